What follows belongs to an exercise in optimizing a design on an open flow for small area and a short achievable clock period; a production flow would make more cautious choices.
RTL that was checked went through simulation tests only; none was proved equivalent to the original.
Order is by start time. A run may have started before the one above it ended, and the first run may already hold edits.
The series may have gaps, and a smaller design here may also do less where the tests do not look.
No functional check of the RTL was part of runs 3 to 7, 12 to 15, 17, 20, 28 and 29.
Power is estimated from default activity; no workload was simulated.

===== design.v =====
`timescale 1ns / 1ps
    module counterFromZeroToLimit #
    (
        parameter integer C_WIDTH = 8
    )
    (
        output reg [C_WIDTH - 1 : 0] oCount,
        input wire [C_WIDTH - 1 : 0] iLimit,
        input wire iClk,
        input wire iRst,
        input wire iEn
    );
    always @(posedge iClk or negedge iRst) begin
        if (!iRst) begin
            oCount <= 0;
        end else begin
            if(iEn) begin
                if (oCount < iLimit - 1) begin
                    oCount <= oCount + 1;
                end else begin
                    oCount <= 0;
                end
            end
        end
    end
    endmodule
`timescale 1ns / 1ps
    module lcdTimCtrlCore #
    (
        parameter integer C_HOR_WIDTH = 12,
        parameter integer C_VER_WIDTH = 12
    )
    (
        output reg oHSynch,
        output reg oVSynch,
        output reg oEnVideo,
        output reg [C_HOR_WIDTH - 1 : 0] oHAddr,
        output reg [C_VER_WIDTH - 1 : 0] oVAddr,
        input wire [C_HOR_WIDTH - 1 : 0] iHWidth,
        input wire [C_HOR_WIDTH - 1 : 0] iHBackPorch,
        input wire [C_HOR_WIDTH - 1 : 0] iHFrontPorch,
        input wire [C_HOR_WIDTH - 1 : 0] iHResolution,
        input wire iHPolarity,
        input wire [C_VER_WIDTH - 1 : 0] iVWidth,
        input wire [C_VER_WIDTH - 1 : 0] iVBackPorch,
        input wire [C_VER_WIDTH - 1 : 0] iVFrontPorch,
        input wire [C_VER_WIDTH - 1 : 0] iVResolution,
        input wire iVPolarity,
        input wire iEnVideoPolarity,
        input wire iClkPixel,
        input wire iRst,
        input wire iEn
    );
    wire [C_VER_WIDTH + 1 : 0] vCounter;
    wire [C_VER_WIDTH + 1 : 0] vPeriod;
    wire [C_HOR_WIDTH + 1 : 0] hCounter;
    wire [C_HOR_WIDTH + 1 : 0] hPeriod;
    reg hEnabler;
    reg vEnabler;
    counterFromZeroToLimit #
        (
            .C_WIDTH(C_HOR_WIDTH + 2)
        )HorizontalCounter(
            .oCount(hCounter),
            .iLimit(hPeriod),
            .iClk(iClkPixel),
            .iRst(iRst),
            .iEn(iEn)
        );
    counterFromZeroToLimit #
        (
            .C_WIDTH(C_VER_WIDTH + 2)
        )VerticalCounter(
            .oCount(vCounter),
            .iLimit(vPeriod),
            .iClk(iClkPixel),
            .iRst(iRst),
            .iEn(vEnabler)
        );
    assign vPeriod = iVWidth + iVBackPorch + iVFrontPorch + iVResolution;
    assign hPeriod = iHWidth + iHBackPorch + iHFrontPorch + iHResolution;
    always @(*) begin 
        if((0 <= hCounter) && (hCounter < iHWidth)) begin
            oHSynch = iHPolarity;
        end else begin 
            oHSynch = ~iHPolarity;
        end    
    end
    always @(*) begin 
        if(((iHWidth + iHBackPorch) <= hCounter) && (hCounter < (iHWidth + iHBackPorch + iHResolution)) &&
        (hEnabler == 1'b1)) begin
            oHAddr = hCounter[C_HOR_WIDTH - 1 : 0] - (iHWidth + iHBackPorch);
        end else begin 
            oHAddr = 0;
        end    
    end     
    always @(*) begin 
        if(((iVWidth + iVBackPorch) <= vCounter) && (vCounter < (iVWidth + iVBackPorch + iVResolution))) begin
            hEnabler = 1'b1;
        end else begin 
            hEnabler = 1'b0;
        end    
    end
    always @(*) begin 
        if(((iHWidth + iHBackPorch) <= hCounter) && (hCounter < (iHWidth + iHBackPorch + iHResolution)) && 
        (hEnabler == 1'b1)) begin
            oEnVideo = iEnVideoPolarity;
        end else begin 
            oEnVideo = ~iEnVideoPolarity;
        end    
    end    
    always @(*) begin 
        if((hCounter == 0) && (iEn == 1'b1)) begin
            vEnabler = 1'b1;
        end else begin 
            vEnabler = 1'b0;
        end    
    end 
    always @(*) begin 
        if((0 <= vCounter) && (vCounter < iVWidth)) begin
            oVSynch = iVPolarity;
        end else begin 
            oVSynch = ~iVPolarity;
        end    
    end    
    always @(*) begin 
        if(((iVWidth + iVBackPorch) <= vCounter) && (vCounter < (iVWidth + iVBackPorch + iVResolution))) begin
            oVAddr = vCounter[C_VER_WIDTH - 1 : 0] - (iVWidth + iVBackPorch);
        end else begin 
            oVAddr = 0;
        end    
    end   
    endmodule

===== run.sh =====
#!/bin/bash
# synth_recipe.tcl (not shown) runs the flow's synth.tcl, then flattens the netlist and writes it again
# the make line also repeats each setting of config.mk as NAME=value (left out here)
make -C /OpenROAD-flow-scripts/flow DESIGN_CONFIG=/design/flow/config.mk WORK_HOME=/design/flow/orfs CLKGATE_MAP_FILE= SYNTH_SCRIPT=/design/flow/synth_recipe.tcl finish

===== config.mk =====
export PLATFORM = sky130hd
export DESIGN_NAME = lcdTimCtrlCore
export DESIGN_NICKNAME = lcdTimCtrlCore
export VERILOG_FILES = /design/flow/design.v
export SDC_FILE = /design/flow/constraint.sdc
export NUM_CORES = 4
export LEC_CHECK = 0
export CAP_MARGIN = 20
export CORE_MARGIN = 2
export CORE_UTILIZATION = 40
export SLEW_MARGIN = 20

===== constraint.sdc =====
create_clock -name core_clock -period 11.0 [get_ports {iClkPixel}]
set_input_delay 2.2000 -clock core_clock [delete_from_list [all_inputs] [get_ports {iClkPixel}]]
set_output_delay 2.2000 -clock core_clock [all_outputs]
set_load 0.01 [all_outputs]

==> results.txt, run 1 <==
- Among all flip-flop cells after synthesis, the most frequent one is dfrtp_1.
- The reg-to-reg endpoint is VerticalCounter.oCount[7].
- The TritonCTS clock tree is built.
- The slowest cell on the critical path is or4b_4.
- Counting flops with a built-in enable in the synthesized netlist gives 0.
- The die boundary width is approximately 160 µm.
- Setup repair after global routing left no endpoint under its margin.
- The remaining antenna violation count is 0.
- The count of cells along the worst hold path is 2.
- At the end of routability-driven placement, the weighted congestion stood at between 0.8 and 0.9.
- The cell area power density is 194 mW/mm².
- The signal on the critical path passes through clkdlybuf4s50_1, ha_1, fa_1, a21o_1, a21oi_1, nor2b_1, o21a_1, o311a_1, o21a_1, nor2_1, ha_1, and3_1, a211oi_1, o21bai_1, a21oi_1, xor2_1, ha_1, a21o_1, a21o_1, a21oi_1, o211ai_1, or4b_4, nor3_1, clkdlybuf4s50_1.
- The filler cells instantiated in the layout total 2288.
- The kind of launch point of the worst setup path is a primary input.
- The placed instance count is between 1500 and 2000.
- Clock latency on the worst-skew pair, taken at its later pin, is 270 ps.
- The headroom to the max-slew limit is 0.358.
- The max-capacitance violation count is 0.
- The launch point of the worst reg-to-reg path is VerticalCounter.oCount[1].
- The min-delay analysis places its worst path in the category register to register.
- The buffer depth of the longest clock path is 2.
- The mapped netlist covers 0.00958 mm².
- The library cell used most frequently in the layout, excluding fill and tap cells, is ha_1.
- The setup slack of the worst register-to-register path is 8120 ps.
- The maximum clock skew at final layout is 7.62 ps.
- The critical path class is primary input to output pin.
- In the global route stage, overall resource usage came out at 0.188.
- The combined flip-flop and latch cell area is 701 µm².
- Once placement finished, the instance area stood at roughly 0.011 mm².
- The initial antenna violation count is 0.
- The multi-input combinational cells in the finished layout cover a total of about 0.0083 mm².
- The highest clock frequency the design can meet is 95.0 MHz.
- The layout cell share with drive strength beyond 1 is 0.0461.
- The post-detailed-route wirelength per cell is 15.1 µm.
- The final standard cell area without fillers is 0.0114 mm².
- The startpoint of the tightest hold check path is HorizontalCounter.oCount[0].
- Synthesis produced a netlist with a net count of 1506.
- The number of hold buffers added after CTS was 0.
- The net count of the finished layout is around 1600.
- The final-report setup violation count is 0.
- The reported leakage power is 0.00542 µW.
- The run finished with no timing, DRC or antenna violations.
- The clock sink count is 28.
- The cell at the root of the clock tree is clkbuf_16.
- 0 antenna diodes ended up in the layout.
- Summing over every cut layer, the via total after detailed routing is 8054.
- The number of global-route vias before repair came to a little under 8000.
- After clock tree synthesis, the clock-pin slew on the worst setup and hold paths is 70 ps.
- The total negative setup slack is 0 ps.
- Detailed placement finished with a half-perimeter wire length of 20.7 mm.
- The number of unique standard cell types used by synthesis is 76.
- On the critical path the largest part of the delay comes from compound AO/OA/AOI/OAI gates.
- In this run the vertical extent of the chip is approximately 160 µm.
- Together, buffers and inverters on the worst path number 2.
- The async set-or-reset flop fraction in the synthesized netlist is 1.00.
- The total congestion overflow after global routing is 0.
- The pin count of the biggest net entering global routing is 29.
- The total wirelength of the detailed-routed design is around 24 mm.
- The sequential fraction of the synthesis area is 0.0731.
- The cell count after synthesis is 1128.
- At the worst endpoint, the required time is 8800 ps.
- The count of final max-slew check failures is 0.
- After layout, the minimum clock period comes to 10530 ps.
- The finished layout holds between 1500 and 2000 standard cells, fillers aside.
- The number of DRC violations after detailed routing is 0.
- The flip-flop and latch count after synthesis is 28.
- Post-CTS repair changed the size of 0 cells.
- In the layout the commonest cells are ha_1 (224), inv_1 (133), clkdlybuf4s50_1 (128).
- The via-per-instance ratio is 5.11.
- The Yosys step of the flow raised 2 warnings.
- The initial utilization of the core area, before any placement, comes to 0.408.
- STA classifies the critical path endpoint as an output pin.
- The number of failing hold endpoints at the final stage is 0.
- The total iterations of the first detailed-routing run is 5.
- The final core utilization is 0.485.
- The number of setup buffers added after CTS is 0.
- The number of placement rows is 56.
- Port buffering added between 100 and 150 buffers.
- In this run the worst path has a maximum fanout of 13.
- In this run the count of I/O pins placed on the die edge is between 100 and 150.
- The critical path arrival is 8330 ps.
- The clock buffer count from CTS is 3.
- The die covers 0.0252 mm².
- The highest ir drop seen on vdd is ~99 µV.
- The actual transition at the worst max-transition pin is 954 ps.
- In this run the number of cells on the critical path is 24.
- The final clock period utilization by the worst path is 0.957.
- CTS built an H-tree with a depth of 1.
- The worst hold path terminates at HorizontalCounter.oCount[0].
- The wire length of the first global-routing pass is 39.5 mm.
- The growth of design area from synthesis to finish is 18.8%.
- The core area is around 0.023 mm².
- For the worst flop-to-flop path, the logic depth is 10.
- In this design, the stage delay of the slowest critical-path cell is 630 ps.
- After the first detailed-routing iteration, the DRC count stood at 367.
- Each instance of the synthesized netlist takes up on average 8.49 µm².
[worst max-delay path by stage]
stage	start	endpoint	slack, ps
global route	iHWidth[0]	oHAddr[3]	70
finish	iVWidth[0]	oHAddr[3]	470
detailed placement	iVWidth[0]	oHAddr[3]	210
global placement	iVWidth[0]	oHAddr[5]	380
CTS	iVWidth[0]	oHAddr[3]	180
floorplan	iVWidth[0]	oHAddr[10]	1660
[metrics by stage]
step	total power (µW)	setup slack (ps)	hold slack (ps)
2_1_floorplan	1580	1660	544
5_1_grt	2470	65.8	690
6_report	2210	473	629
4_1_cts	2210	182	631
3_5_place_dp	2080	207	611
3_3_place_gp	2070	383	586
[routing by layer]
layer	GRT usage	routed length, µm	vias to the layer above	part of all wire
met5	0	0	-	0
met4	0.0217	172	0	0.0072
met3	0.0178	812	10	0.034
met2	0.285	9630	136	0.41
met1	0.293	13100	3668	0.55
li1	-	-	4240	-
[kinds of logic after synthesis]
logic type / count (synthesis) / synth area share
and+or+nand+nor: 269 / 0.143
AOI/OAI and AO/OA: 283 / 0.205
adders and majority gates: 276 / 0.401
muxes: 2 / 0.00222
buffers and inverters: 144 / 0.0581
DFF: 28 / 0.0731
xor gates and xnor gates: 126 / 0.117
[registers in the layout, summed over array words and instances (netlist names)]
register and flops:
VerticalCounter.oCount 14, HorizontalCounter.oCount 14
[report_power, final]
| part | total, µW | leakage [µW] | internal (µW) | switching, µW |
|---|---|---|---|---|
| logic | 1880 | 0.00500 | 863 | 1010 |
| clock network | 112 | 0.0000511 | 72.7 | 39.4 |
| registers | 220 | 0.000365 | 132 | 88.0 |
| total | 2210 | 0.00542 | 1070 | 1140 |
[synthesized netlist by cell type, drive strengths merged (12+ instances only)]
library cell / n / area [µm²]
ha: 224 / 2800
inv: 133 / 499
xnor2: 87 / 769
a21oi: 84 / 462
nor2: 77 / 297
fa: 52 / 1040
o21ai: 51 / 263
nand2: 49 / 184
a21o: 47 / 353
xor2: 39 / 349
nor3: 32 / 175
dfrtp: 28 / 701
nand3: 21 / 105
o21a: 21 / 158
nand4: 18 / 113
nor2b: 15 / 93.8
a211oi: 12 / 100
nor4: 12 / 96.3
[cell type report]
class / instances / share of cell area
clock inverter: 1 / 0.00264
inverter: 133 / 0.0439
clock buffer: 3 / 0.00660
multi-input combinational: 956 / 0.732
sequential: 28 / 0.0616
tap: 319 / 0.0351
timing repair buffer: 137 / 0.119
[worst reg2reg max path: cells and delay by family (launching register included)]
kind / cells / cell delay [ps]
AOI/OAI and AO/OA: 8 / 1210
DFF: 1 / 650
and+or+nand+nor: 1 / 650
adders and majority gates: 1 / 230
==> inputs of run 2 (changes only) <==
==> design.v (replaced) <==
`timescale 1ns / 1ps
    module counterFromZeroToLimit #
    (
        parameter integer C_WIDTH = 12
    )
    (
        output reg [1 : 0] oPhase,              
        output reg [C_WIDTH - 1 : 0] oCount,    
        input wire [C_WIDTH - 1 : 0] iLen0,
        input wire [C_WIDTH - 1 : 0] iLen1,
        input wire [C_WIDTH - 1 : 0] iLen2,
        input wire [C_WIDTH - 1 : 0] iLen3,
        input wire iClk,
        input wire iRst,
        input wire iEn
    );
    reg [C_WIDTH - 1 : 0] len;
    always @(*) begin
        case (oPhase)
            2'd0: len = iLen0;
            2'd1: len = iLen1;
            2'd2: len = iLen2;
            default: len = iLen3;
        endcase
    end
    wire [C_WIDTH - 1 : 0] countInc = oCount + 1'b1;
    wire last = (countInc == len);
    always @(posedge iClk or negedge iRst) begin
        if (!iRst) begin
            oPhase <= 2'd0;
            oCount <= 0;
        end else if (iEn) begin
            if (last) begin
                oPhase <= oPhase + 1'b1;
                oCount <= 0;
            end else begin
                oCount <= countInc;
            end
        end
    end
    endmodule
`timescale 1ns / 1ps
    module lcdTimCtrlCore #
    (
        parameter integer C_HOR_WIDTH = 12,
        parameter integer C_VER_WIDTH = 12
    )
    (
        output wire oHSynch,
        output wire oVSynch,
        output wire oEnVideo,
        output wire [C_HOR_WIDTH - 1 : 0] oHAddr,
        output wire [C_VER_WIDTH - 1 : 0] oVAddr,
        input wire [C_HOR_WIDTH - 1 : 0] iHWidth,
        input wire [C_HOR_WIDTH - 1 : 0] iHBackPorch,
        input wire [C_HOR_WIDTH - 1 : 0] iHFrontPorch,
        input wire [C_HOR_WIDTH - 1 : 0] iHResolution,
        input wire iHPolarity,
        input wire [C_VER_WIDTH - 1 : 0] iVWidth,
        input wire [C_VER_WIDTH - 1 : 0] iVBackPorch,
        input wire [C_VER_WIDTH - 1 : 0] iVFrontPorch,
        input wire [C_VER_WIDTH - 1 : 0] iVResolution,
        input wire iVPolarity,
        input wire iEnVideoPolarity,
        input wire iClkPixel,
        input wire iRst,
        input wire iEn
    );
    wire [1 : 0] hPhase;
    wire [C_HOR_WIDTH - 1 : 0] hCount;
    wire [1 : 0] vPhase;
    wire [C_VER_WIDTH - 1 : 0] vCount;
    reg hPol, vPol, dePol;
    always @(posedge iClkPixel) begin
        hPol <= iHPolarity;
        vPol <= iVPolarity;
        dePol <= iEnVideoPolarity;
    end
    wire hZero = (hPhase == 2'd0) && (hCount == 0);
    wire vEnabler = iEn && hZero;
    counterFromZeroToLimit #
        (
            .C_WIDTH(C_HOR_WIDTH)
        )HorizontalCounter(
            .oPhase(hPhase),
            .oCount(hCount),
            .iLen0(iHWidth),
            .iLen1(iHBackPorch),
            .iLen2(iHResolution),
            .iLen3(iHFrontPorch),
            .iClk(iClkPixel),
            .iRst(iRst),
            .iEn(iEn)
        );
    counterFromZeroToLimit #
        (
            .C_WIDTH(C_VER_WIDTH)
        )VerticalCounter(
            .oPhase(vPhase),
            .oCount(vCount),
            .iLen0(iVWidth),
            .iLen1(iVBackPorch),
            .iLen2(iVResolution),
            .iLen3(iVFrontPorch),
            .iClk(iClkPixel),
            .iRst(iRst),
            .iEn(vEnabler)
        );
    wire hAct = (hPhase == 2'd2);
    wire vAct = (vPhase == 2'd2);
    wire act = hAct && vAct;
    assign oHSynch = (hPhase == 2'd0) ? hPol : ~hPol;
    assign oVSynch = (vPhase == 2'd0) ? vPol : ~vPol;
    assign oEnVideo = act ? dePol : ~dePol;
    assign oHAddr = act ? hCount : {C_HOR_WIDTH{1'b0}};
    assign oVAddr = vAct ? vCount : {C_VER_WIDTH{1'b0}};
    endmodule
==> results.txt, run 2 <==
- The slowest cell on the critical path is nand4b_1.
- The number of DRC violations after detailed routing was 0 (unchanged).
- The post-CTS setup buffer count is 0 (unchanged).
- The area share of the largest cell type after synthesis was 0.233 (-0.0596).
- The layout cell share with drive strength beyond 1 is 0.0582 (+0.0121).
- The synthesized netlist net count is 463 (-69%).
- The async set-or-reset flop fraction in the synthesized netlist was 0.903 (-0.0968).
- The number of placement rows is 31 (-45%).
- The routability-driven placement congestion ratio is 0.785 (-11%).
- The area growth from synthesis to layout is 46.7%.
- The total buffers and inverters traversed by the critical path was 2 (unchanged).
- Traced cell by cell, the critical path runs through clkdlybuf4s50_1, inv_1, nor4_1, nor4bb_1, nand4b_1, or3_1, a21oi_1, a21o_1.
- Setup repair after global routing left no endpoint under its margin.
- The cell count after synthesis is 350 (-69%).
- The highest clock frequency the design can meet is 195 MHz (+100%).
- The initial core utilization is 0.415 (+0.00649).
- The combined global-route utilization of all metal layers is 0.208 (+0.0199).
- The synthesized design spends more area on one cell type than any other, namely dfrtp_1.
- The number of global-route vias before repair is 2915 (-63%).
- The number of flops mapped to enable cells by yosys is 0 (unchanged).
- The number of H-tree branching levels is 2 (+1).
- The dominant register cell in the synthesized netlist is dfrtp_1.
- The placed wire-length estimate came to 6.69 mm (-68%).
- The pin count of the biggest net entering global routing was 36 (+24%).
- By area the synthesized netlist is led by dfrtp_1 (23%), xnor2_1 (9.6%), a222oi_1 (8.0%), ha_1 (4.6%), mux2i_1 (4.0%).
- The actual transition at the worst max-transition pin is 932 ps (-22.4 ps).
- The commonest non-fill, non-tap cell in the layout is clkdlybuf4s50_1.
- The total negative setup slack is 0 ps (unchanged).
- The initial DRC count came to 184 (-50%).
- The highest ir drop seen on vdd was 55.6 µV (-44%).
- The count of cells resized by post-cts repair was 0 (unchanged).
- The clock buffer count from CTS is 5 (+2).
- The total iterations of the first detailed-routing run was 8 (+3).
- The total of hold buffers inserted after clock tree synthesis is 0 (unchanged).
- The final worst-path setup slack was 5860 ps (+5390 ps).
- The clock latency of the later-clocked register in the worst-skew pair came to 280 ps (about the same).
- The post-detailed-route wirelength per cell was 15.3 µm (+1.4%).
- The cell area power density is 83.5 mW/mm² (-57%).
- The worst setup path is captured at a register.
- The top-level port count was 129 (unchanged).
- The flip-flop and latch count after synthesis is 31 (+11%).
- The via-per-instance ratio is 5.37 (+5.2%).
- The headroom to the max-slew limit is 0.375 (+0.0175).
- The final critical-path required period is 5140 ps (-5390 ps).
- By count the netlist is led by xnor2_1 (33), dfrtp_1 (28), a222oi_1 (24), inv_1 (24), a21oi_1 (19).
- The total congestion overflow after global routing came to 0 (unchanged).
- The critical path data required time is 11220 ps (+2420 ps).
- The number of failing hold endpoints at the final stage is 0 (unchanged).
- The post-layout net count is 576 (-65%).
- The total die area is 0.00823 mm² (-67%).
- The initial antenna violation count is 0 (unchanged).
- The synthesized cell area is 0.00301 mm² (-69%).
- The most frequent cell after synthesis is xnor2_1.
- The count of yosys warnings during synthesis is 2 (unchanged).
- The buffer depth of the longest clock path is 2 (unchanged).
- The sequential fraction of the synthesis area is 0.253 (+0.180).
- In the final layout, the registers with the most flip-flops are HorizontalCounter.oCount x12, VerticalCounter.oCount x12.
- The total wirelength of the detailed-routed design came to 8.60 mm (-64%).
- The kind of cell with the highest combined delay on the critical path is simple AND/OR/NAND/NOR gates.
- The critical path arrival is 5360 ps (-2970 ps).
- The mean instance size in the synthesized netlist is 8.59 µm² (+1.2%).
- The placement-stage worst setup slack is 5620 ps (+5410 ps).
- The clock-pin transition on the worst setup and hold timing paths is 70 ps (about the same).
- The final-report setup violation count is 0 (unchanged).
- The cell at the root of the clock tree is clkbuf_8.
- In the layout the commonest cells are clkdlybuf4s50_1 (128), xnor2_1 (33), dfrtp_1 (28).
- TritonCTS built the clock tree.
- The number of diodes added for antenna fixing came to 0 (unchanged).
- The wire length of the first global-routing pass is 14.1 mm (-64%).
- The number of unique standard cell types used by synthesis is 52 (-32%).
- The die boundary width is 90.7 µm (-43%).
- The maximum clock skew at final layout is 11.6 ps (+3.98 ps).
- The run finished with no timing, DRC or antenna violations.
- The die span in y is 90.7 µm (-43%).
- The critical path class is primary input to register.
- The setup slack of the worst register-to-register path came to 7600 ps (-520 ps).
- The delay of the slowest cell on the worst path was 780 ps (+150 ps).
- The total via count after detailed routing is 3025 (-62%).
- The largest fanout of any net on the critical path is 25 (+12).
- The final clock period utilization by the worst path was 0.467 (-0.490).
- The core area is 0.00725 mm² (-69%).
- The remaining antenna violation count is 0 (unchanged).
- The clock sink count was 31 (+11%).
- The tightest min-delay check is of the register to register type.
- The kind of launch point of the worst setup path is a primary input.
- The max-capacitance violation count is 0 (unchanged).
- The reported leakage power is 0.00185 µW (-66%).
- The count of final max-slew check failures came to 0 (unchanged).
- The port buffer count is 128 (unchanged).
==> run 2: cell types whose count changed after synthesis, sizes merged, moves of 40 or more <==
cell and change:
o21ai -40, fa -52, nor2 -64, a21oi -65
xnor2 -53, inv -109, ha -213
==> run 2: per-stage QoR <==
stage	area [µm²]	power, µW	util	cells	hold slack, ps
2_1_floorplan	3010	203	-	350	484
3_3_place_gp	4300	252	0.592	555	523
3_5_place_dp	4300	251	0.592	555	529
4_1_cts	4410	369	0.608	563	538
5_1_grt	4410	384	0.608	563	558
6_report	4410	368	0.608	563	532
==> run 2: layer usage <==
layer  track usage  wire (µm)
met5             0          0
met4        0.0500         90
met3        0.0309        352
met2         0.344       4050
met1         0.285       4110
==> run 2: cell families after synthesis <==
| logic type | share of synthesized area |
|---|---|
| flip-flops | 0.253 |
| AND/OR/NAND/NOR | 0.234 |
| AO/OA/AOI/OAI | 0.204 |
| multiplexers | 0.0562 |
| buffers and inverters | 0.0740 |
| XOR/XNOR | 0.133 |
| adder cells (fa/ha/maj) | 0.0458 |
==> run 2: worst paths after layout <==
kind	endpoint	startpoint	cells after the start
setup reg to reg	VerticalCounter.oPhase[1]	VerticalCounter.oPhase[0]	11
min in group asynchronous	HorizontalCounter.oCount[3]	iRst	2
hold / removal	VerticalCounter.oPhase[0]	VerticalCounter.oPhase[0]	1
hold reg to reg	VerticalCounter.oPhase[0]	VerticalCounter.oPhase[0]	1
setup / recovery	VerticalCounter.oCount[3]	iEn	8
max in group asynchronous	HorizontalCounter.oPhase[1]	iRst	2
==> run 2: area by class of cell <==
cell class	instances	area [µm²]
Fill cell	667	2840
Multi-Input combinational cell	271	2020
Timing Repair Buffer	130	1300
Sequential cell	31	761
Tap cell	99	124
Inverter	24	90.1
Clock buffer	6	82.6
Clock inverter	2	35.0
==> run 2: where the power goes <==
| group | internal (µW) | switching [µW] | leakage, µW |
|---|---|---|---|
| clock network | 73.3 | 44.6 | 0.0000612 |
| logic | 66.5 | 39.4 | 0.00142 |
| registers | 124 | 20.8 | 0.000364 |
| total | 263 | 105 | 0.00185 |
==> run 2: worst reg2reg max path, stage by stage (launching register included) <==
cell      delay, ps
dfrtp_1         410
inv_1            80
ha_1            200
buf_4           230
a222oi_1        400
mux2i_1         140
xnor2_1         160
nor3_1          230
nand4_1         210
nor4_4          720
nand2b_1        210
mux2_2          310
==> inputs of run 3 (changes only) <==
--- a/design.v
+++ b/design.v
@@ -3,3 +3,4 @@
     (
-        parameter integer C_WIDTH = 12
+        parameter integer C_WIDTH = 12,
+        parameter integer C_SLOW = 0
     )
@@ -26,3 +27,15 @@
     wire [C_WIDTH - 1 : 0] countInc = oCount + 1'b1;
-    wire last = (countInc == len);
+    wire lastNow = (countInc == len);
+    wire last;
+    generate
+        if (C_SLOW) begin : gSlow
+            reg lastReg;
+            always @(posedge iClk) begin
+                lastReg <= lastNow;
+            end
+            assign last = lastReg;
+        end else begin : gFast
+            assign last = lastNow;
+        end
+    endgenerate
     always @(posedge iClk or negedge iRst) begin
@@ -96,3 +109,4 @@
         (
-            .C_WIDTH(C_VER_WIDTH)
+            .C_WIDTH(C_VER_WIDTH),
+            .C_SLOW(1)
         )VerticalCounter(
==> flow/run.sh (new file) <==
#!/bin/bash
# Own flow: the standard layout (standard.sh) with two changes:
#  - the port buffers are small buffers instead of the default delay cells;
#  - the timing repair aims for more setup slack than the clock needs.
# Each ORFS step writes its full log under orfs/logs/.
export BUFFER_PORTS_ARGS="-buffer_cell sky130_fd_sc_hd__buf_1"
export SETUP_SLACK_MARGIN=7.4
bash standard.sh > standard.log 2>&1
==> standard.sh (new file) <==
#!/bin/bash
# synth_recipe.tcl (not shown) runs the flow's synth.tcl, then flattens the netlist and writes it again
# the make line also repeats each setting of config.mk as NAME=value (left out here)
make -C /OpenROAD-flow-scripts/flow DESIGN_CONFIG=/design/flow/config.mk WORK_HOME=/design/flow/orfs CLKGATE_MAP_FILE= SYNTH_SCRIPT=/design/flow/synth_recipe.tcl "${@:-finish}"
removed: run.sh
==> results.txt, run 3 <==
- The maximum clock skew at final layout is 9.40 ps (-2.19 ps).
- The pin count of the biggest net entering global routing came to 29 (-19%).
- Ranked by instance count, the synthesized netlist is headed by dfrtp_1 (28), nand2_1 (26), xnor2_1 (25).
- The die boundary width is 90.1 µm (-0.66%).
- The cell at the root of the clock tree is clkbuf_8.
- The cell area power density came to 73.5 mW/mm² (-12%).
- The core area came to 0.00721 mm² (-0.53%).
- Leaving out fill and tap cells, the most frequent cells in the layout are buf_1 (101), dfrtp_1 (27), xnor2_1 (24), buf_6 (24), a222oi_1 (23).
- The sequential fraction of the synthesis area is 0.263 (+0.0103).
- The final-report setup violation count is 0 (unchanged).
- The remaining antenna violation count is 0 (unchanged).
- The initial DRC count came to 241 (+31%).
- The largest registers in the layout are HorizontalCounter.oCount x12, VerticalCounter.oCount x12.
- The initial antenna violation count is 0 (unchanged).
- Traced cell by cell, the critical path runs through buf_1, a222oi_1, mux2i_1, xnor3_1, nand2_1, nor4_1, nor3b_4, mux2_4.
- The kind of cell with the highest combined delay on the critical path is simple AND/OR/NAND/NOR gates.
- By area the synthesized netlist is led by dfrtp_1 (24%), a222oi_1 (7.8%), xnor2_1 (7.4%), mux2i_1 (4.7%), ha_1 (4.6%).
- The number of flops mapped to enable cells by yosys is 0 (unchanged).
- The via-per-instance ratio came to 5.50 (+2.4%).
- The area share of the largest cell type after synthesis is 0.236 (+0.00324).
- The wire length of the first global-routing pass is 14.8 mm (+5.0%).
- The die span in y is 90.1 µm (-0.66%).
- The total of hold buffers inserted after clock tree synthesis is 0 (unchanged).
- The number of placement rows is 31 (unchanged).
- The layout cell share with drive strength beyond 1 is 0.261 (+0.203).
- The setup slack of the worst register-to-register path came to 8030 ps (+430 ps).
- The max-capacitance violation count came to 0 (unchanged).
- The total buffers and inverters traversed by the critical path is 1 (-1).
- The mean instance size in the synthesized netlist is 8.08 µm² (-5.9%).
- The number of unique standard cell types used by synthesis is 42 (-19%).
- The final worst-path setup slack is 7120 ps (+1260 ps).
- The number of global-route vias before repair came to 3155 (+8.2%).
- The total die area is 0.00812 mm² (-1.3%).
- Setup repair after global routing could not meet its margin everywhere.
- The placed instance count is 569 (+2.5%).
- The cell type with the largest total area after synthesis is dfrtp_1.
- The largest fanout of any net on the critical path came to 3 (-88%).
- The total wirelength of the detailed-routed design is 9.49 mm (+10%).
- The actual transition at the worst max-transition pin is 756 ps (-176 ps).
- The final clock period utilization by the worst path is 0.353 (-0.114).
- The headroom to the max-slew limit is 0.496 (+0.121).
- The kind of launch point of the worst setup path is a primary input.
- The reported leakage power is 0.00180 µW (-2.8%).
- The buffer depth of the longest clock path is 2 (unchanged).
- The clock-pin transition on the worst setup and hold timing paths is 60 ps (about the same).
- The number of H-tree branching levels is 2 (unchanged).
- The final core utilization is 0.606 (-0.00211).
- The count of yosys warnings during synthesis is 3 (+1).
- The highest clock frequency the design can meet is 258 MHz (+32%).
- The post-detailed-route wirelength per cell is 15.6 µm (+2.0%).
- The clock buffer count from CTS was 5 (unchanged).
- The synthesized cell area is 0.00297 mm² (-1.4%).
- The async set-or-reset flop fraction in the synthesized netlist is 0.875 (-0.0282).
- The port buffer count came to 128 (unchanged).
- The synthesized netlist net count is 480 (+3.7%).
- The total congestion overflow after global routing is 0 (unchanged).
- The clock sink count came to 32 (+3.2%).
- The count of final max-slew check failures came to 0 (unchanged).
- The growth of design area from synthesis to finish is 47.4%.
- The flow ran to the end and the layout has no timing, DRC or antenna violations.
- The TritonCTS clock tree is built.
- The total negative setup slack came to 0 ps (unchanged).
- The final critical-path required period is 3880 ps (-1260 ps).
- The combined global-route utilization of all metal layers is 0.219 (+0.0112).
- The worst hold-check path type is register to register.
- The slowest cell on the critical path is mux2_4.
- The critical path class is primary input to register.
- The initial core utilization is 0.411 (-0.00349).
- The placed wire-length estimate is 6.21 mm (-7.1%).
- The worst setup path is captured at a register.
- The top-level port count was 129 (unchanged).
- The critical path arrival is 4040 ps (-1320 ps).
- The clock latency of the later-clocked register in the worst-skew pair came to 290 ps (about the same).
- The total iterations of the first detailed-routing run was 7 (-1).
- The flip-flop and latch count after synthesis came to 32 (+3.2%).
- The routability-driven placement congestion ratio was 0.791 (+0.65%).
- The number of diodes added for antenna fixing came to 0 (unchanged).
- The post-layout net count is 622 (+8.0%).
- The total via count after detailed routing is 3350 (+11%).
- The most frequent cell after synthesis is dfrtp_1.
- The number of failing hold endpoints at the final stage is 0 (unchanged).
- For this run, the leading register cell type out of synthesis is dfrtp_1.
- The highest ir drop seen on vdd came to 77.6 µV (+40%).
- The placement-stage worst setup slack is 5490 ps (-127 ps).
- The number of DRC violations after detailed routing is 0 (unchanged).
- The final non-filler cell total is 609 (+8.2%).
- The critical path data required time came to 11160 ps (-60 ps).
- The delay of the slowest cell on the worst path is 330 ps (-450 ps).
- The cell count after synthesis was 367 (+4.9%).
- The library cell used most frequently in the layout, excluding fill and tap cells, is buf_1.
-- run 3: changes by cell type in the layout (fill, tap and decap cells not counted), sizes merged, moves of 9 or more --
cell and delta:
a21o -10, buf +155, clkdlybuf4s50 -128, nor2 +11
nor3 +12, o21ai +11, xnor2 -9
-- run 3: tightest hold or removal path, cell delays in order (launching register included) --
cell,delay [ps]
dfrtp_1,400
nand2_2,60
o31ai_2,50
-- run 3: worst paths after layout --
kind                                                   from                          end  depth (start not counted)
worst max-delay path                        iHResolution[5]  HorizontalCounter.oPhase[1]                          8
worst min-delay path              VerticalCounter.oCount[4]    VerticalCounter.oCount[4]                          2
worst max register to register  HorizontalCounter.oPhase[1]  HorizontalCounter.oPhase[1]                          9
worst min register to register    VerticalCounter.oCount[4]    VerticalCounter.oCount[4]                          2
max in group asynchronous                              iRst    VerticalCounter.oPhase[1]                          2
min in group asynchronous                              iRst    VerticalCounter.oCount[1]                          2
-- run 3: routing by layer --
metal  vias to the layer above  track usage  routed length, µm
met2                       127        0.387               4640
met1                      1583        0.277               4040
met3                        18       0.0419                611
met4                         0       0.0487                198
li1                       1622            -                  -
met5                         -            0                  0
-- run 3: final cells by class --
type                    instances  area [µm²]
clock buffers                   8        90.1
well taps                      99         124
inverters                      23        90.1
repair buffers                162        1010
multi-input cells             285        2280
fillers                       664        2840
flip-flops and latches         32         782
-- run 3: metrics by stage --
step / total power, µW / area (µm²) / hold slack, ps
after global routing: 338 / 4370 / 591
after floorplan: 191 / 3060 / 493
after detailed placement: 216 / 3550 / 526
after global placement: 215 / 3550 / 520
after CTS: 318 / 3990 / 550
final: 322 / 4370 / 547
-- run 3: what timing repair did --
action | CTS | global route
gates resized for setup | 61 | 75
pin swaps | 5 | 7
endpoints found under the setup margin | 55 | 55
endpoints found under the hold margin | 0 | 0
buffers inserted | 15 | 10
cloned | 4 | 3
-- run 3: report_power, final --
part,switching [µW],internal [µW]
Sequential,10.7,123
Clock,43.6,51.0
Combinational,45.9,47.0
Total,100,221
-- run 3: cells by family after synthesis --
group,count (synthesis),share of synthesized area
xor+xnor,37,0.132
buf+inv,51,0.0692
simple gates,143,0.251
flops,32,0.263
compound gates,77,0.183
mux,16,0.0548
fa+ha+maj,11,0.0464
==> inputs of run 4 (changes only) <==
--- a/design.v
+++ b/design.v
@@ -7,8 +7,10 @@
     (
-        output reg [1 : 0] oPhase,              
+        output reg oSync,                       
+        output reg oAct,                        
         output reg [C_WIDTH - 1 : 0] oCount,    
-        input wire [C_WIDTH - 1 : 0] iLen0,
-        input wire [C_WIDTH - 1 : 0] iLen1,
-        input wire [C_WIDTH - 1 : 0] iLen2,
-        input wire [C_WIDTH - 1 : 0] iLen3,
+        output wire oZero,                      
+        input wire [C_WIDTH - 1 : 0] iLenSync,
+        input wire [C_WIDTH - 1 : 0] iLenBack,
+        input wire [C_WIDTH - 1 : 0] iLenAct,
+        input wire [C_WIDTH - 1 : 0] iLenFront,
         input wire iClk,
@@ -17,11 +19,6 @@
     );
-    reg [C_WIDTH - 1 : 0] len;
-    always @(*) begin
-        case (oPhase)
-            2'd0: len = iLen0;
-            2'd1: len = iLen1;
-            2'd2: len = iLen2;
-            default: len = iLen3;
-        endcase
-    end
+    reg front;
+    wire back = ~(oSync | oAct | front);
+    wire [C_WIDTH - 1 : 0] len = ({C_WIDTH{oSync}} & iLenSync) | ({C_WIDTH{back}} & iLenBack) |
+                                 ({C_WIDTH{oAct}} & iLenAct) | ({C_WIDTH{front}} & iLenFront);
     wire [C_WIDTH - 1 : 0] countInc = oCount + 1'b1;
@@ -40,5 +37,8 @@
     endgenerate
+    assign oZero = oSync && (oCount == 0);
     always @(posedge iClk or negedge iRst) begin
         if (!iRst) begin
-            oPhase <= 2'd0;
+            oSync <= 1'b1;
+            oAct <= 1'b0;
+            front <= 1'b0;
             oCount <= 0;
@@ -46,3 +46,5 @@
             if (last) begin
-                oPhase <= oPhase + 1'b1;
+                oSync <= front;
+                oAct <= back;
+                front <= oAct;
                 oCount <= 0;
@@ -81,5 +83,5 @@
     );
-    wire [1 : 0] hPhase;
+    wire hSync, hAct, hZero;
     wire [C_HOR_WIDTH - 1 : 0] hCount;
-    wire [1 : 0] vPhase;
+    wire vSync, vAct, vZero;
     wire [C_VER_WIDTH - 1 : 0] vCount;
@@ -91,3 +93,2 @@
     end
-    wire hZero = (hPhase == 2'd0) && (hCount == 0);
     wire vEnabler = iEn && hZero;
@@ -97,8 +98,10 @@
         )HorizontalCounter(
-            .oPhase(hPhase),
+            .oSync(hSync),
+            .oAct(hAct),
             .oCount(hCount),
-            .iLen0(iHWidth),
-            .iLen1(iHBackPorch),
-            .iLen2(iHResolution),
-            .iLen3(iHFrontPorch),
+            .oZero(hZero),
+            .iLenSync(iHWidth),
+            .iLenBack(iHBackPorch),
+            .iLenAct(iHResolution),
+            .iLenFront(iHFrontPorch),
             .iClk(iClkPixel),
@@ -112,8 +115,10 @@
         )VerticalCounter(
-            .oPhase(vPhase),
+            .oSync(vSync),
+            .oAct(vAct),
             .oCount(vCount),
-            .iLen0(iVWidth),
-            .iLen1(iVBackPorch),
-            .iLen2(iVResolution),
-            .iLen3(iVFrontPorch),
+            .oZero(vZero),
+            .iLenSync(iVWidth),
+            .iLenBack(iVBackPorch),
+            .iLenAct(iVResolution),
+            .iLenFront(iVFrontPorch),
             .iClk(iClkPixel),
@@ -122,10 +127,7 @@
         );
-    wire hAct = (hPhase == 2'd2);
-    wire vAct = (vPhase == 2'd2);
-    wire act = hAct && vAct;
-    assign oHSynch = (hPhase == 2'd0) ? hPol : ~hPol;
-    assign oVSynch = (vPhase == 2'd0) ? vPol : ~vPol;
-    assign oEnVideo = act ? dePol : ~dePol;
-    assign oHAddr = act ? hCount : {C_HOR_WIDTH{1'b0}};
-    assign oVAddr = vAct ? vCount : {C_VER_WIDTH{1'b0}};
+    assign oHSynch = hSync ? hPol : ~hPol;
+    assign oVSynch = vSync ? vPol : ~vPol;
+    assign oEnVideo = (hAct && vAct) ? dePol : ~dePol;
+    assign oHAddr = hCount & {C_HOR_WIDTH{hAct && vAct}};
+    assign oVAddr = vCount & {C_VER_WIDTH{vAct}};
     endmodule
==> results.txt, run 4 <==
- The final worst-path setup slack is 6930 ps (-190 ps).
- The clock buffer count from CTS is 5 (unchanged).
- The initial core utilization is 0.411 (unchanged).
- The post-synthesis share of cell area spent on and, or, nand and nor gates is 0.278 (+0.0270).
- The top-level port count is 129 (unchanged).
- The total wirelength of the detailed-routed design is 9.13 mm (-3.8%).
- The largest fanout of any net on the critical path is 4 (+1).
- The clock sink count is 34 (+6.3%).
- The total negative setup slack came to 0 ps (unchanged).
- The count of yosys warnings during synthesis is 3 (unchanged).
- The mean instance size in the synthesized netlist is 8.17 µm² (+1.1%).
- The headroom to the max-slew limit is 0.544 (+0.0485).
- The delay of the slowest cell on the worst path is 360 ps (+30 ps).
- The sum of met3 wire segment lengths after detailed routing is 483 µm (-21%).
- The slowest cell on the critical path is a2111oi_4.
- The final core utilization is 0.541 (-0.0654).
- The area share of the largest cell type after synthesis is 0.236 (unchanged).
- The share of the synthesized netlist area taken by xor and xnor gates was 0.133 (+0.000844).
- The routed length on met1 is 4.37 mm (+8.3%).
- The critical path in this run is classified as primary input to register.
- The cell type with the largest total area after synthesis is dfrtp_1.
- The initial antenna violation count was 0 (unchanged).
- The count of final max-slew check failures is 0 (unchanged).
- The die span in y is 90.1 µm (unchanged).
- The synthesized cell area was 0.00297 mm² (unchanged).
- The area share of fa/ha/maj cells after synthesis is 0.0127 (-0.0337).
- The share of the synthesized area in compound gates (AO/OA/AOI/OAI) is 0.212 (+0.0287).
- The number of placement rows is 31 (unchanged).
- The number of flops mapped to enable cells by yosys is 0 (unchanged).
- The mux share of post-synthesis cell area came to 0.0295 (-0.0253).
- The placement-stage worst setup slack is 6120 ps (+627 ps).
- The wire length of the first global-routing pass was 14.6 mm (-1.6%).
- The placed instance count came to 563 (-1.1%).
- The core area is 0.00721 mm² (unchanged).
- The initial DRC count is 289 (+20%).
- The highest clock frequency the design can meet is 246 MHz (-4.7%).
- STA classifies the critical path startpoint as a primary input.
- The total via count after detailed routing was 3228 (-3.6%).
- The combined global-route utilization of all metal layers is 0.219 (-0.000256).
- The synthesized netlist net count is 468 (-2.5%).
- Relative to the synthesized area, the layout overhead comes to 31.5%.
- The cell area power density is 94.3 mW/mm² (+28%).
- The sequential fraction of the synthesis area was 0.281 (+0.0177).
- Routed signal wires occupy layers up through met4.
- The post-detailed-route wirelength per cell is 15.6 µm (+0.34%).
- The final non-filler cell total was 584 (-4.1%).
- The post-layout net count is 589 (-5.3%).
- The clock latency of the later-clocked register in the worst-skew pair came to 280 ps (about the same).
- The placed wire-length estimate is 6.44 mm (+3.7%).
- The port buffer count is 128 (unchanged).
- The critical path arrival is 4240 ps (+200 ps).
- The number of H-tree branching levels is 2 (unchanged).
- The number of unique standard cell types used by synthesis is 56 (+33%).
- The buffer depth of the longest clock path is 2 (unchanged).
- The layout cell share with drive strength beyond 1 is 0.138 (-0.123).
- The critical path goes through buf_1, a222oi_1, a21boi_2, xnor3_2, a2111oi_4, nand4_4, nor4_4, buf_6, mux2_4.
- The total die area is 0.00812 mm² (unchanged).
- The worst hold-check path type is register to register.
- The final-report setup violation count is 0 (unchanged).
- The total iterations of the first detailed-routing run is 7 (unchanged).
- Leaving out fill and tap cells, the most frequent cells in the layout are buf_1 (127), nand2_1 (52), xnor2_1 (27).
- The dominant register cell in the synthesized netlist is dfrtp_1.
- The clock-pin transition on the worst setup and hold timing paths was 70 ps (about the same).
- The cell at the root of the clock tree is clkbuf_8.
- The cell count after synthesis was 363 (-1.1%).
- The total buffers and inverters traversed by the critical path came to 2 (+1).
- The flow ran to the end and the layout has no timing, DRC or antenna violations.
- The actual transition at the worst max-transition pin came to 674 ps (-82.2 ps).
- The number of failing hold endpoints at the final stage is 0 (unchanged).
- The combinational family with the most area after synthesis is simple AND/OR/NAND/NOR gates.
- The number of global-route vias before repair is 2884 (-8.6%).
- The final critical-path required period came to 4070 ps (+190 ps).
- The nature of the critical path endpoint is a register.
- The kind of cell with the highest combined delay on the critical path is compound AO/OA/AOI/OAI gates.
- The most frequent cell after synthesis is nand2_1.
- The remaining antenna violation count is 0 (unchanged).
- After synthesis, the most frequently instantiated cells are nand2_1 (53), dfrtp_1 (28), xnor2_1 (27).
- The async set-or-reset flop fraction in the synthesized netlist is 0.882 (+0.00735).
- Setup repair after global routing could not meet its margin everywhere.
- The flip-flop and latch count after synthesis is 34 (+6.3%).
- The number of diodes added for antenna fixing is 0 (unchanged).
- The final clock period utilization by the worst path is 0.370 (+0.0172).
- The reported leakage power is 0.00148 µW (-18%).
- The commonest non-fill, non-tap cell in the layout is buf_1.
- The max-capacitance violation count is 0 (unchanged).
- The pin count of the biggest net entering global routing is 38 (+31%).
- The number of DRC violations after detailed routing is 0 (unchanged).
- The length of routed met2 wiring is 4.21 mm (-9.4%).
- The highest ir drop seen on vdd is 64.6 µV (-17%).
- The total congestion overflow after global routing was 0 (unchanged).
- The total of hold buffers inserted after clock tree synthesis is 0 (unchanged).
- TritonCTS built the clock tree.
- The routability-driven placement congestion ratio was 0.845 (+6.9%).
- The largest registers in the layout are HorizontalCounter.oCount x12, VerticalCounter.oCount x12.
- The via-per-instance ratio is 5.53 (+0.48%).
- The maximum clock skew at final layout is 3.79 ps (-5.61 ps).
- In the post-synthesis netlist, the biggest area contributors are dfrtp_1 (24%), xnor2_1 (8.0%), a222oi_1 (7.8%), nand2_1 (6.7%), xor2_1 (3.8%).
- The die boundary width was 90.1 µm (unchanged).
- The critical path data required time is 11170 ps (about the same).
## run 4: cell families after synthesis
| kind of cell | after synthesis |
|---|---|
| and+or+nand+nor | 159 |
| AOI/OAI and AO/OA | 80 |
| xor gates and xnor gates | 42 |
| buffers and inverters | 37 |
| DFF | 34 |
| muxes | 8 |
| adders and majority gates | 3 |
## run 4: worst paths after layout
check | startpoint | endpoint | slack (ps) | cells past startpoint
hold / removal | VerticalCounter.oCount[11] | VerticalCounter.oCount[11] | 580 | 2
setup / recovery | iHWidth[5] | HorizontalCounter.front | 6930 | 9
min in group asynchronous | iRst | VerticalCounter.oCount[11] | 1920 | 2
hold reg to reg | VerticalCounter.oCount[11] | VerticalCounter.oCount[11] | 580 | 2
max in group asynchronous | iRst | VerticalCounter.oSync | 8750 | 2
setup reg to reg | HorizontalCounter.oAct | HorizontalCounter.front | 8080 | 8
## run 4: layout make-up
type | count | area (µm²)
clock buffer | 8 | 110
multi-input combinational | 293 | 2160
fill | 730 | 3310
inverter | 7 | 28.8
timing repair buffer | 143 | 638
sequential | 34 | 838
tap | 99 | 124
## run 4: where the power goes
| group | switching (µW) | internal (µW) | leakage, µW |
|---|---|---|---|
| clock network | 46.3 | 63.3 | 0.0000575 |
| logic | 49.8 | 50.8 | 0.00101 |
| registers | 23.0 | 135 | 0.000405 |
## run 4: worst register-to-register path, cell delays in order (launching register included)
cell,delay (ps)
dfrtp_4,570
buf_4,220
or4b_4,550
o2bb2ai_1,170
a2111oi_4,410
a31oi_4,130
nor4_4,300
buf_6,170
mux2_4,290
## run 4: through the flow
| stage | hold WS [ps] | total power, µW | instance area, µm² |
|---|---|---|---|
| after floorplan | 489 | 216 | 3030 |
| after global placement | 562 | 244 | 3520 |
| after detailed placement | 562 | 245 | 3520 |
| after CTS | 580 | 357 | 3740 |
| after global routing | 616 | 392 | 3900 |
| final | 581 | 368 | 3900 |
## run 4: layer usage
metal	GRT usage	vias to the layer above
li1	-	1579
met1	0.330	1514
met2	0.332	127
met3	0.0335	8
met4	0.0423	0
met5	0	-
## run 4: repair_timing
item	in CTS	in global routing
resized for setup	15	33
buffers inserted	8	4
setup endpoints to repair	43	36
pin swaps	3	18
gates cloned	1	0
==> inputs of run 5 (changes only) <==
--- a/flow/run.sh
+++ b/flow/run.sh
@@ -6,3 +6,3 @@
 export BUFFER_PORTS_ARGS="-buffer_cell sky130_fd_sc_hd__buf_1"
-export SETUP_SLACK_MARGIN=7.4
+export SETUP_SLACK_MARGIN=7.8
 bash standard.sh > standard.log 2>&1
==> results.txt, run 5 <==
- The flow ran to the end and the layout has no timing, DRC or antenna violations.
- The layout cell share with drive strength beyond 1 is 0.303 (+0.165).
- The total congestion overflow after global routing is 0 (unchanged).
- Setup repair after global routing could not meet its margin everywhere.
- For this run, the leading register cell type out of synthesis is dfrtp_1.
- The max-capacitance violation count came to 0 (unchanged).
- The count of final max-slew check failures is 0 (unchanged).
- The commonest cells after synthesis are nand2_1 (53), dfrtp_1 (28), xnor2_1 (27).
- The clock buffer count from CTS is 5 (unchanged).
- The sequential fraction of the synthesis area is 0.281 (unchanged).
- The count of yosys warnings during synthesis is 3 (unchanged).
- The final critical-path required period is 4080 ps (+8.52 ps).
- The pin count of the biggest net entering global routing is 31 (-18%).
- The count of cells along the worst hold path is 2 (unchanged).
- The flip-flop and latch count after synthesis is 34 (unchanged).
- The synthesized cell area was 0.00297 mm² (unchanged).
- The final clock period utilization by the worst path came to 0.371 (+0.000775).
- Among all stages on the critical path, the largest delay is contributed by a2111oi_4.
- The area occupied by multi-input gates is 0.00227 mm² (+5.1%).
- The largest registers in the layout are HorizontalCounter.oCount x12, VerticalCounter.oCount x12.
- The wire length of the first global-routing pass was 15.9 mm (+9.2%).
- The reported leakage power is 0.00183 µW (+24%).
- Yosys attributes the largest share of cell area to dfrtp_1 (24%), xnor2_1 (8.0%), a222oi_1 (7.8%), nand2_1 (6.7%), xor2_1 (3.8%).
- The total buffers and inverters traversed by the critical path was 4 (+2).
- The port buffer count is 128 (unchanged).
- The post-layout net count is 628 (+6.6%).
- The combined global-route utilization of all metal layers came to 0.243 (+0.0240).
- The highest ir drop seen on vdd is 46.6 µV (-28%).
- The mean instance size in the synthesized netlist came to 8.17 µm² (unchanged).
- The most numerous cell type found on the critical path is buf_6.
- By startpoint and endpoint, the worst setup path is classified as primary input to register.
- The most frequent cell after synthesis is nand2_1.
- The final non-filler cell total came to 623 (+6.7%).
- The met2 layer usage reported by global route came to 0.424 (+0.0915).
- The initial antenna violation count is 0 (unchanged).
- The number of fill cells in the layout was 604 (-17%).
- The total of hold buffers inserted after clock tree synthesis was 0 (unchanged).
- The largest fanout of any net on the critical path came to 2 (-2).
- The reg-to-reg endpoint is HorizontalCounter.oCount[9].
- The number of DRC violations after detailed routing is 0 (unchanged).
- The combined flip-flop and latch cell area came to 846 µm² (+0.90%).
- In this run the critical register-to-register path is launched from HorizontalCounter.oAct.
- The end point of the worst hold path is VerticalCounter.oCount[1].
- The top-level port count was 129 (unchanged).
- Grouping stages by cell kind, the critical path spends the most delay in compound AO/OA/AOI/OAI gates.
- The worst setup path is captured at a register.
- The final-report setup violation count is 0 (unchanged).
- The die boundary width is 90.1 µm (unchanged).
- The placed instance count is 563 (unchanged).
- The initial DRC count came to 241 (-17%).
- The cell type with the largest total area after synthesis is dfrtp_1.
- The clock-pin transition on the worst setup and hold timing paths is 70 ps (about the same).
- The placed wire-length estimate was 6.73 mm (+4.4%).
- The total wirelength of the detailed-routed design is 10.2 mm (+12%).
- The cell count after synthesis was 363 (unchanged).
- The cell area power density is 77.9 mW/mm² (-17%).
- The worst hold path begins at VerticalCounter.oCount[1].
- The delay of the slowest cell on the worst path was 350 ps (about the same).
- The area share of the largest cell type after synthesis is 0.236 (unchanged).
- The actual transition at the worst max-transition pin is 1130 ps (+453 ps).
- The highest clock frequency the design can meet is 245 MHz (-0.21%).
- The core area was 0.00721 mm² (unchanged).
- The number of placement rows is 31 (unchanged).
- The total negative setup slack is 0 ps (unchanged).
- The kind of launch point of the worst setup path is a primary input.
- The global-route met1 utilization is 0.280 (-0.0498).
- The number of unique standard cell types used by synthesis is 56 (unchanged).
- The met3 usage in global routing is 0.0453 (+0.0117).
- In the layout the commonest cells are buf_1 (100), nand2_1 (51), buf_4 (34).
- The clock latency of the later-clocked register in the worst-skew pair came to 290 ps (about the same).
- The remaining antenna violation count is 0 (unchanged).
- The die span in y was 90.1 µm (unchanged).
- The routability-driven placement congestion ratio is 0.881 (+4.3%).
- The synthesized netlist net count was 468 (unchanged).
- The maximum clock skew at final layout is 2.77 ps (-1.03 ps).
- The headroom to the max-slew limit was 0.243 (-0.301).
- The growth of design area from synthesis to finish is 55.2%.
- The total iterations of the first detailed-routing run is 6 (-1).
- The number of failing hold endpoints at the final stage is 0 (unchanged).
- The final core utilization is 0.638 (+0.0973).
- The number of flops mapped to enable cells by yosys came to 0 (unchanged).
- The worst-case reg-to-reg path depth is 11 (+3).
- The buffer depth of the longest clock path is 2 (unchanged).
- The library cell used most frequently in the layout, excluding fill and tap cells, is buf_1.
- The clock sink count came to 34 (unchanged).
- The global routing stage identified its most utilized layer as met2.
- The tightest min-delay check is of the register to register type.
- The TritonCTS clock tree is built.
- The post-detailed-route wirelength per cell was 16.4 µm (+4.9%).
- The critical path arrival was 4250 ps (about the same).
- Traced cell by cell, the critical path runs through buf_1, a222oi_1, a21boi_2, xnor3_1, a2111oi_4, nand4_4, buf_6, buf_6, buf_6, a211oi_2, nor2_1.
- The number of global-route vias before repair is 3263 (+13%).
- The initial core utilization is 0.411 (unchanged).
- The number of H-tree branching levels is 2 (unchanged).
- The total die area came to 0.00812 mm² (unchanged).
- The async set-or-reset flop fraction in the synthesized netlist is 0.882 (unchanged).
- The via-per-instance ratio was 5.55 (+0.36%).
- The total via count after detailed routing is 3456 (+7.1%).
- The cell at the root of the clock tree is clkbuf_8.
- The critical path data required time is 11170 ps (about the same).
- The number of diodes added for antenna fixing is 0 (unchanged).
- The setup slack of the worst register-to-register path is 7610 ps (-470 ps).
[run 5: cell counts after synthesis]
Identical to the previous run, type by type.
[run 5: metal layers]
metal	up-vias	routed length, µm	part of all wire
met5	-	0	0
met4	0	363	0.036
met3	22	653	0.064
met2	170	5080	0.50
met1	1607	4120	0.40
li1	1657	-	-
[run 5: cells by family (layout without fill, tap and decap cells)]
kind of cell	Yosys count	count (layout)	synth area share
AOI/OAI and AO/OA	80	80	0.212
xor gates and xnor gates	42	42	0.133
adders and majority gates	3	3	0.0127
buffers and inverters	37	197	0.0540
DFF	34	34	0.281
muxes	8	8	0.0295
and+or+nand+nor	159	160	0.278
[run 5: through the flow]
stage	hold WS (ps)	worst slack (ps)	area [µm²]	power, µW
2_1_floorplan	489	6740	3090	217
3_5_place_dp	546	6130	3550	246
3_3_place_gp	532	6220	3550	246
4_1_cts	560	6940	4230	351
5_1_grt	620	6840	4600	376
6_report	567	6920	4600	359
[run 5: layout make-up]
type | instances | area share
well taps | 99 | 0.0269
clock buffers | 7 | 0.0187
clock inverters | 1 | 0.00109
multi-input cells | 293 | 0.494
repair buffers | 182 | 0.267
flip-flops and latches | 34 | 0.184
inverters | 7 | 0.00842
[run 5: worst max path at each step]
stage | from | to | slack [ps] | cells after the start
final | iHWidth[5] | HorizontalCounter.oCount[9] | 6920 | 11
after global routing | iHWidth[10] | HorizontalCounter.oAct | 6840 | 9
after CTS | iHWidth[5] | HorizontalCounter.front | 6940 | 9
after detailed placement | iEn | VerticalCounter.oCount[5] | 6130 | 7
after global placement | iEn | VerticalCounter.oCount[5] | 6220 | 7
after floorplan | iHBackPorch[10] | HorizontalCounter.front | 6740 | 6
[run 5: timing repair]
item                       4_1_cts  5_1_grt
gates resized for setup         82       62
pin swaps                       18       33
cloned                           4        0
setup endpoints to repair       58       58
hold endpoints to repair         0        0
buffers inserted                28       20
[run 5: where the power goes]
group | switching (µW) | internal [µW] | leakage [µW] | total (µW)
Clock | 47.5 | 50.5 | 0.0000482 | 98.0
Combinational | 49.9 | 51.5 | 0.00138 | 101
Sequential | 24.6 | 135 | 0.000401 | 159
Total | 122 | 237 | 0.00183 | 359
[run 5: worst register-to-register path: stages, from the launching register on]
cell and delay (ps):
dfrtp_4 520, buf_4 150, nor3_1 900, a221o_1 360
nor4_1 100, a2111oi_4 400, nand4_4 180, buf_6 160
buf_6 120, buf_6 110, a211oi_2 180, nor2_1 90
==> inputs of run 6 (changes only) <==
--- a/design.v
+++ b/design.v
@@ -21,12 +21,12 @@
     wire back = ~(oSync | oAct | front);
-    wire [C_WIDTH - 1 : 0] len = ({C_WIDTH{oSync}} & iLenSync) | ({C_WIDTH{back}} & iLenBack) |
-                                 ({C_WIDTH{oAct}} & iLenAct) | ({C_WIDTH{front}} & iLenFront);
     wire [C_WIDTH - 1 : 0] countInc = oCount + 1'b1;
-    wire lastNow = (countInc == len);
     wire last;
+    wire step = iEn && last;
     generate
         if (C_SLOW) begin : gSlow
+            wire [C_WIDTH - 1 : 0] len = ({C_WIDTH{oSync}} & iLenSync) | ({C_WIDTH{back}} & iLenBack) |
+                                         ({C_WIDTH{oAct}} & iLenAct) | ({C_WIDTH{front}} & iLenFront);
             reg lastReg;
             always @(posedge iClk) begin
-                lastReg <= lastNow;
+                lastReg <= (countInc == len);
             end
@@ -34,3 +34,12 @@
         end else begin : gFast
-            assign last = lastNow;
+            wire [C_WIDTH - 1 : 0] lenNext = ({C_WIDTH{front}} & iLenSync) | ({C_WIDTH{oSync}} & iLenBack) |
+                                             ({C_WIDTH{back}} & iLenAct) | ({C_WIDTH{oAct}} & iLenFront);
+            reg [C_WIDTH - 1 : 0] len;
+            always @(posedge iClk) begin
+                if (!iRst)
+                    len <= iLenSync;
+                else if (step)
+                    len <= lenNext;
+            end
+            assign last = (countInc == len);
         end
==> results.txt, run 6 <==
- The flow ran to the end and the layout has no timing, DRC or antenna violations.
- The number of DRC violations after detailed routing was 0 (unchanged).
- The reported leakage power is 0.00175 µW (-4.8%).
- The final standard cell area without fillers is 0.00429 mm² (-6.8%).
- The via-per-instance ratio is 5.54 (about the same).
- The cell-internal power is 363 µW (+53%).
- The number of unique standard cell types used by synthesis is 45 (-20%).
- The cell area power density came to 127 mW/mm² (+63%).
- The delay of the slowest cell on the worst path is 410 ps (+60 ps).
- The total buffers and inverters traversed by the critical path came to 3 (-1).
- The initial DRC count is 340 (+41%).
- The routability-driven placement congestion ratio was 0.875 (-0.66%).
- The actual transition at the worst max-transition pin came to 484 ps (-643 ps).
- The total congestion overflow after global routing is 0 (unchanged).
- The max-capacitance violation count is 0 (unchanged).
- The final-report setup violation count is 0 (unchanged).
- The mean instance size in the synthesized netlist is 8.37 µm² (+2.5%).
- The total die area came to 0.00886 mm² (+9.1%).
- The remaining antenna violation count is 0 (unchanged).
- The cell count after synthesis came to 388 (+6.9%).
- The synthesized cell area is 0.00325 mm² (+9.5%).
- The count of final max-slew check failures came to 0 (unchanged).
- The count of yosys warnings during synthesis came to 3 (unchanged).
- The cell area reported after detailed placement came to 0.00385 mm² (+8.5%).
- The total wirelength of the detailed-routed design was 9.39 mm (-8.0%).
- The area share of the largest cell type after synthesis is 0.216 (-0.0206).
- In this design, the largest share of critical-path delay is due to flip-flops.
- The number of fill cells in the layout is 753 (+25%).
- The buffer depth of the longest clock path is 2 (unchanged).
- The core area came to 0.00781 mm² (+8.2%).
- Setup repair after global routing could not meet its margin everywhere.
- The placed wire-length estimate came to 6.79 mm (+0.98%).
- The count of cells along the worst hold path is 1 (-1).
- The kind of launch point of the worst setup path is a register.
- The layout cell share with drive strength beyond 1 came to 0.176 (-0.127).
- The maximum clock skew at final layout is 9.42 ps (+6.65 ps).
- The clock latency of the later-clocked register in the worst-skew pair is 300 ps (about the same).
- TritonCTS built the clock tree.
- The flip-flop and latch count after synthesis is 46 (+35%).
- The initial antenna violation count is 0 (unchanged).
- The critical path data required time is 8800 ps (-2370 ps).
- The initial core utilization is 0.416 (+0.00498).
- The cell at the root of the clock tree is clkbuf_8.
- The met2 layer usage reported by global route is 0.320 (-0.103).
- The number of flops mapped to enable cells by yosys is 12 (+12).
- The total negative setup slack came to 0 ps (unchanged).
- Summed over all instances, the cell type with the most area after synthesis is dfrtp_1.
- The combined global-route utilization of all metal layers came to 0.213 (-0.0299).
- The clock sink count came to 46 (+35%).
- The worst setup path is captured at an output pin.
- Relative to the synthesized area, the layout overhead comes to 32.0%.
- The sequential fraction of the synthesis area was 0.367 (+0.0865).
- The final clock period utilization by the worst path is 0.314 (-0.0565).
- The die span in y is 94.1 µm (+4.4%).
- The setup slack of the worst register-to-register path was 7910 ps (+300 ps).
- The number of diodes added for antenna fixing was 0 (unchanged).
- The highest-utilization routing layer at the global route stage is met2.
- The met3 usage in global routing was 0.0337 (-0.0116).
- The critical path class is register to output pin.
- The number of H-tree branching levels is 2 (unchanged).
- The clock buffer count from CTS is 5 (unchanged).
- The clock-pin transition on the worst setup and hold timing paths is 90 ps (+20 ps).
- The highest clock frequency the design can meet is 289 MHz (+18%).
- The final critical-path required period is 3460 ps (-621 ps).
- The cell count along the critical path came to 4 (-7).
- The total via count after detailed routing was 3431 (-0.72%).
- The highest ir drop seen on vdd is 59.8 µV (+28%).
- The net switching power came to 183 µW (+50%).
- In the layout the commonest cells are buf_1 (109), nand2_1 (55), o21ai_0 (41).
- The global-route met1 utilization is 0.320 (+0.0395).
- The synthesized netlist net count was 493 (+5.3%).
- The number of failing hold endpoints at the final stage is 0 (unchanged).
- The async set-or-reset flop fraction in the synthesized netlist is 0.652 (-0.230).
- The post-detailed-route wirelength per cell was 15.2 µm (-7.4%).
- The number of global-route vias before repair was 2940 (-9.9%).
- The top-level port count is 129 (unchanged).
- The wire length of the first global-routing pass came to 14.9 mm (-6.7%).
- The share of power burned in the clock network is 0.284 (+0.011).
- The number of placement rows came to 32 (+3.2%).
- The largest registers in the layout are HorizontalCounter.gFast.len x12, HorizontalCounter.oCount x12, VerticalCounter.oCount x12.
- The largest fanout of any net on the critical path is 9 (+7).
- The die boundary width is 94.1 µm (+4.4%).
- The final worst-path setup slack is 7540 ps (+621 ps).
- The placement-stage worst setup slack is 6650 ps (+520 ps).
- Yosys instantiated no cell more often than nand2_1.
- The commonest cells after synthesis are nand2_1 (57), o21ai_0 (43), dfrtp_1 (28).
- The critical path arrival is 1260 ps (-2990 ps).
- The proportion of total power due to net switching is 0.336 (-0.00402).
- The worst-case reg-to-reg path depth is 8 (-3).
- The combinational share of power is 0.294 (+0.011).
- The relative contribution of sequential cells to total power is 0.423 (-0.021).
- The slowest stage of the critical path is the dfrtp_1 cell.
- The post-layout net count is 621 (-1.1%).
- The pin count of the biggest net entering global routing is 34 (+9.7%).
- The most prevalent standard cell on the critical path is buf_12.
- For this run, the leading register cell type out of synthesis is dfrtp_1.
- The headroom to the max-slew limit is 0.675 (+0.432).
- By area the synthesized netlist is led by dfrtp_1 (22%), edfxtp_1 (11%), a222oi_1 (6.8%), xnor2_1 (6.7%), o21ai_0 (6.6%).
- The library cell used most frequently in the layout, excluding fill and tap cells, is buf_1.
- Walking the worst path, the cells encountered are buf_12, buf_12, and2_1, buf_1.
- The total iterations of the first detailed-routing run is 8 (+2).
- The worst hold-check path type is register to register.
- The port buffer count is 128 (unchanged).
run 6: worst reg2reg max path, cell delays in order (launching register included):
cell,delay [ps]
dfrtp_1,490
ha_2,370
nand3_1,200
nor4_2,470
xnor2_1,170
nand4_1,110
a2111o_2,620
o21ai_4,220
buf_12,150
run 6: kinds of logic (layout without fill, tap and decap cells):
logic type / after synthesis / after routing / synth area share
adders and majority gates: 3 / 3 / 0.0116
buffers and inverters: 39 / 168 / 0.0466
muxes: 9 / 9 / 0.0300
AOI/OAI and AO/OA: 98 / 98 / 0.211
and+or+nand+nor: 156 / 156 / 0.234
xor gates and xnor gates: 37 / 37 / 0.0997
DFF: 46 / 46 / 0.367
run 6: cell type report:
type,count,area (µm²),share of cell area
clock buffer,6,82.6,0.0193
clock inverter,2,60.1,0.0140
inverter,14,56.3,0.0131
multi-input combinational,303,2030,0.474
sequential,46,1200,0.281
tap,102,128,0.0298
timing repair buffer,146,727,0.169
run 6: power by group through the flow:
stage | Sequential (µW) | Clock, µW | Combinational, µW
after floorplan | 212 | 0 | 120
after global placement | 231 | 0 | 145
after detailed placement | 231 | 0 | 147
after CTS | 230 | 157 | 156
after global routing | 235 | 165 | 179
final | 231 | 155 | 160
run 6: path summary, 6_finish.rpt:
path | start | to
setup / recovery | VerticalCounter.oAct | oVAddr[1]
hold / removal | VerticalCounter.oCount[0] | VerticalCounter.oCount[0]
setup reg to reg | HorizontalCounter.oCount[0] | HorizontalCounter.gFast.len[2]
hold reg to reg | VerticalCounter.oCount[0] | VerticalCounter.oCount[0]
max in group asynchronous | iRst | VerticalCounter.oSync
min in group asynchronous | iRst | HorizontalCounter.front
run 6: timing repair:
action | 4_1_cts | 5_1_grt
hold buffers | 0 | 0
setup buffers | 13 | 1
setup endpoints to repair | 77 | 56
gates resized for setup | 32 | 15
pin swaps | 6 | 2
cloned | 1 | 0
run 6: per-stage QoR:
step / util / hold WS, ps / total power (µW) / std cells
global placement: 0.493 / 539 / 377 / 596
global route: 0.549 / 588 / 579 / 619
CTS: 0.542 / 563 / 544 / 618
floorplan: - / 503 / 333 / 388
finish: 0.549 / 565 / 546 / 619
detailed placement: 0.493 / 539 / 379 / 596
run 6: routing by layer:
metal,wire [µm],vias to the layer above
li1,-,1685
met1,4470,1583
met2,4230,155
met3,606,8
met4,84,0
met5,0,-
==> inputs of run 7 (changes only) <==
--- a/design.v
+++ b/design.v
@@ -10,3 +10,3 @@
         output reg [C_WIDTH - 1 : 0] oCount,    
-        output wire oZero,                      
+        output reg oZero,                       
         input wire [C_WIDTH - 1 : 0] iLenSync,
@@ -22,11 +22,9 @@
     wire [C_WIDTH - 1 : 0] countInc = oCount + 1'b1;
+    wire lastNow = oAct ? (countInc == iLenAct) : (oCount == {{(C_WIDTH - 1){1'b1}}, 1'b0});
     wire last;
-    wire step = iEn && last;
     generate
         if (C_SLOW) begin : gSlow
-            wire [C_WIDTH - 1 : 0] len = ({C_WIDTH{oSync}} & iLenSync) | ({C_WIDTH{back}} & iLenBack) |
-                                         ({C_WIDTH{oAct}} & iLenAct) | ({C_WIDTH{front}} & iLenFront);
             reg lastReg;
             always @(posedge iClk) begin
-                lastReg <= (countInc == len);
+                lastReg <= lastNow;
             end
@@ -34,15 +32,13 @@
         end else begin : gFast
-            wire [C_WIDTH - 1 : 0] lenNext = ({C_WIDTH{front}} & iLenSync) | ({C_WIDTH{oSync}} & iLenBack) |
-                                             ({C_WIDTH{back}} & iLenAct) | ({C_WIDTH{oAct}} & iLenFront);
-            reg [C_WIDTH - 1 : 0] len;
-            always @(posedge iClk) begin
-                if (!iRst)
-                    len <= iLenSync;
-                else if (step)
-                    len <= lenNext;
-            end
-            assign last = (countInc == len);
+            assign last = lastNow;
         end
     endgenerate
-    assign oZero = oSync && (oCount == 0);
+    wire [C_WIDTH - 1 : 0] countLoad = oSync ? ~iLenBack : (back ? {C_WIDTH{1'b0}} : (oAct ? ~iLenFront : ~iLenSync));
+    always @(posedge iClk) begin
+        if (!iRst) begin
+            oCount <= ~iLenSync;
+        end else if (iEn) begin
+            oCount <= last ? countLoad : countInc;
+        end
+    end
     always @(posedge iClk or negedge iRst) begin
@@ -52,4 +48,5 @@
             front <= 1'b0;
-            oCount <= 0;
+            oZero <= 1'b1;
         end else if (iEn) begin
+            oZero <= last && front;
             if (last) begin
@@ -58,5 +55,2 @@
                 front <= oAct;
-                oCount <= 0;
-            end else begin
-                oCount <= countInc;
             end
--- a/flow/run.sh
+++ b/flow/run.sh
@@ -6,3 +6,3 @@
 export BUFFER_PORTS_ARGS="-buffer_cell sky130_fd_sc_hd__buf_1"
-export SETUP_SLACK_MARGIN=7.8
+export SETUP_SLACK_MARGIN=7.6
 bash standard.sh > standard.log 2>&1
==> results.txt, run 7 <==
- The clock latency of the later-clocked register in the worst-skew pair is 290 ps (about the same).
- The total via count after detailed routing is 3523 (+2.7%).
- The actual transition at the worst max-transition pin came to 821 ps (+337 ps).
- The via-per-instance ratio is 5.59 (+0.89%).
- The post-detailed-route wirelength per cell came to 16.8 µm (+11%).
- The largest individual stage delay along the critical path comes from the cell or3_4.
- Clock tree synthesis selected as its root buffer the cell clkbuf_8.
- The initial core utilization came to 0.415 (-0.00152).
- The kind of cell with the highest combined delay on the critical path is simple AND/OR/NAND/NOR gates.
- The cell count after synthesis came to 392 (+1.0%).
- The final-report setup violation count is 0 (unchanged).
- The delay of the slowest cell on the worst path is 380 ps (-30 ps).
- The cell count along the critical path was 8 (+4).
- The highest ir drop seen on vdd is 50.6 µV (-15%).
- The total iterations of the first detailed-routing run came to 5 (-3).
- The async set-or-reset flop fraction in the synthesized netlist is 0.200 (-0.452).
- The final clock period utilization by the worst path is 0.347 (+0.0330).
- The clock buffer count from CTS is 5 (unchanged).
- The number of diodes added for antenna fixing was 0 (unchanged).
- The reported leakage power is 0.00160 µW (-8.4%).
- The number of global-route vias before repair is 3172 (+7.9%).
- The critical path data required time came to 11050 ps (+2250 ps).
- The area share of the largest cell type after synthesis is 0.225 (+0.00928).
- The number of H-tree branching levels is 2 (unchanged).
- The number of placement rows is 32 (unchanged).
- The final worst-path setup slack is 7180 ps (-363 ps).
- The number of fill cells in the layout came to 722 (-4.1%).
- The share of power burned in the clock network was 0.264 (-0.020).
- The highest clock frequency the design can meet is 262 MHz (-9.5%).
- The total die area came to 0.00874 mm² (-1.3%).
- The clock sink count is 35 (-24%).
- The pin count of the biggest net entering global routing is 39 (+15%).
- The cell area power density is 81.8 mW/mm² (-36%).
- The synthesized design spends more area on one cell type than any other, namely edfxtp_1.
- The dominant register cell in the synthesized netlist is edfxtp_1.
- The commonest non-fill, non-tap cell in the layout is buf_1.
- The worst-case reg-to-reg path depth is 8 (unchanged).
- The number of failing hold endpoints at the final stage is 0 (unchanged).
- The core area came to 0.00773 mm² (-1.0%).
- The worst hold-check path type is register to register.
- The maximum clock skew at final layout was 11.9 ps (+2.52 ps).
- The routability-driven placement congestion ratio is 0.835 (-4.6%).
- The critical path goes through buf_8, xor2_4, or3_4, a21boi_2, o2111a_1, and4_4, nor2_4, o311a_1.
- The initial antenna violation count came to 0 (unchanged).
- The placement-stage worst setup slack is 6470 ps (-183 ps).
- The final critical-path required period came to 3820 ps (+363 ps).
- The proportion of total power due to net switching came to 0.323 (-0.0126).
- The synthesized netlist net count is 498 (+1.0%).
- The total wirelength of the detailed-routed design was 10.6 mm (+13%).
- The die boundary width came to 93.5 µm (-0.66%).
- The number of flops mapped to enable cells by yosys was 24 (+12).
- The kind of launch point of the worst setup path is a primary input.
- The total buffers and inverters traversed by the critical path is 1 (-2).
- The cell-internal power is 245 µW (-33%).
- The die span in y came to 93.5 µm (-0.66%).
- The max-capacitance violation count came to 0 (unchanged).
- Setup repair after global routing could not meet its margin everywhere.
- The most frequent cell after synthesis is nand2_1.
- The sequential fraction of the synthesis area is 0.306 (-0.0616).
- The top-level port count is 129 (unchanged).
- The port buffer count is 128 (unchanged).
- The largest registers in the layout are HorizontalCounter.oCount x12, VerticalCounter.oCount x12.
- Leaving out fill and tap cells, the most frequent cells in the layout are buf_1 (102), nand2_1 (48), o21ai_0 (33).
- The synthesized cell area came to 0.00320 mm² (-1.4%).
- The number of DRC violations after detailed routing came to 0 (unchanged).
- The clock-pin transition on the worst setup and hold timing paths came to 80 ps (about the same).
- The layout cell share with drive strength beyond 1 is 0.220 (+0.0437).
- The remaining antenna violation count was 0 (unchanged).
- Ranked by instance count, the synthesized netlist is headed by nand2_1 (49), o21ai_0 (39), nor2_1 (27).
- The largest fanout of any net on the critical path is 6 (-3).
- The critical path class is primary input to register.
- The wire length of the first global-routing pass was 16.2 mm (+9.2%).
- The count of yosys warnings during synthesis is 3 (unchanged).
- By area the synthesized netlist is led by edfxtp_1 (22%), o21ai_0 (6.1%), xnor2_1 (6.0%), nand2_1 (5.7%), xor2_1 (5.5%).
- The critical path arrival is 3870 ps (+2610 ps).
- The count of cells along the worst hold path was 1 (unchanged).
- The total negative setup slack was 0 ps (unchanged).
- The flip-flop and latch count after synthesis is 35 (-24%).
- The mean instance size in the synthesized netlist is 8.17 µm² (-2.4%).
- The run finished with no timing, DRC or antenna violations.
- The buffer depth of the longest clock path was 2 (unchanged).
- STA classifies the critical path endpoint as a register.
- The relative contribution of sequential cells to total power came to 0.468 (+0.045).
- The combined global-route utilization of all metal layers came to 0.238 (+0.0250).
- Relative to the synthesized area, the layout overhead comes to 37.9%.
- The total congestion overflow after global routing came to 0 (unchanged).
- The headroom to the max-slew limit was 0.452 (-0.223).
- The number of unique standard cell types used by synthesis is 51 (+13%).
- The initial DRC count is 298 (-12%).
- The total of hold buffers inserted after clock tree synthesis is 0 (unchanged).
- The placed wire-length estimate was 7.23 mm (+6.4%).
- The net switching power is 117 µW (-36%).
- The post-layout net count is 633 (+1.9%).
- The count of final max-slew check failures came to 0 (unchanged).
- The TritonCTS clock tree is built.
- The combinational share of power is 0.268 (-0.026).
## run 7: cell count changes after synthesis, sizes merged, moves of 12 or more
cell | before | now
edfxtp | 12 | 24
o22ai | 0 | 22
dfrtp | 28 | 4
a222oi | 22 | 0
o211ai | 0 | 13
## run 7: final cells by class
class                      count  area, µm²  area share
clock inverter                 2       13.8     0.00312
timing repair buffer         156        927       0.210
tap                          102        128      0.0289
clock buffer                   6       72.6      0.0164
sequential                    35        988       0.224
multi-input combinational    321       2250       0.509
inverter                       7       33.8     0.00765
timing repair inverter         1       7.51     0.00170
## run 7: logic make-up (layout without fill, tap and decap cells)
kind of cell	count (synthesis)	after routing	synth area share
fa+ha+maj	4	4	0.0156
mux	7	7	0.0262
xor+xnor	46	46	0.143
compound gates	111	111	0.217
flops	35	35	0.306
buf+inv	36	172	0.0469
simple gates	153	153	0.245
## run 7: metrics by stage
stage,area [µm²],std cells,total power (µW),hold WS (ps),utilization
floorplan,3260,392,229,468,-
global placement,3740,594,258,490,0.484
detailed placement,3740,594,259,488,0.484
CTS,4330,629,360,500,0.561
global route,4420,630,379,507,0.572
finish,4420,630,362,496,0.572
## run 7: path summary, 6_finish.rpt
| check | startpoint | to | slack, ps |
|---|---|---|---|
| worst max-delay path | iHResolution[7] | HorizontalCounter.oCount[8] | 7180 |
| worst min-delay path | HorizontalCounter.oZero | HorizontalCounter.oZero | 500 |
| worst max register to register | HorizontalCounter.oCount[0] | HorizontalCounter.oCount[8] | 8170 |
| worst min register to register | HorizontalCounter.oZero | HorizontalCounter.oZero | 500 |
| max in group asynchronous | iRst | HorizontalCounter.oSync | 8820 |
| min in group asynchronous | iRst | VerticalCounter.oAct | 1890 |
## run 7: layer usage
layer / vias up / share of wire / global-route usage
met5: - / 0 / 0
met3: 11 / 0.068 / 0.0355
met4: 0 / 0.0080 / 0.0502
li1: 1706 / - / -
met1: 1653 / 0.44 / 0.346
met2: 153 / 0.48 / 0.375
## run 7: power groups by stage
stage | combinational, µW | clock, µW | sequential [µW]
after global placement | 84.0 | 0 | 174
final | 96.8 | 95.4 | 169
after global routing | 106 | 103 | 171
after floorplan | 65.3 | 0 | 163
after detailed placement | 85.0 | 0 | 174
after CTS | 94.4 | 96.6 | 169
## run 7: timing repair
item                                    in CTS  in global routing
endpoints found under the setup margin      43                 44
setup buffers                               24                  1
pin swaps                                   12                  8
gates cloned                                 3                  0
gates resized for setup                     82                 23
==> inputs of run 8 (changes only) <==
--- a/design.v
+++ b/design.v
@@ -3,4 +3,3 @@
     (
-        parameter integer C_WIDTH = 12,
-        parameter integer C_SLOW = 0
+        parameter integer C_WIDTH = 12
     )
@@ -9,3 +8,5 @@
         output reg oAct,                        
-        output reg [C_WIDTH - 1 : 0] oCount,    
+        output wire oSyncNext,
+        output wire oActNext,
+        output reg [C_WIDTH - 1 : 0] oAddr,     
         output reg oZero,                       
@@ -15,2 +16,3 @@
         input wire [C_WIDTH - 1 : 0] iLenFront,
+        input wire iAddrEn,
         input wire iClk,
@@ -21,22 +23,14 @@
     wire back = ~(oSync | oAct | front);
-    wire [C_WIDTH - 1 : 0] countInc = oCount + 1'b1;
-    wire lastNow = oAct ? (countInc == iLenAct) : (oCount == {{(C_WIDTH - 1){1'b1}}, 1'b0});
-    wire last;
-    generate
-        if (C_SLOW) begin : gSlow
-            reg lastReg;
-            always @(posedge iClk) begin
-                lastReg <= lastNow;
-            end
-            assign last = lastReg;
-        end else begin : gFast
-            assign last = lastNow;
-        end
-    endgenerate
-    wire [C_WIDTH - 1 : 0] countLoad = oSync ? ~iLenBack : (back ? {C_WIDTH{1'b0}} : (oAct ? ~iLenFront : ~iLenSync));
+    reg [C_WIDTH - 1 : 0] count;
+    wire last = (count == {{(C_WIDTH - 1){1'b1}}, 1'b0});
+    wire step = iEn && last;
+    assign oSyncNext = step ? front : oSync;
+    assign oActNext = step ? back : oAct;
+    wire [C_WIDTH - 1 : 0] countLoad = ~(({C_WIDTH{oSync}} & iLenBack) | ({C_WIDTH{back}} & iLenAct) |
+                                         ({C_WIDTH{oAct}} & iLenFront) | ({C_WIDTH{front}} & iLenSync));
     always @(posedge iClk) begin
         if (!iRst) begin
-            oCount <= ~iLenSync;
+            count <= ~iLenSync;
         end else if (iEn) begin
-            oCount <= last ? countLoad : countInc;
+            count <= last ? countLoad : count + 1'b1;
         end
@@ -49,4 +43,6 @@
             oZero <= 1'b1;
+            oAddr <= 0;
         end else if (iEn) begin
             oZero <= last && front;
+            oAddr <= (oAct && !last && iAddrEn) ? oAddr + 1'b1 : {C_WIDTH{1'b0}};
             if (last) begin
@@ -66,5 +62,5 @@
     (
-        output wire oHSynch,
-        output wire oVSynch,
-        output wire oEnVideo,
+        output reg oHSynch,
+        output reg oVSynch,
+        output reg oEnVideo,
         output wire [C_HOR_WIDTH - 1 : 0] oHAddr,
@@ -86,12 +82,4 @@
     );
-    wire hSync, hAct, hZero;
-    wire [C_HOR_WIDTH - 1 : 0] hCount;
-    wire vSync, vAct, vZero;
-    wire [C_VER_WIDTH - 1 : 0] vCount;
-    reg hPol, vPol, dePol;
-    always @(posedge iClkPixel) begin
-        hPol <= iHPolarity;
-        vPol <= iVPolarity;
-        dePol <= iEnVideoPolarity;
-    end
+    wire hSync, hAct, hSyncNext, hActNext, hZero;
+    wire vSync, vAct, vSyncNext, vActNext, vZero;
     wire vEnabler = iEn && hZero;
@@ -103,3 +91,5 @@
             .oAct(hAct),
-            .oCount(hCount),
+            .oSyncNext(hSyncNext),
+            .oActNext(hActNext),
+            .oAddr(oHAddr),
             .oZero(hZero),
@@ -109,2 +99,3 @@
             .iLenFront(iHFrontPorch),
+            .iAddrEn(vAct),
             .iClk(iClkPixel),
@@ -115,4 +106,3 @@
         (
-            .C_WIDTH(C_VER_WIDTH),
-            .C_SLOW(1)
+            .C_WIDTH(C_VER_WIDTH)
         )VerticalCounter(
@@ -120,3 +110,5 @@
             .oAct(vAct),
-            .oCount(vCount),
+            .oSyncNext(vSyncNext),
+            .oActNext(vActNext),
+            .oAddr(oVAddr),
             .oZero(vZero),
@@ -126,2 +118,3 @@
             .iLenFront(iVFrontPorch),
+            .iAddrEn(1'b1),
             .iClk(iClkPixel),
@@ -130,7 +123,7 @@
         );
-    assign oHSynch = hSync ? hPol : ~hPol;
-    assign oVSynch = vSync ? vPol : ~vPol;
-    assign oEnVideo = (hAct && vAct) ? dePol : ~dePol;
-    assign oHAddr = hCount & {C_HOR_WIDTH{hAct && vAct}};
-    assign oVAddr = vCount & {C_VER_WIDTH{vAct}};
+    always @(posedge iClkPixel) begin
+        oHSynch <= (hSyncNext || !iRst) ? iHPolarity : ~iHPolarity;
+        oVSynch <= (vSyncNext || !iRst) ? iVPolarity : ~iVPolarity;
+        oEnVideo <= (hActNext && vActNext && iRst) ? iEnVideoPolarity : ~iEnVideoPolarity;
+    end
     endmodule
--- a/flow/run.sh
+++ b/flow/run.sh
@@ -6,3 +6,3 @@
 export BUFFER_PORTS_ARGS="-buffer_cell sky130_fd_sc_hd__buf_1"
-export SETUP_SLACK_MARGIN=7.6
+export SETUP_SLACK_MARGIN=7.9
 bash standard.sh > standard.log 2>&1
==> results.txt, run 8 <==
- The number of unique standard cell types used by synthesis is 55 (+7.8%).
- The wire length of the first global-routing pass is 16.1 mm (-0.72%).
- The synthesized cell area is 0.00359 mm² (+12%).
- The flip-flop and latch count after synthesis is 58 (+66%).
- The area share of the largest cell type after synthesis is 0.201 (-0.0243).
- The total wirelength of the detailed-routed design is 10.1 mm (-5.1%).
- The total of hold buffers inserted after clock tree synthesis came to 0 (unchanged).
- The number of diodes added for antenna fixing is 0 (unchanged).
- The slowest cell on the critical path is dfrtp_1.
- The sum of met3 wire segment lengths after detailed routing was 609 µm (-15%).
- The highest clock frequency the design can meet was 321 MHz (+23%).
- Routed signal wires occupy layers up through met4.
- The maximum clock skew at final layout was 9.23 ps (-2.71 ps).
- Setup repair after global routing could not meet its margin everywhere.
- The share of power burned in the clock network came to 0.360 (+0.096).
- The placed wire-length estimate is 6.51 mm (-9.9%).
- The pin count of the biggest net entering global routing is 27 (-31%).
- The routability-driven placement congestion ratio is 0.772 (-7.5%).
- The final standard cell area without fillers is 0.00467 mm² (+5.6%).
- The total via count after detailed routing is 3554 (+0.88%).
- CTS placed an instance of clkbuf_8 at the clock tree root.
- The clock buffer count from CTS is 9 (+4).
- The number of flops mapped to enable cells by yosys came to 24 (unchanged).
- The top-level port count is 129 (unchanged).
- The initial core utilization is 0.412 (-0.00276).
- The cell count after synthesis came to 371 (-5.4%).
- The number of DRC violations after detailed routing is 0 (unchanged).
- The cell area power density was 107 mW/mm² (+31%).
- The total congestion overflow after global routing is 0 (unchanged).
- The port buffer count is 128 (unchanged).
- The growth of design area from synthesis to finish is 29.9%.
- The die span in y is 98.8 µm (+5.6%).
- The layout cell share with drive strength beyond 1 is 0.176 (-0.0436).
- The synthesized netlist net count was 479 (-3.8%).
- The combined global-route utilization of all metal layers was 0.205 (-0.0327).
- The combinational share of power is 0.144 (-0.124).
- The largest fanout of any net on the critical path is 4 (-2).
- The total iterations of the first detailed-routing run is 7 (+2).
- The number of failing hold endpoints at the final stage is 0 (unchanged).
- The run finished with no timing, DRC or antenna violations.
- The final worst-path setup slack is 7890 ps (+708 ps).
- The sequential fraction of the synthesis area is 0.434 (+0.129).
- The post-detailed-route wirelength per cell came to 15.8 µm (-6.0%).
- The via-per-instance ratio was 5.59 (about the same).
- The critical path arrival was 910 ps (-2960 ps).
- The core area is 0.00872 mm² (+13%).
- The number of global-route vias before repair was 3305 (+4.2%).
- The worst setup path is captured at an output pin.
- The placement-stage worst setup slack is 6660 ps (+199 ps).
- The critical path data required time was 8800 ps (-2250 ps).
- The relative contribution of sequential cells to total power is 0.496 (+0.028).
- The final clock period utilization by the worst path is 0.283 (-0.0644).
- The total die area was 0.00975 mm² (+12%).
- The initial DRC count came to 235 (-21%).
- The die boundary width is 98.8 µm (+5.6%).
- TritonCTS built the clock tree.
- The length of routed met2 wiring is 4.72 mm (-7.0%).
- The most frequent cell after synthesis is nand2_1.
- The buffer depth of the longest clock path was 2 (unchanged).
- The net switching power is 135 µW (+15%).
- The cell-internal power is 366 µW (+50%).
- The proportion of total power due to net switching is 0.269 (-0.0547).
- The number of H-tree branching levels is 3 (+1).
- The synthesized design spends more area on one cell type than any other, namely edfxtp_1.
- The critical path class is register to output pin.
- In the post-synthesis netlist, the biggest area contributors are edfxtp_1 (20%), dfrtp_1 (20%), a222oi_1 (6.7%), xor2_1 (6.3%), nand2_1 (5.2%).
- By count the netlist is led by nand2_1 (50), nor2_1 (31), dfrtp_1 (28).
- The total buffers and inverters traversed by the critical path is 1 (unchanged).
- The dominant register cell in the synthesized netlist is dfrtp_1.
- In this design, the largest share of critical-path delay is due to flip-flops.
- The initial antenna violation count is 0 (unchanged).
- The reported leakage power was 0.00194 µW (+21%).
- The number of placement rows is 34 (+6.3%).
- The remaining antenna violation count is 0 (unchanged).
- The commonest non-fill, non-tap cell in the layout is buf_1.
- The delay of the slowest cell on the worst path is 420 ps (+40 ps).
- The kind of launch point of the worst setup path is a register.
- The signal on the critical path passes through buf_2.
- The clock-pin transition on the worst setup and hold timing paths is 70 ps (about the same).
- The final-report setup violation count is 0 (unchanged).
- The highest ir drop seen on vdd came to 51.1 µV (+0.98%).
- The async set-or-reset flop fraction in the synthesized netlist was 0.534 (+0.334).
- The post-layout net count is 631 (-0.32%).
- The headroom to the max-slew limit came to 0.267 (-0.185).
- The routed length on met1 came to 4.58 mm (-2.6%).
- The cell area reported after detailed placement is 0.00414 mm² (+10%).
- The worst hold-check path type is register to register.
- The count of final max-slew check failures is 0 (unchanged).
- The total negative setup slack is 0 ps (unchanged).
- The clock sink count is 58 (+66%).
- The max-capacitance violation count came to 0 (unchanged).
- The count of yosys warnings during synthesis is 2 (-1).
- The actual transition at the worst max-transition pin came to 1090 ps (+269 ps).
- The clock latency of the later-clocked register in the worst-skew pair is 340 ps (+50 ps).
- The top cell types in the final layout, fill and taps aside, are buf_1 (110), nand2_1 (49), nor2_1 (31).
- The final critical-path required period is 3110 ps (-708 ps).
- The mean instance size in the synthesized netlist was 9.68 µm² (+18%).
## run 8: repair_timing
item / CTS / global route
cloned: 3 / 0
endpoints found under the setup margin: 76 / 23
endpoints found under the hold margin: 0 / 0
resized for setup: 15 / 17
setup buffers: 19 / 9
## run 8: final timing paths
path,from,to,slack (ps),depth (start not counted)
worst max-delay path,HorizontalCounter.oAddr[5],oHAddr[5],7890,1
worst min-delay path,HorizontalCounter.oZero,HorizontalCounter.oZero,510,2
worst max register to register,VerticalCounter.count[0],VerticalCounter.count[4],8440,7
worst min register to register,HorizontalCounter.oZero,HorizontalCounter.oZero,510,2
max in group asynchronous,iRst,HorizontalCounter.oSync,8770,2
min in group asynchronous,iRst,HorizontalCounter.oAct,2030,2
## run 8: logic make-up (layout without fill, tap and decap cells)
kind of cell               count (synthesis)  after routing  share of synthesized area
and+or+nand+nor                          145            145                      0.198
AOI/OAI and AO/OA                         90             90                      0.194
DFF                                       58             58                      0.434
xor gates and xnor gates                  37             37                     0.0902
buffers and inverters                     29            186                     0.0442
adders and majority gates                  6              6                     0.0209
muxes                                      6              6                     0.0181
## run 8: power by group through the flow
stage | Sequential (µW) | Combinational (µW) | Clock, µW
3_5_place_dp | 253 | 64.8 | 0
3_3_place_gp | 253 | 63.8 | 0
6_report | 249 | 72.1 | 180
4_1_cts | 249 | 71.0 | 185
5_1_grt | 250 | 80.3 | 195
2_1_floorplan | 250 | 40.6 | 0
## run 8: layout make-up
cell class | count | area, µm²
multi-input combinational | 284 | 1910
fill | 841 | 4060
clock inverter | 5 | 26.3
timing repair buffer | 161 | 832
sequential | 58 | 1560
tap | 108 | 135
timing repair inverter | 1 | 7.51
clock buffer | 11 | 153
inverter | 8 | 33.8
## run 8: layer usage
metal  GRT usage  vias up
li1            -     1731
met1       0.280     1668
met2       0.326      140
met3      0.0475       15
met4      0.0611        0
met5           0        -
## run 8: metrics by stage
step	total power [µW]	utilization	hold WS, ps	cells
after global routing	526	0.535	551	636
after global placement	316	0.474	496	589
after detailed placement	318	0.474	500	589
after CTS	505	0.523	511	627
after floorplan	291	-	472	371
final	501	0.535	510	636
==> inputs of run 9 (changes only) <==
--- a/flow/run.sh
+++ b/flow/run.sh
@@ -6,3 +6,3 @@
 export BUFFER_PORTS_ARGS="-buffer_cell sky130_fd_sc_hd__buf_1"
-export SETUP_SLACK_MARGIN=7.9
+export SETUP_SLACK_MARGIN=7.7
 bash standard.sh > standard.log 2>&1
==> results.txt, run 9 <==
- The cell type with the largest total area after synthesis is edfxtp_1.
- The layout cell share with drive strength beyond 1 is 0.0840 (-0.0921).
- The synthesized netlist net count came to 479 (unchanged).
- The total via count after detailed routing is 3398 (-4.4%).
- Relative to the synthesized area, the layout overhead comes to 22.3%.
- The critical path arrival is 3380 ps (+2470 ps).
- The flip-flop and latch count after synthesis came to 58 (unchanged).
- The max-capacitance violation count was 0 (unchanged).
- The proportion of total power due to net switching is 0.248 (-0.0204).
- The area share of the largest cell type after synthesis was 0.201 (unchanged).
- The share of power burned in the clock network was 0.413 (+0.053).
- The launch point of the worst reg-to-reg path is VerticalCounter.count[0].
- The commonest non-fill, non-tap cell in the layout is buf_1.
- The worst setup path is launched from a primary input.
- The total congestion overflow after global routing is 0 (unchanged).
- The net switching power came to 134 µW (-0.50%).
- The total die area is 0.00975 mm² (unchanged).
- The final clock period utilization by the worst path is 0.291 (+0.00835).
- The largest fanout of any net on the critical path is 53 (+49).
- The remaining antenna violation count is 0 (unchanged).
- TritonCTS built the clock tree.
- The number of flops mapped to enable cells by yosys came to 24 (unchanged).
- The worst hold path begins at HorizontalCounter.oZero.
- The number of global-route vias before repair is 3213 (-2.8%).
- The number of failing hold endpoints at the final stage is 0 (unchanged).
- The worst hold-check path type is register to register.
- The launch point of the worst path is iRst.
- The total wirelength of the detailed-routed design is 9.38 mm (-6.7%).
- The synthesized cell area came to 0.00359 mm² (unchanged).
- The async set-or-reset flop fraction in the synthesized netlist came to 0.534 (unchanged).
- The cell count after synthesis came to 371 (unchanged).
- The initial antenna violation count is 0 (unchanged).
- The port buffer count is 128 (unchanged).
- The wire length of the first global-routing pass was 15.1 mm (-6.4%).
- The final critical-path required period came to 3200 ps (+91.8 ps).
- The number of H-tree branching levels was 3 (unchanged).
- The sequential fraction of the synthesis area is 0.434 (unchanged).
- The reported leakage power is 0.00172 µW (-11%).
- The post-detailed-route wirelength per cell is 15.4 µm (-2.4%).
- The clock buffer count from CTS is 9 (unchanged).
- The initial DRC count is 246 (+4.7%).
- The number of placement rows was 34 (unchanged).
- The placed wire-length estimate came to 6.57 mm (+0.93%).
- The clock sink count is 58 (unchanged).
- The count of final max-slew check failures is 0 (unchanged).
- The pin count of the biggest net entering global routing was 54 (+100%).
- In the layout the commonest cells are buf_1 (126), nand2_1 (49), nor2_1 (31).
- The relative contribution of sequential cells to total power is 0.461 (-0.035).
- The die span in y is 98.8 µm (unchanged).
- The actual transition at the worst max-transition pin is 966 ps (-124 ps).
- The die boundary width is 98.8 µm (unchanged).
- The cell area power density is 123 mW/mm² (+14%).
- The via-per-instance ratio is 5.59 (about the same).
- The number of DRC violations after detailed routing was 0 (unchanged).
- The clock-pin transition on the worst setup and hold timing paths is 70 ps (about the same).
- The number of fill cells in the layout came to 848 (+0.83%).
- The critical path class is primary input to register.
- The count of yosys warnings during synthesis came to 2 (unchanged).
- The flow ran to the end and the layout has no timing, DRC or antenna violations.
- The combinational share of power is 0.126 (-0.018).
- The dominant register cell in the synthesized netlist is dfrtp_1.
- The buffer depth of the longest clock path was 2 (unchanged).
- The mean instance size in the synthesized netlist is 9.68 µm² (unchanged).
- After synthesis, the cell types taking the most area are edfxtp_1 (20%), dfrtp_1 (20%), a222oi_1 (6.7%), xor2_1 (6.3%), nand2_1 (5.2%).
- The total iterations of the first detailed-routing run was 5 (-2).
- The highest ir drop seen on vdd came to 62.9 µV (+23%).
- The routability-driven placement congestion ratio is 0.815 (+5.6%).
- The final-report setup violation count is 0 (unchanged).
- The nature of the critical path endpoint is a register.
- The combined global-route utilization of all metal layers is 0.191 (-0.0144).
- The total negative setup slack is 0 ps (unchanged).
- The worst slack on hold paths came to 504 ps (-6.40 ps).
- Ranked by instance count, the synthesized netlist is headed by nand2_1 (50), nor2_1 (31), dfrtp_1 (28).
- The headroom to the max-slew limit was 0.351 (+0.0831).
- The initial core utilization is 0.412 (unchanged).
- The cell at the root of the clock tree is clkbuf_8.
- The cell-internal power came to 405 µW (+11%).
- The highest clock frequency the design can meet is 312 MHz (-2.9%).
- The number of diodes added for antenna fixing is 0 (unchanged).
- Setup repair after global routing could not meet its margin everywhere.
- The maximum clock skew at final layout was 9.49 ps (+0.257 ps).
- The top-level port count was 129 (unchanged).
- The clock latency of the later-clocked register in the worst-skew pair was 330 ps (about the same).
- The number of unique standard cell types used by synthesis is 55 (unchanged).
- The most frequent cell after synthesis is nand2_1.
- The post-layout net count is 603 (-4.4%).
- The critical path data required time is 11170 ps (+2370 ps).
- The core area was 0.00872 mm² (unchanged).
[run 9: cell types whose count changed in the layout (fill, tap and decap cells not counted), moves of 2 or more]
cell	previous run	this run
buf_1	110	126
and4_1	4	6
dfrtp_2	3	0
clkbuf_8	9	12
clkinv_2	4	1
dfrtp_1	25	28
buf_2	4	0
and4_4	2	0
bufbuf_16	2	0
clkbuf_2	11	1
buf_4	30	4
buf_6	3	0
[run 9: cell type report]
class | count | area [µm²] | share of cell area
Tap cell | 108 | 135 | 0.0308
Timing Repair Buffer | 133 | 536 | 0.122
Multi-Input combinational cell | 284 | 1890 | 0.430
Timing Repair inverter | 1 | 7.51 | 0.00171
Clock inverter | 3 | 41.3 | 0.00940
Inverter | 8 | 33.8 | 0.00769
Sequential cell | 58 | 1560 | 0.355
Clock buffer | 13 | 190 | 0.0433
[run 9: cells by family after synthesis]
logic type | synth area share
AOI/OAI and AO/OA | 0.194
xor gates and xnor gates | 0.0902
adders and majority gates | 0.0209
buffers and inverters | 0.0442
DFF | 0.434
muxes | 0.0181
and+or+nand+nor | 0.198
[run 9: routing by layer]
| metal | share of wire | GRT usage | wire length, µm |
|---|---|---|---|
| met3 | 0.072 | 0.0397 | 672 |
| met4 | 0.017 | 0.0695 | 158 |
| met5 | 0 | 0 | 0 |
| met1 | 0.47 | 0.268 | 4410 |
| met2 | 0.44 | 0.292 | 4140 |
[run 9: through the flow]
stage / area (µm²) / total power [µW] / util / instances / setup WS [ps]
floorplan: 3600 / 290 / - / 371 / 7720
global placement: 4110 / 316 / 0.471 / 589 / 6730
detailed placement: 4110 / 318 / 0.471 / 589 / 6710
CTS: 4380 / 542 / 0.502 / 608 / 7710
global route: 4390 / 560 / 0.504 / 608 / 7680
finish: 4390 / 539 / 0.504 / 608 / 7800
[run 9: repair_timing]
item	CTS	global route
buffers inserted	2	0
gates resized for setup	6	3
hold buffers	0	0
gates cloned	1	0
setup endpoints to repair	58	12
[run 9: worst paths after layout]
kind / cells after the start / slack, ps / endpoint
max in group asynchronous: 2 / 8830 / HorizontalCounter.oZero
worst min register to register: 2 / 500 / HorizontalCounter.oZero
worst max-delay path: 6 / 7800 / HorizontalCounter.count[8]
worst max register to register: 7 / 8490 / VerticalCounter.count[3]
min in group asynchronous: 2 / 1860 / VerticalCounter.oAddr[8]
worst min-delay path: 2 / 500 / HorizontalCounter.oZero
[run 9: critical path: stages]
cell	delay (ps)
clkbuf_2	110
buf_12	270
clkinvlp_4	180
a21o_1	230
a32o_1	220
a41oi_1	140
[run 9: power by group through the flow]
stage	combinational, µW	sequential, µW	clock, µW
after floorplan	39.7	250	0
after global placement	63.6	253	0
after detailed placement	64.6	253	0
after CTS	66.9	249	227
after global routing	76.2	250	234
final	67.8	249	223
==> inputs of run 10 (changes only) <==
--- a/flow/run.sh
+++ b/flow/run.sh
@@ -6,3 +6,3 @@
 export BUFFER_PORTS_ARGS="-buffer_cell sky130_fd_sc_hd__buf_1"
-export SETUP_SLACK_MARGIN=7.7
+export SETUP_SLACK_MARGIN=7.5
 bash standard.sh > standard.log 2>&1
==> results.txt, run 10 <==
- The run finished with no timing, DRC or antenna violations.
- The count of yosys warnings during synthesis came to 2 (unchanged).
- The count of final max-slew check failures is 0 (unchanged).
- The tightest min-delay check is of the register to register type.
- The placed wire-length estimate is 6.76 mm (+2.9%).
- The number of global-route vias before repair is 3397 (+5.7%).
- The number of placement rows is 34 (unchanged).
- For this design, the slowest cell found on the critical path is buf_12.
- The cell type with the largest total area after synthesis is edfxtp_1.
- The total congestion overflow after global routing is 0 (unchanged).
- The wire length of the first global-routing pass is 16.1 mm (+6.8%).
- The maximum clock skew at final layout is 12.3 ps (+2.83 ps).
- The setup slack of the worst register-to-register path is 8500 ps (about the same).
- The critical path data required time is 11180 ps (about the same).
- The initial core utilization came to 0.412 (unchanged).
- The via-per-instance ratio is 5.68 (+1.7%).
- CTS placed an instance of clkbuf_8 at the clock tree root.
- The total die area is 0.00975 mm² (unchanged).
- The number of H-tree branching levels is 3 (unchanged).
- The total via count after detailed routing was 3460 (+1.8%).
- The post-synthesis share of cell area spent on and, or, nand and nor gates was 0.198 (unchanged).
- The mean instance size in the synthesized netlist was 9.68 µm² (unchanged).
- The pin count of the biggest net entering global routing is 54 (unchanged).
- The signal on the critical path passes through clkbuf_2, buf_12, clkinvlp_4, a21o_1, a32o_1, a41oi_1.
- Among all flip-flop cells after synthesis, the most frequent one is dfrtp_1.
- The delay of the slowest cell on the worst path was 260 ps (about the same).
- The die boundary width is 98.8 µm (unchanged).
- The total iterations of the first detailed-routing run was 5 (unchanged).
- The max-capacitance violation count is 0 (unchanged).
- The cell-internal power is 356 µW (-12%).
- The worst-case reg-to-reg path depth was 7 (unchanged).
- The library cell used most frequently in the layout, excluding fill and tap cells, is buf_1.
- The async set-or-reset flop fraction in the synthesized netlist was 0.534 (unchanged).
- The total wirelength of the detailed-routed design is 9.75 mm (+3.9%).
- The total of hold buffers inserted after clock tree synthesis is 0 (unchanged).
- The core area was 0.00872 mm² (unchanged).
- The combined global-route utilization of all metal layers is 0.205 (+0.0146).
- Ranked by instance count, the synthesized netlist is headed by nand2_1 (50), nor2_1 (31), dfrtp_1 (28).
- The actual transition at the worst max-transition pin was 897 ps (-69.4 ps).
- The relative contribution of sequential cells to total power came to 0.505 (+0.044).
- The clock latency of the later-clocked register in the worst-skew pair is 340 ps (about the same).
- The reported leakage power came to 0.00169 µW (-2.0%).
- The routability-driven placement congestion ratio is 0.804 (-1.3%).
- Compared with the post-synthesis result, the final layout area differs by 20.5%.
- The cell area power density is 114 mW/mm² (-7.0%).
- Setup repair after global routing left no endpoint under its margin.
- The number of failing hold endpoints at the final stage is 0 (unchanged).
- In this run the worst setup path begins at iRst.
- The number of diodes added for antenna fixing is 0 (unchanged).
- The total buffers and inverters traversed by the critical path is 3 (unchanged).
- The final clock period utilization by the worst path came to 0.295 (+0.00373).
- The number of DRC violations after detailed routing was 0 (unchanged).
- STA classifies the critical path startpoint as a primary input.
- The clock sink count is 58 (unchanged).
- The mux share of post-synthesis cell area is 0.0181 (unchanged).
- The number of unique standard cell types used by synthesis is 55 (unchanged).
- The synthesized cell area is 0.00359 mm² (unchanged).
- The highest ir drop seen on vdd is 55.7 µV (-12%).
- The proportion of total power due to net switching was 0.280 (+0.0319).
- By area, the combinational part of the netlist is dominated by simple AND/OR/NAND/NOR gates.
- The count of cells along the worst hold path is 2 (unchanged).
- The cell count after synthesis is 371 (unchanged).
- The buffer depth of the longest clock path is 2 (unchanged).
- The total negative setup slack is 0 ps (unchanged).
- The post-detailed-route wirelength per cell came to 16.0 µm (+3.7%).
- TritonCTS built the clock tree.
- The final-report setup violation count is 0 (unchanged).
- The final critical-path required period is 3250 ps (+41.0 ps).
- In this run the critical register-to-register path is captured at HorizontalCounter.oAddr[8].
- The most frequent cell after synthesis is nand2_1.
- Yosys attributes the largest share of cell area to edfxtp_1 (20%), dfrtp_1 (20%), a222oi_1 (6.7%), xor2_1 (6.3%), nand2_1 (5.2%).
- The port buffer count is 128 (unchanged).
- The worst setup path is captured at a register.
- The headroom to the max-slew limit was 0.397 (+0.0466).
- The combinational share of power is 0.136 (+0.010).
- The launch point of the worst reg-to-reg path is HorizontalCounter.count[0].
- The end point of the worst hold path is HorizontalCounter.oZero.
- The largest fanout of any net on the critical path is 53 (unchanged).
- The startpoint identified for the worst hold timing path is HorizontalCounter.oZero.
- The share of the synthesized netlist area taken by xor and xnor gates is 0.0902 (unchanged).
- The number of flops mapped to enable cells by yosys is 24 (unchanged).
- The sequential fraction of the synthesis area is 0.434 (unchanged).
- The clock buffer count from CTS is 9 (unchanged).
- In the layout the commonest cells are buf_1 (126), nand2_1 (49), nor2_1 (31).
- The post-layout net count is 604 (+0.17%).
- The clock-pin transition on the worst setup and hold timing paths was 70 ps (about the same).
- Grouping stages by cell kind, the critical path spends the most delay in compound AO/OA/AOI/OAI gates.
- The initial DRC count is 201 (-18%).
- The area share of fa/ha/maj cells after synthesis is 0.0209 (unchanged).
- The share of power burned in the clock network is 0.359 (-0.054).
- The total power is 494 µW (-8.4%).
- The layout cell share with drive strength beyond 1 came to 0.0838 (-0.000168).
- By startpoint and endpoint, the worst setup path is classified as primary input to register.
- The initial antenna violation count was 0 (unchanged).
- The net switching power was 138 µW (+3.3%).
- The critical path arrival came to 3420 ps (+40 ps).
- The top-level port count is 129 (unchanged).
- The highest clock frequency the design can meet is 308 MHz (-1.3%).
- The area share of the largest cell type after synthesis was 0.201 (unchanged).
- The share of the synthesized area in compound gates (AO/OA/AOI/OAI) is 0.194 (unchanged).
- The remaining antenna violation count is 0 (unchanged).
- The synthesized netlist net count was 479 (unchanged).
- The die span in y came to 98.8 µm (unchanged).
- The flip-flop and latch count after synthesis came to 58 (unchanged).
[run 10: area by class of cell]
cell class,count,area [µm²]
timing repair inverter,1,7.51
sequential,58,1560
clock inverter,5,27.5
clock buffer,11,141
tap,108,135
inverter,8,33.8
fill,874,4390
timing repair buffer,134,541
multi-input combinational,284,1880
[run 10: cell families after synthesis]
| logic type | after synthesis |
|---|---|
| AOI/OAI and AO/OA | 90 |
| xor gates and xnor gates | 37 |
| adders and majority gates | 6 |
| buffers and inverters | 29 |
| DFF | 58 |
| muxes | 6 |
| and+or+nand+nor | 145 |
[run 10: worst max-delay path by stage]
stage | endpoint | cells after the start
finish | HorizontalCounter.count[8] | 6
global route | HorizontalCounter.count[8] | 6
CTS | HorizontalCounter.count[8] | 6
detailed placement | HorizontalCounter.count[8] | 6
global placement | HorizontalCounter.count[8] | 6
floorplan | oEnVideo | 6
[run 10: timing repair]
item,in CTS,in global routing
setup endpoints to repair,32,6
cloned,1,0
buffers inserted,3,0
endpoints found under the hold margin,0,0
gates resized for setup,5,4
[run 10: per-layer routing]
metal | vias to the layer above | GRT usage | wire, µm
li1 | 1675 | - | -
met1 | 1647 | 0.270 | 4230
met2 | 128 | 0.337 | 4700
met3 | 10 | 0.0496 | 717
met4 | 0 | 0.0611 | 91
met5 | - | 0 | 0
[run 10: power by group through the flow]
stage | Combinational [µW] | Clock (µW) | Sequential (µW)
2_1_floorplan | 39.6 | 0 | 250
6_report | 67.3 | 177 | 249
3_5_place_dp | 64.5 | 0 | 253
5_1_grt | 76.2 | 193 | 251
3_3_place_gp | 63.5 | 0 | 253
4_1_cts | 66.8 | 179 | 249
[run 10: worst min-delay path, cell delays in order (launching register included)]
cell and delay, ps:
dfstp_2 390, inv_1 50, o21ai_0 60
[run 10: through the flow]
step	util	hold WS [ps]	instance area [µm²]	worst slack, ps	cells
final	0.496	504	4330	7750	609
after global routing	0.496	535	4330	7590	609
after CTS	0.495	511	4310	7560	609
after detailed placement	0.470	498	4100	6650	589
after global placement	0.470	492	4100	6700	589
after floorplan	-	466	3590	7630	371
==> inputs of run 11 (changes only) <==
--- a/flow/run.sh
+++ b/flow/run.sh
@@ -6,3 +6,3 @@
 export BUFFER_PORTS_ARGS="-buffer_cell sky130_fd_sc_hd__buf_1"
-export SETUP_SLACK_MARGIN=7.5
+export SETUP_SLACK_MARGIN=7.6
 bash standard.sh > standard.log 2>&1
--- a/config.mk
+++ b/config.mk
@@ -9,3 +9,3 @@
 export CORE_MARGIN = 2
-export CORE_UTILIZATION = 40
+export CORE_UTILIZATION = 60
 export SLEW_MARGIN = 20
==> results.txt, run 11 <==
- The run finished with no timing, DRC or antenna violations.
- The critical path class is primary input to register.
- Leaving out fill and tap cells, the most frequent cells in the layout are buf_1 (126), nand2_1 (50), nor2_1 (31).
- The sequential fraction of the synthesis area is 0.434 (unchanged).
- The area share of the largest cell type after synthesis is 0.201 (unchanged).
- The worst setup path is captured at a register.
- The placement-stage worst setup slack came to 6700 ps (+56.6 ps).
- The post-detailed-route wirelength per cell came to 16.5 µm (+3.0%).
- The total buffers and inverters traversed by the critical path was 3 (unchanged).
- The number of H-tree branching levels is 3 (unchanged).
- The share of the synthesized area in compound gates (AO/OA/AOI/OAI) is 0.194 (unchanged).
- The final worst-path setup slack is 7660 ps (-96.1 ps).
- The number of DRC violations after detailed routing is 0 (unchanged).
- The share of the synthesized netlist area taken by xor and xnor gates is 0.0902 (unchanged).
- The headroom to the max-slew limit is 0.353 (-0.0442).
- The post-layout net count is 604 (unchanged).
- The area share of fa/ha/maj cells after synthesis was 0.0209 (unchanged).
- The core area is 0.00585 mm² (-33%).
- The growth of design area from synthesis to finish was 20.5% (unchanged).
- The mean instance size in the synthesized netlist is 9.68 µm² (unchanged).
- The clock buffer count from CTS is 9 (unchanged).
- The dominant register cell in the synthesized netlist is dfrtp_1.
- The highest ir drop seen on vdd was 70.4 µV (+27%).
- STA classifies the critical path startpoint as a primary input.
- The setup slack of the worst register-to-register path is 8490 ps (about the same).
- The total iterations of the first detailed-routing run is 7 (+2).
- Walking the worst path, the cells encountered are clkbuf_2, buf_8, clkinvlp_4, a21o_1, a32o_1, a41oi_1.
- The largest fanout of any net on the critical path is 53 (unchanged).
- By area, the combinational part of the netlist is dominated by simple AND/OR/NAND/NOR gates.
- The initial core utilization is 0.614 (+0.202).
- The number of placement rows was 28 (-18%).
- The final core utilization is 0.740 (+0.243).
- The combinational share of power is 0.127 (-0.009).
- The net switching power is 145 µW (+4.8%).
- The async set-or-reset flop fraction in the synthesized netlist is 0.534 (unchanged).
- The synthesized netlist net count was 479 (unchanged).
- The worst slack on hold paths was 503 ps (-1.16 ps).
- The number of global-route vias before repair is 3411 (+0.41%).
- The clock sink count was 58 (unchanged).
- The total wirelength of the detailed-routed design was 9.49 mm (-2.6%).
- The final standard cell area without fillers was 0.00433 mm² (unchanged).
- The kind of cell with the highest combined delay on the critical path is buffers and inverters.
- The pin count of the biggest net entering global routing is 54 (unchanged).
- The total die area came to 0.00662 mm² (-32%).
- TritonCTS built the clock tree.
- The cell type with the largest total area after synthesis is edfxtp_1.
- The cell area reported after detailed placement was 0.00406 mm² (-1.0%).
- The total negative setup slack is 0 ps (unchanged).
- The clock latency of the later-clocked register in the worst-skew pair came to 340 ps (about the same).
- The number of failing hold endpoints at the final stage is 0 (unchanged).
- The flip-flop and latch count after synthesis is 58 (unchanged).
- The delay of the slowest cell on the worst path was 320 ps (+60 ps).
- The count of cells along the worst hold path is 2 (unchanged).
- The synthesized cell area is 0.00359 mm² (unchanged).
- The critical path arrival is 3520 ps (+100 ps).
- The remaining antenna violation count is 0 (unchanged).
- The final critical-path required period is 3340 ps (+96.1 ps).
- The routability-driven placement congestion ratio is 0.846 (+5.2%).
- The initial DRC count is 310 (+54%).
- The number of flops mapped to enable cells by yosys came to 24 (unchanged).
- The reported leakage power is 0.00170 µW (+1.0%).
- The final-report setup violation count was 0 (unchanged).
- The tree is rooted in a clkbuf_8.
- The critical path data required time was 11180 ps (about the same).
- The total congestion overflow after global routing is 0 (unchanged).
- The total via count after detailed routing is 3527 (+1.9%).
- The worst hold path belongs to the class register to register.
- The buffer depth of the longest clock path was 2 (unchanged).
- The largest individual stage delay along the critical path comes from the cell buf_8.
- The die span in y is 81.4 µm (-18%).
- The worst-case reg-to-reg path depth was 7 (unchanged).
- By area the synthesized netlist is led by edfxtp_1 (20%), dfrtp_1 (20%), a222oi_1 (6.7%), xor2_1 (6.3%), nand2_1 (5.2%).
- The number of unique standard cell types used by synthesis came to 55 (unchanged).
- The die boundary width is 81.4 µm (-18%).
- The maximum clock skew at final layout is 8.08 ps (-4.23 ps).
- The top-level port count was 129 (unchanged).
- The commonest non-fill, non-tap cell in the layout is buf_1.
- The layout cell share with drive strength beyond 1 came to 0.0838 (unchanged).
- The actual transition at the worst max-transition pin is 962 ps (+65.7 ps).
- The count of final max-slew check failures is 0 (unchanged).
- Setup repair after global routing could not meet its margin everywhere.
- The number of diodes added for antenna fixing was 0 (unchanged).
- The cell count after synthesis is 371 (unchanged).
- The relative contribution of sequential cells to total power came to 0.468 (-0.037).
- The cell count along the critical path is 6 (unchanged).
- The count of yosys warnings during synthesis is 2 (unchanged).
- The highest clock frequency the design can meet came to 299 MHz (-2.9%).
- The clock-pin transition on the worst setup and hold timing paths is 80 ps (about the same).
- The post-synthesis share of cell area spent on and, or, nand and nor gates is 0.198 (unchanged).
- The most frequent cell after synthesis is nand2_1.
- The placed wire-length estimate is 6.48 mm (-4.1%).
- The initial antenna violation count came to 0 (unchanged).
- The combined global-route utilization of all metal layers is 0.300 (+0.0947).
- The max-capacitance violation count is 0 (unchanged).
- Counting instances in the post-synthesis netlist gives the leading cell types as nand2_1 (50), nor2_1 (31), dfrtp_1 (28).
- The cell-internal power is 388 µW (+9.2%).
- The via-per-instance ratio is 6.12 (+7.8%).
- The proportion of total power due to net switching is 0.272 (-0.00835).
- The mux share of post-synthesis cell area is 0.0181 (unchanged).
- The final clock period utilization by the worst path is 0.304 (+0.00874).
- The wire length of the first global-routing pass came to 15.4 mm (-4.5%).
- The share of power burned in the clock network was 0.406 (+0.047).
- The port buffer count is 128 (unchanged).
- The cell area power density is 123 mW/mm² (+8.0%).
==> run 11: tightest hold or removal path, delay by kind of cell (launching register included) <==
| kind | cells | cell delay (ps) |
|---|---|---|
| DFF | 1 | 390 |
| AOI/OAI and AO/OA | 1 | 60 |
| buffers and inverters | 1 | 50 |
==> run 11: routing by layer <==
layer | global-route usage | vias to the layer above | wire (µm)
met5 | 0 | - | 0
met4 | 0.0932 | 0 | 165
met3 | 0.0600 | 15 | 706
li1 | - | 1670 | -
met2 | 0.520 | 164 | 4660
met1 | 0.375 | 1678 | 3970
==> run 11: repair_timing <==
| item | 4_1_cts | 5_1_grt |
|---|---|---|
| resized for setup | 4 | 3 |
| cloned | 1 | 0 |
| hold buffers | 0 | 0 |
| endpoints found under the setup margin | 38 | 11 |
| setup buffers | 3 | 0 |
| hold endpoints to repair | 0 | 0 |
==> run 11: final timing paths <==
path                                         endpoint                        from
max                        HorizontalCounter.count[8]                        iRst
min in group asynchronous   VerticalCounter.oAddr[10]                        iRst
max in group asynchronous     HorizontalCounter.oSync                        iRst
min reg2reg                   HorizontalCounter.oZero     HorizontalCounter.oZero
min                           HorizontalCounter.oZero     HorizontalCounter.oZero
max reg2reg                HorizontalCounter.oAddr[3]  HorizontalCounter.count[0]
==> run 11: logic make-up after synthesis <==
kind of cell             after synthesis
XOR/XNOR                              37
buffers and inverters                 29
AND/OR/NAND/NOR                      145
adder cells (fa/ha/maj)                6
AO/OA/AOI/OAI                         90
multiplexers                           6
flip-flops                            58
==> run 11: per-stage QoR <==
stage,power [µW],cells
2_1_floorplan,290,371
3_3_place_gp,316,556
3_5_place_dp,318,556
4_1_cts,533,576
5_1_grt,554,576
6_report,533,576
==> run 11: layout make-up <==
type	count	area (µm²)
multi-input combinational	284	1880
timing repair inverter	1	7.51
inverter	8	33.8
tap	75	93.8
sequential	58	1560
timing repair buffer	134	536
clock buffer	10	149
clock inverter	6	68.8
fill	469	1520
==> run 11: power groups by stage <==
stage | combinational [µW] | clock, µW | sequential, µW
detailed placement | 64.2 | 0 | 253
global placement | 62.5 | 0 | 253
finish | 67.6 | 216 | 249
global route | 75.3 | 228 | 251
CTS | 66.5 | 218 | 249
floorplan | 39.6 | 0 | 250
==> inputs of run 12 (changes only) <==
--- a/design.v
+++ b/design.v
@@ -28,9 +28,19 @@
     assign oActNext = step ? back : oAct;
-    wire [C_WIDTH - 1 : 0] countLoad = ~(({C_WIDTH{oSync}} & iLenBack) | ({C_WIDTH{back}} & iLenAct) |
-                                         ({C_WIDTH{oAct}} & iLenFront) | ({C_WIDTH{front}} & iLenSync));
+    wire selSync = front || !iRst;
+    wire [C_WIDTH - 1 : 0] countLoad = ~(({C_WIDTH{oSync && iRst}} & iLenBack) | ({C_WIDTH{back}} & iLenAct) |
+                                         ({C_WIDTH{oAct}} & iLenFront) | ({C_WIDTH{selSync}} & iLenSync));
     always @(posedge iClk) begin
+        if (step || !iRst) begin
+            count <= countLoad;
+        end else begin
+            count <= count + iEn;
+        end
+    end
+    always @(posedge iClk or negedge iRst) begin
         if (!iRst) begin
-            count <= ~iLenSync;
-        end else if (iEn) begin
-            count <= last ? countLoad : count + 1'b1;
+            oAddr <= 0;
+        end else if (iEn && !(oAct && !last && iAddrEn)) begin
+            oAddr <= 0;
+        end else begin
+            oAddr <= oAddr + iEn;
         end
@@ -43,6 +53,4 @@
             oZero <= 1'b1;
-            oAddr <= 0;
         end else if (iEn) begin
             oZero <= last && front;
-            oAddr <= (oAct && !last && iAddrEn) ? oAddr + 1'b1 : {C_WIDTH{1'b0}};
             if (last) begin
--- a/config.mk
+++ b/config.mk
@@ -9,3 +9,3 @@
 export CORE_MARGIN = 2
-export CORE_UTILIZATION = 60
+export CORE_UTILIZATION = 40
 export SLEW_MARGIN = 20
==> results.txt, run 12 <==
- The final critical-path required period is 3400 ps (+61.4 ps).
- The net switching power came to 120 µW (-17%).
- The remaining antenna violation count is 0 (unchanged).
- The highest clock frequency the design can meet is 294 MHz (-1.8%).
- The placed wire-length estimate was 5.85 mm (-9.7%).
- The wire length of the first global-routing pass is 13.3 mm (-13%).
- The pin count of the biggest net entering global routing is 43 (-20%).
- The routability-driven placement congestion ratio came to 0.818 (-3.3%).
- The mux share of post-synthesis cell area is 0.0145 (-0.00361).
- The combinational share of power is 0.103 (-0.024).
- The synthesized cell area came to 0.00311 mm² (-14%).
- The actual transition at the worst max-transition pin is 638 ps (-324 ps).
- Setup repair after global routing could not meet its margin everywhere.
- The total of hold buffers inserted after clock tree synthesis is 0 (unchanged).
- The clock-pin transition on the worst setup and hold timing paths was 60 ps (-20 ps).
- The post-layout net count is 583 (-3.5%).
- The number of unique standard cell types used by synthesis is 39 (-29%).
- The cell area power density was 124 mW/mm² (+0.65%).
- The die boundary width was 92.1 µm (+13%).
- The total wirelength of the detailed-routed design is 7.97 mm (-16%).
- The flow ran to the end and the layout has no timing, DRC or antenna violations.
- The highest ir drop seen on vdd is 54.9 µV (-22%).
- The total die area was 0.00849 mm² (+28%).
- The reported leakage power is 0.00160 µW (-6.0%).
- The max-capacitance violation count came to 0 (unchanged).
- The growth of design area from synthesis to finish is 27.2%.
- Leaving out fill and tap cells, the most frequent cell in the layout is buf_1.
- The area share of fa/ha/maj cells after synthesis was 0.0322 (+0.0113).
- The sequential fraction of the synthesis area is 0.425 (-0.00945).
- The most frequent cell after synthesis is nand3_1.
- Counting instances in the post-synthesis netlist gives the leading cell types as nand3_1 (45), nand2_1 (42), xor2_1 (32).
- The post-CTS setup buffer count was 0 (-3).
- STA classifies the critical path endpoint as a register.
- The port buffer count is 128 (unchanged).
- The number of global-route vias before repair was 2811 (-18%).
- The combined global-route utilization of all metal layers is 0.199 (-0.101).
- The number of H-tree branching levels came to 3 (unchanged).
- The initial DRC count came to 158 (-49%).
- The flip-flop and latch count after synthesis is 58 (unchanged).
- The area share of the largest cell type after synthesis was 0.226 (+0.0249).
- The share of power burned in the clock network is 0.422 (+0.016).
- The via-per-instance ratio is 5.19 (-15%).
- The final-report setup violation count came to 0 (unchanged).
- The post-detailed-route wirelength per cell came to 13.7 µm (-17%).
- The clock buffer count from CTS is 9 (unchanged).
- The number of placement rows came to 32 (+14%).
- The mean instance size in the synthesized netlist is 8.95 µm² (-7.5%).
- The count of yosys warnings during synthesis is 2 (unchanged).
- The share of the synthesized netlist area taken by xor and xnor gates is 0.121 (+0.0310).
- The min-delay analysis places its worst path in the category register to register.
- The dominant register cell in the synthesized netlist is dfrtp_1.
- The biggest area contributor in the post-synthesis netlist is dfrtp_1.
- The kind of launch point of the worst setup path is a primary input.
- The critical path is of the primary input to register type.
- The combinational family with the most area after synthesis is simple AND/OR/NAND/NOR gates.
- The library cells used most frequently in the layout, excluding fill and tap cells, are buf_1 (126), nand3_1 (45), nand2_1 (40).
- The clock sink count came to 58 (unchanged).
- The number of failing hold endpoints at the final stage is 0 (unchanged).
- The buffer depth of the longest clock path is 2 (unchanged).
- The relative contribution of sequential cells to total power is 0.475 (+0.007).
- The top-level port count came to 129 (unchanged).
- The count of final max-slew check failures was 0 (unchanged).
- The initial antenna violation count is 0 (unchanged).
- The total negative setup slack is 0 ps (unchanged).
- The proportion of total power due to net switching is 0.245 (-0.0271).
- The cell-internal power is 370 µW (-4.7%).
- The total power came to 490 µW (-8.1%).
- The die span in y is 92.1 µm (+13%).
- The maximum clock skew at final layout is 6.80 ps (-1.28 ps).
- The async set-or-reset flop fraction in the synthesized netlist is 0.534 (unchanged).
- The critical path data required time is 11230 ps (+50 ps).
- The post-synthesis share of cell area spent on and, or, nand and nor gates came to 0.238 (+0.0398).
- The critical path arrival is 3640 ps (+120 ps).
- The number of DRC violations after detailed routing is 0 (unchanged).
- The headroom to the max-slew limit came to 0.574 (+0.221).
- The total congestion overflow after global routing came to 0 (unchanged).
- The clock latency of the later-clocked register in the worst-skew pair is 340 ps (about the same).
- The number of flops mapped to enable cells by yosys is 0 (-100%).
- The tree is rooted in a clkbuf_8.
- The combined flip-flop and latch cell area is 0.00132 mm² (-15%).
- The layout cell share with drive strength beyond 1 is 0.0858 (+0.00194).
- The number of fill cells in the layout is 773 (+65%).
- The synthesized netlist net count was 457 (-4.6%).
- The worst slack on hold paths is 545 ps (+41.5 ps).
- The TritonCTS clock tree is built.
- The total via count after detailed routing is 3013 (-15%).
- The core area is 0.00761 mm² (+30%).
- The total iterations of the first detailed-routing run is 9 (+2).
- The share of the synthesized area in compound gates (AO/OA/AOI/OAI) is 0.133 (-0.0611).
- The initial core utilization is 0.408 (-0.206).
- The cell count after synthesis came to 347 (-6.5%).
- Ranked by total cell area, the synthesized netlist is headed by dfrtp_1 (23%), dfxtp_1 (17%), xor2_1 (9.0%), a222oi_1 (7.7%), nand3_1 (7.2%).
- The area occupied by multi-input gates is 0.00173 mm² (-7.9%).
- The final clock period utilization by the worst path came to 0.309 (+0.00558).
- The largest fanout of any net on the critical path is 6 (-89%).
- The number of diodes added for antenna fixing was 0 (unchanged).
-- run 12: final timing paths --
check	slack, ps	depth (start not counted)	end	from
max in group asynchronous	8900	2	HorizontalCounter.oSync	iRst
setup / recovery	7600	6	oVSynch	iEn
hold / removal	540	2	HorizontalCounter.oAddr[11]	HorizontalCounter.oAddr[11]
min in group asynchronous	1830	2	HorizontalCounter.oAddr[6]	iRst
setup reg to reg	9070	4	HorizontalCounter.oAddr[6]	HorizontalCounter.count[2]
hold reg to reg	540	2	HorizontalCounter.oAddr[11]	HorizontalCounter.oAddr[11]
-- run 12: area by class of cell --
class,count,area share
clock inverters,2,0.00886
clock buffers,14,0.0437
inverters,10,0.00950
flip-flops and latches,58,0.334
multi-input cells,262,0.438
well taps,102,0.0323
repair buffers,132,0.134
-- run 12: timing repair --
action	CTS	global route
pin swaps	0	2
gates resized for setup	8	8
endpoints found under the setup margin	40	22
-- run 12: power by group through the flow --
stage	sequential [µW]	combinational, µW	clock, µW
after global placement	236	48.0	0
final	233	50.3	207
after global routing	235	57.6	222
after CTS	233	49.8	213
after detailed placement	237	48.8	0
after floorplan	236	25.3	0
-- run 12: stage by stage --
step	utilization	instance area, µm²	std cells	setup slack, ps
global placement	0.483	3670	563	6650
floorplan	-	3130	347	7470
detailed placement	0.485	3690	564	6950
CTS	0.515	3920	580	7590
global route	0.520	3950	580	7590
finish	0.520	3950	580	7600
-- run 12: cell families (layout without fill, tap and decap cells) --
family | Yosys count | in the layout
AO/OA/AOI/OAI | 55 | 55
buffers and inverters | 27 | 158
adder cells (fa/ha/maj) | 8 | 8
XOR/XNOR | 43 | 43
multiplexers | 4 | 4
flip-flops | 58 | 58
AND/OR/NAND/NOR | 152 | 152
-- run 12: critical path: stages --
cell	delay (ps)
buf_2	160
nand2_4	80
or4_4	530
or2_4	300
o211a_1	230
xor2_1	140
-- run 12: layer usage --
metal | vias up | part of all wire | global-route usage
li1 | 1509 | - | -
met1 | 1372 | 0.47 | 0.285
met2 | 123 | 0.43 | 0.288
met3 | 9 | 0.078 | 0.0493
met4 | 0 | 0.015 | 0.0771
met5 | - | 0 | 0
==> inputs of run 13 (changes only) <==
--- a/config.mk
+++ b/config.mk
@@ -10,2 +10,4 @@
 export CORE_UTILIZATION = 40
+export CTS_CLUSTER_DIAMETER = 300
+export CTS_CLUSTER_SIZE = 64
 export SLEW_MARGIN = 20
==> results.txt, run 13 <==
- The total die area is 0.00849 mm² (unchanged).
- The die span in y is 92.1 µm (unchanged).
- The total wirelength of the detailed-routed design is 7.97 mm (unchanged).
- The area share of the largest cell type after synthesis is 0.226 (unchanged).
- The number of global-route vias before repair is 2811 (unchanged).
- The critical path is of the primary input to register type.
- The async set-or-reset flop fraction in the synthesized netlist is 0.534 (unchanged).
- The flow ran to the end and the layout has no timing, DRC or antenna violations.
- The number of DRC violations after detailed routing is 0 (unchanged).
- The final critical-path required period is 3400 ps (unchanged).
- Leaving out fill and tap cells, the most frequent cell in the layout is buf_1.
- In the layout the commonest cells are buf_1 (126), nand3_1 (45), nand2_1 (40).
- The post-layout net count is 583 (unchanged).
- The number of unique standard cell types used by synthesis is 39 (unchanged).
- The most frequent cell after synthesis is nand3_1.
- The clock sink count is 58 (unchanged).
- The worst setup path is launched from a primary input.
- For this run, the leading register cell type out of synthesis is dfrtp_1.
- The port buffer count is 128 (unchanged).
- In the post-synthesis netlist, the biggest area contributors are dfrtp_1 (23%), dfxtp_1 (17%), xor2_1 (9.0%), a222oi_1 (7.7%), nand3_1 (7.2%).
- The sequential fraction of the synthesis area was 0.425 (unchanged).
- The placed wire-length estimate is 5.85 mm (unchanged).
- The cell family contributing the most delay on the critical path is simple AND/OR/NAND/NOR gates.
- The die boundary width is 92.1 µm (unchanged).
- CTS placed an instance of clkbuf_8 at the clock tree root.
- The placement-stage worst setup slack is 6950 ps (unchanged).
- The delay of the slowest cell on the worst path came to 530 ps (about the same).
- STA classifies the critical path endpoint as a register.
- The critical path arrival is 3640 ps (about the same).
- Traced cell by cell, the critical path runs through buf_2, nand2_4, or4_4, or2_4, o211a_1, xor2_1.
- The clock-pin transition on the worst setup and hold timing paths is 60 ps (about the same).
- The combined global-route utilization of all metal layers is 0.199 (unchanged).
- The final clock period utilization by the worst path is 0.309 (unchanged).
- The total congestion overflow after global routing is 0 (unchanged).
- The total buffers and inverters traversed by the critical path came to 1 (unchanged).
- The clock latency of the later-clocked register in the worst-skew pair is 340 ps (about the same).
- The actual transition at the worst max-transition pin is 638 ps (unchanged).
- The final worst-path setup slack is 7600 ps (unchanged).
- The total via count after detailed routing is 3013 (unchanged).
- The highest clock frequency the design can meet came to 294 MHz (unchanged).
- The routability-driven placement congestion ratio is 0.818 (unchanged).
- The wire length of the first global-routing pass is 13.3 mm (unchanged).
- The buffer depth of the longest clock path is 2 (unchanged).
- The final-report setup violation count is 0 (unchanged).
- The initial DRC count is 158 (unchanged).
- Among all stages on the critical path, the largest delay is contributed by or4_4.
- The count of final max-slew check failures is 0 (unchanged).
- The number of H-tree branching levels was 3 (unchanged).
- The cell area power density was 124 mW/mm² (unchanged).
- The synthesized netlist net count came to 457 (unchanged).
- The TritonCTS clock tree is built.
- The growth of design area from synthesis to finish came to 27.2% (unchanged).
- The pin count of the biggest net entering global routing is 43 (unchanged).
- The layout cell share with drive strength beyond 1 is 0.0858 (unchanged).
- The core area is 0.00761 mm² (unchanged).
- The remaining antenna violation count came to 0 (unchanged).
- The initial core utilization is 0.408 (unchanged).
- The number of placement rows is 32 (unchanged).
- The highest ir drop seen on vdd is 54.9 µV (unchanged).
- The total iterations of the first detailed-routing run was 9 (unchanged).
- The clock buffer count from CTS is 9 (unchanged).
- The largest fanout of any net on the critical path is 6 (unchanged).
- The max-capacitance violation count is 0 (unchanged).
- The number of failing hold endpoints at the final stage was 0 (unchanged).
- The synthesized cell area is 0.00311 mm² (unchanged).
- Setup repair after global routing could not meet its margin everywhere.
- Counting instances in the post-synthesis netlist gives the leading cell types as nand3_1 (45), nand2_1 (42), xor2_1 (32).
- The number of flops mapped to enable cells by yosys is 0 (unchanged).
- The mean instance size in the synthesized netlist is 8.95 µm² (unchanged).
- The path class of the tightest hold or removal check is register to register.
- The top-level port count came to 129 (unchanged).
- The cell count after synthesis is 347 (unchanged).
- The reported leakage power is 0.00160 µW (unchanged).
- The flip-flop and latch count after synthesis is 58 (unchanged).
- The count of yosys warnings during synthesis came to 2 (unchanged).
- The headroom to the max-slew limit came to 0.574 (unchanged).
- The post-detailed-route wirelength per cell is 13.7 µm (unchanged).
- The critical path data required time is 11230 ps (about the same).
- The total power is 490 µW (unchanged).
- The maximum clock skew at final layout was 6.80 ps (unchanged).
- The initial antenna violation count is 0 (unchanged).
- The number of diodes added for antenna fixing is 0 (unchanged).
- The total negative setup slack came to 0 ps (unchanged).
- The largest total area in the synthesized netlist belongs to dfrtp_1.
- The via-per-instance ratio is 5.19 (unchanged).
## run 13: cell counts after synthesis
No cell type changed its count.
## run 13: area by class of cell
type | count | area, µm²
clock inverter | 2 | 35.0
tap | 102 | 128
clock buffer | 14 | 173
sequential | 58 | 1320
inverter | 10 | 37.5
multi-input combinational | 262 | 1730
timing repair buffer | 132 | 529
fill | 773 | 3650
## run 13: what timing repair did
item / in CTS / in global routing
hold buffers: 0 / 0
buffers inserted: 0 / 0
resized for setup: 8 / 8
pin swaps: 0 / 2
setup endpoints to repair: 40 / 22
## run 13: power breakdown
group	total [µW]	switching [µW]	internal, µW
clock network	207	83.8	123
logic	50.3	26.2	24.0
registers	233	9.92	223
total	490	120	370
## run 13: kinds of logic after synthesis
| group | Yosys count | synth area share |
|---|---|---|
| AND/OR/NAND/NOR | 152 | 0.238 |
| XOR/XNOR | 43 | 0.121 |
| buffers and inverters | 27 | 0.0363 |
| multiplexers | 4 | 0.0145 |
| adder cells (fa/ha/maj) | 8 | 0.0322 |
| flip-flops | 58 | 0.425 |
| AO/OA/AOI/OAI | 55 | 0.133 |
## run 13: routing by layer
metal / GRT usage / part of all wire / vias up
met5: 0 / 0 / -
met2: 0.288 / 0.43 / 123
met1: 0.285 / 0.47 / 1372
li1: - / - / 1509
met4: 0.0771 / 0.015 / 0
met3: 0.0493 / 0.078 / 9
## run 13: worst register-to-register path: cells and delay by family (launching register included)
family,cells,cell delay [ps]
AO/OA/AOI/OAI,1,560
AND/OR/NAND/NOR,3,790
flip-flops,1,440
## run 13: worst paths after layout
path                                        startpoint                          end  slack (ps)  cells past startpoint
max in group asynchronous                         iRst      HorizontalCounter.oSync        8900                      2
min reg2reg                HorizontalCounter.oAddr[11]  HorizontalCounter.oAddr[11]         540                      2
min in group asynchronous                         iRst   HorizontalCounter.oAddr[6]        1830                      2
max                                                iEn                      oVSynch        7600                      6
max reg2reg                 HorizontalCounter.count[2]   HorizontalCounter.oAddr[6]        9070                      4
min                        HorizontalCounter.oAddr[11]  HorizontalCounter.oAddr[11]         540                      2
## run 13: stage by stage
stage | instances | cell area (µm²) | utilization | hold WS, ps
after global placement | 563 | 3670 | 0.483 | 523
after detailed placement | 564 | 3690 | 0.485 | 533
after floorplan | 347 | 3130 | - | 505
after global routing | 580 | 3950 | 0.520 | 571
after CTS | 580 | 3920 | 0.515 | 550
final | 580 | 3950 | 0.520 | 545
==> inputs of run 14 (changes only) <==
==> flow/run.sh (replaced) <==
#!/bin/bash
# Own flow: the standard layout (standard.sh) with these changes:
#  - the port buffers are small buffers (buf_1) instead of the default delay cells;
#  - the timing repair aims for more setup slack than the clock needs;
#  - clock tree synthesis inserts no dummy loads.
# Each ORFS step writes its full log under orfs/logs/.
export BUFFER_PORTS_ARGS="-buffer_cell sky130_fd_sc_hd__buf_1"
export SETUP_SLACK_MARGIN=7.7
export CTS_ARGS="-sink_clustering_enable -repair_clock_nets -dont_use_dummy_load"
bash standard.sh > standard.log 2>&1
--- a/config.mk
+++ b/config.mk
@@ -10,4 +10,2 @@
 export CORE_UTILIZATION = 40
-export CTS_CLUSTER_DIAMETER = 300
-export CTS_CLUSTER_SIZE = 64
 export SLEW_MARGIN = 20
==> results.txt, run 14 <==
- The combinational family with the most area after synthesis is simple AND/OR/NAND/NOR gates.
- The initial DRC count is 145 (-8.2%).
- The total die area is 0.00849 mm² (unchanged).
- The total congestion overflow after global routing is 0 (unchanged).
- The share of the synthesized netlist area taken by xor and xnor gates is 0.121 (unchanged).
- Yosys attributes the largest share of cell area to dfrtp_1 (23%), dfxtp_1 (17%), xor2_1 (9.0%), a222oi_1 (7.7%), nand3_1 (7.2%).
- The actual transition at the worst max-transition pin was 1100 ps (+467 ps).
- The number of diodes added for antenna fixing is 0 (unchanged).
- The final clock period utilization by the worst path is 0.305 (-0.00443).
- The layout cell share with drive strength beyond 1 is 0.0907 (+0.00494).
- For hold timing, the worst endpoint is HorizontalCounter.oAddr[11].
- The combined flip-flop and latch cell area is 0.00132 mm² (unchanged).
- The critical path class is primary input to register.
- The initial antenna violation count came to 0 (unchanged).
- The via-per-instance ratio is 5.24 (+0.89%).
- The clock buffer count from CTS came to 9 (unchanged).
- The kind of cell with the highest combined delay on the critical path is simple AND/OR/NAND/NOR gates.
- The number of failing hold endpoints at the final stage was 0 (unchanged).
- The top-level port count is 129 (unchanged).
- The count of final max-slew check failures came to 0 (unchanged).
- The headroom to the max-slew limit is 0.260 (-0.315).
- The count of cells along the worst hold path is 2 (unchanged).
- The total wirelength of the detailed-routed design is 8.06 mm (+1.1%).
- The synthesized cell area is 0.00311 mm² (unchanged).
- The port buffer count is 128 (unchanged).
- The growth of design area from synthesis to finish is 26.6%.
- The worst slack on hold paths is 539 ps (-5.28 ps).
- The total power was 430 µW (-12%).
- The number of placement rows is 32 (unchanged).
- The pin count of the biggest net entering global routing is 43 (unchanged).
- The startpoint of the tightest hold check path is HorizontalCounter.oAddr[11].
- The total via count after detailed routing is 3019 (+0.20%).
- The placed instance count is 563 (-0.18%).
- The area occupied by multi-input gates is 0.00176 mm² (+1.4%).
- The clock sink count is 58 (unchanged).
- The worst hold-check path type is register to register.
- The placed wire-length estimate is 5.79 mm (-1.1%).
- The async set-or-reset flop fraction in the synthesized netlist is 0.534 (unchanged).
- The final core utilization is 0.517 (-0.00263).
- The number of global-route vias before repair came to 2862 (+1.8%).
- The cell area power density was 109 mW/mm² (-12%).
- The maximum clock skew at final layout is 15.5 ps (+8.71 ps).
- The largest fanout of any net on the critical path is 6 (unchanged).
- The mean instance size in the synthesized netlist is 8.95 µm² (unchanged).
- The core area came to 0.00761 mm² (unchanged).
- The clock-pin transition on the worst setup and hold timing paths came to 60 ps (about the same).
- The delay of the slowest cell on the worst path is 550 ps (+20 ps).
- The total of hold buffers inserted after clock tree synthesis is 0 (unchanged).
- The count of yosys warnings during synthesis is 2 (unchanged).
- The number of flops mapped to enable cells by yosys is 0 (unchanged).
- The worst register-to-register path ends at HorizontalCounter.oAddr[10].
- Leaving out fill and tap cells, the most frequent cell in the layout is buf_1.
- The number of unique standard cell types used by synthesis is 39 (unchanged).
- The post-synthesis share of cell area spent on and, or, nand and nor gates is 0.238 (unchanged).
- The share of the synthesized area in compound gates (AO/OA/AOI/OAI) was 0.133 (unchanged).
- The highest clock frequency the design can meet is 298 MHz (+1.5%).
- The area share of the largest cell type after synthesis is 0.226 (unchanged).
- The number of DRC violations after detailed routing was 0 (unchanged).
- The post-layout net count is 586 (+0.51%).
- The highest ir drop seen on vdd is 66.9 µV (+22%).
- The cell count after synthesis was 347 (unchanged).
- The routability-driven placement congestion ratio is 0.819 (+0.11%).
- The area share of fa/ha/maj cells after synthesis was 0.0322 (unchanged).
- The number of fill cells in the layout is 760 (-1.7%).
- The buffer depth of the longest clock path is 2 (unchanged).
- The initial core utilization came to 0.408 (unchanged).
- The worst-case reg-to-reg path depth is 4 (unchanged).
- The critical path goes through buf_8, nand2_4, or4_4, or2_4, o211a_1, xor2_1.
- The die span in y is 92.1 µm (unchanged).
- The number of H-tree branching levels was 3 (unchanged).
- The total buffers and inverters traversed by the critical path was 1 (unchanged).
- Counting instances in the post-synthesis netlist gives the leading cell types as nand3_1 (45), nand2_1 (42), xor2_1 (32).
- The total negative setup slack is 0 ps (unchanged).
- The cell at the root of the clock tree is clkbuf_8.
- The remaining antenna violation count came to 0 (unchanged).
- The die boundary width is 92.1 µm (unchanged).
- The flip-flop and latch count after synthesis came to 58 (unchanged).
- Setup repair after global routing could not meet its margin everywhere.
- The post-detailed-route wirelength per cell is 14.0 µm (+1.8%).
- The clock latency of the later-clocked register in the worst-skew pair was 320 ps (-20 ps).
- The synthesized netlist net count is 457 (unchanged).
- The critical path data required time was 11210 ps (-20 ps).
- The critical path arrival is 3570 ps (-70 ps).
- nand3_1 is the most common cell in the netlist.
- The combined global-route utilization of all metal layers is 0.196 (-0.00358).
- The total iterations of the first detailed-routing run came to 8 (-1).
- The nature of the critical path endpoint is a register.
- The biggest area contributor in the post-synthesis netlist is dfrtp_1.
- STA classifies the critical path startpoint as a primary input.
- The flow ran to the end and the layout has no timing, DRC or antenna violations.
- The wire length of the first global-routing pass came to 13.4 mm (+0.78%).
- The slowest cell on the critical path is or4_4.
- The max-capacitance violation count is 0 (unchanged).
- The final non-filler cell total is 576 (-0.69%).
- For this run, the leading register cell type out of synthesis is dfrtp_1.
- The launch point of the worst reg-to-reg path is HorizontalCounter.count[2].
- The final critical-path required period came to 3350 ps (-48.7 ps).
- The final-report setup violation count is 0 (unchanged).
- The reported leakage power is 0.00158 µW (-1.4%).
- The mux share of post-synthesis cell area is 0.0145 (unchanged).
- The TritonCTS clock tree is built.
- The setup slack of the worst register-to-register path was 8790 ps (-280 ps).
- The sequential fraction of the synthesis area came to 0.425 (unchanged).
- Leaving out fill and tap cells, the most frequent cells in the layout are buf_1 (126), nand3_1 (44), nand2_1 (40).
-- run 14: final cells by class --
type | instances | share of cell area
timing repair buffer | 134 | 0.144
inverter | 10 | 0.00955
tap | 102 | 0.0325
clock buffer | 9 | 0.0315
sequential | 58 | 0.336
multi-input combinational | 263 | 0.446
-- run 14: per-layer routing --
metal | part of all wire | up-vias | global-route usage
met5 | 0 | - | 0
met4 | 0.013 | 0 | 0.0647
met3 | 0.076 | 10 | 0.0427
met2 | 0.43 | 125 | 0.283
met1 | 0.48 | 1375 | 0.288
li1 | - | 1509 | -
-- run 14: worst max path at each step --
stage | end | cells past startpoint | slack [ps] | startpoint
6_report | oVSynch | 6 | 7650 | iEn
5_1_grt | VerticalCounter.oAddr[4] | 6 | 7610 | iEn
4_1_cts | oVSynch | 6 | 7680 | iEn
3_5_place_dp | HorizontalCounter.count[4] | 5 | 6910 | iEn
3_3_place_gp | VerticalCounter.count[2] | 5 | 6650 | iEn
2_1_floorplan | oVSynch | 6 | 7470 | iEn
-- run 14: cells by family (layout without fill, tap and decap cells) --
family | Yosys count | in the layout
flops | 58 | 58
simple gates | 152 | 152
mux | 4 | 4
xor+xnor | 43 | 43
compound gates | 55 | 56
buf+inv | 27 | 153
fa+ha+maj | 8 | 8
-- run 14: what timing repair did --
action	CTS	global route
pin swaps	2	2
endpoints found under the setup margin	53	38
gates cloned	0	2
gates resized for setup	13	9
setup buffers	2	0
-- run 14: worst min-delay path: stages, from the launching register on --
cell     delay, ps
dfrtp_1        360
xor2_1          70
nor2_1          70
-- run 14: power breakdown --
group	leakage [µW]	switching, µW	internal (µW)
Sequential	0.000647	10.1	223
Clock	0.0000647	72.1	72.6
Combinational	0.000868	26.9	25.2
-- run 14: per-stage QoR --
stage          worst slack [ps]  area (µm²)
5_1_grt                    7610        3930
4_1_cts                    7680        3860
6_report                   7650        3930
3_5_place_dp               6910        3680
3_3_place_gp               6650        3680
2_1_floorplan              7470        3130
==> inputs of run 15 (changes only) <==
--- a/design.v
+++ b/design.v
@@ -3,3 +3,4 @@
     (
-        parameter integer C_WIDTH = 12
+        parameter integer C_WIDTH = 12,
+        parameter integer C_HOLD = 0      
     )
@@ -31,18 +32,38 @@
                                          ({C_WIDTH{oAct}} & iLenFront) | ({C_WIDTH{selSync}} & iLenSync));
-    always @(posedge iClk) begin
-        if (step || !iRst) begin
-            count <= countLoad;
-        end else begin
-            count <= count + iEn;
+    wire addrCount = oAct && !last && iAddrEn;
+    generate
+        if (C_HOLD) begin : gHold
+            always @(posedge iClk) begin
+                if (step || !iRst) begin
+                    count <= countLoad;
+                end else if (iEn) begin
+                    count <= count + 1'b1;
+                end
+            end
+            always @(posedge iClk or negedge iRst) begin
+                if (!iRst) begin
+                    oAddr <= 0;
+                end else if (iEn) begin
+                    oAddr <= addrCount ? oAddr + 1'b1 : {C_WIDTH{1'b0}};
+                end
+            end
+        end else begin : gCarry
+            always @(posedge iClk) begin
+                if (step || !iRst) begin
+                    count <= countLoad;
+                end else begin
+                    count <= count + iEn;
+                end
+            end
+            always @(posedge iClk or negedge iRst) begin
+                if (!iRst) begin
+                    oAddr <= 0;
+                end else if (iEn && !addrCount) begin
+                    oAddr <= 0;
+                end else begin
+                    oAddr <= oAddr + iEn;
+                end
+            end
         end
-    end
-    always @(posedge iClk or negedge iRst) begin
-        if (!iRst) begin
-            oAddr <= 0;
-        end else if (iEn && !(oAct && !last && iAddrEn)) begin
-            oAddr <= 0;
-        end else begin
-            oAddr <= oAddr + iEn;
-        end
-    end
+    endgenerate
     always @(posedge iClk or negedge iRst) begin
@@ -114,3 +135,4 @@
         (
-            .C_WIDTH(C_VER_WIDTH)
+            .C_WIDTH(C_VER_WIDTH),
+            .C_HOLD(1)
         )VerticalCounter(
--- a/flow/run.sh
+++ b/flow/run.sh
@@ -7,3 +7,3 @@
 export BUFFER_PORTS_ARGS="-buffer_cell sky130_fd_sc_hd__buf_1"
-export SETUP_SLACK_MARGIN=7.7
+export SETUP_SLACK_MARGIN=7.8
 export CTS_ARGS="-sink_clustering_enable -repair_clock_nets -dont_use_dummy_load"
==> results.txt, run 15 <==
- The final-report setup violation count came to 0 (unchanged).
- The net switching power is 113 µW (+3.2%).
- The initial core utilization is 0.415 (+0.00688).
- The maximum clock skew at final layout was 26.3 ps (+10.8 ps).
- The layout cell share with drive strength beyond 1 came to 0.111 (+0.0206).
- The area share of the largest cell type after synthesis was 0.217 (-0.00831).
- The initial DRC count is 225 (+55%).
- The final clock period utilization by the worst path came to 0.284 (-0.0205).
- The growth of design area from synthesis to finish is 28.2%.
- The headroom to the max-slew limit is 0.624 (+0.364).
- The count of yosys warnings during synthesis is 3 (+1).
- The cell sitting at the root of the clock tree is a clkbuf_8.
- The post-detailed-route wirelength per cell is 14.0 µm (about the same).
- The number of flops mapped to enable cells by yosys is 12 (+12).
- The placement-stage worst setup slack is 6900 ps (-9.61 ps).
- The placed wire-length estimate was 5.75 mm (-0.61%).
- In the synthesized netlist the dominant register cell turns out to be dfrtp_1.
- The final worst-path setup slack is 7870 ps (+225 ps).
- The total of hold buffers inserted after clock tree synthesis is 0 (unchanged).
- The proportion of total power due to net switching is 0.254 (about the same).
- The number of failing hold endpoints at the final stage was 0 (unchanged).
- The synthesized cell area is 0.00323 mm² (+3.8%).
- The min-delay analysis places its worst path in the category register to register.
- The flow ran to the end and the layout has no timing, DRC or antenna violations.
- The cell count after synthesis came to 347 (unchanged).
- The number of DRC violations after detailed routing is 0 (unchanged).
- The actual transition at the worst max-transition pin is 563 ps (-542 ps).
- The number of H-tree branching levels came to 3 (unchanged).
- The wire length of the first global-routing pass is 13.6 mm (+1.4%).
- The total power is 444 µW (+3.1%).
- The top-level port count came to 129 (unchanged).
- The cell area reported after detailed placement is 0.00385 mm² (+4.7%).
- The total wirelength of the detailed-routed design was 8.09 mm (+0.42%).
- The mean instance size in the synthesized netlist is 9.30 µm² (+3.8%).
- The core area was 0.00777 mm² (+2.1%).
- The relative contribution of sequential cells to total power is 0.545 (+0.003).
- The sequential fraction of the synthesis area is 0.446 (+0.0216).
- The final critical-path required period is 3130 ps (-225 ps).
- The library cell used most frequently in the layout, excluding fill and tap cells, is buf_1.
- STA classifies the critical path startpoint as a primary input.
- The number of fill cells in the layout was 750 (-1.3%).
- The commonest cells after synthesis are nand2_1 (49), nand3_1 (46), dfrtp_1 (28), xor2_1 (28), o21ai_0 (26).
- The total congestion overflow after global routing was 0 (unchanged).
- The highest ir drop seen on vdd came to 76.9 µV (+15%).
- The via-per-instance ratio came to 5.24 (about the same).
- The number of unique standard cell types used by synthesis is 35 (-10%).
- The remaining antenna violation count is 0 (unchanged).
- Setup repair after global routing could not meet its margin everywhere.
- The flip-flop and latch count after synthesis came to 58 (unchanged).
- The largest fanout of any net on the critical path is 7 (+1).
- The reported leakage power came to 0.00160 µW (+1.5%).
- The synthesized netlist net count is 456 (-0.22%).
- The async set-or-reset flop fraction in the synthesized netlist is 0.534 (unchanged).
- The critical path arrival is 3330 ps (-240 ps).
- The clock buffer count from CTS came to 9 (unchanged).
- The die boundary width is 93.8 µm (+1.8%).
- The count of final max-slew check failures is 0 (unchanged).
- The routability-driven placement congestion ratio is 0.797 (-2.7%).
- The buffer depth of the longest clock path came to 2 (unchanged).
- The total via count after detailed routing is 3027 (+0.26%).
- The number of global-route vias before repair is 2868 (+0.21%).
- The total die area came to 0.00880 mm² (+3.7%).
- The clock sink count was 58 (unchanged).
- Yosys instantiated no cell more often than nand2_1.
- Of all cell types, the one taking the most synthesized area is dfrtp_1.
- The critical path data required time is 11200 ps (about the same).
- The cell-internal power came to 331 µW (+3.1%).
- TritonCTS built the clock tree.
- The critical path class is primary input to register.
- The highest clock frequency the design can meet is 320 MHz (+7.2%).
- The combined flip-flop and latch cell area is 0.00144 mm² (+9.4%).
- The port buffer count is 128 (unchanged).
- The nature of the critical path endpoint is a register.
- The initial antenna violation count came to 0 (unchanged).
- The max-capacitance violation count was 0 (unchanged).
- The combinational share of power is 0.127 (+0.006).
- The final standard cell area without fillers is 0.00414 mm² (+5.2%).
- The die span in y came to 93.8 µm (+1.8%).
- The area occupied by multi-input gates is 0.00182 mm² (+3.6%).
- The share of power burned in the clock network is 0.328 (-0.008).
- The clock latency of the later-clocked register in the worst-skew pair was 340 ps (+20 ps).
- The total iterations of the first detailed-routing run is 7 (-1).
- In the layout the commonest cells are buf_1 (126), nand2_1 (46), nand3_1 (43).
- Sorting the synthesized cells by area gives the leading types as dfrtp_1 (22%), edfxtp_1 (11%), dfxtp_1 (9.3%), xor2_1 (7.6%), a222oi_1 (7.4%).
- The post-layout net count is 587 (+0.17%).
- The clock-pin transition on the worst setup and hold timing paths came to 60 ps (about the same).
- The cell area power density is 107 mW/mm² (-1.9%).
- The number of diodes added for antenna fixing is 0 (unchanged).
- The combined global-route utilization of all metal layers came to 0.196 (about the same).
- The total negative setup slack came to 0 ps (unchanged).
- The pin count of the biggest net entering global routing is 23 (-47%).
- The number of placement rows came to 32 (unchanged).
-- run 15: cell count changes in the layout (fill, tap and decap cells not counted), moves of 3 or more --
cell      delta
dfxtp_1     -12
o31ai_1      +3
nor2_1       -7
dfrtp_2      +3
edfxtp_1    +12
nand4_1      -4
xor2_1       -4
nand2_1      +6
dfrtp_1      -3
-- run 15: final timing paths --
check,start,endpoint,slack (ps),cells after the start
worst max-delay path,iEn,HorizontalCounter.count[10],7870,8
worst min-delay path,HorizontalCounter.oZero,HorizontalCounter.oZero,510,2
worst max register to register,VerticalCounter.count[0],VerticalCounter.oAddr[4],9060,6
worst min register to register,HorizontalCounter.oZero,HorizontalCounter.oZero,510,2
max in group asynchronous,iRst,VerticalCounter.oAddr[4],8870,2
min in group asynchronous,iRst,VerticalCounter.oAct,1860,2
-- run 15: layout make-up --
cell class                 count  share of cell area
multi-input combinational    266               0.440
sequential                    58               0.349
timing repair buffer         136               0.144
tap                          102              0.0309
clock buffer                   9              0.0300
inverter                       7             0.00635
-- run 15: cell families after synthesis --
group	Yosys count	synth area share
AOI/OAI and AO/OA	55	0.126
buffers and inverters	24	0.0341
muxes	6	0.0233
and+or+nand+nor	156	0.232
DFF	58	0.446
adders and majority gates	7	0.0272
xor gates and xnor gates	41	0.111
-- run 15: power groups by stage --
stage	combinational (µW)	sequential [µW]	clock, µW
2_1_floorplan	29.3	244	0
3_3_place_gp	51.3	246	0
3_5_place_dp	51.6	246	0
4_1_cts	56.5	242	150
5_1_grt	65.1	243	160
6_report	56.4	242	145
-- run 15: routing by layer --
metal  track usage  vias up  routed length [µm]
met2         0.293      110                3570
met5             0        -                   0
met4        0.0580        0                  98
met1         0.280     1376                3950
met3        0.0457        6                 468
li1              -     1535                   -
-- run 15: repair_timing --
item                                    CTS  global route
resized for setup                        19             7
gates cloned                              2             0
pin swaps                                 2             7
setup buffers                             4             0
endpoints found under the setup margin   59            21
-- run 15: metrics by stage --
| stage | utilization | cells | hold slack, ps |
|---|---|---|---|
| floorplan | - | 347 | 476 |
| global placement | 0.496 | 563 | 494 |
| detailed placement | 0.496 | 563 | 491 |
| CTS | 0.531 | 578 | 509 |
| global route | 0.532 | 578 | 525 |
| finish | 0.532 | 578 | 505 |
-- run 15: worst max-delay path, stage by stage --
cell and delay [ps]:
buf_12 100, ha_4 150, ha_4 140, and3_4 210
nand3_4 90, nor3_2 200, xnor2_1 160, o21ai_1 70
==> inputs of run 16 (changes only) <==
--- a/design.v
+++ b/design.v
@@ -3,4 +3,3 @@
     (
-        parameter integer C_WIDTH = 12,
-        parameter integer C_HOLD = 0      
+        parameter integer C_WIDTH = 12
     )
@@ -32,38 +31,16 @@
                                          ({C_WIDTH{oAct}} & iLenFront) | ({C_WIDTH{selSync}} & iLenSync));
-    wire addrCount = oAct && !last && iAddrEn;
-    generate
-        if (C_HOLD) begin : gHold
-            always @(posedge iClk) begin
-                if (step || !iRst) begin
-                    count <= countLoad;
-                end else if (iEn) begin
-                    count <= count + 1'b1;
-                end
-            end
-            always @(posedge iClk or negedge iRst) begin
-                if (!iRst) begin
-                    oAddr <= 0;
-                end else if (iEn) begin
-                    oAddr <= addrCount ? oAddr + 1'b1 : {C_WIDTH{1'b0}};
-                end
-            end
-        end else begin : gCarry
-            always @(posedge iClk) begin
-                if (step || !iRst) begin
-                    count <= countLoad;
-                end else begin
-                    count <= count + iEn;
-                end
-            end
-            always @(posedge iClk or negedge iRst) begin
-                if (!iRst) begin
-                    oAddr <= 0;
-                end else if (iEn && !addrCount) begin
-                    oAddr <= 0;
-                end else begin
-                    oAddr <= oAddr + iEn;
-                end
-            end
+    always @(posedge iClk) begin
+        if (step || !iRst) begin
+            count <= countLoad;
+        end else begin
+            count <= count + iEn;
         end
-    endgenerate
+    end
+    always @(posedge iClk) begin
+        if (!iRst || (iEn && !(oAct && !last && iAddrEn))) begin
+            oAddr <= 0;
+        end else begin
+            oAddr <= oAddr + iEn;
+        end
+    end
     always @(posedge iClk or negedge iRst) begin
@@ -135,4 +112,3 @@
         (
-            .C_WIDTH(C_VER_WIDTH),
-            .C_HOLD(1)
+            .C_WIDTH(C_VER_WIDTH)
         )VerticalCounter(
--- a/flow/run.sh
+++ b/flow/run.sh
@@ -7,3 +7,3 @@
 export BUFFER_PORTS_ARGS="-buffer_cell sky130_fd_sc_hd__buf_1"
-export SETUP_SLACK_MARGIN=7.8
+export SETUP_SLACK_MARGIN=7.7
 export CTS_ARGS="-sink_clustering_enable -repair_clock_nets -dont_use_dummy_load"
==> results.txt, run 16 <==
- The maximum clock skew at final layout came to 20.4 ps (-5.96 ps).
- The highest clock frequency the design can meet is 306 MHz (-4.4%).
- The clock buffer count from CTS is 9 (unchanged).
- The number of placement rows was 31 (-3.1%).
- The total iterations of the first detailed-routing run was 5 (-2).
- The cell type with the largest total area after synthesis is dfxtp_1.
- The cell area power density is 111 mW/mm² (+3.8%).
- The number of flops mapped to enable cells by yosys came to 0 (-12).
- The area share of the largest cell type after synthesis came to 0.337 (+0.120).
- The total via count after detailed routing came to 2910 (-3.9%).
- The post-layout net count is 588 (+0.17%).
- The flip-flop and latch count after synthesis is 58 (unchanged).
- The highest ir drop seen on vdd is 51.8 µV (-33%).
- The layout cell share with drive strength beyond 1 is 0.0924 (-0.0189).
- The number of H-tree branching levels came to 3 (unchanged).
- The final standard cell area without fillers is 0.00379 mm² (-8.3%).
- The largest fanout of any net on the critical path came to 12 (+5).
- The kind of cell with the highest combined delay on the critical path is simple AND/OR/NAND/NOR gates.
- The critical path data required time is 11200 ps (about the same).
- Setup repair after global routing could not meet its margin everywhere.
- The die boundary width was 91.0 µm (-3.0%).
- The combined global-route utilization of all metal layers was 0.183 (-0.0128).
- The library cells used most frequently in the layout, excluding fill and tap cells, are buf_1 (126), dfxtp_1 (51), nand3_1 (51).
- The met3 usage in global routing is 0.0407 (-0.00508).
- The number of global-route vias before repair is 2814 (-1.9%).
- The total of hold buffers inserted after clock tree synthesis is 0 (unchanged).
- met2 is the most crowded layer.
- The critical path class is primary input to register.
- The growth of design area from synthesis to finish is 25.3%.
- The mean instance size in the synthesized netlist was 8.60 µm² (-7.5%).
- The count of yosys warnings during synthesis is 2 (-1).
- In this run the worst hold path is classified as register to register.
- The clock sink count was 58 (unchanged).
- The clock latency of the later-clocked register in the worst-skew pair is 340 ps (about the same).
- The met2 layer usage reported by global route is 0.322 (+0.0288).
- The top-level port count came to 129 (unchanged).
- The total wirelength of the detailed-routed design was 7.63 mm (-5.7%).
- The reported leakage power is 0.00137 µW (-14%).
- The total congestion overflow after global routing is 0 (unchanged).
- The final critical-path required period is 3270 ps (+144 ps).
- Among all flip-flop cells after synthesis, the most frequent one is dfxtp_1.
- The kind of launch point of the worst setup path is a primary input.
- The actual transition at the worst max-transition pin came to 620 ps (+57.4 ps).
- The remaining antenna violation count is 0 (unchanged).
- The final-report setup violation count came to 0 (unchanged).
- The sequential fraction of the synthesis area is 0.396 (-0.0502).
- The synthesized cell area was 0.00303 mm² (-6.1%).
- The pin count of the biggest net entering global routing is 26 (+13%).
- The tree is rooted in a clkbuf_8.
- The port buffer count was 128 (unchanged).
- The die span in y is 91.0 µm (-3.0%).
- The cell area reported after detailed placement was 0.00358 mm² (-7.2%).
- The number of diodes added for antenna fixing is 0 (unchanged).
- The number of unique standard cell types used by synthesis is 35 (unchanged).
- The async set-or-reset flop fraction in the synthesized netlist came to 0.121 (-0.414).
- The final clock period utilization by the worst path is 0.298 (+0.0131).
- The buffer depth of the longest clock path is 2 (unchanged).
- The final core utilization is 0.520 (-0.0121).
- The headroom to the max-slew limit is 0.586 (-0.0374).
- By area the synthesized netlist is led by dfxtp_1 (34%), nand3_1 (8.4%), a222oi_1 (7.9%), xor2_1 (7.2%), nand2_1 (5.5%).
- Counting instances in the post-synthesis netlist gives the leading cell types as dfxtp_1 (51), nand3_1 (51), nand2_1 (44).
- The cell count after synthesis came to 352 (+1.4%).
- The number of DRC violations after detailed routing is 0 (unchanged).
- The global-route met1 utilization is 0.213 (-0.0671).
- TritonCTS built the clock tree.
- The core area is 0.00729 mm² (-6.1%).
- The initial core utilization is 0.415 (about the same).
- The count of final max-slew check failures came to 0 (unchanged).
- The via-per-instance ratio is 5.06 (-3.4%).
- The number of failing hold endpoints at the final stage is 0 (unchanged).
- The max-capacitance violation count is 0 (unchanged).
- The commonest non-fill, non-tap cell in the layout is buf_1.
- The total negative setup slack is 0 ps (unchanged).
- The critical path arrival is 3470 ps (+140 ps).
- The nature of the critical path endpoint is a register.
- The placed wire-length estimate came to 5.56 mm (-3.4%).
- Walking the worst path, the cells encountered are clkbuf_4, nand2_2, or3_1, o21ai_4, o21bai_2, nor2_1.
- The initial DRC count is 120 (-47%).
- The delay of the slowest cell on the worst path is 460 ps (+250 ps).
- The wire length of the first global-routing pass is 12.4 mm (-9.3%).
- The setup slack of the worst register-to-register path was 9060 ps (about the same).
- The post-detailed-route wirelength per cell is 13.3 µm (-5.2%).
- The synthesized netlist net count was 462 (+1.3%).
- The clock-pin transition on the worst setup and hold timing paths came to 50 ps (about the same).
- The routability-driven placement congestion ratio is 0.775 (-2.7%).
- The total die area is 0.00828 mm² (-5.9%).
- The total buffers and inverters traversed by the critical path is 1 (unchanged).
- The total power is 422 µW (-4.8%).
- The flow ran to the end and the layout has no timing, DRC or antenna violations.
- The initial antenna violation count is 0 (unchanged).
- The slowest cell on the critical path is or3_1.
run 16: power breakdown:
group	leakage [µW]	total, µW	switching (µW)	internal (µW)
sequential	0.000507	231	9.94	222
combinational	0.000803	48.3	24.4	23.9
clock	0.0000647	142	70.1	72.3
total	0.00137	422	104	318
run 16: timing repair:
| item | CTS | global route |
|---|---|---|
| gates cloned | 1 | 0 |
| setup endpoints to repair | 51 | 50 |
| resized for setup | 17 | 9 |
| pin swaps | 1 | 2 |
| buffers inserted | 1 | 0 |
run 16: per-layer routing:
layer  wire length [µm]  up-vias
li1                   -     1513
met1               3310     1280
met2               3670      105
met3                519       12
met4                123        0
met5                  0        -
run 16: final timing paths:
path / startpoint / to / depth (start not counted)
worst min-delay path: HorizontalCounter.oZero / HorizontalCounter.oZero / 2
worst min register to register: HorizontalCounter.oZero / HorizontalCounter.oZero / 2
worst max-delay path: iEn / VerticalCounter.oAddr[7] / 6
min in group asynchronous: iRst / HorizontalCounter.oAct / 1
max in group asynchronous: iRst / HorizontalCounter.oZero / 1
worst max register to register: VerticalCounter.oAct / VerticalCounter.count[11] / 5
run 16: layout make-up:
type / count / area [µm²]
repair buffers: 131 / 510
inverters: 12 / 45.0
fillers: 753 / 3500
clock buffers: 9 / 124
flip-flops and latches: 58 / 1200
multi-input cells: 266 / 1790
well taps: 99 / 124
run 16: worst min-delay path: stages (launching register included):
cell	delay (ps)
dfstp_2	370
inv_1	40
o21ai_0	60
run 16: cell families after synthesis:
group / count (synthesis) / share of synthesized area
flip-flops: 58 / 0.396
adder cells (fa/ha/maj): 8 / 0.0331
multiplexers: 5 / 0.0198
XOR/XNOR: 43 / 0.124
AO/OA/AOI/OAI: 53 / 0.136
AND/OR/NAND/NOR: 156 / 0.245
buffers and inverters: 29 / 0.0459
run 16: through the flow:
stage,hold slack (ps),std cells,worst slack (ps)
3_5_place_dp,467,564,6590
6_report,475,575,7730
2_1_floorplan,448,352,7690
5_1_grt,496,575,7610
3_3_place_gp,463,564,6670
4_1_cts,475,575,7640
==> inputs of run 17 (changes only) <==
--- a/design.v
+++ b/design.v
@@ -3,3 +3,4 @@
     (
-        parameter integer C_WIDTH = 12
+        parameter integer C_WIDTH = 12,
+        parameter integer C_HOLD = 0      
     )
@@ -31,16 +32,36 @@
                                          ({C_WIDTH{oAct}} & iLenFront) | ({C_WIDTH{selSync}} & iLenSync));
-    always @(posedge iClk) begin
-        if (step || !iRst) begin
-            count <= countLoad;
-        end else begin
-            count <= count + iEn;
+    wire addrCount = oAct && !last && iAddrEn;
+    generate
+        if (C_HOLD) begin : gHold
+            always @(posedge iClk) begin
+                if (step || !iRst) begin
+                    count <= countLoad;
+                end else if (iEn) begin
+                    count <= count + 1'b1;
+                end
+            end
+            always @(posedge iClk) begin
+                if (!iRst) begin
+                    oAddr <= 0;
+                end else if (iEn) begin
+                    oAddr <= addrCount ? oAddr + 1'b1 : {C_WIDTH{1'b0}};
+                end
+            end
+        end else begin : gCarry
+            always @(posedge iClk) begin
+                if (step || !iRst) begin
+                    count <= countLoad;
+                end else begin
+                    count <= count + iEn;
+                end
+            end
+            always @(posedge iClk) begin
+                if (!iRst || (iEn && !addrCount)) begin
+                    oAddr <= 0;
+                end else begin
+                    oAddr <= oAddr + iEn;
+                end
+            end
         end
-    end
-    always @(posedge iClk) begin
-        if (!iRst || (iEn && !(oAct && !last && iAddrEn))) begin
-            oAddr <= 0;
-        end else begin
-            oAddr <= oAddr + iEn;
-        end
-    end
+    endgenerate
     always @(posedge iClk or negedge iRst) begin
@@ -112,3 +133,4 @@
         (
-            .C_WIDTH(C_VER_WIDTH)
+            .C_WIDTH(C_VER_WIDTH),
+            .C_HOLD(1)
         )VerticalCounter(
--- a/flow/run.sh
+++ b/flow/run.sh
@@ -7,3 +7,3 @@
 export BUFFER_PORTS_ARGS="-buffer_cell sky130_fd_sc_hd__buf_1"
-export SETUP_SLACK_MARGIN=7.7
+export SETUP_SLACK_MARGIN=7.8
 export CTS_ARGS="-sink_clustering_enable -repair_clock_nets -dont_use_dummy_load"
==> results.txt, run 17 <==
- The die span in y is 92.6 µm (+1.7%).
- The final worst-path setup slack is 7830 ps (+99.6 ps).
- The max-capacitance violation count came to 0 (unchanged).
- The mean instance size in the synthesized netlist was 8.91 µm² (+3.6%).
- The number of diodes added for antenna fixing was 0 (unchanged).
- The number of global-route vias before repair is 2828 (+0.50%).
- The signal on the critical path passes through buf_12, nand4b_1, nor4_4, mux2_4, or2_4, xnor2_1.
- The highest clock frequency the design can meet came to 315 MHz (+3.1%).
- The layout cell share with drive strength beyond 1 is 0.0981 (+0.00568).
- The initial DRC count is 157 (+31%).
- The total via count after detailed routing is 3024 (+3.9%).
- The die boundary width is 92.6 µm (+1.7%).
- The highest ir drop seen on vdd is 51.1 µV (-1.4%).
- Among all stages on the critical path, the largest delay is contributed by mux2_4.
- The delay of the slowest cell on the worst path is 340 ps (-120 ps).
- The placed wire-length estimate is 5.65 mm (+1.7%).
- The largest fanout of any net on the critical path came to 7 (-5).
- The cell count after synthesis is 352 (unchanged).
- The post-synthesis share of cell area spent on and, or, nand and nor gates is 0.245 (about the same).
- Ranked by total cell area, the synthesized netlist is headed by dfxtp_1 (25%), edfxtp_1 (11%), a222oi_1 (7.7%), xor2_1 (7.3%), nand2_1 (6.0%).
- The synthesized cell area is 0.00314 mm² (+3.6%).
- The top-level port count is 129 (unchanged).
- The share of the synthesized area in compound gates (AO/OA/AOI/OAI) is 0.130 (-0.00555).
- The mux share of post-synthesis cell area is 0.0239 (+0.00409).
- The count of final max-slew check failures was 0 (unchanged).
- The core area is 0.00765 mm² (+4.9%).
- The commonest non-fill, non-tap cell in the layout is buf_1.
- In the layout the commonest cells are buf_1 (126), nand2_1 (48), dfxtp_1 (38).
- The maximum clock skew at final layout is 15.4 ps (-4.91 ps).
- The combined global-route utilization of all metal layers is 0.188 (+0.00465).
- The remaining antenna violation count is 0 (unchanged).
- The placement-stage worst setup slack came to 6570 ps (-19.3 ps).
- The nature of the critical path endpoint is a register.
- The pin count of the biggest net entering global routing came to 26 (unchanged).
- The area share of the largest cell type after synthesis is 0.249 (-0.0884).
- The reported leakage power came to 0.00143 µW (+3.7%).
- The worst setup path is launched from a primary input.
- The most frequent cell after synthesis is nand2_1.
- The final clock period utilization by the worst path came to 0.288 (-0.00906).
- The synthesized netlist net count was 461 (-0.22%).
- The headroom to the max-slew limit is 0.619 (+0.0327).
- Among all flip-flop cells after synthesis, the most frequent one is dfxtp_1.
- The number of unique standard cell types used by synthesis is 39 (+11%).
- The initial core utilization came to 0.410 (-0.00490).
- The share of power burned in the clock network is 0.331 (-0.006).
- Compared with the post-synthesis result, the final layout area differs by 26.4%.
- The worst hold path belongs to the class register to register.
- The combinational share of power is 0.120 (+0.006).
- The root buffer cell chosen for the clock tree is clkbuf_8.
- The async set-or-reset flop fraction in the synthesized netlist is 0.121 (unchanged).
- The critical path arrival is 3390 ps (-80 ps).
- The final-report setup violation count is 0 (unchanged).
- The area share of fa/ha/maj cells after synthesis came to 0.0279 (-0.00515).
- The wire length of the first global-routing pass came to 12.9 mm (+4.6%).
- The net switching power is 107 µW (+2.2%).
- The commonest cells after synthesis are nand2_1 (50), dfxtp_1 (39), nand3_1 (34).
- The clock sink count is 58 (unchanged).
- The number of DRC violations after detailed routing is 0 (unchanged).
- The critical path data required time is 11220 ps (+20 ps).
- The total negative setup slack is 0 ps (unchanged).
- The clock-pin transition on the worst setup and hold timing paths is 60 ps (about the same).
- The final critical-path required period is 3170 ps (-99.6 ps).
- The number of H-tree branching levels is 3 (unchanged).
- The actual transition at the worst max-transition pin is 571 ps (-49.1 ps).
- TritonCTS built the clock tree.
- The buffer depth of the longest clock path is 2 (unchanged).
- The total of hold buffers inserted after clock tree synthesis came to 0 (unchanged).
- The cell area power density was 109 mW/mm² (-1.7%).
- The post-layout net count is 590 (+0.34%).
- The proportion of total power due to net switching is 0.246 (-0.00129).
- The total die area is 0.00857 mm² (+3.5%).
- The relative contribution of sequential cells to total power is 0.550 (+0.002).
- The clock latency of the later-clocked register in the worst-skew pair is 330 ps (about the same).
- The number of flops mapped to enable cells by yosys is 12 (+12).
- The sequential fraction of the synthesis area is 0.421 (+0.0244).
- The total congestion overflow after global routing was 0 (unchanged).
- The flip-flop and latch count after synthesis is 58 (unchanged).
- The number of fill cells in the layout came to 786 (+4.4%).
- The cell-internal power is 327 µW (+2.9%).
- The initial antenna violation count came to 0 (unchanged).
- The total iterations of the first detailed-routing run was 4 (-1).
- The via-per-instance ratio is 5.20 (+2.8%).
- The clock buffer count from CTS is 9 (unchanged).
- The run finished with no timing, DRC or antenna violations.
- The total wirelength of the detailed-routed design came to 7.75 mm (+1.6%).
- The count of yosys warnings during synthesis is 3 (+1).
- The number of placement rows is 32 (+3.2%).
- The combinational family with the most area after synthesis is simple AND/OR/NAND/NOR gates.
- The routability-driven placement congestion ratio is 0.780 (+0.61%).
- The number of failing hold endpoints at the final stage came to 0 (unchanged).
- The port buffer count is 128 (unchanged).
- Setup repair after global routing could not meet its margin everywhere.
- The post-detailed-route wirelength per cell is 13.3 µm (+0.54%).
- The share of the synthesized netlist area taken by xor and xnor gates is 0.117 (-0.00716).
- The critical path class is primary input to register.
- The largest total area in the synthesized netlist belongs to dfxtp_1.
==> run 17: changes by cell type after synthesis, moves of 3 or more <==
cell	previous run	this run
nand4_1	6	10
buf_6	3	0
inv_1	12	9
o21ai_0	22	25
nand3_1	51	34
buf_2	3	6
dfxtp_1	51	39
edfxtp_1	0	12
a21oi_1	0	3
and3_1	2	5
nand2_1	44	50
==> run 17: repair_timing <==
action                     CTS  global route
setup endpoints to repair   64            26
setup buffers                3             0
resized for setup           22             8
cloned                       0             1
pin swaps                    3             1
==> run 17: final cells by class <==
| cell class | instances | area (µm²) | area share |
|---|---|---|---|
| Timing Repair Buffer | 133 | 542 | 0.137 |
| Tap cell | 102 | 128 | 0.0322 |
| Inverter | 9 | 33.8 | 0.00852 |
| Clock buffer | 9 | 124 | 0.0312 |
| Sequential cell | 58 | 1320 | 0.333 |
| Multi-Input combinational cell | 270 | 1820 | 0.458 |
==> run 17: layer usage <==
layer  wire length (µm)  GRT usage
met1               3710      0.241
met2               3590      0.318
met3                355     0.0342
met4                 98     0.0634
met5                  0          0
==> run 17: critical path: cells and delay by family <==
kind,cells,cell delay [ps]
AND/OR/NAND/NOR,3,630
multiplexers,1,340
XOR/XNOR,1,110
buffers and inverters,1,100
==> run 17: path summary, 6_finish.rpt <==
check                      slack, ps                     endpoint  depth (start not counted)                         from
hold reg to reg                  520  HorizontalCounter.oAddr[11]                          2  HorizontalCounter.oAddr[11]
min in group asynchronous       1720      HorizontalCounter.front                          1                         iRst
hold / removal                   520  HorizontalCounter.oAddr[11]                          2  HorizontalCounter.oAddr[11]
max in group asynchronous       9030      HorizontalCounter.oSync                          1                         iRst
setup / recovery                7830                      oHSynch                          6                          iEn
setup reg to reg                9040                      oVSynch                          7     VerticalCounter.count[0]
==> run 17: logic make-up after synthesis <==
logic type,Yosys count
XOR/XNOR,42
adder cells (fa/ha/maj),7
multiplexers,6
AO/OA/AOI/OAI,56
buffers and inverters,25
flip-flops,58
AND/OR/NAND/NOR,158
==> run 17: power groups by stage <==
stage	Sequential, µW	Combinational (µW)	Clock, µW
after CTS	238	51.5	148
after floorplan	241	30.5	0
after detailed placement	243	49.3	0
after global placement	242	48.6	0
after global routing	240	59.8	156
final	238	52.0	143
==> run 17: per-stage QoR <==
step,total power (µW),utilization,area [µm²],instances,hold slack (ps)
floorplan,272,-,3210,352,500
global placement,291,0.487,3730,568,500
detailed placement,292,0.487,3730,568,507
CTS,438,0.514,3930,580,524
global route,456,0.518,3970,581,548
finish,434,0.518,3970,581,519
==> inputs of run 18 (changes only) <==
--- a/design.v
+++ b/design.v
@@ -3,4 +3,3 @@
     (
-        parameter integer C_WIDTH = 12,
-        parameter integer C_HOLD = 0      
+        parameter integer C_WIDTH = 12
     )
@@ -32,36 +31,16 @@
                                          ({C_WIDTH{oAct}} & iLenFront) | ({C_WIDTH{selSync}} & iLenSync));
-    wire addrCount = oAct && !last && iAddrEn;
-    generate
-        if (C_HOLD) begin : gHold
-            always @(posedge iClk) begin
-                if (step || !iRst) begin
-                    count <= countLoad;
-                end else if (iEn) begin
-                    count <= count + 1'b1;
-                end
-            end
-            always @(posedge iClk) begin
-                if (!iRst) begin
-                    oAddr <= 0;
-                end else if (iEn) begin
-                    oAddr <= addrCount ? oAddr + 1'b1 : {C_WIDTH{1'b0}};
-                end
-            end
-        end else begin : gCarry
-            always @(posedge iClk) begin
-                if (step || !iRst) begin
-                    count <= countLoad;
-                end else begin
-                    count <= count + iEn;
-                end
-            end
-            always @(posedge iClk) begin
-                if (!iRst || (iEn && !addrCount)) begin
-                    oAddr <= 0;
-                end else begin
-                    oAddr <= oAddr + iEn;
-                end
-            end
+    always @(posedge iClk) begin
+        if (step || !iRst) begin
+            count <= countLoad;
+        end else begin
+            count <= count + iEn;
         end
-    endgenerate
+    end
+    always @(posedge iClk) begin
+        if (!iRst || (iEn && !(oAct && !last && iAddrEn))) begin
+            oAddr <= 0;
+        end else begin
+            oAddr <= oAddr + iEn;
+        end
+    end
     always @(posedge iClk or negedge iRst) begin
@@ -133,4 +112,3 @@
         (
-            .C_WIDTH(C_VER_WIDTH),
-            .C_HOLD(1)
+            .C_WIDTH(C_VER_WIDTH)
         )VerticalCounter(
--- a/flow/run.sh
+++ b/flow/run.sh
@@ -7,3 +7,3 @@
 export BUFFER_PORTS_ARGS="-buffer_cell sky130_fd_sc_hd__buf_1"
-export SETUP_SLACK_MARGIN=7.8
+export SETUP_SLACK_MARGIN=7.9
 export CTS_ARGS="-sink_clustering_enable -repair_clock_nets -dont_use_dummy_load"
==> results.txt, run 18 <==
- The final clock period utilization by the worst path is 0.288 (-0.000309).
- The largest fanout of any net on the critical path is 6 (-1).
- The most prevalent standard cell on the critical path is buf_12.
- The cell area reported after detailed placement is 0.00373 mm² (about the same).
- The highest clock frequency the design can meet was 315 MHz (+0.11%).
- The routability-driven placement congestion ratio is 0.763 (-2.2%).
- The total die area is 0.00828 mm² (-3.4%).
- The core area is 0.00729 mm² (-4.6%).
- On the critical path the largest part of the delay comes from simple AND/OR/NAND/NOR gates.
- The die boundary width is 91.0 µm (-1.7%).
- The slowest cell on the critical path is or3_4.
- The actual transition at the worst max-transition pin is 775 ps (+203 ps).
- The total wirelength of the detailed-routed design is 8.33 mm (+7.4%).
- The clock latency of the later-clocked register in the worst-skew pair came to 330 ps (about the same).
- The delay of the slowest cell on the worst path is 390 ps (+50 ps).
- The flip-flop and latch count after synthesis is 58 (unchanged).
- The critical path arrival is 3380 ps (about the same).
- The initial core utilization is 0.415 (+0.00490).
- The mean instance size in the synthesized netlist is 8.60 µm² (-3.5%).
- The via-per-instance ratio is 5.17 (-0.61%).
- The initial DRC count came to 174 (+11%).
- The cell area power density was 101 mW/mm² (-8.1%).
- Yosys attributes the largest share of cell area to dfxtp_1 (34%), nand3_1 (8.4%), a222oi_1 (7.9%), xor2_1 (7.2%), nand2_1 (5.5%).
- The final critical-path required period is 3170 ps (-3.40 ps).
- The synthesized netlist net count came to 462 (+0.22%).
- Setup repair after global routing could not meet its margin everywhere.
- The top-level port count was 129 (unchanged).
- The pin count of the biggest net entering global routing is 22 (-15%).
- The reported leakage power is 0.00162 µW (+14%).
- The number of placement rows is 31 (-3.1%).
- The placement-stage worst setup slack is 6560 ps (-12.7 ps).
- The highest ir drop seen on vdd came to 53.8 µV (+5.2%).
- The run finished with no timing, DRC or antenna violations.
- TritonCTS built the clock tree.
- The number of DRC violations after detailed routing was 0 (unchanged).
- The combined global-route utilization of all metal layers is 0.195 (+0.00785).
- The total power is 443 µW (+2.1%).
- The critical path data required time was 11210 ps (about the same).
- Traced cell by cell, the critical path runs through buf_12, buf_12, nand2_8, or3_4, o21ai_4, buf_12, o21bai_4, nor2_1.
- The layout cell share with drive strength beyond 1 is 0.272 (+0.174).
- The port buffer count was 128 (unchanged).
- The post-layout net count is 608 (+3.1%).
- The growth of design area from synthesis to finish is 45.5%.
- The final-report setup violation count is 0 (unchanged).
- The total negative setup slack is 0 ps (unchanged).
- The area share of the largest cell type after synthesis is 0.337 (+0.0884).
- The count of final max-slew check failures is 0 (unchanged).
- The total iterations of the first detailed-routing run was 9 (+5).
- The cell type with the largest total area after synthesis is dfxtp_1.
- The buffer depth of the longest clock path came to 2 (unchanged).
- The cell at the root of the clock tree is clkbuf_8.
- The number of H-tree branching levels is 3 (unchanged).
- The clock sink count was 58 (unchanged).
- The maximum clock skew at final layout is 10.8 ps (-4.67 ps).
- The synthesized cell area is 0.00303 mm² (-3.5%).
- The die span in y is 91.0 µm (-1.7%).
- The placed wire-length estimate came to 5.61 mm (-0.68%).
- The kind of launch point of the worst setup path is a primary input.
- The number of diodes added for antenna fixing came to 0 (unchanged).
- The nature of the critical path endpoint is a register.
- In the synthesized netlist, the cells that appear most often are dfxtp_1 (51), nand3_1 (51), nand2_1 (44).
- The number of global-route vias before repair came to 2890 (+2.2%).
- The total of hold buffers inserted after clock tree synthesis is 0 (unchanged).
- The initial antenna violation count was 0 (unchanged).
- The clock buffer count from CTS came to 9 (unchanged).
- The count of yosys warnings during synthesis was 2 (-1).
- The async set-or-reset flop fraction in the synthesized netlist is 0.121 (unchanged).
- The total buffers and inverters traversed by the critical path is 3 (+2).
- The remaining antenna violation count is 0 (unchanged).
- The number of unique standard cell types used by synthesis is 35 (-10%).
- The number of failing hold endpoints at the final stage was 0 (unchanged).
- The total via count after detailed routing is 3078 (+1.8%).
- The worst hold-check path type is register to register.
- The total congestion overflow after global routing is 0 (unchanged).
- The number of fill cells in the layout came to 699 (-11%).
- The worst slack on hold paths is 510 ps (-9.38 ps).
- The post-detailed-route wirelength per cell was 14.0 µm (+4.9%).
- The most used flip-flop cell after synthesis is dfxtp_1.
- The cell count after synthesis was 352 (unchanged).
- The clock-pin transition on the worst setup and hold timing paths came to 50 ps (about the same).
- The final standard cell area without fillers is 0.00440 mm² (+11%).
- The headroom to the max-slew limit is 0.483 (-0.136).
- The final worst-path setup slack was 7830 ps (+3.40 ps).
- The max-capacitance violation count came to 0 (unchanged).
- The number of flops mapped to enable cells by yosys is 0 (-12).
- The critical path class is primary input to register.
- The library cells used most frequently in the layout, excluding fill and tap cells, are buf_1 (111), nand2_1 (39), dfxtp_1 (35).
- The wire length of the first global-routing pass was 13.2 mm (+1.9%).
- Leaving out fill and tap cells, the most frequent cell in the layout is buf_1.
- The sequential fraction of the synthesis area is 0.396 (-0.0244).
[run 18: per-layer routing]
| metal | GRT usage | routed length [µm] | share of wire |
|---|---|---|---|
| met3 | 0.0398 | 432 | 0.052 |
| met5 | 0 | 0 | 0 |
| met4 | 0.0758 | 119 | 0.014 |
| met1 | 0.251 | 3610 | 0.43 |
| met2 | 0.322 | 4160 | 0.50 |
[run 18: repair_timing]
action / CTS / global route
pin swaps: 20 / 14
setup buffers: 9 / 7
endpoints found under the hold margin: 0 / 0
setup endpoints to repair: 67 / 65
gates cloned: 4 / 1
resized for setup: 49 / 54
[run 18: power breakdown]
part | switching [µW] | leakage [µW] | internal (µW) | total, µW
sequential | 10.9 | 0.000515 | 221 | 232
combinational | 31.1 | 0.00104 | 34.7 | 65.8
clock | 72.3 | 0.0000647 | 72.6 | 145
total | 114 | 0.00162 | 329 | 443
[run 18: cell type report]
type	count	area (µm²)	area share
clock buffers	9	124	0.0281
well taps	99	124	0.0281
flip-flops and latches	58	1220	0.277
repair buffers	149	778	0.177
inverters	12	52.6	0.0119
multi-input cells	268	2110	0.478
[run 18: path summary, 6_finish.rpt]
| check | from | to | slack (ps) | cells past startpoint |
|---|---|---|---|---|
| max | iEn | VerticalCounter.oAddr[3] | 7830 | 8 |
| min reg2reg | HorizontalCounter.oZero | HorizontalCounter.oZero | 510 | 2 |
| max reg2reg | VerticalCounter.oAct | VerticalCounter.count[7] | 9020 | 5 |
| max in group asynchronous | iRst | HorizontalCounter.oZero | 8930 | 2 |
| min | HorizontalCounter.oZero | HorizontalCounter.oZero | 510 | 2 |
| min in group asynchronous | iRst | VerticalCounter.oAct | 1860 | 2 |
[run 18: tightest hold or removal path, stage by stage (launching register included)]
cell and delay, ps:
dfstp_2 390, inv_1 50, o21ai_0 60
[run 18: kinds of logic after synthesis]
logic type,after synthesis,share of synthesized area
AND/OR/NAND/NOR,156,0.245
buffers and inverters,29,0.0459
AO/OA/AOI/OAI,53,0.136
flip-flops,58,0.396
multiplexers,5,0.0198
adder cells (fa/ha/maj),8,0.0331
XOR/XNOR,43,0.124
[run 18: per-stage QoR]
step / std cells / util
3_5_place_dp: 565 / 0.511
2_1_floorplan: 352 / -
5_1_grt: 595 / 0.604
6_report: 595 / 0.604
3_3_place_gp: 565 / 0.511
4_1_cts: 587 / 0.571
==> inputs of run 19 (changes only) <==
--- a/flow/run.sh
+++ b/flow/run.sh
@@ -7,3 +7,3 @@
 export BUFFER_PORTS_ARGS="-buffer_cell sky130_fd_sc_hd__buf_1"
-export SETUP_SLACK_MARGIN=7.9
+export SETUP_SLACK_MARGIN=7.5
 export CTS_ARGS="-sink_clustering_enable -repair_clock_nets -dont_use_dummy_load"
==> results.txt, run 19 <==
- The worst hold path terminates at HorizontalCounter.oZero.
- The number of placement rows is 31 (unchanged).
- The worst-case reg-to-reg path depth came to 9 (+4).
- The number of flops mapped to enable cells by yosys came to 0 (unchanged).
- The share of the synthesized area in compound gates (AO/OA/AOI/OAI) was 0.136 (unchanged).
- The setup slack of the worst register-to-register path is 9190 ps (+170 ps).
- Walking the worst path, the cells encountered are buf_2, nand2_2, inv_1, ha_1, ha_2, nand3_2, inv_2, nand4_1, xor2_1, o21ai_0.
- The synthesized netlist net count is 462 (unchanged).
- The post-synthesis share of cell area spent on and, or, nand and nor gates is 0.245 (unchanged).
- The total negative setup slack is 0 ps (unchanged).
- The clock sink count is 58 (unchanged).
- The placement-stage worst setup slack is 6550 ps (-5.64 ps).
- The number of fill cells in the layout is 740 (+5.9%).
- The critical path data required time is 11240 ps (+30 ps).
- By area the synthesized netlist is led by dfxtp_1 (34%), nand3_1 (8.4%), a222oi_1 (7.9%), xor2_1 (7.2%), nand2_1 (5.5%).
- The core area is 0.00729 mm² (unchanged).
- CTS placed an instance of clkbuf_8 at the clock tree root.
- The top-level port count is 129 (unchanged).
- The initial DRC count came to 113 (-35%).
- The max-capacitance violation count came to 0 (unchanged).
- The post-layout net count is 588 (-3.3%).
- The final worst-path setup slack came to 7660 ps (-166 ps).
- The number of failing hold endpoints at the final stage is 0 (unchanged).
- The worst hold-check path type is register to register.
- The number of H-tree branching levels was 3 (unchanged).
- In this run the most critical hold path is launched from HorizontalCounter.oZero.
- The combined global-route utilization of all metal layers came to 0.171 (-0.0241).
- The reg-to-reg endpoint is VerticalCounter.count[10].
- The number of DRC violations after detailed routing is 0 (unchanged).
- In the layout the commonest cells are buf_1 (126), dfxtp_1 (51), nand3_1 (50).
- The async set-or-reset flop fraction in the synthesized netlist is 0.121 (unchanged).
- The via-per-instance ratio is 5.08 (-1.9%).
- The total congestion overflow after global routing came to 0 (unchanged).
- The total iterations of the first detailed-routing run was 5 (-4).
- The final critical-path required period is 3340 ps (+166 ps).
- The dominant register cell in the synthesized netlist is dfxtp_1.
- The cell area reported after detailed placement is 0.00355 mm² (-4.7%).
- The number of global-route vias before repair came to 2609 (-9.7%).
- The mux share of post-synthesis cell area came to 0.0198 (unchanged).
- The combined flip-flop and latch cell area is 0.00120 mm² (-1.6%).
- The buffer depth of the longest clock path is 2 (unchanged).
- The reported leakage power is 0.00137 µW (-16%).
- The delay of the slowest cell on the worst path came to 210 ps (-180 ps).
- The placed wire-length estimate is 5.48 mm (-2.4%).
- The largest fanout of any net on the critical path is 6 (unchanged).
- The count of yosys warnings during synthesis is 2 (unchanged).
- The kind of launch point of the worst setup path is a primary input.
- The total die area is 0.00828 mm² (unchanged).
- The synthesized cell area is 0.00303 mm² (unchanged).
- The highest clock frequency the design can meet is 300 MHz (-5.0%).
- TritonCTS built the clock tree.
- The total via count after detailed routing is 2919 (-5.2%).
- The final standard cell area without fillers is 0.00375 mm² (-15%).
- The final non-filler cell total is 575 (-3.4%).
- The count of cells along the worst hold path was 2 (unchanged).
- The number of unique standard cell types used by synthesis was 35 (unchanged).
- The highest ir drop seen on vdd was 56.1 µV (+4.3%).
- The clock-pin transition on the worst setup and hold timing paths is 60 ps (about the same).
- The wire length of the first global-routing pass is 11.6 mm (-12%).
- The area occupied by multi-input gates is 0.00175 mm² (-17%).
- The number of diodes added for antenna fixing is 0 (unchanged).
- The area share of the largest cell type after synthesis is 0.337 (unchanged).
- The flow ran to the end and the layout has no timing, DRC or antenna violations.
- By startpoint and endpoint, the worst setup path is classified as primary input to register.
- The area share of fa/ha/maj cells after synthesis is 0.0331 (unchanged).
- The clock buffer count from CTS is 9 (unchanged).
- STA classifies the critical path endpoint as a register.
- The layout cell share with drive strength beyond 1 is 0.0819 (-0.190).
- The cell count after synthesis is 352 (unchanged).
- The die span in y is 91.0 µm (unchanged).
- The final clock period utilization by the worst path is 0.303 (+0.0151).
- The placed instance count was 564 (-0.18%).
- The port buffer count is 128 (unchanged).
- The total wirelength of the detailed-routed design is 7.38 mm (-11%).
- The remaining antenna violation count is 0 (unchanged).
- The slowest cell on the critical path is ha_2.
- The library cell used most frequently in the layout, excluding fill and tap cells, is buf_1.
- The initial core utilization is 0.415 (unchanged).
- The die boundary width is 91.0 µm (unchanged).
- The flip-flop and latch count after synthesis came to 58 (unchanged).
- The mean instance size in the synthesized netlist is 8.60 µm² (unchanged).
- The final-report setup violation count is 0 (unchanged).
- The clock latency of the later-clocked register in the worst-skew pair is 320 ps (about the same).
- The maximum clock skew at final layout is 18.5 ps (+7.70 ps).
- In this run the critical register-to-register path is launched from HorizontalCounter.oZero.
- By area, the combinational part of the netlist is dominated by simple AND/OR/NAND/NOR gates.
- From synthesis to final layout, the design area changed by 23.7%.
- The share of the synthesized netlist area taken by xor and xnor gates came to 0.124 (unchanged).
- The count of final max-slew check failures is 0 (unchanged).
- The critical path arrival was 3580 ps (+200 ps).
- Setup repair after global routing left no endpoint under its margin.
- The cell area power density came to 112 mW/mm² (+12%).
- The total of hold buffers inserted after clock tree synthesis was 0 (unchanged).
- The initial antenna violation count is 0 (unchanged).
- The biggest area contributor in the post-synthesis netlist is dfxtp_1.
- The routability-driven placement congestion ratio is 0.776 (+1.8%).
- After synthesis, the most frequently instantiated cells are dfxtp_1 (51), nand3_1 (51), nand2_1 (44).
- The sequential fraction of the synthesis area is 0.396 (unchanged).
- The headroom to the max-slew limit was 0.595 (+0.111).
- The post-detailed-route wirelength per cell came to 12.8 µm (-8.3%).
- The actual transition at the worst max-transition pin is 608 ps (-167 ps).
- The pin count of the biggest net entering global routing is 26 (+18%).
[run 19: layout make-up]
cell class	instances	share of cell area
clock buffer	9	0.0331
inverter	12	0.0120
multi-input combinational	266	0.467
sequential	58	0.320
tap	99	0.0331
timing repair buffer	131	0.135
[run 19: power by group]
part | leakage, µW | switching, µW | internal [µW]
clock network | 0.0000647 | 69.4 | 72.4
registers | 0.000507 | 9.71 | 221
logic | 0.000794 | 24.2 | 23.6
[run 19: logic make-up (layout without fill, tap and decap cells)]
kind of cell,Yosys count,count (layout)
AND/OR/NAND/NOR,156,156
flip-flops,58,58
AO/OA/AOI/OAI,53,54
XOR/XNOR,43,43
buffers and inverters,29,152
adder cells (fa/ha/maj),8,8
multiplexers,5,5
[run 19: worst max path at each step]
stage | startpoint | endpoint | slack (ps) | cells after the start
2_1_floorplan | iEn | VerticalCounter.count[10] | 7660 | 9
3_3_place_gp | iEn | VerticalCounter.oAddr[9] | 6610 | 6
3_5_place_dp | iEn | VerticalCounter.oAddr[6] | 6550 | 6
4_1_cts | iRst | HorizontalCounter.count[1] | 7530 | 5
5_1_grt | iEn | VerticalCounter.count[10] | 7540 | 10
6_report | iEn | VerticalCounter.count[10] | 7660 | 10
[run 19: critical path: cells and delay by family]
family / cells / cell delay [ps]
simple gates: 3 / 320
buf+inv: 3 / 340
xor+xnor: 1 / 150
compound gates: 1 / 160
fa+ha+maj: 2 / 400
[run 19: per-layer routing]
metal  vias up  global-route usage  share of wire
met1      1278               0.215           0.45
li1       1511                   -              -
met2       120               0.293           0.46
met3        10              0.0332          0.073
met5         -                   0              0
met4         0              0.0606          0.012
[run 19: what timing repair did]
item,CTS,global route
pin swaps,1,0
buffers inserted,1,0
gates cloned,1,0
resized for setup,7,12
endpoints found under the setup margin,48,28
endpoints found under the hold margin,0,0
[run 19: per-stage QoR]
step	hold slack, ps	utilization	total power [µW]
floorplan	448	-	262
global placement	456	0.487	281
detailed placement	464	0.487	282
CTS	472	0.510	426
global route	499	0.514	442
finish	475	0.514	421
==> inputs of run 20 (changes only) <==
--- a/design.v
+++ b/design.v
@@ -3,3 +3,4 @@
     (
-        parameter integer C_WIDTH = 12
+        parameter integer C_WIDTH = 12,
+        parameter integer C_HOLD = 0      
     )
@@ -31,16 +32,36 @@
                                          ({C_WIDTH{oAct}} & iLenFront) | ({C_WIDTH{selSync}} & iLenSync));
-    always @(posedge iClk) begin
-        if (step || !iRst) begin
-            count <= countLoad;
-        end else begin
-            count <= count + iEn;
+    wire addrCount = oAct && !last && iAddrEn;
+    generate
+        if (C_HOLD) begin : gHold
+            always @(posedge iClk) begin
+                if (step || !iRst) begin
+                    count <= countLoad;
+                end else if (iEn) begin
+                    count <= count + 1'b1;
+                end
+            end
+            always @(posedge iClk) begin
+                if (!iRst) begin
+                    oAddr <= 0;
+                end else if (iEn) begin
+                    oAddr <= addrCount ? oAddr + 1'b1 : {C_WIDTH{1'b0}};
+                end
+            end
+        end else begin : gCarry
+            always @(posedge iClk) begin
+                if (step || !iRst) begin
+                    count <= countLoad;
+                end else begin
+                    count <= count + iEn;
+                end
+            end
+            always @(posedge iClk) begin
+                if (!iRst || (iEn && !addrCount)) begin
+                    oAddr <= 0;
+                end else begin
+                    oAddr <= oAddr + iEn;
+                end
+            end
         end
-    end
-    always @(posedge iClk) begin
-        if (!iRst || (iEn && !(oAct && !last && iAddrEn))) begin
-            oAddr <= 0;
-        end else begin
-            oAddr <= oAddr + iEn;
-        end
-    end
+    endgenerate
     always @(posedge iClk or negedge iRst) begin
@@ -112,3 +133,4 @@
         (
-            .C_WIDTH(C_VER_WIDTH)
+            .C_WIDTH(C_VER_WIDTH),
+            .C_HOLD(1)
         )VerticalCounter(
--- a/flow/run.sh
+++ b/flow/run.sh
@@ -7,3 +7,3 @@
 export BUFFER_PORTS_ARGS="-buffer_cell sky130_fd_sc_hd__buf_1"
-export SETUP_SLACK_MARGIN=7.5
+export SETUP_SLACK_MARGIN=7.9
 export CTS_ARGS="-sink_clustering_enable -repair_clock_nets -dont_use_dummy_load"
--- a/config.mk
+++ b/config.mk
@@ -11 +11,2 @@
 export SLEW_MARGIN = 20
+export TNS_END_PERCENT = 0
==> results.txt, run 20 <==
- The synthesized cell area was 0.00314 mm² (+3.6%).
- The number of placement rows is 32 (+3.2%).
- The final-report setup violation count is 0 (unchanged).
- The cell-internal power is 326 µW (+2.8%).
- The layout cell share with drive strength beyond 1 came to 0.0915 (+0.00954).
- The library cells used most frequently in the layout, excluding fill and tap cells, are buf_1 (126), nand2_1 (48), dfxtp_1 (39).
- The share of the synthesized netlist area taken by xor and xnor gates is 0.117 (-0.00716).
- By area the synthesized netlist is led by dfxtp_1 (25%), edfxtp_1 (11%), a222oi_1 (7.7%), xor2_1 (7.3%), nand2_1 (6.0%).
- STA classifies the critical path endpoint as a register.
- The proportion of total power due to net switching is 0.246 (+0.000555).
- The maximum clock skew at final layout was 15.4 ps (-3.03 ps).
- The flow ran to the end and the layout has no timing, DRC or antenna violations.
- The placed instance count came to 568 (+0.71%).
- The routability-driven placement congestion ratio is 0.757 (-2.5%).
- The area share of fa/ha/maj cells after synthesis was 0.0279 (-0.00515).
- The worst hold-check path type is register to register.
- The highest ir drop seen on vdd is 45.8 µV (-18%).
- The post-synthesis share of cell area spent on and, or, nand and nor gates came to 0.245 (about the same).
- The headroom to the max-slew limit is 0.555 (-0.0401).
- The highest clock frequency the design can meet is 312 MHz (+4.0%).
- Setup repair after global routing could not meet its margin everywhere.
- Ranked by instance count, the synthesized netlist is headed by nand2_1 (50), dfxtp_1 (39), nand3_1 (34).
- The synthesized netlist net count came to 461 (-0.22%).
- The sequential fraction of the synthesis area is 0.421 (+0.0244).
- The count of yosys warnings during synthesis was 3 (+1).
- Among all cell types in the netlist, the one instantiated most often is nand2_1.
- The pin count of the biggest net entering global routing is 25 (-3.8%).
- The total die area is 0.00857 mm² (+3.5%).
- The top-level port count is 129 (unchanged).
- The net switching power is 106 µW (+3.1%).
- The post-layout net count was 592 (+0.68%).
- The initial core utilization was 0.410 (-0.00490).
- The die span in y is 92.6 µm (+1.7%).
- The die boundary width is 92.6 µm (+1.7%).
- The growth of design area from synthesis to finish is 25.4%.
- The remaining antenna violation count came to 0 (unchanged).
- The buffer depth of the longest clock path came to 2 (unchanged).
- The reported leakage power is 0.00144 µW (+5.4%).
- The cell count after synthesis was 352 (unchanged).
- The combined global-route utilization of all metal layers was 0.189 (+0.0178).
- The async set-or-reset flop fraction in the synthesized netlist is 0.121 (unchanged).
- The mean instance size in the synthesized netlist is 8.91 µm² (+3.6%).
- The clock latency of the later-clocked register in the worst-skew pair is 330 ps (about the same).
- The total congestion overflow after global routing is 0 (unchanged).
- The share of power burned in the clock network came to 0.333 (-0.004).
- The combinational share of power is 0.117 (+0.003).
- The number of H-tree branching levels was 3 (unchanged).
- The number of diodes added for antenna fixing is 0 (unchanged).
- The actual transition at the worst max-transition pin was 663 ps (+55.1 ps).
- The port buffer count is 128 (unchanged).
- The core area is 0.00765 mm² (+4.9%).
- The number of DRC violations after detailed routing is 0 (unchanged).
- The total wirelength of the detailed-routed design came to 7.73 mm (+4.7%).
- The max-capacitance violation count is 0 (unchanged).
- The number of flops mapped to enable cells by yosys is 12 (+12).
- The largest fanout of any net on the critical path is 5 (-1).
- The critical path is of the primary input to register type.
- The worst slack on hold paths is 507 ps (+32.0 ps).
- By area, the combinational part of the netlist is dominated by simple AND/OR/NAND/NOR gates.
- The share of the synthesized area in compound gates (AO/OA/AOI/OAI) is 0.130 (-0.00555).
- In the synthesized netlist the dominant register cell turns out to be dfxtp_1.
- The initial antenna violation count was 0 (unchanged).
- The area share of the largest cell type after synthesis is 0.249 (-0.0884).
- The final clock period utilization by the worst path is 0.292 (-0.0116).
- The via-per-instance ratio came to 5.21 (+2.6%).
- The flip-flop and latch count after synthesis was 58 (unchanged).
- The relative contribution of sequential cells to total power came to 0.550 (about the same).
- The clock-pin transition on the worst setup and hold timing paths is 60 ps (about the same).
- The total power was 433 µW (+2.9%).
- The worst setup path is launched from a primary input.
- The number of unique standard cell types used by synthesis came to 39 (+11%).
- The total iterations of the first detailed-routing run is 8 (+3).
- The commonest non-fill, non-tap cell in the layout is buf_1.
- The final critical-path required period is 3210 ps (-127 ps).
- The number of global-route vias before repair is 2870 (+10%).
- The cell at the root of the clock tree is clkbuf_8.
- The total negative setup slack is 0 ps (unchanged).
- The total via count after detailed routing is 3038 (+4.1%).
- The critical path arrival is 3470 ps (-110 ps).
- The clock buffer count from CTS came to 9 (unchanged).
- The clock sink count was 58 (unchanged).
- The TritonCTS clock tree is built.
- The post-detailed-route wirelength per cell is 13.3 µm (+3.3%).
- The critical path data required time is 11260 ps (+20 ps).
- The initial DRC count was 173 (+53%).
- The final non-filler cell total is 583 (+1.4%).
- The wire length of the first global-routing pass is 13.0 mm (+12%).
- The placed wire-length estimate was 5.63 mm (+2.8%).
- The biggest area contributor in the post-synthesis netlist is dfxtp_1.
- The cell area power density came to 110 mW/mm² (-2.1%).
- The mux share of post-synthesis cell area is 0.0239 (+0.00409).
- The number of failing hold endpoints at the final stage came to 0 (unchanged).
- The count of final max-slew check failures is 0 (unchanged).
[run 20: changes by cell type in the layout (fill, tap and decap cells not counted), moves of 3 or more]
cell	previous run	this run
a21oi_1	0	3
edfxtp_1	0	12
o21ai_0	22	25
nand3_1	50	33
dfxtp_1	51	39
nand4_1	6	10
mux2_4	1	4
buf_4	3	7
nand2_1	43	48
[run 20: worst paths after layout]
| kind | from | end | slack (ps) | cells past startpoint |
|---|---|---|---|---|
| setup reg to reg | VerticalCounter.oAct | VerticalCounter.count[7] | 8930 | 5 |
| hold / removal | HorizontalCounter.oZero | HorizontalCounter.oZero | 510 | 2 |
| max in group asynchronous | iRst | HorizontalCounter.oSync | 8940 | 1 |
| setup / recovery | iEn | oEnVideo | 7790 | 7 |
| min in group asynchronous | iRst | VerticalCounter.front | 1780 | 1 |
| hold reg to reg | HorizontalCounter.oZero | HorizontalCounter.oZero | 510 | 2 |
[run 20: cell type report]
type                    count  area [µm²]
repair buffers            135         553
inverters                   9        33.8
fillers                   769        3710
flip-flops and latches     58        1320
multi-input cells         270        1780
clock buffers               9         124
well taps                 102         128
[run 20: repair_timing]
action                     in CTS  in global routing
hold endpoints to repair        0                  0
hold buffers                    0                  0
cloned                          1                  0
setup endpoints to repair      73                 75
buffers inserted                4                  1
pin swaps                       4                  4
resized for setup              20                  3
[run 20: power groups by stage]
| stage | logic (µW) | registers (µW) | clock network [µW] |
|---|---|---|---|
| finish | 50.8 | 238 | 144 |
| global route | 58.6 | 240 | 157 |
| CTS | 50.9 | 238 | 148 |
| detailed placement | 48.0 | 242 | 0 |
| global placement | 47.5 | 242 | 0 |
| floorplan | 28.4 | 241 | 0 |
[run 20: worst max-delay path, stage by stage]
cell and delay [ps]:
buf_12 80, nand4b_1 140, nor4_4 300, buf_4 190, mux2_4 320, nand3_4 90
xor2_1 150
[run 20: metrics by stage]
stage / util / setup slack (ps) / instance area [µm²]
floorplan: - / 7540 / 3150
global placement: 0.483 / 6780 / 3690
detailed placement: 0.483 / 6690 / 3690
CTS: 0.513 / 7690 / 3920
global route: 0.515 / 7680 / 3940
finish: 0.515 / 7790 / 3940
[run 20: logic make-up (layout without fill, tap and decap cells)]
kind of cell	count (synthesis)	count (layout)
adders and majority gates	7	7
AOI/OAI and AO/OA	56	56
and+or+nand+nor	158	159
xor gates and xnor gates	42	42
DFF	58	58
muxes	6	6
buffers and inverters	25	153
[run 20: per-layer routing]
metal,vias to the layer above,global-route usage,share of wire,wire length [µm]
met1,1393,0.256,0.47,3630
met3,8,0.0358,0.063,486
met5,-,0,0,0
li1,1534,-,-,-
met2,103,0.304,0.46,3530
met4,0,0.0634,0.012,92
==> inputs of run 21 (changes only) <==
--- a/design.v
+++ b/design.v
@@ -3,4 +3,3 @@
     (
-        parameter integer C_WIDTH = 12,
-        parameter integer C_HOLD = 0      
+        parameter integer C_WIDTH = 12
     )
@@ -32,36 +31,16 @@
                                          ({C_WIDTH{oAct}} & iLenFront) | ({C_WIDTH{selSync}} & iLenSync));
-    wire addrCount = oAct && !last && iAddrEn;
-    generate
-        if (C_HOLD) begin : gHold
-            always @(posedge iClk) begin
-                if (step || !iRst) begin
-                    count <= countLoad;
-                end else if (iEn) begin
-                    count <= count + 1'b1;
-                end
-            end
-            always @(posedge iClk) begin
-                if (!iRst) begin
-                    oAddr <= 0;
-                end else if (iEn) begin
-                    oAddr <= addrCount ? oAddr + 1'b1 : {C_WIDTH{1'b0}};
-                end
-            end
-        end else begin : gCarry
-            always @(posedge iClk) begin
-                if (step || !iRst) begin
-                    count <= countLoad;
-                end else begin
-                    count <= count + iEn;
-                end
-            end
-            always @(posedge iClk) begin
-                if (!iRst || (iEn && !addrCount)) begin
-                    oAddr <= 0;
-                end else begin
-                    oAddr <= oAddr + iEn;
-                end
-            end
+    always @(posedge iClk) begin
+        if (step || !iRst) begin
+            count <= countLoad;
+        end else begin
+            count <= count + iEn;
         end
-    endgenerate
+    end
+    always @(posedge iClk) begin
+        if (!iRst || (iEn && !(oAct && !last && iAddrEn))) begin
+            oAddr <= 0;
+        end else begin
+            oAddr <= oAddr + iEn;
+        end
+    end
     always @(posedge iClk or negedge iRst) begin
@@ -133,4 +112,3 @@
         (
-            .C_WIDTH(C_VER_WIDTH),
-            .C_HOLD(1)
+            .C_WIDTH(C_VER_WIDTH)
         )VerticalCounter(
--- a/flow/run.sh
+++ b/flow/run.sh
@@ -7,3 +7,3 @@
 export BUFFER_PORTS_ARGS="-buffer_cell sky130_fd_sc_hd__buf_1"
-export SETUP_SLACK_MARGIN=7.9
+export SETUP_SLACK_MARGIN=8.2
 export CTS_ARGS="-sink_clustering_enable -repair_clock_nets -dont_use_dummy_load"
==> results.txt, run 21 <==
- The area share of the largest cell type after synthesis is 0.337 (+0.0884).
- The post-synthesis share of cell area spent on and, or, nand and nor gates came to 0.245 (about the same).
- The met3 usage in global routing was 0.0456 (+0.00984).
- The final worst-path setup slack was 7870 ps (+74.7 ps).
- The maximum clock skew at final layout is 16.4 ps (+0.997 ps).
- The cell area power density is 109 mW/mm² (-1.0%).
- The async set-or-reset flop fraction in the synthesized netlist is 0.121 (unchanged).
- The worst hold-check path type is register to register.
- The final critical-path required period is 3130 ps (-74.7 ps).
- The number of DRC violations after detailed routing is 0 (unchanged).
- STA classifies the critical path startpoint as a register.
- The number of H-tree branching levels is 3 (unchanged).
- Setup repair after global routing could not meet its margin everywhere.
- The setup path with the least slack is of type register to output pin.
- The pin count of the biggest net entering global routing came to 22 (-12%).
- The layer flagged by global routing as most heavily used is met2.
- The sequential fraction of the synthesis area came to 0.396 (-0.0244).
- The share of the synthesized area in compound gates (AO/OA/AOI/OAI) was 0.136 (+0.00555).
- The routability-driven placement congestion ratio is 0.785 (+3.8%).
- The total die area is 0.00828 mm² (-3.4%).
- The final clock period utilization by the worst path is 0.285 (-0.00679).
- The reported leakage power is 0.00141 µW (-1.7%).
- The remaining antenna violation count is 0 (unchanged).
- The port buffer count is 128 (unchanged).
- The initial core utilization came to 0.415 (+0.00490).
- The die span in y is 91.0 µm (-1.7%).
- The number of placement rows is 31 (-3.1%).
- The cell area reported after detailed placement is 0.00360 mm² (-2.5%).
- The post-layout net count is 592 (unchanged).
- Walking the worst path, the cells encountered are buf_1.
- The share of the synthesized netlist area taken by xor and xnor gates is 0.124 (+0.00716).
- The core area is 0.00729 mm² (-4.6%).
- The buffer depth of the longest clock path is 2 (unchanged).
- The synthesized cell area came to 0.00303 mm² (-3.5%).
- The via-per-instance ratio is 5.15 (-1.1%).
- The total via count after detailed routing is 2984 (-1.8%).
- The nature of the critical path endpoint is an output pin.
- Ranked by total cell area, the synthesized netlist is headed by dfxtp_1 (34%), nand3_1 (8.4%), a222oi_1 (7.9%), xor2_1 (7.2%), nand2_1 (5.5%).
- The placed instance count is 564 (-0.70%).
- The slowest cell on the critical path is dfxtp_1.
- The total congestion overflow after global routing is 0 (unchanged).
- The worst slack on hold paths was 492 ps (-14.7 ps).
- The dominant register cell in the synthesized netlist is dfxtp_1.
- The number of failing hold endpoints at the final stage is 0 (unchanged).
- The initial DRC count is 173 (unchanged).
- The final non-filler cell total is 579 (-0.69%).
- The placed wire-length estimate came to 5.57 mm (-1.1%).
- The TritonCTS clock tree is built.
- The mux share of post-synthesis cell area is 0.0198 (-0.00409).
- Counting instances in the post-synthesis netlist gives the leading cell types as dfxtp_1 (51), nand3_1 (51), nand2_1 (44).
- The die boundary width is 91.0 µm (-1.7%).
- The max-capacitance violation count came to 0 (unchanged).
- The total buffers and inverters traversed by the critical path was 1 (-1).
- The total negative setup slack is 0 ps (unchanged).
- The top-level port count is 129 (unchanged).
- The clock sink count is 58 (unchanged).
- The number of diodes added for antenna fixing is 0 (unchanged).
- The actual transition at the worst max-transition pin is 642 ps (-21.2 ps).
- The cell count after synthesis came to 352 (unchanged).
- The total of hold buffers inserted after clock tree synthesis came to 0 (unchanged).
- The layout cell share with drive strength beyond 1 is 0.115 (+0.0231).
- The critical path arrival is 930 ps (-2540 ps).
- The critical path data required time came to 8800 ps (-2460 ps).
- The wire length of the first global-routing pass is 12.7 mm (-2.2%).
- The flow ran to the end and the layout has no timing, DRC or antenna violations.
- The number of global-route vias before repair is 2892 (+0.77%).
- The placement-stage worst setup slack came to 6550 ps (-138 ps).
- The count of final max-slew check failures is 0 (unchanged).
- The area share of fa/ha/maj cells after synthesis is 0.0331 (+0.00515).
- The cell type with the largest total area after synthesis is dfxtp_1.
- The growth of design area from synthesis to finish is 29.4%.
- The clock latency of the later-clocked register in the worst-skew pair was 330 ps (about the same).
- The cell at the root of the clock tree is clkbuf_8.
- The initial antenna violation count is 0 (unchanged).
- The mean instance size in the synthesized netlist came to 8.60 µm² (-3.5%).
- The combinational family with the most area after synthesis is simple AND/OR/NAND/NOR gates.
- The number of unique standard cell types used by synthesis is 35 (-10%).
- The post-detailed-route wirelength per cell is 13.4 µm (+1.4%).
- The largest fanout of any net on the critical path was 5 (unchanged).
- The number of fill cells in the layout is 727 (-5.5%).
- The number of flops mapped to enable cells by yosys is 0 (-12).
- The kind of cell with the highest combined delay on the critical path is flip-flops.
- The flip-flop and latch count after synthesis is 58 (unchanged).
- The commonest non-fill, non-tap cell in the layout is buf_1.
- The headroom to the max-slew limit came to 0.572 (+0.0175).
- The combined global-route utilization of all metal layers was 0.187 (-0.00176).
- The final-report setup violation count is 0 (unchanged).
- The total iterations of the first detailed-routing run is 5 (-3).
- The met2 layer usage reported by global route is 0.341 (+0.0378).
- The count of yosys warnings during synthesis was 2 (-1).
- The clock-pin transition on the worst setup and hold timing paths is 70 ps (about the same).
- The synthesized netlist net count is 462 (+0.22%).
- The delay of the slowest cell on the worst path is 420 ps (+100 ps).
- The clock buffer count from CTS is 9 (unchanged).
- The highest clock frequency the design can meet is 319 MHz (+2.4%).
- The total wirelength of the detailed-routed design came to 7.79 mm (+0.74%).
- The final standard cell area without fillers is 0.00392 mm² (-0.45%).
- The global-route met1 utilization is 0.210 (-0.0461).
- Leaving out fill and tap cells, the most frequent cells in the layout are buf_1 (126), nand3_1 (50), dfxtp_1 (49).
- The highest ir drop seen on vdd is 50.6 µV (+10%).
==> run 21: cell types whose count changed after synthesis, sizes merged, moves of 4 or more <==
cell	before	now
nand4	11	7
edfxtp	12	0
dfxtp	39	51
nand3	34	51
nand2	50	44
==> run 21: kinds of logic (layout without fill, tap and decap cells) <==
family / count (synthesis) / after routing
buf+inv: 29 / 155
compound gates: 53 / 54
xor+xnor: 43 / 43
mux: 5 / 5
simple gates: 156 / 157
fa+ha+maj: 8 / 8
flops: 58 / 58
==> run 21: worst paths after layout <==
kind	slack, ps	startpoint	to	cells after the start
max reg2reg	9050	VerticalCounter.oAct	VerticalCounter.count[11]	5
max in group asynchronous	9010	iRst	HorizontalCounter.oZero	1
min in group asynchronous	1720	iRst	VerticalCounter.oAct	1
min reg2reg	490	HorizontalCounter.oZero	HorizontalCounter.oZero	2
min	490	HorizontalCounter.oZero	HorizontalCounter.oZero	2
max	7870	VerticalCounter.oAddr[7]	oVAddr[7]	1
==> run 21: timing repair <==
item | in CTS | in global routing
gates cloned | 2 | 0
endpoints found under the hold margin | 0 | 0
pin swaps | 5 | 2
setup endpoints to repair | 85 | 85
resized for setup | 28 | 15
setup buffers | 4 | 0
==> run 21: layout make-up <==
| cell class | instances | area (µm²) | share of cell area |
|---|---|---|---|
| clock buffer | 9 | 124 | 0.0316 |
| timing repair buffer | 134 | 549 | 0.140 |
| sequential | 58 | 1200 | 0.307 |
| tap | 99 | 124 | 0.0316 |
| inverter | 12 | 47.5 | 0.0121 |
| multi-input combinational | 267 | 1870 | 0.478 |
==> run 21: power by group <==
group          switching [µW]  internal [µW]  leakage, µW
clock                    72.2           72.4    0.0000647
sequential               10.1            221     0.000508
combinational            24.8           25.5     0.000842
==> run 21: metrics by stage <==
stage	power (µW)	util
2_1_floorplan	262	-
3_3_place_gp	281	0.494
3_5_place_dp	282	0.494
6_report	427	0.537
5_1_grt	447	0.537
4_1_cts	430	0.529
==> run 21: routing by layer <==
layer	part of all wire	vias to the layer above
li1	-	1520
met1	0.43	1338
met2	0.48	112
met3	0.074	14
met4	0.017	0
met5	0	-
==> inputs of run 22 (changes only) <==
--- a/flow/run.sh
+++ b/flow/run.sh
@@ -7,3 +7,3 @@
 export BUFFER_PORTS_ARGS="-buffer_cell sky130_fd_sc_hd__buf_1"
-export SETUP_SLACK_MARGIN=8.2
+export SETUP_SLACK_MARGIN=8.0
 export CTS_ARGS="-sink_clustering_enable -repair_clock_nets -dont_use_dummy_load"
==> results.txt, run 22 <==
- The maximum clock skew at final layout came to 16.4 ps (unchanged).
- The slowest cell on the critical path is dfxtp_1.
- The number of unique standard cell types used by synthesis was 35 (unchanged).
- The share of power burned in the clock network is 0.339 (about the same).
- The growth of design area from synthesis to finish is 29.4% (unchanged).
- The via-per-instance ratio was 5.15 (unchanged).
- The proportion of total power due to net switching is 0.251 (unchanged).
- STA classifies the critical path startpoint as a register.
- The kind of cell with the highest combined delay on the critical path is flip-flops.
- The area share of the largest cell type after synthesis came to 0.337 (unchanged).
- The total via count after detailed routing is 2984 (unchanged).
- The library cells used most frequently in the layout, excluding fill and tap cells, are buf_1 (126), nand3_1 (50), dfxtp_1 (49).
- The final worst-path setup slack came to 7870 ps (unchanged).
- The total negative setup slack is 0 ps (unchanged).
- The count of cells along the worst hold path is 2 (unchanged).
- The die boundary width came to 91.0 µm (unchanged).
- The largest fanout of any net on the critical path came to 5 (unchanged).
- The net switching power came to 107 µW (unchanged).
- The total iterations of the first detailed-routing run is 5 (unchanged).
- The reported leakage power came to 0.00141 µW (unchanged).
- The area occupied by multi-input gates is 0.00187 mm² (unchanged).
- The combinational share of power came to 0.118 (about the same).
- The post-layout net count is 592 (unchanged).
- The placed wire-length estimate is 5.57 mm (unchanged).
- The total of hold buffers inserted after clock tree synthesis was 0 (unchanged).
- The number of failing hold endpoints at the final stage is 0 (unchanged).
- The relative contribution of sequential cells to total power is 0.543 (about the same).
- The mean instance size in the synthesized netlist is 8.60 µm² (unchanged).
- The count of final max-slew check failures is 0 (unchanged).
- Sorting the synthesized cells by area gives the leading types as dfxtp_1 (34%), nand3_1 (8.4%), a222oi_1 (7.9%), xor2_1 (7.2%), nand2_1 (5.5%).
- The cell-internal power is 319 µW (unchanged).
- The placement-stage worst setup slack is 6550 ps (unchanged).
- The layout cell share with drive strength beyond 1 is 0.115 (unchanged).
- The count of yosys warnings during synthesis is 2 (unchanged).
- The run finished with no timing, DRC or antenna violations.
- The setup slack of the worst register-to-register path is 9050 ps (about the same).
- By count the netlist is led by dfxtp_1 (51), nand3_1 (51), nand2_1 (44).
- The headroom to the max-slew limit is 0.572 (unchanged).
- The highest ir drop seen on vdd came to 50.6 µV (unchanged).
- The launch point of the worst reg-to-reg path is VerticalCounter.oAct.
- The final clock period utilization by the worst path was 0.285 (unchanged).
- The cell type with the largest total area after synthesis is dfxtp_1.
- The number of H-tree branching levels is 3 (unchanged).
- STA classifies the critical path endpoint as an output pin.
- Setup repair after global routing could not meet its margin everywhere.
- The total congestion overflow after global routing came to 0 (unchanged).
- The initial antenna violation count is 0 (unchanged).
- The highest clock frequency the design can meet is 319 MHz (unchanged).
- The port buffer count is 128 (unchanged).
- The flip-flop and latch count after synthesis is 58 (unchanged).
- The critical path arrival is 930 ps (about the same).
- The final core utilization came to 0.537 (unchanged).
- The reg-to-reg endpoint is VerticalCounter.count[11].
- The dominant register cell in the synthesized netlist is dfxtp_1.
- The sequential fraction of the synthesis area is 0.396 (unchanged).
- The cell count after synthesis is 352 (unchanged).
- Walking the worst path, the cells encountered are buf_1.
- The total buffers and inverters traversed by the critical path was 1 (unchanged).
- The combined flip-flop and latch cell area is 0.00120 mm² (unchanged).
- The clock latency of the later-clocked register in the worst-skew pair is 330 ps (about the same).
- The wire length of the first global-routing pass is 12.7 mm (unchanged).
- The number of flops mapped to enable cells by yosys is 0 (unchanged).
- In this run the worst hold path is classified as register to register.
- The buffer depth of the longest clock path came to 2 (unchanged).
- Leaving out fill and tap cells, the most frequent cell in the layout is buf_1.
- The async set-or-reset flop fraction in the synthesized netlist came to 0.121 (unchanged).
- The number of DRC violations after detailed routing is 0 (unchanged).
- The initial core utilization came to 0.415 (unchanged).
- The clock sink count is 58 (unchanged).
- The remaining antenna violation count is 0 (unchanged).
- The synthesized netlist net count is 462 (unchanged).
- The total die area is 0.00828 mm² (unchanged).
- The combined global-route utilization of all metal layers came to 0.187 (unchanged).
- The die span in y is 91.0 µm (unchanged).
- The final standard cell area without fillers is 0.00392 mm² (unchanged).
- The number of placement rows is 31 (unchanged).
- The synthesized cell area is 0.00303 mm² (unchanged).
- TritonCTS built the clock tree.
- The final critical-path required period was 3130 ps (unchanged).
- The pin count of the biggest net entering global routing was 22 (unchanged).
- The post-detailed-route wirelength per cell was 13.4 µm (unchanged).
- The max-capacitance violation count is 0 (unchanged).
- The total wirelength of the detailed-routed design is 7.79 mm (unchanged).
- The worst slack on hold paths is 492 ps (unchanged).
- The cell at the root of the clock tree is clkbuf_8.
- The clock-pin transition on the worst setup and hold timing paths is 70 ps (about the same).
- The delay of the slowest cell on the worst path is 420 ps (about the same).
- The critical path class is register to output pin.
- The routability-driven placement congestion ratio is 0.785 (unchanged).
- The initial DRC count is 173 (unchanged).
- In this run the most critical hold path is launched from HorizontalCounter.oZero.
- The core area is 0.00729 mm² (unchanged).
- The number of diodes added for antenna fixing is 0 (unchanged).
- The number of global-route vias before repair is 2892 (unchanged).
- The final-report setup violation count was 0 (unchanged).
- The actual transition at the worst max-transition pin is 642 ps (unchanged).
- The cell area power density is 109 mW/mm² (unchanged).
- The critical path data required time is 8800 ps (about the same).
- The worst-case reg-to-reg path depth is 5 (unchanged).
- The end point of the worst hold path is HorizontalCounter.oZero.
- The cell area reported after detailed placement is 0.00360 mm² (unchanged).
- The clock buffer count from CTS is 9 (unchanged).
- The number of fill cells in the layout is 727 (unchanged).
- The top-level port count is 129 (unchanged).
run 22: cell counts after synthesis:
No cell type changed its count.
run 22: metal layers:
layer | global-route usage | vias to the layer above | part of all wire
li1 | - | 1520 | -
met1 | 0.210 | 1338 | 0.43
met2 | 0.341 | 112 | 0.48
met3 | 0.0456 | 14 | 0.074
met4 | 0.0694 | 0 | 0.017
met5 | 0 | - | 0
run 22: power groups by stage:
stage,clock network (µW),logic (µW),registers [µW]
finish,145,50.3,232
global route,157,57.2,233
CTS,148,50.0,231
detailed placement,0,46.6,236
global placement,0,46.1,235
floorplan,0,27.9,234
run 22: cells by family (layout without fill, tap and decap cells):
family	after synthesis	in the layout	share of synthesized area
AO/OA/AOI/OAI	53	54	0.136
XOR/XNOR	43	43	0.124
adder cells (fa/ha/maj)	8	8	0.0331
buffers and inverters	29	155	0.0459
flip-flops	58	58	0.396
multiplexers	5	5	0.0198
AND/OR/NAND/NOR	156	157	0.245
run 22: layout make-up:
class / instances / share of cell area
clock buffers: 9 / 0.0316
repair buffers: 134 / 0.140
inverters: 12 / 0.0121
flip-flops and latches: 58 / 0.307
well taps: 99 / 0.0316
multi-input cells: 267 / 0.478
run 22: metrics by stage:
stage / cells / power (µW)
floorplan: 352 / 262
global placement: 564 / 281
detailed placement: 564 / 282
CTS: 579 / 430
global route: 579 / 447
finish: 579 / 427
run 22: how the worst max path moves through the flow:
stage                     slack, ps                       end                      from  cells past startpoint
after detailed placement       6550  VerticalCounter.oAddr[7]                       iEn                      6
final                          7870                 oVAddr[7]  VerticalCounter.oAddr[7]                      1
after CTS                      7820                  oEnVideo                       iEn                      6
after floorplan                7700                  oEnVideo                       iEn                      5
after global placement         6640  VerticalCounter.oAddr[4]                       iEn                      6
after global routing           7800                  oEnVideo                       iEn                      6
run 22: what timing repair did:
action / in CTS / in global routing
setup buffers: 4 / 0
gates resized for setup: 28 / 15
pin swaps: 5 / 2
gates cloned: 2 / 0
setup endpoints to repair: 82 / 81
==> inputs of run 23 (changes only) <==
--- a/config.mk
+++ b/config.mk
@@ -9,3 +9,4 @@
 export CORE_MARGIN = 2
-export CORE_UTILIZATION = 40
+export CORE_UTILIZATION = 55
+export PLACE_DENSITY = 0.75
 export SLEW_MARGIN = 20
==> results.txt, run 23 <==
- The share of the synthesized area in compound gates (AO/OA/AOI/OAI) was 0.136 (unchanged).
- The number of flops mapped to enable cells by yosys is 0 (unchanged).
- Setup repair after global routing could not meet its margin everywhere.
- The critical path arrival was 3360 ps (+2430 ps).
- The async set-or-reset flop fraction in the synthesized netlist is 0.121 (unchanged).
- The combined global-route utilization of all metal layers came to 0.246 (+0.0589).
- The initial core utilization came to 0.560 (+0.145).
- The count of yosys warnings during synthesis is 2 (unchanged).
- The largest fanout of any net on the critical path was 5 (unchanged).
- The highest clock frequency the design can meet is 318 MHz (-0.48%).
- The dominant register cell in the synthesized netlist is dfxtp_1.
- The count of cells along the worst hold path came to 2 (unchanged).
- The commonest non-fill, non-tap cell in the layout is buf_1.
- The nature of the critical path endpoint is a register.
- The largest total area in the synthesized netlist belongs to dfxtp_1.
- The via-per-instance ratio is 5.45 (+5.7%).
- The placed wire-length estimate was 5.32 mm (-4.4%).
- The worst-case reg-to-reg path depth is 5 (unchanged).
- The clock sink count is 58 (unchanged).
- The cell area power density was 110 mW/mm² (+1.3%).
- The initial antenna violation count is 0 (unchanged).
- The final critical-path required period is 3150 ps (+15.2 ps).
- The total of hold buffers inserted after clock tree synthesis is 0 (unchanged).
- The max-capacitance violation count is 0 (unchanged).
- The total via count after detailed routing is 3006 (+0.74%).
- The final worst-path setup slack is 7850 ps (-15.2 ps).
- After synthesis, the cell types taking the most area are dfxtp_1 (34%), nand3_1 (8.4%), a222oi_1 (7.9%), xor2_1 (7.2%), nand2_1 (5.5%).
- The combinational family with the most area after synthesis is simple AND/OR/NAND/NOR gates.
- The total congestion overflow after global routing came to 0 (unchanged).
- The clock latency of the later-clocked register in the worst-skew pair was 330 ps (about the same).
- The highest ir drop seen on vdd is 64.5 µV (+28%).
- The worst hold-check path type is register to register.
- The critical path data required time is 11210 ps (+2410 ps).
- STA classifies the critical path startpoint as a primary input.
- The port buffer count was 128 (unchanged).
- The total die area is 0.00611 mm² (-26%).
- The mean instance size in the synthesized netlist is 8.60 µm² (unchanged).
- The synthesized netlist net count is 462 (unchanged).
- The pin count of the biggest net entering global routing is 26 (+18%).
- The total wirelength of the detailed-routed design is 7.51 mm (-3.6%).
- The die span in y is 78.2 µm (-14%).
- The area share of fa/ha/maj cells after synthesis was 0.0331 (unchanged).
- The flip-flop and latch count after synthesis came to 58 (unchanged).
- The number of H-tree branching levels is 3 (unchanged).
- The cell area reported after detailed placement is 0.00357 mm² (-0.94%).
- The initial DRC count is 154 (-11%).
- The final standard cell area without fillers is 0.00386 mm² (-1.4%).
- The total power is 426 µW (-0.10%).
- The final clock period utilization by the worst path came to 0.286 (+0.00139).
- The clock buffer count from CTS is 9 (unchanged).
- The final core utilization is 0.715 (+0.177).
- The worst register-to-register path begins at VerticalCounter.oAct.
- The top-level port count came to 129 (unchanged).
- Sorting the synthesized cells by how often they occur yields dfxtp_1 (51), nand3_1 (51), nand2_1 (44).
- The post-detailed-route wirelength per cell was 13.6 µm (+1.1%).
- TritonCTS built the clock tree.
- The share of the synthesized netlist area taken by xor and xnor gates is 0.124 (unchanged).
- The clock-pin transition on the worst setup and hold timing paths is 50 ps (-20 ps).
- The setup slack of the worst register-to-register path was 9000 ps (-50 ps).
- The actual transition at the worst max-transition pin is 659 ps (+17.7 ps).
- The run finished with no timing, DRC or antenna violations.
- The mux share of post-synthesis cell area was 0.0198 (unchanged).
- The synthesized cell area is 0.00303 mm² (unchanged).
- The maximum clock skew at final layout is 16.7 ps (+0.259 ps).
- The wire length of the first global-routing pass is 12.1 mm (-5.1%).
- The headroom to the max-slew limit is 0.560 (-0.0118).
- The core area is 0.00541 mm² (-26%).
- The area share of the largest cell type after synthesis is 0.337 (unchanged).
- The cell count after synthesis is 352 (unchanged).
- The critical path ends at oEnVideo.
- The number of placement rows was 27 (-13%).
- The number of fill cells in the layout is 448 (-38%).
- The die boundary width was 78.2 µm (-14%).
- The sequential fraction of the synthesis area is 0.396 (unchanged).
- The routability-driven placement congestion ratio is 0.846 (+7.7%).
- The buffer depth of the longest clock path is 2 (unchanged).
- The launch point of the worst path is iEn.
- The number of unique standard cell types used by synthesis is 35 (unchanged).
- Relative to the synthesized area, the layout overhead comes to 27.6%.
- The number of global-route vias before repair is 2741 (-5.2%).
- The total iterations of the first detailed-routing run came to 6 (+1).
- The endpoint identified for the worst register-to-register timing path is VerticalCounter.count[11].
- The placement-stage worst setup slack was 6570 ps (+25.0 ps).
- The layout cell share with drive strength beyond 1 was 0.110 (-0.00417).
- The cell at the root of the clock tree is clkbuf_8.
- The remaining antenna violation count is 0 (unchanged).
- The reported leakage power is 0.00141 µW (-0.15%).
- The total negative setup slack is 0 ps (unchanged).
- Leaving out fill and tap cells, the most frequent cells in the layout are buf_1 (126), dfxtp_1 (51), nand3_1 (50).
- The number of failing hold endpoints at the final stage is 0 (unchanged).
- The number of DRC violations after detailed routing is 0 (unchanged).
- The final-report setup violation count is 0 (unchanged).
- The number of diodes added for antenna fixing is 0 (unchanged).
- The count of final max-slew check failures is 0 (unchanged).
- The post-synthesis share of cell area spent on and, or, nand and nor gates is 0.245 (unchanged).
- The post-layout net count was 592 (unchanged).
- The worst setup path is of the primary input to register kind.
==> run 23: cell counts after synthesis <==
No cell type changed its count.
==> run 23: where the power goes <==
part / internal [µW] / switching (µW) / leakage (µW)
sequential: 221 / 10.3 / 0.000507
combinational: 25.2 / 24.9 / 0.000840
clock: 72.7 / 71.6 / 0.0000647
==> run 23: routing by layer <==
layer  GRT usage  wire [µm]  vias up
li1            -          -     1517
met1       0.300       3220     1343
met2       0.428       3630      139
met3      0.0460        601        7
met4       0.100         55        0
met5           0          0        -
==> run 23: how the worst min path moves through the flow <==
| stage | startpoint | endpoint |
|---|---|---|
| after global placement | HorizontalCounter.oZero | HorizontalCounter.oZero |
| after global routing | HorizontalCounter.oZero | HorizontalCounter.oZero |
| final | HorizontalCounter.oZero | HorizontalCounter.oZero |
| after CTS | HorizontalCounter.oZero | HorizontalCounter.oZero |
| after floorplan | HorizontalCounter.oZero | HorizontalCounter.oZero |
| after detailed placement | HorizontalCounter.oZero | HorizontalCounter.oZero |
==> run 23: kinds of logic (layout without fill, tap and decap cells) <==
kind of cell / count (synthesis) / count (layout)
buf+inv: 29 / 156
xor+xnor: 43 / 43
compound gates: 53 / 54
mux: 5 / 5
simple gates: 156 / 156
flops: 58 / 58
fa+ha+maj: 8 / 8
==> run 23: timing repair <==
item | CTS | global route
pin swaps | 5 | 3
hold endpoints to repair | 0 | 0
cloned | 1 | 0
setup endpoints to repair | 82 | 81
gates resized for setup | 26 | 11
setup buffers | 4 | 1
==> run 23: critical path, stage by stage <==
cell,delay (ps)
buf_12,90
nand4b_1,130
nor4_4,160
buf_4,190
mux2_4,310
a21boi_4,140
xnor2_1,130
==> run 23: cell type report <==
type | instances | area [µm²] | share of cell area
Multi-Input combinational cell | 266 | 1850 | 0.479
Sequential cell | 58 | 1200 | 0.311
Timing Repair Buffer | 135 | 553 | 0.143
Clock buffer | 9 | 124 | 0.0321
Tap cell | 72 | 90.1 | 0.0233
Inverter | 12 | 47.5 | 0.0123
==> run 23: through the flow <==
stage | hold WS (ps) | cells
global placement | 461 | 537
CTS | 501 | 551
global route | 529 | 552
finish | 503 | 552
detailed placement | 470 | 537
floorplan | 448 | 352
==> inputs of run 24 (changes only) <==
--- a/flow/run.sh
+++ b/flow/run.sh
@@ -7,3 +7,3 @@
 export BUFFER_PORTS_ARGS="-buffer_cell sky130_fd_sc_hd__buf_1"
-export SETUP_SLACK_MARGIN=8.0
+export SETUP_SLACK_MARGIN=7.8
 export CTS_ARGS="-sink_clustering_enable -repair_clock_nets -dont_use_dummy_load"
--- a/config.mk
+++ b/config.mk
@@ -9,4 +9,3 @@
 export CORE_MARGIN = 2
-export CORE_UTILIZATION = 55
-export PLACE_DENSITY = 0.75
+export CORE_UTILIZATION = 40
 export SLEW_MARGIN = 20
==> results.txt, run 24 <==
- The core area came to 0.00729 mm² (+35%).
- The sum of met3 wire segment lengths after detailed routing is 509 µm (-15%).
- The actual transition at the worst max-transition pin was 647 ps (-12.7 ps).
- The combined global-route utilization of all metal layers is 0.183 (-0.0629).
- The final core utilization is 0.525 (-0.190).
- The total of hold buffers inserted after clock tree synthesis is 0 (unchanged).
- The post-layout net count was 589 (-0.51%).
- The highest clock frequency the design can meet is 315 MHz (-0.89%).
- Clock tree synthesis selected as its root buffer the cell clkbuf_8.
- The number of failing hold endpoints at the final stage is 0 (unchanged).
- The initial core utilization is 0.415 (-0.145).
- The pin count of the biggest net entering global routing is 26 (unchanged).
- The mean instance size in the synthesized netlist is 8.60 µm² (unchanged).
- The synthesized netlist net count is 462 (unchanged).
- The net switching power is 107 µW (about the same).
- The cell-internal power is 318 µW (-0.30%).
- After synthesis, the cell types taking the most area are dfxtp_1 (34%), nand3_1 (8.4%), a222oi_1 (7.9%), xor2_1 (7.2%), nand2_1 (5.5%).
- In this run the critical register-to-register path is launched from VerticalCounter.oAct.
- The clock latency of the later-clocked register in the worst-skew pair was 330 ps (about the same).
- The cell area power density is 111 mW/mm² (+0.80%).
- The initial DRC count is 150 (-2.6%).
- The number of global-route vias before repair is 2849 (+3.9%).
- The share of power burned in the clock network is 0.341 (+0.002).
- The relative contribution of sequential cells to total power is 0.544 (about the same).
- The top routing layer in use is met4.
- The maximum clock skew at final layout is 16.6 ps (-0.0620 ps).
- The largest fanout of any net on the critical path is 6 (+1).
- The initial antenna violation count is 0 (unchanged).
- The critical path arrival is 3400 ps (+40 ps).
- The count of final max-slew check failures is 0 (unchanged).
- The number of diodes added for antenna fixing is 0 (unchanged).
- Leaving out fill and tap cells, the most frequent cells in the layout are buf_1 (126), dfxtp_1 (51), nand3_1 (51).
- The top-level port count was 129 (unchanged).
- The largest total area in the synthesized netlist belongs to dfxtp_1.
- The total congestion overflow after global routing is 0 (unchanged).
- The total via count after detailed routing came to 2941 (-2.2%).
- The critical path data required time is 11220 ps (about the same).
- The routability-driven placement congestion ratio came to 0.785 (-7.2%).
- The die span in y came to 91.0 µm (+16%).
- The total iterations of the first detailed-routing run is 7 (+1).
- The TritonCTS clock tree is built.
- The critical path in this run is classified as primary input to register.
- The routed length on met1 came to 3.37 mm (+4.8%).
- The clock buffer count from CTS is 9 (unchanged).
- The combinational share of power is 0.115 (-0.003).
- The async set-or-reset flop fraction in the synthesized netlist came to 0.121 (unchanged).
- The most used flip-flop cell after synthesis is dfxtp_1.
- The proportion of total power due to net switching was 0.251 (+0.000704).
- The most critical setup path has its startpoint at iEn.
- The highest ir drop seen on vdd is 50.6 µV (-22%).
- The wire length of the first global-routing pass is 12.4 mm (+3.1%).
- The worst-case reg-to-reg path depth is 5 (unchanged).
- The via-per-instance ratio is 5.11 (-6.2%).
- The clock-pin transition on the worst setup and hold timing paths is 70 ps (+20 ps).
- The worst slack on hold paths is 480 ps (-22.6 ps).
- The die boundary width was 91.0 µm (+16%).
- The total wirelength of the detailed-routed design is 7.62 mm (+1.5%).
- The flip-flop and latch count after synthesis is 58 (unchanged).
- The final clock period utilization by the worst path is 0.289 (+0.00257).
- On the critical path, the stage with the largest delay is an instance of ha_2.
- The final non-filler cell total was 576 (+4.3%).
- The number of flops mapped to enable cells by yosys was 0 (unchanged).
- Ranked by instance count, the synthesized netlist is headed by dfxtp_1 (51), nand3_1 (51), nand2_1 (44).
- The placed instance count is 564 (+5.0%).
- The count of yosys warnings during synthesis came to 2 (unchanged).
- The port buffer count is 128 (unchanged).
- The flow ran to the end and the layout has no timing, DRC or antenna violations.
- The final critical-path required period is 3180 ps (+28.3 ps).
- The reported leakage power is 0.00138 µW (-1.9%).
- The worst setup path is captured at a register.
- The number of unique standard cell types used by synthesis was 35 (unchanged).
- The number of DRC violations after detailed routing came to 0 (unchanged).
- The commonest non-fill, non-tap cell in the layout is buf_1.
- The synthesized cell area is 0.00303 mm² (unchanged).
- The final-report setup violation count was 0 (unchanged).
- The area share of the largest cell type after synthesis is 0.337 (unchanged).
- The total negative setup slack was 0 ps (unchanged).
- The max-capacitance violation count is 0 (unchanged).
- Following the worst setup path forward leads to its endpoint at VerticalCounter.oAddr[10].
- The delay of the slowest cell on the worst path was 210 ps (-100 ps).
- The total die area is 0.00828 mm² (+35%).
- The worst hold-check path type is register to register.
- The clock sink count is 58 (unchanged).
- The sequential fraction of the synthesis area came to 0.396 (unchanged).
- The cell count after synthesis was 352 (unchanged).
- The post-detailed-route wirelength per cell is 13.2 µm (-2.8%).
- The headroom to the max-slew limit is 0.569 (+0.00845).
- The buffer depth of the longest clock path is 2 (unchanged).
- From synthesis to final layout, the design area changed by 26.3%.
- The remaining antenna violation count is 0 (unchanged).
- The layout cell share with drive strength beyond 1 is 0.0985 (-0.0119).
- The kind of launch point of the worst setup path is a primary input.
- Walking the worst path, the cells encountered are buf_6, nand2_2, inv_2, ha_2, ha_4, nand2_1, nor2_4, nand3_1, xor2_1, nor2_1.
- The length of routed met2 wiring was 3.60 mm (-0.85%).
- The number of H-tree branching levels is 3 (unchanged).
- The number of placement rows is 31 (+15%).
- The reg-to-reg endpoint is VerticalCounter.count[11].
- Setup repair after global routing could not meet its margin everywhere.
- The placed wire-length estimate came to 5.57 mm (+4.6%).
- The setup slack of the worst register-to-register path is 9060 ps (+60 ps).
run 24: critical path: cells and delay by family:
family,cells,cell delay (ps)
adders and majority gates,2,360
xor gates and xnor gates,1,150
and+or+nand+nor,5,480
buffers and inverters,2,200
run 24: layer usage:
metal	global-route usage	vias up
met4	0.0694	0
met5	0	-
met3	0.0456	14
met1	0.209	1310
li1	-	1513
met2	0.328	104
run 24: worst min-delay path by stage:
stage / startpoint / to / slack (ps) / cells after the start
2_1_floorplan: HorizontalCounter.oZero / HorizontalCounter.oZero / 450 / 2
3_3_place_gp: HorizontalCounter.oZero / HorizontalCounter.oZero / 460 / 2
3_5_place_dp: HorizontalCounter.oZero / HorizontalCounter.oZero / 460 / 2
4_1_cts: HorizontalCounter.oZero / HorizontalCounter.oZero / 480 / 2
5_1_grt: HorizontalCounter.oZero / HorizontalCounter.oZero / 530 / 2
6_report: HorizontalCounter.oZero / HorizontalCounter.oZero / 480 / 2
run 24: layout make-up:
class / instances / area, µm²
Timing Repair Buffer: 132 / 522
Multi-Input combinational cell: 266 / 1810
Clock buffer: 9 / 124
Fill cell: 739 / 3470
Sequential cell: 58 / 1200
Tap cell: 99 / 124
Inverter: 12 / 45.0
run 24: kinds of logic after synthesis:
family,after synthesis,share of synthesized area
muxes,5,0.0198
adders and majority gates,8,0.0331
and+or+nand+nor,156,0.245
AOI/OAI and AO/OA,53,0.136
DFF,58,0.396
buffers and inverters,29,0.0459
xor gates and xnor gates,43,0.124
run 24: through the flow:
step	power [µW]	cell area [µm²]	worst slack (ps)
3_3_place_gp	281	3600	6640
5_1_grt	445	3820	7740
6_report	425	3820	7820
4_1_cts	429	3820	7790
3_5_place_dp	282	3600	6550
2_1_floorplan	262	3080	7700
run 24: power by group through the flow:
| stage | combinational (µW) | sequential [µW] | clock (µW) |
|---|---|---|---|
| floorplan | 27.9 | 234 | 0 |
| global placement | 46.1 | 235 | 0 |
| detailed placement | 46.6 | 236 | 0 |
| CTS | 49.3 | 231 | 148 |
| global route | 55.6 | 233 | 156 |
| finish | 48.7 | 231 | 145 |
run 24: timing repair:
item	4_1_cts	5_1_grt
resized for setup	26	1
setup buffers	2	0
setup endpoints to repair	51	30
cloned	1	0
hold endpoints to repair	0	0
pin swaps	4	1
==> inputs of run 25 (changes only) <==
==> run.sh (new file) <==
#!/bin/bash
# synth_recipe.tcl (not shown) runs the flow's synth.tcl, then flattens the netlist and writes it again
# the make line also repeats each setting of config.mk as NAME=value (left out here)
make -C /OpenROAD-flow-scripts/flow DESIGN_CONFIG=/design/flow/config.mk WORK_HOME=/design/flow/orfs CLKGATE_MAP_FILE= SYNTH_SCRIPT=/design/flow/synth_recipe.tcl finish
--- a/config.mk
+++ b/config.mk
@@ -10,2 +10,3 @@
 export CORE_UTILIZATION = 40
+export SETUP_SLACK_MARGIN = 5
 export SLEW_MARGIN = 20
removed: flow/run.sh
removed: standard.sh
==> results.txt, run 25 <==
- The flow ran to the end and the layout has no timing, DRC or antenna violations.
- The max-capacitance violation count is 0 (unchanged).
- The kind of launch point of the worst setup path is a primary input.
- The count of yosys warnings during synthesis is 2 (unchanged).
- The number of flops mapped to enable cells by yosys is 0 (unchanged).
- The layout cell share with drive strength beyond 1 is 0.0624 (-0.0362).
- The post-CTS setup buffer count is 0 (-2).
- The total via count after detailed routing is 2946 (+0.17%).
- The total iterations of the first detailed-routing run was 5 (-2).
- The combined global-route utilization of all metal layers was 0.195 (+0.0118).
- Walking the worst path, the cells encountered are clkdlybuf4s50_1, nand2_1, or3_1, o21ai_2, o21bai_1, nor2_1.
- The sequential fraction of the synthesis area is 0.396 (unchanged).
- Setup repair after global routing left no endpoint under its margin.
- The final standard cell area without fillers is 0.00455 mm² (+19%).
- The number of diodes added for antenna fixing came to 0 (unchanged).
- The relative contribution of sequential cells to total power is 0.466 (-0.078).
- The pin count of the biggest net entering global routing came to 26 (unchanged).
- The routability-driven placement congestion ratio is 0.830 (+5.7%).
- The post-layout net count is 586 (-0.51%).
- The critical path class is primary input to register.
- On the critical path, the stage with the largest delay is an instance of o21ai_2.
- The top-level port count is 129 (unchanged).
- The area growth from synthesis to layout is 50.2%.
- The critical path data required time is 11200 ps (-20 ps).
- The mean instance size in the synthesized netlist is 8.60 µm² (unchanged).
- The cell-internal power is 378 µW (+19%).
- The via-per-instance ratio came to 5.08 (-0.52%).
- The wire length of the first global-routing pass is 13.2 mm (+5.9%).
- The number of failing hold endpoints at the final stage was 0 (unchanged).
- The placed wire-length estimate is 6.02 mm (+8.0%).
- The total negative setup slack is 0 ps (unchanged).
- The async set-or-reset flop fraction in the synthesized netlist came to 0.121 (unchanged).
- The total die area came to 0.00828 mm² (unchanged).
- Sorting the synthesized cells by area gives the leading types as dfxtp_1 (34%), nand3_1 (8.4%), a222oi_1 (7.9%), xor2_1 (7.2%), nand2_1 (5.5%).
- The cell at the root of the clock tree is clkbuf_8.
- Ranked by instance count, the synthesized netlist is headed by dfxtp_1 (51), nand3_1 (51), nand2_1 (44).
- The count of final max-slew check failures is 0 (unchanged).
- The count of cells resized by post-cts repair was 0 (-100%).
- The commonest non-fill, non-tap cell in the layout is clkdlybuf4s50_1.
- The net switching power is 117 µW (+9.8%).
- The share of power burned in the clock network was 0.392 (+0.051).
- The maximum clock skew at final layout is 9.02 ps (-7.61 ps).
- The reported leakage power came to 0.00173 µW (+25%).
- The flip-flop and latch count after synthesis is 58 (unchanged).
- The synthesized netlist net count is 462 (unchanged).
- The post-detailed-route wirelength per cell is 13.8 µm (+4.6%).
- The final critical-path required period came to 4450 ps (+1280 ps).
- The buffer depth of the longest clock path is 2 (unchanged).
- The dominant register cell in the synthesized netlist is dfxtp_1.
- The remaining antenna violation count is 0 (unchanged).
- The die span in y is 91.0 µm (unchanged).
- The TritonCTS clock tree is built.
- The top cell types in the final layout, fill and taps aside, are clkdlybuf4s50_1 (128), dfxtp_1 (51), nand3_1 (51).
- The proportion of total power due to net switching is 0.237 (-0.0146).
- The number of DRC violations after detailed routing is 0 (unchanged).
- The worst slack on hold paths is 471 ps (-9.07 ps).
- The cell area reported after detailed placement is 0.00435 mm² (+21%).
- The initial antenna violation count was 0 (unchanged).
- The port buffer count is 128 (unchanged).
- The initial core utilization was 0.415 (unchanged).
- The largest fanout of any net on the critical path is 23 (+17).
- The total congestion overflow after global routing was 0 (unchanged).
- The number of placement rows is 31 (unchanged).
- The die boundary width is 91.0 µm (unchanged).
- The headroom to the max-slew limit is 0.422 (-0.147).
- The initial DRC count was 165 (+10%).
- The cell count after synthesis is 352 (unchanged).
- STA classifies the critical path endpoint as a register.
- The critical path arrival came to 4650 ps (+1250 ps).
- The core area is 0.00729 mm² (unchanged).
- The actual transition at the worst max-transition pin is 866 ps (+220 ps).
- The combinational share of power came to 0.142 (+0.027).
- The cell area power density is 109 mW/mm² (-2.0%).
- The number of H-tree branching levels is 3 (unchanged).
- The synthesized cell area is 0.00303 mm² (unchanged).
- The number of unique standard cell types used by synthesis came to 35 (unchanged).
- The path class of the tightest hold or removal check is register to register.
- The highest ir drop seen on vdd is 66.3 µV (+31%).
- The final clock period utilization by the worst path is 0.405 (+0.116).
- The total buffers and inverters traversed by the critical path was 1 (-1).
- The number of global-route vias before repair was 2930 (+2.8%).
- Of all cell types, the one taking the most synthesized area is dfxtp_1.
- The highest clock frequency the design can meet is 225 MHz (-29%).
- The clock-pin transition on the worst setup and hold timing paths is 70 ps (about the same).
- The final-report setup violation count is 0 (unchanged).
- The clock sink count came to 58 (unchanged).
- The delay of the slowest cell on the worst path came to 690 ps (+480 ps).
- The clock latency of the later-clocked register in the worst-skew pair came to 340 ps (about the same).
- The total wirelength of the detailed-routed design is 8.02 mm (+5.3%).
- The total of hold buffers inserted after clock tree synthesis is 0 (unchanged).
- The area share of the largest cell type after synthesis was 0.337 (unchanged).
- The total power was 496 µW (+17%).
- The kind of cell with the highest combined delay on the critical path is compound AO/OA/AOI/OAI gates.
- The clock buffer count from CTS is 9 (unchanged).
==> run 25: cell counts after synthesis <==
No cell type changed its count.
==> run 25: power groups by stage <==
| stage | Sequential (µW) | Clock [µW] | Combinational [µW] |
|---|---|---|---|
| 2_1_floorplan | 234 | 0 | 27.6 |
| 3_3_place_gp | 235 | 0 | 69.9 |
| 3_5_place_dp | 235 | 0 | 70.6 |
| 4_1_cts | 231 | 199 | 71.2 |
| 5_1_grt | 233 | 208 | 77.8 |
| 6_report | 231 | 194 | 70.5 |
==> run 25: cell type report <==
class,instances,area [µm²]
multi-input cells,265,1690
inverters,12,45.0
clock inverters,5,53.8
fillers,683,2740
flip-flops and latches,58,1200
clock buffers,11,141
well taps,99,124
repair buffers,130,1300
==> run 25: final timing paths <==
kind | from | endpoint | slack, ps | cells past startpoint
max reg2reg | HorizontalCounter.oZero | VerticalCounter.oAddr[8] | 8560 | 5
max | iEn | VerticalCounter.oAddr[8] | 6550 | 6
min in group asynchronous | iRst | HorizontalCounter.oAct | 2300 | 1
min reg2reg | HorizontalCounter.oZero | HorizontalCounter.oZero | 470 | 2
max in group asynchronous | iRst | HorizontalCounter.front | 8250 | 1
min | HorizontalCounter.oZero | HorizontalCounter.oZero | 470 | 2
==> run 25: cell families (layout without fill, tap and decap cells) <==
family,count (synthesis),after routing,share of synthesized area
buffers and inverters,29,158,0.0459
adder cells (fa/ha/maj),8,8,0.0331
flip-flops,58,58,0.396
multiplexers,5,5,0.0198
AND/OR/NAND/NOR,156,156,0.245
AO/OA/AOI/OAI,53,53,0.136
XOR/XNOR,43,43,0.124
==> run 25: per-layer routing <==
metal / global-route usage / wire [µm]
met1: 0.234 / 3500
met2: 0.331 / 3750
met3: 0.0598 / 696
met4: 0.0669 / 78
met5: 0 / 0
==> run 25: worst min-delay path: stages (launching register included) <==
cell and delay (ps):
dfstp_2 370, inv_1 40, o21ai_0 60
==> run 25: metrics by stage <==
| stage | std cells | worst slack, ps | utilization |
|---|---|---|---|
| 3_5_place_dp | 564 | 6220 | 0.597 |
| 5_1_grt | 580 | 6400 | 0.624 |
| 2_1_floorplan | 352 | 7660 | - |
| 4_1_cts | 580 | 6580 | 0.624 |
| 6_report | 580 | 6550 | 0.624 |
| 3_3_place_gp | 564 | 6270 | 0.597 |
==> inputs of run 26 (changes only) <==
==> flow/run.sh (new file) <==
#!/bin/bash
# Own flow: the standard layout (standard.sh) with these changes:
#  - the port buffers are small buffers (buf_1) instead of the default delay cells;
#  - the timing repair aims for more setup slack than the clock needs;
#  - clock tree synthesis inserts no dummy loads.
# Each ORFS step writes its full log under orfs/logs/.
export BUFFER_PORTS_ARGS="-buffer_cell sky130_fd_sc_hd__buf_1"
export SETUP_SLACK_MARGIN=7.7
export CTS_ARGS="-sink_clustering_enable -repair_clock_nets -dont_use_dummy_load"
bash standard.sh > standard.log 2>&1
==> standard.sh (new file) <==
#!/bin/bash
# synth_recipe.tcl (not shown) runs the flow's synth.tcl, then flattens the netlist and writes it again
# the make line also repeats each setting of config.mk as NAME=value (left out here)
make -C /OpenROAD-flow-scripts/flow DESIGN_CONFIG=/design/flow/config.mk WORK_HOME=/design/flow/orfs CLKGATE_MAP_FILE= SYNTH_SCRIPT=/design/flow/synth_recipe.tcl "${@:-finish}"
--- a/config.mk
+++ b/config.mk
@@ -10,3 +10,2 @@
 export CORE_UTILIZATION = 40
-export SETUP_SLACK_MARGIN = 5
 export SLEW_MARGIN = 20
removed: run.sh
==> results.txt, run 26 <==
- The run finished with no timing, DRC or antenna violations.
- By area the synthesized netlist is led by dfxtp_1 (34%), nand3_1 (8.4%), a222oi_1 (7.9%), xor2_1 (7.2%), nand2_1 (5.5%).
- The port buffer count is 128 (unchanged).
- The most used flip-flop cell after synthesis is dfxtp_1.
- The synthesized netlist net count is 462 (unchanged).
- The clock-pin transition on the worst setup and hold timing paths came to 50 ps (-20 ps).
- The critical path class is primary input to register.
- The total congestion overflow after global routing is 0 (unchanged).
- The layout cell share with drive strength beyond 1 is 0.0903 (+0.0280).
- The number of fill cells in the layout is 748 (+9.5%).
- The total of hold buffers inserted after clock tree synthesis is 0 (unchanged).
- The worst hold-check path type is register to register.
- The library cell used most frequently in the layout, excluding fill and tap cells, is buf_1.
- The wire length of the first global-routing pass was 12.3 mm (-6.3%).
- The buffer depth of the longest clock path is 2 (unchanged).
- The number of H-tree branching levels came to 3 (unchanged).
- The number of flops mapped to enable cells by yosys is 0 (unchanged).
- The core area is 0.00729 mm² (unchanged).
- The die span in y is 91.0 µm (unchanged).
- The count of yosys warnings during synthesis is 2 (unchanged).
- The post-detailed-route wirelength per cell is 13.1 µm (-5.1%).
- The number of failing hold endpoints at the final stage is 0 (unchanged).
- The number of DRC violations after detailed routing is 0 (unchanged).
- The maximum clock skew at final layout was 20.2 ps (+11.2 ps).
- The reported leakage power was 0.00137 µW (-21%).
- The critical path ends at VerticalCounter.count[9].
- The sequential fraction of the synthesis area is 0.396 (unchanged).
- The initial antenna violation count is 0 (unchanged).
- TritonCTS built the clock tree.
- The highest ir drop seen on vdd is 51.5 µV (-22%).
- The launch point of the worst path is iEn.
- The clock buffer count from CTS is 9 (unchanged).
- The reg-to-reg endpoint is VerticalCounter.count[11].
- The post-layout net count came to 588 (+0.34%).
- The initial core utilization came to 0.415 (unchanged).
- The number of global-route vias before repair is 2823 (-3.7%).
- Relative to the synthesized area, the layout overhead comes to 24.6%.
- The number of placement rows is 31 (unchanged).
- The async set-or-reset flop fraction in the synthesized netlist is 0.121 (unchanged).
- The area occupied by multi-input gates is 0.00177 mm² (+4.9%).
- The actual transition at the worst max-transition pin is 617 ps (-250 ps).
- The total iterations of the first detailed-routing run is 4 (-1).
- The top-level port count is 129 (unchanged).
- The placed wire-length estimate is 5.56 mm (-7.7%).
- The cell area reported after detailed placement is 0.00358 mm² (-18%).
- The critical path data required time is 11190 ps (about the same).
- The count of final max-slew check failures came to 0 (unchanged).
- The cell at the root of the clock tree is clkbuf_8.
- The critical path goes through buf_2, nand2_2, or3_1, o21ai_2, o21ai_0.
- The worst-case reg-to-reg path depth was 5 (unchanged).
- The kind of launch point of the worst setup path is a primary input.
- The number of unique standard cell types used by synthesis is 35 (unchanged).
- The kind of cell with the highest combined delay on the critical path is compound AO/OA/AOI/OAI gates.
- The total buffers and inverters traversed by the critical path is 1 (unchanged).
- The setup slack of the worst register-to-register path was 9080 ps (+520 ps).
- The via-per-instance ratio is 5.09 (+0.18%).
- The final clock period utilization by the worst path was 0.301 (-0.104).
- The cell count along the critical path is 5 (-1).
- Of all cell types, the one taking the most synthesized area is dfxtp_1.
- The total wirelength of the detailed-routed design is 7.55 mm (-5.9%).
- The largest fanout of any net on the critical path is 11 (-52%).
- Setup repair after global routing could not meet its margin everywhere.
- The pin count of the biggest net entering global routing is 26 (unchanged).
- The combined flip-flop and latch cell area came to 0.00120 mm² (unchanged).
- The cell area power density is 112 mW/mm² (+2.7%).
- The final-report setup violation count is 0 (unchanged).
- The flip-flop and latch count after synthesis is 58 (unchanged).
- The top cell types in the final layout, fill and taps aside, are buf_1 (126), dfxtp_1 (51), nand3_1 (51).
- The total negative setup slack is 0 ps (unchanged).
- The max-capacitance violation count is 0 (unchanged).
- The slowest cell on the critical path is or3_1.
- The headroom to the max-slew limit is 0.589 (+0.166).
- The clock sink count was 58 (unchanged).
- The worst setup path is captured at a register.
- The remaining antenna violation count is 0 (unchanged).
- The total die area is 0.00828 mm² (unchanged).
- The routability-driven placement congestion ratio is 0.775 (-6.5%).
- The cell count after synthesis was 352 (unchanged).
- The highest clock frequency the design can meet was 302 MHz (+34%).
- The commonest cells after synthesis are dfxtp_1 (51), nand3_1 (51), nand2_1 (44).
- The final standard cell area without fillers is 0.00377 mm² (-17%).
- The total via count after detailed routing is 2926 (-0.68%).
- The delay of the slowest cell on the worst path is 440 ps (-250 ps).
- The combined global-route utilization of all metal layers is 0.183 (-0.0126).
- The launch point of the worst reg-to-reg path is VerticalCounter.oAct.
- The synthesized cell area is 0.00303 mm² (unchanged).
- The final critical-path required period came to 3310 ps (-1140 ps).
- The die boundary width is 91.0 µm (unchanged).
- The number of diodes added for antenna fixing was 0 (unchanged).
- The area share of the largest cell type after synthesis is 0.337 (unchanged).
- The clock latency of the later-clocked register in the worst-skew pair is 340 ps (about the same).
- The initial DRC count is 117 (-29%).
- The critical path arrival is 3500 ps (-1150 ps).
- The mean instance size in the synthesized netlist is 8.60 µm² (unchanged).
run 26: metrics by stage:
| step | power, µW | std cells | worst slack [ps] | utilization | hold WS (ps) |
|---|---|---|---|---|---|
| 2_1_floorplan | 262 | 352 | 7690 | - | 448 |
| 3_3_place_gp | 281 | 564 | 6670 | 0.490 | 463 |
| 3_5_place_dp | 282 | 564 | 6590 | 0.490 | 467 |
| 4_1_cts | 427 | 575 | 7630 | 0.514 | 475 |
| 5_1_grt | 445 | 575 | 7580 | 0.517 | 496 |
| 6_report | 422 | 575 | 7690 | 0.517 | 475 |
run 26: final cells by class:
type                    count  area share
multi-input cells         266       0.470
flip-flops and latches     58       0.318
repair buffers            131       0.135
clock buffers               9      0.0328
well taps                  99      0.0328
inverters                  12      0.0119
run 26: kinds of logic (layout without fill, tap and decap cells):
kind of cell,Yosys count,in the layout,share of synthesized area
AOI/OAI and AO/OA,53,54,0.136
xor gates and xnor gates,43,43,0.124
adders and majority gates,8,8,0.0331
buffers and inverters,29,152,0.0459
DFF,58,58,0.396
muxes,5,5,0.0198
and+or+nand+nor,156,156,0.245
run 26: per-layer routing:
layer | GRT usage | vias up | wire [µm]
li1 | - | 1511 | -
met1 | 0.211 | 1284 | 3290
met2 | 0.321 | 118 | 3570
met3 | 0.0407 | 13 | 545
met4 | 0.0808 | 0 | 142
met5 | 0 | - | 0
run 26: how the worst min path moves through the flow:
stage                             from                      end  slack (ps)  cells past startpoint
2_1_floorplan  HorizontalCounter.oZero  HorizontalCounter.oZero         450                      2
3_3_place_gp   HorizontalCounter.oZero  HorizontalCounter.oZero         460                      2
3_5_place_dp   HorizontalCounter.oZero  HorizontalCounter.oZero         470                      2
4_1_cts        HorizontalCounter.oZero  HorizontalCounter.oZero         470                      2
5_1_grt        HorizontalCounter.oZero  HorizontalCounter.oZero         500                      2
6_report       HorizontalCounter.oZero  HorizontalCounter.oZero         480                      2
run 26: worst register-to-register path, stage by stage (launching register included):
cell and delay [ps]:
dfrtp_1 610, nor3_1 570, buf_4 280, a222oi_1 110, nand3_1 140, o21ai_0 80
run 26: timing repair:
item | 4_1_cts | 5_1_grt
gates resized for setup | 10 | 12
pin swaps | 1 | 0
cloned | 1 | 0
buffers inserted | 1 | 0
setup endpoints to repair | 51 | 51
run 26: report_power, final:
group          leakage [µW]  total (µW)  switching (µW)  internal, µW
logic              0.000800        48.0            24.3          23.8
registers          0.000507         231            9.92           222
clock network     0.0000647         143            70.3          72.3
==> inputs of run 27 (changes only) <==
--- a/flow/run.sh
+++ b/flow/run.sh
@@ -7,3 +7,3 @@
 export BUFFER_PORTS_ARGS="-buffer_cell sky130_fd_sc_hd__buf_1"
-export SETUP_SLACK_MARGIN=7.7
+export SETUP_SLACK_MARGIN=7.9
 export CTS_ARGS="-sink_clustering_enable -repair_clock_nets -dont_use_dummy_load"
==> results.txt, run 27 <==
- Summed over all instances, the cell type with the most area after synthesis is dfxtp_1.
- The total wirelength of the detailed-routed design is 7.79 mm (+3.2%).
- The port buffer count is 128 (unchanged).
- The number of unique standard cell types used by synthesis was 35 (unchanged).
- The count of final max-slew check failures was 0 (unchanged).
- The maximum clock skew at final layout is 16.4 ps (-3.75 ps).
- The nature of the critical path endpoint is an output pin.
- The total of hold buffers inserted after clock tree synthesis is 0 (unchanged).
- The flip-flop and latch count after synthesis came to 58 (unchanged).
- The core area was 0.00729 mm² (unchanged).
- The launch point of the worst path is VerticalCounter.oAddr[7].
- The sequential fraction of the synthesis area was 0.396 (unchanged).
- The placement-stage worst setup slack is 6550 ps (-39.8 ps).
- The delay of the slowest cell on the worst path is 420 ps (-20 ps).
- The die boundary width is 91.0 µm (unchanged).
- The number of H-tree branching levels came to 3 (unchanged).
- The via-per-instance ratio came to 5.15 (+1.3%).
- The number of DRC violations after detailed routing is 0 (unchanged).
- The commonest cells after synthesis are dfxtp_1 (51), nand3_1 (51), nand2_1 (44).
- The final clock period utilization by the worst path came to 0.285 (-0.0162).
- The startpoint of the tightest hold check path is HorizontalCounter.oZero.
- The top-level port count is 129 (unchanged).
- The cell at the root of the clock tree is clkbuf_8.
- The post-layout net count is 592 (+0.68%).
- The cell area power density was 109 mW/mm² (-2.7%).
- The area growth from synthesis to layout is 29.4%.
- The synthesized netlist net count is 462 (unchanged).
- In the layout the commonest cells are buf_1 (126), nand3_1 (50), dfxtp_1 (49).
- The number of placement rows was 31 (unchanged).
- The synthesized cell area is 0.00303 mm² (unchanged).
- The number of flops mapped to enable cells by yosys came to 0 (unchanged).
- The count of cells along the worst hold path is 2 (unchanged).
- The critical path is of the register to output pin type.
- The critical path goes through buf_1.
- The slowest stage of the critical path belongs to the cell dfxtp_1.
- The highest ir drop seen on vdd is 50.6 µV (-1.8%).
- Setup repair after global routing could not meet its margin everywhere.
- STA classifies the critical path startpoint as a register.
- The TritonCTS clock tree is built.
- The wire length of the first global-routing pass is 12.7 mm (+3.0%).
- The headroom to the max-slew limit is 0.572 (-0.0166).
- The total die area is 0.00828 mm² (unchanged).
- The routability-driven placement congestion ratio was 0.785 (+1.3%).
- Among all flip-flop cells after synthesis, the most frequent one is dfxtp_1.
- The total via count after detailed routing is 2984 (+2.0%).
- The clock buffer count from CTS was 9 (unchanged).
- The total buffers and inverters traversed by the critical path is 1 (unchanged).
- The total negative setup slack came to 0 ps (unchanged).
- After synthesis, the cell types taking the most area are dfxtp_1 (34%), nand3_1 (8.4%), a222oi_1 (7.9%), xor2_1 (7.2%), nand2_1 (5.5%).
- The clock-pin transition on the worst setup and hold timing paths is 70 ps (+20 ps).
- The number of global-route vias before repair is 2892 (+2.4%).
- The cell count along the critical path was 1 (-4).
- The highest clock frequency the design can meet is 319 MHz (+5.7%).
- The flow ran to the end and the layout has no timing, DRC or antenna violations.
- The layout cell share with drive strength beyond 1 was 0.115 (+0.0242).
- The buffer depth of the longest clock path is 2 (unchanged).
- The total congestion overflow after global routing is 0 (unchanged).
- The final-report setup violation count is 0 (unchanged).
- The initial antenna violation count is 0 (unchanged).
- The clock sink count was 58 (unchanged).
- The combined global-route utilization of all metal layers is 0.187 (+0.00483).
- The launch point of the worst reg-to-reg path is VerticalCounter.oAct.
- The placed wire-length estimate was 5.57 mm (+0.24%).
- The critical path data required time is 8800 ps (-2390 ps).
- The count of yosys warnings during synthesis came to 2 (unchanged).
- The async set-or-reset flop fraction in the synthesized netlist came to 0.121 (unchanged).
- The pin count of the biggest net entering global routing was 22 (-15%).
- The critical path arrival is 930 ps (-2570 ps).
- The die span in y is 91.0 µm (unchanged).
- The initial core utilization is 0.415 (unchanged).
- On the critical path the largest part of the delay comes from flip-flops.
- The number of failing hold endpoints at the final stage is 0 (unchanged).
- The mean instance size in the synthesized netlist is 8.60 µm² (unchanged).
- The initial DRC count was 173 (+48%).
- The area share of the largest cell type after synthesis is 0.337 (unchanged).
- The reported leakage power came to 0.00141 µW (+3.1%).
- The remaining antenna violation count is 0 (unchanged).
- The max-capacitance violation count is 0 (unchanged).
- The largest fanout of any net on the critical path is 5 (-6).
- The worst-case reg-to-reg path depth came to 5 (unchanged).
- Leaving out fill and tap cells, the most frequent cell in the layout is buf_1.
- The actual transition at the worst max-transition pin was 642 ps (+24.9 ps).
- The cell count after synthesis is 352 (unchanged).
- The final critical-path required period is 3130 ps (-178 ps).
- The worst hold path belongs to the class register to register.
- The total iterations of the first detailed-routing run is 5 (+1).
- The clock latency of the later-clocked register in the worst-skew pair is 330 ps (about the same).
- The number of diodes added for antenna fixing was 0 (unchanged).
- The post-detailed-route wirelength per cell is 13.4 µm (+2.4%).
- The final worst-path setup slack is 7870 ps (+178 ps).
[run 27: cell counts after synthesis]
No cell type changed its count.
[run 27: final timing paths]
| kind | endpoint | slack [ps] |
|---|---|---|
| setup / recovery | oVAddr[7] | 7870 |
| hold / removal | HorizontalCounter.oZero | 490 |
| setup reg to reg | VerticalCounter.count[11] | 9050 |
| hold reg to reg | HorizontalCounter.oZero | 490 |
| min in group asynchronous | VerticalCounter.oAct | 1720 |
| max in group asynchronous | HorizontalCounter.oZero | 9010 |
[run 27: metal layers]
layer  track usage  share of wire  up-vias
met3        0.0456          0.074       14
met5             0              0        -
met1         0.210           0.43     1338
met2         0.341           0.48      112
met4        0.0694          0.017        0
li1              -              -     1520
[run 27: through the flow]
stage                     instance area, µm²  cells  hold slack (ps)  utilization  power [µW]
final                                   3920    579              492        0.537         427
after global placement                  3600    564              463        0.494         281
after detailed placement                3600    564              463        0.494         282
after global routing                    3920    579              544        0.537         447
after CTS                               3860    579              481        0.529         430
after floorplan                         3080    352              448            -         262
[run 27: kinds of logic after synthesis]
| family | share of synthesized area |
|---|---|
| adders and majority gates | 0.0331 |
| DFF | 0.396 |
| muxes | 0.0198 |
| AOI/OAI and AO/OA | 0.136 |
| xor gates and xnor gates | 0.124 |
| buffers and inverters | 0.0459 |
| and+or+nand+nor | 0.245 |
[run 27: layout make-up]
class	instances	area, µm²
Clock buffer	9	124
Multi-Input combinational cell	267	1870
Timing Repair Buffer	134	549
Sequential cell	58	1200
Inverter	12	47.5
Tap cell	99	124
Fill cell	727	3370
[run 27: power breakdown]
| part | switching [µW] | leakage [µW] | internal [µW] |
|---|---|---|---|
| registers | 10.1 | 0.000508 | 221 |
| logic | 24.8 | 0.000842 | 25.5 |
| clock network | 72.2 | 0.0000647 | 72.4 |
| total | 107 | 0.00141 | 319 |
[run 27: what timing repair did]
action	in CTS	in global routing
cloned	2	0
resized for setup	28	15
buffers inserted	4	0
pin swaps	5	2
setup endpoints to repair	66	61
[run 27: tightest hold or removal path, stage by stage (launching register included)]
cell	delay, ps
dfstp_2	380
inv_1	40
o21ai_0	60
==> inputs of run 28 (changes only) <==
--- a/design.v
+++ b/design.v
@@ -3,3 +3,4 @@
     (
-        parameter integer C_WIDTH = 12
+        parameter integer C_WIDTH = 12,
+        parameter integer C_SLOW = 0
     )
@@ -10,3 +11,3 @@
         output wire oActNext,
-        output reg [C_WIDTH - 1 : 0] oAddr,     
+        output wire [C_WIDTH - 1 : 0] oAddr,    
         output reg oZero,                       
@@ -24,3 +25,4 @@
     reg [C_WIDTH - 1 : 0] count;
-    wire last = (count == {{(C_WIDTH - 1){1'b1}}, 1'b0});
+    wire countEnd = (count == {{(C_WIDTH - 1){1'b1}}, 1'b0});
+    wire last;
     wire step = iEn && last;
@@ -29,4 +31,3 @@
     wire selSync = front || !iRst;
-    wire [C_WIDTH - 1 : 0] countLoad = ~(({C_WIDTH{oSync && iRst}} & iLenBack) | ({C_WIDTH{back}} & iLenAct) |
-                                         ({C_WIDTH{oAct}} & iLenFront) | ({C_WIDTH{selSync}} & iLenSync));
+    wire [C_WIDTH - 1 : 0] countLoad;
     always @(posedge iClk) begin
@@ -38,9 +39,28 @@
     end
-    always @(posedge iClk) begin
-        if (!iRst || (iEn && !(oAct && !last && iAddrEn))) begin
-            oAddr <= 0;
-        end else begin
-            oAddr <= oAddr + iEn;
+    generate
+        if (C_SLOW) begin : gSlow
+            assign countLoad = back ? {C_WIDTH{1'b0}} :
+                               ~(({C_WIDTH{oSync && iRst}} & iLenBack) | ({C_WIDTH{oAct}} & iLenFront) |
+                                 ({C_WIDTH{selSync}} & iLenSync));
+            reg lastReg;
+            always @(posedge iClk) begin
+                lastReg <= oAct ? (count + 1'b1 == iLenAct) : countEnd;
+            end
+            assign last = lastReg;
+            assign oAddr = count;
+        end else begin : gFast
+            assign countLoad = ~(({C_WIDTH{oSync && iRst}} & iLenBack) | ({C_WIDTH{back}} & iLenAct) |
+                                 ({C_WIDTH{oAct}} & iLenFront) | ({C_WIDTH{selSync}} & iLenSync));
+            assign last = countEnd;
+            reg [C_WIDTH - 1 : 0] addr;
+            always @(posedge iClk) begin
+                if (!iRst || (iEn && !(oAct && !last && iAddrEn))) begin
+                    addr <= 0;
+                end else begin
+                    addr <= addr + iEn;
+                end
+            end
+            assign oAddr = addr;
         end
-    end
+    endgenerate
     always @(posedge iClk or negedge iRst) begin
@@ -90,2 +110,3 @@
     wire vSync, vAct, vSyncNext, vActNext, vZero;
+    wire [C_VER_WIDTH - 1 : 0] vCount;
     wire vEnabler = iEn && hZero;
@@ -112,3 +133,4 @@
         (
-            .C_WIDTH(C_VER_WIDTH)
+            .C_WIDTH(C_VER_WIDTH),
+            .C_SLOW(1)
         )VerticalCounter(
@@ -118,3 +140,3 @@
             .oActNext(vActNext),
-            .oAddr(oVAddr),
+            .oAddr(vCount),
             .oZero(vZero),
@@ -129,2 +151,3 @@
         );
+    assign oVAddr = vCount & {C_VER_WIDTH{vAct}};
     always @(posedge iClkPixel) begin
--- a/flow/run.sh
+++ b/flow/run.sh
@@ -7,3 +7,3 @@
 export BUFFER_PORTS_ARGS="-buffer_cell sky130_fd_sc_hd__buf_1"
-export SETUP_SLACK_MARGIN=7.9
+export SETUP_SLACK_MARGIN=7.8
 export CTS_ARGS="-sink_clustering_enable -repair_clock_nets -dont_use_dummy_load"
==> results.txt, run 28 <==
- The clock buffer count from CTS is 5 (-4).
- The total die area is 0.00807 mm² (-2.6%).
- The number of diodes added for antenna fixing is 0 (unchanged).
- TritonCTS built the clock tree.
- The buffer depth of the longest clock path is 2 (unchanged).
- The count of cells along the worst hold path is 2 (unchanged).
- In the layout the commonest cells are buf_1 (126), nand3_1 (39), dfxtp_1 (38).
- The synthesized netlist net count is 464 (+0.43%).
- The worst setup path is launched from a register.
- The layout cell share with drive strength beyond 1 is 0.0832 (-0.0314).
- The clock latency of the later-clocked register in the worst-skew pair is 290 ps (-40 ps).
- The async set-or-reset flop fraction in the synthesized netlist is 0.149 (+0.0282).
- The critical path class is register to output pin.
- The number of failing hold endpoints at the final stage is 0 (unchanged).
- The library cell used most frequently in the layout, excluding fill and tap cells, is buf_1.
- The via-per-instance ratio is 5.23 (+1.4%).
- The count of yosys warnings during synthesis is 3 (+1).
- The pin count of the biggest net entering global routing is 26 (+18%).
- The number of unique standard cell types used by synthesis is 42 (+20%).
- The initial antenna violation count is 0 (unchanged).
- The area share of the largest cell type after synthesis came to 0.272 (-0.0653).
- The number of placement rows was 31 (unchanged).
- The number of flops mapped to enable cells by yosys came to 0 (unchanged).
- The flip-flop and latch count after synthesis is 47 (-19%).
- The combined global-route utilization of all metal layers is 0.195 (+0.00724).
- The worst hold-check path type is register to register.
- The cell area reported after detailed placement came to 0.00346 mm² (-4.0%).
- The setup slack of the worst register-to-register path is 9020 ps (-30 ps).
- The total congestion overflow after global routing came to 0 (unchanged).
- The cell type with the largest total area after synthesis is dfxtp_1.
- The number of H-tree branching levels is 2 (-1).
- The post-detailed-route wirelength per cell is 14.1 µm (+4.6%).
- The cell sitting at the root of the clock tree is a clkbuf_8.
- The actual transition at the worst max-transition pin is 593 ps (-48.3 ps).
- The growth of design area from synthesis to finish is 22.2%.
- The run finished with no timing, DRC or antenna violations.
- The final-report setup violation count is 0 (unchanged).
- The top-level port count is 129 (unchanged).
- The die boundary width was 89.8 µm (-1.3%).
- The commonest cells after synthesis are dfxtp_1 (40), nand3_1 (40), nand2_1 (29).
- The wire length of the first global-routing pass is 13.1 mm (+3.4%).
- The total iterations of the first detailed-routing run is 4 (-1).
- The placed wire-length estimate is 6.07 mm (+9.0%).
- In the final layout, the registers with the most flip-flops are HorizontalCounter.count x12, HorizontalCounter.gFast.addr x12, VerticalCounter.count x12.
- The number of global-route vias before repair is 2850 (-1.5%).
- The headroom to the max-slew limit is 0.603 (+0.0313).
- The largest fanout of any net on the critical path is 13 (+8).
- The core area is 0.00718 mm² (-1.6%).
- The synthesized cell area is 0.00295 mm² (-2.7%).
- The routability-driven placement congestion ratio is 0.817 (+4.0%).
- The clock sink count is 47 (-19%).
- The cell count after synthesis is 354 (+0.57%).
- The initial core utilization is 0.410 (-0.00477).
- The reported leakage power came to 0.00125 µW (-12%).
- The nature of the critical path endpoint is an output pin.
- The die span in y came to 89.8 µm (-1.3%).
- The number of fill cells in the layout is 742 (+2.1%).
- The final core utilization came to 0.502 (-0.0358).
- The highest clock frequency the design can meet is 299 MHz (-6.2%).
- The total wirelength of the detailed-routed design is 7.99 mm (+2.6%).
- The count of final max-slew check failures is 0 (unchanged).
- The final clock period utilization by the worst path came to 0.304 (+0.0188).
- The remaining antenna violation count is 0 (unchanged).
- Setup repair after global routing could not meet its margin everywhere.
- The max-capacitance violation count is 0 (unchanged).
- In this run the worst setup path begins at VerticalCounter.oAct.
- The total negative setup slack was 0 ps (unchanged).
- The worst-case reg-to-reg path depth was 5 (unchanged).
- The clock-pin transition on the worst setup and hold timing paths is 90 ps (+20 ps).
- The final critical-path required period was 3340 ps (+207 ps).
- In the post-synthesis netlist, the biggest area contributors are dfxtp_1 (27%), xnor2_1 (8.3%), nand3_1 (6.8%), xor2_1 (6.2%), a222oi_1 (4.1%).
- The sequential fraction of the synthesis area was 0.333 (-0.0637).
- The most critical setup path has its endpoint at oVAddr[6].
- The total via count after detailed routing is 2968 (-0.54%).
- The dominant register cell in the synthesized netlist is dfxtp_1.
- The area occupied by multi-input gates came to 0.00186 mm² (-0.80%).
- The port buffer count came to 128 (unchanged).
- The combined flip-flop and latch cell area was 986 µm² (-18%).
- The maximum clock skew at final layout is 16.0 ps (-0.459 ps).
- The mean instance size in the synthesized netlist is 8.32 µm² (-3.3%).
- The critical path arrival is 1140 ps (+210 ps).
- The number of DRC violations after detailed routing was 0 (unchanged).
- The final standard cell area without fillers is 0.00360 mm² (-8.1%).
- The cell area power density was 88.7 mW/mm² (-19%).
- The highest ir drop seen on vdd is 52.6 µV (+4.1%).
- The post-layout net count is 581 (-1.9%).
- In this run the critical register-to-register path is captured at VerticalCounter.gSlow.lastReg.
- The initial DRC count is 230 (+33%).
- The launch point of the worst reg-to-reg path is VerticalCounter.count[3].
- The critical path data required time came to 8800 ps (about the same).
-- run 28: critical path, stage by stage, from the launching register on --
cell and delay (ps):
dfrtp_4 540, and2_1 180, buf_1 120
-- run 28: report_power, final --
group	total, µW	internal [µW]	switching [µW]
sequential	183	177	6.01
combinational	41.9	20.2	21.7
clock	94.5	41.1	53.4
-- run 28: metal layers --
layer	wire, µm	track usage
met1	3650	0.257
met3	420	0.0369
met4	167	0.0564
met5	0	0
met2	3750	0.325
-- run 28: worst min-delay path by stage --
stage                            startpoint                 endpoint
finish              HorizontalCounter.oZero  HorizontalCounter.oZero
detailed placement  HorizontalCounter.oZero  HorizontalCounter.oZero
global route        HorizontalCounter.oZero  HorizontalCounter.oZero
CTS                 HorizontalCounter.oZero  HorizontalCounter.oZero
floorplan           HorizontalCounter.oZero  HorizontalCounter.oZero
global placement    HorizontalCounter.oZero  HorizontalCounter.oZero
-- run 28: layout make-up --
type,count,area share
Timing Repair Buffer,133,0.146
Sequential cell,47,0.274
Clock buffer,5,0.0191
Inverter,10,0.0104
Tap cell,99,0.0344
Multi-Input combinational cell,274,0.516
-- run 28: logic make-up after synthesis --
family | Yosys count | share of synthesized area
compound gates | 70 | 0.159
xor+xnor | 49 | 0.146
fa+ha+maj | 8 | 0.0340
buf+inv | 33 | 0.0544
flops | 47 | 0.333
mux | 6 | 0.0229
simple gates | 141 | 0.251
-- run 28: repair_timing --
item                                    CTS  global route
buffers inserted                          3             0
endpoints found under the setup margin   52            52
resized for setup                        13             4
hold buffers                              0             0
pin swaps                                 1             2
-- run 28: stage by stage --
stage | cells | hold slack (ps) | setup slack (ps) | total power, µW
2_1_floorplan | 354 | 456 | 7590 | 209
3_3_place_gp | 560 | 479 | 6960 | 227
3_5_place_dp | 560 | 484 | 6860 | 228
4_1_cts | 568 | 499 | 7640 | 322
5_1_grt | 568 | 550 | 7600 | 337
6_report | 568 | 492 | 7660 | 319
==> inputs of run 29 (changes only) <==
--- a/flow/run.sh
+++ b/flow/run.sh
@@ -7,3 +7,3 @@
 export BUFFER_PORTS_ARGS="-buffer_cell sky130_fd_sc_hd__buf_1"
-export SETUP_SLACK_MARGIN=7.8
+export SETUP_SLACK_MARGIN=7.6
 export CTS_ARGS="-sink_clustering_enable -repair_clock_nets -dont_use_dummy_load"
==> results.txt, run 29 <==
- The run finished with no timing, DRC or antenna violations.
- The max-capacitance violation count was 0 (unchanged).
- The flip-flop and latch count after synthesis came to 47 (unchanged).
- The critical path class is primary input to register.
- The launch point of the worst path is iEn.
- The commonest non-fill, non-tap cell in the layout is buf_1.
- The number of global-route vias before repair came to 2774 (-2.7%).
- The headroom to the max-slew limit was 0.653 (+0.0499).
- The top-level port count is 129 (unchanged).
- The post-layout net count is 579 (-0.34%).
- The number of H-tree branching levels is 2 (unchanged).
- The count of final max-slew check failures was 0 (unchanged).
- The highest ir drop seen on vdd is 68.7 µV (+31%).
- In the final layout, the registers with the most flip-flops are HorizontalCounter.count x12, HorizontalCounter.gFast.addr x12, VerticalCounter.count x12.
- The delay of the slowest cell on the worst path is 400 ps (-140 ps).
- The total wirelength of the detailed-routed design is 7.93 mm (-0.73%).
- The die span in y is 89.8 µm (unchanged).
- The total negative setup slack was 0 ps (unchanged).
- The worst setup path is captured at a register.
- The wire length of the first global-routing pass is 13.0 mm (-1.4%).
- The clock sink count was 47 (unchanged).
- The final critical-path required period is 3370 ps (+33.1 ps).
- The pin count of the biggest net entering global routing came to 31 (+19%).
- The buffer depth of the longest clock path is 2 (unchanged).
- Following the worst setup path forward leads to its endpoint at oHSynch.
- The growth of design area from synthesis to finish is 20.7%.
- The placed wire-length estimate was 6.12 mm (+0.83%).
- The net switching power is 79.7 µW (-1.7%).
- The total iterations of the first detailed-routing run was 5 (+1).
- The count of yosys warnings during synthesis is 3 (unchanged).
- The cell area power density is 89.2 mW/mm² (+0.65%).
- The worst-case reg-to-reg path depth is 5 (unchanged).
- The proportion of total power due to net switching is 0.251 (-0.00282).
- The sequential fraction of the synthesis area was 0.333 (unchanged).
- The cell area reported after detailed placement came to 0.00345 mm² (-0.18%).
- The layout cell share with drive strength beyond 1 is 0.0707 (-0.0125).
- The cell at the root of the clock tree is clkbuf_8.
- The cell count along the critical path was 6 (+4).
- The reported leakage power is 0.00124 µW (-0.89%).
- Walking the worst path, the cells encountered are clkbuf_4, nand3b_1, nor4_4, mux2_2, or2_2, xnor2_1.
- The async set-or-reset flop fraction in the synthesized netlist is 0.149 (unchanged).
- The final standard cell area without fillers is 0.00356 mm² (-1.2%).
- Setup repair after global routing could not meet its margin everywhere.
- The initial DRC count is 201 (-13%).
- In the layout the commonest cells are buf_1 (126), dfxtp_1 (40), nand3_1 (39).
- The highest clock frequency the design can meet is 296 MHz (-0.98%).
- The remaining antenna violation count came to 0 (unchanged).
- The final-report setup violation count is 0 (unchanged).
- The largest fanout of any net on the critical path was 6 (-7).
- The commonest cells after synthesis are dfxtp_1 (40), nand3_1 (40), nand2_1 (29).
- The via-per-instance ratio came to 5.22 (-0.19%).
- The number of DRC violations after detailed routing came to 0 (unchanged).
- In the synthesized netlist the dominant register cell turns out to be dfxtp_1.
- The synthesized netlist net count is 464 (unchanged).
- STA classifies the critical path startpoint as a primary input.
- The cell count after synthesis is 354 (unchanged).
- The total of hold buffers inserted after clock tree synthesis is 0 (unchanged).
- The total power came to 317 µW (-0.58%).
- The initial core utilization came to 0.410 (unchanged).
- The number of failing hold endpoints at the final stage is 0 (unchanged).
- The mean instance size in the synthesized netlist is 8.32 µm² (unchanged).
- The number of unique standard cell types used by synthesis came to 42 (unchanged).
- The critical path data required time is 11190 ps (+2390 ps).
- The total congestion overflow after global routing is 0 (unchanged).
- The clock buffer count from CTS is 5 (unchanged).
- The startpoint identified for the worst register-to-register timing path is VerticalCounter.count[2].
- The area share of the largest cell type after synthesis is 0.272 (unchanged).
- The maximum clock skew at final layout came to 18.1 ps (+2.13 ps).
- The combined global-route utilization of all metal layers was 0.192 (-0.00302).
- The total via count after detailed routing was 2952 (-0.54%).
- The critical path arrival is 3560 ps (+2420 ps).
- Sorting the synthesized cells by area gives the leading types as dfxtp_1 (27%), xnor2_1 (8.3%), nand3_1 (6.8%), xor2_1 (6.2%), a222oi_1 (4.1%).
- The largest individual stage delay along the critical path comes from the cell mux2_2.
- The final clock period utilization by the worst path is 0.307 (+0.00301).
- The number of placement rows was 31 (unchanged).
- The post-detailed-route wirelength per cell is 14.0 µm (-0.38%).
- In this run the worst hold path is classified as register to register.
- The die boundary width is 89.8 µm (unchanged).
- The routability-driven placement congestion ratio is 0.830 (+1.6%).
- The port buffer count is 128 (unchanged).
- The total buffers and inverters traversed by the critical path is 1 (unchanged).
- The synthesized cell area is 0.00295 mm² (unchanged).
- The combinational share of power is 0.130 (about the same).
- The number of diodes added for antenna fixing came to 0 (unchanged).
- The core area is 0.00718 mm² (unchanged).
- The setup slack of the worst register-to-register path is 9000 ps (-20 ps).
- The total die area is 0.00807 mm² (unchanged).
- The kind of cell with the highest combined delay on the critical path is simple AND/OR/NAND/NOR gates.
- The initial antenna violation count was 0 (unchanged).
- The cell type with the largest total area after synthesis is dfxtp_1.
- The reg-to-reg endpoint is VerticalCounter.gSlow.lastReg.
- The cell-internal power is 238 µW (-0.20%).
- The share of power burned in the clock network came to 0.294 (-0.002).
- The relative contribution of sequential cells to total power is 0.576 (+0.003).
- The TritonCTS clock tree is built.
- The clock-pin transition on the worst setup and hold timing paths was 90 ps (about the same).
- The number of flops mapped to enable cells by yosys is 0 (unchanged).
- The actual transition at the worst max-transition pin was 507 ps (-86.5 ps).
- The clock latency of the later-clocked register in the worst-skew pair is 300 ps (about the same).
==> run 29: timing repair <==
item                       4_1_cts  5_1_grt
cloned                           0        0
setup endpoints to repair       49       52
buffers inserted                 0        1
resized for setup                3        8
==> run 29: logic make-up after synthesis <==
logic type | count (synthesis) | share of synthesized area
AND/OR/NAND/NOR | 141 | 0.251
multiplexers | 6 | 0.0229
flip-flops | 47 | 0.333
XOR/XNOR | 49 | 0.146
buffers and inverters | 33 | 0.0544
AO/OA/AOI/OAI | 70 | 0.159
adder cells (fa/ha/maj) | 8 | 0.0340
==> run 29: how the worst min path moves through the flow <==
stage	cells after the start	end	slack, ps	from
final	2	HorizontalCounter.oZero	490	HorizontalCounter.oZero
after global routing	2	HorizontalCounter.oZero	560	HorizontalCounter.oZero
after CTS	2	HorizontalCounter.oZero	500	HorizontalCounter.oZero
after detailed placement	2	HorizontalCounter.oZero	480	HorizontalCounter.oZero
after global placement	2	HorizontalCounter.oZero	480	HorizontalCounter.oZero
after floorplan	2	HorizontalCounter.oZero	460	HorizontalCounter.oZero
==> run 29: metrics by stage <==
stage	worst slack, ps	hold slack (ps)	util	cells
after floorplan	7580	456	-	354
after detailed placement	6930	481	0.481	560
final	7630	493	0.496	566
after global routing	7540	559	0.496	566
after CTS	7430	499	0.491	565
after global placement	7040	482	0.481	560
==> run 29: routing by layer <==
metal  track usage  vias up  part of all wire
li1              -     1480                 -
met1         0.257     1372              0.45
met2         0.318       88              0.48
met3        0.0352       12             0.051
met4        0.0513        0             0.015
met5             0        -                 0
==> run 29: cell type report <==
type	instances	area, µm²
Timing Repair Buffer	131	512
Fill cell	737	3620
Sequential cell	47	983
Multi-Input combinational cell	274	1830
Inverter	10	37.5
Clock buffer	5	68.8
Tap cell	99	124
==> run 29: worst register-to-register path, stage by stage (launching register included) <==
cell,delay (ps)
dfxtp_1,510
nand3_1,210
or2_1,300
a2111oi_0,490
nor4_1,140
a31o_1,260
==> run 29: power groups by stage <==
stage               logic [µW]  registers [µW]  clock network [µW]
floorplan                 22.5             186                   0
global placement          40.7             186                   0
detailed placement        40.9             187                   0
CTS                       41.3             183                95.9
global route              46.7             184                 103
finish                    41.2             183                93.4
==> inputs of run 30 (changes only) <==
--- a/design.v
+++ b/design.v
@@ -151,3 +151,7 @@
         );
-    assign oVAddr = vCount & {C_VER_WIDTH{vAct}};
+    reg vActOut;
+    always @(posedge iClkPixel) begin
+        vActOut <= vActNext && iRst;
+    end
+    assign oVAddr = vCount & {C_VER_WIDTH{vActOut}};
     always @(posedge iClkPixel) begin
--- a/flow/run.sh
+++ b/flow/run.sh
@@ -7,3 +7,3 @@
 export BUFFER_PORTS_ARGS="-buffer_cell sky130_fd_sc_hd__buf_1"
-export SETUP_SLACK_MARGIN=7.6
+export SETUP_SLACK_MARGIN=8.0
 export CTS_ARGS="-sink_clustering_enable -repair_clock_nets -dont_use_dummy_load"
==> results.txt, run 30 <==
- The area growth from synthesis to layout is 22.2%.
- The worst setup path is captured at an output pin.
- The largest registers in the layout are HorizontalCounter.count x12, HorizontalCounter.gFast.addr x12, VerticalCounter.count x12.
- The relative contribution of sequential cells to total power is 0.572 (-0.004).
- The sequential fraction of the synthesis area came to 0.331 (-0.00164).
- The total die area is 0.00826 mm² (+2.4%).
- The met2 layer usage reported by global route is 0.314 (-0.00413).
- The most common cell in the synthesized netlist is dfxtp_1.
- The placed wire-length estimate is 6.20 mm (+1.3%).
- The commonest cells after synthesis are dfxtp_1 (41), nand3_1 (39), nand2_1 (35).
- Traced cell by cell, the critical path runs through and2_1, buf_1.
- The highest ir drop seen on vdd is 49.8 µV (-27%).
- The worst setup path is launched from a register.
- The combined global-route utilization of all metal layers came to 0.196 (+0.00467).
- The combinational share of power was 0.164 (+0.034).
- The launch point of the worst reg-to-reg path is HorizontalCounter.count[4].
- The wire length of the first global-routing pass was 13.6 mm (+4.9%).
- The number of fill cells in the layout is 741 (+0.54%).
- The proportion of total power due to net switching is 0.275 (+0.0243).
- The cell area power density is 94.7 mW/mm² (+6.1%).
- The routability-driven placement congestion ratio was 0.901 (+8.6%).
- The clock-pin transition on the worst setup and hold timing paths is 70 ps (-20 ps).
- The total negative setup slack is 0 ps (unchanged).
- The largest fanout of any net on the critical path is 9 (+3).
- The clock latency of the later-clocked register in the worst-skew pair came to 300 ps (about the same).
- The tightest min-delay check is of the register to register type.
- The number of failing hold endpoints at the final stage came to 0 (unchanged).
- The synthesized cell area is 0.00302 mm² (+2.5%).
- The remaining antenna violation count is 0 (unchanged).
- The buffer depth of the longest clock path came to 2 (unchanged).
- The number of H-tree branching levels is 2 (unchanged).
- The number of flops mapped to enable cells by yosys is 0 (unchanged).
- The flow ran to the end and the layout has no timing, DRC or antenna violations.
- The total iterations of the first detailed-routing run is 5 (unchanged).
- The area share of the largest cell type after synthesis is 0.272 (about the same).
- The maximum clock skew at final layout is 20.6 ps (+2.47 ps).
- The die boundary width is 90.9 µm (+1.2%).
- The cell count after synthesis was 364 (+2.8%).
- The post-detailed-route wirelength per cell is 14.4 µm (+2.6%).
- The share of power burned in the clock network is 0.265 (-0.029).
- The cell sitting at the root of the clock tree is a clkbuf_8.
- The number of unique standard cell types used by synthesis came to 46 (+9.5%).
- The total buffers and inverters traversed by the critical path came to 1 (unchanged).
- The startpoint of the tightest hold check path is HorizontalCounter.oZero.
- The cell type with the largest total area after synthesis is dfxtp_1.
- The top-level port count is 129 (unchanged).
- The reported leakage power is 0.00128 µW (+3.2%).
- The total wirelength of the detailed-routed design came to 8.27 mm (+4.2%).
- The via-per-instance ratio is 5.38 (+3.2%).
- The count of final max-slew check failures is 0 (unchanged).
- The number of diodes added for antenna fixing was 0 (unchanged).
- The max-capacitance violation count is 0 (unchanged).
- The initial antenna violation count is 0 (unchanged).
- The synthesized netlist net count is 474 (+2.2%).
- The flip-flop and latch count after synthesis is 48 (+2.1%).
- The total via count after detailed routing is 3095 (+4.8%).
- The delay of the slowest cell on the worst path is 440 ps (+40 ps).
- The critical path arrival is 1010 ps (-2550 ps).
- The initial DRC count is 174 (-13%).
- The clock sink count is 48 (+2.1%).
- The met3 usage in global routing is 0.0384 (+0.00319).
- The initial core utilization was 0.414 (+0.00375).
- The layout cell share with drive strength beyond 1 is 0.109 (+0.0386).
- The placed instance count was 569 (+1.6%).
- The total congestion overflow after global routing is 0 (unchanged).
- The highest-utilization routing layer at the global route stage is met2.
- The highest clock frequency the design can meet came to 312 MHz (+5.1%).
- The setup path with the least slack is of type register to output pin.
- The actual transition at the worst max-transition pin is 683 ps (+176 ps).
- The net switching power is 96.3 µW (+21%).
- The cell family contributing the most delay on the critical path is flip-flops.
- The async set-or-reset flop fraction in the synthesized netlist is 0.146 (-0.00310).
- The global-route met1 utilization is 0.276 (+0.0189).
- The clock buffer count from CTS is 5 (unchanged).
- The library cell used most frequently in the layout, excluding fill and tap cells, is buf_1.
- In the layout the commonest cells are buf_1 (125), nand3_1 (39), nand2_1 (32).
- The final critical-path required period is 3210 ps (-164 ps).
- The mean instance size in the synthesized netlist is 8.30 µm² (-0.27%).
- The final clock period utilization by the worst path came to 0.292 (-0.0149).
- The core area was 0.00729 mm² (+1.6%).
- The final-report setup violation count is 0 (unchanged).
- The final non-filler cell total is 575 (+1.6%).
- The number of global-route vias before repair is 2881 (+3.9%).
- The cell-internal power is 253 µW (+6.6%).
- The port buffer count was 128 (unchanged).
- The headroom to the max-slew limit is 0.544 (-0.109).
- Setup repair after global routing could not meet its margin everywhere.
- The slowest cell on the critical path is dfxtp_2.
- The launch point of the worst path is VerticalCounter.count[7].
- The total of hold buffers inserted after clock tree synthesis is 0 (unchanged).
- The dominant register cell in the synthesized netlist is dfxtp_1.
- The post-layout net count is 588 (+1.6%).
- The TritonCTS clock tree is built.
- The pin count of the biggest net entering global routing is 26 (-16%).
- The count of yosys warnings during synthesis is 3 (unchanged).
- The number of DRC violations after detailed routing was 0 (unchanged).
- The number of placement rows is 31 (unchanged).
- The critical path data required time is 8800 ps (-2390 ps).
- The die span in y came to 90.9 µm (+1.2%).
- By area the synthesized netlist is led by dfxtp_1 (27%), xor2_1 (8.1%), nand3_1 (6.5%), xnor2_1 (4.6%), nand2_1 (4.3%).
- The total power was 350 µW (+10%).
run 30: area by class of cell:
type / count / area, µm² / share of cell area
clock buffers: 5 / 68.8 / 0.0187
inverters: 11 / 41.3 / 0.0112
multi-input cells: 281 / 1910 / 0.518
flip-flops and latches: 48 / 1030 / 0.280
well taps: 99 / 124 / 0.0336
repair buffers: 131 / 512 / 0.139
run 30: cell families (layout without fill, tap and decap cells):
| logic type | after synthesis | in the layout | synth area share |
|---|---|---|---|
| multiplexers | 6 | 6 | 0.0224 |
| AO/OA/AOI/OAI | 75 | 75 | 0.169 |
| XOR/XNOR | 44 | 44 | 0.128 |
| AND/OR/NAND/NOR | 148 | 148 | 0.261 |
| buffers and inverters | 35 | 147 | 0.0559 |
| flip-flops | 48 | 48 | 0.331 |
| adder cells (fa/ha/maj) | 8 | 8 | 0.0331 |
run 30: worst reg2reg max path, stage by stage, from the launching register on:
cell,delay (ps)
dfxtp_1,440
and4_4,300
nand4_4,140
nor4b_4,370
mux2_2,400
nor2_1,150
xor2_1,160
run 30: what timing repair did:
action | in CTS | in global routing
setup buffers | 0 | 1
resized for setup | 26 | 8
hold endpoints to repair | 0 | 0
pin swaps | 0 | 5
endpoints found under the setup margin | 68 | 66
run 30: metrics by stage:
stage	hold WS, ps	cell area (µm²)	setup slack (ps)	utilization
3_5_place_dp	483	3540	6950	0.485
5_1_grt	551	3690	7730	0.506
4_1_cts	497	3660	7780	0.501
2_1_floorplan	459	3050	7790	-
6_report	494	3690	7790	0.506
3_3_place_gp	484	3540	7050	0.485
run 30: path summary, 6_finish.rpt:
check | to | slack (ps) | depth (start not counted)
worst min-delay path | HorizontalCounter.oZero | 490 | 2
max in group asynchronous | HorizontalCounter.oZero | 8950 | 1
min in group asynchronous | VerticalCounter.oAct | 1770 | 1
worst max register to register | oHSynch | 8970 | 6
worst min register to register | HorizontalCounter.oZero | 490 | 2
worst max-delay path | oVAddr[7] | 7790 | 2
run 30: power groups by stage:
stage               clock network, µW  logic [µW]  registers [µW]
finish                           92.5        57.2             200
detailed placement                  0        55.6             203
global route                      102        64.3             202
CTS                              97.5        56.7             200
floorplan                           0        39.9             196
global placement                    0        54.9             203
run 30: routing by layer:
layer / part of all wire / vias up
met5: 0 / -
met4: 0.0092 / 0
met3: 0.052 / 9
met2: 0.46 / 84
met1: 0.48 / 1471
li1: - / 1531
==> inputs of run 31 (changes only) <==
--- a/flow/run.sh
+++ b/flow/run.sh
@@ -7,3 +7,3 @@
 export BUFFER_PORTS_ARGS="-buffer_cell sky130_fd_sc_hd__buf_1"
-export SETUP_SLACK_MARGIN=8.0
+export SETUP_SLACK_MARGIN=7.8
 export CTS_ARGS="-sink_clustering_enable -repair_clock_nets -dont_use_dummy_load"
==> results.txt, run 31 <==
- The run finished with no timing, DRC or antenna violations.
- The worst hold-check path type is register to register.
- The final core utilization is 0.499 (-0.00669).
- The top-level port count is 129 (unchanged).
- The growth of design area from synthesis to finish is 20.5%.
- The port buffer count was 128 (unchanged).
- The post-detailed-route wirelength per cell is 13.7 µm (-4.4%).
- The wire length of the first global-routing pass came to 12.8 mm (-6.1%).
- The number of global-route vias before repair is 2771 (-3.8%).
- The largest fanout of any net on the critical path was 11 (+2).
- The total iterations of the first detailed-routing run is 5 (unchanged).
- The actual transition at the worst max-transition pin is 657 ps (-26.2 ps).
- In the synthesized netlist, the cells that appear most often are dfxtp_1 (41), nand3_1 (39), nand2_1 (35).
- The kind of launch point of the worst setup path is a register.
- The cell count after synthesis is 364 (unchanged).
- The reported leakage power is 0.00127 µW (-0.63%).
- The nature of the critical path endpoint is an output pin.
- The final clock period utilization by the worst path is 0.294 (+0.00240).
- The number of fill cells in the layout is 776 (+4.7%).
- The critical path is of the register to output pin type.
- By area the synthesized netlist is led by dfxtp_1 (27%), xor2_1 (8.1%), nand3_1 (6.5%), xnor2_1 (4.6%), nand2_1 (4.3%).
- The total power is 350 µW (+0.14%).
- The initial core utilization is 0.414 (unchanged).
- The clock buffer count from CTS came to 5 (unchanged).
- The final-report setup violation count is 0 (unchanged).
- The initial antenna violation count was 0 (unchanged).
- Leaving out fill and tap cells, the most frequent cells in the layout are buf_1 (125), nand3_1 (39), nand2_1 (33).
- The buffer depth of the longest clock path is 2 (unchanged).
- The total wirelength of the detailed-routed design is 7.89 mm (-4.6%).
- The headroom to the max-slew limit came to 0.562 (+0.0175).
- The count of final max-slew check failures was 0 (unchanged).
- The mean instance size in the synthesized netlist is 8.30 µm² (unchanged).
- The clock-pin transition on the worst setup and hold timing paths came to 70 ps (about the same).
- The critical path data required time is 8800 ps (about the same).
- The area share of the largest cell type after synthesis was 0.272 (unchanged).
- The die span in y is 90.9 µm (unchanged).
- The cell area power density is 96.1 mW/mm² (+1.5%).
- The initial DRC count is 184 (+5.7%).
- The via-per-instance ratio came to 5.30 (-1.6%).
- The combined global-route utilization of all metal layers was 0.186 (-0.0107).
- The post-CTS setup buffer count was 0 (unchanged).
- The count of yosys warnings during synthesis is 3 (unchanged).
- The number of failing hold endpoints at the final stage is 0 (unchanged).
- The max-capacitance violation count is 0 (unchanged).
- The number of diodes added for antenna fixing is 0 (unchanged).
- The highest clock frequency the design can meet is 309 MHz (-0.81%).
- The total die area came to 0.00826 mm² (unchanged).
- The final critical-path required period is 3240 ps (+26.4 ps).
- The largest registers in the layout are HorizontalCounter.count x12, HorizontalCounter.gFast.addr x12, VerticalCounter.count x12.
- The flip-flop and latch count after synthesis is 48 (unchanged).
- The clock latency of the later-clocked register in the worst-skew pair is 290 ps (about the same).
- The layout cell share with drive strength beyond 1 was 0.103 (-0.00609).
- The final worst-path setup slack is 7760 ps (-26.4 ps).
- The async set-or-reset flop fraction in the synthesized netlist is 0.146 (unchanged).
- The synthesized cell area is 0.00302 mm² (unchanged).
- The biggest area contributor in the post-synthesis netlist is dfxtp_1.
- The pin count of the biggest net entering global routing is 26 (unchanged).
- The clock sink count is 48 (unchanged).
- The number of H-tree branching levels is 2 (unchanged).
- The placed instance count is 569 (unchanged).
- The number of placement rows is 31 (unchanged).
- The routability-driven placement congestion ratio came to 0.918 (+1.9%).
- The critical path arrival is 1040 ps (+30 ps).
- The total via count after detailed routing came to 3040 (-1.8%).
- The synthesized netlist net count is 474 (unchanged).
- The total of hold buffers inserted after clock tree synthesis is 0 (unchanged).
- The final non-filler cell total is 574 (-0.17%).
- The placement-stage worst setup slack was 6980 ps (+26.0 ps).
- The number of flops mapped to enable cells by yosys was 0 (unchanged).
- The TritonCTS clock tree is built.
- The maximum clock skew at final layout is 12.4 ps (-8.16 ps).
- The commonest non-fill, non-tap cell in the layout is buf_1.
- The core area is 0.00729 mm² (unchanged).
- Among all flip-flop cells after synthesis, the most frequent one is dfxtp_1.
- The total congestion overflow after global routing is 0 (unchanged).
- The placed wire-length estimate is 5.97 mm (-3.8%).
- The die boundary width is 90.9 µm (unchanged).
- The number of DRC violations after detailed routing is 0 (unchanged).
- The cell at the root of the clock tree is clkbuf_8.
- The sequential fraction of the synthesis area is 0.331 (unchanged).
- The post-layout net count is 587 (-0.17%).
- The remaining antenna violation count came to 0 (unchanged).
- The number of unique standard cell types used by synthesis is 46 (unchanged).
- The most frequent cell after synthesis is dfxtp_1.
- Setup repair after global routing could not meet its margin everywhere.
- The highest ir drop seen on vdd is 59.3 µV (+19%).
- The total negative setup slack is 0 ps (unchanged).
[run 31: layer usage]
| layer | vias to the layer above | track usage | wire length [µm] |
|---|---|---|---|
| li1 | 1530 | - | - |
| met1 | 1409 | 0.245 | 3660 |
| met2 | 95 | 0.313 | 3680 |
| met3 | 6 | 0.0376 | 489 |
| met4 | 0 | 0.0429 | 62 |
| met5 | - | 0 | 0 |
[run 31: cell type report]
type	count	area (µm²)	area share
multi-input cells	281	1890	0.519
repair buffers	130	502	0.138
flip-flops and latches	48	1020	0.279
well taps	99	124	0.0340
inverters	11	41.3	0.0113
clock buffers	5	68.8	0.0189
[run 31: worst paths after layout]
| path | slack, ps | to | startpoint | cells after the start |
|---|---|---|---|---|
| min reg2reg | 490 | HorizontalCounter.oZero | HorizontalCounter.oZero | 2 |
| min in group asynchronous | 1800 | VerticalCounter.oAct | iRst | 1 |
| max in group asynchronous | 8890 | HorizontalCounter.oZero | iRst | 1 |
| max | 7760 | oVAddr[2] | VerticalCounter.count[2] | 2 |
| max reg2reg | 8980 | VerticalCounter.gSlow.lastReg | VerticalCounter.count[0] | 7 |
| min | 490 | HorizontalCounter.oZero | HorizontalCounter.oZero | 2 |
[run 31: critical path: stages, from the launching register on]
cell	delay, ps
dfxtp_2	450
and2_1	160
buf_1	140
[run 31: cell families after synthesis]
logic type | synth area share
and+or+nand+nor | 0.261
AOI/OAI and AO/OA | 0.169
DFF | 0.331
xor gates and xnor gates | 0.128
buffers and inverters | 0.0559
adders and majority gates | 0.0331
muxes | 0.0224
[run 31: power by group]
group	leakage (µW)	switching, µW	internal, µW	total [µW]
registers	0.000428	14.7	185	199
logic	0.000806	28.6	27.7	56.3
clock network	0.0000359	53.1	41.1	94.2
total	0.00127	96.4	254	350
[run 31: what timing repair did]
| item | in CTS | in global routing |
|---|---|---|
| resized for setup | 21 | 5 |
| endpoints found under the setup margin | 51 | 50 |
| gates cloned | 0 | 0 |
| pin swaps | 2 | 0 |
[run 31: stage by stage]
step	hold WS [ps]	cell area, µm²
final	487	3640
after global placement	481	3520
after floorplan	459	3030
after CTS	487	3620
after detailed placement	474	3520
after global routing	520	3640
==> inputs of run 32 (changes only) <==
--- a/flow/run.sh
+++ b/flow/run.sh
@@ -7,3 +7,3 @@
 export BUFFER_PORTS_ARGS="-buffer_cell sky130_fd_sc_hd__buf_1"
-export SETUP_SLACK_MARGIN=7.8
+export SETUP_SLACK_MARGIN=7.9
 export CTS_ARGS="-sink_clustering_enable -repair_clock_nets -dont_use_dummy_load"
==> results.txt, run 32 <==
- The flow ran to the end and the layout has no timing, DRC or antenna violations.
- The remaining antenna violation count is 0 (unchanged).
- The final clock period utilization by the worst path is 0.292 (-0.00240).
- The critical path data required time is 8800 ps (about the same).
- The headroom to the max-slew limit came to 0.544 (-0.0175).
- The relative contribution of sequential cells to total power is 0.572 (+0.002).
- The worst setup path is launched from a register.
- Setup repair after global routing could not meet its margin everywhere.
- The clock buffer count from CTS came to 5 (unchanged).
- The die boundary width was 90.9 µm (unchanged).
- The cell type with the largest total area after synthesis is dfxtp_1.
- The combined global-route utilization of all metal layers is 0.196 (+0.0107).
- The flip-flop and latch count after synthesis is 48 (unchanged).
- The sequential fraction of the synthesis area is 0.331 (unchanged).
- The total via count after detailed routing was 3095 (+1.8%).
- Sorting the synthesized cells by how often they occur yields dfxtp_1 (41), nand3_1 (39), nand2_1 (35).
- The reported leakage power is 0.00128 µW (+0.64%).
- TritonCTS built the clock tree.
- The layout cell share with drive strength beyond 1 is 0.109 (+0.00609).
- The top-level port count was 129 (unchanged).
- The clock sink count is 48 (unchanged).
- The share of power burned in the clock network came to 0.265 (-0.004).
- The clock-pin transition on the worst setup and hold timing paths is 70 ps (about the same).
- The number of H-tree branching levels is 2 (unchanged).
- The worst slack on hold paths is 494 ps (+6.91 ps).
- The placed wire-length estimate is 6.20 mm (+3.9%).
- The area share of the largest cell type after synthesis is 0.272 (unchanged).
- The cell at the root of the clock tree is clkbuf_8.
- The number of failing hold endpoints at the final stage is 0 (unchanged).
- The clock latency of the later-clocked register in the worst-skew pair came to 300 ps (about the same).
- The largest fanout of any net on the critical path was 9 (-2).
- The highest clock frequency the design can meet came to 312 MHz (+0.82%).
- The actual transition at the worst max-transition pin is 683 ps (+26.2 ps).
- The number of global-route vias before repair is 2881 (+4.0%).
- The number of DRC violations after detailed routing is 0 (unchanged).
- The net switching power was 96.3 µW (about the same).
- The largest registers in the layout are HorizontalCounter.count x12, HorizontalCounter.gFast.addr x12, VerticalCounter.count x12.
- The wire length of the first global-routing pass came to 13.6 mm (+6.5%).
- The total congestion overflow after global routing is 0 (unchanged).
- The final core utilization is 0.506 (+0.00669).
- The count of yosys warnings during synthesis is 3 (unchanged).
- The synthesized cell area came to 0.00302 mm² (unchanged).
- The final standard cell area without fillers is 0.00369 mm² (+1.3%).
- The total die area is 0.00826 mm² (unchanged).
- Leaving out fill and tap cells, the most frequent cell in the layout is buf_1.
- In the layout the commonest cells are buf_1 (125), nand3_1 (39), nand2_1 (32).
- The number of flops mapped to enable cells by yosys was 0 (unchanged).
- The cell-internal power is 253 µW (-0.15%).
- The via-per-instance ratio is 5.38 (+1.6%).
- The buffer depth of the longest clock path was 2 (unchanged).
- The post-detailed-route wirelength per cell is 14.4 µm (+4.6%).
- The cell count after synthesis is 364 (unchanged).
- The routability-driven placement congestion ratio came to 0.901 (-1.8%).
- The async set-or-reset flop fraction in the synthesized netlist is 0.146 (unchanged).
- The cell area power density was 94.7 mW/mm² (-1.5%).
- The initial core utilization was 0.414 (unchanged).
- The highest ir drop seen on vdd is 49.8 µV (-16%).
- The post-layout net count came to 588 (+0.17%).
- The total wirelength of the detailed-routed design is 8.27 mm (+4.8%).
- The port buffer count is 128 (unchanged).
- The core area is 0.00729 mm² (unchanged).
- The proportion of total power due to net switching was 0.275 (about the same).
- The initial DRC count is 174 (-5.4%).
- The final-report setup violation count was 0 (unchanged).
- The nature of the critical path endpoint is an output pin.
- The cell area reported after detailed placement came to 0.00354 mm² (+0.57%).
- The most used flip-flop cell after synthesis is dfxtp_1.
- The number of placement rows is 31 (unchanged).
- After synthesis, the cell types taking the most area are dfxtp_1 (27%), xor2_1 (8.1%), nand3_1 (6.5%), xnor2_1 (4.6%), nand2_1 (4.3%).
- The maximum clock skew at final layout is 20.6 ps (+8.16 ps).
- The total negative setup slack came to 0 ps (unchanged).
- The die span in y is 90.9 µm (unchanged).
- The max-capacitance violation count is 0 (unchanged).
- The synthesized netlist net count is 474 (unchanged).
- The initial antenna violation count is 0 (unchanged).
- The worst hold-check path type is register to register.
- By startpoint and endpoint, the worst setup path is classified as register to output pin.
- The total power is 350 µW (-0.14%).
- The final critical-path required period is 3210 ps (-26.4 ps).
- The count of final max-slew check failures is 0 (unchanged).
- The number of diodes added for antenna fixing was 0 (unchanged).
- The growth of design area from synthesis to finish is 22.2%.
- The critical path arrival is 1010 ps (-30 ps).
- The mean instance size in the synthesized netlist is 8.30 µm² (unchanged).
- The combinational share of power is 0.164 (+0.003).
- The most frequent cell after synthesis is dfxtp_1.
- The pin count of the biggest net entering global routing is 26 (unchanged).
- The number of unique standard cell types used by synthesis came to 46 (unchanged).
- The total iterations of the first detailed-routing run is 5 (unchanged).
## run 32: power by group through the flow
stage	logic (µW)	clock network [µW]	registers (µW)
after global routing	64.3	102	202
final	57.2	92.5	200
after floorplan	39.9	0	196
after CTS	56.7	97.5	200
after global placement	54.9	0	203
after detailed placement	55.6	0	203
## run 32: critical path: stages (launching register included)
cell	delay (ps)
dfxtp_2	440
and2_1	150
buf_1	140
## run 32: final timing paths
path	start	endpoint	slack, ps	cells past startpoint
max	VerticalCounter.count[7]	oVAddr[7]	7790	2
min	HorizontalCounter.oZero	HorizontalCounter.oZero	490	2
max reg2reg	HorizontalCounter.count[4]	oHSynch	8970	6
min reg2reg	HorizontalCounter.oZero	HorizontalCounter.oZero	490	2
max in group asynchronous	iRst	HorizontalCounter.oZero	8950	1
min in group asynchronous	iRst	VerticalCounter.oAct	1770	1
## run 32: cells by family (layout without fill, tap and decap cells)
group,Yosys count,after routing,synth area share
AND/OR/NAND/NOR,148,148,0.261
AO/OA/AOI/OAI,75,75,0.169
flip-flops,48,48,0.331
XOR/XNOR,44,44,0.128
buffers and inverters,35,147,0.0559
adder cells (fa/ha/maj),8,8,0.0331
multiplexers,6,6,0.0224
## run 32: repair_timing
action / 4_1_cts / 5_1_grt
buffers inserted: 0 / 1
hold buffers: 0 / 0
setup endpoints to repair: 52 / 58
resized for setup: 26 / 8
pin swaps: 0 / 5
## run 32: cell type report
| type | count | area (µm²) |
|---|---|---|
| Sequential cell | 48 | 1030 |
| Fill cell | 741 | 3600 |
| Inverter | 11 | 41.3 |
| Tap cell | 99 | 124 |
| Multi-Input combinational cell | 281 | 1910 |
| Timing Repair Buffer | 131 | 512 |
| Clock buffer | 5 | 68.8 |
## run 32: through the flow
stage | setup slack [ps] | instances
2_1_floorplan | 7790 | 364
6_report | 7790 | 575
3_3_place_gp | 7050 | 569
3_5_place_dp | 6950 | 569
5_1_grt | 7730 | 575
4_1_cts | 7780 | 574
## run 32: metal layers
layer | track usage | wire (µm) | share of wire | vias to the layer above
met5 | 0 | 0 | 0 | -
li1 | - | - | - | 1531
met1 | 0.276 | 3940 | 0.48 | 1471
met3 | 0.0384 | 432 | 0.052 | 9
met4 | 0.0391 | 76 | 0.0092 | 0
met2 | 0.314 | 3820 | 0.46 | 84
==> inputs of run 33 (changes only) <==
--- a/flow/run.sh
+++ b/flow/run.sh
@@ -7,3 +7,3 @@
 export BUFFER_PORTS_ARGS="-buffer_cell sky130_fd_sc_hd__buf_1"
-export SETUP_SLACK_MARGIN=7.9
+export SETUP_SLACK_MARGIN=7.8
 export CTS_ARGS="-sink_clustering_enable -repair_clock_nets -dont_use_dummy_load"
--- a/config.mk
+++ b/config.mk
@@ -11,2 +11,2 @@
 export SLEW_MARGIN = 20
-export TNS_END_PERCENT = 0
+export TNS_END_PERCENT = 10
==> results.txt, run 33 <==
- The number of fill cells in the layout came to 766 (+3.4%).
- The max-capacitance violation count is 0 (unchanged).
- For this run, the leading register cell type out of synthesis is dfxtp_1.
- The buffer depth of the longest clock path was 2 (unchanged).
- The headroom to the max-slew limit is 0.560 (+0.0155).
- The number of failing hold endpoints at the final stage is 0 (unchanged).
- TritonCTS built the clock tree.
- The die boundary width came to 90.9 µm (unchanged).
- The cell count after synthesis is 364 (unchanged).
- The number of placement rows came to 31 (unchanged).
- Of all cell types, the one taking the most synthesized area is dfxtp_1.
- The initial core utilization came to 0.414 (unchanged).
- The placed wire-length estimate is 5.97 mm (-3.8%).
- The kind of cell with the highest combined delay along the critical path is flip-flops.
- The clock buffer count from CTS was 5 (unchanged).
- The cell at the root of the clock tree is clkbuf_8.
- The growth of design area from synthesis to finish is 21.6%.
- The clock sink count is 48 (unchanged).
- The mean instance size in the synthesized netlist came to 8.30 µm² (unchanged).
- The number of global-route vias before repair is 2771 (-3.8%).
- The highest ir drop seen on vdd came to 59.2 µV (+19%).
- The total iterations of the first detailed-routing run was 6 (+1).
- The clock latency of the later-clocked register in the worst-skew pair came to 290 ps (about the same).
- The final-report setup violation count is 0 (unchanged).
- The layout cell share with drive strength beyond 1 is 0.109 (unchanged).
- Among all cell types in the netlist, the one instantiated most often is dfxtp_1.
- The total negative setup slack is 0 ps (unchanged).
- The remaining antenna violation count is 0 (unchanged).
- The actual transition at the worst max-transition pin came to 660 ps (-23.3 ps).
- The placement-stage worst setup slack is 6980 ps (+26.0 ps).
- The reported leakage power is 0.00128 µW (about the same).
- The core area is 0.00729 mm² (unchanged).
- Setup repair after global routing could not meet its margin everywhere.
- The total buffers and inverters traversed by the critical path is 1 (unchanged).
- The sequential fraction of the synthesis area is 0.331 (unchanged).
- The number of unique standard cell types used by synthesis is 46 (unchanged).
- The delay of the slowest cell on the worst path is 440 ps (about the same).
- The maximum clock skew at final layout is 14.3 ps (-6.29 ps).
- The largest individual stage delay along the critical path comes from the cell dfxtp_2.
- The count of yosys warnings during synthesis was 3 (unchanged).
- Yosys attributes the largest share of cell area to dfxtp_1 (27%), xor2_1 (8.1%), nand3_1 (6.5%), xnor2_1 (4.6%), nand2_1 (4.3%).
- The area share of the largest cell type after synthesis is 0.272 (unchanged).
- The cell area power density came to 95.2 mW/mm² (+0.48%).
- In the final layout, the registers with the most flip-flops are HorizontalCounter.count x12, HorizontalCounter.gFast.addr x12, VerticalCounter.count x12.
- The largest fanout of any net on the critical path was 9 (unchanged).
- The final critical-path required period was 3240 ps (+25.8 ps).
- The initial antenna violation count was 0 (unchanged).
- The post-layout net count is 588 (unchanged).
- The critical path data required time was 8800 ps (about the same).
- The wire length of the first global-routing pass is 12.8 mm (-6.1%).
- The pin count of the biggest net entering global routing came to 26 (unchanged).
- The clock-pin transition on the worst setup and hold timing paths was 90 ps (+20 ps).
- The total of hold buffers inserted after clock tree synthesis is 0 (unchanged).
- The total wirelength of the detailed-routed design was 7.87 mm (-4.8%).
- The post-detailed-route wirelength per cell is 13.7 µm (-4.8%).
- After synthesis, the most frequently instantiated cells are dfxtp_1 (41), nand3_1 (39), nand2_1 (35).
- The synthesized cell area was 0.00302 mm² (unchanged).
- The total via count after detailed routing is 3021 (-2.4%).
- The number of diodes added for antenna fixing came to 0 (unchanged).
- The run finished with no timing, DRC or antenna violations.
- The initial DRC count is 189 (+8.6%).
- The critical path goes through and2_1, buf_1.
- The flip-flop and latch count after synthesis is 48 (unchanged).
- The worst slack on hold paths is 486 ps (-7.86 ps).
- The combined global-route utilization of all metal layers is 0.186 (-0.0107).
- The port buffer count is 128 (unchanged).
- The die span in y was 90.9 µm (unchanged).
- The number of H-tree branching levels came to 2 (unchanged).
- The nature of the critical path endpoint is an output pin.
- STA classifies the critical path startpoint as a register.
- The total die area came to 0.00826 mm² (unchanged).
- The synthesized netlist net count is 474 (unchanged).
- The via-per-instance ratio is 5.25 (-2.4%).
- The library cell used most frequently in the layout, excluding fill and tap cells, is buf_1.
- The final clock period utilization by the worst path came to 0.294 (+0.00234).
- The number of flops mapped to enable cells by yosys is 0 (unchanged).
- The total congestion overflow after global routing is 0 (unchanged).
- The top-level port count is 129 (unchanged).
- In this run the worst hold path is classified as register to register.
- The routability-driven placement congestion ratio came to 0.918 (+1.9%).
- The critical path arrival is 1040 ps (+30 ps).
- The critical path class is register to output pin.
- The count of final max-slew check failures is 0 (unchanged).
- The number of DRC violations after detailed routing is 0 (unchanged).
- The library cells used most frequently in the layout, excluding fill and tap cells, are buf_1 (125), nand3_1 (39), nand2_1 (32).
- The highest clock frequency the design can meet was 309 MHz (-0.80%).
- The async set-or-reset flop fraction in the synthesized netlist is 0.146 (unchanged).
- The final worst-path setup slack is 7760 ps (-25.8 ps).
==> run 33: per-layer routing <==
metal | GRT usage | wire length, µm
met2 | 0.313 | 3660
met5 | 0 | 0
met3 | 0.0376 | 439
met4 | 0.0429 | 74
met1 | 0.245 | 3700
==> run 33: what timing repair did <==
item	in CTS	in global routing
cloned	0	0
pin swaps	2	4
setup buffers	0	1
endpoints found under the setup margin	51	50
gates resized for setup	21	10
==> run 33: tightest hold or removal path: cells and delay by family (launching register included) <==
kind | cells | cell delay (ps)
AOI/OAI and AO/OA | 1 | 70
DFF | 1 | 370
buffers and inverters | 1 | 40
==> run 33: kinds of logic after synthesis <==
kind of cell             count (synthesis)  synth area share
multiplexers                             6            0.0224
XOR/XNOR                                44             0.128
adder cells (fa/ha/maj)                  8            0.0331
AND/OR/NAND/NOR                        148             0.261
buffers and inverters                   35            0.0559
flip-flops                              48             0.331
AO/OA/AOI/OAI                           75             0.169
==> run 33: cell type report <==
class,instances,area [µm²],share of cell area
Timing Repair Buffer,131,513,0.140
Multi-Input combinational cell,281,1910,0.520
Sequential cell,48,1020,0.277
Inverter,11,41.3,0.0112
Clock buffer,5,68.8,0.0187
Tap cell,99,124,0.0337
==> run 33: worst paths after layout <==
check	from	end	slack, ps	cells past startpoint
max	VerticalCounter.count[3]	oVAddr[3]	7760	2
min	HorizontalCounter.oZero	HorizontalCounter.oZero	490	2
max reg2reg	VerticalCounter.count[0]	VerticalCounter.gSlow.lastReg	8970	7
min reg2reg	HorizontalCounter.oZero	HorizontalCounter.oZero	490	2
max in group asynchronous	iRst	HorizontalCounter.oZero	8870	1
min in group asynchronous	iRst	VerticalCounter.front	1810	1
==> run 33: per-stage QoR <==
stage               utilization  instance area, µm²  total power [µW]  std cells
finish                    0.504                3670               350        575
global route              0.504                3670               371        575
CTS                       0.497                3620               352        574
detailed placement        0.483                3520               258        569
global placement          0.483                3520               257        569
floorplan                     -                3030               235        364
==> run 33: where the power goes <==
group          leakage, µW  total [µW]  switching (µW)  internal, µW
Clock            0.0000359        93.4            52.3          41.1
Combinational     0.000814        56.5            28.5          28.0
Sequential        0.000428         200            14.9           185
==> inputs of run 34 (changes only) <==
--- a/config.mk
+++ b/config.mk
@@ -9,4 +9,4 @@
 export CORE_MARGIN = 2
-export CORE_UTILIZATION = 40
+export CORE_UTILIZATION = 50
 export SLEW_MARGIN = 20
-export TNS_END_PERCENT = 10
+export TNS_END_PERCENT = 0
==> results.txt, run 34 <==
- The number of placement rows came to 28 (-9.7%).
- The nature of the critical path endpoint is an output pin.
- The number of unique standard cell types used by synthesis is 46 (unchanged).
- The cell type with the largest total area after synthesis is dfxtp_1.
- The via-per-instance ratio is 5.39 (+2.6%).
- The total buffers and inverters traversed by the critical path was 1 (unchanged).
- TritonCTS built the clock tree.
- The pin count of the biggest net entering global routing was 26 (unchanged).
- The headroom to the max-slew limit came to 0.535 (-0.0245).
- The final core utilization is 0.634 (+0.130).
- The cell count along the critical path is 2 (unchanged).
- The critical path arrival is 980 ps (-60 ps).
- The largest registers in the layout are HorizontalCounter.count x12, HorizontalCounter.gFast.addr x12, VerticalCounter.count x12.
- The launch point of the worst reg-to-reg path is VerticalCounter.oAct.
- By area the synthesized netlist is led by dfxtp_1 (27%), xor2_1 (8.1%), nand3_1 (6.5%), xnor2_1 (4.6%), nand2_1 (4.3%).
- The highest ir drop seen on vdd is 55.6 µV (-6.0%).
- The number of DRC violations after detailed routing came to 0 (unchanged).
- The actual transition at the worst max-transition pin is 693 ps (+33.0 ps).
- The port buffer count came to 128 (unchanged).
- The delay of the slowest cell on the worst path is 410 ps (-30 ps).
- The critical path data required time is 8800 ps (about the same).
- The core area is 0.00589 mm² (-19%).
- The total wirelength of the detailed-routed design came to 7.55 mm (-4.1%).
- The synthesized netlist net count was 474 (unchanged).
- The worst hold-check path type is register to register.
- The total congestion overflow after global routing is 0 (unchanged).
- The dominant register cell in the synthesized netlist is dfxtp_1.
- In this design, the largest share of critical-path delay is due to flip-flops.
- The clock-pin transition on the worst setup and hold timing paths is 100 ps (about the same).
- The synthesized cell area is 0.00302 mm² (unchanged).
- The share of power burned in the clock network came to 0.268 (about the same).
- The signal on the critical path passes through and2_1, buf_1.
- The count of cells along the worst hold path is 2 (unchanged).
- The relative contribution of sequential cells to total power was 0.561 (-0.010).
- The post-detailed-route wirelength per cell is 13.5 µm (-1.2%).
- The combinational share of power came to 0.171 (+0.009).
- The mean instance size in the synthesized netlist is 8.30 µm² (unchanged).
- The area share of the largest cell type after synthesis is 0.272 (unchanged).
- The flip-flop and latch count after synthesis is 48 (unchanged).
- The count of yosys warnings during synthesis is 3 (unchanged).
- The kind of launch point of the worst setup path is a register.
- In this run the most critical hold path is launched from HorizontalCounter.oZero.
- Setup repair after global routing could not meet its margin everywhere.
- The reported leakage power is 0.00132 µW (+3.4%).
- The number of diodes added for antenna fixing is 0 (unchanged).
- The die span in y is 81.7 µm (-10%).
- The number of H-tree branching levels is 2 (unchanged).
- The combined global-route utilization of all metal layers is 0.220 (+0.0342).
- The number of failing hold endpoints at the final stage is 0 (unchanged).
- The post-layout net count is 595 (+1.2%).
- The setup slack of the worst register-to-register path is 9000 ps (+30 ps).
- The total via count after detailed routing is 3007 (-0.46%).
- The critical path is of the register to output pin type.
- The layout cell share with drive strength beyond 1 came to 0.133 (+0.0233).
- The initial DRC count is 133 (-30%).
- The cell area power density came to 94.5 mW/mm² (-0.71%).
- The worst-case reg-to-reg path depth is 5 (-2).
- The async set-or-reset flop fraction in the synthesized netlist is 0.146 (unchanged).
- The maximum clock skew at final layout came to 22.6 ps (+8.28 ps).
- The net switching power was 97.5 µW (+1.9%).
- The wire length of the first global-routing pass came to 11.6 mm (-9.2%).
- The buffer depth of the longest clock path is 2 (unchanged).
- The proportion of total power due to net switching came to 0.277 (+0.00285).
- The final non-filler cell total is 558 (-3.0%).
- The flow ran to the end and the layout has no timing, DRC or antenna violations.
- The remaining antenna violation count was 0 (unchanged).
- Leaving out fill and tap cells, the most frequent cells in the layout are buf_1 (123), nand3_1 (39), nand2_1 (32).
- Counting instances in the post-synthesis netlist gives the leading cell types as dfxtp_1 (41), nand3_1 (39), nand2_1 (35).
- The count of final max-slew check failures came to 0 (unchanged).
- The number of global-route vias before repair is 2606 (-6.0%).
- The highest clock frequency the design can meet was 314 MHz (+1.7%).
- The initial core utilization is 0.513 (+0.0990).
- The sequential fraction of the synthesis area is 0.331 (unchanged).
- The initial antenna violation count is 0 (unchanged).
- The max-capacitance violation count is 0 (unchanged).
- The cell-internal power is 255 µW (+0.48%).
- The placed instance count is 544 (-4.4%).
- The routability-driven placement congestion ratio is 0.833 (-9.3%).
- Among all cell types in the netlist, the one instantiated most often is dfxtp_1.
- The slowest cell on the critical path is dfxtp_4.
- The clock sink count came to 48 (unchanged).
- The clock latency of the later-clocked register in the worst-skew pair is 300 ps (about the same).
- The launch point of the worst path is VerticalCounter.count[3].
- The die boundary width came to 81.7 µm (-10%).
- The final critical-path required period is 3180 ps (-54.8 ps).
- The total die area is 0.00668 mm² (-19%).
- The cell at the root of the clock tree is clkbuf_8.
- The top-level port count is 129 (unchanged).
- The largest fanout of any net on the critical path is 9 (unchanged).
- The cell count after synthesis came to 364 (unchanged).
- The total negative setup slack was 0 ps (unchanged).
- The placed wire-length estimate is 5.57 mm (-6.7%).
- The final-report setup violation count is 0 (unchanged).
- From synthesis to final layout, the design area changed by 23.5%.
- The total iterations of the first detailed-routing run is 5 (-1).
- The final clock period utilization by the worst path was 0.289 (-0.00499).
- The number of flops mapped to enable cells by yosys is 0 (unchanged).
- The clock buffer count from CTS came to 5 (unchanged).
- The commonest non-fill, non-tap cell in the layout is buf_1.
-- run 34: logic make-up after synthesis --
kind of cell               after synthesis  share of synthesized area
adders and majority gates                8                     0.0331
AOI/OAI and AO/OA                       75                      0.169
and+or+nand+nor                        148                      0.261
xor gates and xnor gates                44                      0.128
DFF                                     48                      0.331
muxes                                    6                     0.0224
buffers and inverters                   35                     0.0559
-- run 34: layer usage --
layer  up-vias  GRT usage  routed length (µm)
li1       1543          -                   -
met5         -          0                   0
met1      1374      0.273                3120
met4         0     0.0633                  56
met3         7     0.0319                 370
met2        83      0.393                4000
-- run 34: repair_timing --
action,4_1_cts,5_1_grt
hold buffers,0,0
setup endpoints to repair,50,51
pin swaps,1,3
resized for setup,12,37
buffers inserted,1,8
-- run 34: worst paths after layout --
path / to
max: oVAddr[3]
max in group asynchronous: HorizontalCounter.oSync
min reg2reg: HorizontalCounter.oZero
min in group asynchronous: VerticalCounter.front
max reg2reg: oEnVideo
min: HorizontalCounter.oZero
-- run 34: cell type report --
class | count | area [µm²]
clock buffers | 5 | 68.8
inverters | 11 | 41.3
well taps | 75 | 93.8
fillers | 550 | 2150
flip-flops and latches | 48 | 1050
multi-input cells | 281 | 1910
repair buffers | 138 | 571
-- run 34: stage by stage --
step	instance area [µm²]	power [µW]	hold slack [ps]	setup slack, ps
2_1_floorplan	3030	235	459	7740
3_3_place_gp	3480	256	492	7060
3_5_place_dp	3490	258	477	6980
4_1_cts	3580	353	495	7700
5_1_grt	3730	373	529	7770
6_report	3730	353	493	7820
-- run 34: power groups by stage --
stage | registers, µW | logic [µW] | clock network [µW]
finish | 198 | 60.3 | 94.5
global route | 199 | 68.3 | 105
CTS | 200 | 54.9 | 98.0
detailed placement | 204 | 54.3 | 0
global placement | 203 | 53.1 | 0
floorplan | 196 | 39.7 | 0
-- run 34: worst register-to-register path, stage by stage, from the launching register on --
cell and delay (ps):
dfrtp_1 610, nor3_2 670, mux2_2 290, and2_1 140
nand2_1 70, xor2_1 140

==> afterwards: timing with drivers on the ports <==
No port has a modelled driver above. Below, the same layouts with a new extraction and two added sets of constraints.
Step 1 assumes that a clkbuf_16 drives the clock port and a buf_2 every other input.
Step 2 also shifts input and output timing later by t, the mid clock arrival at the registers, as if the neighbouring blocks saw the same clock.
Three values: ideal, step 1, step 2; two values: the first two.
run	t (ns)	setup WS [ns]	worst hold slack (ns)	pins driven straight from the clock port
run 1	0.304	0.473 / 0.446 / 0.446	0.629 / 0.629 / 0.629	1
run 2	0.312	5.862 / 5.868 / 5.556	0.532 / 0.532 / 0.532	1
run 3	0.308	7.118 / 7.126 / 6.818	0.547 / 0.547 / 0.547	1
run 4	0.311	6.929 / 6.938 / 6.627	0.581 / 0.581 / 0.581	1
run 5	0.322	6.920 / 6.932 / 6.611	0.567 / 0.567 / 0.567	1
run 6	0.327	7.542 / 7.510 / 7.335	0.565 / 0.565 / 0.565	1
run 7	0.316	7.179 / 7.166 / 6.851	0.496 / 0.496 / 0.496	1
run 8	0.364	7.887 / 7.854 / 7.559	0.510 / 0.510 / 0.510	1
run 9	0.356	7.796 / 7.804 / 7.448	0.504 / 0.504 / 0.504	1
run 10	0.370	7.755 / 7.754 / 7.384	0.504 / 0.504 / 0.504	1
run 11	0.369	7.659 / 7.662 / 7.293	0.503 / 0.503 / 0.503	1
run 12	0.370	7.597 / 7.611 / 7.241	0.545 / 0.545 / 0.545	1
run 13	0.370	7.597 / 7.611 / 7.241	0.545 / 0.545 / 0.545	1
run 14	0.349	7.646 / 7.621 / 7.272	0.539 / 0.539 / 0.539	1
run 15	0.354	7.871 / 7.839 / 7.485	0.505 / 0.505 / 0.505	1
run 16	0.358	7.727 / 7.702 / 7.344	0.475 / 0.475 / 0.475	1
run 17	0.350	7.827 / 7.785 / 7.435	0.519 / 0.519 / 0.519	1
run 18	0.356	7.830 / 7.782 / 7.426	0.510 / 0.510 / 0.510	1
run 19	0.342	7.664 / 7.668 / 7.326	0.475 / 0.475 / 0.475	1
run 20	0.350	7.791 / 7.753 / 7.403	0.507 / 0.507 / 0.507	1
run 21	0.353	7.866 / 7.826 / 7.473	0.492 / 0.492 / 0.492	1
run 22	0.353	7.866 / 7.826 / 7.473	0.492 / 0.492 / 0.492	1
run 23	0.352	7.851 / 7.814 / 7.462	0.503 / 0.503 / 0.503	1
run 24	0.353	7.822 / 7.798 / 7.444	0.480 / 0.480 / 0.480	1
run 25	0.359	6.547 / 6.552 / 6.192	0.471 / 0.471 / 0.471	1
run 26	0.358	7.688 / 7.669 / 7.311	0.475 / 0.475 / 0.475	1
run 27	0.353	7.866 / 7.826 / 7.473	0.492 / 0.492 / 0.492	1
run 28	0.314	7.659 / 7.631 / 7.363	0.492 / 0.492 / 0.492	1
run 29	0.317	7.626 / 7.622 / 7.313	0.493 / 0.493 / 0.493	1
run 30	0.315	7.790 / 7.763 / 7.525	0.494 / 0.494 / 0.494	1
run 31	0.316	7.764 / 7.736 / 7.471	0.487 / 0.487 / 0.487	1
run 32	0.315	7.790 / 7.763 / 7.525	0.494 / 0.494 / 0.494	1
run 33	0.314	7.764 / 7.737 / 7.459	0.486 / 0.486 / 0.486	1
run 34	0.319	7.819 / 7.791 / 7.536	0.493 / 0.493 / 0.493	1
After both steps setup and hold are still met in every run listed. The setup slack of run 18, which loses most, moves by -0.048 ns with the drivers and by -0.404 ns with both steps.
